From an optimization exercise on the open Yosys and OpenROAD flow, aimed at small area, a short achievable clock period and few clock cycles per item; shortcuts taken in it are not production practice. Function was checked by simulation only, so behaviour that the tests miss may differ from the original. Order is by start time. A run may have started before the one above it ended, and the first run may already hold edits. The series may have gaps, and a smaller design here may also do less where the tests do not look. Power figures rest on the tool's default switching activity, not on a simulated workload.

--- flow/config.mk ---
export PLATFORM = sky130hd
export DESIGN_NAME = shift_add_multiplier
export DESIGN_NICKNAME = shift_add_multiplier
export VERILOG_FILES = /design/flow/design.v
export SDC_FILE = /design/flow/constraint.sdc
export NUM_CORES = 4
export LEC_CHECK = 0
export CAP_MARGIN = 20
export CORE_MARGIN = 2
export CORE_UTILIZATION = 40
export SLEW_MARGIN = 20
--- flow/constraint.sdc ---
create_clock -name core_clock -period 5.0 [get_ports {clk}]
set_input_delay 1.0000 -clock core_clock [delete_from_list [all_inputs] [get_ports {clk}]]
set_output_delay 1.0000 -clock core_clock [all_outputs]
set_load 0.01 [all_outputs]
--- flow/design.v ---
`default_nettype none `timescale 1ns / 1ns
module shift_add_multiplier #(
    parameter integer WIDTH = 16
) (
    input wire clk,
    input wire reset_n,
    input wire tvalid_slave_1,
    input signed [WIDTH-1:0] tdata_slave_1,
    output wire tready_slave_1,
    input wire tvalid_slave_2,
    input signed [WIDTH-1:0] tdata_slave_2,
    output wire tready_slave_2,
    output reg tvalid_master,
    output reg signed [WIDTH-1:0] tdata_master,
    input wire tready_master
);
  localparam StateInput = 0;
  localparam StateSignCorrection = 1;
  localparam StateCalc = 2;
  localparam StateOutput = 3;
  reg signed [2*WIDTH:0] product;
  wire input_transaction_1;
  wire input_transaction_2;
  wire output_transaction;
  reg [2:0] state;
  reg received_1;
  reg received_2;
  reg signed [WIDTH-1:0] factor_a;
  reg signed [WIDTH-1:0] factor_b;
  reg [$clog2(WIDTH-1):0] counter;
  assign input_transaction_1 = tvalid_slave_1 & tready_slave_1;
  assign input_transaction_2 = tvalid_slave_2 & tready_slave_2;
  assign output_transaction = tvalid_master & tready_master;
  assign tready_slave_1 = !received_1 & reset_n;
  assign tready_slave_2 = !received_2 & reset_n;
  always @(posedge clk) begin
    case (state)
      StateInput: begin
        if ((input_transaction_1 | received_1) & (input_transaction_2 | received_2)) begin
          state <= StateSignCorrection;
        end
        if (input_transaction_1) begin
          received_1 <= 1;
          factor_a   <= tdata_slave_1;
        end
        if (input_transaction_2) begin
          received_2 <= 1;
          factor_b   <= tdata_slave_2;
        end
      end
      StateSignCorrection: begin
        state <= StateCalc;
        product[2*WIDTH:WIDTH] <= {factor_a[WIDTH-1], {(WIDTH) {1'b0}}};
        if (factor_a < 0) begin
          factor_a <= ~factor_a + 1;
          product[WIDTH-1:0] <= ~factor_b + 1;
        end else begin
          product[WIDTH-1:0] <= factor_b;
        end
      end
      StateCalc: begin
        if (product[0] == 1) begin
          if (counter == WIDTH) begin
            product <= ({product[2*WIDTH:WIDTH] - factor_a, product[WIDTH-1:0]}) >>> 1;
          end else begin
            product <= ({product[2*WIDTH:WIDTH] + factor_a, product[WIDTH-1:0]}) >>> 1;
          end
        end else begin
          product <= product >>> 1;
        end
        if (counter == WIDTH) begin
          state <= StateOutput;
          tvalid_master <= 1;
          tdata_master <= product[WIDTH-1:0];
          counter <= 0;
        end else begin
          counter <= counter + 1;
        end
      end
      StateOutput: begin
        if (output_transaction) begin
          state <= StateInput;
          tvalid_master <= 0;
          received_1 <= 0;
          received_2 <= 0;
        end
      end
      default: begin
      end
    endcase
    if (!reset_n) begin
      state <= StateInput;
      product <= 0;
      received_1 <= 0;
      received_2 <= 0;
      factor_a <= 0;
      factor_b <= 0;
      counter <= 0;
      tvalid_master <= 0;
      tdata_master <= 0;
    end
  end
endmodule
--- flow/run.sh ---
#!/bin/bash
# synth_recipe.tcl (not shown) runs the flow's synth.tcl, then flattens the netlist and writes it again
# the make line also repeats each setting of config.mk as NAME=value (left out here)
make -C /OpenROAD-flow-scripts/flow DESIGN_CONFIG=/design/flow/config.mk WORK_HOME=/design/flow/orfs CLKGATE_MAP_FILE= SYNTH_SCRIPT=/design/flow/synth_recipe.tcl finish
==> results.json, run 1 <==
{
  "setup.worst_path.end_class": "output port",
  "min_period_over_period_pct": 60.2,
  "critical_path.max_stage_delay_ns": 0.61,
  "synth_top_cell_by_area": "sky130_fd_sc_hd__dfxtp_1",
  "worst_r2r_endpoint": "product[28]",
  "ordered_cell_list_for_the_critical_path": "buf_2, nor2b_1, clkdlybuf4s50_1",
  "synth.lib_cells_used.distinct": 68,
  "synth_enable_flop_cells": 0,
  "antenna_found_initial": 0,
  "setup_repair_after_global_routing_missed_its_margin": "false",
  "crit_path_end": "tready_slave_2",
  "cts.repair_timing.setup_buffer_count": 0,
  "fin_tns_setup_ns": 0,
  "io_pins": 56,
  "path_buf_inv": 2,
  "synth_seq_cells": 91,
  "place_congestion": 0.905,
  "worst_tran_pin_value_ns": 0.999,
  "grt_start_max_net_pins": 93,
  "grt_pass1_wl_um": 26800,
  "power-per-cell-area_nw_per_um2": 445,
  "leakagePower_uw": 0.00273,
  "drc_violation_count_after_routing": 0,
  "worst_path_max_delay_cell": "sky130_fd_sc_hd__clkdlybuf4s50_1",
  "routedWlPerCell_um": 16.2,
  "hold_class": "reg2reg",
  "cts.htree.levels": 3,
  "fin_hold_ws_ns": 0.454,
  "first_global_vias": 5267,
  "yosys.cell_count.top_type": "sky130_fd_sc_hd__nand2_1",
  "fmax_mhz": 332,
  "timing.setup.critical_path_class": "in2out",
  "per_cell_via_count_in_the_routed_design": 5.52,
  "area_growth_pct": 15.5,
  "timing.critical_path.required_ns": 4.00,
  "cts.reportedPaths.clkPinSlew_ns": 0.07,
  "clock_insertion_delay_at_the_later_pin_of_the_skew_report_ns": 0.34,
  "drt_iter0_markers": 479,
  "cts.repair.resized": 0,
  "clk_root_buffer_cell": "sky130_fd_sc_hd__clkbuf_16",
  "synth_area_leaders": "sky130_fd_sc_hd__dfxtp_1 (29%), sky130_fd_sc_hd__ha_1 (8.1%), sky130_fd_sc_hd__nand2_1 (7.6%)",
  "yosysWarnings": 1,
  "std_cell_rows": 45,
  "routed_wirelength_um": 16700,
  "worst_setup_path_startpoint": "reset_n",
  "total_power_uw": 3190,
  "synth_flop_cell": "sky130_fd_sc_hd__dfxtp_1",
  "io_buffers": 55,
  "start_util_pct": 40.8,
  "die-width_um": 129,
  "regToRegSetupSlack_ns": 2.06,
  "cts.sink_count": 91,
  "timing.critical_path.depth": 3,
  "groute.usage.overall_pct": 20.3,
  "hp_start": "tdata_master[9]",
  "antenna_cells_inserted": 0,
  "detail_route.first_pass.iterations": 5,
  "timing_max_transition_violations_final": 0,
  "critical_path_peak_fanout": 3,
  "mappedNetlistArea_um2": 6210,
  "synthesis.instances": 818,
  "ys_seq_area_share_pct": 29.3,
  "dp_hpwl_um": 12300,
  "netlist.area_leader.share_pct": 29.3,
  "y_dimension_of_the_die_um": 129,
  "clock_tree_from_tritoncts": "built",
  "mean_post_synth_cell_area_um2": 7.59,
  "vdd_drop_max_mv": 0.221,
  "vias": 5706,
  "finalClockSkew_ns": 0.00795,
  "run_status": "no timing/DRC/antenna violations",
  "postSynth.asyncResetShare_pct": 0,
  "fp.dieArea_um2": 16500,
  "worst_setup_path_start_kind": "input pin",
  "arrival_ns": 2.01,
  "cap_viol_max_count": 0,
  "cell_family_with_the_largest_share_of_critical_path_delay": "buffers and inverters",
  "slew_headroom_pct": 33.0,
  "nNetsFinal": 919,
  "finalSetupViolations": 0,
  "timing.final.crit_period_ns": 3.01,
  "reg2reg_from": "factor_a[1]",
  "overflow": 0,
  "hold_buffers": 0,
  "cts_inserted_buffers": 9,
  "core_region_area_um2": 15200,
  "cts-root-to-sink-buffers": 2,
  "antenna_violating_nets_post_route": 0,
  "drive_gt1_share_pct": 4.14,
  "synth_fp_nets": 897,
  "synth_top_cells_by_count": "sky130_fd_sc_hd__nand2_1 (125), sky130_fd_sc_hd__dfxtp_1 (91), sky130_fd_sc_hd__o21ai_0 (59), sky130_fd_sc_hd__a21oi_1 (56), sky130_fd_sc_hd__inv_1 (51)",
  "worst-r2r-cell-count": 9,
  "final-hold-violation-count": 0
}
==> worst min-delay path, stage by stage (launching register included) <==
cell and delay (ns):
sky130_fd_sc_hd__dfxtp_1 0.31, sky130_fd_sc_hd__nand2_1 0.05, sky130_fd_sc_hd__a21boi_1 0.05
==> per-stage QoR <==
step           util (%)  cell area (um^2)  cells  setup WS [ns]
2_1_floorplan         -              6210    818           2.05
3_3_place_gp       44.9              6830   1017           1.67
3_5_place_dp       44.9              6830   1017           1.69
5_1_grt            47.2              7170   1033           1.76
4_1_cts            47.1              7170   1033           1.99
6_report           47.2              7170   1033           1.99
==> worst min-delay path by stage <==
stage	to	slack (ns)	cells past startpoint
after floorplan	tdata_master[11]	0.44	2
after global placement	tdata_master[8]	0.45	2
after detailed placement	tdata_master[9]	0.45	2
after CTS	tdata_master[9]	0.46	2
after global routing	tdata_master[11]	0.48	2
final	tdata_master[9]	0.45	2
==> per-layer routing <==
layer | global-route usage (%) | vias up | share of wire (%)
met5 | 0 | - | 0
met4 | 4.60 | 0 | 1.5
met3 | 3.33 | 16 | 5.1
met2 | 32.1 | 162 | 44
met1 | 29.0 | 2627 | 50
li1 | - | 2901 | -
==> flip-flops by register name, summed over array words and instances (netlist names) <==
name and flops:
tvalid_master 1, tdata_master 16, received_1 1, factor_a 16, counter 5, product 33
factor_b 16, state 2, received_2 1
==> logic make-up after synthesis <==
logic type      count (synthesis)  synth area share [%]
xor+xnor                       32                  4.52
flops                          91                  29.3
mux                            21                  3.39
compound gates                249                  25.9
simple gates                  281                  21.8
buf+inv                       102                  6.41
fa+ha+maj                      42                  8.71
==> layout make-up <==
type                       instances  area [um^2]
sequential                        91         1820
timing repair buffer              61          591
multi-input combinational        625         3990
clock buffer                      11          253
fill                            1552         8030
tap                              188          235
inverter                          52          195
clock inverter                     5         83.8
==> power by group <==
| part | leakage, uW | total, uW | internal (uW) | switching, uW |
|---|---|---|---|---|
| Combinational | 0.00183 | 1440 | 534 | 904 |
| Clock | 0.000158 | 765 | 467 | 298 |
| Sequential | 0.000739 | 988 | 832 | 156 |
| Total | 0.00273 | 3190 | 1830 | 1360 |
==> cells in the final DEF, fill, tap and decap left out, types with 4 or more instances in the layout <==
master | Yosys | final
sky130_fd_sc_hd__nand3_1 | 22 | 22
sky130_fd_sc_hd__o31ai_1 | 5 | 5
sky130_fd_sc_hd__a21boi_1 | 13 | 13
sky130_fd_sc_hd__o21ai_1 | 21 | 21
sky130_fd_sc_hd__and3_1 | 6 | 6
sky130_fd_sc_hd__nor3b_1 | 5 | 5
sky130_fd_sc_hd__clkdlybuf4s50_1 | 0 | 54
sky130_fd_sc_hd__xor2_1 | 15 | 15
sky130_fd_sc_hd__clkbuf_16 | 0 | 9
sky130_fd_sc_hd__a21oi_1 | 56 | 56
sky130_fd_sc_hd__nand2_1 | 125 | 125
sky130_fd_sc_hd__o22ai_1 | 7 | 7
sky130_fd_sc_hd__mux2i_1 | 21 | 21
sky130_fd_sc_hd__inv_1 | 51 | 51
sky130_fd_sc_hd__a21o_1 | 8 | 8
sky130_fd_sc_hd__o211ai_1 | 11 | 11
sky130_fd_sc_hd__buf_4 | 0 | 6
sky130_fd_sc_hd__o211a_1 | 4 | 4
sky130_fd_sc_hd__dfxtp_1 | 91 | 91
sky130_fd_sc_hd__nand2b_1 | 6 | 6
sky130_fd_sc_hd__a2111oi_0 | 4 | 4
sky130_fd_sc_hd__and2_1 | 10 | 10
sky130_fd_sc_hd__a21boi_0 | 21 | 21
sky130_fd_sc_hd__nor4_1 | 7 | 7
sky130_fd_sc_hd__nor2_1 | 38 | 37
sky130_fd_sc_hd__nor2b_1 | 25 | 25
sky130_fd_sc_hd__nor3_1 | 14 | 14
sky130_fd_sc_hd__ha_1 | 40 | 40
sky130_fd_sc_hd__o21ai_0 | 59 | 59
sky130_fd_sc_hd__nand4_1 | 8 | 8
sky130_fd_sc_hd__xnor2_1 | 17 | 17
sky130_fd_sc_hd__o21a_1 | 4 | 4
sky130_fd_sc_hd__a31oi_1 | 7 | 7
Testbench counts, summed over its fixed seeds: cycles 24,000, items 1,200.
==> run 2, diff against run 1 <==
==> flow/design.v (replaced) <==
`default_nettype none `timescale 1ns / 1ns
module shift_add_multiplier #(
    parameter integer WIDTH = 16
) (
    input wire clk,
    input wire reset_n,
    input wire tvalid_slave_1,
    input signed [WIDTH-1:0] tdata_slave_1,
    output wire tready_slave_1,
    input wire tvalid_slave_2,
    input signed [WIDTH-1:0] tdata_slave_2,
    output wire tready_slave_2,
    output wire tvalid_master,
    output wire signed [WIDTH-1:0] tdata_master,
    input wire tready_master
);
  reg held_1;
  reg held_2;
  reg [WIDTH-1:0] factor_a;
  reg [WIDTH-1:0] factor_b;
  wire output_transaction = tvalid_master & tready_master;
  wire input_transaction_1 = tvalid_slave_1 & tready_slave_1;
  wire input_transaction_2 = tvalid_slave_2 & tready_slave_2;
  assign tvalid_master  = held_1 & held_2;
  assign tready_slave_1 = ~held_1 | output_transaction;
  assign tready_slave_2 = ~held_2 | output_transaction;
  assign tdata_master   = factor_a * factor_b;
  always @(posedge clk) begin
    if (input_transaction_1) factor_a <= tdata_slave_1;
    if (input_transaction_2) factor_b <= tdata_slave_2;
    if (!reset_n) begin
      held_1 <= 1'b0;
      held_2 <= 1'b0;
    end else begin
      if (input_transaction_1) held_1 <= 1'b1;
      else if (output_transaction) held_1 <= 1'b0;
      if (input_transaction_2) held_2 <= 1'b1;
      else if (output_transaction) held_2 <= 1'b0;
    end
  end
endmodule
==> run 2 against run 1 <==
Register-to-register slack improved by 1.3 ns. Highest routed layer unchanged. Wire length is 36% lower. Clock skew down 0.0050 ns. Die area is 18% lower. Largest power group unchanged. The layout now fails its checks (negative setup slack). Non-clock buffer count increased by 79.
==> results.json, run 2 <==
{
  "run_status": "complete, but fails checks",
  "checkFailReasons": "negative setup slack",
  "die-width_um": 116,
  "ys_seq_area_share_pct": 19.9,
  "synthSimpleGateAreaFrac_pct": 15.4,
  "arrival_ns": 5.22,
  "hold_buffers": 0,
  "io_pins": 56,
  "holdPathStages": 2,
  "cap_viol_max_count": 0,
  "yosys-mux-area-fraction_pct": 0,
  "synth_enable_flop_cells": 32,
  "detail_route.first_pass.iterations": 4,
  "slew_headroom_pct": 50.4,
  "clock_insertion_delay_at_the_later_pin_of_the_skew_report_ns": 0.27,
  "routedWlPerCell_um": 13.1,
  "mappedNetlistArea_um2": 5030,
  "layout_setup_ws_ns": -1.22,
  "worst-r2r-cell-count": 4,
  "fillerInstances": 1091,
  "nNetsFinal": 814,
  "seq_area_um2": 1000,
  "setup.worst_path.end_class": "output port",
  "post_synth_xor_area_fraction_pct": 7.37,
  "synth_area_leaders": "sky130_fd_sc_hd__fa_1 (32%), sky130_fd_sc_hd__edfxtp_1 (19%), sky130_fd_sc_hd__ha_1 (12%)",
  "timing_max_transition_violations_final": 0,
  "synth_top_cell_by_area": "sky130_fd_sc_hd__fa_1",
  "netlist.area_leader.share_pct": 31.9,
  "antenna_cells_inserted": 0,
  "worst_setup_path_start_kind": "flip-flop",
  "postSynth.asyncResetShare_pct": 0,
  "routed_wirelength_um": 10700,
  "min_period_over_period_pct": 124,
  "timing.setup.critical_path_class": "reg2out",
  "utilization_pct": 56.2,
  "setup_repair_after_global_routing_missed_its_margin": "true",
  "timing.final.crit_period_ns": 6.22,
  "synth_top_cells_by_count": "sky130_fd_sc_hd__inv_1 (115), sky130_fd_sc_hd__fa_1 (80), sky130_fd_sc_hd__nand2_1 (78), sky130_fd_sc_hd__and2_1 (67), sky130_fd_sc_hd__ha_1 (49)",
  "drt_iter0_markers": 147,
  "synth_fp_nets": 680,
  "fp.dieArea_um2": 13500,
  "clk_root_buffer_cell": "sky130_fd_sc_hd__clkbuf_16",
  "vdd_drop_max_mv": 0.602,
  "largest_registers": "factor_a: 16 flops, factor_b: 16 flops",
  "per_cell_via_count_in_the_routed_design": 4.46,
  "dp_hpwl_um": 9250,
  "vias": 3645,
  "leakagePower_uw": 0.00323,
  "synth_seq_cells": 34,
  "worst_tran_pin_value_ns": 0.744,
  "finalSetupViolations": 9,
  "timing.critical_path.required_ns": 4.00,
  "power-per-cell-area_nw_per_um2": 718,
  "cts_inserted_buffers": 5,
  "layout.cells.non_filler": 817,
  "fmax_mhz": 161,
  "mean_post_synth_cell_area_um2": 9.78,
  "finalClockSkew_ns": 0.00295,
  "io_buffers": 55,
  "antenna_violating_nets_post_route": 0,
  "final-hold-violation-count": 0,
  "groute.usage.overall_pct": 17.3,
  "std_cell_rows": 40,
  "clock_tree_from_tritoncts": "built",
  "synth.lib_cells_used.distinct": 30,
  "grt_start_max_net_pins": 17,
  "synthAdderAreaFrac_pct": 44.1,
  "antenna_found_initial": 0,
  "start_util_pct": 41.3,
  "cts.htree.levels": 2,
  "synth_top_family_by_area": "adder cells",
  "drc_violation_count_after_routing": 0,
  "critical_path_peak_fanout": 7,
  "cts-root-to-sink-buffers": 2,
  "most-common-layout-cells": "sky130_fd_sc_hd__inv_1 (105), sky130_fd_sc_hd__fa_1 (78), sky130_fd_sc_hd__nand2_1 (73)",
  "multi_input_area_um2": 3840,
  "area_growth_pct": 35.9,
  "first_global_vias": 3879,
  "place_congestion": 0.860,
  "cts.reportedPaths.clkPinSlew_ns": 0.05,
  "hold_class": "reg2reg",
  "y_dimension_of_the_die_um": 116,
  "synth_flop_cell": "sky130_fd_sc_hd__edfxtp_1",
  "synth_compound_gate_area_share_pct": 3.53,
  "most_common_library_cell_in_the_layout_ignoring_fill_and_taps": "sky130_fd_sc_hd__inv_1",
  "drive_gt1_share_pct": 26.3,
  "overflow": 0,
  "cts.sink_count": 34,
  "grt_pass1_wl_um": 18100,
  "yosysWarnings": 1,
  "synthesis.instances": 514,
  "placedCellCount": 800,
  "yosys.cell_count.top_type": "sky130_fd_sc_hd__inv_1",
  "core_region_area_um2": 12200
}
==> run 2: changes by cell type after synthesis, moves of 25 or more <==
cell / change
sky130_fd_sc_hd__o21ai_0: -57
sky130_fd_sc_hd__inv_1: +64
sky130_fd_sc_hd__nor2b_1: -25
sky130_fd_sc_hd__dfxtp_1: -89
sky130_fd_sc_hd__and2_1: +57
sky130_fd_sc_hd__nand2_1: -47
sky130_fd_sc_hd__a21oi_1: -47
sky130_fd_sc_hd__fa_1: +78
sky130_fd_sc_hd__clkbuf_1: -26
sky130_fd_sc_hd__edfxtp_1: +32
sky130_fd_sc_hd__nor2_1: -32
==> run 2: metrics by stage <==
step	cell area (um^2)	setup slack (ns)	power, uW	setup TNS, ns	hold WS [ns]
after detailed placement	6430	-1.42	4670	-10.51	0.616
after floorplan	5190	-0.797	3020	-3.52	0.564
after global routing	6830	-1.43	5360	-10.06	0.668
after CTS	6740	-1.25	4850	-8.29	0.634
after global placement	6430	-1.37	4580	-10.06	0.585
final	6830	-1.22	4900	-8.34	0.622
==> run 2: timing repair <==
item	4_1_cts	5_1_grt
setup buffers	7	3
gates resized for setup	84	23
setup endpoints to repair	11	11
pin swaps	28	32
==> run 2: final timing paths <==
path / startpoint / to / slack, ns
worst max-delay path: factor_b[3] / tdata_master[13] / -1.22
worst min-delay path: held_1 / held_1 / 0.62
worst max register to register: held_1 / factor_b[12] / 3.40
worst min register to register: held_1 / held_1 / 0.62
==> run 2: worst max-delay path, cell delays in order (launching register included) <==
cell	delay, ns
sky130_fd_sc_hd__edfxtp_1	0.52
sky130_fd_sc_hd__buf_6	0.19
sky130_fd_sc_hd__and2_1	0.17
sky130_fd_sc_hd__fa_1	0.59
sky130_fd_sc_hd__fa_1	0.44
sky130_fd_sc_hd__ha_2	0.19
sky130_fd_sc_hd__fa_1	0.47
sky130_fd_sc_hd__inv_1	0.05
sky130_fd_sc_hd__fa_1	0.45
sky130_fd_sc_hd__fa_1	0.50
sky130_fd_sc_hd__inv_2	0.04
sky130_fd_sc_hd__ha_4	0.15
sky130_fd_sc_hd__or4_4	0.54
sky130_fd_sc_hd__a31o_1	0.23
sky130_fd_sc_hd__a21oi_2	0.16
sky130_fd_sc_hd__xnor2_2	0.12
sky130_fd_sc_hd__buf_2	0.14
==> run 2: area by class of cell <==
class | count | share of cell area (%)
multi-input cells | 352 | 56.2
flip-flops and latches | 34 | 14.6
repair buffers | 140 | 17.8
inverters | 115 | 6.32
clock inverters | 2 | 0.128
clock buffers | 6 | 1.89
well taps | 168 | 3.08
==> run 2: cells by family after synthesis <==
kind of cell / after synthesis
AND/OR/NAND/NOR: 157
adder cells (fa/ha/maj): 129
buffers and inverters: 128
XOR/XNOR: 39
flip-flops: 34
AO/OA/AOI/OAI: 27
==> run 2: metal layers <==
| layer | part of all wire (%) | GRT usage (%) |
|---|---|---|
| met1 | 48 | 24.7 |
| met2 | 47 | 28.8 |
| met3 | 3.6 | 1.56 |
| met4 | 1.1 | 4.29 |
| met5 | 0 | 0 |
==> run 2: where the power goes <==
| part | internal (uW) | switching [uW] | total, uW |
|---|---|---|---|
| registers | 334 | 16.9 | 351 |
| logic | 2270 | 2000 | 4270 |
| clock network | 181 | 100 | 281 |
| total | 2780 | 2120 | 4900 |
Testbench counts for the RTL of run 2, summed over its fixed seeds: cycles 1,208, items 1,200.
--- run 3: outline of the changes from run 2 ---
flow/design.v: 41 -> 417 lines; modules unchanged: 0
  shift_add_multiplier: edited, 40 -> 416 lines, shown in part
==> module shift_add_multiplier, changes in run 3, first 26 of 420 lines <==
@@ -9,32 +9,408 @@
     input wire tvalid_slave_2,
     input signed [WIDTH-1:0] tdata_slave_2,
     output wire tready_slave_2,
-    output wire tvalid_master,
-    output wire signed [WIDTH-1:0] tdata_master,
+    output reg tvalid_master,
+    output reg signed [WIDTH-1:0] tdata_master,
     input wire tready_master
 );
   reg held_1;
   reg held_2;
   reg [WIDTH-1:0] factor_a;
   reg [WIDTH-1:0] factor_b;
-  wire output_transaction = tvalid_master & tready_master;
+  wire [WIDTH-1:0] product;
+  wire advance = held_1 & held_2 & (~tvalid_master | tready_master);
   wire input_transaction_1 = tvalid_slave_1 & tready_slave_1;
   wire input_transaction_2 = tvalid_slave_2 & tready_slave_2;
-  assign tvalid_master  = held_1 & held_2;
-  assign tready_slave_1 = ~held_1 | output_transaction;
-  assign tready_slave_2 = ~held_2 | output_transaction;
-  assign tdata_master   = factor_a * factor_b;
+  assign tready_slave_1 = ~held_1 | advance;
+  assign tready_slave_2 = ~held_2 | advance;
   always @(posedge clk) begin
==> run 3 against run 2 <==
Flip-flop and latch count rose by 17. Utilization fell by 5.5 points. Cell count fell by 20%. Sequential share of layout area rose by 10 points. Critical endpoint is now tdata_master[15]. The layout still fails its checks (negative setup slack). Register-to-register slack got worse by 5.4 ns. Maximum frequency fell by 11%. Sequential power rose by 86%. Global-route usage rose by 1.1 points. Combinational power fell by 62%. Critical path depth rose by 5.
==> results.json, run 3 <==
{
  "run_status": "complete, but fails checks",
  "checkFailReasons": "negative setup slack",
  "grt_start_max_net_pins": 20,
  "fp.dieArea_um2": 13200,
  "ys_seq_area_share_pct": 30.5,
  "antenna_violating_nets_post_route": 0,
  "ordered_cell_list_for_the_critical_path": "and2_4, fa_1, inv_1, fa_1, fa_1, inv_2, fa_2, fa_2, fa_2, fa_2, fa_2, fa_2, fa_2, fa_2, fa_2, fa_2, xnor2_2, xnor2_2, xnor2_2, xnor2_1, xnor3_1",
  "grt_pass1_wl_um": 18100,
  "layout.cells.non_filler": 657,
  "postSynth.asyncResetShare_pct": 0,
  "grt_use_met3_pct": 2.64,
  "mappedNetlistArea_um2": 4920,
  "synth_top_cells_by_count": "sky130_fd_sc_hd__and2_1 (95), sky130_fd_sc_hd__fa_1 (91), sky130_fd_sc_hd__inv_1 (81), sky130_fd_sc_hd__edfxtp_1 (48), sky130_fd_sc_hd__nand2_1 (44)",
  "hold_buffers": 0,
  "arrival_ns": 7.07,
  "drt_iter0_markers": 120,
  "largest_registers": "factor_a: 16 flops, factor_b: 16 flops, tdata_master: 16 flops",
  "global_route.peak_usage_layer": "met2",
  "placedCellCount": 647,
  "io_pins": 56,
  "yosysWarnings": 1,
  "cap_viol_max_count": 0,
  "antenna_cells_inserted": 0,
  "detail_route.first_pass.iterations": 4,
  "worst_tran_pin_value_ns": 0.748,
  "setup_repair_after_global_routing_missed_its_margin": "true",
  "synth_fp_nets": 566,
  "yosys.cell_count.top_type": "sky130_fd_sc_hd__and2_1",
  "setup.worst_path.end_class": "flip-flop",
  "synth.lib_cells_used.distinct": 16,
  "critical_path_peak_fanout": 6,
  "cts.reportedPaths.clkPinSlew_ns": 0.09,
  "overflow": 0,
  "hold_class": "reg2reg",
  "timing_max_transition_violations_final": 0,
  "fin_tns_setup_ns": -4.48,
  "mean_post_synth_cell_area_um2": 11.6,
  "finalSetupViolations": 5,
  "area_growth_pct": 23.8,
  "grt_util_met1_pct": 24.5,
  "nNetsFinal": 651,
  "timing.final.crit_period_ns": 7.01,
  "cts.htree.levels": 2,
  "y_dimension_of_the_die_um": 115,
  "place_congestion": 0.894,
  "timing.critical_path.mode_cell": "sky130_fd_sc_hd__fa_2",
  "fmax_mhz": 143,
  "netlist.area_leader.share_pct": 37.0,
  "power-per-cell-area_nw_per_um2": 437,
  "vias": 3004,
  "first_global_vias": 3417,
  "groute.usage.overall_pct": 18.4,
  "clk_root_buffer_cell": "sky130_fd_sc_hd__clkbuf_16",
  "dp_hpwl_um": 9100,
  "std_cell_rows": 40,
  "comb_power_share_pct": 61.0,
  "routedWlPerCell_um": 16.5,
  "leakagePower_uw": 0.00259,
  "fillerInstances": 1115,
  "global_route.usage.met2_pct": 31.8,
  "layout_setup_ws_ns": -2.01,
  "most-common-layout-cells": "sky130_fd_sc_hd__and2_1 (93), sky130_fd_sc_hd__inv_1 (79), sky130_fd_sc_hd__fa_1 (79)",
  "p_sw_uw": 1020,
  "final-hold-violation-count": 0,
  "synth_seq_cells": 51,
  "start_util_pct": 41.0,
  "cts_inserted_buffers": 5,
  "synth_flop_cell": "sky130_fd_sc_hd__edfxtp_1",
  "final_area_um2": 6090,
  "critical_path.max_stage_delay_ns": 0.54,
  "swShare_pct": 38.3,
  "most_common_library_cell_in_the_layout_ignoring_fill_and_taps": "sky130_fd_sc_hd__and2_1",
  "clock_insertion_delay_at_the_later_pin_of_the_skew_report_ns": 0.31,
  "cts.sink_count": 51,
  "path_buf_inv": 2,
  "power_share_of_the_clock_group_pct": 14.4,
  "worst_setup_path_start_kind": "flip-flop",
  "timing.critical_path.required_ns": 5.06,
  "timing.setup.critical_path_class": "reg2reg",
  "drive_gt1_share_pct": 12.5,
  "die-width_um": 115,
  "synth_area_leaders": "sky130_fd_sc_hd__fa_1 (37%), sky130_fd_sc_hd__edfxtp_1 (29%), sky130_fd_sc_hd__and2_1 (12%)",
  "drc_violation_count_after_routing": 0,
  "antenna_found_initial": 0,
  "power_frac_seq_pct": 24.6,
  "worst_path_max_delay_cell": "sky130_fd_sc_hd__fa_1",
  "per_cell_via_count_in_the_routed_design": 4.57,
  "dp_slack_ns": -2.03,
  "clock_tree_from_tritoncts": "built",
  "synth_enable_flop_cells": 48,
  "internal_power_contribution_uw": 1640,
  "post_dp_cell_area_um2": 5890,
  "min_period_over_period_pct": 140,
  "slew_headroom_pct": 50.1,
  "cts-root-to-sink-buffers": 2,
  "routed_wirelength_um": 10900,
  "synthesis.instances": 424,
  "vdd_drop_max_mv": 0.253,
  "finalClockSkew_ns": 0.0113,
  "synth_top_cell_by_area": "sky130_fd_sc_hd__fa_1",
  "cell_family_with_the_largest_share_of_critical_path_delay": "adder cells",
  "core_region_area_um2": 12000,
  "io_buffers": 55
}
## run 3: logic make-up (layout without fill, tap and decap cells)
family                   after synthesis  in the layout  synth area share [%]
XOR/XNOR                              28             28                  5.42
AND/OR/NAND/NOR                      141            141                  15.7
adder cells (fa/ha/maj)              105            105                  40.6
AO/OA/AOI/OAI                          5              5                 0.661
buffers and inverters                 94            180                  7.17
flip-flops                            51             51                  30.5
## run 3: cell type report
class                      count  area, um^2  area share (%)
sequential                    51        1500            24.6
clock inverter                 3        33.8           0.554
tap                          147         184            3.02
multi-input combinational    279        3120            51.3
inverter                      81         304            4.99
clock buffer                   5         125            2.05
timing repair buffer          91         821            13.5
## run 3: path summary, 6_finish.rpt
path	start	to	slack [ns]	cells past startpoint
hold reg to reg	held_2	tvalid_master	0.51	2
hold / removal	held_2	tvalid_master	0.51	2
setup / recovery	factor_a[0]	tdata_master[15]	-2.01	21
setup reg to reg	factor_a[0]	tdata_master[15]	-2.01	21
## run 3: metrics by stage
step,utilization [%],hold slack [ns],power [uW]
2_1_floorplan,-,0.470,1770
6_report,50.7,0.512,2660
3_5_place_dp,49.1,0.500,2240
3_3_place_gp,49.1,0.493,2180
4_1_cts,50.5,0.521,2660
5_1_grt,50.7,0.561,2950
## run 3: power by group through the flow
stage / Sequential, uW / Combinational, uW / Clock (uW)
finish: 654 / 1630 / 383
detailed placement: 664 / 1580 / 0
global placement: 663 / 1520 / 0
global route: 660 / 1880 / 407
CTS: 654 / 1610 / 390
floorplan: 675 / 1090 / 0
## run 3: per-layer routing
metal  wire length, um  part of all wire [%]
met1              4770                    44
met3               364                   3.4
met2              5500                    51
met4               223                   2.1
met5                 0                     0
## run 3: what timing repair did
| item | 4_1_cts | 5_1_grt |
|---|---|---|
| pin swaps | 2 | 3 |
| setup buffers | 1 | 1 |
| cloned | 0 | 0 |
| resized for setup | 2 | 4 |
| endpoints found under the setup margin | 5 | 5 |
## run 3: worst register-to-register path, stage by stage (launching register included)
cell,delay (ns)
sky130_fd_sc_hd__edfxtp_1,0.48
sky130_fd_sc_hd__and2_4,0.19
sky130_fd_sc_hd__fa_1,0.50
sky130_fd_sc_hd__inv_1,0.05
sky130_fd_sc_hd__fa_1,0.47
sky130_fd_sc_hd__fa_1,0.54
sky130_fd_sc_hd__inv_2,0.05
sky130_fd_sc_hd__fa_2,0.38
sky130_fd_sc_hd__fa_2,0.36
sky130_fd_sc_hd__fa_2,0.35
sky130_fd_sc_hd__fa_2,0.35
sky130_fd_sc_hd__fa_2,0.35
sky130_fd_sc_hd__fa_2,0.36
sky130_fd_sc_hd__fa_2,0.35
sky130_fd_sc_hd__fa_2,0.36
sky130_fd_sc_hd__fa_2,0.35
sky130_fd_sc_hd__fa_2,0.38
sky130_fd_sc_hd__xnor2_2,0.17
sky130_fd_sc_hd__xnor2_2,0.16
sky130_fd_sc_hd__xnor2_2,0.16
sky130_fd_sc_hd__xnor2_1,0.18
sky130_fd_sc_hd__xnor3_1,0.24
Testbench counts for the RTL of run 3, summed over its fixed seeds: cycles 1,216, items 1,200.
## Run 4: large edit since run 3, in outline
flow/design.v: 417 -> 322 lines; modules unchanged: 0
  shift_add_multiplier: edited, 416 -> 321 lines, shown in part
==> module shift_add_multiplier as of run 4, first 30 of 321 lines <==
module shift_add_multiplier #(
    parameter integer WIDTH = 16
) (
    input wire clk,
    input wire reset_n,
    input wire tvalid_slave_1,
    input signed [WIDTH-1:0] tdata_slave_1,
    output wire tready_slave_1,
    input wire tvalid_slave_2,
    input signed [WIDTH-1:0] tdata_slave_2,
    output wire tready_slave_2,
    output reg tvalid_master,
    output reg signed [WIDTH-1:0] tdata_master,
    input wire tready_master
);
  reg held_1;
  reg held_2;
  reg [WIDTH-1:0] factor_a;
  reg [WIDTH-1:0] factor_b;
  wire [WIDTH-1:0] product;
  wire advance = held_1 & held_2 & (~tvalid_master | tready_master);
  wire input_transaction_1 = tvalid_slave_1 & tready_slave_1;
  wire input_transaction_2 = tvalid_slave_2 & tready_slave_2;
  assign tready_slave_1 = ~held_1 | advance;
  assign tready_slave_2 = ~held_2 | advance;
  always @(posedge clk) begin
    if (input_transaction_1) factor_a <= tdata_slave_1;
    if (input_transaction_2) factor_b <= tdata_slave_2;
    if (advance) tdata_master <= product;
    if (!reset_n) begin
==> run 4 against run 3 <==
The run now finishes clean. Maximum frequency rose by 46%. Hold slack improved by 0.021 ns. Die area rose by 10%. Via count rose by 59%. Combinational power rose by 23%. Non-clock buffer count rose by 26. Worst setup slack improved by 2.2 ns. Critical path depth fell by 5. Register-to-register slack improved by 2.2 ns. Wire length rose by 39%.
==> results.json, run 4 <==
{
  "vdd_drop_max_mv": 0.364,
  "run_status": "no timing/DRC/antenna violations",
  "timing.setup.critical_path_class": "reg2reg",
  "clock_insertion_delay_at_the_later_pin_of_the_skew_report_ns": 0.31,
  "routedWlPerCell_um": 17.5,
  "synth_top_cells_by_count": "sky130_fd_sc_hd__a21oi_1 (61), sky130_fd_sc_hd__nor2_1 (51), sky130_fd_sc_hd__edfxtp_1 (48), sky130_fd_sc_hd__inv_1 (43), sky130_fd_sc_hd__o21ai_0 (41)",
  "placedCellCount": 844,
  "antenna_cells_inserted": 0,
  "drive_gt1_share_pct": 12.6,
  "synth_top_cell_by_area": "sky130_fd_sc_hd__edfxtp_1",
  "vias": 4764,
  "overflow": 0,
  "synth_area_leaders": "sky130_fd_sc_hd__edfxtp_1 (26%), sky130_fd_sc_hd__fa_1 (14%), sky130_fd_sc_hd__a21oi_1 (5.6%)",
  "cts-root-to-sink-buffers": 2,
  "yosys.cell_count.top_type": "sky130_fd_sc_hd__a21oi_1",
  "start_util_pct": 41.0,
  "leakagePower_uw": 0.00262,
  "mappedNetlistArea_um2": 5450,
  "synthesis.instances": 616,
  "hold_class": "reg2reg",
  "synth_seq_cells": 51,
  "total_power_uw": 3100,
  "worst_setup_path_start_kind": "flip-flop",
  "synth_top_family_by_area": "compound AO/OA/AOI/OAI gates",
  "place_congestion": 0.890,
  "ys_seq_area_share_pct": 27.5,
  "synth_compound_gate_area_share_pct": 24.1,
  "utilization_pct": 50.2,
  "layout.cells.non_filler": 860,
  "detail_route.first_pass.iterations": 5,
  "hold_buffers": 0,
  "first_global_vias": 4623,
  "yosys-mux-area-fraction_pct": 0.184,
  "drc_violation_count_after_routing": 0,
  "finalClockSkew_ns": 0.00592,
  "antenna_found_initial": 0,
  "setup.worst_path.end_class": "flip-flop",
  "synth_flop_cell": "sky130_fd_sc_hd__edfxtp_1",
  "post_synth_xor_area_fraction_pct": 8.51,
  "routed_wirelength_um": 15000,
  "most_common_library_cell_in_the_layout_ignoring_fill_and_taps": "sky130_fd_sc_hd__buf_4",
  "fp.dieArea_um2": 14600,
  "std_cell_rows": 42,
  "dp_hpwl_um": 11600,
  "dp_slack_ns": -0.0239,
  "mean_post_synth_cell_area_um2": 8.85,
  "fmax_mhz": 208,
  "cts.reportedPaths.clkPinSlew_ns": 0.07,
  "critical_path.max_stage_delay_ns": 0.59,
  "ordered_cell_list_for_the_critical_path": "buf_4, buf_4, and2_1, a22oi_1, o21ai_0, fa_1, fa_1, fa_1, fa_1, xor2_2, xnor2_2, xnor2_2, xnor2_1, xnor3_2, xnor2_2, xor2_1",
  "grt_start_max_net_pins": 25,
  "synthAdderAreaFrac_pct": 19.6,
  "grt_pass1_wl_um": 24300,
  "clock_tree_from_tritoncts": "built",
  "timing.critical_path.required_ns": 5.05,
  "synthSimpleGateAreaFrac_pct": 12.6,
  "synth_enable_flop_cells": 48,
  "finalSetupViolations": 0,
  "fin_hold_ws_ns": 0.533,
  "area_growth_pct": 22.3,
  "timing.critical_path.mode_cell": "sky130_fd_sc_hd__fa_1",
  "slew_headroom_pct": 44.5,
  "io_pins": 56,
  "layout_setup_ws_ns": 0.200,
  "nNetsFinal": 779,
  "groute.usage.overall_pct": 21.5,
  "worst_tran_pin_value_ns": 0.833,
  "largest_registers": "factor_a: 16 flops, factor_b: 16 flops, tdata_master: 16 flops",
  "postSynth.asyncResetShare_pct": 0,
  "clk_root_buffer_cell": "sky130_fd_sc_hd__clkbuf_16",
  "setup_repair_after_global_routing_missed_its_margin": "true",
  "antenna_violating_nets_post_route": 0,
  "cts.sink_count": 51,
  "power-per-cell-area_nw_per_um2": 465,
  "netlist.area_leader.share_pct": 26.4,
  "yosysWarnings": 1,
  "core_region_area_um2": 13300,
  "cap_viol_max_count": 0,
  "most-common-layout-cells": "sky130_fd_sc_hd__buf_4 (62), sky130_fd_sc_hd__a21oi_1 (61), sky130_fd_sc_hd__clkdlybuf4s50_1 (55)",
  "synth_fp_nets": 712,
  "drt_iter0_markers": 349,
  "min_period_over_period_pct": 96.0,
  "worst_path_max_delay_cell": "sky130_fd_sc_hd__fa_1",
  "die-width_um": 121,
  "timing_max_transition_violations_final": 0,
  "arrival_ns": 4.85,
  "io_buffers": 55,
  "timing.final.crit_period_ns": 4.80,
  "per_cell_via_count_in_the_routed_design": 5.54,
  "cts_inserted_buffers": 5,
  "synth.lib_cells_used.distinct": 50,
  "y_dimension_of_the_die_um": 121,
  "final-hold-violation-count": 0,
  "cts.htree.levels": 2,
  "critical_path_peak_fanout": 9
}
==> run 4: changes by cell type after synthesis, moves of 19 or more <==
cell,previous run,this run
sky130_fd_sc_hd__a211oi_1,0,19
sky130_fd_sc_hd__a21oi_1,2,61
sky130_fd_sc_hd__a22oi_1,0,28
sky130_fd_sc_hd__and2_1,95,16
sky130_fd_sc_hd__clkbuf_1,13,33
sky130_fd_sc_hd__fa_1,91,39
sky130_fd_sc_hd__inv_1,81,43
sky130_fd_sc_hd__nor2_1,0,51
sky130_fd_sc_hd__o21ai_0,0,41
==> run 4: worst max-delay path: cells and delay by family (launching register included) <==
kind	cells	cell delay, ns
flip-flops	1	0.46
AO/OA/AOI/OAI	2	0.28
AND/OR/NAND/NOR	1	0.17
XOR/XNOR	7	1.28
adder cells (fa/ha/maj)	4	1.99
buffers and inverters	2	0.36
==> run 4: worst paths after layout <==
kind	depth (start not counted)	endpoint	from	slack (ns)
hold reg to reg	2	tvalid_master	tvalid_master	0.53
setup reg to reg	16	tdata_master[15]	factor_b[9]	0.20
setup / recovery	16	tdata_master[15]	factor_b[9]	0.20
hold / removal	2	tvalid_master	tvalid_master	0.53
==> run 4: per-layer routing <==
layer | wire length [um] | up-vias | part of all wire [%] | track usage, %
met4 | 276 | 0 | 1.8 | 5.89
met5 | 0 | - | 0 | 0
met1 | 6810 | 2290 | 45 | 29.7
met3 | 759 | 19 | 5.0 | 3.30
met2 | 7190 | 142 | 48 | 35.1
li1 | - | 2313 | - | -
==> run 4: cells by family after synthesis <==
family / Yosys count
AO/OA/AOI/OAI: 207
XOR/XNOR: 49
adder cells (fa/ha/maj): 63
buffers and inverters: 101
flip-flops: 51
multiplexers: 1
AND/OR/NAND/NOR: 144
==> run 4: area by class of cell <==
| cell class | instances | area [um^2] |
|---|---|---|
| clock inverters | 2 | 38.8 |
| multi-input cells | 464 | 3590 |
| inverters | 44 | 165 |
| clock buffers | 6 | 139 |
| flip-flops and latches | 51 | 1500 |
| well taps | 176 | 220 |
| fillers | 1292 | 6630 |
| repair buffers | 117 | 1020 |
==> run 4: where the power goes <==
group          internal [uW]  total [uW]  switching (uW)
registers                627         657            30.3
logic                    983        2010            1030
clock network            252         426             174
total                   1860        3100            1240
==> run 4: through the flow <==
step | setup TNS (ns) | instance area (um^2)
finish | 0 | 6670
global route | -0.0451 | 6670
CTS | 0 | 6600
detailed placement | -0.0239 | 6390
global placement | 0 | 6390
floorplan | 0 | 5460
==> run 4: what timing repair did <==
| item | CTS | global route |
|---|---|---|
| resized for setup | 1 | 8 |
| setup buffers | 4 | 4 |
| pin swaps | 0 | 1 |
| hold endpoints to repair | 0 | 0 |
| endpoints found under the setup margin | 2 | 3 |
Testbench counts for the RTL of run 4, summed over its fixed seeds: cycles 1,216, items 1,200.
==> run 5: too many edits to list; what changed since run 4 <==
flow/design.v: 322 -> 459 lines; modules unchanged: 0
  shift_add_multiplier: edited, 321 -> 429 lines, not shown
  sam_fa: new, 10 lines
  sam_ha: new, 9 lines
  sam_bsel: new, 10 lines, not shown
==> module sam_fa as of run 5 <==
module sam_fa (
    input wire a,
    input wire b,
    input wire c,
    output wire s,
    output wire co
);
  assign s  = a ^ b ^ c;
  assign co = (a & b) | (a & c) | (b & c);
endmodule
==> module sam_ha as of run 5 <==
module sam_ha (
    input wire a,
    input wire b,
    output wire s,
    output wire co
);
  assign s  = a ^ b;
  assign co = a & b;
endmodule
--- a/flow/config.mk
+++ b/flow/config.mk
@@ -9,3 +9,4 @@
 export CORE_MARGIN = 2
 export CORE_UTILIZATION = 40
 export SLEW_MARGIN = 20
+export SYNTH_HIERARCHICAL = 1
==> run 5 against run 4 <==
Hold slack worse by 0.016 ns. Combinational power up 7%. Sequential share of layout area up 3.8 points. Wire length down 35%. Register-to-register slack better by 0.32 ns. Final area down 14%. Clock skew up 0.0051 ns.
==> results.json, run 5 <==
{
  "yosys.cell_count.top_type": "sky130_fd_sc_hd__xnor2_1",
  "postSynth.asyncResetShare_pct": 0,
  "synth_fp_nets": 469,
  "regToRegSetupSlack_ns": 0.52,
  "synth_top_cell_by_area": "sky130_fd_sc_hd__edfxtp_1",
  "cts_inserted_buffers": 5,
  "grt_pass1_wl_um": 16300,
  "io_pins": 56,
  "hold_class": "reg2reg",
  "power_frac_seq_pct": 21.9,
  "clock_insertion_delay_at_the_later_pin_of_the_skew_report_ns": 0.30,
  "antenna_cells_inserted": 0,
  "antenna_violating_nets_post_route": 0,
  "per_cell_via_count_in_the_routed_design": 5.17,
  "timing.critical_path.required_ns": 5.04,
  "mean_post_synth_cell_area_um2": 12.6,
  "overflow": 0,
  "worstHoldEndpoint": "tvalid_master",
  "routedWlPerCell_um": 16.3,
  "fin_tns_setup_ns": 0,
  "largest_registers": "factor_a: 16 flops, factor_b: 16 flops, tdata_master: 16 flops",
  "finalSetupViolations": 0,
  "synthesis.instances": 375,
  "holdPathStages": 2,
  "swShare_pct": 40.3,
  "synth_top_cells_by_count": "sky130_fd_sc_hd__xnor2_1 (86), sky130_fd_sc_hd__a22oi_2 (64), sky130_fd_sc_hd__edfxtp_1 (48), sky130_fd_sc_hd__fa_1 (37), sky130_fd_sc_hd__nand2_1 (22)",
  "drc_violation_count_after_routing": 0,
  "timing.setup.critical_path_class": "reg2reg",
  "power_share_of_the_clock_group_pct": 11.3,
  "routed_wirelength_um": 9710,
  "cts-root-to-sink-buffers": 2,
  "most-common-layout-cells": "sky130_fd_sc_hd__xnor2_1 (86), sky130_fd_sc_hd__a22oi_2 (64), sky130_fd_sc_hd__clkdlybuf4s50_1 (55)",
  "reg2reg_from": "factor_b[1]",
  "synth_flop_cell": "sky130_fd_sc_hd__edfxtp_1",
  "setup.worst_path.end_class": "flip-flop",
  "cap_viol_max_count": 0,
  "critical_path_peak_fanout": 17,
  "internal_power_contribution_uw": 1930,
  "timing.final.crit_period_ns": 4.48,
  "std_cell_rows": 39,
  "seq_area_um2": 1500,
  "synth_enable_flop_cells": 48,
  "placedCellCount": 589,
  "netlist.area_leader.share_pct": 30.6,
  "fmax_mhz": 223,
  "min_period_over_period_pct": 89.6,
  "worst-r2r-cell-count": 15,
  "worst_setup_path_start_kind": "flip-flop",
  "hold_buffers": 0,
  "timing_max_transition_violations_final": 0,
  "clock_tree_from_tritoncts": "built",
  "worst_tran_pin_value_ns": 0.835,
  "antenna_found_initial": 0,
  "finalClockSkew_ns": 0.0110,
  "hp_start": "held_1",
  "grt_start_max_net_pins": 19,
  "layout.cells.non_filler": 597,
  "start_util_pct": 41.1,
  "synth.lib_cells_used.distinct": 29,
  "multi_input_area_um2": 3190,
  "ys_seq_area_share_pct": 31.9,
  "power-per-cell-area_nw_per_um2": 567,
  "area_growth_pct": 21.3,
  "nNetsFinal": 547,
  "io_buffers": 55,
  "cts.htree.levels": 2,
  "vias": 3087,
  "final-hold-violation-count": 0,
  "detail_route.first_pass.iterations": 4,
  "synth_area_leaders": "sky130_fd_sc_hd__edfxtp_1 (31%), sky130_fd_sc_hd__a22oi_2 (17%), sky130_fd_sc_hd__xnor2_1 (16%)",
  "die-width_um": 113,
  "cts.repair.resized": 0,
  "leakagePower_uw": 0.00193,
  "dp_hpwl_um": 7650,
  "p_sw_uw": 1310,
  "most_common_library_cell_in_the_layout_ignoring_fill_and_taps": "sky130_fd_sc_hd__xnor2_1",
  "setup_repair_after_global_routing_missed_its_margin": "false",
  "mappedNetlistArea_um2": 4710,
  "fp.dieArea_um2": 12700,
  "cts.sink_count": 51,
  "synth_seq_cells": 51,
  "drive_gt1_share_pct": 20.5,
  "fillerInstances": 988,
  "cts.reportedPaths.clkPinSlew_ns": 0.07,
  "slew_headroom_pct": 44.1,
  "arrival_ns": 4.52,
  "run_status": "no timing/DRC/antenna violations",
  "first_global_vias": 3205,
  "worst_r2r_endpoint": "tdata_master[15]",
  "yosysWarnings": 7,
  "vdd_drop_max_mv": 0.596,
  "cts.repair_timing.setup_buffer_count": 0,
  "clk_root_buffer_cell": "sky130_fd_sc_hd__clkbuf_16",
  "comb_power_share_pct": 66.8,
  "drt_iter0_markers": 101,
  "place_congestion": 0.787,
  "core_region_area_um2": 11500,
  "y_dimension_of_the_die_um": 113,
  "groute.usage.overall_pct": 16.4
}
-- run 5: logic make-up after synthesis --
group                    after synthesis  share of synthesized area, %
AO/OA/AOI/OAI                        100                          22.0
buffers and inverters                  4                         0.319
AND/OR/NAND/NOR                       65                          6.56
XOR/XNOR                              98                          18.2
adder cells (fa/ha/maj)               57                          21.0
flip-flops                            51                          31.9
-- run 5: power groups by stage --
stage	Combinational [uW]	Sequential (uW)	Clock, uW
2_1_floorplan	1670	744	0
3_3_place_gp	2120	719	0
3_5_place_dp	2170	720	0
4_1_cts	2180	711	378
5_1_grt	2460	716	393
6_report	2160	709	365
-- run 5: worst max path at each step --
| stage | depth (start not counted) | slack [ns] | start | end |
|---|---|---|---|---|
| finish | 15 | 0.52 | factor_b[1] | tdata_master[15] |
| global route | 15 | 0.26 | factor_b[1] | tdata_master[15] |
| CTS | 15 | 0.50 | factor_b[1] | tdata_master[15] |
| detailed placement | 15 | 0.52 | factor_b[1] | tdata_master[15] |
| global placement | 15 | 0.57 | factor_b[1] | tdata_master[15] |
| floorplan | 13 | 0.04 | factor_b[1] | tdata_master[15] |
-- run 5: through the flow --
stage                     utilization (%)  hold WS, ns  power (uW)  area, um^2  worst slack (ns)
after detailed placement             48.5        0.510        2890        5560             0.519
after CTS                            49.8        0.519        3270        5710             0.502
final                                49.8        0.518        3240        5710             0.518
after global routing                 49.8        0.559        3570        5710             0.258
after floorplan                         -        0.470        2410        4710            0.0381
after global placement               48.5        0.497        2840        5560             0.573
-- run 5: layer usage --
metal	share of wire [%]	vias to the layer above	GRT usage (%)
li1	-	1528	-
met2	49	55	27.6
met3	2.7	9	2.48
met1	47	1495	22.3
met4	1.2	0	4.23
met5	0	-	0
-- run 5: per-module statistics from Yosys (local to each module, per instance) --
module	copies in the design	flops+latches	cells inside	cell area [um^2]
sam_bsel	64	0	2	21.3
shift_add_multiplier	1	51	205	2550
sam_fa	36	0	1	20.0
sam_ha	6	0	1	12.5
-- run 5: cell type report --
| type | count | area share (%) |
|---|---|---|
| Inverter | 4 | 0.263 |
| Tap cell | 143 | 3.13 |
| Multi-Input combinational cell | 320 | 55.9 |
| Sequential cell | 51 | 26.3 |
| Clock inverter | 3 | 0.504 |
| Clock buffer | 5 | 2.19 |
| Timing Repair Buffer | 71 | 11.7 |
-- run 5: worst max-delay path, cell delays in order (launching register included) --
cell                       delay (ns)
sky130_fd_sc_hd__edfxtp_1        0.40
sky130_fd_sc_hd__buf_4           0.31
sky130_fd_sc_hd__nor2b_1         0.17
sky130_fd_sc_hd__buf_4           0.28
sky130_fd_sc_hd__a22oi_2         0.09
sky130_fd_sc_hd__xnor2_1         0.27
sky130_fd_sc_hd__fa_1            0.48
sky130_fd_sc_hd__fa_1            0.39
sky130_fd_sc_hd__fa_1            0.40
sky130_fd_sc_hd__fa_1            0.41
sky130_fd_sc_hd__xnor2_1         0.18
sky130_fd_sc_hd__xnor2_1         0.15
sky130_fd_sc_hd__xnor2_1         0.16
sky130_fd_sc_hd__xnor2_1         0.10
sky130_fd_sc_hd__xnor2_1         0.30
sky130_fd_sc_hd__xnor2_1         0.11
Testbench counts for the RTL of run 5, summed over its fixed seeds: cycles 1,216, items 1,200.
## Run 6: large edit since run 5, in outline
flow/design.v: 459 -> 547 lines; modules unchanged: 3
  shift_add_multiplier: edited, 429 -> 517 lines, shown in part
==> module shift_add_multiplier as of run 6, first 30 of 517 lines <==
module shift_add_multiplier #(
    parameter integer WIDTH = 16
) (
    input wire clk,
    input wire reset_n,
    input wire tvalid_slave_1,
    input signed [WIDTH-1:0] tdata_slave_1,
    output wire tready_slave_1,
    input wire tvalid_slave_2,
    input signed [WIDTH-1:0] tdata_slave_2,
    output wire tready_slave_2,
    output reg tvalid_master,
    output reg signed [WIDTH-1:0] tdata_master,
    input wire tready_master
);
  reg held_1;
  reg held_2;
  reg [WIDTH-1:0] factor_a;
  reg [WIDTH-1:0] factor_b;
  wire [WIDTH-1:0] product;
  wire advance = held_1 & held_2 & (~tvalid_master | tready_master);
  wire input_transaction_1 = tvalid_slave_1 & tready_slave_1;
  wire input_transaction_2 = tvalid_slave_2 & tready_slave_2;
  assign tready_slave_1 = ~held_1 | advance;
  assign tready_slave_2 = ~held_2 | advance;
  always @(posedge clk) begin
    if (input_transaction_1) factor_a <= tdata_slave_1;
    if (input_transaction_2) factor_b <= tdata_slave_2;
    if (advance) tdata_master <= product;
    if (!reset_n) begin
==> run 6 against run 5 <==
Cell count rose by 6.2%. Critical path depth down 3. Still clean on timing, DRC and antenna. Non-clock buffer count down 11. Largest cell class unchanged. Worst setup slack got worse by 0.12 ns. Clock power decreased by 2%.
==> results.json, run 6 <==
{
  "synth_compound_gate_area_share_pct": 3.78,
  "power-per-cell-area_nw_per_um2": 475,
  "power_frac_seq_pct": 23.7,
  "fmax_mhz": 217,
  "grt_start_max_net_pins": 18,
  "fp.dieArea_um2": 13400,
  "mappedNetlistArea_um2": 5000,
  "cts.sink_count": 51,
  "worst_setup_path_start_kind": "flip-flop",
  "finalClockSkew_ns": 0.00559,
  "power_share_of_the_clock_group_pct": 12.8,
  "synth_area_leaders": "sky130_fd_sc_hd__fa_1 (32%), sky130_fd_sc_hd__edfxtp_1 (29%), sky130_fd_sc_hd__and2_1 (15%)",
  "clk_root_buffer_cell": "sky130_fd_sc_hd__clkbuf_16",
  "synth_top_cells_by_count": "sky130_fd_sc_hd__and2_1 (121), sky130_fd_sc_hd__fa_1 (79), sky130_fd_sc_hd__edfxtp_1 (48), sky130_fd_sc_hd__xnor2_1 (32), sky130_fd_sc_hd__ha_1 (27)",
  "yosysWarnings": 7,
  "grt_pass1_wl_um": 18800,
  "cap_viol_max_count": 0,
  "internal_power_contribution_uw": 1720,
  "cts_inserted_buffers": 5,
  "per_cell_via_count_in_the_routed_design": 4.80,
  "area_growth_pct": 18.0,
  "std_cell_rows": 40,
  "clock_insertion_delay_at_the_later_pin_of_the_skew_report_ns": 0.30,
  "detail_route.first_pass.iterations": 4,
  "drive_gt1_share_pct": 3.86,
  "yosys.cell_count.top_type": "sky130_fd_sc_hd__and2_1",
  "swShare_pct": 38.7,
  "ordered_cell_list_for_the_critical_path": "and2_1, fa_1, fa_1, fa_1, fa_1, fa_1, ha_1, o21ai_0, nor2_1, a21o_1, o41a_1, xnor2_1",
  "overflow": 0,
  "finalSetupViolations": 0,
  "hold_class": "reg2reg",
  "vdd_drop_max_mv": 0.266,
  "synth_seq_cells": 51,
  "cts.repair_timing.setup_buffer_count": 0,
  "hp_start": "held_2",
  "netlist.area_leader.share_pct": 31.6,
  "critical_path_peak_fanout": 14,
  "arrival_ns": 4.66,
  "worst_path_max_delay_cell": "sky130_fd_sc_hd__edfxtp_1",
  "timing.final.crit_period_ns": 4.60,
  "nNetsFinal": 608,
  "worst_r2r_endpoint": "tdata_master[15]",
  "core_region_area_um2": 12100,
  "drc_violation_count_after_routing": 0,
  "final-hold-violation-count": 0,
  "min_period_over_period_pct": 92.1,
  "cts.repair.resized": 0,
  "vias": 3045,
  "synthAdderAreaFrac_pct": 38.4,
  "synth_flop_cell": "sky130_fd_sc_hd__edfxtp_1",
  "synth_fp_nets": 553,
  "ys_seq_area_share_pct": 30.0,
  "die-width_um": 116,
  "synth_top_family_by_area": "adder cells",
  "synth_enable_flop_cells": 48,
  "setup.worst_path.end_class": "flip-flop",
  "drt_iter0_markers": 155,
  "synth.lib_cells_used.distinct": 31,
  "largest_registers": "factor_a: 16 flops, factor_b: 16 flops, tdata_master: 16 flops",
  "cts.reportedPaths.clkPinSlew_ns": 0.08,
  "timing.setup.critical_path_class": "reg2reg",
  "antenna_violating_nets_post_route": 0,
  "yosys-mux-area-fraction_pct": 0,
  "worst-r2r-cell-count": 12,
  "post_synth_xor_area_fraction_pct": 7.33,
  "io_pins": 56,
  "reg2reg_from": "factor_a[2]",
  "critical_path.max_stage_delay_ns": 0.58,
  "synth_top_cell_by_area": "sky130_fd_sc_hd__fa_1",
  "timing.critical_path.mode_cell": "sky130_fd_sc_hd__fa_1",
  "postSynth.asyncResetShare_pct": 0,
  "comb_power_share_pct": 63.5,
  "p_sw_uw": 1080,
  "start_util_pct": 41.3,
  "slew_headroom_pct": 49.6,
  "synthesis.instances": 410,
  "timing_max_transition_violations_final": 0,
  "routed_wirelength_um": 11300,
  "worstHoldEndpoint": "tvalid_master",
  "antenna_found_initial": 0,
  "regToRegSetupSlack_ns": 0.40,
  "fin_tns_setup_ns": 0,
  "first_global_vias": 3480,
  "cts.htree.levels": 2,
  "y_dimension_of_the_die_um": 116,
  "cts-root-to-sink-buffers": 2,
  "worst_tran_pin_value_ns": 0.756,
  "fillerInstances": 1113,
  "antenna_cells_inserted": 0,
  "timing.critical_path.required_ns": 5.06,
  "hold_buffers": 0,
  "utilization_pct": 48.7,
  "run_status": "no timing/DRC/antenna violations",
  "dp_hpwl_um": 8990,
  "clock_tree_from_tritoncts": "built",
  "setup_repair_after_global_routing_missed_its_margin": "false",
  "groute.usage.overall_pct": 18.7,
  "mean_post_synth_cell_area_um2": 12.2,
  "holdPathStages": 2,
  "most-common-layout-cells": "sky130_fd_sc_hd__and2_1 (121), sky130_fd_sc_hd__fa_1 (79), sky130_fd_sc_hd__clkdlybuf4s50_1 (55)",
  "routedWlPerCell_um": 17.8,
  "place_congestion": 0.840,
  "leakagePower_uw": 0.00238,
  "io_buffers": 55,
  "synthSimpleGateAreaFrac_pct": 19.1,
  "most_common_library_cell_in_the_layout_ignoring_fill_and_taps": "sky130_fd_sc_hd__and2_1"
}
## run 6: per-stage QoR
| step | area (um^2) | std cells | setup slack [ns] | hold slack [ns] | total power [uW] |
|---|---|---|---|---|---|
| 6_report | 5900 | 634 | 0.396 | 0.516 | 2800 |
| 5_1_grt | 5900 | 634 | 0.181 | 0.571 | 3060 |
| 4_1_cts | 5900 | 634 | 0.399 | 0.523 | 2820 |
| 3_5_place_dp | 5760 | 626 | 0.418 | 0.513 | 2450 |
| 3_3_place_gp | 5760 | 626 | 0.504 | 0.491 | 2410 |
| 2_1_floorplan | 5000 | 410 | 0.600 | 0.470 | 2050 |
## run 6: critical path: cells and delay by family (launching register included)
family	cells	cell delay (ns)
adder cells (fa/ha/maj)	6	2.59
AO/OA/AOI/OAI	3	0.75
flip-flops	1	0.58
AND/OR/NAND/NOR	2	0.32
XOR/XNOR	1	0.13
## run 6: modules after synthesis, one instance, submodules excluded
module                flip-flops and latches  cells  times used  cell area, um^2
shift_add_multiplier                      51    319           1             3280
sam_ha                                     0      1          13             12.5
sam_fa                                     0      1          78             20.0
## run 6: cells by family (layout without fill, tap and decap cells)
kind of cell	count (synthesis)	in the layout
buffers and inverters	19	75
flip-flops	51	51
AO/OA/AOI/OAI	28	28
XOR/XNOR	41	41
adder cells (fa/ha/maj)	106	106
AND/OR/NAND/NOR	165	165
## run 6: worst max path at each step
stage / startpoint / end / slack [ns] / cells past startpoint
4_1_cts: factor_a[2] / tdata_master[15] / 0.40 / 12
2_1_floorplan: factor_a[1] / tdata_master[15] / 0.60 / 13
3_3_place_gp: factor_a[2] / tdata_master[15] / 0.50 / 12
3_5_place_dp: factor_a[2] / tdata_master[15] / 0.42 / 12
5_1_grt: factor_a[2] / tdata_master[15] / 0.18 / 12
6_report: factor_a[2] / tdata_master[15] / 0.40 / 12
## run 6: power groups by stage
stage	registers, uW	logic (uW)	clock network, uW
finish	665	1780	359
global placement	675	1740	0
global route	672	2000	384
CTS	666	1790	364
floorplan	673	1380	0
detailed placement	676	1780	0
## run 6: layout make-up
class	count	area, um^2	share of cell area [%]
clock buffers	5	125	2.12
clock inverters	3	22.5	0.382
inverters	7	26.3	0.445
multi-input cells	340	3430	58.1
flip-flops and latches	51	1500	25.4
well taps	168	210	3.56
repair buffers	60	588	9.96
## run 6: layer usage
metal | up-vias | track usage (%) | routed length, um
met5 | - | 0 | 0
met3 | 11 | 3.66 | 463
met4 | 0 | 4.68 | 193
li1 | 1444 | - | -
met2 | 74 | 31.6 | 5350
met1 | 1516 | 25.1 | 5290
Testbench counts for the RTL of run 6, summed over its fixed seeds: cycles 1,216, items 1,200.
## Run 7: large edit since run 6, in outline
flow/design.v: 547 -> 481 lines; modules unchanged: 3
  shift_add_multiplier: edited, 517 -> 444 lines, shown in part
  sam_x2: new, 7 lines
==> module shift_add_multiplier as of run 7, first 27 of 444 lines <==
module shift_add_multiplier #(
    parameter integer WIDTH = 16
) (
    input wire clk,
    input wire reset_n,
    input wire tvalid_slave_1,
    input signed [WIDTH-1:0] tdata_slave_1,
    output wire tready_slave_1,
    input wire tvalid_slave_2,
    input signed [WIDTH-1:0] tdata_slave_2,
    output wire tready_slave_2,
    output reg tvalid_master,
    output reg signed [WIDTH-1:0] tdata_master,
    input wire tready_master
);
  reg held_1;
  reg held_2;
  reg [WIDTH-1:0] factor_a;
  reg [WIDTH-1:0] factor_b;
  wire [WIDTH-1:0] product;
  wire advance = held_1 & held_2 & (~tvalid_master | tready_master);
  wire input_transaction_1 = tvalid_slave_1 & tready_slave_1;
  wire input_transaction_2 = tvalid_slave_2 & tready_slave_2;
  assign tready_slave_1 = ~held_1 | advance;
  assign tready_slave_2 = ~held_2 | advance;
  always @(posedge clk) begin
    if (input_transaction_1) factor_a <= tdata_slave_1;
==> module sam_x2 as of run 7 <==
module sam_x2 (
    input wire a,
    input wire b,
    output wire y
);
  assign y = a ^ b;
endmodule
==> run 7 against run 6 <==
Flip-flop and latch count is the same. Synthesized area decreased by 4.1%. Still clean. Via count increased by 6.0%. Combinational power increased by 31%. Clock power is 4% higher.
==> results.json, run 7 <==
{
  "synth.lib_cells_used.distinct": 33,
  "arrival_ns": 4.78,
  "vdd_drop_max_mv": 0.278,
  "timing.setup.critical_path_class": "reg2reg",
  "overflow": 0,
  "first_global_vias": 3323,
  "synthesis.instances": 388,
  "cts-root-to-sink-buffers": 2,
  "leakagePower_uw": 0.00205,
  "fin_tns_setup_ns": 0,
  "detail_route.first_pass.iterations": 4,
  "clock_tree_from_tritoncts": "built",
  "dp_hpwl_um": 8120,
  "netlist.area_leader.share_pct": 30.0,
  "std_cell_rows": 40,
  "fillerInstances": 1083,
  "dp_slack_ns": 0.287,
  "setup.worst_path.end_class": "flip-flop",
  "finalSetupViolations": 0,
  "most-common-layout-cells": "sky130_fd_sc_hd__xnor2_1 (71), sky130_fd_sc_hd__a22oi_2 (64), sky130_fd_sc_hd__clkdlybuf4s50_1 (55)",
  "synth_top_cells_by_count": "sky130_fd_sc_hd__xnor2_1 (71), sky130_fd_sc_hd__a22oi_2 (64), sky130_fd_sc_hd__edfxtp_1 (48), sky130_fd_sc_hd__fa_1 (37), sky130_fd_sc_hd__xor2_1 (25)",
  "io_buffers": 55,
  "cell_family_with_the_largest_share_of_critical_path_delay": "adder cells",
  "slew_headroom_pct": 25.6,
  "synth_top_cell_by_area": "sky130_fd_sc_hd__edfxtp_1",
  "io_pins": 56,
  "comb_power_share_pct": 68.5,
  "timing.critical_path.required_ns": 5.04,
  "path_buf_inv": 1,
  "antenna_violating_nets_post_route": 0,
  "cts.repair.resized": 0,
  "routedWlPerCell_um": 16.5,
  "ys_seq_area_share_pct": 31.3,
  "worst_path_max_delay_cell": "sky130_fd_sc_hd__edfxtp_1",
  "post_dp_cell_area_um2": 5720,
  "grt_start_max_net_pins": 20,
  "clk_root_buffer_cell": "sky130_fd_sc_hd__clkbuf_16",
  "area_growth_pct": 22.4,
  "fp.dieArea_um2": 12900,
  "synth_fp_nets": 482,
  "mappedNetlistArea_um2": 4800,
  "place_congestion": 0.845,
  "ordered_cell_list_for_the_critical_path": "buf_4, xor2_1, and2_1, nor2b_1, ha_1, fa_1, fa_1, fa_1, ha_1, a21o_1, a21o_1, a221o_1, xor2_1",
  "drt_iter0_markers": 123,
  "cts_inserted_buffers": 5,
  "hold_buffers": 0,
  "final_area_um2": 5870,
  "cts.sink_count": 51,
  "fmax_mhz": 211,
  "power_share_of_the_clock_group_pct": 11.0,
  "groute.usage.overall_pct": 16.9,
  "mean_post_synth_cell_area_um2": 12.4,
  "timing.critical_path.mode_cell": "sky130_fd_sc_hd__fa_1",
  "synth_seq_cells": 51,
  "cts.htree.levels": 2,
  "internal_power_contribution_uw": 1970,
  "worst_setup_path_start_kind": "flip-flop",
  "most_common_library_cell_in_the_layout_ignoring_fill_and_taps": "sky130_fd_sc_hd__xnor2_1",
  "antenna_cells_inserted": 0,
  "total_power_uw": 3420,
  "antenna_found_initial": 0,
  "grt_pass1_wl_um": 17000,
  "yosys.cell_count.top_type": "sky130_fd_sc_hd__xnor2_1",
  "synth_flop_cell": "sky130_fd_sc_hd__edfxtp_1",
  "drc_violation_count_after_routing": 0,
  "layout_setup_ws_ns": 0.259,
  "synth_enable_flop_cells": 48,
  "swShare_pct": 42.4,
  "per_cell_via_count_in_the_routed_design": 5.21,
  "vias": 3229,
  "cts.repair_timing.setup_buffer_count": 0,
  "largest_registers": "factor_a: 16 flops, factor_b: 16 flops, tdata_master: 16 flops",
  "critical_path_peak_fanout": 8,
  "yosysWarnings": 7,
  "core_region_area_um2": 11900,
  "y_dimension_of_the_die_um": 114,
  "hold_class": "reg2reg",
  "power-per-cell-area_nw_per_um2": 582,
  "drive_gt1_share_pct": 22.4,
  "finalClockSkew_ns": 0.00750,
  "p_sw_uw": 1450,
  "timing.final.crit_period_ns": 4.74,
  "final-hold-violation-count": 0,
  "setup_repair_after_global_routing_missed_its_margin": "false",
  "cap_viol_max_count": 0,
  "power_frac_seq_pct": 20.6,
  "die-width_um": 114,
  "min_period_over_period_pct": 94.8,
  "routed_wirelength_um": 10200,
  "cts.reportedPaths.clkPinSlew_ns": 0.08,
  "nNetsFinal": 566,
  "postSynth.asyncResetShare_pct": 0,
  "start_util_pct": 40.5,
  "run_status": "no timing/DRC/antenna violations",
  "timing_max_transition_violations_final": 0,
  "synth_area_leaders": "sky130_fd_sc_hd__edfxtp_1 (30%), sky130_fd_sc_hd__a22oi_2 (17%), sky130_fd_sc_hd__fa_1 (15%)",
  "worst_tran_pin_value_ns": 1.10,
  "critical_path.max_stage_delay_ns": 0.53,
  "clock_insertion_delay_at_the_later_pin_of_the_skew_report_ns": 0.31
}
## run 7: cell types whose count changed in the layout (fill, tap and decap cells not counted), moves of 7 or more
cell,delta
sky130_fd_sc_hd__a22oi_2,+64
sky130_fd_sc_hd__and2_1,-113
sky130_fd_sc_hd__buf_4,+18
sky130_fd_sc_hd__fa_1,-42
sky130_fd_sc_hd__ha_1,-7
sky130_fd_sc_hd__nor2_1,+8
sky130_fd_sc_hd__xnor2_1,+39
sky130_fd_sc_hd__xor2_1,+16
## run 7: worst register-to-register path: stages, from the launching register on
cell,delay [ns]
sky130_fd_sc_hd__edfxtp_1,0.53
sky130_fd_sc_hd__buf_4,0.23
sky130_fd_sc_hd__xor2_1,0.52
sky130_fd_sc_hd__and2_1,0.27
sky130_fd_sc_hd__nor2b_1,0.06
sky130_fd_sc_hd__ha_1,0.31
sky130_fd_sc_hd__fa_1,0.38
sky130_fd_sc_hd__fa_1,0.52
sky130_fd_sc_hd__fa_1,0.42
sky130_fd_sc_hd__ha_1,0.37
sky130_fd_sc_hd__a21o_1,0.19
sky130_fd_sc_hd__a21o_1,0.18
sky130_fd_sc_hd__a221o_1,0.35
sky130_fd_sc_hd__xor2_1,0.16
## run 7: logic make-up after synthesis
logic type / share of synthesized area, %
AND/OR/NAND/NOR: 6.91
adder cells (fa/ha/maj): 20.6
XOR/XNOR: 17.5
buffers and inverters: 0.730
flip-flops: 31.3
AO/OA/AOI/OAI: 22.9
## run 7: through the flow
step                      cells  hold slack, ns  util (%)
after floorplan             388           0.470         -
after global placement      612           0.485      48.2
after detailed placement    612           0.493      48.2
after CTS                   620           0.505      49.5
after global routing        620           0.558      49.5
final                       620           0.515      49.5
## run 7: final cells by class
type	instances	area, um^2	share of cell area, %
multi-input cells	328	3280	55.8
clock buffers	5	125	2.13
repair buffers	78	723	12.3
well taps	147	184	3.13
clock inverters	3	33.8	0.575
flip-flops and latches	51	1500	25.6
inverters	8	30.0	0.511
## run 7: worst paths after layout
check	from	to	slack, ns	cells after the start
setup / recovery	factor_b[9]	tdata_master[15]	0.26	13
hold / removal	held_2	tvalid_master	0.52	2
setup reg to reg	factor_b[9]	tdata_master[15]	0.26	13
hold reg to reg	held_2	tvalid_master	0.52	2
## run 7: power groups by stage
stage               Combinational (uW)  Sequential, uW  Clock (uW)
floorplan                         1800             742           0
global placement                  2290             712           0
detailed placement                2340             714           0
CTS                               2350             704         384
global route                      2630             710         406
finish                            2340             703         375
## run 7: per-layer routing
layer,share of wire [%],vias up,track usage [%]
li1,-,1596,-
met1,46,1562,22.3
met2,50,61,29.5
met3,2.7,10,2.55
met4,1.2,0,4.23
met5,0,-,0
## run 7: per-module statistics from Yosys (local to each module, per instance)
module,cell area [um^2],cells,times used
sam_x2,8.76,1,15
sam_fa,20.0,1,36
sam_bsel,21.3,2,64
sam_ha,12.5,1,6
shift_add_multiplier,2510,203,1
Testbench counts for the RTL of run 7, summed over its fixed seeds: cycles 1,216, items 1,200.
==> run 8, diff against run 7 <==
--- a/flow/config.mk
+++ b/flow/config.mk
@@ -5,8 +5,9 @@
 export SDC_FILE = /design/flow/constraint.sdc
 export NUM_CORES = 4
 export LEC_CHECK = 0
-export CAP_MARGIN = 20
+export CAP_MARGIN = 0
 export CORE_MARGIN = 2
 export CORE_UTILIZATION = 40
-export SLEW_MARGIN = 20
+export CTS_BUF_LIST = sky130_fd_sc_hd__clkbuf_4 sky130_fd_sc_hd__clkbuf_8
+export SLEW_MARGIN = 0
 export SYNTH_HIERARCHICAL = 1
==> run 8 against run 7 <==
Still clean on timing, DRC and antenna. First-iteration DRC count down 15%. Worst setup slack worse by 0.0054 ns. Via count down 0.25%. Register-to-register slack about the same. Hold slack about the same. Combinational power about the same. Largest power group unchanged.
==> results.json, run 8 <==
{
  "dp_hpwl_um": 8120,
  "regToRegSetupSlack_ns": 0.25,
  "total_power_uw": 3330,
  "fp.dieArea_um2": 12900,
  "per_cell_via_count_in_the_routed_design": 5.20,
  "synth_fp_nets": 482,
  "antenna_found_initial": 0,
  "synth_top_cell_by_area": "sky130_fd_sc_hd__edfxtp_1",
  "groute.usage.overall_pct": 16.9,
  "hold_buffers": 0,
  "worst_tran_pin_value_ns": 1.05,
  "timing.critical_path.mode_cell": "sky130_fd_sc_hd__fa_1",
  "cap_viol_max_count": 0,
  "io_buffers": 55,
  "min_period_over_period_pct": 94.9,
  "grt_pass1_wl_um": 17100,
  "fillerInstances": 1091,
  "timing.setup.critical_path_class": "reg2reg",
  "vdd_drop_max_mv": 0.280,
  "hold_class": "reg2reg",
  "drt_iter0_markers": 105,
  "first_global_vias": 3328,
  "postSynth.asyncResetShare_pct": 0,
  "critical_path_peak_fanout": 8,
  "detail_route.first_pass.iterations": 4,
  "cts_inserted_buffers": 5,
  "fin_tns_setup_ns": 0,
  "path_buf_inv": 1,
  "place_congestion": 0.845,
  "cts.sink_count": 51,
  "std_cell_rows": 40,
  "cts.reportedPaths.clkPinSlew_ns": 0.11,
  "synthesis.instances": 388,
  "cts-root-to-sink-buffers": 2,
  "synth_flop_cell": "sky130_fd_sc_hd__edfxtp_1",
  "timing.final.crit_period_ns": 4.75,
  "fmax_mhz": 211,
  "power-per-cell-area_nw_per_um2": 572,
  "synth_compound_gate_area_share_pct": 22.9,
  "ys_seq_area_share_pct": 31.3,
  "yosys.cell_count.top_type": "sky130_fd_sc_hd__xnor2_1",
  "cts.repair_timing.setup_buffer_count": 0,
  "timing_max_transition_violations_final": 0,
  "most-common-layout-cells": "sky130_fd_sc_hd__xnor2_1 (71), sky130_fd_sc_hd__a22oi_2 (64), sky130_fd_sc_hd__clkdlybuf4s50_1 (55)",
  "setup.worst_path.end_class": "flip-flop",
  "synth_top_cells_by_count": "sky130_fd_sc_hd__xnor2_1 (71), sky130_fd_sc_hd__a22oi_2 (64), sky130_fd_sc_hd__edfxtp_1 (48), sky130_fd_sc_hd__fa_1 (37), sky130_fd_sc_hd__xor2_1 (25)",
  "die-width_um": 114,
  "critical_path.max_stage_delay_ns": 0.54,
  "yosysWarnings": 7,
  "ordered_cell_list_for_the_critical_path": "buf_4, xor2_1, and2_1, nor2b_1, ha_1, fa_1, fa_1, fa_1, ha_1, a21o_1, a21o_1, a221o_1, xor2_1",
  "synth_enable_flop_cells": 48,
  "most_common_library_cell_in_the_layout_ignoring_fill_and_taps": "sky130_fd_sc_hd__xnor2_1",
  "finalSetupViolations": 0,
  "area_growth_pct": 21.2,
  "routedWlPerCell_um": 16.5,
  "setup_repair_after_global_routing_missed_its_margin": "false",
  "layout.cells.non_filler": 620,
  "yosys-mux-area-fraction_pct": 0,
  "synthSimpleGateAreaFrac_pct": 6.91,
  "post_synth_xor_area_fraction_pct": 17.5,
  "utilization_pct": 49.1,
  "y_dimension_of_the_die_um": 114,
  "placedCellCount": 612,
  "overflow": 0,
  "antenna_violating_nets_post_route": 0,
  "slew_headroom_pct": 29.4,
  "run_status": "no timing/DRC/antenna violations",
  "cts.htree.levels": 2,
  "cts.repair.resized": 0,
  "start_util_pct": 40.5,
  "final-hold-violation-count": 0,
  "core_region_area_um2": 11900,
  "fin_hold_ws_ns": 0.515,
  "routed_wirelength_um": 10200,
  "cell_family_with_the_largest_share_of_critical_path_delay": "adder cells",
  "clk_root_buffer_cell": "sky130_fd_sc_hd__clkbuf_8",
  "synthAdderAreaFrac_pct": 20.6,
  "arrival_ns": 4.82,
  "mappedNetlistArea_um2": 4800,
  "timing.critical_path.required_ns": 5.07,
  "io_pins": 56,
  "leakagePower_uw": 0.00202,
  "synth.lib_cells_used.distinct": 33,
  "worst_path_max_delay_cell": "sky130_fd_sc_hd__edfxtp_1",
  "synth_area_leaders": "sky130_fd_sc_hd__edfxtp_1 (30%), sky130_fd_sc_hd__a22oi_2 (17%), sky130_fd_sc_hd__fa_1 (15%)",
  "drive_gt1_share_pct": 22.4,
  "nNetsFinal": 566,
  "worst_setup_path_start_kind": "flip-flop",
  "synth_top_family_by_area": "compound AO/OA/AOI/OAI gates",
  "finalClockSkew_ns": 0.0113,
  "clock_insertion_delay_at_the_later_pin_of_the_skew_report_ns": 0.33,
  "grt_start_max_net_pins": 20,
  "largest_registers": "factor_a: 16 flops, factor_b: 16 flops, tdata_master: 16 flops",
  "clock_tree_from_tritoncts": "built",
  "netlist.area_leader.share_pct": 30.0,
  "drc_violation_count_after_routing": 0,
  "synth_seq_cells": 51,
  "antenna_cells_inserted": 0,
  "mean_post_synth_cell_area_um2": 12.4,
  "vias": 3221
}
-- run 8: where the power goes --
part / switching [uW] / total (uW) / internal, uW
Combinational: 1230 / 2350 / 1120
Sequential: 43.3 / 703 / 659
Clock: 169 / 276 / 107
-- run 8: final cells by class --
cell class	instances	area, um^2	share of cell area, %
Clock buffer	5	68.8	1.18
Clock inverter	3	33.8	0.581
Inverter	8	30.0	0.516
Multi-Input combinational cell	328	3280	56.3
Sequential cell	51	1500	25.8
Tap cell	147	184	3.16
Timing Repair Buffer	78	723	12.4
-- run 8: per-module statistics from Yosys, one instance, submodules excluded --
module | flops+latches | copies in the design | cell area [um^2]
sam_bsel | 0 | 64 | 21.3
sam_fa | 0 | 36 | 20.0
sam_ha | 0 | 6 | 12.5
sam_x2 | 0 | 15 | 8.76
shift_add_multiplier | 51 | 1 | 2510
-- run 8: kinds of logic after synthesis --
family,Yosys count
AOI/OAI and AO/OA,106
xor gates and xnor gates,96
adders and majority gates,57
buffers and inverters,9
DFF,51
and+or+nand+nor,69
-- run 8: through the flow --
| stage | cell area [um^2] | setup slack [ns] |
|---|---|---|
| floorplan | 4810 | 0.0820 |
| global placement | 5720 | 0.371 |
| detailed placement | 5720 | 0.287 |
| CTS | 5820 | 0.263 |
| global route | 5820 | 0.0204 |
| finish | 5820 | 0.253 |
-- run 8: path summary, 6_finish.rpt --
path                      end        start  depth (start not counted)
max          tdata_master[15]  factor_b[9]                         13
min             tvalid_master       held_2                          2
max reg2reg  tdata_master[15]  factor_b[9]                         13
min reg2reg     tvalid_master       held_2                          2
-- run 8: layer usage --
layer  track usage (%)  share of wire [%]  up-vias
met2              29.5                 50       61
met5                 0                  0        -
met1              22.3                 46     1555
met3              2.39                2.8        9
li1                  -                  -     1596
met4              4.47                1.3        0
-- run 8: worst reg2reg max path, cell delays in order (launching register included) --
cell,delay [ns]
sky130_fd_sc_hd__edfxtp_1,0.54
sky130_fd_sc_hd__buf_4,0.23
sky130_fd_sc_hd__xor2_1,0.52
sky130_fd_sc_hd__and2_1,0.27
sky130_fd_sc_hd__nor2b_1,0.07
sky130_fd_sc_hd__ha_1,0.32
sky130_fd_sc_hd__fa_1,0.39
sky130_fd_sc_hd__fa_1,0.52
sky130_fd_sc_hd__fa_1,0.42
sky130_fd_sc_hd__ha_1,0.37
sky130_fd_sc_hd__a21o_1,0.19
sky130_fd_sc_hd__a21o_1,0.18
sky130_fd_sc_hd__a221o_1,0.35
sky130_fd_sc_hd__xor2_1,0.16
==> run 9: too many edits to list; what changed since run 8 <==
flow/design.v: 481 -> 534 lines; modules unchanged: 4
  shift_add_multiplier: edited, 444 -> 497 lines, not shown
==> flow/config.mk (replaced) <==
export PLATFORM = sky130hd
export DESIGN_NAME = shift_add_multiplier
export DESIGN_NICKNAME = shift_add_multiplier
export VERILOG_FILES = /design/flow/design.v
export SDC_FILE = /design/flow/constraint.sdc
export NUM_CORES = 4
export LEC_CHECK = 0
export CAP_MARGIN = 20
export CORE_MARGIN = 2
export CORE_UTILIZATION = 40
export SLEW_MARGIN = 20
export SYNTH_HIERARCHICAL = 1
==> run 9 against run 8 <==
Register-to-register slack better by 1.1 ns. Combinational power down 66%. Still clean. Highest routed layer unchanged. Sequential power up 47%. Clock skew down 0.0054 ns. Via count up 7.2%. Critical path type unchanged. Utilization down 0.37 points. Critical path depth down 5. Cell count up 8.7%. Clock power up 140%. Worst setup slack better by 1.1 ns.
==> results.json, run 9 <==
{
  "cts_inserted_buffers": 9,
  "vdd_drop_max_mv": 0.179,
  "utilization_pct": 48.7,
  "critical_path_peak_fanout": 20,
  "start_util_pct": 40.6,
  "cts-root-to-sink-buffers": 2,
  "hold_buffers": 0,
  "synth_flop_cell": "sky130_fd_sc_hd__edfxtp_1",
  "placedCellCount": 658,
  "cts.htree.levels": 3,
  "clock_tree_from_tritoncts": "built",
  "synthesis.instances": 407,
  "io_pins": 56,
  "nNetsFinal": 581,
  "leakagePower_uw": 0.00238,
  "io_buffers": 55,
  "hold_class": "reg2reg",
  "timing.setup.critical_path_class": "reg2reg",
  "die-width_um": 125,
  "total_power_uw": 2500,
  "dp_slack_ns": 1.36,
  "power_frac_seq_pct": 41.2,
  "fmax_mhz": 274,
  "grt_start_max_net_pins": 39,
  "overflow": 0,
  "fillerInstances": 1281,
  "slew_headroom_pct": 36.8,
  "finalSetupViolations": 0,
  "antenna_violating_nets_post_route": 0,
  "timing.final.crit_period_ns": 3.65,
  "clock_insertion_delay_at_the_later_pin_of_the_skew_report_ns": 0.35,
  "yosysWarnings": 7,
  "p_sw_uw": 750,
  "power-per-cell-area_nw_per_um2": 355,
  "vias": 3454,
  "finalClockSkew_ns": 0.00592,
  "synth_area_leaders": "sky130_fd_sc_hd__edfxtp_1 (44%), sky130_fd_sc_hd__a22oi_2 (14%), sky130_fd_sc_hd__fa_1 (13%)",
  "std_cell_rows": 44,
  "run_status": "no timing/DRC/antenna violations",
  "grt_util_met1_pct": 19.3,
  "timing.critical_path.required_ns": 5.10,
  "cap_viol_max_count": 0,
  "grt_pass1_wl_um": 19000,
  "synth_top_cells_by_count": "sky130_fd_sc_hd__edfxtp_1 (86), sky130_fd_sc_hd__xnor2_1 (67), sky130_fd_sc_hd__a22oi_2 (64), sky130_fd_sc_hd__fa_1 (39), sky130_fd_sc_hd__xor2_1 (25)",
  "detail_route.first_pass.iterations": 4,
  "grt_use_met3_pct": 2.61,
  "netlist.area_leader.share_pct": 43.9,
  "worst_setup_path_start_kind": "flip-flop",
  "most_common_library_cell_in_the_layout_ignoring_fill_and_taps": "sky130_fd_sc_hd__edfxtp_1",
  "setup_repair_after_global_routing_missed_its_margin": "false",
  "postSynth.asyncResetShare_pct": 0,
  "routed_wirelength_um": 11200,
  "area_growth_pct": 19.8,
  "global_route.usage.met2_pct": 26.5,
  "comb_power_share_pct": 32.2,
  "first_global_vias": 3757,
  "drc_violation_count_after_routing": 0,
  "fp.dieArea_um2": 15700,
  "drive_gt1_share_pct": 19.8,
  "synth_enable_flop_cells": 86,
  "y_dimension_of_the_die_um": 125,
  "drt_iter0_markers": 97,
  "antenna_found_initial": 0,
  "min_period_over_period_pct": 72.9,
  "synth_fp_nets": 503,
  "cts.repair_timing.setup_buffer_count": 0,
  "core_region_area_um2": 14500,
  "most-common-layout-cells": "sky130_fd_sc_hd__edfxtp_1 (86), sky130_fd_sc_hd__xnor2_1 (67), sky130_fd_sc_hd__a22oi_2 (64)",
  "cts.repair.resized": 0,
  "worst_tran_pin_value_ns": 0.948,
  "mean_post_synth_cell_area_um2": 14.5,
  "dp_hpwl_um": 8340,
  "swShare_pct": 30.0,
  "mappedNetlistArea_um2": 5880,
  "clk_root_buffer_cell": "sky130_fd_sc_hd__clkbuf_16",
  "place_congestion": 0.803,
  "layout_setup_ws_ns": 1.35,
  "groute.usage.overall_pct": 15.6,
  "antenna_cells_inserted": 0,
  "cts.sink_count": 90,
  "yosys.cell_count.top_type": "sky130_fd_sc_hd__edfxtp_1",
  "internal_power_contribution_uw": 1750,
  "fin_tns_setup_ns": 0,
  "final-hold-violation-count": 0,
  "per_cell_via_count_in_the_routed_design": 5.12,
  "setup.worst_path.end_class": "flip-flop",
  "timing_max_transition_violations_final": 0,
  "largest_registers": "factor_a: 16 flops, factor_b: 16 flops, tdata_master: 16 flops",
  "routedWlPerCell_um": 16.6,
  "arrival_ns": 3.74,
  "global_route.peak_usage_layer": "met2",
  "cts.reportedPaths.clkPinSlew_ns": 0.06,
  "synth.lib_cells_used.distinct": 36,
  "power_share_of_the_clock_group_pct": 26.6,
  "ys_seq_area_share_pct": 45.2,
  "synth_seq_cells": 90,
  "layout.cells.non_filler": 674,
  "synth_top_cell_by_area": "sky130_fd_sc_hd__edfxtp_1"
}
run 9: changes by cell type after synthesis, moves of 3 or more:
cell	before	now
sky130_fd_sc_hd__o21a_1	0	4
sky130_fd_sc_hd__inv_1	8	3
sky130_fd_sc_hd__xnor2_1	71	67
sky130_fd_sc_hd__a21oi_1	12	4
sky130_fd_sc_hd__edfxtp_1	48	86
sky130_fd_sc_hd__nor3_1	3	0
sky130_fd_sc_hd__nand2_1	24	19
sky130_fd_sc_hd__nor2b_1	9	15
sky130_fd_sc_hd__nor2_1	15	11
sky130_fd_sc_hd__nand2b_1	4	1
run 9: through the flow:
stage / area [um^2] / hold WS (ns)
final: 7050 / 0.425
after floorplan: 5880 / 0.400
after global placement: 6750 / 0.406
after CTS: 7050 / 0.426
after detailed placement: 6750 / 0.411
after global routing: 7050 / 0.430
run 9: power groups by stage:
stage               sequential [uW]  clock [uW]  combinational (uW)
floorplan                      1030           0                 595
global placement               1050           0                 793
detailed placement             1050           0                 812
CTS                            1030         690                 817
global route                   1040         717                 921
finish                         1030         665                 804
run 9: kinds of logic (layout without fill, tap and decap cells):
kind of cell	Yosys count	in the layout	synth area share [%]
adder cells (fa/ha/maj)	59	59	17.5
XOR/XNOR	92	92	13.7
buffers and inverters	4	87	0.383
AO/OA/AOI/OAI	101	101	17.9
flip-flops	90	90	45.2
AND/OR/NAND/NOR	61	61	5.21
run 9: per-layer routing:
| layer | vias to the layer above | wire, um |
|---|---|---|
| met5 | - | 0 |
| met4 | 0 | 267 |
| met3 | 15 | 323 |
| met2 | 55 | 5530 |
| met1 | 1708 | 5090 |
| li1 | 1676 | - |
run 9: path summary, 6_finish.rpt:
| check | start | to | depth (start not counted) | slack, ns |
|---|---|---|---|---|
| setup / recovery | factor_b[1] | pipe_p194 | 8 | 1.35 |
| hold / removal | pipe_r267 | tdata_master[5] | 0 | 0.42 |
| setup reg to reg | factor_b[1] | pipe_p194 | 8 | 1.35 |
| hold reg to reg | pipe_r267 | tdata_master[5] | 0 | 0.42 |
run 9: final cells by class:
class | count | area, um^2 | share of cell area, %
clock buffer | 10 | 229 | 3.25
multi-input combinational | 313 | 3200 | 45.4
timing repair buffer | 68 | 648 | 9.20
clock inverter | 6 | 67.6 | 0.959
tap | 184 | 230 | 3.27
sequential | 90 | 2660 | 37.8
inverter | 3 | 11.3 | 0.160
run 9: worst max-delay path: stages, from the launching register on:
cell	delay [ns]
sky130_fd_sc_hd__edfxtp_1	0.97
sky130_fd_sc_hd__nand2_1	0.10
sky130_fd_sc_hd__o21ai_1	0.46
sky130_fd_sc_hd__buf_4	0.30
sky130_fd_sc_hd__a22oi_2	0.08
sky130_fd_sc_hd__xnor2_1	0.18
sky130_fd_sc_hd__fa_1	0.58
sky130_fd_sc_hd__fa_1	0.41
sky130_fd_sc_hd__ha_1	0.29
run 9: per-module statistics from Yosys, one instance, submodules excluded:
module	cells	copies in the design	flip-flops and latches	area (um^2)
sam_bsel	2	64	0	21.3
shift_add_multiplier	222	1	90	3600
sam_x2	1	15	0	8.76
sam_fa	1	36	0	20.0
sam_ha	1	6	0	12.5
Testbench counts for the RTL of run 9, summed over its fixed seeds: cycles 1,224, items 1,200.
==> run 10, diff against run 9 <==
--- a/flow/design.v
+++ b/flow/design.v
@@ -20,45 +20,39 @@
   reg [WIDTH-1:0] factor_b;
   wire [WIDTH-1:0] product;
   reg mid_valid;
-  reg pipe_s126;
-  reg pipe_s129;
-  reg pipe_s128;
-  reg pipe_s130;
-  reg pipe_s133;
-  reg pipe_s132;
-  reg pipe_s113;
-  reg pipe_s144;
-  reg pipe_s145;
-  reg pipe_s119;
-  reg pipe_s146;
-  reg pipe_s147;
-  reg pipe_s123;
-  reg pipe_s148;
-  reg pipe_s149;
-  reg pipe_s150;
-  reg pipe_s127;
-  reg pipe_s151;
   reg pipe_s131;
   reg pipe_s152;
+  reg pipe_s153;
   reg pipe_s135;
-  reg pipe_s167;
-  reg pipe_s166;
-  reg pipe_s168;
-  reg pipe_g193;
-  reg pipe_p194;
-  reg pipe_g191;
-  reg pipe_p192;
-  reg pipe_G212;
-  reg pipe_P213;
+  reg pipe_s154;
+  reg pipe_s155;
+  reg pipe_s171;
+  reg pipe_s170;
+  reg pipe_s173;
+  reg pipe_s172;
+  reg pipe_s175;
+  reg pipe_s174;
+  reg pipe_s176;
+  reg pipe_g197;
+  reg pipe_p198;
+  reg pipe_g195;
+  reg pipe_p196;
+  reg pipe_g201;
+  reg pipe_g199;
+  reg pipe_G228;
+  reg pipe_P229;
   reg pipe_G224;
   reg pipe_P225;
-  reg pipe_x288;
+  reg pipe_p194;
+  reg pipe_G240;
+  reg pipe_x289;
   reg pipe_pp3;
   reg pipe_p182;
   reg pipe_r264;
   reg pipe_r265;
   reg pipe_r266;
   reg pipe_r267;
+  reg pipe_r268;
   wire advance_out = mid_valid & (~tvalid_master | tready_master);
   wire advance = held_1 & held_2 & (~mid_valid | advance_out);
   wire input_transaction_1 = tvalid_slave_1 & tready_slave_1;
@@ -69,45 +63,39 @@
     if (input_transaction_1) factor_a <= tdata_slave_1;
     if (input_transaction_2) factor_b <= tdata_slave_2;
     if (advance) begin
-      pipe_s126 <= s126;
-      pipe_s129 <= s129;
-      pipe_s128 <= s128;
-      pipe_s130 <= s130;
-      pipe_s133 <= s133;
-      pipe_s132 <= s132;
-      pipe_s113 <= s113;
-      pipe_s144 <= s144;
-      pipe_s145 <= s145;
-      pipe_s119 <= s119;
-      pipe_s146 <= s146;
-      pipe_s147 <= s147;
-      pipe_s123 <= s123;
-      pipe_s148 <= s148;
-      pipe_s149 <= s149;
-      pipe_s150 <= s150;
-      pipe_s127 <= s127;
-      pipe_s151 <= s151;
       pipe_s131 <= s131;
       pipe_s152 <= s152;
+      pipe_s153 <= s153;
       pipe_s135 <= s135;
-      pipe_s167 <= s167;
-      pipe_s166 <= s166;
-      pipe_s168 <= s168;
-      pipe_g193 <= g193;
-      pipe_p194 <= p194;
-      pipe_g191 <= g191;
-      pipe_p192 <= p192;
-      pipe_G212 <= G212;
-      pipe_P213 <= P213;
+      pipe_s154 <= s154;
+      pipe_s155 <= s155;
+      pipe_s171 <= s171;
+      pipe_s170 <= s170;
+      pipe_s173 <= s173;
+      pipe_s172 <= s172;
+      pipe_s175 <= s175;
+      pipe_s174 <= s174;
+      pipe_s176 <= s176;
+      pipe_g197 <= g197;
+      pipe_p198 <= p198;
+      pipe_g195 <= g195;
+      pipe_p196 <= p196;
+      pipe_g201 <= g201;
+      pipe_g199 <= g199;
+      pipe_G228 <= G228;
+      pipe_P229 <= P229;
       pipe_G224 <= G224;
       pipe_P225 <= P225;
-      pipe_x288 <= x288;
+      pipe_p194 <= p194;
+      pipe_G240 <= G240;
+      pipe_x289 <= x289;
       pipe_pp3 <= pp3;
       pipe_p182 <= p182;
       pipe_r264 <= r264;
       pipe_r265 <= r265;
       pipe_r266 <= r266;
       pipe_r267 <= r267;
+      pipe_r268 <= r268;
     end
     if (advance_out) tdata_master <= product;
     if (!reset_n) begin
@@ -341,9 +329,9 @@
   wire s151, s152;
   sam_fa u_s151 (.a(s122), .b(s125), .c(s124), .s(s151), .co(s152));
   wire s153, s154;
-  sam_fa u_s153 (.a(pipe_s126), .b(pipe_s129), .c(pipe_s128), .s(s153), .co(s154));
+  sam_fa u_s153 (.a(s126), .b(s129), .c(s128), .s(s153), .co(s154));
   wire s155, s156;
-  sam_fa u_s155 (.a(pipe_s130), .b(pipe_s133), .c(pipe_s132), .s(s155), .co(s156));
+  sam_fa u_s155 (.a(s130), .b(s133), .c(s132), .s(s155), .co(s156));
   wire s157, s158;
   sam_ha u_s157 (.a(pc23), .b(pp7), .s(s157), .co(s158));
   wire s159, s160;
@@ -357,17 +345,17 @@
   wire s167, s168;
   sam_fa u_s167 (.a(s142), .b(s111), .c(s143), .s(s167), .co(s168));
   wire s169, s170;
-  sam_fa u_s169 (.a(pipe_s113), .b(pipe_s144), .c(pipe_s145), .s(s169), .co(s170));
+  sam_fa u_s169 (.a(s113), .b(s144), .c(s145), .s(s169), .co(s170));
   wire s171, s172;
-  sam_fa u_s171 (.a(pipe_s119), .b(pipe_s146), .c(pipe_s147), .s(s171), .co(s172));
+  sam_fa u_s171 (.a(s119), .b(s146), .c(s147), .s(s171), .co(s172));
   wire s173, s174;
-  sam_fa u_s173 (.a(pipe_s123), .b(pipe_s148), .c(pipe_s149), .s(s173), .co(s174));
+  sam_fa u_s173 (.a(s123), .b(s148), .c(s149), .s(s173), .co(s174));
   wire s175, s176;
-  sam_fa u_s175 (.a(pipe_s150), .b(pipe_s127), .c(pipe_s151), .s(s175), .co(s176));
+  sam_fa u_s175 (.a(s150), .b(s127), .c(s151), .s(s175), .co(s176));
   wire s177, s178;
-  sam_fa u_s177 (.a(pipe_s131), .b(pipe_s152), .c(s153), .s(s177), .co(s178));
+  sam_fa u_s177 (.a(pipe_s131), .b(pipe_s152), .c(pipe_s153), .s(s177), .co(s178));
   wire s179, s180;
-  sam_fa u_s179 (.a(pipe_s135), .b(s154), .c(s155), .s(s179), .co(s180));
+  sam_fa u_s179 (.a(pipe_s135), .b(pipe_s154), .c(pipe_s155), .s(s179), .co(s180));
   wire g181 = pc4 & pp5;
   wire p182 = pc4 ^ pp5;
   wire g183 = pp22 & pp6;
@@ -382,18 +370,18 @@
   wire p192 = s163 ^ s162;
   wire g193 = s165 & s164;
   wire p194 = s165 ^ s164;
-  wire g195 = pipe_s167 & pipe_s166;
-  wire p196 = pipe_s167 ^ pipe_s166;
-  wire g197 = s169 & pipe_s168;
-  wire p198 = s169 ^ pipe_s168;
+  wire g195 = s167 & s166;
+  wire p196 = s167 ^ s166;
+  wire g197 = s169 & s168;
+  wire p198 = s169 ^ s168;
   wire g199 = s171 & s170;
-  wire p200 = s171 ^ s170;
+  wire p200 = pipe_s171 ^ pipe_s170;
   wire g201 = s173 & s172;
-  wire p202 = s173 ^ s172;
-  wire g203 = s175 & s174;
-  wire p204 = s175 ^ s174;
-  wire g205 = s177 & s176;
-  wire p206 = s177 ^ s176;
+  wire p202 = pipe_s173 ^ pipe_s172;
+  wire g203 = pipe_s175 & pipe_s174;
+  wire p204 = pipe_s175 ^ pipe_s174;
+  wire g205 = s177 & pipe_s176;
+  wire p206 = s177 ^ pipe_s176;
   wire g207 = s179 & s178;
   wire p208 = s179 ^ s178;
   wire P209 = p182 & pp3;
@@ -401,11 +389,11 @@
   wire P211 = p186 & p184;
   wire G212 = g189 | (p190 & g187);
   wire P213 = p190 & p188;
-  wire G214 = pipe_g193 | (pipe_p194 & pipe_g191);
-  wire P215 = pipe_p194 & pipe_p192;
-  wire G216 = g197 | (p198 & g195);
-  wire P217 = p198 & p196;
-  wire G218 = g201 | (p202 & g199);
+  wire G214 = g193 | (p194 & g191);
+  wire P215 = p194 & p192;
+  wire G216 = pipe_g197 | (pipe_p198 & pipe_g195);
+  wire P217 = pipe_p198 & pipe_p196;
+  wire G218 = pipe_g201 | (p202 & pipe_g199);
   wire P219 = p202 & p200;
   wire G220 = g205 | (p206 & g203);
   wire P221 = p206 & p204;
@@ -413,11 +401,11 @@
   wire P223 = p184 & P209;
   wire G224 = G210 | (P211 & g181);
   wire P225 = P211 & P209;
-  wire G226 = pipe_g191 | (pipe_p192 & pipe_G212);
-  wire P227 = pipe_p192 & pipe_P213;
-  wire G228 = G214 | (P215 & pipe_G212);
-  wire P229 = P215 & pipe_P213;
-  wire G230 = g199 | (p200 & G216);
+  wire G226 = g191 | (p192 & G212);
+  wire P227 = p192 & P213;
+  wire G228 = G214 | (P215 & G212);
+  wire P229 = P215 & P213;
+  wire G230 = pipe_g199 | (p200 & G216);
   wire P231 = p200 & P217;
   wire G232 = G218 | (P219 & G216);
   wire P233 = P219 & P217;
@@ -425,20 +413,20 @@
   wire P235 = p208 & P221;
   wire G236 = g187 | (p188 & G224);
   wire P237 = p188 & P225;
-  wire G238 = pipe_G212 | (pipe_P213 & pipe_G224);
-  wire P239 = pipe_P213 & pipe_P225;
-  wire G240 = G226 | (P227 & pipe_G224);
-  wire P241 = P227 & pipe_P225;
-  wire G242 = G228 | (P229 & pipe_G224);
-  wire P243 = P229 & pipe_P225;
+  wire G238 = G212 | (P213 & G224);
+  wire P239 = P213 & P225;
+  wire G240 = G226 | (P227 & G224);
+  wire P241 = P227 & P225;
+  wire G242 = pipe_G228 | (pipe_P229 & pipe_G224);
+  wire P243 = pipe_P229 & pipe_P225;
   wire G244 = g203 | (p204 & G232);
   wire P245 = p204 & P233;
   wire G246 = G220 | (P221 & G232);
   wire P247 = P221 & P233;
   wire G248 = G234 | (P235 & G232);
   wire P249 = P235 & P233;
-  wire G250 = g195 | (p196 & G242);
-  wire P251 = p196 & P243;
+  wire G250 = pipe_g195 | (pipe_p196 & G242);
+  wire P251 = pipe_p196 & P243;
   wire G252 = G216 | (P217 & G242);
   wire P253 = P217 & P243;
   wire G254 = G230 | (P231 & G242);
@@ -455,10 +443,10 @@
   wire r265 = p186 ^ G222;
   wire r266 = p188 ^ G224;
   wire r267 = p190 ^ G236;
-  wire r268 = pipe_p192 ^ G238;
-  wire r269 = pipe_p194 ^ G240;
-  wire r270 = p196 ^ G242;
-  wire r271 = p198 ^ G250;
+  wire r268 = p192 ^ G238;
+  wire r269 = pipe_p194 ^ pipe_G240;
+  wire r270 = pipe_p196 ^ G242;
+  wire r271 = pipe_p198 ^ G250;
   wire r272 = p200 ^ G252;
   wire r273 = p202 ^ G254;
   wire r274 = p204 ^ G256;
@@ -489,12 +477,12 @@
   wire x288;
   sam_x2 u_x288 (.a(s136), .b(x287), .y(x288));
   wire x289;
-  sam_x2 u_x289 (.a(pipe_x288), .b(s156), .y(x289));
+  sam_x2 u_x289 (.a(x288), .b(s156), .y(x289));
   wire x290;
-  sam_x2 u_x290 (.a(x289), .b(s180), .y(x290));
+  sam_x2 u_x290 (.a(pipe_x289), .b(s180), .y(x290));
   wire x291;
   sam_x2 u_x291 (.a(x290), .b(G262), .y(x291));
-  assign product = {x291, r276, r275, r274, r273, r272, r271, r270, r269, r268, pipe_r267, pipe_r266, pipe_r265, pipe_r264, pipe_p182, pipe_pp3};
+  assign product = {x291, r276, r275, r274, r273, r272, r271, r270, r269, pipe_r268, pipe_r267, pipe_r266, pipe_r265, pipe_r264, pipe_p182, pipe_pp3};
 endmodule
 module sam_fa (
     input wire a,
==> run 10 against run 9 <==
Combinational power increased by 17%. Synthesized cell count decreased by 3.2%. Utilization is 0.58 points higher. Clock-buffer cell count shrank 1. Sequential power hardly changed. Largest cell class unchanged. Largest power group unchanged.
==> results.json, run 10 <==
{
  "synth_seq_cells": 84,
  "finalClockSkew_ns": 0.0108,
  "multi_input_area_um2": 3130,
  "io_pins": 56,
  "worst_setup_path_start_kind": "flip-flop",
  "synth_fp_nets": 488,
  "power_share_of_the_clock_group_pct": 24.6,
  "setup_repair_after_global_routing_missed_its_margin": "false",
  "yosys.cell_count.top_type": "sky130_fd_sc_hd__edfxtp_1",
  "place_congestion": 0.791,
  "most-common-layout-cells": "sky130_fd_sc_hd__edfxtp_1 (80), sky130_fd_sc_hd__xnor2_1 (69), sky130_fd_sc_hd__a22oi_2 (64)",
  "power-per-cell-area_nw_per_um2": 379,
  "post_dp_cell_area_um2": 6530,
  "core_region_area_um2": 13800,
  "drc_violation_count_after_routing": 0,
  "vdd_drop_max_mv": 0.179,
  "drive_gt1_share_pct": 20.4,
  "antenna_violating_nets_post_route": 0,
  "yosysWarnings": 7,
  "critical_path_peak_fanout": 19,
  "drt_iter0_markers": 170,
  "io_buffers": 55,
  "timing.final.crit_period_ns": 3.82,
  "cap_viol_max_count": 0,
  "final_area_um2": 6810,
  "p_sw_uw": 828,
  "swShare_pct": 32.1,
  "netlist.area_leader.share_pct": 42.7,
  "largest_registers": "factor_a: 16 flops, factor_b: 16 flops, tdata_master: 16 flops",
  "timing_max_transition_violations_final": 0,
  "routedWlPerCell_um": 16.7,
  "hold_class": "reg2reg",
  "cts.reportedPaths.clkPinSlew_ns": 0.07,
  "dp_hpwl_um": 7950,
  "leakagePower_uw": 0.00233,
  "clk_root_buffer_cell": "sky130_fd_sc_hd__clkbuf_16",
  "mappedNetlistArea_um2": 5630,
  "synth_top_cell_by_area": "sky130_fd_sc_hd__edfxtp_1",
  "groute.usage.overall_pct": 16.3,
  "layout_setup_ws_ns": 1.18,
  "detail_route.first_pass.iterations": 4,
  "run_status": "no timing/DRC/antenna violations",
  "routed_wirelength_um": 11000,
  "cts.repair_timing.setup_buffer_count": 0,
  "clock_tree_from_tritoncts": "built",
  "hold_buffers": 0,
  "arrival_ns": 3.91,
  "mean_post_synth_cell_area_um2": 14.3,
  "cts.repair.resized": 0,
  "total_power_uw": 2580,
  "power_frac_seq_pct": 38.9,
  "fin_hold_ws_ns": 0.419,
  "fillerInstances": 1191,
  "cts-root-to-sink-buffers": 2,
  "cts.sink_count": 84,
  "worst_tran_pin_value_ns": 0.972,
  "seq_area_um2": 2480,
  "timing.critical_path.required_ns": 5.10,
  "fmax_mhz": 262,
  "std_cell_rows": 43,
  "ys_seq_area_share_pct": 44.1,
  "area_growth_pct": 21.0,
  "setup.worst_path.end_class": "flip-flop",
  "nNetsFinal": 570,
  "comb_power_share_pct": 36.5,
  "synth_area_leaders": "sky130_fd_sc_hd__edfxtp_1 (43%), sky130_fd_sc_hd__a22oi_2 (14%), sky130_fd_sc_hd__fa_1 (14%)",
  "start_util_pct": 40.7,
  "cts.htree.levels": 3,
  "clock_insertion_delay_at_the_later_pin_of_the_skew_report_ns": 0.35,
  "synth_enable_flop_cells": 80,
  "first_global_vias": 3431,
  "final-hold-violation-count": 0,
  "synth_flop_cell": "sky130_fd_sc_hd__edfxtp_1",
  "most_common_library_cell_in_the_layout_ignoring_fill_and_taps": "sky130_fd_sc_hd__edfxtp_1",
  "internal_power_contribution_uw": 1750,
  "vias": 3353,
  "postSynth.asyncResetShare_pct": 0,
  "die-width_um": 123,
  "antenna_found_initial": 0,
  "timing.setup.critical_path_class": "reg2reg",
  "y_dimension_of_the_die_um": 123,
  "antenna_cells_inserted": 0,
  "slew_headroom_pct": 35.2,
  "per_cell_via_count_in_the_routed_design": 5.07,
  "grt_start_max_net_pins": 33,
  "fp.dieArea_um2": 15000,
  "grt_pass1_wl_um": 18100,
  "synth.lib_cells_used.distinct": 24,
  "dp_slack_ns": 1.25,
  "fin_tns_setup_ns": 0,
  "finalSetupViolations": 0,
  "synthesis.instances": 394,
  "overflow": 0,
  "cts_inserted_buffers": 9,
  "synth_top_cells_by_count": "sky130_fd_sc_hd__edfxtp_1 (80), sky130_fd_sc_hd__xnor2_1 (69), sky130_fd_sc_hd__a22oi_2 (64), sky130_fd_sc_hd__fa_1 (38), sky130_fd_sc_hd__xor2_1 (28)",
  "min_period_over_period_pct": 76.4
}
==> run 10: cell types whose count changed after synthesis, sizes merged, moves of 2 or more <==
cell    delta
xnor2      +3
xor2       +3
edfxtp     -6
or2        -2
a211oi     -2
a32oi      -2
inv        +3
a31o       -2
==> run 10: cells by family after synthesis <==
family | synth area share (%)
AO/OA/AOI/OAI | 17.3
buffers and inverters | 0.400
XOR/XNOR | 15.4
flip-flops | 44.1
AND/OR/NAND/NOR | 5.09
adder cells (fa/ha/maj) | 17.7
==> run 10: stage by stage <==
stage | utilization (%) | instances
final | 49.3 | 661
after global routing | 49.3 | 661
after CTS | 49.3 | 661
after detailed placement | 47.2 | 645
after global placement | 47.2 | 645
after floorplan | - | 394
==> run 10: worst paths after layout <==
kind,startpoint,to,slack (ns),depth (start not counted)
setup / recovery,factor_b[3],pipe_p198,1.18,9
hold / removal,pipe_r266,tdata_master[4],0.42,0
setup reg to reg,factor_b[3],pipe_p198,1.18,9
hold reg to reg,pipe_r266,tdata_master[4],0.42,0
==> run 10: worst max-delay path, cell delays in order, from the launching register on <==
cell	delay, ns
sky130_fd_sc_hd__edfxtp_1	0.95
sky130_fd_sc_hd__nand2_1	0.10
sky130_fd_sc_hd__o21ai_1	0.31
sky130_fd_sc_hd__buf_4	0.29
sky130_fd_sc_hd__a22oi_2	0.08
sky130_fd_sc_hd__xnor2_1	0.19
sky130_fd_sc_hd__fa_1	0.44
sky130_fd_sc_hd__fa_1	0.51
sky130_fd_sc_hd__fa_1	0.41
sky130_fd_sc_hd__ha_1	0.28
==> run 10: routing by layer <==
layer  vias up  track usage (%)  part of all wire, %
met3        13             3.76                  3.3
met2        53             26.8                   49
met4         0             5.75                  1.5
met1      1673             21.2                   46
li1       1614                -                    -
met5         -                0                    0
==> run 10: layout make-up <==
type / count / share of cell area, %
Clock buffer: 9 / 3.31
Tap cell: 180 / 3.31
Multi-Input combinational cell: 304 / 45.9
Clock inverter: 7 / 0.863
Inverter: 6 / 0.331
Sequential cell: 84 / 36.5
Timing Repair Buffer: 71 / 9.85
==> run 10: power groups by stage <==
stage               registers, uW  clock network [uW]  logic [uW]
global route                 1010                 685        1080
detailed placement           1020                   0         960
floorplan                    1010                   0         711
global placement             1020                   0         937
CTS                          1000                 657         964
finish                       1000                 635         943
==> run 10: per-module statistics from Yosys, one instance, submodules excluded <==
module	times used	area, um^2
shift_add_multiplier	1	3340
sam_bsel	64	21.3
sam_ha	6	12.5
sam_fa	36	20.0
sam_x2	15	8.76
Testbench counts for the RTL of run 10, summed over its fixed seeds: cycles 1,224, items 1,200.
==> run 11, diff against run 10 <==
==> flow/design.v: back to that of run 5 <==
--- a/flow/config.mk
+++ b/flow/config.mk
@@ -8,5 +8,6 @@
 export CAP_MARGIN = 20
 export CORE_MARGIN = 2
 export CORE_UTILIZATION = 40
+export SETUP_SLACK_MARGIN = 1.0
 export SLEW_MARGIN = 20
 export SYNTH_HIERARCHICAL = 1
==> run 11 against run 10 <==
Synthesized area fell by 16%. Still clean. Die area fell by 16%. Via count shrank 2.8%. Register-to-register slack got worse by 0.25 ns. Total power grew 43%. Highest routed layer unchanged. Critical path depth is 8 higher. Flip-flop and latch count down 33. Utilization rose by 5.8 points. Clock-buffer cell count is 4 lower. Clock skew fell by 0.0074 ns.
==> results.json, run 11 <==
{
  "total_power_uw": 3680,
  "ordered_cell_list_for_the_critical_path": "buf_12, nor2_1, nand2_1, o21ai_4, buf_12, a22oi_2, xnor2_1, ha_1, fa_2, fa_1, fa_2, xnor2_2, xnor2_1, xnor2_1, xnor2_1, xnor2_1, xnor2_1",
  "vias": 3260,
  "dp_slack_ns": 0.604,
  "layout_setup_ws_ns": 0.936,
  "synth_top_cell_by_area": "sky130_fd_sc_hd__edfxtp_1",
  "final-hold-violation-count": 0,
  "std_cell_rows": 39,
  "critical_path_peak_fanout": 8,
  "synth_top_cells_by_count": "sky130_fd_sc_hd__xnor2_1 (86), sky130_fd_sc_hd__a22oi_2 (64), sky130_fd_sc_hd__edfxtp_1 (48), sky130_fd_sc_hd__fa_1 (37), sky130_fd_sc_hd__nand2_1 (22)",
  "grt_start_max_net_pins": 19,
  "timing.critical_path.required_ns": 5.05,
  "synth_seq_cells": 51,
  "ys_seq_area_share_pct": 31.9,
  "worst_tran_pin_value_ns": 0.806,
  "worst_path_max_delay_cell": "sky130_fd_sc_hd__edfxtp_1",
  "arrival_ns": 4.12,
  "yosys.cell_count.top_type": "sky130_fd_sc_hd__xnor2_1",
  "grt_pass1_wl_um": 17400,
  "synth_flop_cell": "sky130_fd_sc_hd__edfxtp_1",
  "leakagePower_uw": 0.00219,
  "fin_tns_setup_ns": 0,
  "first_global_vias": 3274,
  "drt_iter0_markers": 103,
  "start_util_pct": 41.1,
  "io_pins": 56,
  "setup_repair_after_global_routing_missed_its_margin": "true",
  "most-common-layout-cells": "sky130_fd_sc_hd__xnor2_1 (77), sky130_fd_sc_hd__a22oi_2 (64), sky130_fd_sc_hd__clkdlybuf4s50_1 (55)",
  "core_region_area_um2": 11500,
  "mappedNetlistArea_um2": 4710,
  "timing_max_transition_violations_final": 0,
  "antenna_cells_inserted": 0,
  "netlist.area_leader.share_pct": 30.6,
  "routedWlPerCell_um": 16.8,
  "hold_class": "reg2reg",
  "cap_viol_max_count": 0,
  "synthesis.instances": 375,
  "worst_setup_path_start_kind": "flip-flop",
  "mean_post_synth_cell_area_um2": 12.6,
  "most_common_library_cell_in_the_layout_ignoring_fill_and_taps": "sky130_fd_sc_hd__xnor2_1",
  "cts.sink_count": 51,
  "cts_inserted_buffers": 5,
  "critical_path.max_stage_delay_ns": 0.49,
  "routed_wirelength_um": 10600,
  "synth_fp_nets": 469,
  "timing.critical_path.mode_cell": "sky130_fd_sc_hd__xnor2_1",
  "synth_enable_flop_cells": 48,
  "vdd_drop_max_mv": 0.616,
  "regToRegSetupSlack_ns": 0.94,
  "synth.lib_cells_used.distinct": 29,
  "antenna_found_initial": 0,
  "y_dimension_of_the_die_um": 113,
  "detail_route.first_pass.iterations": 4,
  "groute.usage.overall_pct": 17.6,
  "fillerInstances": 965,
  "die-width_um": 113,
  "largest_registers": "factor_a: 16 flops, factor_b: 16 flops, tdata_master: 16 flops",
  "cts-root-to-sink-buffers": 2,
  "timing.final.crit_period_ns": 4.06,
  "finalSetupViolations": 0,
  "drc_violation_count_after_routing": 0,
  "min_period_over_period_pct": 81.3,
  "per_cell_via_count_in_the_routed_design": 5.17,
  "drive_gt1_share_pct": 33.6,
  "fmax_mhz": 246,
  "io_buffers": 55,
  "antenna_violating_nets_post_route": 0,
  "cts.reportedPaths.clkPinSlew_ns": 0.07,
  "postSynth.asyncResetShare_pct": 0,
  "timing.setup.critical_path_class": "reg2reg",
  "dp_hpwl_um": 8140,
  "finalClockSkew_ns": 0.00337,
  "overflow": 0,
  "clock_insertion_delay_at_the_later_pin_of_the_skew_report_ns": 0.31,
  "synth_area_leaders": "sky130_fd_sc_hd__edfxtp_1 (31%), sky130_fd_sc_hd__a22oi_2 (17%), sky130_fd_sc_hd__xnor2_1 (16%)",
  "setup.worst_path.end_class": "flip-flop",
  "run_status": "no timing/DRC/antenna violations",
  "clock_tree_from_tritoncts": "built",
  "place_congestion": 0.883,
  "slew_headroom_pct": 46.3,
  "nNetsFinal": 581,
  "clk_root_buffer_cell": "sky130_fd_sc_hd__clkbuf_16",
  "yosysWarnings": 7,
  "area_growth_pct": 34.1,
  "power-per-cell-area_nw_per_um2": 582,
  "fp.dieArea_um2": 12700,
  "cts.htree.levels": 2
}
[run 11: changes by cell type in the layout (fill, tap and decap cells not counted), moves of 8 or more]
cell and delta:
sky130_fd_sc_hd__xnor2_2 +8, sky130_fd_sc_hd__xnor2_1 +8, sky130_fd_sc_hd__buf_4 +23, sky130_fd_sc_hd__edfxtp_1 -32, sky130_fd_sc_hd__xor2_1 -20
[run 11: worst paths after layout]
path                                   from          endpoint  cells past startpoint
worst min-delay path                 held_2     tvalid_master                      2
worst min register to register       held_2     tvalid_master                      2
worst max-delay path            factor_b[3]  tdata_master[15]                     17
worst max register to register  factor_b[3]  tdata_master[15]                     17
[run 11: final cells by class]
type	instances	area, um^2	area share (%)
Clock buffer	5	125	1.98
Clock inverter	3	27.5	0.436
Inverter	4	15.0	0.238
Multi-Input combinational cell	320	3470	54.9
Sequential cell	51	1500	23.8
Tap cell	143	179	2.83
Timing Repair Buffer	105	1000	15.8
[run 11: worst max-delay path, delay by kind of cell, from the launching register on]
kind                     cells  cell delay, ns
flip-flops                   1            0.49
adder cells (fa/ha/maj)      4            1.56
buffers and inverters        2            0.32
AO/OA/AOI/OAI                2            0.14
AND/OR/NAND/NOR              2            0.18
XOR/XNOR                     7            1.12
[run 11: what timing repair did]
item | CTS | global route
hold buffers | 0 | 0
hold endpoints to repair | 0 | 0
endpoints found under the setup margin | 5 | 4
gates cloned | 0 | 0
pin swaps | 12 | 19
buffers inserted | 20 | 15
resized for setup | 16 | 21
[run 11: metal layers]
metal  vias to the layer above  track usage (%)  wire length, um
met5                         -                0                0
met4                         0             6.18              199
met3                        12             2.65              297
met2                        58             29.2             5200
met1                      1593             23.8             4930
li1                       1597                -                -
[run 11: kinds of logic (layout without fill, tap and decap cells)]
| family | count (synthesis) | count (layout) | share of synthesized area (%) |
|---|---|---|---|
| flip-flops | 51 | 51 | 31.9 |
| buffers and inverters | 4 | 117 | 0.319 |
| AND/OR/NAND/NOR | 65 | 65 | 6.56 |
| XOR/XNOR | 98 | 98 | 18.2 |
| AO/OA/AOI/OAI | 100 | 100 | 22.0 |
| adder cells (fa/ha/maj) | 57 | 57 | 21.0 |
[run 11: power breakdown]
part | internal (uW) | switching (uW) | total (uW)
logic | 1370 | 1230 | 2600
registers | 662 | 47.8 | 710
clock network | 190 | 174 | 364
[run 11: Yosys stat by module, one instance, submodules excluded]
module / copies in the design / flip-flops and latches / area, um^2 / cells inside
sam_ha: 6 / 0 / 12.5 / 1
sam_fa: 36 / 0 / 20.0 / 1
shift_add_multiplier: 1 / 51 / 2550 / 205
sam_bsel: 64 / 0 / 21.3 / 2
[run 11: metrics by stage]
step | hold slack, ns | instances | instance area (um^2) | utilization [%]
detailed placement | 0.500 | 588 | 5680 | 49.5
CTS | 0.512 | 616 | 6080 | 53.1
finish | 0.506 | 631 | 6320 | 55.1
global route | 0.569 | 631 | 6320 | 55.1
floorplan | 0.470 | 375 | 4840 | -
global placement | 0.487 | 588 | 5680 | 49.5
Testbench counts for the RTL of run 11, summed over its fixed seeds: cycles 1,216, items 1,200.
==> run 12, diff against run 11 <==
==> flow/design.v: back to that of run 9 <==
--- a/flow/config.mk
+++ b/flow/config.mk
@@ -8,6 +8,6 @@
 export CAP_MARGIN = 20
 export CORE_MARGIN = 2
 export CORE_UTILIZATION = 40
-export SETUP_SLACK_MARGIN = 1.0
+export SETUP_SLACK_MARGIN = 2.2
 export SLEW_MARGIN = 20
 export SYNTH_HIERARCHICAL = 1
==> run 12 against run 11 <==
Wire length up 15%. Maximum frequency is 43% higher. Register-to-register slack improved by 1.3 ns. Synthesized cell count rose by 8.5%. Flip-flop and latch count rose by 39. Clock power is 87% higher. Sequential share of layout area rose by 9.9 points. Hold slack worse by 0.087 ns. Critical path type is now in2out. Critical endpoint is now tready_slave_1. Largest power group is now sequential cells.
==> results.json, run 12 <==
{
  "synth_seq_cells": 90,
  "dp_slack_ns": 1.41,
  "synth_top_cell_by_area": "sky130_fd_sc_hd__edfxtp_1",
  "hold_class": "reg2reg",
  "cts.htree.levels": 3,
  "min_period_over_period_pct": 56.8,
  "arrival_ns": 1.84,
  "vdd_drop_max_mv": 0.178,
  "mean_post_synth_cell_area_um2": 14.5,
  "cts-root-to-sink-buffers": 2,
  "layout_setup_ws_ns": 2.16,
  "per_cell_via_count_in_the_routed_design": 5.08,
  "setup_repair_after_global_routing_missed_its_margin": "true",
  "most_common_library_cell_in_the_layout_ignoring_fill_and_taps": "sky130_fd_sc_hd__edfxtp_1",
  "dp_hpwl_um": 8430,
  "vias": 3740,
  "total_power_uw": 2670,
  "synth_top_cells_by_count": "sky130_fd_sc_hd__edfxtp_1 (86), sky130_fd_sc_hd__xnor2_1 (67), sky130_fd_sc_hd__a22oi_2 (64), sky130_fd_sc_hd__fa_1 (39), sky130_fd_sc_hd__xor2_1 (25)",
  "detail_route.first_pass.iterations": 4,
  "power_frac_seq_pct": 38.0,
  "power_share_of_the_clock_group_pct": 25.5,
  "post_dp_cell_area_um2": 6890,
  "synth.lib_cells_used.distinct": 36,
  "finalClockSkew_ns": 0.00625,
  "fin_tns_setup_ns": 0,
  "grt_pass1_wl_um": 19100,
  "groute.usage.overall_pct": 15.9,
  "antenna_cells_inserted": 0,
  "clock_insertion_delay_at_the_later_pin_of_the_skew_report_ns": 0.36,
  "final-hold-violation-count": 0,
  "first_global_vias": 3827,
  "setup.worst_path.end_class": "output port",
  "io_buffers": 55,
  "run_status": "no timing/DRC/antenna violations",
  "reg2reg_from": "pipe_s126",
  "most-common-layout-cells": "sky130_fd_sc_hd__edfxtp_1 (86), sky130_fd_sc_hd__a22oi_2 (64), sky130_fd_sc_hd__xnor2_1 (63)",
  "yosys.cell_count.top_type": "sky130_fd_sc_hd__edfxtp_1",
  "timing_max_transition_violations_final": 0,
  "largest_registers": "factor_a: 16 flops, factor_b: 16 flops, tdata_master: 16 flops",
  "mappedNetlistArea_um2": 5880,
  "drive_gt1_share_pct": 38.2,
  "clock_tree_from_tritoncts": "built",
  "timing.final.crit_period_ns": 2.84,
  "clk_root_buffer_cell": "sky130_fd_sc_hd__clkbuf_16",
  "swShare_pct": 30.4,
  "nNetsFinal": 643,
  "p_sw_uw": 812,
  "yosysWarnings": 7,
  "antenna_found_initial": 0,
  "fin_hold_ws_ns": 0.419,
  "slew_headroom_pct": 50.1,
  "grt_start_max_net_pins": 39,
  "routed_wirelength_um": 12200,
  "synth_area_leaders": "sky130_fd_sc_hd__edfxtp_1 (44%), sky130_fd_sc_hd__a22oi_2 (14%), sky130_fd_sc_hd__fa_1 (13%)",
  "die-width_um": 125,
  "leakagePower_uw": 0.00276,
  "final_area_um2": 7910,
  "cts.reportedPaths.clkPinSlew_ns": 0.06,
  "synth_enable_flop_cells": 86,
  "power-per-cell-area_nw_per_um2": 337,
  "drc_violation_count_after_routing": 0,
  "worst_setup_path_start_kind": "input pin",
  "antenna_violating_nets_post_route": 0,
  "postSynth.asyncResetShare_pct": 0,
  "cts.sink_count": 90,
  "start_util_pct": 40.6,
  "synthesis.instances": 407,
  "timing.setup.critical_path_class": "in2out",
  "drt_iter0_markers": 112,
  "area_growth_pct": 34.5,
  "fmax_mhz": 352,
  "cap_viol_max_count": 0,
  "synth_flop_cell": "sky130_fd_sc_hd__edfxtp_1",
  "hp_start": "pipe_r266",
  "place_congestion": 0.822,
  "cts_inserted_buffers": 9,
  "netlist.area_leader.share_pct": 43.9,
  "ys_seq_area_share_pct": 45.2,
  "synth_fp_nets": 503,
  "std_cell_rows": 44,
  "fp.dieArea_um2": 15700,
  "critical_path_peak_fanout": 3,
  "finalSetupViolations": 0,
  "routedWlPerCell_um": 16.6,
  "overflow": 0,
  "internal_power_contribution_uw": 1850,
  "core_region_area_um2": 14500,
  "y_dimension_of_the_die_um": 125,
  "timing.critical_path.required_ns": 4.00,
  "comb_power_share_pct": 36.5,
  "worst_tran_pin_value_ns": 0.748,
  "io_pins": 56,
  "worst_setup_path_startpoint": "tready_master"
}
run 12: cell families (layout without fill, tap and decap cells):
group | Yosys count | count (layout) | synth area share (%)
adders and majority gates | 59 | 59 | 17.5
xor gates and xnor gates | 92 | 92 | 13.7
buffers and inverters | 4 | 149 | 0.383
and+or+nand+nor | 61 | 61 | 5.21
AOI/OAI and AO/OA | 101 | 101 | 17.9
DFF | 90 | 90 | 45.2
run 12: worst paths after layout:
path / to / slack, ns / cells past startpoint
setup / recovery: tready_slave_1 / 2.16 / 9
hold / removal: tdata_master[4] / 0.42 / 0
setup reg to reg: tdata_master[15] / 2.19 / 7
hold reg to reg: tdata_master[4] / 0.42 / 0
run 12: final cells by class:
class                   count  area (um^2)
clock inverters             6         65.1
multi-input cells         313         3500
flip-flops and latches     90         2660
repair buffers            130         1210
fillers                  1192         6570
clock buffers              10          229
inverters                   3         15.0
well taps                 184          230
run 12: power by group through the flow:
| stage | Sequential, uW | Combinational (uW) | Clock, uW |
|---|---|---|---|
| 3_3_place_gp | 1050 | 831 | 0 |
| 6_report | 1010 | 973 | 681 |
| 3_5_place_dp | 1050 | 855 | 0 |
| 5_1_grt | 1020 | 1090 | 726 |
| 4_1_cts | 1020 | 932 | 699 |
| 2_1_floorplan | 1040 | 634 | 0 |
run 12: Yosys stat by module, one instance, submodules excluded:
module,cell area [um^2],cells inside
sam_bsel,21.3,2
sam_x2,8.76,1
shift_add_multiplier,3600,222
sam_ha,12.5,1
sam_fa,20.0,1
run 12: repair_timing:
action / in CTS / in global routing
hold buffers: 0 / 0
resized for setup: 24 / 24
endpoints found under the setup margin: 35 / 13
setup buffers: 50 / 19
pin swaps: 8 / 19
run 12: metrics by stage:
stage	std cells	utilization, %
2_1_floorplan	407	-
3_3_place_gp	651	47.6
3_5_place_dp	651	47.6
4_1_cts	717	52.8
5_1_grt	736	54.6
6_report	736	54.6
run 12: layer usage:
| metal | global-route usage [%] | vias to the layer above | routed length, um |
|---|---|---|---|
| met3 | 3.59 | 13 | 350 |
| li1 | - | 1805 | - |
| met2 | 26.8 | 58 | 6220 |
| met4 | 6.86 | 0 | 281 |
| met5 | 0 | - | 0 |
| met1 | 19.8 | 1864 | 5350 |
run 12: critical path, stage by stage:
cell and delay (ns):
sky130_fd_sc_hd__buf_6 0.09, sky130_fd_sc_hd__nor2b_4 0.12, sky130_fd_sc_hd__nand2_2 0.07, sky130_fd_sc_hd__nand3_2 0.08, sky130_fd_sc_hd__clkinvlp_4 0.10, sky130_fd_sc_hd__buf_6 0.13
sky130_fd_sc_hd__nor2b_4 0.11, sky130_fd_sc_hd__inv_2 0.04, sky130_fd_sc_hd__buf_6 0.11
Testbench counts for the RTL of run 12, summed over its fixed seeds: cycles 1,224, items 1,200.
==> run 13, diff against run 12 <==
--- a/flow/config.mk
+++ b/flow/config.mk
@@ -8,6 +8,6 @@
 export CAP_MARGIN = 20
 export CORE_MARGIN = 2
 export CORE_UTILIZATION = 40
-export SETUP_SLACK_MARGIN = 2.2
+export SETUP_SLACK_MARGIN = 2.6
 export SLEW_MARGIN = 20
 export SYNTH_HIERARCHICAL = 1
==> run 13 against run 12 <==
Clock-buffer cell count decreased by 1. Combinational power rose by 11%. First-iteration DRC count up 33%. Global-route usage rose by 1.3 points. Worst setup slack got worse by 0.0021 ns. Flip-flop and latch count did not move. Maximum frequency barely moved. Wire length up 6.9%. Via count increased by 4.9%. Sequential share of layout area down 2.1 points. Cell count up 3.1%. Synthesized cell count stayed put. Largest power group is now combinational cells. Highest routed layer unchanged.
==> results.json, run 13 <==
{
  "run_status": "no timing/DRC/antenna violations",
  "vdd_drop_max_mv": 0.174,
  "io_buffers": 55,
  "finalClockSkew_ns": 0.00544,
  "worst_setup_path_startpoint": "tready_master",
  "timing.critical_path.required_ns": 4.00,
  "nNetsFinal": 666,
  "start_util_pct": 40.6,
  "final-hold-violation-count": 0,
  "worst_tran_pin_value_ns": 0.666,
  "antenna_violating_nets_post_route": 0,
  "mean_post_synth_cell_area_um2": 14.5,
  "synth_area_leaders": "sky130_fd_sc_hd__edfxtp_1 (44%), sky130_fd_sc_hd__a22oi_2 (14%), sky130_fd_sc_hd__fa_1 (13%)",
  "hold_class": "reg2reg",
  "synth_top_cell_by_area": "sky130_fd_sc_hd__edfxtp_1",
  "synthesis.instances": 407,
  "per_cell_via_count_in_the_routed_design": 5.17,
  "clock_tree_from_tritoncts": "built",
  "synth_top_cells_by_count": "sky130_fd_sc_hd__edfxtp_1 (86), sky130_fd_sc_hd__xnor2_1 (67), sky130_fd_sc_hd__a22oi_2 (64), sky130_fd_sc_hd__fa_1 (39), sky130_fd_sc_hd__xor2_1 (25)",
  "synth_compound_gate_area_share_pct": 17.9,
  "io_pins": 56,
  "netlist.area_leader.share_pct": 43.9,
  "leakagePower_uw": 0.00304,
  "area_growth_pct": 43.5,
  "timing.final.crit_period_ns": 2.84,
  "timing.setup.critical_path_class": "in2out",
  "min_period_over_period_pct": 56.9,
  "drc_violation_count_after_routing": 0,
  "fin_tns_setup_ns": 0,
  "cts.htree.levels": 3,
  "arrival_ns": 1.84,
  "synth_flop_cell": "sky130_fd_sc_hd__edfxtp_1",
  "cts.sink_count": 90,
  "fmax_mhz": 352,
  "antenna_found_initial": 0,
  "die-width_um": 125,
  "yosysWarnings": 7,
  "dp_hpwl_um": 8430,
  "cts.reportedPaths.clkPinSlew_ns": 0.06,
  "setup.worst_path.end_class": "output port",
  "cts_inserted_buffers": 9,
  "vias": 3925,
  "drt_iter0_markers": 149,
  "hp_start": "pipe_r266",
  "power-per-cell-area_nw_per_um2": 340,
  "final_area_um2": 8440,
  "std_cell_rows": 44,
  "cap_viol_max_count": 0,
  "hold_buffers": 0,
  "core_region_area_um2": 14500,
  "synth_fp_nets": 503,
  "largest_registers": "factor_a: 16 flops, factor_b: 16 flops, tdata_master: 16 flops",
  "fp.dieArea_um2": 15700,
  "synth_seq_cells": 90,
  "most-common-layout-cells": "sky130_fd_sc_hd__edfxtp_1 (86), sky130_fd_sc_hd__buf_4 (67), sky130_fd_sc_hd__a22oi_2 (64)",
  "yosys.cell_count.top_type": "sky130_fd_sc_hd__edfxtp_1",
  "synthAdderAreaFrac_pct": 17.5,
  "routed_wirelength_um": 13000,
  "grt_start_max_net_pins": 39,
  "finalSetupViolations": 0,
  "groute.usage.overall_pct": 17.2,
  "detail_route.first_pass.iterations": 4,
  "cts-root-to-sink-buffers": 2,
  "fin_hold_ws_ns": 0.426,
  "postSynth.asyncResetShare_pct": 0,
  "slew_headroom_pct": 55.6,
  "clock_insertion_delay_at_the_later_pin_of_the_skew_report_ns": 0.35,
  "first_global_vias": 4205,
  "antenna_cells_inserted": 0,
  "place_congestion": 0.840,
  "reg2reg_from": "pipe_s126",
  "mappedNetlistArea_um2": 5880,
  "post_synth_xor_area_fraction_pct": 13.7,
  "post_dp_cell_area_um2": 6890,
  "timing_max_transition_violations_final": 0,
  "grt_pass1_wl_um": 21100,
  "routedWlPerCell_um": 17.2,
  "yosys-mux-area-fraction_pct": 0,
  "total_power_uw": 2870,
  "critical_path_peak_fanout": 2,
  "synthSimpleGateAreaFrac_pct": 5.21,
  "worst_setup_path_start_kind": "input pin",
  "ys_seq_area_share_pct": 45.2,
  "drive_gt1_share_pct": 47.5,
  "synth.lib_cells_used.distinct": 36,
  "synth_top_family_by_area": "compound AO/OA/AOI/OAI gates",
  "overflow": 0,
  "clk_root_buffer_cell": "sky130_fd_sc_hd__clkbuf_16",
  "most_common_library_cell_in_the_layout_ignoring_fill_and_taps": "sky130_fd_sc_hd__edfxtp_1",
  "setup_repair_after_global_routing_missed_its_margin": "true",
  "synth_enable_flop_cells": 86,
  "y_dimension_of_the_die_um": 125
}
[run 13: cell counts after synthesis]
Identical to the previous run, type by type.
[run 13: final timing paths]
kind	endpoint	slack, ns	depth (start not counted)
max	tready_slave_1	2.16	9
min	tdata_master[4]	0.43	0
max reg2reg	tdata_master[15]	2.17	7
min reg2reg	tdata_master[4]	0.43	0
[run 13: worst max-delay path, stage by stage]
cell and delay, ns:
sky130_fd_sc_hd__buf_6 0.09, sky130_fd_sc_hd__nor2b_4 0.11, sky130_fd_sc_hd__nand2_2 0.07, sky130_fd_sc_hd__nand3_2 0.09, sky130_fd_sc_hd__clkinvlp_4 0.10, sky130_fd_sc_hd__buf_6 0.12
sky130_fd_sc_hd__nor2b_4 0.12, sky130_fd_sc_hd__inv_2 0.04, sky130_fd_sc_hd__buf_6 0.11
[run 13: cell families after synthesis]
| logic type | count (synthesis) |
|---|---|
| XOR/XNOR | 92 |
| buffers and inverters | 4 |
| flip-flops | 90 |
| AND/OR/NAND/NOR | 61 |
| AO/OA/AOI/OAI | 101 |
| adder cells (fa/ha/maj) | 59 |
[run 13: final cells by class]
class                           count  area, um^2
Sequential cell                    90        2660
Inverter                            3        15.0
Multi-Input combinational cell    313        3730
Timing Repair Buffer              153        1460
Clock inverter                      7         125
Tap cell                          184         230
Fill cell                        1154        6040
Clock buffer                        9         225
[run 13: timing repair]
action                                  CTS  global route
resized for setup                        72            28
endpoints found under the setup margin   42            33
pin swaps                                49            29
endpoints found under the hold margin     0             0
setup buffers                            80            15
[run 13: metrics by stage]
step | setup slack [ns] | utilization [%] | std cells
final | 2.16 | 58.3 | 759
after global routing | 2.08 | 58.3 | 759
after CTS | 2.16 | 56.5 | 744
after detailed placement | 1.40 | 47.6 | 648
after global placement | 1.46 | 47.6 | 648
after floorplan | 1.78 | - | 407
[run 13: modules after synthesis (local to each module, per instance)]
module,flops+latches,cells inside,copies in the design,area [um^2]
sam_ha,0,1,6,12.5
sam_x2,0,1,15,8.76
sam_bsel,0,2,64,21.3
shift_add_multiplier,90,222,1,3600
sam_fa,0,1,36,20.0
[run 13: where the power goes]
| part | internal, uW | switching, uW |
|---|---|---|
| sequential | 959 | 48.5 |
| combinational | 569 | 507 |
| clock | 493 | 298 |
[run 13: routing by layer]
metal	wire length, um	share of wire, %	vias to the layer above	GRT usage, %
met4	293	2.2	0	6.01
met3	443	3.4	22	3.77
met2	6760	52	90	30.0
met1	5550	43	1966	21.0
met5	0	0	-	0
li1	-	-	1847	-
==> run 14, diff against run 13 <==
==> flow/flow/run.sh (new file) <==
#!/bin/bash
# The standard layout (standard.sh), with the port buffers that global
# placement inserts made from the smallest buffer cell instead of the default.
set -euo pipefail
export BUFFER_PORTS_ARGS="-buffer_cell sky130_fd_sc_hd__buf_1"
bash standard.sh > standard.log 2>&1
==> flow/standard.sh (new file) <==
#!/bin/bash
# synth_recipe.tcl (not shown) runs the flow's synth.tcl, then flattens the netlist and writes it again
# the make line also repeats each setting of config.mk as NAME=value (left out here)
make -C /OpenROAD-flow-scripts/flow DESIGN_CONFIG=/design/flow/config.mk WORK_HOME=/design/flow/orfs CLKGATE_MAP_FILE= SYNTH_SCRIPT=/design/flow/synth_recipe.tcl "${@:-finish}"
--- a/flow/config.mk
+++ b/flow/config.mk
@@ -8,6 +8,6 @@
 export CAP_MARGIN = 20
 export CORE_MARGIN = 2
 export CORE_UTILIZATION = 40
-export SETUP_SLACK_MARGIN = 2.6
+export SETUP_SLACK_MARGIN = 2.2
 export SLEW_MARGIN = 20
 export SYNTH_HIERARCHICAL = 1
removed: flow/run.sh
==> run 14 against run 13 <==
Synthesized area did not move. Global-route usage shrank 0.69 points. Clock skew is 0.00091 ns higher. Worst setup slack gained 0.0096 ns. Critical path depth decreased by 2. Utilization fell by 5.3 points. Clock-buffer cell count is the same. Critical endpoint is now tdata_master[15]. Via count is 2.2% lower. Cell count decreased by 0.92%. Still clean on timing, DRC and antenna. Register-to-register slack is essentially flat. Die area did not move.
==> results.json, run 14 <==
{
  "routed_wirelength_um": 12600,
  "y_dimension_of_the_die_um": 125,
  "core_region_area_um2": 14500,
  "antenna_violating_nets_post_route": 0,
  "synth_top_cell_by_area": "sky130_fd_sc_hd__edfxtp_1",
  "dp_slack_ns": 1.39,
  "place_congestion": 0.818,
  "nNetsFinal": 660,
  "vias": 3838,
  "arrival_ns": 2.93,
  "path_buf_inv": 0,
  "cts.reportedPaths.clkPinSlew_ns": 0.06,
  "synth.lib_cells_used.distinct": 36,
  "cap_viol_max_count": 0,
  "first_global_vias": 3986,
  "worst_setup_path_startpoint": "pipe_s126",
  "most_common_library_cell_in_the_layout_ignoring_fill_and_taps": "sky130_fd_sc_hd__edfxtp_1",
  "slew_headroom_pct": 55.6,
  "drive_gt1_share_pct": 39.3,
  "antenna_cells_inserted": 0,
  "clk_root_buffer_cell": "sky130_fd_sc_hd__clkbuf_16",
  "fin_tns_setup_ns": 0,
  "start_util_pct": 40.6,
  "setup.worst_path.end_class": "flip-flop",
  "fp.dieArea_um2": 15700,
  "hold_class": "reg2reg",
  "timing.critical_path.depth": 7,
  "most-common-layout-cells": "sky130_fd_sc_hd__edfxtp_1 (86), sky130_fd_sc_hd__buf_4 (82), sky130_fd_sc_hd__a22oi_2 (64)",
  "antenna_found_initial": 0,
  "cts_inserted_buffers": 9,
  "timing.critical_path.mode_cell": "sky130_fd_sc_hd__fa_1",
  "finalSetupViolations": 0,
  "min_period_over_period_pct": 56.7,
  "worst-r2r-cell-count": 7,
  "timing.critical_path.required_ns": 5.10,
  "final_area_um2": 7680,
  "layout_setup_ws_ns": 2.17,
  "synth_top_cells_by_count": "sky130_fd_sc_hd__edfxtp_1 (86), sky130_fd_sc_hd__xnor2_1 (67), sky130_fd_sc_hd__a22oi_2 (64), sky130_fd_sc_hd__fa_1 (39), sky130_fd_sc_hd__xor2_1 (25)",
  "post_dp_cell_area_um2": 6530,
  "largest_registers": "factor_a: 16 flops, factor_b: 16 flops, tdata_master: 16 flops",
  "routedWlPerCell_um": 16.8,
  "grt_pass1_wl_um": 20100,
  "clock_tree_from_tritoncts": "built",
  "worst_r2r_endpoint": "tdata_master[15]",
  "drc_violation_count_after_routing": 0,
  "finalClockSkew_ns": 0.00635,
  "timing.setup.critical_path_class": "reg2reg",
  "io_buffers": 55,
  "netlist.area_leader.share_pct": 43.9,
  "cts.sink_count": 90,
  "io_pins": 56,
  "worst_setup_path_start_kind": "flip-flop",
  "mappedNetlistArea_um2": 5880,
  "postSynth.asyncResetShare_pct": 0,
  "leakagePower_uw": 0.00269,
  "vdd_drop_max_mv": 0.201,
  "area_growth_pct": 30.5,
  "timing_max_transition_violations_final": 0,
  "mean_post_synth_cell_area_um2": 14.5,
  "yosysWarnings": 7,
  "synth_seq_cells": 90,
  "detail_route.first_pass.iterations": 4,
  "reg2reg_from": "pipe_s126",
  "final-hold-violation-count": 0,
  "placedCellCount": 649,
  "setup_repair_after_global_routing_missed_its_margin": "true",
  "std_cell_rows": 44,
  "crit_path_end": "tdata_master[15]",
  "synth_fp_nets": 503,
  "cts.htree.levels": 3,
  "ordered_cell_list_for_the_critical_path": "fa_1, fa_1, ha_4, a21o_1, or4_4, a31o_1, xor2_1",
  "grt_start_max_net_pins": 39,
  "drt_iter0_markers": 145,
  "regToRegSetupSlack_ns": 2.17,
  "dp_hpwl_um": 8550,
  "yosys.cell_count.top_type": "sky130_fd_sc_hd__edfxtp_1",
  "worst_path_max_delay_cell": "sky130_fd_sc_hd__fa_1",
  "fmax_mhz": 353,
  "run_status": "no timing/DRC/antenna violations",
  "synth_enable_flop_cells": 86,
  "layout.cells.non_filler": 752,
  "cts-root-to-sink-buffers": 2,
  "timing.final.crit_period_ns": 2.83,
  "critical_path_peak_fanout": 2,
  "overflow": 0,
  "die-width_um": 125,
  "per_cell_via_count_in_the_routed_design": 5.10,
  "cell_family_with_the_largest_share_of_critical_path_delay": "adder cells",
  "groute.usage.overall_pct": 16.5,
  "ys_seq_area_share_pct": 45.2,
  "critical_path.max_stage_delay_ns": 0.54,
  "worst_tran_pin_value_ns": 0.666,
  "synthesis.instances": 407,
  "synth_area_leaders": "sky130_fd_sc_hd__edfxtp_1 (44%), sky130_fd_sc_hd__a22oi_2 (14%), sky130_fd_sc_hd__fa_1 (13%)",
  "clock_insertion_delay_at_the_later_pin_of_the_skew_report_ns": 0.35,
  "synth_flop_cell": "sky130_fd_sc_hd__edfxtp_1",
  "power-per-cell-area_nw_per_um2": 344
}
-- run 14: changes by cell type in the layout (fill, tap and decap cells not counted), moves of 5 or more --
cell,change
sky130_fd_sc_hd__xnor2_1,+16
sky130_fd_sc_hd__buf_1,+52
sky130_fd_sc_hd__ha_1,+5
sky130_fd_sc_hd__fa_1,+7
sky130_fd_sc_hd__clkdlybuf4s50_1,-52
sky130_fd_sc_hd__buf_4,+15
sky130_fd_sc_hd__ha_2,-5
sky130_fd_sc_hd__buf_6,-19
sky130_fd_sc_hd__xnor2_2,-16
sky130_fd_sc_hd__fa_2,-7
-- run 14: worst min-delay path by stage --
stage,endpoint,cells after the start,start
floorplan,tdata_master[0],0,pipe_pp3
global placement,tdata_master[2],0,pipe_r264
detailed placement,tdata_master[0],0,pipe_pp3
CTS,tdata_master[0],0,pipe_pp3
global route,tdata_master[0],0,pipe_pp3
finish,tdata_master[3],0,pipe_r265
-- run 14: layer usage --
metal | GRT usage [%] | vias up | share of wire [%]
met4 | 8.37 | 0 | 2.3
met1 | 20.6 | 1898 | 44
met2 | 27.4 | 82 | 51
met5 | 0 | - | 0
li1 | - | 1841 | -
met3 | 3.04 | 17 | 3.4
-- run 14: area by class of cell --
class | count | area (um^2)
sequential | 90 | 2660
clock buffer | 9 | 225
clock inverter | 6 | 58.8
timing repair buffer | 145 | 952
fill | 1217 | 6800
multi-input combinational | 315 | 3540
tap | 184 | 230
inverter | 3 | 15.0
-- run 14: report_power, final --
group / internal (uW) / switching [uW]
Combinational: 491 / 487
Clock: 380 / 271
Sequential: 959 / 51.0
Total: 1830 / 809
-- run 14: what timing repair did --
item	CTS	global route
hold buffers	0	0
setup buffers	56	30
cloned	1	1
setup endpoints to repair	35	15
pin swaps	6	16
gates resized for setup	8	26
-- run 14: cells by family (layout without fill, tap and decap cells) --
kind of cell / count (synthesis) / count (layout) / share of synthesized area, %
flops: 90 / 90 / 45.2
fa+ha+maj: 59 / 59 / 17.5
buf+inv: 4 / 163 / 0.383
xor+xnor: 92 / 93 / 13.7
compound gates: 101 / 102 / 17.9
simple gates: 61 / 61 / 5.21
-- run 14: modules after synthesis, one instance, submodules excluded --
module                cells  cell area, um^2  copies in the design  flip-flops and latches
sam_bsel                  2             21.3                    64                       0
sam_fa                    1             20.0                    36                       0
shift_add_multiplier    222             3600                     1                      90
sam_ha                    1             12.5                     6                       0
sam_x2                    1             8.76                    15                       0
-- run 14: stage by stage --
stage	power [uW]	hold slack, ns	util (%)
2_1_floorplan	1670	0.400	-
3_3_place_gp	1860	0.407	45.1
3_5_place_dp	1880	0.407	45.1
4_1_cts	2610	0.423	50.5
5_1_grt	2820	0.428	53.0
6_report	2640	0.419	53.0
-- run 14: worst register-to-register path: stages (launching register included) --
cell and delay (ns):
sky130_fd_sc_hd__edfxtp_1 0.41, sky130_fd_sc_hd__fa_1 0.50, sky130_fd_sc_hd__fa_1 0.54, sky130_fd_sc_hd__ha_4 0.21, sky130_fd_sc_hd__a21o_1 0.17, sky130_fd_sc_hd__or4_4 0.42
sky130_fd_sc_hd__a31o_1 0.20, sky130_fd_sc_hd__xor2_1 0.13
==> run 15, diff against run 14 <==
--- a/flow/design.v
+++ b/flow/design.v
@@ -19,7 +19,7 @@
   reg [WIDTH-1:0] factor_a;
   reg [WIDTH-1:0] factor_b;
   wire [WIDTH-1:0] product;
-  reg mid_valid;
+  reg mid_valid_1;
   reg pipe_s126;
   reg pipe_s129;
   reg pipe_s128;
@@ -59,16 +59,18 @@
   reg pipe_r265;
   reg pipe_r266;
   reg pipe_r267;
-  wire advance_out = mid_valid & (~tvalid_master | tready_master);
-  wire advance = held_1 & held_2 & (~mid_valid | advance_out);
+  wire room_1 = ~mid_valid_1 | ~tvalid_master;
+  wire room_2 = ~tvalid_master;
+  wire advance_1 = held_1 & held_2 & (room_1 | tready_master);
+  wire advance_2 = mid_valid_1 & (room_2 | tready_master);
   wire input_transaction_1 = tvalid_slave_1 & tready_slave_1;
   wire input_transaction_2 = tvalid_slave_2 & tready_slave_2;
-  assign tready_slave_1 = ~held_1 | advance;
-  assign tready_slave_2 = ~held_2 | advance;
+  sam_rdy u_rdy_1 (.held(held_1), .other(held_2), .room(room_1), .tready_master(tready_master), .tready(tready_slave_1));
+  sam_rdy u_rdy_2 (.held(held_2), .other(held_1), .room(room_1), .tready_master(tready_master), .tready(tready_slave_2));
   always @(posedge clk) begin
     if (input_transaction_1) factor_a <= tdata_slave_1;
     if (input_transaction_2) factor_b <= tdata_slave_2;
-    if (advance) begin
+    if (advance_1) begin
       pipe_s126 <= s126;
       pipe_s129 <= s129;
       pipe_s128 <= s128;
@@ -109,17 +111,17 @@
       pipe_r266 <= r266;
       pipe_r267 <= r267;
     end
-    if (advance_out) tdata_master <= product;
+    if (advance_2) tdata_master <= product;
     if (!reset_n) begin
       held_1 <= 1'b0;
       held_2 <= 1'b0;
-      mid_valid <= 1'b0;
+      mid_valid_1 <= 1'b0;
       tvalid_master <= 1'b0;
     end else begin
-      held_1 <= input_transaction_1 | (held_1 & ~advance);
-      held_2 <= input_transaction_2 | (held_2 & ~advance);
-      mid_valid <= advance | (mid_valid & ~advance_out);
-      tvalid_master <= advance_out | (tvalid_master & ~tready_master);
+      held_1 <= input_transaction_1 | (held_1 & ~advance_1);
+      held_2 <= input_transaction_2 | (held_2 & ~advance_1);
+      mid_valid_1 <= advance_1 | (mid_valid_1 & ~advance_2);
+      tvalid_master <= advance_2 | (tvalid_master & ~tready_master);
     end
   end
   wire [15:0] a = factor_a;
@@ -496,6 +498,15 @@
   sam_x2 u_x291 (.a(x290), .b(G262), .y(x291));
   assign product = {x291, r276, r275, r274, r273, r272, r271, r270, r269, r268, pipe_r267, pipe_r266, pipe_r265, pipe_r264, pipe_p182, pipe_pp3};
 endmodule
+module sam_rdy (
+    input wire held,
+    input wire other,
+    input wire room,
+    input wire tready_master,
+    output wire tready
+);
+  assign tready = ~held | (other & (room | tready_master));
+endmodule
 module sam_fa (
     input wire a,
     input wire b,
==> run 15 against run 14 <==
Clock-buffer cell count grew 2. Cell count fell by 2.8%. Utilization fell by 1.4 points. Highest routed layer unchanged. Wire length is 4.5% lower. Global-route usage down 0.29 points. Critical path type unchanged. Combinational power hardly changed. Still clean on timing, DRC and antenna. Critical path depth unchanged.
==> results.json, run 15 <==
{
  "run_status": "no timing/DRC/antenna violations",
  "timing.critical_path.required_ns": 5.10,
  "critical_path.max_stage_delay_ns": 0.57,
  "routed_wirelength_um": 12000,
  "synth_area_leaders": "sky130_fd_sc_hd__edfxtp_1 (44%), sky130_fd_sc_hd__a22oi_2 (14%), sky130_fd_sc_hd__fa_1 (13%)",
  "timing_max_transition_violations_final": 0,
  "y_dimension_of_the_die_um": 125,
  "layout.cells.non_filler": 731,
  "setup_repair_after_global_routing_missed_its_margin": "true",
  "vdd_drop_max_mv": 0.179,
  "io_buffers": 55,
  "antenna_found_initial": 0,
  "swShare_pct": 30.0,
  "fp.dieArea_um2": 15700,
  "global_route.peak_usage_layer": "met2",
  "start_util_pct": 40.7,
  "die-width_um": 125,
  "nNetsFinal": 638,
  "clock_tree_from_tritoncts": "built",
  "yosys.cell_count.top_type": "sky130_fd_sc_hd__edfxtp_1",
  "cts.sink_count": 90,
  "cts.reportedPaths.clkPinSlew_ns": 0.06,
  "timing.final.crit_period_ns": 2.80,
  "postSynth.asyncResetShare_pct": 0,
  "drc_violation_count_after_routing": 0,
  "global_route.usage.met2_pct": 26.3,
  "ys_seq_area_share_pct": 45.2,
  "fin_tns_setup_ns": 0,
  "core_region_area_um2": 14500,
  "cell_family_with_the_largest_share_of_critical_path_delay": "adder cells",
  "final-hold-violation-count": 0,
  "cts-root-to-sink-buffers": 2,
  "first_global_vias": 3869,
  "hold_buffers": 0,
  "worst_path_max_delay_cell": "sky130_fd_sc_hd__fa_1",
  "slew_headroom_pct": 45.1,
  "clock_insertion_delay_at_the_later_pin_of_the_skew_report_ns": 0.35,
  "clk_root_buffer_cell": "sky130_fd_sc_hd__clkbuf_16",
  "power_share_of_the_clock_group_pct": 26.7,
  "arrival_ns": 2.90,
  "worst_tran_pin_value_ns": 0.823,
  "cts.htree.levels": 3,
  "cts_inserted_buffers": 9,
  "synth_fp_nets": 505,
  "synth_top_cells_by_count": "sky130_fd_sc_hd__edfxtp_1 (86), sky130_fd_sc_hd__xnor2_1 (67), sky130_fd_sc_hd__a22oi_2 (64), sky130_fd_sc_hd__fa_1 (39), sky130_fd_sc_hd__xor2_1 (25)",
  "multi_input_area_um2": 3450,
  "setup.worst_path.end_class": "flip-flop",
  "worst_setup_path_start_kind": "flip-flop",
  "power_frac_seq_pct": 37.3,
  "internal_power_contribution_uw": 1900,
  "largest_registers": "factor_a: 16 flops, factor_b: 16 flops, tdata_master: 16 flops",
  "fillerInstances": 1256,
  "std_cell_rows": 44,
  "dp_hpwl_um": 8420,
  "synth_enable_flop_cells": 86,
  "groute.usage.overall_pct": 16.2,
  "yosysWarnings": 7,
  "antenna_violating_nets_post_route": 0,
  "drt_iter0_markers": 116,
  "grt_pass1_wl_um": 19800,
  "power-per-cell-area_nw_per_um2": 362,
  "grt_util_met1_pct": 21.3,
  "detail_route.first_pass.iterations": 5,
  "min_period_over_period_pct": 56.0,
  "cap_viol_max_count": 0,
  "critical_path_peak_fanout": 2,
  "mean_post_synth_cell_area_um2": 14.4,
  "routedWlPerCell_um": 16.5,
  "synth_flop_cell": "sky130_fd_sc_hd__edfxtp_1",
  "grt_start_max_net_pins": 39,
  "fmax_mhz": 357,
  "drive_gt1_share_pct": 34.0,
  "synthesis.instances": 409,
  "most_common_library_cell_in_the_layout_ignoring_fill_and_taps": "sky130_fd_sc_hd__edfxtp_1",
  "synth.lib_cells_used.distinct": 37,
  "most-common-layout-cells": "sky130_fd_sc_hd__edfxtp_1 (86), sky130_fd_sc_hd__xnor2_1 (66), sky130_fd_sc_hd__a22oi_2 (64)",
  "finalSetupViolations": 0,
  "placedCellCount": 649,
  "hold_class": "reg2reg",
  "p_sw_uw": 812,
  "timing.setup.critical_path_class": "reg2reg",
  "antenna_cells_inserted": 0,
  "ordered_cell_list_for_the_critical_path": "fa_1, fa_1, ha_4, a21o_1, or4_4, a31o_1, xor2_1",
  "vias": 3740,
  "seq_area_um2": 2660,
  "leakagePower_uw": 0.00256,
  "overflow": 0,
  "path_buf_inv": 0,
  "netlist.area_leader.share_pct": 43.8,
  "synth_seq_cells": 90,
  "per_cell_via_count_in_the_routed_design": 5.12,
  "area_growth_pct": 26.8,
  "synth_top_cell_by_area": "sky130_fd_sc_hd__edfxtp_1",
  "timing.critical_path.mode_cell": "sky130_fd_sc_hd__fa_1",
  "finalClockSkew_ns": 0.00752,
  "grt_use_met3_pct": 3.04,
  "mappedNetlistArea_um2": 5900,
  "comb_power_share_pct": 36.0,
  "regToRegSetupSlack_ns": 2.20,
  "io_pins": 56,
  "place_congestion": 0.776
}
[run 15: cell count changes in the layout (fill, tap and decap cells not counted), sizes merged, moves of 2 or more]
| cell | change |
|---|---|
| and2 | +2 |
| buf | -22 |
| clkinv | -2 |
| clkbuf | +2 |
| nor2b | -3 |
[run 15: cell families (layout without fill, tap and decap cells)]
| logic type | after synthesis | count (layout) | share of synthesized area, % |
|---|---|---|---|
| fa+ha+maj | 59 | 59 | 17.5 |
| buf+inv | 2 | 140 | 0.255 |
| simple gates | 62 | 62 | 5.28 |
| flops | 90 | 90 | 45.2 |
| compound gates | 104 | 104 | 18.2 |
| xor+xnor | 92 | 92 | 13.7 |
[run 15: final timing paths]
check / start / end / cells past startpoint
min reg2reg: pipe_pp3 / tdata_master[0] / 0
max reg2reg: pipe_s126 / tdata_master[15] / 7
max: pipe_s126 / tdata_master[15] / 7
min: pipe_pp3 / tdata_master[0] / 0
[run 15: routing by layer]
metal | wire [um] | share of wire, %
met2 | 5940 | 49
met4 | 263 | 2.2
met3 | 381 | 3.2
met5 | 0 | 0
met1 | 5460 | 45
[run 15: worst reg2reg max path, stage by stage (launching register included)]
cell	delay, ns
sky130_fd_sc_hd__edfxtp_1	0.40
sky130_fd_sc_hd__fa_1	0.57
sky130_fd_sc_hd__fa_1	0.45
sky130_fd_sc_hd__ha_4	0.23
sky130_fd_sc_hd__a21o_1	0.16
sky130_fd_sc_hd__or4_4	0.41
sky130_fd_sc_hd__a31o_1	0.19
sky130_fd_sc_hd__xor2_1	0.13
[run 15: modules after synthesis (local to each module, per instance)]
module	flops+latches	copies in the design	area (um^2)
sam_ha	0	6	12.5
sam_bsel	0	64	21.3
sam_rdy	0	2	8.76
shift_add_multiplier	90	1	3590
sam_x2	0	15	8.76
sam_fa	0	36	20.0
[run 15: area by class of cell]
cell class,count,area share [%]
clock buffer,11,3.25
clock inverter,5,1.04
inverter,1,0.0502
multi-input combinational,317,46.2
sequential,90,35.6
tap,184,3.08
timing repair buffer,123,10.8
[run 15: per-stage QoR]
stage                     util (%)  setup slack (ns)  hold slack [ns]  instance area (um^2)  total power, uW
after floorplan                  -              1.78            0.400                  6050             1700
after global placement        44.8              1.49            0.407                  6490             1890
after CTS                     50.3              2.18            0.423                  7280             2710
after global routing          51.7              2.14            0.426                  7480             2890
final                         51.7              2.20            0.420                  7480             2710
after detailed placement      44.8              1.35            0.407                  6490             1910
[run 15: what timing repair did]
item	CTS	global route
buffers inserted	47	19
gates resized for setup	8	10
pin swaps	8	10
setup endpoints to repair	34	7
[run 15: power by group through the flow]
stage | combinational [uW] | clock (uW) | sequential [uW]
2_1_floorplan | 658 | 0 | 1040
3_5_place_dp | 854 | 0 | 1060
5_1_grt | 1090 | 776 | 1020
6_report | 975 | 723 | 1010
4_1_cts | 948 | 748 | 1020
3_3_place_gp | 835 | 0 | 1060
Testbench counts for the RTL of run 15, summed over its fixed seeds: cycles 1,224, items 1,200.
==> run 16, diff against run 15 <==
--- a/flow/config.mk
+++ b/flow/config.mk
@@ -8,6 +8,6 @@
 export CAP_MARGIN = 20
 export CORE_MARGIN = 2
 export CORE_UTILIZATION = 40
-export SETUP_SLACK_MARGIN = 2.2
+export SETUP_SLACK_MARGIN = 2.5
 export SLEW_MARGIN = 20
 export SYNTH_HIERARCHICAL = 1
==> run 16 against run 15 <==
Wire length rose by 0.50%. Still clean. Flip-flop and latch count did not move. Utilization rose by 1.7 points. Synthesized area did not move. Total power is 4.1% higher. Sequential share of layout area shrank 1.1 points. Register-to-register slack worse by 0.03 ns.
==> results.json, run 16 <==
{
  "antenna_found_initial": 0,
  "std_cell_rows": 44,
  "grt_start_max_net_pins": 39,
  "finalClockSkew_ns": 0.00600,
  "arrival_ns": 2.93,
  "y_dimension_of_the_die_um": 125,
  "vdd_drop_max_mv": 0.212,
  "cts.sink_count": 90,
  "dp_slack_ns": 1.35,
  "timing_max_transition_violations_final": 0,
  "start_util_pct": 40.7,
  "area_growth_pct": 31.0,
  "worst_setup_path_start_kind": "flip-flop",
  "multi_input_area_um2": 3620,
  "yosysWarnings": 7,
  "first_global_vias": 3907,
  "detail_route.first_pass.iterations": 4,
  "synth_fp_nets": 505,
  "yosys.cell_count.top_type": "sky130_fd_sc_hd__edfxtp_1",
  "core_region_area_um2": 14500,
  "worst_setup_path_startpoint": "pipe_s126",
  "route.layer.met1.wl_um": 5370,
  "synth_enable_flop_cells": 86,
  "reg2reg_from": "pipe_s126",
  "met2RoutedLength_um": 6120,
  "io_pins": 56,
  "synth_top_cell_by_area": "sky130_fd_sc_hd__edfxtp_1",
  "utilization_pct": 53.3,
  "routed_wirelength_um": 12100,
  "final-hold-violation-count": 0,
  "critical_path.max_stage_delay_ns": 0.58,
  "timing.setup.critical_path_class": "reg2reg",
  "synth.lib_cells_used.distinct": 37,
  "drc_violation_count_after_routing": 0,
  "cts.htree.levels": 3,
  "fp.dieArea_um2": 15700,
  "setup.worst_path.end_class": "flip-flop",
  "die-width_um": 125,
  "fmax_mhz": 353,
  "ys_seq_area_share_pct": 45.2,
  "netlist.area_leader.share_pct": 43.8,
  "mappedNetlistArea_um2": 5900,
  "hold_buffers": 0,
  "io_buffers": 55,
  "critical_path_peak_fanout": 2,
  "overflow": 0,
  "synth_seq_cells": 90,
  "holdPathStages": 0,
  "fin_tns_setup_ns": 0,
  "most_common_library_cell_in_the_layout_ignoring_fill_and_taps": "sky130_fd_sc_hd__edfxtp_1",
  "leakagePower_uw": 0.00269,
  "drt_iter0_markers": 116,
  "clock_insertion_delay_at_the_later_pin_of_the_skew_report_ns": 0.35,
  "hp_start": "pipe_r264",
  "slew_headroom_pct": 43.6,
  "min_period_over_period_pct": 56.6,
  "regToRegSetupSlack_ns": 2.17,
  "timing.final.crit_period_ns": 2.83,
  "drive_gt1_share_pct": 39.8,
  "power-per-cell-area_nw_per_um2": 365,
  "seq_area_um2": 2660,
  "synth_top_cells_by_count": "sky130_fd_sc_hd__edfxtp_1 (86), sky130_fd_sc_hd__xnor2_1 (67), sky130_fd_sc_hd__a22oi_2 (64), sky130_fd_sc_hd__fa_1 (39), sky130_fd_sc_hd__xor2_1 (25)",
  "place_congestion": 0.776,
  "layout_setup_ws_ns": 2.17,
  "antenna_violating_nets_post_route": 0,
  "setup_repair_after_global_routing_missed_its_margin": "true",
  "met3_length_um": 378,
  "largest_registers": "factor_a: 16 flops, factor_b: 16 flops, tdata_master: 16 flops",
  "worst_tran_pin_value_ns": 0.846,
  "timing.critical_path.required_ns": 5.10,
  "grt_pass1_wl_um": 19600,
  "postSynth.asyncResetShare_pct": 0,
  "routedWlPerCell_um": 16.4,
  "most-common-layout-cells": "sky130_fd_sc_hd__edfxtp_1 (86), sky130_fd_sc_hd__a22oi_2 (64), sky130_fd_sc_hd__buf_4 (59)",
  "groute.usage.overall_pct": 16.1,
  "fillerInstances": 1218,
  "per_cell_via_count_in_the_routed_design": 5.08,
  "mean_post_synth_cell_area_um2": 14.4,
  "synth_area_leaders": "sky130_fd_sc_hd__edfxtp_1 (44%), sky130_fd_sc_hd__a22oi_2 (14%), sky130_fd_sc_hd__fa_1 (13%)",
  "clk_root_buffer_cell": "sky130_fd_sc_hd__clkbuf_16",
  "cts.reportedPaths.clkPinSlew_ns": 0.06,
  "cts-root-to-sink-buffers": 2,
  "clock_tree_from_tritoncts": "built",
  "cts_inserted_buffers": 9,
  "synth_flop_cell": "sky130_fd_sc_hd__edfxtp_1",
  "hold_class": "reg2reg",
  "dr.max_layer_used": "met4",
  "antenna_cells_inserted": 0,
  "vias": 3747,
  "dp_hpwl_um": 8260,
  "worst-r2r-cell-count": 7,
  "worst_path_max_delay_cell": "sky130_fd_sc_hd__fa_1",
  "ordered_cell_list_for_the_critical_path": "fa_1, fa_1, ha_4, a21o_1, or4_4, a31o_1, xor2_1",
  "nNetsFinal": 644,
  "finalSetupViolations": 0,
  "run_status": "no timing/DRC/antenna violations",
  "cap_viol_max_count": 0,
  "synthesis.instances": 409,
  "timing.critical_path.mode_cell": "sky130_fd_sc_hd__fa_1"
}
## run 16: cell types whose count changed in the layout (fill, tap and decap cells not counted), moves of 3 or more
cell                      previous run  this run
sky130_fd_sc_hd__xnor2_2             1        17
sky130_fd_sc_hd__fa_1               26        23
sky130_fd_sc_hd__ha_1               16        10
sky130_fd_sc_hd__xnor2_1            66        50
sky130_fd_sc_hd__fa_2               13        16
sky130_fd_sc_hd__buf_6               3        10
sky130_fd_sc_hd__ha_2                1         6
## run 16: final timing paths
check / endpoint
worst max-delay path: tdata_master[15]
worst min-delay path: tdata_master[2]
worst max register to register: tdata_master[15]
worst min register to register: tdata_master[2]
## run 16: kinds of logic after synthesis
logic type                 share of synthesized area (%)
AOI/OAI and AO/OA                                   18.2
and+or+nand+nor                                     5.28
buffers and inverters                              0.255
xor gates and xnor gates                            13.7
DFF                                                 45.2
adders and majority gates                           17.5
## run 16: critical path: cells and delay by family (launching register included)
kind / cells / cell delay [ns]
AOI/OAI and AO/OA: 2 / 0.36
xor gates and xnor gates: 1 / 0.14
adders and majority gates: 3 / 1.28
and+or+nand+nor: 1 / 0.42
DFF: 1 / 0.39
## run 16: through the flow
step                      hold WS [ns]  std cells  total power (uW)  instance area, um^2
after detailed placement         0.408        650              1920                 6510
final                            0.420        737              2820                 7720
after CTS                        0.423        724              2800                 7540
after global routing             0.442        737              3000                 7720
after floorplan                  0.400        409              1700                 6060
after global placement           0.406        650              1900                 6510
## run 16: timing repair
action | CTS | global route
gates resized for setup | 34 | 18
endpoints found under the setup margin | 40 | 29
pin swaps | 29 | 21
setup buffers | 58 | 13
endpoints found under the hold margin | 0 | 0
## run 16: per-layer routing
metal | up-vias | track usage (%)
met5 | - | 0
met4 | 0 | 7.12
met3 | 14 | 2.87
met2 | 70 | 27.0
met1 | 1846 | 20.4
li1 | 1817 | -
## run 16: power breakdown
| part | switching (uW) | internal [uW] |
|---|---|---|
| Clock | 285 | 490 |
| Sequential | 46.9 | 960 |
| Combinational | 513 | 526 |
## run 16: final cells by class
type,instances,area share [%]
Inverter,1,0.0486
Clock buffer,10,2.97
Sequential cell,90,34.5
Timing Repair Buffer,129,11.1
Multi-Input combinational cell,317,46.9
Clock inverter,6,1.47
Tap cell,184,2.98
## run 16: per-module statistics from Yosys, one instance, submodules excluded
module,cells,flops+latches,times used
shift_add_multiplier,220,90,1
sam_bsel,2,0,64
sam_fa,1,0,36
sam_ha,1,0,6
sam_rdy,2,0,2
sam_x2,1,0,15
==> run 17, diff against run 16 <==
--- a/flow/config.mk
+++ b/flow/config.mk
@@ -8,6 +8,7 @@
 export CAP_MARGIN = 20
 export CORE_MARGIN = 2
 export CORE_UTILIZATION = 40
-export SETUP_SLACK_MARGIN = 2.5
+export CTS_BUF_LIST = sky130_fd_sc_hd__clkbuf_8
+export SETUP_SLACK_MARGIN = 2.2
 export SLEW_MARGIN = 20
 export SYNTH_HIERARCHICAL = 1
==> run 17 against run 16 <==
Non-clock buffer count decreased by 7. Maximum frequency increased by 1.2%. First-iteration DRC count increased by 45%. Synthesized area unchanged. Clock skew increased by 0.0059 ns. Clock power decreased by about 30%. Utilization decreased by 2.3 points. Critical path depth unchanged.
==> results.json, run 17 <==
{
  "synth_seq_cells": 90,
  "netlist.area_leader.share_pct": 43.8,
  "drt_iter0_markers": 168,
  "finalClockSkew_ns": 0.0119,
  "clock_insertion_delay_at_the_later_pin_of_the_skew_report_ns": 0.38,
  "synth.lib_cells_used.distinct": 37,
  "fin_tns_setup_ns": 0,
  "synth_flop_cell": "sky130_fd_sc_hd__edfxtp_1",
  "yosysWarnings": 7,
  "ys_seq_area_share_pct": 45.2,
  "power-per-cell-area_nw_per_um2": 344,
  "hold_buffers": 0,
  "reg2reg_from": "pipe_s126",
  "run_status": "no timing/DRC/antenna violations",
  "worst-r2r-cell-count": 7,
  "synth_top_cells_by_count": "sky130_fd_sc_hd__edfxtp_1 (86), sky130_fd_sc_hd__xnor2_1 (67), sky130_fd_sc_hd__a22oi_2 (64), sky130_fd_sc_hd__fa_1 (39), sky130_fd_sc_hd__xor2_1 (25)",
  "timing.setup.critical_path_class": "reg2reg",
  "nNetsFinal": 637,
  "leakagePower_uw": 0.00252,
  "io_buffers": 55,
  "per_cell_via_count_in_the_routed_design": 5.08,
  "layout.cells.non_filler": 730,
  "worst_tran_pin_value_ns": 0.832,
  "fmax_mhz": 357,
  "grt_start_max_net_pins": 39,
  "worst_r2r_endpoint": "tdata_master[15]",
  "arrival_ns": 2.93,
  "utilization_pct": 51.1,
  "std_cell_rows": 44,
  "timing.critical_path.required_ns": 5.13,
  "antenna_cells_inserted": 0,
  "synth_area_leaders": "sky130_fd_sc_hd__edfxtp_1 (44%), sky130_fd_sc_hd__a22oi_2 (14%), sky130_fd_sc_hd__fa_1 (13%)",
  "detail_route.first_pass.iterations": 4,
  "final-hold-violation-count": 0,
  "antenna_violating_nets_post_route": 0,
  "synth_enable_flop_cells": 86,
  "clock_tree_from_tritoncts": "built",
  "most_common_library_cell_in_the_layout_ignoring_fill_and_taps": "sky130_fd_sc_hd__edfxtp_1",
  "critical_path_peak_fanout": 2,
  "cts_inserted_buffers": 9,
  "cts.htree.levels": 3,
  "worst_setup_path_startpoint": "pipe_s126",
  "first_global_vias": 3836,
  "multi_input_area_um2": 3450,
  "setup.worst_path.end_class": "flip-flop",
  "finalSetupViolations": 0,
  "worst_setup_path_start_kind": "flip-flop",
  "min_period_over_period_pct": 56.0,
  "core_region_area_um2": 14500,
  "drive_gt1_share_pct": 33.5,
  "routed_wirelength_um": 12100,
  "crit_path_end": "tdata_master[15]",
  "vdd_drop_max_mv": 0.178,
  "cap_viol_max_count": 0,
  "dp_hpwl_um": 8420,
  "hp_start": "pipe_pp3",
  "die-width_um": 125,
  "area_growth_pct": 25.4,
  "io_pins": 56,
  "placedCellCount": 649,
  "synthesis.instances": 409,
  "synth_fp_nets": 505,
  "largest_registers": "factor_a: 16 flops, factor_b: 16 flops, tdata_master: 16 flops",
  "grt_pass1_wl_um": 19800,
  "yosys.cell_count.top_type": "sky130_fd_sc_hd__edfxtp_1",
  "most-common-layout-cells": "sky130_fd_sc_hd__edfxtp_1 (86), sky130_fd_sc_hd__xnor2_1 (66), sky130_fd_sc_hd__a22oi_2 (64)",
  "seq_area_um2": 2660,
  "overflow": 0,
  "drc_violation_count_after_routing": 0,
  "groute.usage.overall_pct": 16.1,
  "fin_hold_ws_ns": 0.427,
  "synth_top_cell_by_area": "sky130_fd_sc_hd__edfxtp_1",
  "cts.reportedPaths.clkPinSlew_ns": 0.08,
  "vias": 3709,
  "timing_max_transition_violations_final": 0,
  "hold_class": "reg2reg",
  "antenna_found_initial": 0,
  "start_util_pct": 40.7,
  "mappedNetlistArea_um2": 5900,
  "cts.sink_count": 90,
  "fp.dieArea_um2": 15700,
  "routedWlPerCell_um": 16.5,
  "postSynth.asyncResetShare_pct": 0,
  "fillerInstances": 1266,
  "y_dimension_of_the_die_um": 125,
  "cts-root-to-sink-buffers": 2,
  "setup_repair_after_global_routing_missed_its_margin": "true",
  "place_congestion": 0.776,
  "regToRegSetupSlack_ns": 2.20,
  "mean_post_synth_cell_area_um2": 14.4,
  "clk_root_buffer_cell": "sky130_fd_sc_hd__clkbuf_8",
  "slew_headroom_pct": 44.5,
  "timing.final.crit_period_ns": 2.80
}
==> run 17: cell counts after synthesis <==
Identical to the previous run, type by type.
==> run 17: worst min path at each step <==
stage	end	slack [ns]	cells after the start
detailed placement	tdata_master[0]	0.41	0
global route	tdata_master[1]	0.43	0
finish	tdata_master[0]	0.43	0
floorplan	tdata_master[0]	0.40	0
CTS	tdata_master[0]	0.43	0
global placement	tdata_master[3]	0.41	0
==> run 17: report_power, final <==
group          internal (uW)  switching (uW)
clock                    291             253
combinational            495             492
sequential               959            52.0
total                   1750             797
==> run 17: through the flow <==
stage | power, uW | setup WS (ns) | cell area [um^2]
floorplan | 1700 | 1.78 | 6050
global placement | 1890 | 1.49 | 6490
detailed placement | 1910 | 1.35 | 6490
CTS | 2530 | 2.19 | 7210
global route | 2720 | 2.13 | 7390
finish | 2540 | 2.20 | 7390
==> run 17: critical path, stage by stage, from the launching register on <==
cell                       delay [ns]
sky130_fd_sc_hd__edfxtp_1        0.41
sky130_fd_sc_hd__fa_1            0.57
sky130_fd_sc_hd__fa_1            0.45
sky130_fd_sc_hd__ha_4            0.23
sky130_fd_sc_hd__a21o_1          0.16
sky130_fd_sc_hd__or4_4           0.41
sky130_fd_sc_hd__a31o_1          0.19
sky130_fd_sc_hd__xor2_1          0.13
==> run 17: what timing repair did <==
item                       CTS  global route
setup endpoints to repair   35            11
resized for setup            8             4
setup buffers               48            17
pin swaps                    8            10
==> run 17: per-layer routing <==
metal	track usage, %	wire (um)	vias to the layer above	share of wire [%]
met5	0	0	-	0
met1	21.4	5480	1828	45
met4	6.41	249	0	2.1
met3	2.78	398	16	3.3
li1	-	-	1796	-
met2	26.4	5940	69	49
==> run 17: Yosys stat by module (local to each module, per instance) <==
module | cells inside | cell area (um^2)
sam_bsel | 2 | 21.3
sam_fa | 1 | 20.0
sam_ha | 1 | 12.5
sam_rdy | 2 | 8.76
sam_x2 | 1 | 8.76
shift_add_multiplier | 220 | 3590
==> run 17: area by class of cell <==
cell class                      count  share of cell area [%]
Sequential cell                    90                    36.0
Inverter                            1                  0.0508
Tap cell                          184                    3.11
Timing Repair Buffer              122                    11.2
Clock inverter                      6                    1.10
Multi-Input combinational cell    317                    46.6
Clock buffer                       10                    1.86
==> run 17: cell families after synthesis <==
kind of cell / Yosys count / share of synthesized area (%)
compound gates: 104 / 18.2
xor+xnor: 92 / 13.7
flops: 90 / 45.2
simple gates: 62 / 5.28
fa+ha+maj: 59 / 17.5
buf+inv: 2 / 0.255
==> run 18, diff against run 17 <==
==> flow/config.mk (replaced) <==
export PLATFORM = sky130hd
export DESIGN_NAME = shift_add_multiplier
export DESIGN_NICKNAME = shift_add_multiplier
export VERILOG_FILES = /design/flow/design.v
export SDC_FILE = /design/flow/constraint.sdc
export NUM_CORES = 4
export LEC_CHECK = 0
export CAP_MARGIN = 0
export CORE_MARGIN = 2
export CORE_UTILIZATION = 40
export GPL_TIMING_DRIVEN = 0
export SETUP_SLACK_MARGIN = 2.2
export SLEW_MARGIN = 0
export SYNTH_HIERARCHICAL = 1
==> run 18 against run 17 <==
Sequential share of layout area increased by 0.20 points. Maximum frequency decreased by 0.77%. Flip-flop and latch count unchanged. First-iteration DRC count decreased by 41%. Hold slack got worse by 0.0083 ns. Global-route usage decreased by 0.31 points. Critical path depth unchanged. Critical path type unchanged. Largest cell class unchanged.
==> results.json, run 18 <==
{
  "grt_pass1_wl_um": 19400,
  "synth.lib_cells_used.distinct": 37,
  "run_status": "no timing/DRC/antenna violations",
  "die-width_um": 125,
  "worst_setup_path_start_kind": "flip-flop",
  "timing.setup.critical_path_class": "reg2reg",
  "start_util_pct": 40.7,
  "grt_start_max_net_pins": 39,
  "worst-r2r-cell-count": 7,
  "yosysWarnings": 7,
  "worst_tran_pin_value_ns": 0.810,
  "postSynth.asyncResetShare_pct": 0,
  "cts-root-to-sink-buffers": 2,
  "std_cell_rows": 44,
  "cts_inserted_buffers": 9,
  "yosys.cell_count.top_type": "sky130_fd_sc_hd__edfxtp_1",
  "fmax_mhz": 355,
  "antenna_cells_inserted": 0,
  "reg2reg_from": "pipe_s128",
  "synth_fp_nets": 505,
  "cell_family_with_the_largest_share_of_critical_path_delay": "adder cells",
  "vias": 3684,
  "antenna_violating_nets_post_route": 0,
  "core_region_area_um2": 14500,
  "y_dimension_of_the_die_um": 125,
  "synth_top_cell_by_area": "sky130_fd_sc_hd__edfxtp_1",
  "total_power_uw": 2600,
  "hp_start": "pipe_pp3",
  "per_cell_via_count_in_the_routed_design": 5.09,
  "min_period_over_period_pct": 56.4,
  "antenna_found_initial": 0,
  "synth_enable_flop_cells": 86,
  "area_growth_pct": 24.7,
  "hold_class": "reg2reg",
  "synth_flop_cell": "sky130_fd_sc_hd__edfxtp_1",
  "final-hold-violation-count": 0,
  "worst_path_max_delay_cell": "sky130_fd_sc_hd__fa_1",
  "nNetsFinal": 631,
  "power-per-cell-area_nw_per_um2": 354,
  "finalSetupViolations": 0,
  "clk_root_buffer_cell": "sky130_fd_sc_hd__clkbuf_16",
  "overflow": 0,
  "ys_seq_area_share_pct": 45.2,
  "routed_wirelength_um": 11800,
  "cap_viol_max_count": 0,
  "most-common-layout-cells": "sky130_fd_sc_hd__edfxtp_1 (86), sky130_fd_sc_hd__xnor2_1 (65), sky130_fd_sc_hd__a22oi_2 (64)",
  "timing.final.crit_period_ns": 2.82,
  "critical_path.max_stage_delay_ns": 0.56,
  "synth_area_leaders": "sky130_fd_sc_hd__edfxtp_1 (44%), sky130_fd_sc_hd__a22oi_2 (14%), sky130_fd_sc_hd__fa_1 (13%)",
  "mappedNetlistArea_um2": 5900,
  "slew_headroom_pct": 46.0,
  "seq_area_um2": 2660,
  "timing_max_transition_violations_final": 0,
  "arrival_ns": 2.92,
  "timing.critical_path.mode_cell": "sky130_fd_sc_hd__fa_1",
  "clock_tree_from_tritoncts": "built",
  "synth_top_cells_by_count": "sky130_fd_sc_hd__edfxtp_1 (86), sky130_fd_sc_hd__xnor2_1 (67), sky130_fd_sc_hd__a22oi_2 (64), sky130_fd_sc_hd__fa_1 (39), sky130_fd_sc_hd__xor2_1 (25)",
  "cts.sink_count": 90,
  "drc_violation_count_after_routing": 0,
  "synth_seq_cells": 90,
  "mean_post_synth_cell_area_um2": 14.4,
  "detail_route.first_pass.iterations": 4,
  "worst_r2r_endpoint": "tdata_master[15]",
  "first_global_vias": 3753,
  "netlist.area_leader.share_pct": 43.8,
  "regToRegSetupSlack_ns": 2.18,
  "io_pins": 56,
  "cts.htree.levels": 3,
  "routedWlPerCell_um": 16.3,
  "finalClockSkew_ns": 0.00646,
  "io_buffers": 55,
  "holdPathStages": 0,
  "drt_iter0_markers": 99,
  "setup_repair_after_global_routing_missed_its_margin": "true",
  "synthesis.instances": 409,
  "most_common_library_cell_in_the_layout_ignoring_fill_and_taps": "sky130_fd_sc_hd__edfxtp_1",
  "setup.worst_path.end_class": "flip-flop",
  "critical_path_peak_fanout": 2,
  "groute.usage.overall_pct": 15.8,
  "timing.critical_path.required_ns": 5.10,
  "vdd_drop_max_mv": 0.213,
  "largest_registers": "factor_a: 16 flops, factor_b: 16 flops, tdata_master: 16 flops",
  "cts.reportedPaths.clkPinSlew_ns": 0.06,
  "fillerInstances": 1258,
  "dp_hpwl_um": 8020,
  "fin_tns_setup_ns": 0,
  "multi_input_area_um2": 3450,
  "worstHoldEndpoint": "tdata_master[0]",
  "fp.dieArea_um2": 15700,
  "ordered_cell_list_for_the_critical_path": "fa_1, fa_1, ha_4, a21o_1, or4_4, a31o_1, xor2_1",
  "path_buf_inv": 0,
  "leakagePower_uw": 0.00250,
  "place_congestion": 0.778,
  "drive_gt1_share_pct": 32.6,
  "clock_insertion_delay_at_the_later_pin_of_the_skew_report_ns": 0.35
}
[run 18: cell counts after synthesis]
Identical to the previous run, type by type.
[run 18: cells by family (layout without fill, tap and decap cells)]
group,Yosys count,in the layout,share of synthesized area (%)
buffers and inverters,2,133,0.255
AO/OA/AOI/OAI,104,104,18.2
adder cells (fa/ha/maj),59,59,17.5
flip-flops,90,90,45.2
AND/OR/NAND/NOR,62,62,5.28
XOR/XNOR,92,92,13.7
[run 18: metal layers]
layer / wire [um] / vias up / global-route usage, %
met5: 0 / - / 0
met4: 391 / 0 / 8.63
met3: 399 / 24 / 2.87
met2: 5410 / 72 / 24.5
met1: 5580 / 1802 / 21.2
li1: - / 1786 / -
[run 18: metrics by stage]
step                      util [%]  cell area (um^2)  setup slack [ns]  hold slack [ns]  std cells
after floorplan                  -              6050              1.78            0.400        409
after global placement        44.8              6490              1.41            0.403        648
after detailed placement      44.9              6490              1.37            0.405        649
after CTS                     49.6              7180              2.15            0.420        709
after global routing          50.8              7350              2.09            0.434        724
final                         50.8              7350              2.18            0.419        724
[run 18: power by group]
group / leakage [uW] / switching (uW) / internal [uW]
combinational: 0.00154 / 487 / 484
sequential: 0.000832 / 51.0 / 960
clock: 0.000125 / 285 / 335
[run 18: modules after synthesis, one instance, submodules excluded]
module | area (um^2) | times used | flops+latches
sam_bsel | 21.3 | 64 | 0
sam_fa | 20.0 | 36 | 0
sam_ha | 12.5 | 6 | 0
sam_rdy | 8.76 | 2 | 0
sam_x2 | 8.76 | 15 | 0
shift_add_multiplier | 3590 | 1 | 90
[run 18: how the worst max path moves through the flow]
stage / startpoint / endpoint / slack [ns] / depth (start not counted)
2_1_floorplan: factor_b[1] / pipe_r267 / 1.78 / 8
3_3_place_gp: factor_b[1] / pipe_r267 / 1.41 / 8
3_5_place_dp: factor_b[1] / pipe_r267 / 1.37 / 8
4_1_cts: factor_a[2] / pipe_r267 / 2.15 / 7
5_1_grt: pipe_s128 / tdata_master[15] / 2.09 / 7
6_report: pipe_s128 / tdata_master[15] / 2.18 / 7
[run 18: cell type report]
cell class,count,area share (%)
Multi-Input combinational cell,317,46.9
Sequential cell,90,36.2
Timing Repair Buffer,115,9.87
Tap cell,184,3.13
Clock buffer,9,3.06
Clock inverter,7,0.596
Buffer,1,0.153
Inverter,1,0.0510
[run 18: what timing repair did]
action / CTS / global route
buffers inserted: 44 / 15
resized for setup: 7 / 9
hold buffers: 0 / 0
pin swaps: 6 / 6
setup endpoints to repair: 35 / 9
## Run 19: large edit since run 18, in outline
flow/design.v: 545 -> 682 lines; modules unchanged: 5
  shift_add_multiplier: edited, 499 -> 627 lines, not shown
  sam_ao22: new, 9 lines
==> module sam_ao22 as of run 19 <==
module sam_ao22 (
    input wire x1,
    input wire x2,
    input wire one,
    input wire two,
    output wire m
);
  assign m = (one & x1) | (two & x2);
endmodule
--- a/flow/config.mk
+++ b/flow/config.mk
@@ -8,6 +8,7 @@
 export CAP_MARGIN = 0
 export CORE_MARGIN = 2
 export CORE_UTILIZATION = 40
+export CTS_BUF_LIST = sky130_fd_sc_hd__clkbuf_8
 export GPL_TIMING_DRIVEN = 0
 export SETUP_SLACK_MARGIN = 2.2
 export SLEW_MARGIN = 0
==> run 19 against run 18 <==
Flip-flop and latch count did not move. Synthesized cell count did not move. Worst setup slack got worse by 0.0070 ns. Clock power fell by about 20%. Die area fell by 3.9%. Sequential power barely moved. Largest power group unchanged.
==> results.json, run 19 <==
{
  "synth_enable_flop_cells": 86,
  "dp_slack_ns": 1.38,
  "drt_iter0_markers": 181,
  "cts-root-to-sink-buffers": 2,
  "clock_insertion_delay_at_the_later_pin_of_the_skew_report_ns": 0.38,
  "cap_viol_max_count": 0,
  "std_cell_rows": 43,
  "final-hold-violation-count": 0,
  "vdd_drop_max_mv": 0.244,
  "min_period_over_period_pct": 56.5,
  "critical_path_peak_fanout": 2,
  "most-common-layout-cells": "sky130_fd_sc_hd__edfxtp_1 (86), sky130_fd_sc_hd__xor2_1 (82), sky130_fd_sc_hd__a22o_1 (64)",
  "grt_pass1_wl_um": 17900,
  "synth.lib_cells_used.distinct": 37,
  "setup_repair_after_global_routing_missed_its_margin": "true",
  "ys_seq_area_share_pct": 47.1,
  "cts.reportedPaths.clkPinSlew_ns": 0.09,
  "grt_util_met1_pct": 20.0,
  "synth_seq_cells": 90,
  "antenna_violating_nets_post_route": 0,
  "grt_use_met3_pct": 3.37,
  "fin_hold_ws_ns": 0.425,
  "mappedNetlistArea_um2": 5660,
  "largest_registers": "factor_a: 16 flops, factor_b: 16 flops, tdata_master: 16 flops",
  "nNetsFinal": 613,
  "mean_post_synth_cell_area_um2": 13.8,
  "overflow": 0,
  "synth_fp_nets": 505,
  "place_congestion": 0.843,
  "finalSetupViolations": 0,
  "layout_setup_ws_ns": 2.17,
  "routed_wirelength_um": 10800,
  "postSynth.asyncResetShare_pct": 0,
  "routedWlPerCell_um": 15.4,
  "antenna_found_initial": 0,
  "synthesis.instances": 409,
  "run_status": "no timing/DRC/antenna violations",
  "per_cell_via_count_in_the_routed_design": 5.08,
  "first_global_vias": 3657,
  "io_pins": 56,
  "clock_tree_from_tritoncts": "built",
  "y_dimension_of_the_die_um": 123,
  "synth_flop_cell": "sky130_fd_sc_hd__edfxtp_1",
  "timing_max_transition_violations_final": 0,
  "grt_start_max_net_pins": 39,
  "synth_top_cells_by_count": "sky130_fd_sc_hd__xor2_1 (89), sky130_fd_sc_hd__edfxtp_1 (86), sky130_fd_sc_hd__a22o_1 (64), sky130_fd_sc_hd__fa_1 (39)",
  "hold_class": "reg2reg",
  "fmax_mhz": 354,
  "start_util_pct": 40.9,
  "timing.setup.critical_path_class": "reg2reg",
  "most_common_library_cell_in_the_layout_ignoring_fill_and_taps": "sky130_fd_sc_hd__edfxtp_1",
  "fp.dieArea_um2": 15100,
  "vias": 3563,
  "finalClockSkew_ns": 0.0120,
  "die-width_um": 123,
  "drive_gt1_share_pct": 15.5,
  "leakagePower_uw": 0.00261,
  "netlist.area_leader.share_pct": 45.7,
  "global_route.usage.met2_pct": 26.0,
  "detail_route.first_pass.iterations": 4,
  "timing.final.crit_period_ns": 2.83,
  "seq_area_um2": 2660,
  "arrival_ns": 2.96,
  "synth_top_cell_by_area": "sky130_fd_sc_hd__edfxtp_1",
  "fin_tns_setup_ns": 0,
  "cts.sink_count": 90,
  "area_growth_pct": 21.0,
  "core_region_area_um2": 13800,
  "fillerInstances": 1223,
  "slew_headroom_pct": 44.6,
  "cts_inserted_buffers": 9,
  "dp_hpwl_um": 7570,
  "worst_tran_pin_value_ns": 0.827,
  "io_buffers": 55,
  "cts.htree.levels": 3,
  "global_route.peak_usage_layer": "met2",
  "clk_root_buffer_cell": "sky130_fd_sc_hd__clkbuf_8",
  "timing.critical_path.required_ns": 5.13,
  "groute.usage.overall_pct": 15.7,
  "worst_setup_path_start_kind": "flip-flop",
  "drc_violation_count_after_routing": 0,
  "yosysWarnings": 7,
  "synth_area_leaders": "sky130_fd_sc_hd__edfxtp_1 (46%), sky130_fd_sc_hd__fa_1 (14%), sky130_fd_sc_hd__xor2_1 (14%)",
  "multi_input_area_um2": 3180,
  "setup.worst_path.end_class": "flip-flop",
  "power-per-cell-area_nw_per_um2": 346,
  "antenna_cells_inserted": 0,
  "yosys.cell_count.top_type": "sky130_fd_sc_hd__xor2_1"
}
[run 19: cell count changes after synthesis, sizes merged]
cell   previous run  this run
a22o              0        64
a22oi            64         0
xnor2            67         3
xor2             25        89
[run 19: cell families after synthesis]
kind of cell               synth area share [%]
AOI/OAI and AO/OA                          14.7
xor gates and xnor gates                   14.2
adders and majority gates                  18.2
buffers and inverters                     0.265
DFF                                        47.1
and+or+nand+nor                            5.51
[run 19: cell type report]
class                   instances  area share (%)
repair buffers                 97            8.37
well taps                     180            3.29
flip-flops and latches         90            38.9
multi-input cells             317            46.4
clock inverters                 7           0.987
clock buffers                   9            1.81
inverters                       1          0.0548
plain buffers                   1           0.165
[run 19: routing by layer]
| metal | part of all wire, % | up-vias |
|---|---|---|
| li1 | - | 1743 |
| met1 | 45 | 1729 |
| met2 | 49 | 71 |
| met3 | 3.7 | 20 |
| met4 | 2.1 | 0 |
| met5 | 0 | - |
[run 19: timing repair]
| item | 4_1_cts | 5_1_grt |
|---|---|---|
| buffers inserted | 31 | 10 |
| gates resized for setup | 12 | 13 |
| pin swaps | 7 | 13 |
| endpoints found under the setup margin | 32 | 10 |
| hold buffers | 0 | 0 |
[run 19: final timing paths]
path | depth (start not counted) | from | to | slack, ns
max | 7 | pipe_s190 | tdata_master[15] | 2.17
min | 0 | pipe_r328 | tdata_master[2] | 0.42
max reg2reg | 7 | pipe_s190 | tdata_master[15] | 2.17
min reg2reg | 0 | pipe_r328 | tdata_master[2] | 0.42
[run 19: power by group]
group | leakage, uW | switching, uW | internal [uW]
logic | 0.00168 | 440 | 423
clock network | 0.0000989 | 263 | 230
registers | 0.000832 | 50.1 | 959
total | 0.00261 | 753 | 1610
[run 19: modules after synthesis, one instance, submodules excluded]
| module | times used | cells | cell area, um^2 | flops+latches |
|---|---|---|---|---|
| sam_ha | 6 | 1 | 12.5 | 0 |
| sam_fa | 36 | 1 | 20.0 | 0 |
| shift_add_multiplier | 1 | 220 | 3590 | 90 |
| sam_rdy | 2 | 2 | 8.76 | 0 |
| sam_x2 | 79 | 1 | 8.76 | 0 |
| sam_ao22 | 64 | 1 | 8.76 | 0 |
[run 19: critical path: stages, from the launching register on]
cell and delay (ns):
sky130_fd_sc_hd__edfxtp_1 0.40, sky130_fd_sc_hd__fa_1 0.58, sky130_fd_sc_hd__fa_1 0.45, sky130_fd_sc_hd__ha_4 0.24, sky130_fd_sc_hd__a21o_1 0.16, sky130_fd_sc_hd__or4_4 0.42
sky130_fd_sc_hd__a31o_1 0.20, sky130_fd_sc_hd__xor2_1 0.13
[run 19: through the flow]
| step | util (%) | power (uW) | cell area (um^2) | std cells |
|---|---|---|---|---|
| after global routing | 49.5 | 2540 | 6840 | 702 |
| after detailed placement | 44.6 | 1830 | 6160 | 644 |
| after global placement | 44.6 | 1810 | 6160 | 644 |
| after CTS | 48.3 | 2370 | 6680 | 691 |
| final | 49.5 | 2360 | 6840 | 702 |
| after floorplan | - | 1620 | 5730 | 409 |
Testbench counts for the RTL of run 19, summed over its fixed seeds: cycles 1,224, items 1,200.
==> run 20, diff against run 19 <==
--- a/flow/config.mk
+++ b/flow/config.mk
@@ -5,11 +5,10 @@
 export SDC_FILE = /design/flow/constraint.sdc
 export NUM_CORES = 4
 export LEC_CHECK = 0
-export CAP_MARGIN = 0
+export CAP_MARGIN = 20
 export CORE_MARGIN = 2
 export CORE_UTILIZATION = 40
 export CTS_BUF_LIST = sky130_fd_sc_hd__clkbuf_8
-export GPL_TIMING_DRIVEN = 0
 export SETUP_SLACK_MARGIN = 2.2
-export SLEW_MARGIN = 0
+export SLEW_MARGIN = 20
 export SYNTH_HIERARCHICAL = 1
==> run 20 against run 19 <==
Still clean. Hold slack improved by 0.0017 ns. Worst setup slack got worse by 0.036 ns. Critical path depth did not move. Synthesized cell count did not move. Maximum frequency fell by 1.3%. Largest cell class unchanged. Largest power group unchanged. Highest routed layer unchanged.
==> results.json, run 20 <==
{
  "run_status": "no timing/DRC/antenna violations",
  "antenna_cells_inserted": 0,
  "vias": 3547,
  "postSynth.asyncResetShare_pct": 0,
  "synth_top_cell_by_area": "sky130_fd_sc_hd__edfxtp_1",
  "overflow": 0,
  "min_period_over_period_pct": 57.3,
  "worst_setup_path_start_kind": "flip-flop",
  "io_buffers": 55,
  "slew_headroom_pct": 46.6,
  "arrival_ns": 2.99,
  "routedWlPerCell_um": 16.1,
  "grt_util_met1_pct": 20.0,
  "nNetsFinal": 610,
  "cts_inserted_buffers": 9,
  "place_congestion": 0.848,
  "timing_max_transition_violations_final": 0,
  "vdd_drop_max_mv": 0.185,
  "clock_insertion_delay_at_the_later_pin_of_the_skew_report_ns": 0.38,
  "worst_setup_path_startpoint": "pipe_s190",
  "drt_iter0_markers": 225,
  "start_util_pct": 40.9,
  "dp_hpwl_um": 8050,
  "finalClockSkew_ns": 0.00707,
  "global_route.usage.met2_pct": 26.2,
  "finalSetupViolations": 0,
  "synth_area_leaders": "sky130_fd_sc_hd__edfxtp_1 (46%), sky130_fd_sc_hd__fa_1 (14%), sky130_fd_sc_hd__xor2_1 (14%)",
  "clock_tree_from_tritoncts": "built",
  "drc_violation_count_after_routing": 0,
  "antenna_found_initial": 0,
  "mappedNetlistArea_um2": 5660,
  "routed_wirelength_um": 11300,
  "regToRegSetupSlack_ns": 2.14,
  "synth.lib_cells_used.distinct": 37,
  "mean_post_synth_cell_area_um2": 13.8,
  "timing.critical_path.required_ns": 5.13,
  "grt_use_met3_pct": 3.04,
  "global_route.peak_usage_layer": "met2",
  "hold_class": "reg2reg",
  "antenna_violating_nets_post_route": 0,
  "yosys.cell_count.top_type": "sky130_fd_sc_hd__xor2_1",
  "timing.final.crit_period_ns": 2.86,
  "yosysWarnings": 7,
  "grt_start_max_net_pins": 39,
  "timing.setup.critical_path_class": "reg2reg",
  "clk_root_buffer_cell": "sky130_fd_sc_hd__clkbuf_8",
  "setup.worst_path.end_class": "flip-flop",
  "first_global_vias": 3506,
  "synthesis.instances": 409,
  "worst-r2r-cell-count": 7,
  "per_cell_via_count_in_the_routed_design": 5.07,
  "cts.reportedPaths.clkPinSlew_ns": 0.08,
  "holdPathStages": 0,
  "netlist.area_leader.share_pct": 45.7,
  "reg2reg_from": "pipe_s190",
  "cts-root-to-sink-buffers": 2,
  "fp.dieArea_um2": 15100,
  "fin_hold_ws_ns": 0.426,
  "cts.htree.levels": 3,
  "synth_seq_cells": 90,
  "worst_r2r_endpoint": "tdata_master[15]",
  "setup_repair_after_global_routing_missed_its_margin": "true",
  "worstHoldEndpoint": "tdata_master[0]",
  "cap_viol_max_count": 0,
  "largest_registers": "factor_a: 16 flops, factor_b: 16 flops, tdata_master: 16 flops",
  "fmax_mhz": 349,
  "y_dimension_of_the_die_um": 123,
  "hp_start": "pipe_pp3",
  "hold_buffers": 0,
  "synth_fp_nets": 505,
  "leakagePower_uw": 0.00261,
  "power-per-cell-area_nw_per_um2": 352,
  "most-common-layout-cells": "sky130_fd_sc_hd__edfxtp_1 (86), sky130_fd_sc_hd__xor2_1 (82), sky130_fd_sc_hd__a22o_1 (64)",
  "synth_top_cells_by_count": "sky130_fd_sc_hd__xor2_1 (89), sky130_fd_sc_hd__edfxtp_1 (86), sky130_fd_sc_hd__a22o_1 (64), sky130_fd_sc_hd__fa_1 (39)",
  "io_pins": 56,
  "most_common_library_cell_in_the_layout_ignoring_fill_and_taps": "sky130_fd_sc_hd__edfxtp_1",
  "critical_path_peak_fanout": 2,
  "fin_tns_setup_ns": 0,
  "die-width_um": 123,
  "final-hold-violation-count": 0,
  "grt_pass1_wl_um": 17700,
  "synth_flop_cell": "sky130_fd_sc_hd__edfxtp_1",
  "groute.usage.overall_pct": 15.7,
  "drive_gt1_share_pct": 15.0,
  "detail_route.first_pass.iterations": 4,
  "worst_tran_pin_value_ns": 0.801,
  "area_growth_pct": 20.9,
  "std_cell_rows": 43,
  "ys_seq_area_share_pct": 47.1,
  "synth_enable_flop_cells": 86,
  "core_region_area_um2": 13800,
  "cts.sink_count": 90
}
[run 20: timing repair]
item / in CTS / in global routing
gates cloned: 0 / 1
resized for setup: 8 / 10
setup endpoints to repair: 30 / 12
buffers inserted: 24 / 13
pin swaps: 5 / 4
[run 20: layer usage]
layer,vias up,part of all wire (%)
met5,-,0
li1,1743,-
met3,17,2.8
met1,1719,46
met4,0,2.1
met2,68,49
[run 20: through the flow]
step | cells | utilization (%) | total power (uW) | worst slack (ns) | cell area [um^2]
CTS | 685 | 48.0 | 2410 | 2.14 | 6640
global placement | 645 | 44.6 | 1800 | 1.66 | 6160
detailed placement | 645 | 44.6 | 1820 | 1.55 | 6160
floorplan | 409 | - | 1620 | 1.90 | 5730
global route | 699 | 49.5 | 2570 | 2.06 | 6840
finish | 699 | 49.5 | 2410 | 2.14 | 6840
[run 20: cell type report]
type	instances	area [um^2]
fill	1176	6990
multi-input combinational	318	3180
sequential	90	2660
timing repair buffer	94	553
tap	180	225
clock buffer	9	124
clock inverter	7	93.8
inverter	1	3.75
[run 20: kinds of logic (layout without fill, tap and decap cells)]
kind of cell | after synthesis | after routing | share of synthesized area [%]
AOI/OAI and AO/OA | 104 | 104 | 14.7
xor gates and xnor gates | 92 | 93 | 14.2
adders and majority gates | 59 | 59 | 18.2
buffers and inverters | 2 | 111 | 0.265
DFF | 90 | 90 | 47.1
and+or+nand+nor | 62 | 62 | 5.51
[run 20: worst max-delay path by stage]
stage                                   to  slack [ns]  cells past startpoint
final                     tdata_master[15]        2.14                      7
after global routing      tdata_master[15]        2.06                      7
after CTS                 tdata_master[15]        2.14                      7
after detailed placement         pipe_r331        1.55                      8
after global placement           pipe_r331        1.66                      8
after floorplan                  pipe_r331        1.90                      8
[run 20: power breakdown]
group          switching (uW)  total [uW]  internal, uW
Clock                     265         545           280
Sequential               50.5        1010           959
Combinational             442         852           411
[run 20: critical path, stage by stage, from the launching register on]
cell and delay (ns):
sky130_fd_sc_hd__edfxtp_1 0.41, sky130_fd_sc_hd__fa_1 0.57, sky130_fd_sc_hd__fa_1 0.46, sky130_fd_sc_hd__ha_4 0.24, sky130_fd_sc_hd__a21o_1 0.16, sky130_fd_sc_hd__or4_4 0.43, sky130_fd_sc_hd__a31o_1 0.20, sky130_fd_sc_hd__xor2_1 0.14
[run 20: Yosys stat by module (local to each module, per instance)]
module	times used	area [um^2]	flops+latches
sam_ao22	64	8.76	0
sam_fa	36	20.0	0
sam_ha	6	12.5	0
sam_rdy	2	8.76	0
sam_x2	79	8.76	0
shift_add_multiplier	1	3590	90
## Run 21: large edit since run 20, in outline
flow/design.v: 682 -> 681 lines; modules unchanged: 6
  shift_add_multiplier: edited, 627 -> 626 lines, not shown
--- a/flow/config.mk
+++ b/flow/config.mk
@@ -5,10 +5,11 @@
 export SDC_FILE = /design/flow/constraint.sdc
 export NUM_CORES = 4
 export LEC_CHECK = 0
-export CAP_MARGIN = 20
+export CAP_MARGIN = 0
 export CORE_MARGIN = 2
 export CORE_UTILIZATION = 40
 export CTS_BUF_LIST = sky130_fd_sc_hd__clkbuf_8
+export GPL_TIMING_DRIVEN = 0
 export SETUP_SLACK_MARGIN = 2.2
-export SLEW_MARGIN = 20
+export SLEW_MARGIN = 0
 export SYNTH_HIERARCHICAL = 1
==> run 21 against run 20 <==
Cell count increased by 1.1%. Synthesized area is 4.2% higher. Total power is 0.28% higher. Via count increased by 1.8%. Global-route usage down 1.3 points. Maximum frequency grew 4.0%. Die area is 4.0% higher. Utilization decreased by 2.2 points. Clock-buffer cell count unchanged. Final area about the same. Critical path depth fell by 1. Wire length fell by 3.7%.
==> results.json, run 21 <==
{
  "finalClockSkew_ns": 0.00945,
  "synth_seq_cells": 98,
  "most-common-layout-cells": "sky130_fd_sc_hd__edfxtp_1 (94), sky130_fd_sc_hd__xor2_1 (90), sky130_fd_sc_hd__a22o_1 (64)",
  "fmax_mhz": 363,
  "cts.repair.resized": 0,
  "synth_flop_cell": "sky130_fd_sc_hd__edfxtp_1",
  "dp_hpwl_um": 7710,
  "slew_headroom_pct": 26.6,
  "start_util_pct": 40.7,
  "timing.critical_path.depth": 6,
  "layout_setup_ws_ns": 2.25,
  "critical_path.max_stage_delay_ns": 0.57,
  "grt_start_max_net_pins": 39,
  "hold_class": "reg2reg",
  "synth_top_cells_by_count": "sky130_fd_sc_hd__edfxtp_1 (94), sky130_fd_sc_hd__xor2_1 (90), sky130_fd_sc_hd__a22o_1 (64), sky130_fd_sc_hd__fa_1 (38), sky130_fd_sc_hd__ha_1 (21)",
  "clk_root_buffer_cell": "sky130_fd_sc_hd__clkbuf_8",
  "timing.critical_path.required_ns": 5.14,
  "most_common_library_cell_in_the_layout_ignoring_fill_and_taps": "sky130_fd_sc_hd__edfxtp_1",
  "std_cell_rows": 44,
  "cell_family_with_the_largest_share_of_critical_path_delay": "adder cells",
  "worst-r2r-cell-count": 6,
  "clock_tree_from_tritoncts": "built",
  "mappedNetlistArea_um2": 5890,
  "drive_gt1_share_pct": 11.7,
  "overflow": 0,
  "dp_slack_ns": 2.10,
  "groute.usage.overall_pct": 14.4,
  "antenna_violating_nets_post_route": 0,
  "seq_area_um2": 2900,
  "power-per-cell-area_nw_per_um2": 353,
  "netlist.area_leader.share_pct": 47.9,
  "cap_viol_max_count": 0,
  "yosys.cell_count.top_type": "sky130_fd_sc_hd__edfxtp_1",
  "place_congestion": 0.811,
  "timing_max_transition_violations_final": 0,
  "hold_buffers": 0,
  "final-hold-violation-count": 0,
  "holdPathStages": 0,
  "ordered_cell_list_for_the_critical_path": "a22o_1, xor2_1, fa_1, fa_1, ha_1, and3_1",
  "timing.setup.critical_path_class": "reg2reg",
  "cts.sink_count": 98,
  "synth_top_cell_by_area": "sky130_fd_sc_hd__edfxtp_1",
  "worst_tran_pin_value_ns": 1.10,
  "fp.dieArea_um2": 15700,
  "setup.worst_path.end_class": "flip-flop",
  "routedWlPerCell_um": 15.3,
  "critical_path_peak_fanout": 10,
  "mean_post_synth_cell_area_um2": 14.4,
  "worst_setup_path_start_kind": "flip-flop",
  "die-width_um": 125,
  "core_region_area_um2": 14500,
  "antenna_found_initial": 0,
  "cts-root-to-sink-buffers": 2,
  "fillerInstances": 1294,
  "synth.lib_cells_used.distinct": 31,
  "detail_route.first_pass.iterations": 4,
  "setup_repair_after_global_routing_missed_its_margin": "false",
  "yosysWarnings": 7,
  "leakagePower_uw": 0.00264,
  "grt_pass1_wl_um": 17800,
  "multi_input_area_um2": 2970,
  "cts.reportedPaths.clkPinSlew_ns": 0.09,
  "synth_enable_flop_cells": 94,
  "synth_area_leaders": "sky130_fd_sc_hd__edfxtp_1 (48%), sky130_fd_sc_hd__xor2_1 (13%), sky130_fd_sc_hd__fa_1 (13%)",
  "synth_fp_nets": 506,
  "area_growth_pct": 16.1,
  "run_status": "no timing/DRC/antenna violations",
  "largest_registers": "factor_a: 16 flops, tdata_master: 16 flops",
  "cts.htree.levels": 3,
  "timing.critical_path.mode_cell": "sky130_fd_sc_hd__fa_1",
  "clock_insertion_delay_at_the_later_pin_of_the_skew_report_ns": 0.38,
  "total_power_uw": 2410,
  "cts_inserted_buffers": 9,
  "y_dimension_of_the_die_um": 125,
  "antenna_cells_inserted": 0,
  "io_pins": 56,
  "path_buf_inv": 0,
  "drt_iter0_markers": 163,
  "nNetsFinal": 614,
  "worst_path_max_delay_cell": "sky130_fd_sc_hd__edfxtp_1",
  "routed_wirelength_um": 10800,
  "vias": 3612,
  "ys_seq_area_share_pct": 49.3,
  "arrival_ns": 2.90,
  "postSynth.asyncResetShare_pct": 0,
  "min_period_over_period_pct": 55.1,
  "first_global_vias": 3591,
  "drc_violation_count_after_routing": 0,
  "fin_tns_setup_ns": 0,
  "per_cell_via_count_in_the_routed_design": 5.11,
  "io_buffers": 55,
  "finalSetupViolations": 0,
  "timing.final.crit_period_ns": 2.75,
  "synthesis.instances": 410,
  "vdd_drop_max_mv": 0.152
}
==> run 21: cell types whose count changed after synthesis, sizes merged, moves of 5 or more <==
cell    previous run  this run
nand2             20         3
edfxtp            86        94
nand3b             1         8
nor2              11         4
nand2b             1         7
inv                1         6
==> run 21: modules after synthesis, one instance, submodules excluded <==
module                cells  times used
shift_add_multiplier    221           1
sam_x2                    1          79
sam_rdy                   2           2
sam_ao22                  1          64
sam_ha                    1           6
sam_fa                    1          36
==> run 21: layout make-up <==
cell class	count	share of cell area [%]
timing repair buffer	97	7.63
clock buffer	9	1.81
inverter	6	0.329
clock inverter	7	1.02
multi-input combinational	306	43.4
sequential	98	42.4
tap	184	3.37
==> run 21: cells by family (layout without fill, tap and decap cells) <==
| logic type | after synthesis | count (layout) | share of synthesized area, % |
|---|---|---|---|
| compound gates | 102 | 102 | 13.7 |
| xor+xnor | 95 | 95 | 14.1 |
| fa+ha+maj | 59 | 59 | 17.4 |
| buf+inv | 6 | 119 | 0.382 |
| flops | 98 | 98 | 49.3 |
| simple gates | 50 | 50 | 5.16 |
==> run 21: routing by layer <==
layer | track usage [%] | part of all wire (%)
met1 | 18.8 | 45
met4 | 7.91 | 3.0
met3 | 2.57 | 3.5
met5 | 0 | 0
met2 | 23.0 | 48
==> run 21: worst register-to-register path, stage by stage, from the launching register on <==
cell and delay [ns]:
sky130_fd_sc_hd__edfxtp_1 0.57, sky130_fd_sc_hd__a22o_1 0.29, sky130_fd_sc_hd__xor2_1 0.21, sky130_fd_sc_hd__fa_1 0.46, sky130_fd_sc_hd__fa_1 0.45, sky130_fd_sc_hd__ha_1 0.34
sky130_fd_sc_hd__and3_1 0.19
==> run 21: stage by stage <==
step	utilization (%)	area [um^2]	cells	hold slack [ns]
floorplan	-	5890	410	0.400
global placement	43.7	6330	649	0.403
detailed placement	43.7	6330	649	0.410
CTS	46.2	6690	687	0.432
global route	47.3	6840	707	0.439
finish	47.3	6840	707	0.426
==> run 21: final timing paths <==
path / slack (ns) / endpoint / startpoint
hold reg to reg: 0.43 / tdata_master[0] / pipe_pp1
hold / removal: 0.43 / tdata_master[0] / pipe_pp1
setup / recovery: 2.25 / pipe_P275 / b_two[1]
setup reg to reg: 2.25 / pipe_P275 / b_two[1]
==> run 21: timing repair <==
action / 4_1_cts / 5_1_grt
pin swaps: 0 / 0
endpoints found under the setup margin: 7 / 7
buffers inserted: 22 / 20
endpoints found under the hold margin: 0 / 0
gates cloned: 0 / 0
==> run 21: where the power goes <==
group / switching [uW] / internal, uW / total (uW)
combinational: 423 / 388 / 811
sequential: 49.2 / 1050 / 1100
clock: 272 / 229 / 501
total: 745 / 1670 / 2410
Testbench counts for the RTL of run 21, summed over its fixed seeds: cycles 1,224, items 1,200.
==> run 22, diff against run 21 <==
==> flow/design.v: back to that of run 19 <==
--- a/flow/config.mk
+++ b/flow/config.mk
@@ -7,7 +7,7 @@
 export LEC_CHECK = 0
 export CAP_MARGIN = 0
 export CORE_MARGIN = 2
-export CORE_UTILIZATION = 40
+export CORE_UTILIZATION = 60
 export CTS_BUF_LIST = sky130_fd_sc_hd__clkbuf_8
 export GPL_TIMING_DRIVEN = 0
 export SETUP_SLACK_MARGIN = 2.2
==> run 22 against run 21 <==
Critical endpoint is now tdata_master[15]. Utilization up 25 points. Hold slack better by 0.0019 ns. Global-route usage is 8.1 points higher. Via count grew 0.55%.
==> results.json, run 22 <==
{
  "clock_insertion_delay_at_the_later_pin_of_the_skew_report_ns": 0.36,
  "antenna_cells_inserted": 0,
  "mappedNetlistArea_um2": 5660,
  "antenna_found_initial": 0,
  "drt_iter0_markers": 188,
  "placedCellCount": 575,
  "finalSetupViolations": 0,
  "fmax_mhz": 352,
  "timing.setup.critical_path_class": "reg2reg",
  "cts.reportedPaths.clkPinSlew_ns": 0.09,
  "final-hold-violation-count": 0,
  "io_pins": 56,
  "synth_top_cell_by_area": "sky130_fd_sc_hd__edfxtp_1",
  "postSynth.asyncResetShare_pct": 0,
  "groute.usage.overall_pct": 22.6,
  "yosys.cell_count.top_type": "sky130_fd_sc_hd__xor2_1",
  "timing.final.crit_period_ns": 2.84,
  "leakagePower_uw": 0.00258,
  "first_global_vias": 3630,
  "yosysWarnings": 7,
  "dp_hpwl_um": 7240,
  "timing.critical_path.required_ns": 5.11,
  "detail_route.first_pass.iterations": 5,
  "nNetsFinal": 606,
  "synth_enable_flop_cells": 86,
  "routedWlPerCell_um": 17.0,
  "io_buffers": 55,
  "cts.sink_count": 90,
  "antenna_violating_nets_post_route": 0,
  "grt_pass1_wl_um": 17400,
  "cts-root-to-sink-buffers": 2,
  "start_util_pct": 61.5,
  "critical_path_peak_fanout": 2,
  "vdd_drop_max_mv": 0.237,
  "global_route.usage.met2_pct": 39.2,
  "synth_top_cells_by_count": "sky130_fd_sc_hd__xor2_1 (89), sky130_fd_sc_hd__edfxtp_1 (86), sky130_fd_sc_hd__a22o_1 (64), sky130_fd_sc_hd__fa_1 (39)",
  "timing_max_transition_violations_final": 0,
  "synth.lib_cells_used.distinct": 37,
  "netlist.area_leader.share_pct": 45.7,
  "core_region_area_um2": 9200,
  "fin_tns_setup_ns": 0,
  "grt_util_met1_pct": 28.9,
  "area_growth_pct": 18.0,
  "arrival_ns": 2.95,
  "cap_viol_max_count": 0,
  "setup_repair_after_global_routing_missed_its_margin": "true",
  "drive_gt1_share_pct": 14.2,
  "per_cell_via_count_in_the_routed_design": 5.80,
  "most_common_library_cell_in_the_layout_ignoring_fill_and_taps": "sky130_fd_sc_hd__edfxtp_1",
  "ys_seq_area_share_pct": 47.1,
  "worst_setup_path_start_kind": "flip-flop",
  "synth_fp_nets": 505,
  "worst_tran_pin_value_ns": 0.926,
  "die-width_um": 101,
  "overflow": 0,
  "synth_area_leaders": "sky130_fd_sc_hd__edfxtp_1 (46%), sky130_fd_sc_hd__fa_1 (14%), sky130_fd_sc_hd__xor2_1 (14%)",
  "hold_class": "reg2reg",
  "routed_wirelength_um": 10700,
  "grt_use_met3_pct": 4.02,
  "run_status": "no timing/DRC/antenna violations",
  "hold_buffers": 0,
  "place_congestion": 0.827,
  "drc_violation_count_after_routing": 0,
  "cts.htree.levels": 3,
  "mean_post_synth_cell_area_um2": 13.8,
  "grt_start_max_net_pins": 39,
  "y_dimension_of_the_die_um": 101,
  "synthesis.instances": 409,
  "most-common-layout-cells": "sky130_fd_sc_hd__edfxtp_1 (86), sky130_fd_sc_hd__xor2_1 (83), sky130_fd_sc_hd__a22o_1 (63)",
  "clock_tree_from_tritoncts": "built",
  "slew_headroom_pct": 38.0,
  "layout.cells.non_filler": 626,
  "synth_seq_cells": 90,
  "fp.dieArea_um2": 10200,
  "setup.worst_path.end_class": "flip-flop",
  "utilization_pct": 72.6,
  "global_route.peak_usage_layer": "met2",
  "power-per-cell-area_nw_per_um2": 358,
  "finalClockSkew_ns": 0.0168,
  "vias": 3632,
  "synth_flop_cell": "sky130_fd_sc_hd__edfxtp_1",
  "min_period_over_period_pct": 56.7,
  "cts_inserted_buffers": 9,
  "largest_registers": "factor_a: 16 flops, factor_b: 16 flops, tdata_master: 16 flops",
  "clk_root_buffer_cell": "sky130_fd_sc_hd__clkbuf_8",
  "std_cell_rows": 35
}
run 22: area by class of cell:
class / instances / area (um^2)
Buffer: 1 / 11.3
Clock buffer: 10 / 138
Clock inverter: 6 / 83.8
Fill cell: 626 / 2520
Inverter: 1 / 3.75
Multi-Input combinational cell: 317 / 3140
Sequential cell: 90 / 2660
Tap cell: 111 / 139
Timing Repair Buffer: 90 / 493
run 22: worst paths after layout:
| check | from | slack, ns | cells past startpoint | end |
|---|---|---|---|---|
| worst max register to register | pipe_s190 | 2.16 | 7 | tdata_master[15] |
| worst min-delay path | pipe_r330 | 0.43 | 0 | tdata_master[4] |
| worst min register to register | pipe_r330 | 0.43 | 0 | tdata_master[4] |
| worst max-delay path | pipe_s190 | 2.16 | 7 | tdata_master[15] |
run 22: critical path, stage by stage (launching register included):
cell and delay (ns):
sky130_fd_sc_hd__edfxtp_1 0.40, sky130_fd_sc_hd__fa_1 0.51, sky130_fd_sc_hd__fa_1 0.54, sky130_fd_sc_hd__ha_4 0.21
sky130_fd_sc_hd__a21o_1 0.17, sky130_fd_sc_hd__or4_4 0.43, sky130_fd_sc_hd__a31o_1 0.20, sky130_fd_sc_hd__xor2_1 0.13
run 22: metrics by stage:
step / hold WS, ns / instance area, um^2 / setup slack, ns / power (uW)
detailed placement: 0.405 / 6080 / 1.43 / 1820
global placement: 0.401 / 6070 / 1.47 / 1800
global route: 0.433 / 6670 / 2.10 / 2550
finish: 0.428 / 6670 / 2.16 / 2390
CTS: 0.429 / 6600 / 2.16 / 2390
floorplan: 0.400 / 5730 / 1.90 / 1620
run 22: cell families (layout without fill, tap and decap cells):
kind of cell,count (synthesis),after routing,share of synthesized area (%)
flops,90,90,47.1
simple gates,62,62,5.51
fa+ha+maj,59,59,18.2
buf+inv,2,108,0.265
xor+xnor,92,92,14.2
compound gates,104,104,14.7
run 22: modules after synthesis (local to each module, per instance):
module,times used,cell area (um^2),cells
sam_ao22,64,8.76,1
sam_fa,36,20.0,1
sam_ha,6,12.5,1
sam_rdy,2,8.76,2
sam_x2,79,8.76,1
shift_add_multiplier,1,3590,220
run 22: routing by layer:
metal	share of wire [%]	wire (um)
met1	43	4540
met2	51	5450
met3	4.7	501
met4	1.6	171
met5	0	0
run 22: power breakdown:
| group | leakage [uW] | switching, uW | internal (uW) |
|---|---|---|---|
| Sequential | 0.000832 | 50.6 | 959 |
| Combinational | 0.00163 | 441 | 405 |
| Clock | 0.000115 | 244 | 292 |
| Total | 0.00258 | 735 | 1660 |
run 22: timing repair:
action                     in CTS  in global routing
buffers inserted               32                  2
setup endpoints to repair      31                 18
pin swaps                       7                  3
resized for setup               9                  7
Testbench counts for the RTL of run 22, summed over its fixed seeds: cycles 1,224, items 1,200.
==> run 23: too many edits to list; what changed since run 22 <==
flow/design.v: 682 -> 681 lines; modules unchanged: 6
  shift_add_multiplier: edited, 627 -> 626 lines, not shown
--- a/flow/config.mk
+++ b/flow/config.mk
@@ -7,9 +7,9 @@
 export LEC_CHECK = 0
 export CAP_MARGIN = 0
 export CORE_MARGIN = 2
-export CORE_UTILIZATION = 60
+export CORE_UTILIZATION = 40
 export CTS_BUF_LIST = sky130_fd_sc_hd__clkbuf_8
 export GPL_TIMING_DRIVEN = 0
-export SETUP_SLACK_MARGIN = 2.2
+export SETUP_SLACK_MARGIN = 2.3
 export SLEW_MARGIN = 0
 export SYNTH_HIERARCHICAL = 1
==> run 23 against run 22 <==
Via count fell by 3.3%. Register-to-register slack improved by 0.23 ns. Cell count rose by 10%. Clock-buffer cell count fell by 1. Utilization fell by 26 points. Hold slack got worse by 0.0023 ns. Worst setup slack improved by 0.23 ns. Clock power fell by 19%. Highest routed layer unchanged.
==> results.json, run 23 <==
{
  "fin_tns_setup_ns": 0,
  "start_util_pct": 40.7,
  "post_dp_cell_area_um2": 6310,
  "run_status": "no timing/DRC/antenna violations",
  "timing.critical_path.required_ns": 5.13,
  "place_congestion": 0.796,
  "dp_hpwl_um": 7720,
  "io_buffers": 55,
  "groute.usage.overall_pct": 14.4,
  "cap_viol_max_count": 0,
  "power-per-cell-area_nw_per_um2": 336,
  "worst_tran_pin_value_ns": 1.13,
  "most-common-layout-cells": "sky130_fd_sc_hd__edfxtp_1 (94), sky130_fd_sc_hd__xor2_1 (92), sky130_fd_sc_hd__a22o_1 (64)",
  "synth_area_leaders": "sky130_fd_sc_hd__edfxtp_1 (48%), sky130_fd_sc_hd__xor2_1 (14%), sky130_fd_sc_hd__fa_1 (13%)",
  "critical_path.max_stage_delay_ns": 0.48,
  "clk_root_buffer_cell": "sky130_fd_sc_hd__clkbuf_8",
  "antenna_cells_inserted": 0,
  "setup_repair_after_global_routing_missed_its_margin": "true",
  "fillerInstances": 1316,
  "antenna_found_initial": 0,
  "synth_top_cell_by_area": "sky130_fd_sc_hd__edfxtp_1",
  "finalClockSkew_ns": 0.00867,
  "timing.final.crit_period_ns": 2.61,
  "std_cell_rows": 44,
  "cts_inserted_buffers": 9,
  "power_frac_seq_pct": 48.6,
  "drt_iter0_markers": 203,
  "routedWlPerCell_um": 15.8,
  "total_power_uw": 2260,
  "per_cell_via_count_in_the_routed_design": 5.10,
  "final_area_um2": 6740,
  "drive_gt1_share_pct": 9.50,
  "cts.reportedPaths.clkPinSlew_ns": 0.09,
  "hold_class": "reg2reg",
  "comb_power_share_pct": 32.1,
  "p_sw_uw": 703,
  "slew_headroom_pct": 24.7,
  "synth_seq_cells": 98,
  "worst_setup_path_start_kind": "flip-flop",
  "synth_enable_flop_cells": 94,
  "area_growth_pct": 14.8,
  "cts.sink_count": 98,
  "clock_insertion_delay_at_the_later_pin_of_the_skew_report_ns": 0.37,
  "y_dimension_of_the_die_um": 125,
  "critical_path_peak_fanout": 12,
  "grt_pass1_wl_um": 17700,
  "swShare_pct": 31.0,
  "mean_post_synth_cell_area_um2": 14.4,
  "postSynth.asyncResetShare_pct": 0,
  "synth_fp_nets": 504,
  "drc_violation_count_after_routing": 0,
  "finalSetupViolations": 0,
  "setup.worst_path.end_class": "flip-flop",
  "synth.lib_cells_used.distinct": 31,
  "vdd_drop_max_mv": 0.144,
  "path_buf_inv": 1,
  "synth_flop_cell": "sky130_fd_sc_hd__edfxtp_1",
  "arrival_ns": 2.74,
  "die-width_um": 125,
  "mappedNetlistArea_um2": 5880,
  "min_period_over_period_pct": 52.2,
  "seq_area_um2": 2900,
  "nNetsFinal": 596,
  "ordered_cell_list_for_the_critical_path": "buf_4, a22o_1, xor2_1, fa_1, fa_1, ha_1",
  "most_common_library_cell_in_the_layout_ignoring_fill_and_taps": "sky130_fd_sc_hd__edfxtp_1",
  "overflow": 0,
  "ys_seq_area_share_pct": 49.4,
  "cell_family_with_the_largest_share_of_critical_path_delay": "adder cells",
  "clock_tree_from_tritoncts": "built",
  "largest_registers": "factor_a: 16 flops, tdata_master: 16 flops",
  "yosysWarnings": 7,
  "leakagePower_uw": 0.00256,
  "fmax_mhz": 383,
  "synthesis.instances": 408,
  "synth_top_cells_by_count": "sky130_fd_sc_hd__edfxtp_1 (94), sky130_fd_sc_hd__xor2_1 (92), sky130_fd_sc_hd__a22o_1 (64), sky130_fd_sc_hd__fa_1 (39), sky130_fd_sc_hd__ha_1 (20)",
  "multi_input_area_um2": 3020,
  "routed_wirelength_um": 10900,
  "antenna_violating_nets_post_route": 0,
  "core_region_area_um2": 14400,
  "timing.critical_path.mode_cell": "sky130_fd_sc_hd__fa_1",
  "first_global_vias": 3461,
  "vias": 3511,
  "cts-root-to-sink-buffers": 2,
  "fp.dieArea_um2": 15700,
  "utilization_pct": 46.7,
  "cts.htree.levels": 3,
  "final-hold-violation-count": 0,
  "power_share_of_the_clock_group_pct": 19.3,
  "internal_power_contribution_uw": 1560,
  "timing.setup.critical_path_class": "reg2reg",
  "yosys.cell_count.top_type": "sky130_fd_sc_hd__edfxtp_1",
  "io_pins": 56,
  "timing_max_transition_violations_final": 0,
  "detail_route.first_pass.iterations": 4,
  "worst_path_max_delay_cell": "sky130_fd_sc_hd__fa_1",
  "netlist.area_leader.share_pct": 48.0,
  "grt_start_max_net_pins": 39
}
==> run 23: cell types whose count changed in the layout (fill, tap and decap cells not counted), sizes merged, moves of 2 or more <==
cell,before,now
bufinv,2,0
nand2,20,7
nand2b,1,8
clkinv,2,5
a31o,2,0
xor2,89,92
nand3b,1,7
buf,91,81
a32oi,2,0
nor2,11,7
edfxtp,86,94
==> run 23: Yosys stat by module, one instance, submodules excluded <==
module                flip-flops and latches  cells inside
sam_ao22                                   0             1
sam_ha                                     0             1
sam_rdy                                    0             2
sam_fa                                     0             1
sam_x2                                     0             1
shift_add_multiplier                      98           219
==> run 23: through the flow <==
stage / std cells / setup WS, ns / hold slack (ns)
2_1_floorplan: 408 / 2.47 / 0.400
3_3_place_gp: 647 / 2.20 / 0.404
3_5_place_dp: 647 / 2.07 / 0.406
4_1_cts: 673 / 2.31 / 0.427
5_1_grt: 689 / 2.29 / 0.432
6_report: 689 / 2.39 / 0.425
==> run 23: metal layers <==
metal | share of wire (%) | wire length, um | up-vias | global-route usage, %
li1 | - | - | 1709 | -
met1 | 46 | 4950 | 1696 | 19.3
met2 | 48 | 5170 | 88 | 22.3
met3 | 4.5 | 492 | 18 | 2.61
met4 | 2.4 | 257 | 0 | 7.45
met5 | 0 | 0 | - | 0
==> run 23: what timing repair did <==
item,4_1_cts,5_1_grt
buffers inserted,10,15
setup endpoints to repair,2,4
gates cloned,0,0
gates resized for setup,1,6
pin swaps,0,6
hold buffers,0,0
==> run 23: logic make-up (layout without fill, tap and decap cells) <==
group,count (synthesis),after routing,synth area share (%)
compound gates,94,94,12.8
xor+xnor,94,94,14.0
fa+ha+maj,59,59,17.5
buf+inv,1,98,0.0638
flops,98,98,49.4
simple gates,62,62,6.15
==> run 23: power by group through the flow <==
stage               logic [uW]  clock network, uW  registers, uW
floorplan                  500                  0           1110
global placement           652                  0           1130
detailed placement         672                  0           1140
CTS                        692                458           1110
global route               837                490           1110
finish                     727                437           1100
==> run 23: worst paths after layout <==
path	start	endpoint	slack [ns]	depth (start not counted)
max	b_one[0]	pipe_p240	2.39	6
min	pipe_r314	tdata_master[4]	0.43	0
max reg2reg	b_one[0]	pipe_p240	2.39	6
min reg2reg	pipe_r314	tdata_master[4]	0.43	0
==> run 23: final cells by class <==
cell class,instances,share of cell area [%]
flip-flops and latches,98,43.1
multi-input cells,309,44.7
repair buffers,81,6.33
clock buffers,9,1.84
well taps,184,3.41
clock inverters,7,0.575
inverters,1,0.0557
Testbench counts for the RTL of run 23, summed over its fixed seeds: cycles 1,224, items 1,200.
==> run 24, diff against run 23 <==
==> flow/design.v: back to that of run 21 <==
--- a/flow/config.mk
+++ b/flow/config.mk
@@ -10,6 +10,6 @@
 export CORE_UTILIZATION = 40
 export CTS_BUF_LIST = sky130_fd_sc_hd__clkbuf_8
 export GPL_TIMING_DRIVEN = 0
-export SETUP_SLACK_MARGIN = 2.3
+export SETUP_SLACK_MARGIN = 2.4
 export SLEW_MARGIN = 0
 export SYNTH_HIERARCHICAL = 1
==> run 24 against run 23 <==
Wire length increased by 4.6%. Critical endpoint is now pipe_G262. Worst setup slack worse by 0.030 ns. Synthesized area up 0.30%. Non-clock buffer count up 29. Utilization rose by 2.6 points. Register-to-register slack lost 0.03 ns. Largest cell class unchanged. Total power is 14% higher. Sequential share of layout area is 2.4 points lower. Synthesized cell count is 0.49% higher.
==> results.json, run 24 <==
{
  "synth_area_leaders": "sky130_fd_sc_hd__edfxtp_1 (48%), sky130_fd_sc_hd__xor2_1 (13%), sky130_fd_sc_hd__fa_1 (13%)",
  "netlist.area_leader.share_pct": 47.9,
  "synth_top_cells_by_count": "sky130_fd_sc_hd__edfxtp_1 (94), sky130_fd_sc_hd__xor2_1 (90), sky130_fd_sc_hd__a22o_1 (64), sky130_fd_sc_hd__fa_1 (38), sky130_fd_sc_hd__ha_1 (21)",
  "layout_setup_ws_ns": 2.36,
  "mean_post_synth_cell_area_um2": 14.4,
  "run_status": "no timing/DRC/antenna violations",
  "final_area_um2": 7150,
  "min_period_over_period_pct": 52.8,
  "most_common_library_cell_in_the_layout_ignoring_fill_and_taps": "sky130_fd_sc_hd__edfxtp_1",
  "antenna_cells_inserted": 0,
  "crit_path_end": "pipe_G262",
  "finalSetupViolations": 0,
  "synthesis.instances": 410,
  "fmax_mhz": 379,
  "worst_setup_path_startpoint": "b_one[1]",
  "worst-r2r-cell-count": 7,
  "holdPathStages": 0,
  "io_buffers": 55,
  "hold_buffers": 0,
  "grt_start_max_net_pins": 39,
  "vias": 3638,
  "leakagePower_uw": 0.00275,
  "yosys.cell_count.top_type": "sky130_fd_sc_hd__edfxtp_1",
  "cts.reportedPaths.clkPinSlew_ns": 0.10,
  "largest_registers": "factor_a: 16 flops, tdata_master: 16 flops",
  "die-width_um": 125,
  "cts.htree.levels": 3,
  "ys_seq_area_share_pct": 49.3,
  "total_power_uw": 2580,
  "arrival_ns": 2.79,
  "finalClockSkew_ns": 0.0103,
  "area_growth_pct": 21.3,
  "power-per-cell-area_nw_per_um2": 361,
  "setup.worst_path.end_class": "flip-flop",
  "hp_start": "pipe_r314",
  "reg2reg_from": "b_one[1]",
  "synth.lib_cells_used.distinct": 31,
  "worst_setup_path_start_kind": "flip-flop",
  "core_region_area_um2": 14500,
  "critical_path_peak_fanout": 3,
  "dp_slack_ns": 2.08,
  "first_global_vias": 3718,
  "postSynth.asyncResetShare_pct": 0,
  "place_congestion": 0.803,
  "slew_headroom_pct": 24.4,
  "timing.setup.critical_path_class": "reg2reg",
  "grt_pass1_wl_um": 18600,
  "nNetsFinal": 627,
  "most-common-layout-cells": "sky130_fd_sc_hd__edfxtp_1 (94), sky130_fd_sc_hd__xor2_1 (82), sky130_fd_sc_hd__a22o_1 (64)",
  "timing.final.crit_period_ns": 2.64,
  "overflow": 0,
  "hold_class": "reg2reg",
  "clock_insertion_delay_at_the_later_pin_of_the_skew_report_ns": 0.38,
  "std_cell_rows": 44,
  "regToRegSetupSlack_ns": 2.36,
  "fillerInstances": 1286,
  "synth_seq_cells": 98,
  "seq_area_um2": 2900,
  "yosysWarnings": 7,
  "vdd_drop_max_mv": 0.182,
  "synth_flop_cell": "sky130_fd_sc_hd__edfxtp_1",
  "routed_wirelength_um": 11400,
  "cts-root-to-sink-buffers": 2,
  "fin_tns_setup_ns": 0,
  "synth_fp_nets": 506,
  "cts.sink_count": 98,
  "setup_repair_after_global_routing_missed_its_margin": "true",
  "worst_tran_pin_value_ns": 1.13,
  "io_pins": 56,
  "per_cell_via_count_in_the_routed_design": 5.05,
  "clock_tree_from_tritoncts": "built",
  "start_util_pct": 40.7,
  "antenna_found_initial": 0,
  "clk_root_buffer_cell": "sky130_fd_sc_hd__clkbuf_8",
  "y_dimension_of_the_die_um": 125,
  "synth_enable_flop_cells": 94,
  "timing.critical_path.required_ns": 5.15,
  "mappedNetlistArea_um2": 5890,
  "groute.usage.overall_pct": 15.1,
  "timing_max_transition_violations_final": 0,
  "multi_input_area_um2": 3110,
  "synth_top_cell_by_area": "sky130_fd_sc_hd__edfxtp_1",
  "final-hold-violation-count": 0,
  "detail_route.first_pass.iterations": 4,
  "drc_violation_count_after_routing": 0,
  "drt_iter0_markers": 156,
  "fp.dieArea_um2": 15700,
  "routedWlPerCell_um": 15.8,
  "drive_gt1_share_pct": 18.1,
  "post_dp_cell_area_um2": 6330,
  "dp_hpwl_um": 7730,
  "worst_r2r_endpoint": "pipe_G262",
  "antenna_violating_nets_post_route": 0,
  "cap_viol_max_count": 0,
  "cts_inserted_buffers": 9
}
run 24: cell count changes after synthesis, moves of 2 or more:
cell                       change
sky130_fd_sc_hd__nand4_1       -2
sky130_fd_sc_hd__o21bai_1      +2
sky130_fd_sc_hd__inv_1         +5
sky130_fd_sc_hd__xnor2_1       +3
sky130_fd_sc_hd__nor2_1        -3
sky130_fd_sc_hd__o211ai_1      +3
sky130_fd_sc_hd__a31oi_1       +2
sky130_fd_sc_hd__nand2_1       -4
sky130_fd_sc_hd__xor2_1        -2
run 24: logic make-up (layout without fill, tap and decap cells):
kind of cell,count (synthesis),in the layout,share of synthesized area (%)
AOI/OAI and AO/OA,102,102,13.7
xor gates and xnor gates,95,95,14.1
buffers and inverters,6,132,0.382
adders and majority gates,59,59,17.4
and+or+nand+nor,50,50,5.16
DFF,98,98,49.3
run 24: per-layer routing:
metal,up-vias,global-route usage [%],part of all wire (%)
li1,1772,-,-
met1,1766,19.6,44
met2,80,24.3,49
met3,20,2.78,4.2
met4,0,7.58,2.7
met5,-,0,0
run 24: layout make-up:
cell class,instances,area share (%)
clock inverters,7,1.31
well taps,184,3.22
multi-input cells,306,43.5
inverters,6,0.315
flip-flops and latches,98,40.6
clock buffers,9,1.73
repair buffers,110,9.26
run 24: stage by stage:
step	cells	hold slack, ns	utilization, %
final	720	0.425	49.4
after global routing	720	0.434	49.4
after CTS	716	0.428	48.6
after detailed placement	649	0.406	43.7
after global placement	649	0.403	43.7
after floorplan	410	0.400	-
run 24: worst max-delay path: stages (launching register included):
cell and delay (ns):
sky130_fd_sc_hd__edfxtp_1 0.42, sky130_fd_sc_hd__buf_4 0.16, sky130_fd_sc_hd__a22o_1 0.23, sky130_fd_sc_hd__xor2_1 0.20, sky130_fd_sc_hd__fa_1 0.49, sky130_fd_sc_hd__fa_1 0.54, sky130_fd_sc_hd__ha_4 0.21, sky130_fd_sc_hd__a21o_1 0.15
run 24: worst min-delay path by stage:
stage                            to  slack [ns]
floorplan           tdata_master[0]        0.40
global placement    tdata_master[1]        0.40
detailed placement  tdata_master[5]        0.41
CTS                 tdata_master[5]        0.43
global route        tdata_master[4]        0.43
finish              tdata_master[4]        0.43
run 24: timing repair:
| action | in CTS | in global routing |
|---|---|---|
| setup endpoints to repair | 19 | 19 |
| gates cloned | 0 | 0 |
| pin swaps | 4 | 7 |
| setup buffers | 51 | 4 |
| gates resized for setup | 11 | 15 |
run 24: report_power, final:
part | switching (uW) | internal [uW]
Combinational | 461 | 462
Sequential | 43.3 | 1050
Clock | 277 | 282
Total | 781 | 1800
run 24: modules after synthesis, one instance, submodules excluded:
module                area (um^2)  times used  flops+latches
sam_ha                       12.5           6              0
sam_ao22                     8.76          64              0
sam_x2                       8.76          79              0
sam_rdy                      8.76           2              0
shift_add_multiplier         3830           1             98
sam_fa                       20.0          36              0
Testbench counts for the RTL of run 24, summed over its fixed seeds: cycles 1,224, items 1,200.
## Run 25: large edit since run 24, in outline
flow/design.v: 681 -> 645 lines; modules unchanged: 6
  shift_add_multiplier: edited, 626 -> 590 lines, not shown
--- a/flow/config.mk
+++ b/flow/config.mk
@@ -10,6 +10,6 @@
 export CORE_UTILIZATION = 40
 export CTS_BUF_LIST = sky130_fd_sc_hd__clkbuf_8
 export GPL_TIMING_DRIVEN = 0
-export SETUP_SLACK_MARGIN = 2.4
+export SETUP_SLACK_MARGIN = 2.3
 export SLEW_MARGIN = 0
 export SYNTH_HIERARCHICAL = 1
==> run 25 against run 24 <==
Still clean on timing, DRC and antenna. Synthesized cell count down 2.9%. Register-to-register slack worse by 0.12 ns. Final area down 7.8%. Largest cell class unchanged. Largest power group unchanged. Highest routed layer unchanged.
==> results.json, run 25 <==
{
  "synth_top_cell_by_area": "sky130_fd_sc_hd__edfxtp_1",
  "finalClockSkew_ns": 0.00792,
  "synthesis.instances": 398,
  "core_region_area_um2": 14000,
  "final-hold-violation-count": 0,
  "antenna_violating_nets_post_route": 0,
  "overflow": 0,
  "io_pins": 56,
  "synth_seq_cells": 96,
  "power_frac_seq_pct": 47.1,
  "worst_setup_path_start_kind": "flip-flop",
  "routedWlPerCell_um": 16.0,
  "clock_insertion_delay_at_the_later_pin_of_the_skew_report_ns": 0.37,
  "antenna_cells_inserted": 0,
  "comb_power_share_pct": 29.4,
  "grt_pass1_wl_um": 17600,
  "die-width_um": 124,
  "drc_violation_count_after_routing": 0,
  "global_route.peak_usage_layer": "met2",
  "cap_viol_max_count": 0,
  "cts.htree.levels": 3,
  "vdd_drop_max_mv": 0.143,
  "per_cell_via_count_in_the_routed_design": 5.11,
  "start_util_pct": 41.2,
  "clock_tree_from_tritoncts": "built",
  "drt_iter0_markers": 164,
  "clk_root_buffer_cell": "sky130_fd_sc_hd__clkbuf_8",
  "cts.reportedPaths.clkPinSlew_ns": 0.09,
  "nNetsFinal": 580,
  "mappedNetlistArea_um2": 5760,
  "io_buffers": 55,
  "groute.usage.overall_pct": 15.4,
  "fmax_mhz": 363,
  "mean_post_synth_cell_area_um2": 14.5,
  "place_congestion": 0.811,
  "area_growth_pct": 14.4,
  "global_route.usage.met2_pct": 25.1,
  "detail_route.first_pass.iterations": 4,
  "power-per-cell-area_nw_per_um2": 347,
  "seq_area_um2": 2840,
  "synth.lib_cells_used.distinct": 27,
  "multi_input_area_um2": 2920,
  "cts.sink_count": 96,
  "worst_tran_pin_value_ns": 1.12,
  "synth_enable_flop_cells": 92,
  "synth_flop_cell": "sky130_fd_sc_hd__edfxtp_1",
  "arrival_ns": 3.00,
  "swShare_pct": 29.7,
  "antenna_found_initial": 0,
  "finalSetupViolations": 0,
  "first_global_vias": 3577,
  "grt_use_met3_pct": 2.43,
  "y_dimension_of_the_die_um": 124,
  "ys_seq_area_share_pct": 49.3,
  "run_status": "no timing/DRC/antenna violations",
  "fin_tns_setup_ns": 0,
  "timing.critical_path.required_ns": 5.25,
  "timing_max_transition_violations_final": 0,
  "grt_util_met1_pct": 19.7,
  "min_period_over_period_pct": 55.1,
  "timing.final.crit_period_ns": 2.76,
  "post_dp_cell_area_um2": 6210,
  "p_sw_uw": 680,
  "cts_inserted_buffers": 9,
  "postSynth.asyncResetShare_pct": 0,
  "setup_repair_after_global_routing_missed_its_margin": "true",
  "synth_area_leaders": "sky130_fd_sc_hd__edfxtp_1 (48%), sky130_fd_sc_hd__fa_1 (15%), sky130_fd_sc_hd__xor2_1 (13%)",
  "cts-root-to-sink-buffers": 2,
  "fp.dieArea_um2": 15400,
  "leakagePower_uw": 0.00248,
  "power_share_of_the_clock_group_pct": 23.5,
  "largest_registers": "factor_a: 16 flops, tdata_master: 16 flops",
  "drive_gt1_share_pct": 9.03,
  "synth_top_cells_by_count": "sky130_fd_sc_hd__edfxtp_1 (92), sky130_fd_sc_hd__xor2_1 (88), sky130_fd_sc_hd__a22o_1 (64), sky130_fd_sc_hd__fa_1 (42), sky130_fd_sc_hd__ha_1 (18)",
  "std_cell_rows": 43,
  "synth_fp_nets": 495,
  "most_common_library_cell_in_the_layout_ignoring_fill_and_taps": "sky130_fd_sc_hd__edfxtp_1",
  "fillerInstances": 1295,
  "yosys.cell_count.top_type": "sky130_fd_sc_hd__edfxtp_1",
  "netlist.area_leader.share_pct": 47.9,
  "routed_wirelength_um": 10700,
  "hold_class": "reg2reg",
  "timing.setup.critical_path_class": "reg2reg",
  "grt_start_max_net_pins": 37,
  "critical_path_peak_fanout": 5,
  "slew_headroom_pct": 25.1,
  "final_area_um2": 6590,
  "yosysWarnings": 7,
  "vias": 3411,
  "internal_power_contribution_uw": 1610,
  "dp_hpwl_um": 7680,
  "most-common-layout-cells": "sky130_fd_sc_hd__edfxtp_1 (92), sky130_fd_sc_hd__xor2_1 (86), sky130_fd_sc_hd__a22o_1 (64)",
  "setup.worst_path.end_class": "flip-flop"
}
==> run 25: power by group through the flow <==
stage	clock [uW]	combinational, uW	sequential (uW)
2_1_floorplan	0	482	1090
4_1_cts	558	679	1080
3_5_place_dp	0	650	1110
5_1_grt	590	782	1090
6_report	537	674	1080
3_3_place_gp	0	629	1110
==> run 25: modules after synthesis (local to each module, per instance) <==
module	times used	cells inside	flops+latches	area, um^2
sam_ha	6	1	0	12.5
sam_fa	36	1	0	20.0
sam_x2	79	1	0	8.76
sam_rdy	2	2	0	8.76
sam_ao22	64	1	0	8.76
shift_add_multiplier	1	209	96	3700
==> run 25: final timing paths <==
path	start	end	slack (ns)	cells past startpoint
max	b_one[0]	pipe_r285	2.24	9
min	pipe_r285	tdata_master[5]	0.42	0
max reg2reg	b_one[0]	pipe_r285	2.24	9
min reg2reg	pipe_r285	tdata_master[5]	0.42	0
==> run 25: cell families after synthesis <==
family	Yosys count	synth area share, %
fa+ha+maj	60	18.5
flops	96	49.3
mux	1	0.174
xor+xnor	90	13.7
buf+inv	8	0.521
simple gates	54	5.34
compound gates	89	12.4
==> run 25: area by class of cell <==
cell class,instances,share of cell area [%]
clock buffer,9,1.88
clock inverter,6,1.29
inverter,8,0.455
multi-input combinational,294,44.3
sequential,96,43.1
tap,180,3.42
timing repair buffer,74,5.60
==> run 25: stage by stage <==
stage / util (%) / power (uW) / worst slack (ns) / instances / hold WS [ns]
floorplan: - / 1570 / 2.20 / 398 / 0.400
global placement: 44.3 / 1740 / 1.97 / 633 / 0.403
detailed placement: 44.4 / 1760 / 1.95 / 634 / 0.406
CTS: 46.7 / 2320 / 2.23 / 665 / 0.426
global route: 47.1 / 2460 / 2.15 / 667 / 0.439
finish: 47.1 / 2290 / 2.24 / 667 / 0.424
==> run 25: timing repair <==
item,CTS,global route
hold buffers,0,0
buffers inserted,16,1
resized for setup,0,4
pin swaps,0,1
setup endpoints to repair,3,6
==> run 25: worst max-delay path, cell delays in order, from the launching register on <==
cell,delay [ns]
sky130_fd_sc_hd__edfxtp_1,0.47
sky130_fd_sc_hd__a22o_1,0.28
sky130_fd_sc_hd__xor2_1,0.14
sky130_fd_sc_hd__ha_2,0.19
sky130_fd_sc_hd__fa_2,0.35
sky130_fd_sc_hd__fa_2,0.35
sky130_fd_sc_hd__fa_2,0.33
sky130_fd_sc_hd__inv_1,0.07
sky130_fd_sc_hd__fa_1,0.40
sky130_fd_sc_hd__inv_1,0.06
==> run 25: layer usage <==
layer	routed length (um)	vias up
li1	-	1643
met1	4850	1666
met2	5120	78
met3	404	24
met4	306	0
met5	0	-
Testbench counts for the RTL of run 25, summed over its fixed seeds: cycles 1,224, items 1,200.
==> run 26, diff against run 25 <==
--- a/flow/design.v
+++ b/flow/design.v
@@ -32,15 +32,6 @@
   endgenerate
   wire [WIDTH-1:0] product;
   reg mid_valid_1;
-  reg pipe_s174;
-  reg pipe_s177;
-  reg pipe_s176;
-  reg pipe_s178;
-  reg pipe_s181;
-  reg pipe_s180;
-  reg pipe_s161;
-  reg pipe_s192;
-  reg pipe_s193;
   reg pipe_s167;
   reg pipe_s194;
   reg pipe_s195;
@@ -52,22 +43,27 @@
   reg pipe_s199;
   reg pipe_s179;
   reg pipe_s200;
+  reg pipe_s201;
   reg pipe_s183;
-  reg pipe_s215;
-  reg pipe_s214;
+  reg pipe_s202;
+  reg pipe_s203;
+  reg pipe_s217;
   reg pipe_s216;
-  reg pipe_g239;
-  reg pipe_p240;
-  reg pipe_G260;
+  reg pipe_s218;
+  reg pipe_g243;
+  reg pipe_p244;
   reg pipe_g241;
   reg pipe_p242;
+  reg pipe_G261;
   reg pipe_x306;
+  reg pipe_s204;
   reg pipe_pp1;
   reg pipe_p230;
   reg pipe_r282;
   reg pipe_r283;
   reg pipe_r284;
   reg pipe_r285;
+  reg pipe_r286;
   wire room_1 = ~mid_valid_1 | ~tvalid_master;
   wire room_2 = ~tvalid_master;
   wire advance_1 = held_1 & held_2 & (room_1 | tready_master);
@@ -84,15 +80,6 @@
       b_two <= b_in_two;
     end
     if (advance_1) begin
-      pipe_s174 <= s174;
-      pipe_s177 <= s177;
-      pipe_s176 <= s176;
-      pipe_s178 <= s178;
-      pipe_s181 <= s181;
-      pipe_s180 <= s180;
-      pipe_s161 <= s161;
-      pipe_s192 <= s192;
-      pipe_s193 <= s193;
       pipe_s167 <= s167;
       pipe_s194 <= s194;
       pipe_s195 <= s195;
@@ -104,22 +91,27 @@
       pipe_s199 <= s199;
       pipe_s179 <= s179;
       pipe_s200 <= s200;
+      pipe_s201 <= s201;
       pipe_s183 <= s183;
-      pipe_s215 <= s215;
-      pipe_s214 <= s214;
+      pipe_s202 <= s202;
+      pipe_s203 <= s203;
+      pipe_s217 <= s217;
       pipe_s216 <= s216;
-      pipe_g239 <= g239;
-      pipe_p240 <= p240;
-      pipe_G260 <= G260;
+      pipe_s218 <= s218;
+      pipe_g243 <= g243;
+      pipe_p244 <= p244;
       pipe_g241 <= g241;
       pipe_p242 <= p242;
+      pipe_G261 <= G261;
       pipe_x306 <= x306;
+      pipe_s204 <= s204;
       pipe_pp1 <= pp1;
       pipe_p230 <= p230;
       pipe_r282 <= r282;
       pipe_r283 <= r283;
       pipe_r284 <= r284;
       pipe_r285 <= r285;
+      pipe_r286 <= r286;
     end
     if (advance_2) tdata_master <= product;
     if (!reset_n) begin
@@ -464,9 +456,9 @@
   wire s199, s200;
   sam_fa u_s199 (.a(s170), .b(s173), .c(s172), .s(s199), .co(s200));
   wire s201, s202;
-  sam_fa u_s201 (.a(pipe_s174), .b(pipe_s177), .c(pipe_s176), .s(s201), .co(s202));
+  sam_fa u_s201 (.a(s174), .b(s177), .c(s176), .s(s201), .co(s202));
   wire s203, s204;
-  sam_fa u_s203 (.a(pipe_s178), .b(pipe_s181), .c(pipe_s180), .s(s203), .co(s204));
+  sam_fa u_s203 (.a(s178), .b(s181), .c(s180), .s(s203), .co(s204));
   wire s205, s206;
   sam_ha u_s205 (.a(pc34), .b(pp8), .s(s205), .co(s206));
   wire s207, s208;
@@ -480,7 +472,7 @@
   wire s215, s216;
   sam_fa u_s215 (.a(s190), .b(s159), .c(s191), .s(s215), .co(s216));
   wire s217, s218;
-  sam_fa u_s217 (.a(pipe_s161), .b(pipe_s192), .c(pipe_s193), .s(s217), .co(s218));
+  sam_fa u_s217 (.a(s161), .b(s192), .c(s193), .s(s217), .co(s218));
   wire s219, s220;
   sam_fa u_s219 (.a(pipe_s167), .b(pipe_s194), .c(pipe_s195), .s(s219), .co(s220));
   wire s221, s222;
@@ -488,9 +480,9 @@
   wire s223, s224;
   sam_fa u_s223 (.a(pipe_s198), .b(pipe_s175), .c(pipe_s199), .s(s223), .co(s224));
   wire s225, s226;
-  sam_fa u_s225 (.a(pipe_s179), .b(pipe_s200), .c(s201), .s(s225), .co(s226));
+  sam_fa u_s225 (.a(pipe_s179), .b(pipe_s200), .c(pipe_s201), .s(s225), .co(s226));
   wire s227, s228;
-  sam_fa u_s227 (.a(pipe_s183), .b(s202), .c(s203), .s(s227), .co(s228));
+  sam_fa u_s227 (.a(pipe_s183), .b(pipe_s202), .c(pipe_s203), .s(s227), .co(s228));
   wire g229 = pc2 & pp4;
   wire p230 = pc2 ^ pp4;
   wire g231 = pp33 & pp6;
@@ -505,12 +497,12 @@
   wire p240 = s211 ^ s210;
   wire g241 = s213 & s212;
   wire p242 = s213 ^ s212;
-  wire g243 = pipe_s215 & pipe_s214;
-  wire p244 = pipe_s215 ^ pipe_s214;
-  wire g245 = s217 & pipe_s216;
-  wire p246 = s217 ^ pipe_s216;
-  wire g247 = s219 & s218;
-  wire p248 = s219 ^ s218;
+  wire g243 = s215 & s214;
+  wire p244 = s215 ^ s214;
+  wire g245 = pipe_s217 & pipe_s216;
+  wire p246 = pipe_s217 ^ pipe_s216;
+  wire g247 = s219 & pipe_s218;
+  wire p248 = s219 ^ pipe_s218;
   wire g249 = s221 & s220;
   wire p250 = s221 ^ s220;
   wire g251 = s223 & s222;
@@ -523,17 +515,17 @@
   wire G258 = g233 | (p234 & G257);
   wire G259 = g235 | (p236 & G258);
   wire G260 = g237 | (p238 & G259);
-  wire G261 = pipe_g239 | (pipe_p240 & pipe_G260);
-  wire G262 = g243 | (p244 & pipe_g241);
-  wire P263 = p244 & pipe_p242;
+  wire G261 = g239 | (p240 & G260);
+  wire G262 = pipe_g243 | (pipe_p244 & pipe_g241);
+  wire P263 = pipe_p244 & pipe_p242;
   wire G264 = g247 | (p248 & g245);
   wire P265 = p248 & p246;
   wire G266 = g251 | (p252 & g249);
   wire P267 = p252 & p250;
   wire G268 = g255 | (p256 & g253);
   wire P269 = p256 & p254;
-  wire G270 = pipe_g241 | (pipe_p242 & G261);
-  wire G271 = G262 | (P263 & G261);
+  wire G270 = pipe_g241 | (pipe_p242 & pipe_G261);
+  wire G271 = G262 | (P263 & pipe_G261);
   wire G272 = g249 | (p250 & G264);
   wire P273 = p250 & P265;
   wire G274 = G266 | (P267 & G264);
@@ -548,9 +540,9 @@
   wire r283 = p234 ^ G257;
   wire r284 = p236 ^ G258;
   wire r285 = p238 ^ G259;
-  wire r286 = pipe_p240 ^ pipe_G260;
-  wire r287 = pipe_p242 ^ G261;
-  wire r288 = p244 ^ G270;
+  wire r286 = p240 ^ G260;
+  wire r287 = pipe_p242 ^ pipe_G261;
+  wire r288 = pipe_p244 ^ G270;
   wire r289 = p246 ^ G271;
   wire r290 = p248 ^ G276;
   wire r291 = p250 ^ G277;
@@ -582,12 +574,12 @@
   wire x306;
   sam_x2 u_x306 (.a(s184), .b(x305), .y(x306));
   wire x307;
-  sam_x2 u_x307 (.a(pipe_x306), .b(s204), .y(x307));
+  sam_x2 u_x307 (.a(pipe_x306), .b(pipe_s204), .y(x307));
   wire x308;
   sam_x2 u_x308 (.a(x307), .b(s228), .y(x308));
   wire x309;
   sam_x2 u_x309 (.a(x308), .b(G281), .y(x309));
-  assign product = {x309, r294, r293, r292, r291, r290, r289, r288, r287, r286, pipe_r285, pipe_r284, pipe_r283, pipe_r282, pipe_p230, pipe_pp1};
+  assign product = {x309, r294, r293, r292, r291, r290, r289, r288, r287, pipe_r286, pipe_r285, pipe_r284, pipe_r283, pipe_r282, pipe_p230, pipe_pp1};
 endmodule
 module sam_rdy (
     input wire held,
==> run 26 against run 25 <==
Flip-flop and latch count is 4 lower. Wire length down 2.4%. First-iteration DRC count up 31%. Via count fell by 1.2%. Global-route usage about the same. Sequential share of layout area is 1.4 points lower. Worst setup slack got worse by 0.31 ns. Total power grew 5.5%. Non-clock buffer count rose by 1. Maximum frequency shrank 10%. Synthesized cell count decreased by 1.3%. Critical path type unchanged. Highest routed layer unchanged.
==> results.json, run 26 <==
{
  "hold_buffers": 0,
  "arrival_ns": 3.33,
  "synth_flop_cell": "sky130_fd_sc_hd__edfxtp_1",
  "most_common_library_cell_in_the_layout_ignoring_fill_and_taps": "sky130_fd_sc_hd__edfxtp_1",
  "routed_wirelength_um": 10400,
  "timing.critical_path.required_ns": 5.26,
  "slew_headroom_pct": 27.1,
  "mean_post_synth_cell_area_um2": 14.4,
  "cts.sink_count": 92,
  "setup_repair_after_global_routing_missed_its_margin": "true",
  "detail_route.first_pass.iterations": 4,
  "first_global_vias": 3555,
  "finalSetupViolations": 0,
  "netlist.area_leader.share_pct": 46.7,
  "drive_gt1_share_pct": 11.8,
  "timing.setup.critical_path_class": "reg2reg",
  "drt_iter0_markers": 215,
  "std_cell_rows": 43,
  "antenna_cells_inserted": 0,
  "synth_enable_flop_cells": 88,
  "grt_pass1_wl_um": 17400,
  "synth_top_cell_by_area": "sky130_fd_sc_hd__edfxtp_1",
  "postSynth.asyncResetShare_pct": 0,
  "drc_violation_count_after_routing": 0,
  "dp_hpwl_um": 7490,
  "synth_seq_cells": 92,
  "clock_tree_from_tritoncts": "built",
  "vdd_drop_max_mv": 0.180,
  "fp.dieArea_um2": 15100,
  "finalClockSkew_ns": 0.00480,
  "regToRegSetupSlack_ns": 1.93,
  "place_congestion": 0.791,
  "antenna_found_initial": 0,
  "cts.htree.levels": 3,
  "routedWlPerCell_um": 15.7,
  "cts_inserted_buffers": 9,
  "fin_tns_setup_ns": 0,
  "cts.reportedPaths.clkPinSlew_ns": 0.09,
  "die-width_um": 123,
  "hold_class": "reg2reg",
  "synthesis.instances": 393,
  "worst_setup_path_start_kind": "flip-flop",
  "vias": 3370,
  "y_dimension_of_the_die_um": 123,
  "io_buffers": 55,
  "leakagePower_uw": 0.00245,
  "power-per-cell-area_nw_per_um2": 370,
  "run_status": "no timing/DRC/antenna violations",
  "most-common-layout-cells": "sky130_fd_sc_hd__edfxtp_1 (88), sky130_fd_sc_hd__xor2_1 (86), sky130_fd_sc_hd__a22o_1 (64)",
  "groute.usage.overall_pct": 15.4,
  "final-hold-violation-count": 0,
  "clk_root_buffer_cell": "sky130_fd_sc_hd__clkbuf_8",
  "fin_hold_ws_ns": 0.424,
  "per_cell_via_count_in_the_routed_design": 5.08,
  "yosysWarnings": 7,
  "cap_viol_max_count": 0,
  "fillerInstances": 1232,
  "largest_registers": "factor_a: 16 flops, tdata_master: 16 flops",
  "overflow": 0,
  "synth_area_leaders": "sky130_fd_sc_hd__edfxtp_1 (47%), sky130_fd_sc_hd__fa_1 (15%), sky130_fd_sc_hd__xor2_1 (14%)",
  "setup.worst_path.end_class": "flip-flop",
  "synth.lib_cells_used.distinct": 30,
  "clock_insertion_delay_at_the_later_pin_of_the_skew_report_ns": 0.38,
  "antenna_violating_nets_post_route": 0,
  "min_period_over_period_pct": 61.4,
  "critical_path_peak_fanout": 5,
  "worst_tran_pin_value_ns": 1.09,
  "cts-root-to-sink-buffers": 2,
  "grt_start_max_net_pins": 35,
  "start_util_pct": 40.9,
  "ys_seq_area_share_pct": 48.2,
  "timing.final.crit_period_ns": 3.07,
  "timing_max_transition_violations_final": 0,
  "mappedNetlistArea_um2": 5650,
  "core_region_area_um2": 13800,
  "area_growth_pct": 15.5,
  "fmax_mhz": 326,
  "nNetsFinal": 575,
  "synth_top_cells_by_count": "sky130_fd_sc_hd__edfxtp_1 (88), sky130_fd_sc_hd__xor2_1 (88), sky130_fd_sc_hd__a22o_1 (64), sky130_fd_sc_hd__fa_1 (43), sky130_fd_sc_hd__ha_1 (16)",
  "io_pins": 56,
  "synth_fp_nets": 489
}
## run 26: what timing repair did
action                     4_1_cts  5_1_grt
pin swaps                        0        1
hold endpoints to repair         0        0
gates resized for setup          4       11
setup buffers                   19        1
setup endpoints to repair        9       13
## run 26: metal layers
layer / vias to the layer above / track usage (%) / share of wire, %
met2: 91 / 25.1 / 48
met4: 0 / 8.33 / 3.0
met1: 1633 / 19.5 / 44
met3: 21 / 2.60 / 4.4
li1: 1625 / - / -
met5: - / 0 / 0
## run 26: area by class of cell
cell class | count | area, um^2 | share of cell area (%)
Clock inverter | 7 | 92.6 | 1.42
Sequential cell | 92 | 2720 | 41.7
Tap cell | 180 | 225 | 3.45
Inverter | 10 | 37.5 | 0.575
Timing Repair Buffer | 75 | 372 | 5.69
Clock buffer | 9 | 124 | 1.90
Multi-Input combinational cell | 291 | 2950 | 45.3
## run 26: path summary, 6_finish.rpt
path	startpoint	end	cells after the start
worst max-delay path	b_one[0]	pipe_r286	10
worst min-delay path	pipe_r285	tdata_master[5]	0
worst max register to register	b_one[0]	pipe_r286	10
worst min register to register	pipe_r285	tdata_master[5]	0
## run 26: power breakdown
part | switching (uW) | internal, uW
sequential | 71.6 | 1000
combinational | 417 | 383
clock | 259 | 279
## run 26: per-stage QoR
step                cells  instance area, um^2  util [%]  setup WS [ns]  total power, uW
floorplan             393                 5670         -           1.89             1650
global placement      628                 6100      44.1           1.66             1850
detailed placement    628                 6100      44.1           1.66             1870
CTS                   663                 6470      46.8           1.97             2430
global route          664                 6530      47.2           1.83             2600
finish                664                 6530      47.2           1.93             2410
## run 26: worst max-delay path, cell delays in order, from the launching register on
cell and delay (ns):
sky130_fd_sc_hd__edfxtp_1 0.49, sky130_fd_sc_hd__a22o_1 0.26, sky130_fd_sc_hd__xor2_1 0.14, sky130_fd_sc_hd__ha_2 0.18, sky130_fd_sc_hd__fa_2 0.34, sky130_fd_sc_hd__fa_2 0.35, sky130_fd_sc_hd__fa_2 0.35, sky130_fd_sc_hd__fa_2 0.34
sky130_fd_sc_hd__inv_2 0.06, sky130_fd_sc_hd__fa_1 0.39, sky130_fd_sc_hd__inv_1 0.06
## run 26: cells by family (layout without fill, tap and decap cells)
| family | count (synthesis) | after routing | share of synthesized area, % |
|---|---|---|---|
| DFF | 92 | 92 | 48.2 |
| AOI/OAI and AO/OA | 90 | 90 | 13.1 |
| xor gates and xnor gates | 90 | 90 | 13.9 |
| adders and majority gates | 59 | 59 | 18.8 |
| and+or+nand+nor | 52 | 52 | 5.33 |
| buffers and inverters | 10 | 101 | 0.664 |
## run 26: modules after synthesis, one instance, submodules excluded
module / flip-flops and latches / cells inside / area, um^2 / copies in the design
shift_add_multiplier: 92 / 204 / 3590 / 1
sam_fa: 0 / 1 / 20.0 / 36
sam_ha: 0 / 1 / 12.5 / 6
sam_ao22: 0 / 1 / 8.76 / 64
sam_rdy: 0 / 2 / 8.76 / 2
sam_x2: 0 / 1 / 8.76 / 79
Testbench counts for the RTL of run 26, summed over its fixed seeds: cycles 1,224, items 1,200.
## Run 27: large edit since run 26, in outline
flow/design.v: 637 -> 797 lines; modules unchanged: 6
  shift_add_multiplier: edited, 582 -> 734 lines, not shown
  sam_maj: new, 8 lines
==> module sam_maj as of run 27 <==
module sam_maj (
    input wire a,
    input wire b,
    input wire c,
    output wire y
);
  assign y = (a & b) | (a & c) | (b & c);
endmodule
==> run 27 against run 26 <==
Non-clock buffer count is 4 lower. Global-route usage is 0.54 points lower. Clock-buffer cell count stayed put. Clock power is 13% lower. Utilization is 1.5 points lower. Sequential share of layout area is 0.52 points lower. Hold slack better by 0.0073 ns. Wire length is 6.2% higher. Maximum frequency is 19% higher. First-iteration DRC count is 13% lower. Critical endpoint is now tdata_master[14]. Highest routed layer unchanged.
==> results.json, run 27 <==
{
  "vias": 3849,
  "per_cell_via_count_in_the_routed_design": 5.10,
  "y_dimension_of_the_die_um": 128,
  "overflow": 0,
  "antenna_violating_nets_post_route": 0,
  "synth_enable_flop_cells": 92,
  "postSynth.asyncResetShare_pct": 0,
  "start_util_pct": 40.7,
  "fillerInstances": 1437,
  "netlist.area_leader.share_pct": 45.0,
  "hold_class": "reg2reg",
  "mean_post_synth_cell_area_um2": 12.8,
  "synthesis.instances": 479,
  "holdPathStages": 0,
  "finalSetupViolations": 0,
  "met3_length_um": 483,
  "final-hold-violation-count": 0,
  "placedCellCount": 723,
  "power-per-cell-area_nw_per_um2": 358,
  "io_buffers": 55,
  "cts.reportedPaths.clkPinSlew_ns": 0.10,
  "worst-r2r-cell-count": 8,
  "clock_insertion_delay_at_the_later_pin_of_the_skew_report_ns": 0.39,
  "io_pins": 56,
  "yosysWarnings": 7,
  "vdd_drop_max_mv": 0.233,
  "slew_headroom_pct": 23.0,
  "clk_root_buffer_cell": "sky130_fd_sc_hd__clkbuf_8",
  "detail_route.first_pass.iterations": 4,
  "synth_flop_cell": "sky130_fd_sc_hd__edfxtp_1",
  "multi_input_area_um2": 3270,
  "std_cell_rows": 45,
  "cts_inserted_buffers": 9,
  "fmax_mhz": 387,
  "first_global_vias": 3777,
  "drc_violation_count_after_routing": 0,
  "area_growth_pct": 12.5,
  "ys_seq_area_share_pct": 46.3,
  "timing_max_transition_violations_final": 0,
  "groute.usage.overall_pct": 14.8,
  "largest_registers": "factor_a: 16 flops, tdata_master: 16 flops",
  "die-width_um": 128,
  "synth_area_leaders": "sky130_fd_sc_hd__edfxtp_1 (45%), sky130_fd_sc_hd__xor2_1 (23%), sky130_fd_sc_hd__a22o_1 (9.1%)",
  "route.layer.met1.wl_um": 4980,
  "yosys.cell_count.top_type": "sky130_fd_sc_hd__xor2_1",
  "synth_top_cells_by_count": "sky130_fd_sc_hd__xor2_1 (159), sky130_fd_sc_hd__edfxtp_1 (92), sky130_fd_sc_hd__a22o_1 (64), sky130_fd_sc_hd__maj3_2 (36), sky130_fd_sc_hd__ha_1 (20)",
  "critical_path_peak_fanout": 4,
  "grt_pass1_wl_um": 18700,
  "seq_area_um2": 2840,
  "timing.critical_path.required_ns": 5.14,
  "core_region_area_um2": 15100,
  "dp_slack_ns": 2.19,
  "drt_iter0_markers": 187,
  "place_congestion": 0.792,
  "nNetsFinal": 622,
  "cts-root-to-sink-buffers": 2,
  "worst_tran_pin_value_ns": 1.15,
  "finalClockSkew_ns": 0.0144,
  "arrival_ns": 2.72,
  "setup.worst_path.end_class": "flip-flop",
  "setup_repair_after_global_routing_missed_its_margin": "true",
  "most_common_library_cell_in_the_layout_ignoring_fill_and_taps": "sky130_fd_sc_hd__xor2_1",
  "synth_top_cell_by_area": "sky130_fd_sc_hd__edfxtp_1",
  "min_period_over_period_pct": 51.7,
  "fin_hold_ws_ns": 0.431,
  "antenna_cells_inserted": 0,
  "synth.lib_cells_used.distinct": 29,
  "grt_start_max_net_pins": 37,
  "clock_tree_from_tritoncts": "built",
  "fin_tns_setup_ns": 0,
  "cts.htree.levels": 3,
  "dp_hpwl_um": 8190,
  "timing.final.crit_period_ns": 2.58,
  "timing.setup.critical_path_class": "reg2reg",
  "antenna_found_initial": 0,
  "cts.sink_count": 96,
  "layout.cells.non_filler": 754,
  "dr.max_layer_used": "met4",
  "drive_gt1_share_pct": 13.3,
  "synth_fp_nets": 540,
  "met2RoutedLength_um": 5410,
  "cap_viol_max_count": 0,
  "worst_setup_path_start_kind": "flip-flop",
  "routed_wirelength_um": 11100,
  "utilization_pct": 45.7,
  "run_status": "no timing/DRC/antenna violations",
  "layout_setup_ws_ns": 2.42,
  "leakagePower_uw": 0.00267,
  "fp.dieArea_um2": 16300,
  "mappedNetlistArea_um2": 6140,
  "most-common-layout-cells": "sky130_fd_sc_hd__xor2_1 (159), sky130_fd_sc_hd__edfxtp_1 (92), sky130_fd_sc_hd__a22o_1 (64)",
  "synth_seq_cells": 96,
  "routedWlPerCell_um": 14.7
}
[run 27: area by class of cell]
class | instances | area share (%)
well taps | 188 | 3.41
inverters | 10 | 0.544
clock buffers | 9 | 1.79
multi-input cells | 373 | 47.4
flip-flops and latches | 96 | 41.2
clock inverters | 7 | 0.780
repair buffers | 71 | 4.91
[run 27: path summary, 6_finish.rpt]
check             startpoint                to  slack, ns
hold / removal     pipe_p266   tdata_master[1]       0.43
setup / recovery   pipe_p274  tdata_master[14]       2.42
setup reg to reg   pipe_p274  tdata_master[14]       2.42
hold reg to reg    pipe_p266   tdata_master[1]       0.43
[run 27: worst max-delay path, stage by stage (launching register included)]
cell,delay (ns)
sky130_fd_sc_hd__edfxtp_1,0.37
sky130_fd_sc_hd__ha_1,0.19
sky130_fd_sc_hd__or2_2,0.27
sky130_fd_sc_hd__ha_1,0.19
sky130_fd_sc_hd__o211ai_1,0.28
sky130_fd_sc_hd__nand2_2,0.16
sky130_fd_sc_hd__a211o_1,0.32
sky130_fd_sc_hd__fa_1,0.38
sky130_fd_sc_hd__xor2_1,0.18
[run 27: where the power goes]
part	switching, uW	internal, uW
registers	65.8	1030
logic	471	429
clock network	284	186
[run 27: Yosys stat by module (local to each module, per instance)]
| module | cells | copies in the design | flip-flops and latches | area [um^2] |
|---|---|---|---|---|
| sam_maj | 1 | 36 | 0 | 11.3 |
| sam_x2 | 1 | 151 | 0 | 8.76 |
| sam_ao22 | 1 | 64 | 0 | 8.76 |
| sam_ha | 1 | 6 | 0 | 12.5 |
| sam_rdy | 2 | 2 | 0 | 8.76 |
| shift_add_multiplier | 218 | 1 | 96 | 3760 |
[run 27: through the flow]
| step | instance area (um^2) | power [uW] |
|---|---|---|
| after floorplan | 6140 | 1830 |
| after CTS | 6880 | 2510 |
| after global routing | 6900 | 2660 |
| after detailed placement | 6610 | 2020 |
| after global placement | 6580 | 2000 |
| final | 6900 | 2470 |
[run 27: routing by layer]
layer	up-vias	global-route usage, %
met1	1818	19.0
met3	13	3.34
li1	1940	-
met2	78	24.6
met4	0	5.62
met5	-	0
[run 27: logic make-up after synthesis]
group / count (synthesis) / synth area share, %
buf+inv: 10 / 0.612
fa+ha+maj: 60 / 12.0
xor+xnor: 162 / 23.1
simple gates: 57 / 5.28
compound gates: 94 / 12.7
flops: 96 / 46.3
[run 27: timing repair]
action                                  CTS  global route
pin swaps                                 1             0
endpoints found under the setup margin    2             2
buffers inserted                         13             2
cloned                                    0             0
resized for setup                         0             1
hold buffers                              0             0
Testbench counts for the RTL of run 27, summed over its fixed seeds: cycles 1,224, items 1,200.
==> run 28, diff against run 27 <==
--- a/flow/design.v
+++ b/flow/design.v
@@ -32,42 +32,39 @@
   endgenerate
   wire [WIDTH-1:0] product;
   reg mid_valid_1;
-  reg pipe_xy253;
-  reg pipe_c217;
-  reg pipe_xy256;
-  reg pipe_s222;
-  reg pipe_s187;
-  reg pipe_c220;
+  reg pipe_xy259;
+  reg pipe_s225;
   reg pipe_c188;
   reg pipe_c223;
-  reg pipe_s225;
+  reg pipe_xy262;
+  reg pipe_c226;
   reg pipe_s199;
   reg pipe_s228;
-  reg pipe_c226;
-  reg pipe_s248;
-  reg pipe_c246;
   reg pipe_s251;
   reg pipe_c249;
+  reg pipe_s254;
   reg pipe_c252;
+  reg pipe_s257;
   reg pipe_c255;
-  reg pipe_g273;
-  reg pipe_p274;
-  reg pipe_G295;
+  reg pipe_c258;
   reg pipe_g275;
   reg pipe_p276;
+  reg pipe_G296;
   reg pipe_g279;
   reg pipe_p280;
   reg pipe_g277;
   reg pipe_p278;
+  reg pipe_g283;
   reg pipe_g281;
-  reg pipe_x340;
-  reg pipe_x341;
+  reg pipe_p282;
   reg pipe_c229;
+  reg pipe_x342;
   reg pipe_pp1;
   reg pipe_p266;
   reg pipe_r318;
   reg pipe_r319;
   reg pipe_r320;
+  reg pipe_r321;
   wire room_1 = ~mid_valid_1 | ~tvalid_master;
   wire room_2 = ~tvalid_master;
   wire advance_1 = held_1 & held_2 & (room_1 | tready_master);
@@ -84,42 +81,39 @@
       b_two <= b_in_two;
     end
     if (advance_1) begin
-      pipe_xy253 <= xy253;
-      pipe_c217 <= c217;
-      pipe_xy256 <= xy256;
-      pipe_s222 <= s222;
-      pipe_s187 <= s187;
-      pipe_c220 <= c220;
+      pipe_xy259 <= xy259;
+      pipe_s225 <= s225;
       pipe_c188 <= c188;
       pipe_c223 <= c223;
-      pipe_s225 <= s225;
+      pipe_xy262 <= xy262;
+      pipe_c226 <= c226;
       pipe_s199 <= s199;
       pipe_s228 <= s228;
-      pipe_c226 <= c226;
-      pipe_s248 <= s248;
-      pipe_c246 <= c246;
       pipe_s251 <= s251;
       pipe_c249 <= c249;
+      pipe_s254 <= s254;
       pipe_c252 <= c252;
+      pipe_s257 <= s257;
       pipe_c255 <= c255;
-      pipe_g273 <= g273;
-      pipe_p274 <= p274;
-      pipe_G295 <= G295;
+      pipe_c258 <= c258;
       pipe_g275 <= g275;
       pipe_p276 <= p276;
+      pipe_G296 <= G296;
       pipe_g279 <= g279;
       pipe_p280 <= p280;
       pipe_g277 <= g277;
       pipe_p278 <= p278;
+      pipe_g283 <= g283;
       pipe_g281 <= g281;
-      pipe_x340 <= x340;
-      pipe_x341 <= x341;
+      pipe_p282 <= p282;
       pipe_c229 <= c229;
+      pipe_x342 <= x342;
       pipe_pp1 <= pp1;
       pipe_p266 <= p266;
       pipe_r318 <= r318;
       pipe_r319 <= r319;
       pipe_r320 <= r320;
+      pipe_r321 <= r321;
     end
     if (advance_2) tdata_master <= product;
     if (!reset_n) begin
@@ -614,25 +608,25 @@
   wire xy253;
   sam_x2 u_xy253 (.a(s181), .b(s219), .y(xy253));
   wire s254;
-  sam_x2 u_s254 (.a(pipe_xy253), .b(pipe_c217), .y(s254));
+  sam_x2 u_s254 (.a(xy253), .b(c217), .y(s254));
   wire c255;
   sam_maj u_c255 (.a(s181), .b(s219), .c(c217), .y(c255));
   wire xy256;
   sam_x2 u_xy256 (.a(s187), .b(c220), .y(xy256));
   wire s257;
-  sam_x2 u_s257 (.a(pipe_xy256), .b(pipe_s222), .y(s257));
+  sam_x2 u_s257 (.a(xy256), .b(s222), .y(s257));
   wire c258;
-  sam_maj u_c258 (.a(pipe_s187), .b(pipe_c220), .c(pipe_s222), .y(c258));
+  sam_maj u_c258 (.a(s187), .b(c220), .c(s222), .y(c258));
   wire xy259;
-  sam_x2 u_xy259 (.a(pipe_c188), .b(pipe_c223), .y(xy259));
+  sam_x2 u_xy259 (.a(c188), .b(c223), .y(xy259));
   wire s260;
-  sam_x2 u_s260 (.a(xy259), .b(pipe_s225), .y(s260));
+  sam_x2 u_s260 (.a(pipe_xy259), .b(pipe_s225), .y(s260));
   wire c261;
   sam_maj u_c261 (.a(pipe_c188), .b(pipe_c223), .c(pipe_s225), .y(c261));
   wire xy262;
-  sam_x2 u_xy262 (.a(pipe_s199), .b(pipe_s228), .y(xy262));
+  sam_x2 u_xy262 (.a(s199), .b(s228), .y(xy262));
   wire s263;
-  sam_x2 u_s263 (.a(xy262), .b(pipe_c226), .y(s263));
+  sam_x2 u_s263 (.a(pipe_xy262), .b(pipe_c226), .y(s263));
   wire c264;
   sam_maj u_c264 (.a(pipe_s199), .b(pipe_s228), .c(pipe_c226), .y(c264));
   wire g265 = pc2 & pp4;
@@ -652,26 +646,26 @@
   wire g279 = s245 & c243;
   wire p280 = s245 ^ c243;
   wire g281 = s248 & c246;
-  wire p282 = pipe_s248 ^ pipe_c246;
-  wire g283 = pipe_s251 & pipe_c249;
+  wire p282 = s248 ^ c246;
+  wire g283 = s251 & c249;
   wire p284 = pipe_s251 ^ pipe_c249;
-  wire g285 = s254 & pipe_c252;
-  wire p286 = s254 ^ pipe_c252;
-  wire g287 = s257 & pipe_c255;
-  wire p288 = s257 ^ pipe_c255;
-  wire g289 = s260 & c258;
-  wire p290 = s260 ^ c258;
+  wire g285 = pipe_s254 & pipe_c252;
+  wire p286 = pipe_s254 ^ pipe_c252;
+  wire g287 = pipe_s257 & pipe_c255;
+  wire p288 = pipe_s257 ^ pipe_c255;
+  wire g289 = s260 & pipe_c258;
+  wire p290 = s260 ^ pipe_c258;
   wire g291 = s263 & c261;
   wire p292 = s263 ^ c261;
   wire G293 = g267 | (p268 & g265);
   wire G294 = g269 | (p270 & G293);
   wire G295 = g271 | (p272 & G294);
-  wire G296 = pipe_g273 | (pipe_p274 & pipe_G295);
-  wire G297 = pipe_g275 | (pipe_p276 & G296);
+  wire G296 = g273 | (p274 & G295);
+  wire G297 = pipe_g275 | (pipe_p276 & pipe_G296);
   wire G298 = pipe_g279 | (pipe_p280 & pipe_g277);
   wire P299 = pipe_p280 & pipe_p278;
-  wire G300 = g283 | (p284 & pipe_g281);
-  wire P301 = p284 & p282;
+  wire G300 = pipe_g283 | (p284 & pipe_g281);
+  wire P301 = p284 & pipe_p282;
   wire G302 = g287 | (p288 & g285);
   wire P303 = p288 & p286;
   wire G304 = g291 | (p292 & g289);
@@ -682,7 +676,7 @@
   wire P309 = p286 & P301;
   wire G310 = G302 | (P303 & G300);
   wire P311 = P303 & P301;
-  wire G312 = pipe_g281 | (p282 & G307);
+  wire G312 = pipe_g281 | (pipe_p282 & G307);
   wire G313 = G300 | (P301 & G307);
   wire G314 = G308 | (P309 & G307);
   wire G315 = G310 | (P311 & G307);
@@ -691,11 +685,11 @@
   wire r318 = p268 ^ g265;
   wire r319 = p270 ^ G293;
   wire r320 = p272 ^ G294;
-  wire r321 = pipe_p274 ^ pipe_G295;
-  wire r322 = pipe_p276 ^ G296;
+  wire r321 = p274 ^ G295;
+  wire r322 = pipe_p276 ^ pipe_G296;
   wire r323 = pipe_p278 ^ G297;
   wire r324 = pipe_p280 ^ G306;
-  wire r325 = p282 ^ G307;
+  wire r325 = pipe_p282 ^ G307;
   wire r326 = p284 ^ G312;
   wire r327 = p286 ^ G313;
   wire r328 = p288 ^ G314;
@@ -724,14 +718,14 @@
   wire x341;
   sam_x2 u_x341 (.a(x339), .b(c200), .y(x341));
   wire x342;
-  sam_x2 u_x342 (.a(pipe_x340), .b(pipe_x341), .y(x342));
+  sam_x2 u_x342 (.a(x340), .b(x341), .y(x342));
   wire x343;
-  sam_x2 u_x343 (.a(pipe_c229), .b(x342), .y(x343));
+  sam_x2 u_x343 (.a(pipe_c229), .b(pipe_x342), .y(x343));
   wire x344;
   sam_x2 u_x344 (.a(c264), .b(x343), .y(x344));
   wire x345;
   sam_x2 u_x345 (.a(x344), .b(G317), .y(x345));
-  assign product = {x345, r330, r329, r328, r327, r326, r325, r324, r323, r322, r321, pipe_r320, pipe_r319, pipe_r318, pipe_p266, pipe_pp1};
+  assign product = {x345, r330, r329, r328, r327, r326, r325, r324, r323, r322, pipe_r321, pipe_r320, pipe_r319, pipe_r318, pipe_p266, pipe_pp1};
 endmodule
 module sam_rdy (
     input wire held,
==> run 28 against run 27 <==
Still clean. Clock power hardly changed. First-iteration DRC count shrank 29%. Register-to-register slack worse by 0.13 ns. Sequential share of layout area decreased by 1.1 points. Critical path depth is 1 higher. Die area down 2.2%. Clock skew is 0.0029 ns higher. Largest power group unchanged. Largest cell class unchanged. Flip-flop and latch count fell by 3. Maximum frequency fell by 4.8%. Cell count fell by 2.0%. Highest routed layer unchanged. Sequential power about the same. Final area decreased by 0.60%.
==> results.json, run 28 <==
{
  "run_status": "no timing/DRC/antenna violations",
  "drive_gt1_share_pct": 16.0,
  "power-per-cell-area_nw_per_um2": 372,
  "timing.critical_path.mode_cell": "sky130_fd_sc_hd__fa_2",
  "antenna_violating_nets_post_route": 0,
  "fin_tns_setup_ns": 0,
  "reg2reg_from": "b_one[0]",
  "worst_tran_pin_value_ns": 1.21,
  "postSynth.asyncResetShare_pct": 0,
  "timing_max_transition_violations_final": 0,
  "vdd_drop_max_mv": 0.172,
  "area_growth_pct": 14.4,
  "cap_viol_max_count": 0,
  "min_period_over_period_pct": 54.3,
  "vias": 3757,
  "grt_start_max_net_pins": 34,
  "most_common_library_cell_in_the_layout_ignoring_fill_and_taps": "sky130_fd_sc_hd__xor2_1",
  "cts_inserted_buffers": 9,
  "timing.critical_path.required_ns": 5.25,
  "fin_hold_ws_ns": 0.427,
  "worst_setup_path_start_kind": "flip-flop",
  "timing.setup.critical_path_class": "reg2reg",
  "arrival_ns": 2.97,
  "critical_path.max_stage_delay_ns": 0.46,
  "clk_root_buffer_cell": "sky130_fd_sc_hd__clkbuf_8",
  "io_pins": 56,
  "synth_area_leaders": "sky130_fd_sc_hd__edfxtp_1 (45%), sky130_fd_sc_hd__xor2_1 (23%), sky130_fd_sc_hd__a22o_1 (9.4%)",
  "regToRegSetupSlack_ns": 2.29,
  "place_congestion": 0.830,
  "worst_r2r_endpoint": "pipe_r321",
  "routedWlPerCell_um": 14.7,
  "finalSetupViolations": 0,
  "clock_tree_from_tritoncts": "built",
  "std_cell_rows": 44,
  "cts.sink_count": 93,
  "synth_flop_cell": "sky130_fd_sc_hd__edfxtp_1",
  "die-width_um": 126,
  "ordered_cell_list_for_the_critical_path": "a22o_1, xor2_1, ha_2, fa_2, fa_2, fa_2, inv_1, fa_1, inv_1",
  "yosys.cell_count.top_type": "sky130_fd_sc_hd__xor2_1",
  "start_util_pct": 41.1,
  "most-common-layout-cells": "sky130_fd_sc_hd__xor2_1 (150), sky130_fd_sc_hd__edfxtp_1 (89), sky130_fd_sc_hd__a22o_1 (64)",
  "ys_seq_area_share_pct": 45.9,
  "worst-r2r-cell-count": 9,
  "synth_top_cell_by_area": "sky130_fd_sc_hd__edfxtp_1",
  "groute.usage.overall_pct": 14.0,
  "setup_repair_after_global_routing_missed_its_margin": "true",
  "drc_violation_count_after_routing": 0,
  "leakagePower_uw": 0.00262,
  "clock_insertion_delay_at_the_later_pin_of_the_skew_report_ns": 0.38,
  "worstHoldEndpoint": "tdata_master[5]",
  "per_cell_via_count_in_the_routed_design": 5.08,
  "setup.worst_path.end_class": "flip-flop",
  "cts-root-to-sink-buffers": 2,
  "mean_post_synth_cell_area_um2": 12.9,
  "synth_enable_flop_cells": 89,
  "timing.final.crit_period_ns": 2.71,
  "largest_registers": "factor_a: 16 flops, tdata_master: 16 flops",
  "synth_fp_nets": 526,
  "grt_pass1_wl_um": 17800,
  "drt_iter0_markers": 132,
  "synth.lib_cells_used.distinct": 30,
  "core_region_area_um2": 14600,
  "cts.htree.levels": 3,
  "dp_hpwl_um": 8000,
  "worst_path_max_delay_cell": "sky130_fd_sc_hd__edfxtp_1",
  "yosysWarnings": 7,
  "final-hold-violation-count": 0,
  "cts.reportedPaths.clkPinSlew_ns": 0.10,
  "overflow": 0,
  "mappedNetlistArea_um2": 5990,
  "holdPathStages": 0,
  "fp.dieArea_um2": 16000,
  "antenna_found_initial": 0,
  "layout_setup_ws_ns": 2.29,
  "post_dp_cell_area_um2": 6440,
  "critical_path_peak_fanout": 4,
  "nNetsFinal": 610,
  "synth_top_cells_by_count": "sky130_fd_sc_hd__xor2_1 (160), sky130_fd_sc_hd__edfxtp_1 (89), sky130_fd_sc_hd__a22o_1 (64), sky130_fd_sc_hd__maj3_2 (36), sky130_fd_sc_hd__ha_1 (18)",
  "netlist.area_leader.share_pct": 44.6,
  "synth_seq_cells": 93,
  "slew_headroom_pct": 19.1,
  "antenna_cells_inserted": 0,
  "final_area_um2": 6860,
  "finalClockSkew_ns": 0.0173,
  "fillerInstances": 1316,
  "hp_start": "pipe_r321",
  "timing.critical_path.depth": 9,
  "routed_wirelength_um": 10900,
  "synthesis.instances": 466,
  "dp_slack_ns": 1.91,
  "io_buffers": 55,
  "first_global_vias": 3757,
  "cell_family_with_the_largest_share_of_critical_path_delay": "adder cells",
  "detail_route.first_pass.iterations": 4,
  "hold_class": "reg2reg",
  "y_dimension_of_the_die_um": 126,
  "fmax_mhz": 369,
  "path_buf_inv": 2
}
[run 28: area by class of cell]
class,count,area [um^2],area share (%)
multi-input cells,363,3290,48.0
well taps,184,230,3.36
clock buffers,9,124,1.81
repair buffers,73,367,5.34
flip-flops and latches,93,2750,40.1
clock inverters,7,57.6,0.839
inverters,10,37.5,0.547
[run 28: stage by stage]
step,instances,utilization [%],power [uW]
after floorplan,466,-,1880
after detailed placement,705,44.2,2070
final,739,47.0,2550
after global routing,739,47.0,2740
after global placement,705,44.1,2050
after CTS,737,46.3,2560
[run 28: logic make-up after synthesis]
| kind of cell | count (synthesis) | synth area share (%) |
|---|---|---|
| AND/OR/NAND/NOR | 51 | 4.91 |
| XOR/XNOR | 164 | 24.0 |
| adder cells (fa/ha/maj) | 59 | 12.2 |
| flip-flops | 93 | 45.9 |
| AO/OA/AOI/OAI | 89 | 12.4 |
| buffers and inverters | 10 | 0.626 |
[run 28: routing by layer]
layer / track usage [%] / vias to the layer above / wire length [um]
li1: - / 1877 / -
met1: 17.3 / 1806 / 5010
met2: 24.1 / 57 / 5330
met3: 2.24 / 17 / 294
met4: 6.53 / 0 / 261
met5: 0 / - / 0
[run 28: power by group]
group          leakage (uW)  internal [uW]  switching [uW]
clock             0.0000935            187             281
sequential         0.000867           1020            63.7
combinational       0.00166            472             526
total               0.00262           1680             871
[run 28: Yosys stat by module (local to each module, per instance)]
module	area (um^2)	times used
sam_rdy	8.76	2
sam_ha	12.5	6
sam_maj	11.3	36
sam_x2	8.76	151
sam_ao22	8.76	64
shift_add_multiplier	3610	1
[run 28: repair_timing]
item                       4_1_cts  5_1_grt
setup endpoints to repair        3       10
resized for setup                1       10
buffers inserted                16        2
hold buffers                     0        0
pin swaps                        1        3
[run 28: worst register-to-register path: cells and delay by family, from the launching register on]
family                   cells  cell delay, ns
adder cells (fa/ha/maj)      5            1.62
flip-flops                   1            0.46
AO/OA/AOI/OAI                1            0.24
XOR/XNOR                     1            0.14
buffers and inverters        2            0.13
[run 28: how the worst max path moves through the flow]
stage | slack, ns | start | endpoint
final | 2.29 | b_one[0] | pipe_r321
after global routing | 2.17 | b_one[0] | pipe_r321
after CTS | 2.26 | b_one[0] | pipe_r321
after detailed placement | 1.91 | factor_a[1] | pipe_r321
after global placement | 1.93 | factor_a[1] | pipe_r321
after floorplan | 2.20 | factor_a[1] | pipe_r321
Testbench counts for the RTL of run 28, summed over its fixed seeds: cycles 1,224, items 1,200.
--- run 29: outline of the changes from run 28 ---
flow/design.v: 791 -> 833 lines; modules unchanged: 7
  shift_add_multiplier: edited, 728 -> 770 lines, not shown
==> run 29 against run 28 <==
Final area increased by 1.1%. Maximum frequency increased by 10%. Critical path depth decreased by 3. Critical endpoint is now pipe_c226. Largest cell class unchanged. Highest routed layer unchanged.
==> results.json, run 29 <==
{
  "cts_inserted_buffers": 9,
  "antenna_cells_inserted": 0,
  "p_sw_uw": 811,
  "cap_viol_max_count": 0,
  "cts-root-to-sink-buffers": 2,
  "power_share_of_the_clock_group_pct": 21.7,
  "cts.repair_timing.setup_buffer_count": 0,
  "vias": 3840,
  "io_buffers": 55,
  "clock_tree_from_tritoncts": "built",
  "yosys.cell_count.top_type": "sky130_fd_sc_hd__xor2_1",
  "critical_path_peak_fanout": 14,
  "most_common_library_cell_in_the_layout_ignoring_fill_and_taps": "sky130_fd_sc_hd__xor2_1",
  "synth.lib_cells_used.distinct": 31,
  "global_route.peak_usage_layer": "met2",
  "antenna_found_initial": 0,
  "grt_util_met1_pct": 17.5,
  "min_period_over_period_pct": 49.2,
  "drive_gt1_share_pct": 11.3,
  "synth_top_cells_by_count": "sky130_fd_sc_hd__xor2_1 (162), sky130_fd_sc_hd__edfxtp_1 (94), sky130_fd_sc_hd__a22o_1 (64), sky130_fd_sc_hd__maj3_2 (36), sky130_fd_sc_hd__ha_1 (21)",
  "power-per-cell-area_nw_per_um2": 371,
  "final_area_um2": 6940,
  "setup_repair_after_global_routing_missed_its_margin": "false",
  "power_frac_seq_pct": 43.8,
  "worst_tran_pin_value_ns": 1.14,
  "antenna_violating_nets_post_route": 0,
  "fin_hold_ws_ns": 0.426,
  "finalClockSkew_ns": 0.00931,
  "fp.dieArea_um2": 16500,
  "cts.htree.levels": 3,
  "placedCellCount": 722,
  "groute.usage.overall_pct": 14.4,
  "drc_violation_count_after_routing": 0,
  "std_cell_rows": 45,
  "fillerInstances": 1392,
  "synth_enable_flop_cells": 94,
  "y_dimension_of_the_die_um": 128,
  "synthesis.instances": 479,
  "ordered_cell_list_for_the_critical_path": "a22o_1, xor2_1, maj3_2, xor2_1, xor2_1, maj3_2",
  "internal_power_contribution_uw": 1770,
  "synth_seq_cells": 98,
  "timing_max_transition_violations_final": 0,
  "worst_setup_path_start_kind": "flip-flop",
  "setup.worst_path.end_class": "flip-flop",
  "detail_route.first_pass.iterations": 4,
  "post_dp_cell_area_um2": 6630,
  "hold_class": "reg2reg",
  "leakagePower_uw": 0.00267,
  "routedWlPerCell_um": 15.0,
  "routed_wirelength_um": 11200,
  "arrival_ns": 2.59,
  "total_power_uw": 2580,
  "timing.setup.critical_path_class": "reg2reg",
  "area_growth_pct": 12.3,
  "dp_hpwl_um": 8280,
  "grt_start_max_net_pins": 39,
  "cts.sink_count": 98,
  "drt_iter0_markers": 198,
  "layout.cells.non_filler": 746,
  "worst_path_max_delay_cell": "sky130_fd_sc_hd__edfxtp_1",
  "hold_buffers": 0,
  "clk_root_buffer_cell": "sky130_fd_sc_hd__clkbuf_8",
  "critical_path.max_stage_delay_ns": 0.64,
  "path_buf_inv": 0,
  "timing.critical_path.mode_cell": "sky130_fd_sc_hd__xor2_1",
  "first_global_vias": 3753,
  "timing.critical_path.required_ns": 5.13,
  "overflow": 0,
  "postSynth.asyncResetShare_pct": 0,
  "mappedNetlistArea_um2": 6180,
  "place_congestion": 0.830,
  "core_region_area_um2": 15100,
  "nNetsFinal": 612,
  "final-hold-violation-count": 0,
  "grt_use_met3_pct": 2.13,
  "synth_top_cell_by_area": "sky130_fd_sc_hd__edfxtp_1",
  "cts.repair.resized": 0,
  "vdd_drop_max_mv": 0.177,
  "die-width_um": 128,
  "mean_post_synth_cell_area_um2": 12.9,
  "synth_flop_cell": "sky130_fd_sc_hd__edfxtp_1",
  "io_pins": 56,
  "cell_family_with_the_largest_share_of_critical_path_delay": "adder cells",
  "fin_tns_setup_ns": 0,
  "timing.final.crit_period_ns": 2.46,
  "fmax_mhz": 407,
  "run_status": "no timing/DRC/antenna violations",
  "largest_registers": "factor_a: 16 flops, tdata_master: 16 flops",
  "finalSetupViolations": 0,
  "synth_area_leaders": "sky130_fd_sc_hd__edfxtp_1 (46%), sky130_fd_sc_hd__xor2_1 (23%), sky130_fd_sc_hd__a22o_1 (9.1%)",
  "netlist.area_leader.share_pct": 45.7,
  "grt_pass1_wl_um": 18500,
  "swShare_pct": 31.5,
  "per_cell_via_count_in_the_routed_design": 5.15,
  "comb_power_share_pct": 34.5,
  "clock_insertion_delay_at_the_later_pin_of_the_skew_report_ns": 0.38,
  "cts.reportedPaths.clkPinSlew_ns": 0.09,
  "synth_fp_nets": 538,
  "start_util_pct": 40.8,
  "slew_headroom_pct": 23.9,
  "ys_seq_area_share_pct": 47.0,
  "global_route.usage.met2_pct": 25.2,
  "yosysWarnings": 7,
  "most-common-layout-cells": "sky130_fd_sc_hd__xor2_1 (162), sky130_fd_sc_hd__edfxtp_1 (94), sky130_fd_sc_hd__a22o_1 (64)"
}
==> run 29: cell count changes in the layout (fill, tap and decap cells not counted), moves of 3 or more <==
cell / change
sky130_fd_sc_hd__nor2b_1: +3
sky130_fd_sc_hd__xor2_1: +12
sky130_fd_sc_hd__ha_1: +4
sky130_fd_sc_hd__edfxtp_1: +5
sky130_fd_sc_hd__a21o_1: +5
sky130_fd_sc_hd__xor2_2: -10
sky130_fd_sc_hd__inv_1: -8
sky130_fd_sc_hd__fa_2: -3
sky130_fd_sc_hd__buf_4: -11
sky130_fd_sc_hd__nand2_1: -3
==> run 29: logic make-up (layout without fill, tap and decap cells) <==
group,Yosys count,in the layout,share of synthesized area [%]
AO/OA/AOI/OAI,93,93,12.1
XOR/XNOR,168,168,23.8
adder cells (fa/ha/maj),58,58,11.1
buffers and inverters,2,81,0.122
flip-flops,98,98,47.0
multiplexers,1,1,0.162
AND/OR/NAND/NOR,59,59,5.67
==> run 29: layer usage <==
layer	vias up	part of all wire, %
met5	-	0
met4	0	2.3
met3	19	3.3
li1	1931	-
met2	68	49
met1	1822	46
==> run 29: stage by stage <==
stage                     setup slack [ns]  utilization, %
after floorplan                       2.60               -
after global placement                2.16            43.7
after detailed placement              2.04            43.7
after CTS                             2.46            45.2
after global routing                  2.42            45.8
final                                 2.54            45.8
==> run 29: power groups by stage <==
stage	Combinational (uW)	Clock, uW	Sequential (uW)
4_1_cts	885	579	1140
3_5_place_dp	880	0	1160
6_report	888	560	1130
5_1_grt	1010	605	1140
3_3_place_gp	862	0	1150
2_1_floorplan	724	0	1130
==> run 29: final cells by class <==
type	instances	area (um^2)	share of cell area, %
multi-input combinational	379	3270	47.2
sequential	98	2900	41.8
timing repair buffer	63	304	4.38
tap	188	235	3.39
clock buffer	9	124	1.79
clock inverter	7	92.6	1.33
inverter	2	7.51	0.108
==> run 29: path summary, 6_finish.rpt <==
| path | slack [ns] | start | endpoint | cells after the start |
|---|---|---|---|---|
| max | 2.54 | b_one[1] | pipe_c226 | 6 |
| min | 0.43 | pipe_r349 | tdata_master[3] | 0 |
| max reg2reg | 2.54 | b_one[1] | pipe_c226 | 6 |
| min reg2reg | 0.43 | pipe_r349 | tdata_master[3] | 0 |
==> run 29: modules after synthesis (local to each module, per instance) <==
module                copies in the design  flip-flops and latches  cells inside  cell area [um^2]
shift_add_multiplier                     1                      98           218              3800
sam_ha                                   6                       0             1              12.5
sam_maj                                 36                       0             1              11.3
sam_ao22                                64                       0             1              8.76
sam_rdy                                  2                       0             2              8.76
sam_x2                                 151                       0             1              8.76
Testbench counts for the RTL of run 29, summed over its fixed seeds: cycles 1,224, items 1,200.
==> run 30, diff against run 29 <==
==> flow/design.v: back to that of run 27 <==
--- a/flow/config.mk
+++ b/flow/config.mk
@@ -10,6 +10,6 @@
 export CORE_UTILIZATION = 40
 export CTS_BUF_LIST = sky130_fd_sc_hd__clkbuf_8
 export GPL_TIMING_DRIVEN = 0
-export SETUP_SLACK_MARGIN = 2.3
+export SETUP_SLACK_MARGIN = 2.5
 export SLEW_MARGIN = 0
 export SYNTH_HIERARCHICAL = 1
==> run 30 against run 29 <==
Utilization grew 1.3 points. Non-clock buffer count is 24 higher. Die area is 0.68% lower.
==> results.json, run 30 <==
{
  "critical_path_peak_fanout": 4,
  "synth_enable_flop_cells": 92,
  "yosysWarnings": 7,
  "fillerInstances": 1414,
  "vdd_drop_max_mv": 0.215,
  "worst-r2r-cell-count": 8,
  "nNetsFinal": 638,
  "arrival_ns": 2.71,
  "antenna_found_initial": 0,
  "cts.reportedPaths.clkPinSlew_ns": 0.10,
  "run_status": "no timing/DRC/antenna violations",
  "drc_violation_count_after_routing": 0,
  "slew_headroom_pct": 27.4,
  "power-per-cell-area_nw_per_um2": 363,
  "fin_tns_setup_ns": 0,
  "per_cell_via_count_in_the_routed_design": 5.14,
  "synth_top_cells_by_count": "sky130_fd_sc_hd__xor2_1 (159), sky130_fd_sc_hd__edfxtp_1 (92), sky130_fd_sc_hd__a22o_1 (64), sky130_fd_sc_hd__maj3_2 (36), sky130_fd_sc_hd__ha_1 (20)",
  "cts.htree.levels": 3,
  "overflow": 0,
  "regToRegSetupSlack_ns": 2.55,
  "y_dimension_of_the_die_um": 128,
  "routed_wirelength_um": 11600,
  "global_route.peak_usage_layer": "met2",
  "antenna_violating_nets_post_route": 0,
  "cell_family_with_the_largest_share_of_critical_path_delay": "adder cells",
  "io_buffers": 55,
  "synth_fp_nets": 540,
  "reg2reg_from": "b_one[0]",
  "setup.worst_path.end_class": "flip-flop",
  "synthesis.instances": 479,
  "std_cell_rows": 45,
  "die-width_um": 128,
  "fp.dieArea_um2": 16300,
  "largest_registers": "factor_a: 16 flops, tdata_master: 16 flops",
  "synth.lib_cells_used.distinct": 29,
  "detail_route.first_pass.iterations": 4,
  "worst_r2r_endpoint": "pipe_r320",
  "cts_inserted_buffers": 9,
  "groute.usage.overall_pct": 15.2,
  "timing.setup.critical_path_class": "reg2reg",
  "drive_gt1_share_pct": 17.5,
  "start_util_pct": 40.7,
  "mean_post_synth_cell_area_um2": 12.8,
  "seq_area_um2": 2840,
  "finalSetupViolations": 0,
  "first_global_vias": 3858,
  "grt_use_met3_pct": 3.38,
  "global_route.usage.met2_pct": 25.5,
  "dp_hpwl_um": 8380,
  "cts.sink_count": 96,
  "ordered_cell_list_for_the_critical_path": "buf_4, a22o_1, xor2_1, fa_2, fa_2, inv_1, fa_1, inv_1",
  "fmax_mhz": 408,
  "min_period_over_period_pct": 49.0,
  "most-common-layout-cells": "sky130_fd_sc_hd__xor2_1 (157), sky130_fd_sc_hd__edfxtp_1 (92), sky130_fd_sc_hd__a22o_1 (64)",
  "postSynth.asyncResetShare_pct": 0,
  "final-hold-violation-count": 0,
  "synth_seq_cells": 96,
  "synth_flop_cell": "sky130_fd_sc_hd__edfxtp_1",
  "hold_class": "reg2reg",
  "dp_slack_ns": 2.24,
  "grt_start_max_net_pins": 38,
  "ys_seq_area_share_pct": 46.3,
  "netlist.area_leader.share_pct": 45.0,
  "area_growth_pct": 15.9,
  "path_buf_inv": 3,
  "critical_path.max_stage_delay_ns": 0.46,
  "worst_tran_pin_value_ns": 1.09,
  "synth_top_cell_by_area": "sky130_fd_sc_hd__edfxtp_1",
  "vias": 3955,
  "yosys.cell_count.top_type": "sky130_fd_sc_hd__xor2_1",
  "place_congestion": 0.810,
  "clock_insertion_delay_at_the_later_pin_of_the_skew_report_ns": 0.39,
  "synth_area_leaders": "sky130_fd_sc_hd__edfxtp_1 (45%), sky130_fd_sc_hd__xor2_1 (23%), sky130_fd_sc_hd__a22o_1 (9.1%)",
  "setup_repair_after_global_routing_missed_its_margin": "true",
  "timing.critical_path.required_ns": 5.26,
  "cap_viol_max_count": 0,
  "timing.final.crit_period_ns": 2.45,
  "clock_tree_from_tritoncts": "built",
  "worst_setup_path_startpoint": "b_one[0]",
  "layout_setup_ws_ns": 2.55,
  "grt_pass1_wl_um": 19000,
  "most_common_library_cell_in_the_layout_ignoring_fill_and_taps": "sky130_fd_sc_hd__xor2_1",
  "timing_max_transition_violations_final": 0,
  "mappedNetlistArea_um2": 6140,
  "crit_path_end": "pipe_r320",
  "routedWlPerCell_um": 15.1,
  "worst_setup_path_start_kind": "flip-flop",
  "drt_iter0_markers": 184,
  "finalClockSkew_ns": 0.0158,
  "io_pins": 56,
  "clk_root_buffer_cell": "sky130_fd_sc_hd__clkbuf_8",
  "core_region_area_um2": 15100,
  "timing.critical_path.depth": 8,
  "worst_path_max_delay_cell": "sky130_fd_sc_hd__edfxtp_1",
  "leakagePower_uw": 0.00276,
  "antenna_cells_inserted": 0,
  "cts-root-to-sink-buffers": 2,
  "multi_input_area_um2": 3320,
  "grt_util_met1_pct": 18.7
}
run 30: logic make-up (layout without fill, tap and decap cells):
group	count (synthesis)	in the layout	share of synthesized area (%)
xor gates and xnor gates	162	162	23.1
DFF	96	96	46.3
AOI/OAI and AO/OA	94	94	12.7
adders and majority gates	60	60	12.0
and+or+nand+nor	57	57	5.28
buffers and inverters	10	113	0.612
run 30: how the worst min path moves through the flow:
stage / startpoint / endpoint / depth (start not counted)
6_report: pipe_r318 / tdata_master[2] / 0
5_1_grt: pipe_p266 / tdata_master[1] / 0
4_1_cts: pipe_p266 / tdata_master[1] / 0
3_5_place_dp: pipe_p266 / tdata_master[1] / 0
3_3_place_gp: pipe_r319 / tdata_master[3] / 0
2_1_floorplan: pipe_pp1 / tdata_master[0] / 0
run 30: layer usage:
| layer | vias to the layer above | wire [um] |
|---|---|---|
| met1 | 1895 | 5280 |
| li1 | 1970 | - |
| met2 | 70 | 5730 |
| met5 | - | 0 |
| met4 | 0 | 298 |
| met3 | 20 | 342 |
run 30: cell type report:
cell class / count / area share (%)
inverter: 10 / 0.528
timing repair buffer: 87 / 6.65
clock inverter: 6 / 0.985
sequential: 96 / 40.0
tap: 188 / 3.31
clock buffer: 10 / 1.94
multi-input combinational: 373 / 46.6
run 30: timing repair:
item,in CTS,in global routing
setup endpoints to repair,5,13
gates resized for setup,6,5
pin swaps,5,5
buffers inserted,17,15
hold buffers,0,0
run 30: Yosys stat by module (local to each module, per instance):
| module | times used | cell area (um^2) |
|---|---|---|
| sam_rdy | 2 | 8.76 |
| sam_ha | 6 | 12.5 |
| sam_x2 | 151 | 8.76 |
| shift_add_multiplier | 1 | 3760 |
| sam_maj | 36 | 11.3 |
| sam_ao22 | 64 | 8.76 |
run 30: stage by stage:
step	cell area [um^2]	utilization, %	power, uW	hold slack, ns	cells
floorplan	6150	-	1830	0.400	479
global placement	6590	43.7	2000	0.405	722
detailed placement	6590	43.7	2030	0.405	722
CTS	6960	46.2	2600	0.429	755
global route	7110	47.1	2760	0.436	770
finish	7110	47.1	2580	0.427	770
run 30: report_power, final:
group          switching, uW  leakage, uW  internal [uW]
logic                    506      0.00176            448
registers               53.5     0.000895           1030
clock network            291     0.000108            251
total                    851      0.00276           1730
Testbench counts for the RTL of run 30, summed over its fixed seeds: cycles 1,224, items 1,200.
==> run 31: too many edits to list; what changed since run 30 <==
flow/design.v: 797 -> 823 lines; modules unchanged: 7
  shift_add_multiplier: edited, 734 -> 760 lines, shown in part
==> module shift_add_multiplier, changes in run 31, first 54 of 321 lines <==
@@ -31,12 +31,6 @@
   endgenerate
   wire [WIDTH-1:0] product;
   reg mid_valid_1;
-  reg pipe_xy253;
-  reg pipe_c217;
-  reg pipe_xy256;
-  reg pipe_s222;
-  reg pipe_s187;
-  reg pipe_c220;
   reg pipe_c188;
   reg pipe_c223;
   reg pipe_s225;
@@ -47,26 +41,30 @@
   reg pipe_c246;
   reg pipe_s251;
   reg pipe_c249;
+  reg pipe_s254;
   reg pipe_c252;
+  reg pipe_s257;
   reg pipe_c255;
-  reg pipe_g273;
-  reg pipe_p274;
-  reg pipe_G295;
+  reg pipe_c258;
+  reg pipe_g277;
+  reg pipe_p278;
   reg pipe_g275;
   reg pipe_p276;
   reg pipe_g279;
   reg pipe_p280;
-  reg pipe_g277;
-  reg pipe_p278;
-  reg pipe_g281;
-  reg pipe_x340;
-  reg pipe_x341;
+  reg pipe_G296;
+  reg pipe_P297;
+  reg pipe_g271;
+  reg pipe_p272;
+  reg pipe_G308;
+  reg pipe_P309;
+  reg pipe_p274;
   reg pipe_c229;
+  reg pipe_x372;
   reg pipe_pp1;
   reg pipe_p266;
-  reg pipe_r318;
-  reg pipe_r319;
-  reg pipe_r320;
+  reg pipe_r348;
+  reg pipe_r349;
   wire room_1 = ~mid_valid_1 | ~tvalid_master;
   wire room_2 = ~tvalid_master;
==> run 31 against run 30 <==
Still clean on timing, DRC and antenna. Via count is 0.58% lower. Critical path depth is 4 lower. Hold slack got worse by 0.0028 ns. Synthesized cell count down 0.42%. Largest cell class unchanged. Largest power group unchanged.
==> results.json, run 31 <==
{
  "synthSimpleGateAreaFrac_pct": 6.12,
  "synth_fp_nets": 537,
  "groute.usage.overall_pct": 14.7,
  "post_synth_xor_area_fraction_pct": 24.1,
  "area_growth_pct": 17.3,
  "timing.setup.critical_path_class": "in2out",
  "vias": 3932,
  "yosysWarnings": 7,
  "synth_top_cell_by_area": "sky130_fd_sc_hd__edfxtp_1",
  "cts_inserted_buffers": 9,
  "hold_class": "reg2reg",
  "post_dp_cell_area_um2": 6470,
  "fin_hold_ws_ns": 0.425,
  "ys_seq_area_share_pct": 45.6,
  "slew_headroom_pct": 24.2,
  "grt_pass1_wl_um": 18800,
  "placedCellCount": 716,
  "mappedNetlistArea_um2": 6030,
  "worst_tran_pin_value_ns": 1.14,
  "leakagePower_uw": 0.00276,
  "place_congestion": 0.819,
  "synth_enable_flop_cells": 89,
  "cts.reportedPaths.clkPinSlew_ns": 0.09,
  "yosys.cell_count.top_type": "sky130_fd_sc_hd__xor2_1",
  "fp.dieArea_um2": 16100,
  "finalSetupViolations": 0,
  "per_cell_via_count_in_the_routed_design": 5.08,
  "setup.worst_path.end_class": "output port",
  "worst_path_max_delay_cell": "sky130_fd_sc_hd__buf_1",
  "mean_post_synth_cell_area_um2": 12.6,
  "fmax_mhz": 406,
  "antenna_cells_inserted": 0,
  "antenna_found_initial": 0,
  "layout.cells.non_filler": 774,
  "critical_path.max_stage_delay_ns": 0.15,
  "timing.critical_path.required_ns": 4.00,
  "detail_route.first_pass.iterations": 5,
  "synthesis.instances": 477,
  "synthAdderAreaFrac_pct": 11.6,
  "drc_violation_count_after_routing": 0,
  "fin_tns_setup_ns": 0,
  "std_cell_rows": 44,
  "synth_area_leaders": "sky130_fd_sc_hd__edfxtp_1 (44%), sky130_fd_sc_hd__xor2_1 (24%), sky130_fd_sc_hd__a22o_1 (9.3%)",
  "drt_iter0_markers": 168,
  "final_area_um2": 7070,
  "overflow": 0,
  "worst-r2r-cell-count": 7,
  "worstHoldEndpoint": "tdata_master[2]",
  "run_status": "no timing/DRC/antenna violations",
  "first_global_vias": 3807,
  "cap_viol_max_count": 0,
  "largest_registers": "factor_a: 16 flops, tdata_master: 16 flops",
  "ordered_cell_list_for_the_critical_path": "buf_1, o21ai_1, nand2_1, buf_1",
  "timing.critical_path.mode_cell": "sky130_fd_sc_hd__buf_1",
  "hp_start": "pipe_r348",
  "cts.htree.levels": 3,
  "synth_flop_cell": "sky130_fd_sc_hd__edfxtp_1",
  "io_buffers": 55,
  "synth_seq_cells": 93,
  "fillerInstances": 1346,
  "setup_repair_after_global_routing_missed_its_margin": "true",
  "worst_setup_path_start_kind": "input pin",
  "timing.final.crit_period_ns": 2.46,
  "start_util_pct": 41.2,
  "clock_tree_from_tritoncts": "built",
  "grt_start_max_net_pins": 34,
  "most_common_library_cell_in_the_layout_ignoring_fill_and_taps": "sky130_fd_sc_hd__xor2_1",
  "synth_compound_gate_area_share_pct": 12.5,
  "nNetsFinal": 645,
  "routed_wirelength_um": 11500,
  "core_region_area_um2": 14600,
  "clock_insertion_delay_at_the_later_pin_of_the_skew_report_ns": 0.39,
  "netlist.area_leader.share_pct": 44.3,
  "die-width_um": 127,
  "min_period_over_period_pct": 49.2,
  "final-hold-violation-count": 0,
  "cts-root-to-sink-buffers": 2,
  "regToRegSetupSlack_ns": 2.58,
  "postSynth.asyncResetShare_pct": 0,
  "io_pins": 56,
  "synth_top_cells_by_count": "sky130_fd_sc_hd__xor2_1 (162), sky130_fd_sc_hd__edfxtp_1 (89), sky130_fd_sc_hd__a22o_1 (64), sky130_fd_sc_hd__maj3_2 (36), sky130_fd_sc_hd__ha_1 (22)",
  "holdPathStages": 0,
  "timing_max_transition_violations_final": 0,
  "worst_r2r_endpoint": "pipe_p280",
  "most-common-layout-cells": "sky130_fd_sc_hd__xor2_1 (153), sky130_fd_sc_hd__edfxtp_1 (89), sky130_fd_sc_hd__a22o_1 (64)",
  "arrival_ns": 1.46,
  "y_dimension_of_the_die_um": 127,
  "yosys-mux-area-fraction_pct": 0,
  "finalClockSkew_ns": 0.0129,
  "synth_top_family_by_area": "XOR/XNOR gates",
  "vdd_drop_max_mv": 0.178,
  "power-per-cell-area_nw_per_um2": 354,
  "reg2reg_from": "b_one[2]",
  "routedWlPerCell_um": 14.9,
  "cts.sink_count": 93,
  "critical_path_peak_fanout": 3,
  "antenna_violating_nets_post_route": 0,
  "synth.lib_cells_used.distinct": 32,
  "drive_gt1_share_pct": 18.0,
  "clk_root_buffer_cell": "sky130_fd_sc_hd__clkbuf_8",
  "dp_hpwl_um": 8030
}
-- run 31: changes by cell type in the layout (fill, tap and decap cells not counted), moves of 4 or more --
cell,before,now
sky130_fd_sc_hd__inv_1,10,1
sky130_fd_sc_hd__buf_4,30,38
sky130_fd_sc_hd__xor2_2,2,9
sky130_fd_sc_hd__ha_1,17,22
sky130_fd_sc_hd__xor2_1,157,153
-- run 31: repair_timing --
item	in CTS	in global routing
cloned	0	1
hold buffers	0	0
gates resized for setup	0	12
buffers inserted	12	29
setup endpoints to repair	3	45
pin swaps	0	2
-- run 31: cell families (layout without fill, tap and decap cells) --
kind of cell,Yosys count,after routing
adders and majority gates,59,59
DFF,93,93
AOI/OAI and AO/OA,94,94
and+or+nand+nor,64,64
buffers and inverters,1,114
xor gates and xnor gates,166,166
-- run 31: cell type report --
cell class | instances | area, um^2 | area share, %
clock inverter | 7 | 50.0 | 0.707
tap | 184 | 230 | 3.25
sequential | 93 | 2750 | 38.9
clock buffer | 9 | 124 | 1.75
inverter | 1 | 7.51 | 0.106
multi-input combinational | 383 | 3350 | 47.4
timing repair buffer | 96 | 552 | 7.80
timing repair inverter | 1 | 7.51 | 0.106
-- run 31: layer usage --
metal  GRT usage [%]  share of wire [%]  up-vias
met3            2.57                3.4       22
met2            25.6                 49       77
li1                -                  -     1988
met1            18.0                 45     1845
met4            6.21                2.4        0
met5               0                  0        -
-- run 31: critical path, delay by kind of cell --
family	cells	cell delay (ns)
buffers and inverters	2	0.29
AO/OA/AOI/OAI	1	0.09
AND/OR/NAND/NOR	1	0.08
-- run 31: worst max path at each step --
stage	endpoint	cells after the start	slack [ns]	start
after global placement	tdata_master[15]	3	2.23	tready_master
final	tready_slave_1	4	2.54	tready_master
after global routing	pipe_c258	7	2.44	factor_a[6]
after floorplan	pipe_c258	6	2.65	b_one[0]
after detailed placement	pipe_x372	5	2.21	tready_master
after CTS	pipe_c258	7	2.51	b_one[2]
-- run 31: stage by stage --
stage	util (%)	setup WS [ns]	power, uW
finish	48.3	2.54	2510
global route	48.3	2.44	2690
CTS	46.0	2.51	2500
detailed placement	44.2	2.21	2020
global placement	44.2	2.23	2000
floorplan	-	2.65	1840
-- run 31: Yosys stat by module (local to each module, per instance) --
| module | area (um^2) | times used |
|---|---|---|
| sam_maj | 11.3 | 36 |
| sam_x2 | 8.76 | 151 |
| sam_ao22 | 8.76 | 64 |
| sam_rdy | 8.76 | 2 |
| sam_ha | 12.5 | 6 |
| shift_add_multiplier | 3650 | 1 |
-- run 31: power by group --
group	internal (uW)	switching, uW	leakage [uW]
sequential	1000	57.7	0.000866
combinational	480	512	0.00181
clock	183	272	0.0000895
Testbench counts for the RTL of run 31, summed over its fixed seeds: cycles 1,224, items 1,200.
==> run 32, diff against run 31 <==
--- a/flow/design.v
+++ b/flow/design.v
@@ -38,8 +38,6 @@
   reg pipe_s199;
   reg pipe_s228;
   reg pipe_c226;
-  reg pipe_s248;
-  reg pipe_c246;
   reg pipe_s251;
   reg pipe_c249;
   reg pipe_s254;
@@ -51,6 +49,8 @@
   reg pipe_p278;
   reg pipe_g275;
   reg pipe_p276;
+  reg pipe_g281;
+  reg pipe_p282;
   reg pipe_g279;
   reg pipe_p280;
   reg pipe_G296;
@@ -88,8 +88,6 @@
       pipe_s199 <= s199;
       pipe_s228 <= s228;
       pipe_c226 <= c226;
-      pipe_s248 <= s248;
-      pipe_c246 <= c246;
       pipe_s251 <= s251;
       pipe_c249 <= c249;
       pipe_s254 <= s254;
@@ -101,6 +99,8 @@
       pipe_p278 <= p278;
       pipe_g275 <= g275;
       pipe_p276 <= p276;
+      pipe_g281 <= g281;
+      pipe_p282 <= p282;
       pipe_g279 <= g279;
       pipe_p280 <= p280;
       pipe_G296 <= G296;
@@ -647,8 +647,8 @@
   wire p278 = s242 ^ c240;
   wire g279 = s245 & c243;
   wire p280 = s245 ^ c243;
-  wire g281 = pipe_s248 & pipe_c246;
-  wire p282 = pipe_s248 ^ pipe_c246;
+  wire g281 = s248 & c246;
+  wire p282 = s248 ^ c246;
   wire g283 = pipe_s251 & pipe_c249;
   wire p284 = pipe_s251 ^ pipe_c249;
   wire g285 = pipe_s254 & pipe_c252;
@@ -666,8 +666,8 @@
   wire P297 = p274 & p272;
   wire G298 = pipe_g277 | (pipe_p278 & pipe_g275);
   wire P299 = pipe_p278 & pipe_p276;
-  wire G300 = g281 | (p282 & pipe_g279);
-  wire P301 = p282 & pipe_p280;
+  wire G300 = pipe_g281 | (pipe_p282 & pipe_g279);
+  wire P301 = pipe_p282 & pipe_p280;
   wire G302 = g285 | (p286 & g283);
   wire P303 = p286 & p284;
   wire G304 = g289 | (p290 & g287);
@@ -721,7 +721,7 @@
   wire r352 = pipe_p276 ^ G322;
   wire r353 = pipe_p278 ^ G324;
   wire r354 = pipe_p280 ^ G326;
-  wire r355 = p282 ^ G334;
+  wire r355 = pipe_p282 ^ G334;
   wire r356 = p284 ^ G336;
   wire r357 = p286 ^ G338;
   wire r358 = p288 ^ G340;
==> run 32 against run 31 <==
Synthesized cell count is 0.21% higher. Sequential share of layout area is 0.68 points lower. Final area is 1.8% higher. Sequential power hardly changed. Critical endpoint is now tready_slave_2. Largest cell class unchanged.
==> results.json, run 32 <==
{
  "antenna_found_initial": 0,
  "fin_hold_ws_ns": 0.426,
  "first_global_vias": 3946,
  "regToRegSetupSlack_ns": 2.58,
  "power-per-cell-area_nw_per_um2": 358,
  "die-width_um": 127,
  "place_congestion": 0.816,
  "mean_post_synth_cell_area_um2": 12.6,
  "routed_wirelength_um": 11600,
  "critical_path_peak_fanout": 3,
  "timing.critical_path.required_ns": 4.00,
  "min_period_over_period_pct": 49.5,
  "detail_route.first_pass.iterations": 4,
  "core_region_area_um2": 14600,
  "setup_repair_after_global_routing_missed_its_margin": "true",
  "synthesis.instances": 478,
  "drc_violation_count_after_routing": 0,
  "area_growth_pct": 19.3,
  "most_common_library_cell_in_the_layout_ignoring_fill_and_taps": "sky130_fd_sc_hd__xor2_1",
  "start_util_pct": 41.2,
  "fp.dieArea_um2": 16100,
  "mappedNetlistArea_um2": 6040,
  "clk_root_buffer_cell": "sky130_fd_sc_hd__clkbuf_8",
  "met3_length_um": 453,
  "worst-r2r-cell-count": 7,
  "met2RoutedLength_um": 5800,
  "per_cell_via_count_in_the_routed_design": 5.10,
  "timing.setup.critical_path_class": "in2out",
  "finalSetupViolations": 0,
  "run_status": "no timing/DRC/antenna violations",
  "cts.htree.levels": 3,
  "largest_registers": "factor_a: 16 flops, tdata_master: 16 flops",
  "synth_top_cell_by_area": "sky130_fd_sc_hd__edfxtp_1",
  "routedWlPerCell_um": 14.7,
  "overflow": 0,
  "slew_headroom_pct": 25.9,
  "worst_r2r_endpoint": "pipe_p280",
  "holdPathStages": 0,
  "leakagePower_uw": 0.00285,
  "fin_tns_setup_ns": 0,
  "finalClockSkew_ns": 0.00992,
  "vias": 4015,
  "fmax_mhz": 404,
  "cts-root-to-sink-buffers": 2,
  "reg2reg_from": "b_one[2]",
  "synth_seq_cells": 93,
  "grt_start_max_net_pins": 34,
  "timing.final.crit_period_ns": 2.47,
  "placedCellCount": 717,
  "yosys.cell_count.top_type": "sky130_fd_sc_hd__xor2_1",
  "worst_setup_path_start_kind": "input pin",
  "synth.lib_cells_used.distinct": 33,
  "hold_class": "reg2reg",
  "yosysWarnings": 7,
  "timing_max_transition_violations_final": 0,
  "arrival_ns": 1.47,
  "cts.reportedPaths.clkPinSlew_ns": 0.09,
  "worstHoldEndpoint": "tdata_master[2]",
  "route.layer.met1.wl_um": 5080,
  "groute.usage.overall_pct": 15.1,
  "worst_path_max_delay_cell": "sky130_fd_sc_hd__clkbuf_2",
  "clock_insertion_delay_at_the_later_pin_of_the_skew_report_ns": 0.37,
  "hp_start": "pipe_r348",
  "io_buffers": 55,
  "layout.cells.non_filler": 788,
  "io_pins": 56,
  "std_cell_rows": 44,
  "critical_path.max_stage_delay_ns": 0.14,
  "worst_tran_pin_value_ns": 1.11,
  "antenna_cells_inserted": 0,
  "synth_flop_cell": "sky130_fd_sc_hd__edfxtp_1",
  "netlist.area_leader.share_pct": 44.3,
  "synth_enable_flop_cells": 89,
  "cts_inserted_buffers": 9,
  "clock_tree_from_tritoncts": "built",
  "dp_hpwl_um": 8030,
  "synth_area_leaders": "sky130_fd_sc_hd__edfxtp_1 (44%), sky130_fd_sc_hd__xor2_1 (24%), sky130_fd_sc_hd__a22o_1 (9.3%)",
  "nNetsFinal": 659,
  "cts.sink_count": 93,
  "cell_family_with_the_largest_share_of_critical_path_delay": "buffers and inverters",
  "drive_gt1_share_pct": 19.9,
  "utilization_pct": 49.2,
  "path_buf_inv": 2,
  "cap_viol_max_count": 0,
  "synth_fp_nets": 538,
  "setup.worst_path.end_class": "output port",
  "drt_iter0_markers": 180,
  "postSynth.asyncResetShare_pct": 0,
  "synth_top_cells_by_count": "sky130_fd_sc_hd__xor2_1 (162), sky130_fd_sc_hd__edfxtp_1 (89), sky130_fd_sc_hd__a22o_1 (64), sky130_fd_sc_hd__maj3_2 (36), sky130_fd_sc_hd__ha_1 (22)",
  "y_dimension_of_the_die_um": 127,
  "vdd_drop_max_mv": 0.166,
  "final-hold-violation-count": 0,
  "grt_pass1_wl_um": 19100,
  "dr.max_layer_used": "met4",
  "ordered_cell_list_for_the_critical_path": "buf_1, o21ai_1, nand2_1, clkbuf_2",
  "antenna_violating_nets_post_route": 0,
  "most-common-layout-cells": "sky130_fd_sc_hd__xor2_1 (154), sky130_fd_sc_hd__edfxtp_1 (89), sky130_fd_sc_hd__a22o_1 (64)",
  "ys_seq_area_share_pct": 45.6
}
-- run 32: metal layers --
layer | vias to the layer above | GRT usage [%]
met5 | - | 0
met4 | 0 | 7.69
met3 | 16 | 2.66
met2 | 84 | 25.6
met1 | 1900 | 18.4
li1 | 2015 | -
-- run 32: cell families (layout without fill, tap and decap cells) --
group,count (synthesis),after routing,share of synthesized area [%]
simple gates,65,65,6.18
buf+inv,1,127,0.0621
compound gates,94,94,12.5
xor+xnor,166,166,24.1
fa+ha+maj,59,59,11.6
flops,93,93,45.6
-- run 32: final cells by class --
class | count | area (um^2)
Multi-Input combinational cell | 384 | 3340
Clock buffer | 9 | 124
Sequential cell | 93 | 2750
Fill cell | 1318 | 7440
Tap cell | 184 | 230
Timing Repair Buffer | 110 | 671
Inverter | 1 | 7.51
Clock inverter | 7 | 72.6
-- run 32: power breakdown --
part	leakage [uW]	internal [uW]	switching, uW
clock	0.0000997	234	268
combinational	0.00189	494	524
sequential	0.000866	1010	53.0
total	0.00285	1730	845
-- run 32: stage by stage --
step                setup WS (ns)  area, um^2  total power (uW)
finish                       2.53        7200              2580
global route                 2.46        7200              2760
CTS                          2.52        6930              2580
detailed placement           2.22        6480              2040
global placement             2.23        6470              2020
floorplan                    2.65        6040              1850
-- run 32: per-module statistics from Yosys (local to each module, per instance) --
module / times used / flops+latches / cell area, um^2 / cells inside
shift_add_multiplier: 1 / 93 / 3660 / 217
sam_rdy: 2 / 0 / 8.76 / 2
sam_maj: 36 / 0 / 11.3 / 1
sam_x2: 151 / 0 / 8.76 / 1
sam_ha: 6 / 0 / 12.5 / 1
sam_ao22: 64 / 0 / 8.76 / 1
-- run 32: repair_timing --
item	in CTS	in global routing
hold buffers	0	0
pin swaps	0	5
endpoints found under the setup margin	4	48
gates resized for setup	0	15
gates cloned	0	0
buffers inserted	33	22
-- run 32: worst max-delay path by stage --
stage,start,endpoint,slack (ns),depth (start not counted)
6_report,tready_master,tready_slave_2,2.53,4
5_1_grt,b_one[2],pipe_s254,2.46,8
4_1_cts,b_one[0],pipe_c258,2.52,7
3_5_place_dp,tready_master,pipe_s199,2.22,5
3_3_place_gp,tready_master,tdata_master[15],2.23,3
2_1_floorplan,b_one[0],pipe_c258,2.65,6
Testbench counts for the RTL of run 32, summed over its fixed seeds: cycles 1,224, items 1,200.
==> run 33, diff against run 32 <==
--- a/flow/design.v
+++ b/flow/design.v
@@ -32,25 +32,29 @@
   endgenerate
   wire [WIDTH-1:0] product;
   reg mid_valid_1;
+  reg pipe_xy253;
+  reg pipe_c217;
+  reg pipe_xy256;
+  reg pipe_s222;
+  reg pipe_s187;
+  reg pipe_c220;
   reg pipe_c188;
   reg pipe_c223;
   reg pipe_s225;
   reg pipe_s199;
   reg pipe_s228;
   reg pipe_c226;
+  reg pipe_s248;
+  reg pipe_c246;
   reg pipe_s251;
   reg pipe_c249;
-  reg pipe_s254;
   reg pipe_c252;
-  reg pipe_s257;
   reg pipe_c255;
-  reg pipe_c258;
   reg pipe_g277;
   reg pipe_p278;
   reg pipe_g275;
   reg pipe_p276;
   reg pipe_g281;
-  reg pipe_p282;
   reg pipe_g279;
   reg pipe_p280;
   reg pipe_G296;
@@ -60,8 +64,9 @@
   reg pipe_G308;
   reg pipe_P309;
   reg pipe_p274;
+  reg pipe_x370;
+  reg pipe_x371;
   reg pipe_c229;
-  reg pipe_x372;
   reg pipe_pp1;
   reg pipe_p266;
   reg pipe_r348;
@@ -72,8 +77,10 @@
   wire advance_2 = mid_valid_1 & (room_2 | tready_master);
   wire input_transaction_1 = tvalid_slave_1 & tready_slave_1;
   wire input_transaction_2 = tvalid_slave_2 & tready_slave_2;
-  sam_rdy u_rdy_1 (.held(held_1), .other(held_2), .room(room_1), .tready_master(tready_master), .tready(tready_slave_1));
-  sam_rdy u_rdy_2 (.held(held_2), .other(held_1), .room(room_1), .tready_master(tready_master), .tready(tready_slave_2));
+  wire free_1 = ~held_1 | (held_2 & room_1);
+  wire free_2 = ~held_2 | (held_1 & room_1);
+  sam_ao21 u_rdy_1 (.a(held_2), .b(tready_master), .c(free_1), .y(tready_slave_1));
+  sam_ao21 u_rdy_2 (.a(held_1), .b(tready_master), .c(free_2), .y(tready_slave_2));
   always @(posedge clk) begin
     if (input_transaction_1) factor_a <= tdata_slave_1;
     if (input_transaction_2) begin
@@ -82,25 +89,29 @@
       b_two <= b_in_two;
     end
     if (advance_1) begin
+      pipe_xy253 <= xy253;
+      pipe_c217 <= c217;
+      pipe_xy256 <= xy256;
+      pipe_s222 <= s222;
+      pipe_s187 <= s187;
+      pipe_c220 <= c220;
       pipe_c188 <= c188;
       pipe_c223 <= c223;
       pipe_s225 <= s225;
       pipe_s199 <= s199;
       pipe_s228 <= s228;
       pipe_c226 <= c226;
+      pipe_s248 <= s248;
+      pipe_c246 <= c246;
       pipe_s251 <= s251;
       pipe_c249 <= c249;
-      pipe_s254 <= s254;
       pipe_c252 <= c252;
-      pipe_s257 <= s257;
       pipe_c255 <= c255;
-      pipe_c258 <= c258;
       pipe_g277 <= g277;
       pipe_p278 <= p278;
       pipe_g275 <= g275;
       pipe_p276 <= p276;
       pipe_g281 <= g281;
-      pipe_p282 <= p282;
       pipe_g279 <= g279;
       pipe_p280 <= p280;
       pipe_G296 <= G296;
@@ -110,8 +121,9 @@
       pipe_G308 <= G308;
       pipe_P309 <= P309;
       pipe_p274 <= p274;
+      pipe_x370 <= x370;
+      pipe_x371 <= x371;
       pipe_c229 <= c229;
-      pipe_x372 <= x372;
       pipe_pp1 <= pp1;
       pipe_p266 <= p266;
       pipe_r348 <= r348;
@@ -610,15 +622,15 @@
   wire xy253;
   sam_x2 u_xy253 (.a(s181), .b(s219), .y(xy253));
   wire s254;
-  sam_x2 u_s254 (.a(xy253), .b(c217), .y(s254));
+  sam_x2 u_s254 (.a(pipe_xy253), .b(pipe_c217), .y(s254));
   wire c255;
   sam_maj u_c255 (.a(s181), .b(s219), .c(c217), .y(c255));
   wire xy256;
   sam_x2 u_xy256 (.a(s187), .b(c220), .y(xy256));
   wire s257;
-  sam_x2 u_s257 (.a(xy256), .b(s222), .y(s257));
+  sam_x2 u_s257 (.a(pipe_xy256), .b(pipe_s222), .y(s257));
   wire c258;
-  sam_maj u_c258 (.a(s187), .b(c220), .c(s222), .y(c258));
+  sam_maj u_c258 (.a(pipe_s187), .b(pipe_c220), .c(pipe_s222), .y(c258));
   wire xy259;
   sam_x2 u_xy259 (.a(pipe_c188), .b(pipe_c223), .y(xy259));
   wire s260;
@@ -648,15 +660,15 @@
   wire g279 = s245 & c243;
   wire p280 = s245 ^ c243;
   wire g281 = s248 & c246;
-  wire p282 = s248 ^ c246;
+  wire p282 = pipe_s248 ^ pipe_c246;
   wire g283 = pipe_s251 & pipe_c249;
   wire p284 = pipe_s251 ^ pipe_c249;
-  wire g285 = pipe_s254 & pipe_c252;
-  wire p286 = pipe_s254 ^ pipe_c252;
-  wire g287 = pipe_s257 & pipe_c255;
-  wire p288 = pipe_s257 ^ pipe_c255;
-  wire g289 = s260 & pipe_c258;
-  wire p290 = s260 ^ pipe_c258;
+  wire g285 = s254 & pipe_c252;
+  wire p286 = s254 ^ pipe_c252;
+  wire g287 = s257 & pipe_c255;
+  wire p288 = s257 ^ pipe_c255;
+  wire g289 = s260 & c258;
+  wire p290 = s260 ^ c258;
   wire g291 = s263 & c261;
   wire p292 = s263 ^ c261;
   wire P293 = p266 & pp1;
@@ -666,8 +678,8 @@
   wire P297 = p274 & p272;
   wire G298 = pipe_g277 | (pipe_p278 & pipe_g275);
   wire P299 = pipe_p278 & pipe_p276;
-  wire G300 = pipe_g281 | (pipe_p282 & pipe_g279);
-  wire P301 = pipe_p282 & pipe_p280;
+  wire G300 = pipe_g281 | (p282 & pipe_g279);
+  wire P301 = p282 & pipe_p280;
   wire G302 = g285 | (p286 & g283);
   wire P303 = p286 & p284;
   wire G304 = g289 | (p290 & g287);
@@ -721,7 +733,7 @@
   wire r352 = pipe_p276 ^ G322;
   wire r353 = pipe_p278 ^ G324;
   wire r354 = pipe_p280 ^ G326;
-  wire r355 = pipe_p282 ^ G334;
+  wire r355 = p282 ^ G334;
   wire r356 = p284 ^ G336;
   wire r357 = p286 ^ G338;
   wire r358 = p288 ^ G340;
@@ -750,9 +762,9 @@
   wire x371;
   sam_x2 u_x371 (.a(x369), .b(c200), .y(x371));
   wire x372;
-  sam_x2 u_x372 (.a(x370), .b(x371), .y(x372));
+  sam_x2 u_x372 (.a(pipe_x370), .b(pipe_x371), .y(x372));
   wire x373;
-  sam_x2 u_x373 (.a(pipe_c229), .b(pipe_x372), .y(x373));
+  sam_x2 u_x373 (.a(pipe_c229), .b(x372), .y(x373));
   wire x374;
   sam_x2 u_x374 (.a(c264), .b(x373), .y(x374));
   wire x375;
@@ -768,6 +780,14 @@
 );
   assign tready = ~held | (other & (room | tready_master));
 endmodule
+module sam_ao21 (
+    input wire a,
+    input wire b,
+    input wire c,
+    output wire y
+);
+  assign y = (a & b) | c;
+endmodule
 module sam_fa (
     input wire a,
     input wire b,
--- a/flow/config.mk
+++ b/flow/config.mk
@@ -10,6 +10,6 @@
 export CORE_UTILIZATION = 40
 export CTS_BUF_LIST = sky130_fd_sc_hd__clkbuf_8
 export GPL_TIMING_DRIVEN = 0
-export SETUP_SLACK_MARGIN = 2.5
+export SETUP_SLACK_MARGIN = 2.3
 export SLEW_MARGIN = 0
 export SYNTH_HIERARCHICAL = 1
==> run 33 against run 32 <==
Clock power up 15%. Critical path type is now reg2reg. Worst setup slack worse by 0.036 ns. Non-clock buffer count down 45. Critical path depth up 3. Synthesized cell count up 0.63%.
==> results.json, run 33 <==
{
  "run_status": "no timing/DRC/antenna violations",
  "largest_registers": "factor_a: 16 flops, tdata_master: 16 flops",
  "arrival_ns": 2.64,
  "synth.lib_cells_used.distinct": 31,
  "min_period_over_period_pct": 50.2,
  "finalSetupViolations": 0,
  "start_util_pct": 40.9,
  "clock_tree_from_tritoncts": "built",
  "power_frac_seq_pct": 43.4,
  "cts_inserted_buffers": 9,
  "critical_path_peak_fanout": 8,
  "mean_post_synth_cell_area_um2": 12.9,
  "synth_enable_flop_cells": 94,
  "antenna_cells_inserted": 0,
  "leakagePower_uw": 0.00269,
  "core_region_area_um2": 15100,
  "per_cell_via_count_in_the_routed_design": 5.14,
  "p_sw_uw": 828,
  "io_pins": 56,
  "timing.critical_path.required_ns": 5.13,
  "setup.worst_path.end_class": "flip-flop",
  "io_buffers": 55,
  "fmax_mhz": 398,
  "antenna_found_initial": 0,
  "most-common-layout-cells": "sky130_fd_sc_hd__xor2_1 (163), sky130_fd_sc_hd__edfxtp_1 (94), sky130_fd_sc_hd__a22o_1 (64)",
  "dp_slack_ns": 2.05,
  "finalClockSkew_ns": 0.00957,
  "synth_area_leaders": "sky130_fd_sc_hd__edfxtp_1 (46%), sky130_fd_sc_hd__xor2_1 (23%), sky130_fd_sc_hd__a22o_1 (9.1%)",
  "synth_top_cell_by_area": "sky130_fd_sc_hd__edfxtp_1",
  "synth_top_cells_by_count": "sky130_fd_sc_hd__xor2_1 (163), sky130_fd_sc_hd__edfxtp_1 (94), sky130_fd_sc_hd__a22o_1 (64), sky130_fd_sc_hd__maj3_2 (36), sky130_fd_sc_hd__ha_1 (21)",
  "clock_insertion_delay_at_the_later_pin_of_the_skew_report_ns": 0.38,
  "placedCellCount": 724,
  "power-per-cell-area_nw_per_um2": 377,
  "cts-root-to-sink-buffers": 2,
  "cts.htree.levels": 3,
  "yosys.cell_count.top_type": "sky130_fd_sc_hd__xor2_1",
  "std_cell_rows": 45,
  "post_dp_cell_area_um2": 6630,
  "vias": 3858,
  "fillerInstances": 1371,
  "antenna_violating_nets_post_route": 0,
  "total_power_uw": 2630,
  "yosysWarnings": 7,
  "grt_start_max_net_pins": 39,
  "worst_setup_path_start_kind": "flip-flop",
  "dp_hpwl_um": 8100,
  "first_global_vias": 3638,
  "cap_viol_max_count": 0,
  "internal_power_contribution_uw": 1800,
  "power_share_of_the_clock_group_pct": 22.0,
  "postSynth.asyncResetShare_pct": 0,
  "synth_seq_cells": 98,
  "drive_gt1_share_pct": 11.6,
  "cts.reportedPaths.clkPinSlew_ns": 0.10,
  "most_common_library_cell_in_the_layout_ignoring_fill_and_taps": "sky130_fd_sc_hd__xor2_1",
  "timing_max_transition_violations_final": 0,
  "layout_setup_ws_ns": 2.49,
  "slew_headroom_pct": 22.5,
  "timing.final.crit_period_ns": 2.51,
  "layout.cells.non_filler": 750,
  "overflow": 0,
  "routed_wirelength_um": 11100,
  "cts.sink_count": 98,
  "synthesis.instances": 481,
  "worst_tran_pin_value_ns": 1.16,
  "synth_fp_nets": 540,
  "netlist.area_leader.share_pct": 45.6,
  "synth_flop_cell": "sky130_fd_sc_hd__edfxtp_1",
  "clk_root_buffer_cell": "sky130_fd_sc_hd__clkbuf_8",
  "hold_class": "reg2reg",
  "setup_repair_after_global_routing_missed_its_margin": "false",
  "final_area_um2": 6960,
  "comb_power_share_pct": 34.6,
  "place_congestion": 0.833,
  "final-hold-violation-count": 0,
  "mappedNetlistArea_um2": 6190,
  "nNetsFinal": 616,
  "detail_route.first_pass.iterations": 4,
  "vdd_drop_max_mv": 0.147,
  "drc_violation_count_after_routing": 0,
  "groute.usage.overall_pct": 14.2,
  "routedWlPerCell_um": 14.8,
  "timing.setup.critical_path_class": "reg2reg",
  "ys_seq_area_share_pct": 46.9,
  "swShare_pct": 31.5,
  "hold_buffers": 0,
  "drt_iter0_markers": 168,
  "area_growth_pct": 12.5,
  "fp.dieArea_um2": 16500,
  "grt_pass1_wl_um": 18100,
  "fin_tns_setup_ns": 0,
  "y_dimension_of_the_die_um": 128,
  "die-width_um": 128
}
## run 33: cell types whose count changed after synthesis, moves of 2 or more
cell                       change
sky130_fd_sc_hd__nor2_1        -3
sky130_fd_sc_hd__edfxtp_1      +5
sky130_fd_sc_hd__inv_1         +2
sky130_fd_sc_hd__a21o_1        +3
sky130_fd_sc_hd__a21oi_1       -2
sky130_fd_sc_hd__a31oi_1       +2
sky130_fd_sc_hd__o21ai_1       -2
sky130_fd_sc_hd__nand2_1       -2
## run 33: routing by layer
metal / GRT usage [%] / part of all wire (%) / up-vias / routed length, um
li1: - / - / 1940 / -
met1: 18.3 / 46 / 1819 / 5140
met2: 23.5 / 48 / 82 / 5290
met3: 2.04 / 3.3 / 17 / 361
met4: 7.56 / 2.8 / 0 / 315
met5: 0 / 0 / - / 0
## run 33: logic make-up after synthesis
group                      share of synthesized area [%]
and+or+nand+nor                                     5.62
DFF                                                 46.9
muxes                                              0.162
adders and majority gates                           11.1
buffers and inverters                              0.182
AOI/OAI and AO/OA                                   12.2
xor gates and xnor gates                            23.8
## run 33: worst paths after layout
path | startpoint | to | slack [ns] | cells after the start
max | b_one[0] | pipe_c229 | 2.49 | 7
min | pipe_r348 | tdata_master[2] | 0.43 | 0
max reg2reg | b_one[0] | pipe_c229 | 2.49 | 7
min reg2reg | pipe_r348 | tdata_master[2] | 0.43 | 0
## run 33: critical path, stage by stage, from the launching register on
cell and delay [ns]:
sky130_fd_sc_hd__edfxtp_1 0.56, sky130_fd_sc_hd__buf_12 0.21, sky130_fd_sc_hd__a22o_1 0.23, sky130_fd_sc_hd__xor2_1 0.25, sky130_fd_sc_hd__xor2_1 0.20, sky130_fd_sc_hd__xor2_1 0.12, sky130_fd_sc_hd__maj3_2 0.36, sky130_fd_sc_hd__maj3_2 0.32
## run 33: power by group through the flow
stage | clock network (uW) | registers [uW] | logic [uW]
after floorplan | 0 | 1140 | 743
after detailed placement | 0 | 1160 | 901
after global placement | 0 | 1160 | 884
after CTS | 597 | 1140 | 907
after global routing | 629 | 1150 | 1030
final | 578 | 1140 | 909
## run 33: per-module statistics from Yosys, one instance, submodules excluded
module                cells inside  flip-flops and latches  area [um^2]  copies in the design
shift_add_multiplier           222                      98         3810                     1
sam_x2                           1                       0         8.76                   151
sam_maj                          1                       0         11.3                    36
sam_ha                           1                       0         12.5                     6
sam_ao21                         1                       0         7.51                     2
sam_ao22                         1                       0         8.76                    64
## run 33: cell type report
cell class	instances	area, um^2	share of cell area [%]
multi-input combinational	380	3280	47.1
sequential	98	2900	41.7
timing repair buffer	65	307	4.40
tap	188	235	3.38
clock buffer	10	138	1.98
clock inverter	6	90.1	1.29
inverter	3	11.3	0.162
## run 33: metrics by stage
step | hold slack [ns] | utilization [%]
after floorplan | 0.400 | -
after global routing | 0.439 | 46.0
after CTS | 0.428 | 45.3
after detailed placement | 0.407 | 43.8
final | 0.428 | 46.0
after global placement | 0.405 | 43.8
## run 33: timing repair
item / in CTS / in global routing
buffers inserted: 0 / 10
resized for setup: 0 / 0
endpoints found under the setup margin: 0 / 1
Testbench counts for the RTL of run 33, summed over its fixed seeds: cycles 1,224, items 1,200.
==> run 34, diff against run 33 <==
--- a/flow/design.v
+++ b/flow/design.v
@@ -77,10 +77,8 @@
   wire advance_2 = mid_valid_1 & (room_2 | tready_master);
   wire input_transaction_1 = tvalid_slave_1 & tready_slave_1;
   wire input_transaction_2 = tvalid_slave_2 & tready_slave_2;
-  wire free_1 = ~held_1 | (held_2 & room_1);
-  wire free_2 = ~held_2 | (held_1 & room_1);
-  sam_ao21 u_rdy_1 (.a(held_2), .b(tready_master), .c(free_1), .y(tready_slave_1));
-  sam_ao21 u_rdy_2 (.a(held_1), .b(tready_master), .c(free_2), .y(tready_slave_2));
+  sam_rdy u_rdy_1 (.held(held_1), .other(held_2), .room(room_1), .tready_master(tready_master), .tready(tready_slave_1));
+  sam_rdy u_rdy_2 (.held(held_2), .other(held_1), .room(room_1), .tready_master(tready_master), .tready(tready_slave_2));
   always @(posedge clk) begin
     if (input_transaction_1) factor_a <= tdata_slave_1;
     if (input_transaction_2) begin
@@ -780,14 +778,6 @@
 );
   assign tready = ~held | (other & (room | tready_master));
 endmodule
-module sam_ao21 (
-    input wire a,
-    input wire b,
-    input wire c,
-    output wire y
-);
-  assign y = (a & b) | c;
-endmodule
 module sam_fa (
     input wire a,
     input wire b,
==> flow/flow/run.sh (replaced) <==
#!/bin/bash
# The standard layout (standard.sh), with the port buffers that global
# placement inserts made from the smallest buffer cell, and clock tree
# synthesis building larger sink clusters without dummy loads.
set -euo pipefail
export BUFFER_PORTS_ARGS="-buffer_cell sky130_fd_sc_hd__buf_1"
export CTS_ARGS="-sink_clustering_enable -repair_clock_nets -buf_list sky130_fd_sc_hd__clkbuf_8 -sink_clustering_size 24 -dont_use_dummy_load"
bash standard.sh > standard.log 2>&1
==> run 34 against run 33 <==
Non-clock buffer count fell by 2. Utilization down 0.75 points. First-iteration DRC count rose by 12%. Total power fell by 7.9%. Global-route usage rose by 0.16 points. Still clean on timing, DRC and antenna. Via count is 0.75% lower.
==> results.json, run 34 <==
{
  "clock_tree_from_tritoncts": "built",
  "routedWlPerCell_um": 15.1,
  "most-common-layout-cells": "sky130_fd_sc_hd__xor2_1 (162), sky130_fd_sc_hd__edfxtp_1 (94), sky130_fd_sc_hd__a22o_1 (64)",
  "std_cell_rows": 45,
  "yosys.cell_count.top_type": "sky130_fd_sc_hd__xor2_1",
  "ys_seq_area_share_pct": 47.0,
  "hold_buffers": 0,
  "timing.critical_path.required_ns": 5.11,
  "slew_headroom_pct": 23.4,
  "antenna_cells_inserted": 0,
  "yosysWarnings": 7,
  "grt_start_max_net_pins": 39,
  "dp_hpwl_um": 8280,
  "nNetsFinal": 612,
  "reg2reg_from": "b_two[0]",
  "largest_registers": "factor_a: 16 flops, tdata_master: 16 flops",
  "cts.reportedPaths.clkPinSlew_ns": 0.09,
  "synthesis.instances": 479,
  "synth_seq_cells": 98,
  "hold_class": "reg2reg",
  "y_dimension_of_the_die_um": 128,
  "clk_root_buffer_cell": "sky130_fd_sc_hd__clkbuf_8",
  "worst_r2r_endpoint": "pipe_c223",
  "worst_tran_pin_value_ns": 1.15,
  "setup.worst_path.end_class": "flip-flop",
  "start_util_pct": 40.8,
  "groute.usage.overall_pct": 14.4,
  "synth_fp_nets": 538,
  "mappedNetlistArea_um2": 6180,
  "routed_wirelength_um": 11200,
  "power-per-cell-area_nw_per_um2": 353,
  "min_period_over_period_pct": 49.4,
  "arrival_ns": 2.58,
  "total_power_uw": 2420,
  "fp.dieArea_um2": 16500,
  "cts_inserted_buffers": 9,
  "grt_pass1_wl_um": 18500,
  "netlist.area_leader.share_pct": 45.7,
  "die-width_um": 128,
  "final-hold-violation-count": 0,
  "synth_enable_flop_cells": 94,
  "postSynth.asyncResetShare_pct": 0,
  "cts.htree.levels": 3,
  "synth_top_cell_by_area": "sky130_fd_sc_hd__edfxtp_1",
  "antenna_violating_nets_post_route": 0,
  "place_congestion": 0.830,
  "synth_flop_cell": "sky130_fd_sc_hd__edfxtp_1",
  "synth_area_leaders": "sky130_fd_sc_hd__edfxtp_1 (46%), sky130_fd_sc_hd__xor2_1 (23%), sky130_fd_sc_hd__a22o_1 (9.1%)",
  "leakagePower_uw": 0.00262,
  "timing.final.crit_period_ns": 2.47,
  "cts.repair_timing.setup_buffer_count": 0,
  "cts.repair.resized": 0,
  "vias": 3829,
  "overflow": 0,
  "clock_insertion_delay_at_the_later_pin_of_the_skew_report_ns": 0.38,
  "worst_setup_path_startpoint": "b_two[0]",
  "regToRegSetupSlack_ns": 2.53,
  "io_buffers": 55,
  "finalClockSkew_ns": 0.0258,
  "crit_path_end": "pipe_c223",
  "worst-r2r-cell-count": 6,
  "detail_route.first_pass.iterations": 4,
  "run_status": "no timing/DRC/antenna violations",
  "critical_path_peak_fanout": 7,
  "vdd_drop_max_mv": 0.177,
  "mean_post_synth_cell_area_um2": 12.9,
  "drive_gt1_share_pct": 10.5,
  "cts-root-to-sink-buffers": 2,
  "synth.lib_cells_used.distinct": 31,
  "per_cell_via_count_in_the_routed_design": 5.18,
  "area_growth_pct": 10.8,
  "worst_setup_path_start_kind": "flip-flop",
  "timing_max_transition_violations_final": 0,
  "fin_tns_setup_ns": 0,
  "io_pins": 56,
  "fmax_mhz": 405,
  "core_region_area_um2": 15100,
  "finalSetupViolations": 0,
  "drt_iter0_markers": 188,
  "antenna_found_initial": 0,
  "timing.setup.critical_path_class": "reg2reg",
  "cap_viol_max_count": 0,
  "most_common_library_cell_in_the_layout_ignoring_fill_and_taps": "sky130_fd_sc_hd__xor2_1",
  "first_global_vias": 3740,
  "synth_top_cells_by_count": "sky130_fd_sc_hd__xor2_1 (162), sky130_fd_sc_hd__edfxtp_1 (94), sky130_fd_sc_hd__a22o_1 (64), sky130_fd_sc_hd__maj3_2 (36), sky130_fd_sc_hd__ha_1 (21)",
  "cts.sink_count": 98,
  "drc_violation_count_after_routing": 0,
  "setup_repair_after_global_routing_missed_its_margin": "false"
}
==> run 34: cell count changes after synthesis, sizes merged, moves of 2 or more <==
| cell | change |
|---|---|
| nor2b | +3 |
| a21o | -3 |
| a31oi | -2 |
| nand2 | -3 |
==> run 34: layout make-up <==
type                    instances  area (um^2)
repair buffers                 63          304
inverters                       2         7.51
clock buffers                   9          124
well taps                     188          235
fillers                      1397         8300
flip-flops and latches         98         2900
multi-input cells             379         3270
==> run 34: modules after synthesis, one instance, submodules excluded <==
| module | times used | cells inside | flip-flops and latches | cell area, um^2 |
|---|---|---|---|---|
| sam_ha | 6 | 1 | 0 | 12.5 |
| sam_rdy | 2 | 2 | 0 | 8.76 |
| sam_ao22 | 64 | 1 | 0 | 8.76 |
| sam_maj | 36 | 1 | 0 | 11.3 |
| sam_x2 | 151 | 1 | 0 | 8.76 |
| shift_add_multiplier | 1 | 218 | 98 | 3800 |
==> run 34: report_power, final <==
group	leakage [uW]	switching [uW]	internal (uW)	total, uW
Combinational	0.00164	455	430	885
Clock	0.0000647	240	162	401
Sequential	0.000912	76.0	1050	1130
Total	0.00262	770	1650	2420
==> run 34: per-layer routing <==
| metal | global-route usage [%] | vias up | part of all wire (%) |
|---|---|---|---|
| met5 | 0 | - | 0 |
| met4 | 6.79 | 0 | 1.7 |
| met3 | 2.13 | 12 | 3.5 |
| met2 | 25.0 | 69 | 50 |
| met1 | 17.7 | 1825 | 45 |
| li1 | - | 1923 | - |
==> run 34: metrics by stage <==
stage               util (%)  instance area, um^2  setup slack (ns)  hold slack [ns]  cells
finish                  45.2                 6850              2.53            0.429    739
global route            45.2                 6850              2.41            0.432    739
CTS                     44.6                 6750              2.44            0.425    731
detailed placement      43.7                 6630              2.04            0.407    722
global placement        43.7                 6620              2.16            0.403    722
floorplan                  -                 6180              2.60            0.400    479
==> run 34: worst min-delay path by stage <==
stage,start,endpoint,slack (ns),cells past startpoint
floorplan,pipe_pp1,tdata_master[0],0.40,0
global placement,pipe_r349,tdata_master[3],0.40,0
detailed placement,pipe_r349,tdata_master[3],0.41,0
CTS,pipe_r349,tdata_master[3],0.42,0
global route,pipe_r349,tdata_master[3],0.43,0
finish,pipe_r349,tdata_master[3],0.43,0
==> run 34: critical path, cell delays in order (launching register included) <==
cell and delay, ns:
sky130_fd_sc_hd__edfxtp_1 0.54, sky130_fd_sc_hd__buf_12 0.20, sky130_fd_sc_hd__a22o_1 0.22, sky130_fd_sc_hd__xor2_1 0.26
sky130_fd_sc_hd__ha_1 0.33, sky130_fd_sc_hd__maj3_2 0.34, sky130_fd_sc_hd__maj3_2 0.31
==> run 34: cell families after synthesis <==
| logic type | Yosys count | share of synthesized area (%) |
|---|---|---|
| xor+xnor | 168 | 23.8 |
| flops | 98 | 47.0 |
| compound gates | 93 | 12.1 |
| simple gates | 59 | 5.67 |
| fa+ha+maj | 58 | 11.1 |
| buf+inv | 2 | 0.122 |
| mux | 1 | 0.162 |
Testbench counts for the RTL of run 34, summed over its fixed seeds: cycles 1,224, items 1,200.
==> run 35, diff against run 34 <==
==> flow/design.v: back to that of run 32 <==
==> run 35 against run 34 <==
Sequential power decreased by 4%. Synthesized cell count decreased by 0.21%. Combinational power increased by 5.8%. Global-route usage decreased by 0.13 points. Sequential share of layout area decreased by 1.2 points. Synthesized area decreased by 2.3%. Critical path depth unchanged. Highest routed layer unchanged. Clock power decreased by 4%. Maximum frequency decreased by 4.0%. Non-clock buffer count increased by 2. Clock skew increased by 0.0012 ns. Still clean. First-iteration DRC count decreased by 31%.
==> results.json, run 35 <==
{
  "detail_route.first_pass.iterations": 4,
  "most_common_library_cell_in_the_layout_ignoring_fill_and_taps": "sky130_fd_sc_hd__xor2_1",
  "grt_pass1_wl_um": 18200,
  "timing.setup.critical_path_class": "reg2reg",
  "worst_path_max_delay_cell": "sky130_fd_sc_hd__edfxtp_1",
  "clock_insertion_delay_at_the_later_pin_of_the_skew_report_ns": 0.37,
  "mappedNetlistArea_um2": 6040,
  "hold_buffers": 0,
  "seq_area_um2": 2750,
  "yosysWarnings": 7,
  "synth_seq_cells": 93,
  "reg2reg_from": "factor_a[0]",
  "hp_start": "pipe_r348",
  "place_congestion": 0.816,
  "synth.lib_cells_used.distinct": 33,
  "synth_flop_cell": "sky130_fd_sc_hd__edfxtp_1",
  "dp_hpwl_um": 8030,
  "drt_iter0_markers": 130,
  "fmax_mhz": 389,
  "synth_top_cells_by_count": "sky130_fd_sc_hd__xor2_1 (162), sky130_fd_sc_hd__edfxtp_1 (89), sky130_fd_sc_hd__a22o_1 (64), sky130_fd_sc_hd__maj3_2 (36), sky130_fd_sc_hd__ha_1 (22)",
  "finalClockSkew_ns": 0.0270,
  "std_cell_rows": 44,
  "drc_violation_count_after_routing": 0,
  "area_growth_pct": 10.8,
  "largest_registers": "factor_a: 16 flops, tdata_master: 16 flops",
  "leakagePower_uw": 0.00258,
  "critical_path.max_stage_delay_ns": 0.76,
  "multi_input_area_um2": 3280,
  "power-per-cell-area_nw_per_um2": 359,
  "vias": 3808,
  "synth_area_leaders": "sky130_fd_sc_hd__edfxtp_1 (44%), sky130_fd_sc_hd__xor2_1 (24%), sky130_fd_sc_hd__a22o_1 (9.3%)",
  "antenna_violating_nets_post_route": 0,
  "setup.worst_path.end_class": "flip-flop",
  "holdPathStages": 0,
  "clock_tree_from_tritoncts": "built",
  "critical_path_peak_fanout": 16,
  "grt_start_max_net_pins": 34,
  "start_util_pct": 41.2,
  "cts-root-to-sink-buffers": 2,
  "worst-r2r-cell-count": 6,
  "worst_setup_path_startpoint": "factor_a[0]",
  "ordered_cell_list_for_the_critical_path": "and2_1, nor2b_1, ha_1, maj3_2, xor2_1, maj3_2",
  "die-width_um": 127,
  "netlist.area_leader.share_pct": 44.3,
  "overflow": 0,
  "slew_headroom_pct": 22.1,
  "routedWlPerCell_um": 14.8,
  "final-hold-violation-count": 0,
  "vdd_drop_max_mv": 0.158,
  "antenna_cells_inserted": 0,
  "run_status": "no timing/DRC/antenna violations",
  "timing.critical_path.mode_cell": "sky130_fd_sc_hd__maj3_2",
  "drive_gt1_share_pct": 10.7,
  "regToRegSetupSlack_ns": 2.43,
  "first_global_vias": 3761,
  "setup_repair_after_global_routing_missed_its_margin": "false",
  "cts.sink_count": 93,
  "clk_root_buffer_cell": "sky130_fd_sc_hd__clkbuf_8",
  "timing_max_transition_violations_final": 0,
  "cap_viol_max_count": 0,
  "hold_class": "reg2reg",
  "per_cell_via_count_in_the_routed_design": 5.17,
  "synth_top_cell_by_area": "sky130_fd_sc_hd__edfxtp_1",
  "cts.htree.levels": 3,
  "most-common-layout-cells": "sky130_fd_sc_hd__xor2_1 (162), sky130_fd_sc_hd__edfxtp_1 (89), sky130_fd_sc_hd__a22o_1 (64)",
  "groute.usage.overall_pct": 14.3,
  "min_period_over_period_pct": 51.5,
  "routed_wirelength_um": 10900,
  "finalSetupViolations": 0,
  "core_region_area_um2": 14600,
  "yosys.cell_count.top_type": "sky130_fd_sc_hd__xor2_1",
  "ys_seq_area_share_pct": 45.6,
  "worst_tran_pin_value_ns": 1.17,
  "nNetsFinal": 614,
  "y_dimension_of_the_die_um": 127,
  "timing.final.crit_period_ns": 2.57,
  "fin_hold_ws_ns": 0.422,
  "mean_post_synth_cell_area_um2": 12.6,
  "fillerInstances": 1339,
  "postSynth.asyncResetShare_pct": 0,
  "cts.reportedPaths.clkPinSlew_ns": 0.09,
  "synth_fp_nets": 538,
  "synth_enable_flop_cells": 89,
  "io_buffers": 55,
  "io_pins": 56,
  "timing.critical_path.required_ns": 5.10,
  "fp.dieArea_um2": 16100,
  "cts_inserted_buffers": 9,
  "antenna_found_initial": 0,
  "worst_setup_path_start_kind": "flip-flop",
  "fin_tns_setup_ns": 0,
  "arrival_ns": 2.67,
  "synthesis.instances": 478
}
[run 35: cell types whose count changed after synthesis, moves of 2 or more]
cell | previous run | this run
sky130_fd_sc_hd__a21oi_1 | 3 | 5
sky130_fd_sc_hd__a21oi_2 | 2 | 0
sky130_fd_sc_hd__edfxtp_1 | 94 | 89
sky130_fd_sc_hd__nand2_1 | 4 | 9
sky130_fd_sc_hd__nor2_1 | 7 | 10
sky130_fd_sc_hd__nor2b_1 | 15 | 13
sky130_fd_sc_hd__xnor2_1 | 6 | 4
[run 35: cell families after synthesis]
kind of cell	Yosys count	share of synthesized area (%)
XOR/XNOR	166	24.1
AND/OR/NAND/NOR	65	6.18
flip-flops	93	45.6
buffers and inverters	1	0.0621
adder cells (fa/ha/maj)	59	11.6
AO/OA/AOI/OAI	94	12.5
[run 35: final cells by class]
type / count / area share, %
clock buffer: 9 / 1.85
inverter: 1 / 0.0561
multi-input combinational: 384 / 49.1
sequential: 93 / 41.2
tap: 184 / 3.44
timing repair buffer: 65 / 4.40
[run 35: power by group]
group          internal (uW)  switching, uW  leakage (uW)  total (uW)
registers               1010           76.3      0.000866        1080
logic                    450            486       0.00165         936
clock network            161            222     0.0000647         383
total                   1620            784       0.00258        2400
[run 35: worst max-delay path: cells and delay by family, from the launching register on]
| kind | cells | cell delay (ns) |
|---|---|---|
| adder cells (fa/ha/maj) | 3 | 0.98 |
| AND/OR/NAND/NOR | 2 | 0.37 |
| flip-flops | 1 | 0.76 |
| XOR/XNOR | 1 | 0.19 |
[run 35: path summary, 6_finish.rpt]
| path | end |
|---|---|
| max | pipe_c258 |
| min | tdata_master[2] |
| max reg2reg | pipe_c258 |
| min reg2reg | tdata_master[2] |
[run 35: timing repair]
action	CTS	global route
endpoints found under the setup margin	0	5
setup buffers	0	10
gates resized for setup	0	0
[run 35: routing by layer]
metal,track usage [%],wire (um),vias up
met5,0,0,-
met4,7.05,252,0
met3,2.36,475,17
met2,24.1,5170,83
met1,17.8,4970,1787
li1,-,-,1921
[run 35: modules after synthesis (local to each module, per instance)]
module	times used	area (um^2)	flip-flops and latches	cells
shift_add_multiplier	1	3660	93	217
sam_maj	36	11.3	0	1
sam_ao22	64	8.76	0	1
sam_rdy	2	8.76	0	2
sam_x2	151	8.76	0	1
sam_ha	6	12.5	0	1
[run 35: per-stage QoR]
stage	instances	power, uW	setup slack (ns)	instance area, um^2	utilization (%)
6_report	736	2400	2.43	6690	45.7
5_1_grt	736	2580	2.30	6690	45.7
4_1_cts	726	2430	2.31	6600	45.1
3_5_place_dp	717	2040	2.22	6480	44.2
3_3_place_gp	717	2020	2.23	6470	44.2
2_1_floorplan	478	1850	2.65	6040	-
Testbench counts for the RTL of run 35, summed over its fixed seeds: cycles 1,224, items 1,200.
==> run 36, diff against run 35 <==
--- a/flow/design.v
+++ b/flow/design.v
@@ -38,6 +38,8 @@
   reg pipe_s199;
   reg pipe_s228;
   reg pipe_c226;
+  reg pipe_s248;
+  reg pipe_c246;
   reg pipe_s251;
   reg pipe_c249;
   reg pipe_s254;
@@ -49,8 +51,6 @@
   reg pipe_p278;
   reg pipe_g275;
   reg pipe_p276;
-  reg pipe_g281;
-  reg pipe_p282;
   reg pipe_g279;
   reg pipe_p280;
   reg pipe_G296;
@@ -88,6 +88,8 @@
       pipe_s199 <= s199;
       pipe_s228 <= s228;
       pipe_c226 <= c226;
+      pipe_s248 <= s248;
+      pipe_c246 <= c246;
       pipe_s251 <= s251;
       pipe_c249 <= c249;
       pipe_s254 <= s254;
@@ -99,8 +101,6 @@
       pipe_p278 <= p278;
       pipe_g275 <= g275;
       pipe_p276 <= p276;
-      pipe_g281 <= g281;
-      pipe_p282 <= p282;
       pipe_g279 <= g279;
       pipe_p280 <= p280;
       pipe_G296 <= G296;
@@ -647,8 +647,8 @@
   wire p278 = s242 ^ c240;
   wire g279 = s245 & c243;
   wire p280 = s245 ^ c243;
-  wire g281 = s248 & c246;
-  wire p282 = s248 ^ c246;
+  wire g281 = pipe_s248 & pipe_c246;
+  wire p282 = pipe_s248 ^ pipe_c246;
   wire g283 = pipe_s251 & pipe_c249;
   wire p284 = pipe_s251 ^ pipe_c249;
   wire g285 = pipe_s254 & pipe_c252;
@@ -666,8 +666,8 @@
   wire P297 = p274 & p272;
   wire G298 = pipe_g277 | (pipe_p278 & pipe_g275);
   wire P299 = pipe_p278 & pipe_p276;
-  wire G300 = pipe_g281 | (pipe_p282 & pipe_g279);
-  wire P301 = pipe_p282 & pipe_p280;
+  wire G300 = g281 | (p282 & pipe_g279);
+  wire P301 = p282 & pipe_p280;
   wire G302 = g285 | (p286 & g283);
   wire P303 = p286 & p284;
   wire G304 = g289 | (p290 & g287);
@@ -721,7 +721,7 @@
   wire r352 = pipe_p276 ^ G322;
   wire r353 = pipe_p278 ^ G324;
   wire r354 = pipe_p280 ^ G326;
-  wire r355 = pipe_p282 ^ G334;
+  wire r355 = p282 ^ G334;
   wire r356 = p284 ^ G336;
   wire r357 = p286 ^ G338;
   wire r358 = p288 ^ G340;
==> run 36 against run 35 <==
Still clean. Sequential power hardly changed. Utilization is 0.23 points higher. Hold slack worse by 0.00093 ns. Critical path type unchanged. Highest routed layer unchanged.
==> results.json, run 36 <==
{
  "place_congestion": 0.819,
  "cts-root-to-sink-buffers": 2,
  "cell_family_with_the_largest_share_of_critical_path_delay": "XOR/XNOR gates",
  "cap_viol_max_count": 0,
  "timing.setup.critical_path_class": "reg2reg",
  "worst_setup_path_startpoint": "b_one[2]",
  "hold_class": "reg2reg",
  "timing.critical_path.mode_cell": "sky130_fd_sc_hd__xor2_1",
  "area_growth_pct": 11.4,
  "synth_top_cells_by_count": "sky130_fd_sc_hd__xor2_1 (162), sky130_fd_sc_hd__edfxtp_1 (89), sky130_fd_sc_hd__a22o_1 (64), sky130_fd_sc_hd__maj3_2 (36), sky130_fd_sc_hd__ha_1 (22)",
  "crit_path_end": "pipe_c258",
  "worst-r2r-cell-count": 7,
  "synth_enable_flop_cells": 89,
  "run_status": "no timing/DRC/antenna violations",
  "finalSetupViolations": 0,
  "worst_path_max_delay_cell": "sky130_fd_sc_hd__edfxtp_1",
  "critical_path.max_stage_delay_ns": 0.58,
  "setup_repair_after_global_routing_missed_its_margin": "false",
  "final_area_um2": 6720,
  "antenna_cells_inserted": 0,
  "cts_inserted_buffers": 9,
  "ordered_cell_list_for_the_critical_path": "a22o_1, xor2_1, xor2_1, xor2_1, xor2_1, xor2_1, maj3_2",
  "worst_r2r_endpoint": "pipe_c258",
  "power_share_of_the_clock_group_pct": 16.1,
  "critical_path_peak_fanout": 12,
  "post_dp_cell_area_um2": 6470,
  "synth_fp_nets": 537,
  "path_buf_inv": 0,
  "y_dimension_of_the_die_um": 127,
  "most-common-layout-cells": "sky130_fd_sc_hd__xor2_1 (162), sky130_fd_sc_hd__edfxtp_1 (89), sky130_fd_sc_hd__a22o_1 (64)",
  "overflow": 0,
  "synth_seq_cells": 93,
  "fmax_mhz": 401,
  "per_cell_via_count_in_the_routed_design": 5.16,
  "routed_wirelength_um": 10900,
  "arrival_ns": 2.60,
  "utilization_pct": 45.9,
  "power-per-cell-area_nw_per_um2": 356,
  "core_region_area_um2": 14600,
  "setup.worst_path.end_class": "flip-flop",
  "fillerInstances": 1363,
  "finalClockSkew_ns": 0.0289,
  "worst_tran_pin_value_ns": 1.19,
  "slew_headroom_pct": 20.5,
  "yosysWarnings": 7,
  "p_sw_uw": 775,
  "io_pins": 56,
  "cts.reportedPaths.clkPinSlew_ns": 0.10,
  "synth_top_cell_by_area": "sky130_fd_sc_hd__edfxtp_1",
  "worst_setup_path_start_kind": "flip-flop",
  "timing.critical_path.depth": 7,
  "synth_area_leaders": "sky130_fd_sc_hd__edfxtp_1 (44%), sky130_fd_sc_hd__xor2_1 (24%), sky130_fd_sc_hd__a22o_1 (9.3%)",
  "grt_pass1_wl_um": 18300,
  "drc_violation_count_after_routing": 0,
  "fin_tns_setup_ns": 0,
  "drive_gt1_share_pct": 11.3,
  "first_global_vias": 3706,
  "drt_iter0_markers": 153,
  "cts.sink_count": 93,
  "detail_route.first_pass.iterations": 4,
  "clock_tree_from_tritoncts": "built",
  "power_frac_seq_pct": 45.0,
  "routedWlPerCell_um": 14.8,
  "fp.dieArea_um2": 16100,
  "layout_setup_ws_ns": 2.51,
  "timing.critical_path.required_ns": 5.10,
  "grt_start_max_net_pins": 34,
  "mean_post_synth_cell_area_um2": 12.6,
  "vdd_drop_max_mv": 0.178,
  "leakagePower_uw": 0.00260,
  "timing_max_transition_violations_final": 0,
  "most_common_library_cell_in_the_layout_ignoring_fill_and_taps": "sky130_fd_sc_hd__xor2_1",
  "dp_hpwl_um": 8030,
  "ys_seq_area_share_pct": 45.6,
  "hold_buffers": 0,
  "clk_root_buffer_cell": "sky130_fd_sc_hd__clkbuf_8",
  "groute.usage.overall_pct": 14.4,
  "std_cell_rows": 44,
  "antenna_found_initial": 0,
  "postSynth.asyncResetShare_pct": 0,
  "swShare_pct": 32.4,
  "mappedNetlistArea_um2": 6030,
  "netlist.area_leader.share_pct": 44.3,
  "timing.final.crit_period_ns": 2.49,
  "synth_flop_cell": "sky130_fd_sc_hd__edfxtp_1",
  "yosys.cell_count.top_type": "sky130_fd_sc_hd__xor2_1",
  "vias": 3816,
  "nNetsFinal": 618,
  "synthesis.instances": 477,
  "clock_insertion_delay_at_the_later_pin_of_the_skew_report_ns": 0.38,
  "antenna_violating_nets_post_route": 0,
  "dp_slack_ns": 2.21,
  "min_period_over_period_pct": 49.9,
  "cts.htree.levels": 3,
  "largest_registers": "factor_a: 16 flops, tdata_master: 16 flops",
  "seq_area_um2": 2750,
  "reg2reg_from": "b_one[2]",
  "regToRegSetupSlack_ns": 2.51,
  "final-hold-violation-count": 0,
  "comb_power_share_pct": 38.9,
  "internal_power_contribution_uw": 1620,
  "die-width_um": 127,
  "io_buffers": 55,
  "multi_input_area_um2": 3280,
  "start_util_pct": 41.2,
  "fin_hold_ws_ns": 0.421,
  "synth.lib_cells_used.distinct": 32
}
[run 36: cell count changes after synthesis, sizes merged]
cell / before / now
nand2: 9 / 7
nand2b: 7 / 8
nand3b: 6 / 7
nor2: 10 / 9
[run 36: per-stage QoR]
step	cells	total power, uW
final	740	2390
after CTS	725	2420
after floorplan	477	1840
after detailed placement	716	2020
after global routing	740	2570
after global placement	716	2000
[run 36: cells by family after synthesis]
logic type,after synthesis,share of synthesized area [%]
buf+inv,1,0.0622
compound gates,94,12.5
flops,93,45.6
xor+xnor,166,24.1
simple gates,64,6.12
fa+ha+maj,59,11.6
[run 36: routing by layer]
layer | global-route usage, % | routed length (um)
met5 | 0 | 0
met4 | 7.05 | 257
met3 | 2.57 | 340
met2 | 24.1 | 5260
met1 | 17.9 | 5060
[run 36: cell type report]
type / count / share of cell area (%)
Tap cell: 184 / 3.43
Sequential cell: 93 / 41.0
Multi-Input combinational cell: 383 / 48.8
Timing Repair Buffer: 70 / 4.93
Clock buffer: 9 / 1.84
Inverter: 1 / 0.0558
[run 36: power by group through the flow]
stage	logic [uW]	registers (uW)	clock network (uW)
after floorplan	765	1080	0
after global placement	901	1100	0
after detailed placement	919	1100	0
after CTS	924	1090	408
after global routing	1060	1080	434
final	930	1080	385
[run 36: Yosys stat by module (local to each module, per instance)]
module                cell area (um^2)  flip-flops and latches
sam_ao22                          8.76                       0
sam_x2                            8.76                       0
shift_add_multiplier              3650                      93
sam_ha                            12.5                       0
sam_rdy                           8.76                       0
sam_maj                           11.3                       0
[run 36: timing repair]
action / CTS / global route
buffers inserted: 0 / 15
gates resized for setup: 0 / 0
endpoints found under the setup margin: 0 / 3
[run 36: how the worst min path moves through the flow]
stage,from,to,slack (ns),cells after the start
2_1_floorplan,pipe_pp1,tdata_master[0],0.40,0
3_3_place_gp,pipe_r349,tdata_master[3],0.40,0
3_5_place_dp,pipe_r348,tdata_master[2],0.40,0
4_1_cts,pipe_r348,tdata_master[2],0.42,0
5_1_grt,pipe_r348,tdata_master[2],0.43,0
6_report,pipe_r349,tdata_master[3],0.42,0
[run 36: worst register-to-register path: stages, from the launching register on]
cell and delay [ns]:
sky130_fd_sc_hd__edfxtp_1 0.58, sky130_fd_sc_hd__a22o_1 0.31, sky130_fd_sc_hd__xor2_1 0.24, sky130_fd_sc_hd__xor2_1 0.20
sky130_fd_sc_hd__xor2_1 0.26, sky130_fd_sc_hd__xor2_1 0.19, sky130_fd_sc_hd__xor2_1 0.12, sky130_fd_sc_hd__maj3_2 0.31
Testbench counts for the RTL of run 36, summed over its fixed seeds: cycles 1,224, items 1,200.
==> run 37, diff against run 36 <==
==> flow/design.v: back to that of run 29 <==
==> flow/flow/run.sh (replaced) <==
#!/bin/bash
# The standard layout (standard.sh), with the port buffers that global
# placement inserts made from the smallest buffer cell, and clock tree
# synthesis building larger sink clusters without dummy loads.
set -euo pipefail
export BUFFER_PORTS_ARGS="-buffer_cell sky130_fd_sc_hd__buf_1"
export CTS_ARGS="-sink_clustering_enable -repair_clock_nets -buf_list sky130_fd_sc_hd__clkbuf_8 -sink_clustering_size 30 -sink_clustering_max_diameter 150 -dont_use_dummy_load"
bash standard.sh > standard.log 2>&1
==> run 37 against run 36 <==
Final area up 1.9%. Worst setup slack improved by 0.022 ns. Clock-buffer cell count unchanged. Die area is 2.4% higher. Combinational power fell by 4.8%. Synthesized cell count grew 0.42%. Clock power up 4%.
==> results.json, run 37 <==
{
  "detail_route.first_pass.iterations": 4,
  "post_synth_xor_area_fraction_pct": 23.8,
  "synth_seq_cells": 98,
  "fin_tns_setup_ns": 0,
  "grt_util_met1_pct": 17.7,
  "most_common_library_cell_in_the_layout_ignoring_fill_and_taps": "sky130_fd_sc_hd__xor2_1",
  "worst_setup_path_start_kind": "flip-flop",
  "clock_tree_from_tritoncts": "built",
  "synth_area_leaders": "sky130_fd_sc_hd__edfxtp_1 (46%), sky130_fd_sc_hd__xor2_1 (23%), sky130_fd_sc_hd__a22o_1 (9.1%)",
  "cap_viol_max_count": 0,
  "y_dimension_of_the_die_um": 128,
  "place_congestion": 0.830,
  "postSynth.asyncResetShare_pct": 0,
  "worst_setup_path_startpoint": "b_two[0]",
  "global_route.peak_usage_layer": "met2",
  "cts.sink_count": 98,
  "synthSimpleGateAreaFrac_pct": 5.67,
  "ys_seq_area_share_pct": 47.0,
  "cts-root-to-sink-buffers": 2,
  "total_power_uw": 2420,
  "cts.htree.levels": 3,
  "reg2reg_from": "b_two[0]",
  "start_util_pct": 40.8,
  "routedWlPerCell_um": 15.1,
  "hold_class": "reg2reg",
  "drt_iter0_markers": 188,
  "std_cell_rows": 45,
  "synth_top_cell_by_area": "sky130_fd_sc_hd__edfxtp_1",
  "yosys-mux-area-fraction_pct": 0.162,
  "synth_enable_flop_cells": 94,
  "synth_top_family_by_area": "XOR/XNOR gates",
  "cts_inserted_buffers": 9,
  "drc_violation_count_after_routing": 0,
  "fp.dieArea_um2": 16500,
  "vdd_drop_max_mv": 0.177,
  "netlist.area_leader.share_pct": 45.7,
  "fmax_mhz": 405,
  "grt_pass1_wl_um": 18500,
  "drive_gt1_share_pct": 10.5,
  "first_global_vias": 3740,
  "min_period_over_period_pct": 49.4,
  "routed_wirelength_um": 11200,
  "synth_fp_nets": 538,
  "synth_compound_gate_area_share_pct": 12.1,
  "synth.lib_cells_used.distinct": 31,
  "most-common-layout-cells": "sky130_fd_sc_hd__xor2_1 (162), sky130_fd_sc_hd__edfxtp_1 (94), sky130_fd_sc_hd__a22o_1 (64)",
  "clk_root_buffer_cell": "sky130_fd_sc_hd__clkbuf_8",
  "mean_post_synth_cell_area_um2": 12.9,
  "timing.setup.critical_path_class": "reg2reg",
  "largest_registers": "factor_a: 16 flops, tdata_master: 16 flops",
  "groute.usage.overall_pct": 14.4,
  "yosysWarnings": 7,
  "cts.repair.resized": 0,
  "worst-r2r-cell-count": 6,
  "grt_start_max_net_pins": 39,
  "regToRegSetupSlack_ns": 2.53,
  "overflow": 0,
  "synth_flop_cell": "sky130_fd_sc_hd__edfxtp_1",
  "synthesis.instances": 479,
  "timing_max_transition_violations_final": 0,
  "critical_path_peak_fanout": 7,
  "finalClockSkew_ns": 0.0258,
  "io_pins": 56,
  "synth_top_cells_by_count": "sky130_fd_sc_hd__xor2_1 (162), sky130_fd_sc_hd__edfxtp_1 (94), sky130_fd_sc_hd__a22o_1 (64), sky130_fd_sc_hd__maj3_2 (36), sky130_fd_sc_hd__ha_1 (21)",
  "arrival_ns": 2.58,
  "timing.final.crit_period_ns": 2.47,
  "grt_use_met3_pct": 2.13,
  "mappedNetlistArea_um2": 6180,
  "nNetsFinal": 612,
  "leakagePower_uw": 0.00262,
  "yosys.cell_count.top_type": "sky130_fd_sc_hd__xor2_1",
  "antenna_cells_inserted": 0,
  "dp_hpwl_um": 8280,
  "crit_path_end": "pipe_c223",
  "worst_tran_pin_value_ns": 1.15,
  "run_status": "no timing/DRC/antenna violations",
  "per_cell_via_count_in_the_routed_design": 5.18,
  "power-per-cell-area_nw_per_um2": 353,
  "setup_repair_after_global_routing_missed_its_margin": "false",
  "core_region_area_um2": 15100,
  "finalSetupViolations": 0,
  "global_route.usage.met2_pct": 25.0,
  "timing.critical_path.required_ns": 5.11,
  "slew_headroom_pct": 23.4,
  "worst_r2r_endpoint": "pipe_c223",
  "setup.worst_path.end_class": "flip-flop",
  "cts.reportedPaths.clkPinSlew_ns": 0.09,
  "io_buffers": 55,
  "clock_insertion_delay_at_the_later_pin_of_the_skew_report_ns": 0.38,
  "antenna_violating_nets_post_route": 0,
  "die-width_um": 128,
  "synthAdderAreaFrac_pct": 11.1,
  "final-hold-violation-count": 0,
  "vias": 3829,
  "antenna_found_initial": 0,
  "area_growth_pct": 10.8,
  "fillerInstances": 1397,
  "hold_buffers": 0
}
-- run 37: how the worst min path moves through the flow --
stage,startpoint,endpoint,slack [ns],cells after the start
global placement,pipe_r349,tdata_master[3],0.40,0
detailed placement,pipe_r349,tdata_master[3],0.41,0
CTS,pipe_r349,tdata_master[3],0.42,0
floorplan,pipe_pp1,tdata_master[0],0.40,0
finish,pipe_r349,tdata_master[3],0.43,0
global route,pipe_r349,tdata_master[3],0.43,0
-- run 37: stage by stage --
step           setup WS [ns]  std cells  hold slack, ns  area (um^2)  util, %
3_5_place_dp            2.04        722           0.407         6630     43.7
4_1_cts                 2.44        731           0.425         6750     44.6
6_report                2.53        739           0.429         6850     45.2
5_1_grt                 2.41        739           0.432         6850     45.2
3_3_place_gp            2.16        722           0.403         6620     43.7
2_1_floorplan           2.60        479           0.400         6180        -
-- run 37: what timing repair did --
| item | 4_1_cts | 5_1_grt |
|---|---|---|
| endpoints found under the hold margin | 0 | 0 |
| setup endpoints to repair | 0 | 1 |
| buffers inserted | 0 | 8 |
-- run 37: layout make-up --
type,count,area [um^2],area share (%)
Sequential cell,98,2900,42.4
Inverter,2,7.51,0.110
Timing Repair Buffer,63,304,4.44
Tap cell,188,235,3.44
Clock buffer,9,124,1.81
Multi-Input combinational cell,379,3270,47.8
-- run 37: kinds of logic (layout without fill, tap and decap cells) --
| kind of cell | count (synthesis) | in the layout |
|---|---|---|
| DFF | 98 | 98 |
| AOI/OAI and AO/OA | 93 | 93 |
| muxes | 1 | 1 |
| xor gates and xnor gates | 168 | 168 |
| buffers and inverters | 2 | 74 |
| and+or+nand+nor | 59 | 59 |
| adders and majority gates | 58 | 58 |
-- run 37: power by group --
group          leakage, uW  total [uW]  internal, uW  switching (uW)
sequential        0.000912        1130          1050            76.0
combinational      0.00164         885           430             455
clock            0.0000647         401           162             240
total              0.00262        2420          1650             770
-- run 37: worst max-delay path, stage by stage (launching register included) --
cell                       delay [ns]
sky130_fd_sc_hd__edfxtp_1        0.54
sky130_fd_sc_hd__buf_12          0.20
sky130_fd_sc_hd__a22o_1          0.22
sky130_fd_sc_hd__xor2_1          0.26
sky130_fd_sc_hd__ha_1            0.33
sky130_fd_sc_hd__maj3_2          0.34
sky130_fd_sc_hd__maj3_2          0.31
-- run 37: Yosys stat by module (local to each module, per instance) --
module	area, um^2	times used	cells inside	flops+latches
sam_maj	11.3	36	1	0
sam_x2	8.76	151	1	0
sam_ao22	8.76	64	1	0
sam_ha	12.5	6	1	0
sam_rdy	8.76	2	2	0
shift_add_multiplier	3800	1	218	98
-- run 37: metal layers --
metal  up-vias  wire (um)
li1       1923          -
met1      1825       5050
met2        69       5540
met3        12        391
met4         0        187
met5         -          0
Testbench counts for the RTL of run 37, summed over its fixed seeds: cycles 1,224, items 1,200.
==> run 38, diff against run 37 <==
==> flow/design.v: back to that of run 31 <==
==> run 38 against run 37 <==
Still clean on timing, DRC and antenna. Critical path depth grew 1. Sequential share of layout area shrank 1.4 points. Non-clock buffer count grew 7. Clock-buffer cell count is the same. Clock power shrank 4%. Worst setup slack lost 0.022 ns. Hold slack lost 0.0078 ns. Final area shrank 1.8%. Clock skew grew 0.0030 ns. Die area shrank 2.3%. First-iteration DRC count shrank 19%. Flip-flop and latch count shrank 5.
==> results.json, run 38 <==
{
  "comb_power_share_pct": 38.9,
  "ys_seq_area_share_pct": 45.6,
  "routedWlPerCell_um": 14.8,
  "drt_iter0_markers": 153,
  "netlist.area_leader.share_pct": 44.3,
  "hold_buffers": 0,
  "synth_seq_cells": 93,
  "clock_tree_from_tritoncts": "built",
  "routed_wirelength_um": 10900,
  "overflow": 0,
  "fillerInstances": 1363,
  "hold_class": "reg2reg",
  "power-per-cell-area_nw_per_um2": 356,
  "final-hold-violation-count": 0,
  "clock_insertion_delay_at_the_later_pin_of_the_skew_report_ns": 0.38,
  "finalClockSkew_ns": 0.0289,
  "grt_pass1_wl_um": 18300,
  "leakagePower_uw": 0.00260,
  "worst_path_max_delay_cell": "sky130_fd_sc_hd__edfxtp_1",
  "synth_area_leaders": "sky130_fd_sc_hd__edfxtp_1 (44%), sky130_fd_sc_hd__xor2_1 (24%), sky130_fd_sc_hd__a22o_1 (9.3%)",
  "mean_post_synth_cell_area_um2": 12.6,
  "postSynth.asyncResetShare_pct": 0,
  "io_pins": 56,
  "io_buffers": 55,
  "detail_route.first_pass.iterations": 4,
  "y_dimension_of_the_die_um": 127,
  "cts.reportedPaths.clkPinSlew_ns": 0.10,
  "synth_enable_flop_cells": 89,
  "p_sw_uw": 775,
  "run_status": "no timing/DRC/antenna violations",
  "grt_start_max_net_pins": 34,
  "setup.worst_path.end_class": "flip-flop",
  "area_growth_pct": 11.4,
  "place_congestion": 0.819,
  "per_cell_via_count_in_the_routed_design": 5.16,
  "fp.dieArea_um2": 16100,
  "cts-root-to-sink-buffers": 2,
  "setup_repair_after_global_routing_missed_its_margin": "false",
  "fmax_mhz": 401,
  "finalSetupViolations": 0,
  "critical_path_peak_fanout": 12,
  "mappedNetlistArea_um2": 6030,
  "drive_gt1_share_pct": 11.3,
  "synthesis.instances": 477,
  "cts.htree.levels": 3,
  "ordered_cell_list_for_the_critical_path": "a22o_1, xor2_1, xor2_1, xor2_1, xor2_1, xor2_1, maj3_2",
  "final_area_um2": 6720,
  "die-width_um": 127,
  "holdPathStages": 0,
  "internal_power_contribution_uw": 1620,
  "timing_max_transition_violations_final": 0,
  "groute.usage.overall_pct": 14.4,
  "synth_top_cell_by_area": "sky130_fd_sc_hd__edfxtp_1",
  "antenna_violating_nets_post_route": 0,
  "antenna_found_initial": 0,
  "utilization_pct": 45.9,
  "vias": 3816,
  "first_global_vias": 3706,
  "worst-r2r-cell-count": 7,
  "yosysWarnings": 7,
  "cts.sink_count": 93,
  "arrival_ns": 2.60,
  "core_region_area_um2": 14600,
  "antenna_cells_inserted": 0,
  "worst_tran_pin_value_ns": 1.19,
  "cap_viol_max_count": 0,
  "most-common-layout-cells": "sky130_fd_sc_hd__xor2_1 (162), sky130_fd_sc_hd__edfxtp_1 (89), sky130_fd_sc_hd__a22o_1 (64)",
  "slew_headroom_pct": 20.5,
  "start_util_pct": 41.2,
  "post_dp_cell_area_um2": 6470,
  "power_share_of_the_clock_group_pct": 16.1,
  "dp_hpwl_um": 8030,
  "yosys.cell_count.top_type": "sky130_fd_sc_hd__xor2_1",
  "std_cell_rows": 44,
  "clk_root_buffer_cell": "sky130_fd_sc_hd__clkbuf_8",
  "timing.critical_path.mode_cell": "sky130_fd_sc_hd__xor2_1",
  "worst_setup_path_start_kind": "flip-flop",
  "synth.lib_cells_used.distinct": 32,
  "nNetsFinal": 618,
  "largest_registers": "factor_a: 16 flops, tdata_master: 16 flops",
  "seq_area_um2": 2750,
  "cts_inserted_buffers": 9,
  "synth_flop_cell": "sky130_fd_sc_hd__edfxtp_1",
  "power_frac_seq_pct": 45.0,
  "timing.final.crit_period_ns": 2.49,
  "timing.setup.critical_path_class": "reg2reg",
  "multi_input_area_um2": 3280,
  "critical_path.max_stage_delay_ns": 0.58,
  "timing.critical_path.required_ns": 5.10,
  "min_period_over_period_pct": 49.9,
  "swShare_pct": 32.4,
  "most_common_library_cell_in_the_layout_ignoring_fill_and_taps": "sky130_fd_sc_hd__xor2_1",
  "drc_violation_count_after_routing": 0,
  "synth_top_cells_by_count": "sky130_fd_sc_hd__xor2_1 (162), sky130_fd_sc_hd__edfxtp_1 (89), sky130_fd_sc_hd__a22o_1 (64), sky130_fd_sc_hd__maj3_2 (36), sky130_fd_sc_hd__ha_1 (22)",
  "synth_fp_nets": 537,
  "fin_tns_setup_ns": 0,
  "vdd_drop_max_mv": 0.178
}
==> run 38: cell type report <==
class / instances / area share [%]
tap: 184 / 3.43
clock buffer: 9 / 1.84
inverter: 1 / 0.0558
sequential: 93 / 41.0
timing repair buffer: 70 / 4.93
multi-input combinational: 383 / 48.8
==> run 38: power groups by stage <==
stage	Sequential, uW	Combinational [uW]	Clock [uW]
after global routing	1080	1060	434
after detailed placement	1100	919	0
after CTS	1090	924	408
after floorplan	1080	765	0
final	1080	930	385
after global placement	1100	901	0
==> run 38: kinds of logic (layout without fill, tap and decap cells) <==
family,count (synthesis),after routing,synth area share (%)
AOI/OAI and AO/OA,94,94,12.5
xor gates and xnor gates,166,166,24.1
adders and majority gates,59,59,11.6
buffers and inverters,1,80,0.0622
DFF,93,93,45.6
and+or+nand+nor,64,64,6.12
==> run 38: metrics by stage <==
stage | worst slack, ns | power (uW) | hold slack, ns | instances
after floorplan | 2.65 | 1840 | 0.400 | 477
after global placement | 2.23 | 2000 | 0.404 | 716
after detailed placement | 2.21 | 2020 | 0.405 | 716
after CTS | 2.32 | 2420 | 0.423 | 725
after global routing | 2.30 | 2570 | 0.429 | 740
final | 2.51 | 2390 | 0.421 | 740
==> run 38: per-layer routing <==
metal,up-vias,track usage [%],wire length [um]
met3,17,2.57,340
met5,-,0,0
li1,1935,-,-
met4,0,7.05,257
met1,1797,17.9,5060
met2,67,24.1,5260
==> run 38: final timing paths <==
path,startpoint,end,slack (ns)
hold / removal,pipe_r349,tdata_master[3],0.42
setup reg to reg,b_one[2],pipe_c258,2.51
hold reg to reg,pipe_r349,tdata_master[3],0.42
setup / recovery,b_one[2],pipe_c258,2.51
==> run 38: timing repair <==
item / 4_1_cts / 5_1_grt
buffers inserted: 0 / 15
gates resized for setup: 0 / 0
setup endpoints to repair: 0 / 3
==> run 38: critical path, delay by kind of cell, from the launching register on <==
family / cells / cell delay [ns]
adders and majority gates: 1 / 0.31
AOI/OAI and AO/OA: 1 / 0.31
DFF: 1 / 0.58
xor gates and xnor gates: 5 / 1.01
==> run 38: per-module statistics from Yosys (local to each module, per instance) <==
| module | flops+latches | times used | cells inside |
|---|---|---|---|
| shift_add_multiplier | 93 | 1 | 216 |
| sam_x2 | 0 | 151 | 1 |
| sam_ao22 | 0 | 64 | 1 |
| sam_rdy | 0 | 2 | 2 |
| sam_maj | 0 | 36 | 1 |
| sam_ha | 0 | 6 | 1 |
Testbench counts for the RTL of run 38, summed over its fixed seeds: cycles 1,224, items 1,200.
==> run 39, diff against run 38 <==
==> flow/flow/run.sh (replaced) <==
#!/bin/bash
# The standard layout (standard.sh), with the port buffers that global
# placement inserts made from the smallest buffer cell, and clock tree
# synthesis building larger sink clusters without dummy loads.
set -euo pipefail
export BUFFER_PORTS_ARGS="-buffer_cell sky130_fd_sc_hd__buf_1"
export CTS_ARGS="-sink_clustering_enable -repair_clock_nets -buf_list sky130_fd_sc_hd__clkbuf_8 -sink_clustering_size 24 -dont_use_dummy_load"
bash standard.sh > standard.log 2>&1
--- a/flow/config.mk
+++ b/flow/config.mk
@@ -10,6 +10,6 @@
 export CORE_UTILIZATION = 40
 export CTS_BUF_LIST = sky130_fd_sc_hd__clkbuf_8
 export GPL_TIMING_DRIVEN = 0
-export SETUP_SLACK_MARGIN = 2.3
+export SETUP_SLACK_MARGIN = 2.1
 export SLEW_MARGIN = 0
 export SYNTH_HIERARCHICAL = 1
==> run 39 against run 38 <==
First-iteration DRC count up 7.8%. Still clean on timing, DRC and antenna. Via count shrank 1.1%. Total power down 0.61%. Maximum frequency shrank 5.7%. Synthesized area stayed put. Clock power about the same. Cell count decreased by 2.0%. Synthesized cell count unchanged. Register-to-register slack got worse by 0.15 ns. Flip-flop and latch count unchanged.
==> results.json, run 39 <==
{
  "run_status": "no timing/DRC/antenna violations",
  "cts_inserted_buffers": 9,
  "total_power_uw": 2380,
  "postSynth.asyncResetShare_pct": 0,
  "first_global_vias": 3706,
  "die-width_um": 127,
  "fillerInstances": 1368,
  "arrival_ns": 2.74,
  "y_dimension_of_the_die_um": 127,
  "drt_iter0_markers": 165,
  "cell_family_with_the_largest_share_of_critical_path_delay": "adder cells",
  "setup_repair_after_global_routing_missed_its_margin": "false",
  "ordered_cell_list_for_the_critical_path": "xor2_1, ha_1, maj3_2, xor2_1, maj3_2",
  "hold_buffers": 0,
  "drc_violation_count_after_routing": 0,
  "synthAdderAreaFrac_pct": 11.6,
  "cts.htree.levels": 3,
  "start_util_pct": 41.2,
  "io_pins": 56,
  "worst_tran_pin_value_ns": 1.18,
  "fp.dieArea_um2": 16100,
  "worst_path_max_delay_cell": "sky130_fd_sc_hd__edfxtp_1",
  "dp_hpwl_um": 8030,
  "synthSimpleGateAreaFrac_pct": 6.12,
  "synth_enable_flop_cells": 89,
  "largest_registers": "factor_a: 16 flops, tdata_master: 16 flops",
  "detail_route.first_pass.iterations": 4,
  "finalSetupViolations": 0,
  "multi_input_area_um2": 3280,
  "finalClockSkew_ns": 0.0292,
  "mean_post_synth_cell_area_um2": 12.6,
  "io_buffers": 55,
  "synth_fp_nets": 537,
  "cts.reportedPaths.clkPinSlew_ns": 0.10,
  "mappedNetlistArea_um2": 6030,
  "yosys-mux-area-fraction_pct": 0,
  "drive_gt1_share_pct": 8.87,
  "power-per-cell-area_nw_per_um2": 360,
  "timing.setup.critical_path_class": "reg2reg",
  "synth_compound_gate_area_share_pct": 12.5,
  "nNetsFinal": 603,
  "worst_setup_path_start_kind": "flip-flop",
  "slew_headroom_pct": 20.9,
  "groute.usage.overall_pct": 14.4,
  "seq_area_um2": 2750,
  "fmax_mhz": 378,
  "grt_pass1_wl_um": 18300,
  "clk_root_buffer_cell": "sky130_fd_sc_hd__clkbuf_8",
  "yosys.cell_count.top_type": "sky130_fd_sc_hd__xor2_1",
  "fin_tns_setup_ns": 0,
  "synth_top_cell_by_area": "sky130_fd_sc_hd__edfxtp_1",
  "cts.repair_timing.setup_buffer_count": 0,
  "clock_insertion_delay_at_the_later_pin_of_the_skew_report_ns": 0.37,
  "ys_seq_area_share_pct": 45.6,
  "synthesis.instances": 477,
  "hold_class": "reg2reg",
  "synth_seq_cells": 93,
  "final-hold-violation-count": 0,
  "netlist.area_leader.share_pct": 44.3,
  "most-common-layout-cells": "sky130_fd_sc_hd__xor2_1 (162), sky130_fd_sc_hd__edfxtp_1 (89), sky130_fd_sc_hd__a22o_1 (64)",
  "place_congestion": 0.819,
  "routed_wirelength_um": 10800,
  "antenna_violating_nets_post_route": 0,
  "cts-root-to-sink-buffers": 2,
  "area_growth_pct": 9.33,
  "overflow": 0,
  "core_region_area_um2": 14600,
  "leakagePower_uw": 0.00252,
  "synth.lib_cells_used.distinct": 32,
  "grt_start_max_net_pins": 34,
  "vdd_drop_max_mv": 0.178,
  "std_cell_rows": 44,
  "most_common_library_cell_in_the_layout_ignoring_fill_and_taps": "sky130_fd_sc_hd__xor2_1",
  "antenna_cells_inserted": 0,
  "timing.final.crit_period_ns": 2.64,
  "setup.worst_path.end_class": "flip-flop",
  "synth_flop_cell": "sky130_fd_sc_hd__edfxtp_1",
  "yosysWarnings": 7,
  "cts.repair.resized": 0,
  "vias": 3774,
  "critical_path_peak_fanout": 16,
  "routedWlPerCell_um": 14.9,
  "post_synth_xor_area_fraction_pct": 24.1,
  "clock_tree_from_tritoncts": "built",
  "final_area_um2": 6600,
  "antenna_found_initial": 0,
  "post_dp_cell_area_um2": 6470,
  "cts.sink_count": 93,
  "critical_path.max_stage_delay_ns": 0.90,
  "synth_area_leaders": "sky130_fd_sc_hd__edfxtp_1 (44%), sky130_fd_sc_hd__xor2_1 (24%), sky130_fd_sc_hd__a22o_1 (9.3%)",
  "synth_top_cells_by_count": "sky130_fd_sc_hd__xor2_1 (162), sky130_fd_sc_hd__edfxtp_1 (89), sky130_fd_sc_hd__a22o_1 (64), sky130_fd_sc_hd__maj3_2 (36), sky130_fd_sc_hd__ha_1 (22)",
  "timing_max_transition_violations_final": 0,
  "per_cell_via_count_in_the_routed_design": 5.21,
  "min_period_over_period_pct": 52.9,
  "timing.critical_path.required_ns": 5.10,
  "path_buf_inv": 0,
  "synth_top_family_by_area": "XOR/XNOR gates",
  "cap_viol_max_count": 0
}
[run 39: layout make-up]
| type | instances | share of cell area (%) |
|---|---|---|
| multi-input combinational | 383 | 49.7 |
| tap | 184 | 3.49 |
| inverter | 1 | 0.0569 |
| clock buffer | 9 | 1.88 |
| sequential | 93 | 41.7 |
| timing repair buffer | 55 | 3.13 |
[run 39: modules after synthesis (local to each module, per instance)]
module | cell area [um^2] | copies in the design | flip-flops and latches | cells inside
sam_x2 | 8.76 | 151 | 0 | 1
shift_add_multiplier | 3650 | 1 | 93 | 216
sam_maj | 11.3 | 36 | 0 | 1
sam_ha | 12.5 | 6 | 0 | 1
sam_ao22 | 8.76 | 64 | 0 | 1
sam_rdy | 8.76 | 2 | 0 | 2
[run 39: final timing paths]
path              from         endpoint  slack, ns  depth (start not counted)
max           b_neg[0]        pipe_c258       2.36                          5
min          pipe_r349  tdata_master[3]       0.42                          0
max reg2reg   b_neg[0]        pipe_c258       2.36                          5
min reg2reg  pipe_r349  tdata_master[3]       0.42                          0
[run 39: logic make-up after synthesis]
kind of cell | after synthesis
AOI/OAI and AO/OA | 94
xor gates and xnor gates | 166
DFF | 93
adders and majority gates | 59
buffers and inverters | 1
and+or+nand+nor | 64
[run 39: power breakdown]
part	total, uW	internal (uW)	switching (uW)
sequential	1090	1000	81.8
clock	384	161	223
combinational	906	439	467
total	2380	1610	771
[run 39: layer usage]
| metal | vias up | part of all wire, % | track usage, % |
|---|---|---|---|
| met5 | - | 0 | 0 |
| met4 | 0 | 2.1 | 7.05 |
| met3 | 15 | 3.4 | 2.57 |
| met2 | 76 | 48 | 24.1 |
| met1 | 1780 | 47 | 17.9 |
| li1 | 1903 | - | - |
[run 39: worst register-to-register path, stage by stage, from the launching register on]
cell and delay, ns:
sky130_fd_sc_hd__edfxtp_1 0.90, sky130_fd_sc_hd__xor2_1 0.31, sky130_fd_sc_hd__ha_1 0.31, sky130_fd_sc_hd__maj3_2 0.34, sky130_fd_sc_hd__xor2_1 0.19, sky130_fd_sc_hd__maj3_2 0.31
[run 39: through the flow]
stage / setup WS [ns] / utilization [%] / cells / hold WS (ns)
global placement: 2.23 / 44.2 / 716 / 0.404
CTS: 2.32 / 45.0 / 725 / 0.423
finish: 2.36 / 45.0 / 725 / 0.421
floorplan: 2.65 / - / 477 / 0.400
detailed placement: 2.21 / 44.2 / 716 / 0.405
global route: 2.18 / 45.0 / 725 / 0.429
==> run 40, diff against run 39 <==
--- a/flow/config.mk
+++ b/flow/config.mk
@@ -10,6 +10,6 @@
 export CORE_UTILIZATION = 40
 export CTS_BUF_LIST = sky130_fd_sc_hd__clkbuf_8
 export GPL_TIMING_DRIVEN = 0
-export SETUP_SLACK_MARGIN = 2.1
+export SETUP_SLACK_MARGIN = 2.4
 export SLEW_MARGIN = 0
 export SYNTH_HIERARCHICAL = 1
==> run 40 against run 39 <==
Cell count increased by 3.0%. Synthesized cell count unchanged. Flip-flop and latch count unchanged. First-iteration DRC count decreased by 8.5%. Via count increased by 2.5%. Combinational power increased by 4.1%. Clock power about the same. Non-clock buffer count increased by 22. Hold slack about the same. Synthesized area unchanged. Final area increased by 2.8%. Clock-buffer cell count unchanged.
==> results.json, run 40 <==
{
  "run_status": "no timing/DRC/antenna violations",
  "arrival_ns": 2.58,
  "comb_power_share_pct": 39.3,
  "postSynth.asyncResetShare_pct": 0,
  "drive_gt1_share_pct": 13.0,
  "vias": 3868,
  "synth_compound_gate_area_share_pct": 12.5,
  "routedWlPerCell_um": 14.9,
  "setup.worst_path.end_class": "flip-flop",
  "most_common_library_cell_in_the_layout_ignoring_fill_and_taps": "sky130_fd_sc_hd__xor2_1",
  "hold_class": "reg2reg",
  "swShare_pct": 32.5,
  "slew_headroom_pct": 23.5,
  "synth_top_family_by_area": "XOR/XNOR gates",
  "core_region_area_um2": 14600,
  "synth_enable_flop_cells": 89,
  "synth_area_leaders": "sky130_fd_sc_hd__edfxtp_1 (44%), sky130_fd_sc_hd__xor2_1 (24%), sky130_fd_sc_hd__a22o_1 (9.3%)",
  "cts.htree.levels": 3,
  "drc_violation_count_after_routing": 0,
  "cts.sink_count": 93,
  "hold_buffers": 0,
  "yosys.cell_count.top_type": "sky130_fd_sc_hd__xor2_1",
  "vdd_drop_max_mv": 0.179,
  "dp_hpwl_um": 8030,
  "io_buffers": 55,
  "timing.setup.critical_path_class": "reg2reg",
  "die-width_um": 127,
  "synth_top_cell_by_area": "sky130_fd_sc_hd__edfxtp_1",
  "synthSimpleGateAreaFrac_pct": 6.12,
  "critical_path.max_stage_delay_ns": 0.53,
  "cts.reportedPaths.clkPinSlew_ns": 0.09,
  "synth_seq_cells": 93,
  "worst_tran_pin_value_ns": 1.15,
  "nNetsFinal": 625,
  "start_util_pct": 41.2,
  "p_sw_uw": 780,
  "routed_wirelength_um": 11100,
  "mappedNetlistArea_um2": 6030,
  "synthAdderAreaFrac_pct": 11.6,
  "synth_flop_cell": "sky130_fd_sc_hd__edfxtp_1",
  "power_share_of_the_clock_group_pct": 16.1,
  "clk_root_buffer_cell": "sky130_fd_sc_hd__clkbuf_8",
  "ordered_cell_list_for_the_critical_path": "a22o_1, xor2_1, ha_1, maj3_2, xor2_1, maj3_2",
  "cts-root-to-sink-buffers": 2,
  "worst_path_max_delay_cell": "sky130_fd_sc_hd__edfxtp_1",
  "antenna_found_initial": 0,
  "synth.lib_cells_used.distinct": 32,
  "mean_post_synth_cell_area_um2": 12.6,
  "power_frac_seq_pct": 44.6,
  "fin_hold_ws_ns": 0.421,
  "first_global_vias": 3791,
  "netlist.area_leader.share_pct": 44.3,
  "final-hold-violation-count": 0,
  "timing.critical_path.required_ns": 5.10,
  "clock_insertion_delay_at_the_later_pin_of_the_skew_report_ns": 0.38,
  "power-per-cell-area_nw_per_um2": 354,
  "utilization_pct": 46.3,
  "critical_path_peak_fanout": 6,
  "yosysWarnings": 7,
  "ys_seq_area_share_pct": 45.6,
  "std_cell_rows": 44,
  "min_period_over_period_pct": 49.6,
  "drt_iter0_markers": 151,
  "finalSetupViolations": 0,
  "synth_fp_nets": 537,
  "fmax_mhz": 403,
  "setup_repair_after_global_routing_missed_its_margin": "true",
  "io_pins": 56,
  "finalClockSkew_ns": 0.0304,
  "worst_setup_path_start_kind": "flip-flop",
  "grt_start_max_net_pins": 34,
  "leakagePower_uw": 0.00262,
  "timing.final.crit_period_ns": 2.48,
  "place_congestion": 0.819,
  "y_dimension_of_the_die_um": 127,
  "cts_inserted_buffers": 9,
  "area_growth_pct": 12.4,
  "synth_top_cells_by_count": "sky130_fd_sc_hd__xor2_1 (162), sky130_fd_sc_hd__edfxtp_1 (89), sky130_fd_sc_hd__a22o_1 (64), sky130_fd_sc_hd__maj3_2 (36), sky130_fd_sc_hd__ha_1 (22)",
  "largest_registers": "factor_a: 16 flops, tdata_master: 16 flops",
  "most-common-layout-cells": "sky130_fd_sc_hd__xor2_1 (160), sky130_fd_sc_hd__edfxtp_1 (89), sky130_fd_sc_hd__a22o_1 (64)",
  "fin_tns_setup_ns": 0,
  "timing_max_transition_violations_final": 0,
  "fp.dieArea_um2": 16100,
  "internal_power_contribution_uw": 1620,
  "antenna_cells_inserted": 0,
  "detail_route.first_pass.iterations": 4,
  "antenna_violating_nets_post_route": 0,
  "total_power_uw": 2400,
  "post_synth_xor_area_fraction_pct": 24.1,
  "groute.usage.overall_pct": 14.7,
  "synthesis.instances": 477,
  "grt_pass1_wl_um": 18600,
  "clock_tree_from_tritoncts": "built",
  "yosys-mux-area-fraction_pct": 0,
  "overflow": 0,
  "per_cell_via_count_in_the_routed_design": 5.18,
  "cap_viol_max_count": 0
}
-- run 40: cell families after synthesis --
| kind of cell | after synthesis |
|---|---|
| flops | 93 |
| xor+xnor | 166 |
| fa+ha+maj | 59 |
| buf+inv | 1 |
| simple gates | 64 |
| compound gates | 94 |
-- run 40: worst max-delay path, delay by kind of cell (launching register included) --
family | cells | cell delay [ns]
AOI/OAI and AO/OA | 1 | 0.29
xor gates and xnor gates | 2 | 0.43
adders and majority gates | 3 | 0.96
DFF | 1 | 0.53
-- run 40: cell type report --
cell class | count | area (um^2)
Clock buffer | 9 | 124
Tap cell | 184 | 230
Timing Repair Buffer | 77 | 372
Sequential cell | 93 | 2750
Multi-Input combinational cell | 383 | 3290
Inverter | 1 | 7.51
Fill cell | 1368 | 7860
-- run 40: worst paths after layout --
check        cells past startpoint              end       from  slack (ns)
max                              6        pipe_c258   b_one[0]        2.52
min                              0  tdata_master[3]  pipe_r349        0.42
max reg2reg                      6        pipe_c258   b_one[0]        2.52
min reg2reg                      0  tdata_master[3]  pipe_r349        0.42
-- run 40: what timing repair did --
action	in CTS	in global routing
setup buffers	15	7
cloned	0	0
gates resized for setup	0	3
setup endpoints to repair	1	20
-- run 40: per-module statistics from Yosys (local to each module, per instance) --
module,area [um^2],flops+latches,cells inside,times used
sam_ao22,8.76,0,1,64
sam_ha,12.5,0,1,6
sam_maj,11.3,0,1,36
sam_rdy,8.76,0,2,2
sam_x2,8.76,0,1,151
shift_add_multiplier,3650,93,216,1
-- run 40: stage by stage --
stage	cells	setup slack [ns]	area [um^2]
5_1_grt	747	2.36	6780
2_1_floorplan	477	2.65	6030
3_3_place_gp	716	2.23	6470
6_report	747	2.52	6780
4_1_cts	740	2.48	6710
3_5_place_dp	716	2.21	6470
-- run 40: power groups by stage --
| stage | clock (uW) | sequential, uW | combinational (uW) |
|---|---|---|---|
| final | 386 | 1070 | 943 |
| after detailed placement | 0 | 1100 | 919 |
| after global routing | 434 | 1080 | 1070 |
| after global placement | 0 | 1100 | 901 |
| after floorplan | 0 | 1080 | 765 |
| after CTS | 408 | 1080 | 943 |
-- run 40: per-layer routing --
| layer | vias up | wire (um) | global-route usage (%) |
|---|---|---|---|
| li1 | 1948 | - | - |
| met1 | 1824 | 5060 | 18.0 |
| met2 | 79 | 5410 | 25.0 |
| met3 | 17 | 401 | 2.57 |
| met4 | 0 | 245 | 7.05 |
| met5 | - | 0 | 0 |
==> run 41, diff against run 40 <==
--- a/flow/config.mk
+++ b/flow/config.mk
@@ -10,6 +10,7 @@
 export CORE_UTILIZATION = 40
 export CTS_BUF_LIST = sky130_fd_sc_hd__clkbuf_8
 export GPL_TIMING_DRIVEN = 0
-export SETUP_SLACK_MARGIN = 2.4
+export PLACE_DENSITY = 0.75
+export SETUP_SLACK_MARGIN = 2.3
 export SLEW_MARGIN = 0
 export SYNTH_HIERARCHICAL = 1
==> run 41 against run 40 <==
Still clean on timing, DRC and antenna. Hold slack gained 0.0018 ns. Via count decreased by 1.9%. Global-route usage fell by 0.52 points. First-iteration DRC count is 13% higher. Die area stayed put. Critical path type unchanged. Critical endpoint unchanged. Largest cell class unchanged.
==> results.json, run 41 <==
{
  "run_status": "no timing/DRC/antenna violations",
  "fin_hold_ws_ns": 0.423,
  "synth_top_cell_by_area": "sky130_fd_sc_hd__edfxtp_1",
  "crit_path_end": "pipe_c258",
  "detail_route.first_pass.iterations": 4,
  "y_dimension_of_the_die_um": 127,
  "critical_path_peak_fanout": 15,
  "synth_fp_nets": 537,
  "core_region_area_um2": 14600,
  "fin_tns_setup_ns": 0,
  "worst_path_max_delay_cell": "sky130_fd_sc_hd__edfxtp_1",
  "vdd_drop_max_mv": 0.197,
  "drive_gt1_share_pct": 9.04,
  "largest_registers": "factor_a: 16 flops, tdata_master: 16 flops",
  "final-hold-violation-count": 0,
  "synthesis.instances": 477,
  "timing.setup.critical_path_class": "reg2reg",
  "synth.lib_cells_used.distinct": 32,
  "routed_wirelength_um": 10900,
  "io_buffers": 55,
  "ordered_cell_list_for_the_critical_path": "a22o_1, xor2_1, ha_1, maj3_2, xor2_1, maj3_2",
  "yosysWarnings": 7,
  "vias": 3796,
  "drc_violation_count_after_routing": 0,
  "worst_r2r_endpoint": "pipe_c258",
  "reg2reg_from": "b_two[0]",
  "hold_buffers": 0,
  "clock_tree_from_tritoncts": "built",
  "worst_setup_path_start_kind": "flip-flop",
  "synth_enable_flop_cells": 89,
  "slew_headroom_pct": 17.7,
  "fmax_mhz": 390,
  "start_util_pct": 41.2,
  "cts-root-to-sink-buffers": 2,
  "per_cell_via_count_in_the_routed_design": 5.23,
  "drt_iter0_markers": 171,
  "netlist.area_leader.share_pct": 44.3,
  "cts.sink_count": 93,
  "route.layer.met1.wl_um": 5090,
  "die-width_um": 127,
  "cts_inserted_buffers": 9,
  "grt_pass1_wl_um": 18100,
  "std_cell_rows": 44,
  "synth_area_leaders": "sky130_fd_sc_hd__edfxtp_1 (44%), sky130_fd_sc_hd__xor2_1 (24%), sky130_fd_sc_hd__a22o_1 (9.3%)",
  "antenna_violating_nets_post_route": 0,
  "setup.worst_path.end_class": "flip-flop",
  "clk_root_buffer_cell": "sky130_fd_sc_hd__clkbuf_8",
  "synth_flop_cell": "sky130_fd_sc_hd__edfxtp_1",
  "timing.final.crit_period_ns": 2.57,
  "groute.usage.overall_pct": 14.2,
  "first_global_vias": 3694,
  "critical_path.max_stage_delay_ns": 0.63,
  "cts.htree.levels": 3,
  "cap_viol_max_count": 0,
  "setup_repair_after_global_routing_missed_its_margin": "false",
  "met3_length_um": 470,
  "cts.repair.resized": 0,
  "hold_class": "reg2reg",
  "mappedNetlistArea_um2": 6030,
  "cts.repair_timing.setup_buffer_count": 0,
  "most_common_library_cell_in_the_layout_ignoring_fill_and_taps": "sky130_fd_sc_hd__xor2_1",
  "met2RoutedLength_um": 5110,
  "io_pins": 56,
  "mean_post_synth_cell_area_um2": 12.6,
  "utilization_pct": 45.2,
  "antenna_cells_inserted": 0,
  "synth_top_cells_by_count": "sky130_fd_sc_hd__xor2_1 (162), sky130_fd_sc_hd__edfxtp_1 (89), sky130_fd_sc_hd__a22o_1 (64), sky130_fd_sc_hd__maj3_2 (36), sky130_fd_sc_hd__ha_1 (22)",
  "min_period_over_period_pct": 51.3,
  "timing.critical_path.required_ns": 5.12,
  "worst_tran_pin_value_ns": 1.23,
  "ys_seq_area_share_pct": 45.6,
  "clock_insertion_delay_at_the_later_pin_of_the_skew_report_ns": 0.38,
  "regToRegSetupSlack_ns": 2.43,
  "grt_start_max_net_pins": 34,
  "area_growth_pct": 9.66,
  "timing_max_transition_violations_final": 0,
  "dp_hpwl_um": 8170,
  "nNetsFinal": 604,
  "worst-r2r-cell-count": 6,
  "seq_area_um2": 2750,
  "overflow": 0,
  "hp_start": "pipe_pp1",
  "antenna_found_initial": 0,
  "fp.dieArea_um2": 16100,
  "arrival_ns": 2.68,
  "most-common-layout-cells": "sky130_fd_sc_hd__xor2_1 (162), sky130_fd_sc_hd__edfxtp_1 (89), sky130_fd_sc_hd__a22o_1 (64)",
  "place_congestion": 0.866,
  "synth_seq_cells": 93,
  "worst_setup_path_startpoint": "b_two[0]",
  "finalSetupViolations": 0,
  "fillerInstances": 1378,
  "cts.reportedPaths.clkPinSlew_ns": 0.10,
  "power-per-cell-area_nw_per_um2": 363,
  "dr.max_layer_used": "met4",
  "multi_input_area_um2": 3280,
  "leakagePower_uw": 0.00253,
  "routedWlPerCell_um": 15.0,
  "yosys.cell_count.top_type": "sky130_fd_sc_hd__xor2_1",
  "finalClockSkew_ns": 0.0277,
  "postSynth.asyncResetShare_pct": 0
}
-- run 41: cell counts after synthesis --
No cell type changed its count.
-- run 41: worst min path at each step --
stage                            to  slack [ns]  cells past startpoint
floorplan           tdata_master[0]        0.40                      0
global placement    tdata_master[0]        0.41                      0
detailed placement  tdata_master[0]        0.40                      0
CTS                 tdata_master[0]        0.42                      0
global route        tdata_master[1]        0.44                      0
finish              tdata_master[0]        0.42                      0
-- run 41: kinds of logic (layout without fill, tap and decap cells) --
family                     after synthesis  after routing  synth area share (%)
xor gates and xnor gates               166            166                  24.1
AOI/OAI and AO/OA                       94             94                  12.5
DFF                                     93             93                  45.6
and+or+nand+nor                         64             64                  6.12
adders and majority gates               59             59                  11.6
buffers and inverters                    1             66                0.0622
-- run 41: report_power, final --
group	leakage (uW)	switching (uW)	total (uW)	internal, uW
clock network	0.0000647	228	390	161
logic	0.00160	482	927	445
registers	0.000866	78.0	1080	1000
total	0.00253	788	2400	1610
-- run 41: metrics by stage --
| step | area [um^2] | std cells | total power (uW) | worst slack (ns) |
|---|---|---|---|---|
| global route | 6620 | 726 | 2570 | 2.30 |
| finish | 6620 | 726 | 2400 | 2.43 |
| detailed placement | 6470 | 716 | 2030 | 2.21 |
| global placement | 6470 | 716 | 2000 | 2.24 |
| floorplan | 6030 | 477 | 1840 | 2.65 |
| CTS | 6600 | 725 | 2410 | 2.37 |
-- run 41: area by class of cell --
type,instances,share of cell area (%)
inverter,1,0.0567
sequential,93,41.6
clock buffer,9,1.87
tap,184,3.48
multi-input combinational,383,49.6
timing repair buffer,56,3.42
-- run 41: modules after synthesis (local to each module, per instance) --
module	times used	flip-flops and latches	area, um^2
sam_ha	6	0	12.5
shift_add_multiplier	1	93	3650
sam_x2	151	0	8.76
sam_ao22	64	0	8.76
sam_rdy	2	0	8.76
sam_maj	36	0	11.3
-- run 41: worst max-delay path, delay by kind of cell (launching register included) --
family / cells / cell delay, ns
DFF: 1 / 0.63
AOI/OAI and AO/OA: 1 / 0.30
adders and majority gates: 3 / 1.02
xor gates and xnor gates: 2 / 0.34
-- run 41: metal layers --
layer / vias to the layer above / GRT usage [%]
met5: - / 0
met4: 0 / 6.46
met3: 15 / 2.74
met2: 88 / 23.2
met1: 1789 / 18.2
li1: 1904 / -
==> run 42, diff against run 41 <==
--- a/flow/design.v
+++ b/flow/design.v
@@ -32,6 +32,12 @@
   endgenerate
   wire [WIDTH-1:0] product;
   reg mid_valid_1;
+  reg pipe_xy253;
+  reg pipe_c217;
+  reg pipe_xy256;
+  reg pipe_s222;
+  reg pipe_s187;
+  reg pipe_c220;
   reg pipe_c188;
   reg pipe_c223;
   reg pipe_s225;
@@ -42,11 +48,8 @@
   reg pipe_c246;
   reg pipe_s251;
   reg pipe_c249;
-  reg pipe_s254;
   reg pipe_c252;
-  reg pipe_s257;
   reg pipe_c255;
-  reg pipe_c258;
   reg pipe_g277;
   reg pipe_p278;
   reg pipe_g275;
@@ -60,8 +63,9 @@
   reg pipe_G308;
   reg pipe_P309;
   reg pipe_p274;
+  reg pipe_x370;
+  reg pipe_x371;
   reg pipe_c229;
-  reg pipe_x372;
   reg pipe_pp1;
   reg pipe_p266;
   reg pipe_r348;
@@ -82,6 +86,12 @@
       b_two <= b_in_two;
     end
     if (advance_1) begin
+      pipe_xy253 <= xy253;
+      pipe_c217 <= c217;
+      pipe_xy256 <= xy256;
+      pipe_s222 <= s222;
+      pipe_s187 <= s187;
+      pipe_c220 <= c220;
       pipe_c188 <= c188;
       pipe_c223 <= c223;
       pipe_s225 <= s225;
@@ -92,11 +102,8 @@
       pipe_c246 <= c246;
       pipe_s251 <= s251;
       pipe_c249 <= c249;
-      pipe_s254 <= s254;
       pipe_c252 <= c252;
-      pipe_s257 <= s257;
       pipe_c255 <= c255;
-      pipe_c258 <= c258;
       pipe_g277 <= g277;
       pipe_p278 <= p278;
       pipe_g275 <= g275;
@@ -110,8 +117,9 @@
       pipe_G308 <= G308;
       pipe_P309 <= P309;
       pipe_p274 <= p274;
+      pipe_x370 <= x370;
+      pipe_x371 <= x371;
       pipe_c229 <= c229;
-      pipe_x372 <= x372;
       pipe_pp1 <= pp1;
       pipe_p266 <= p266;
       pipe_r348 <= r348;
@@ -610,15 +618,15 @@
   wire xy253;
   sam_x2 u_xy253 (.a(s181), .b(s219), .y(xy253));
   wire s254;
-  sam_x2 u_s254 (.a(xy253), .b(c217), .y(s254));
+  sam_x2 u_s254 (.a(pipe_xy253), .b(pipe_c217), .y(s254));
   wire c255;
   sam_maj u_c255 (.a(s181), .b(s219), .c(c217), .y(c255));
   wire xy256;
   sam_x2 u_xy256 (.a(s187), .b(c220), .y(xy256));
   wire s257;
-  sam_x2 u_s257 (.a(xy256), .b(s222), .y(s257));
+  sam_x2 u_s257 (.a(pipe_xy256), .b(pipe_s222), .y(s257));
   wire c258;
-  sam_maj u_c258 (.a(s187), .b(c220), .c(s222), .y(c258));
+  sam_maj u_c258 (.a(pipe_s187), .b(pipe_c220), .c(pipe_s222), .y(c258));
   wire xy259;
   sam_x2 u_xy259 (.a(pipe_c188), .b(pipe_c223), .y(xy259));
   wire s260;
@@ -651,12 +659,12 @@
   wire p282 = pipe_s248 ^ pipe_c246;
   wire g283 = pipe_s251 & pipe_c249;
   wire p284 = pipe_s251 ^ pipe_c249;
-  wire g285 = pipe_s254 & pipe_c252;
-  wire p286 = pipe_s254 ^ pipe_c252;
-  wire g287 = pipe_s257 & pipe_c255;
-  wire p288 = pipe_s257 ^ pipe_c255;
-  wire g289 = s260 & pipe_c258;
-  wire p290 = s260 ^ pipe_c258;
+  wire g285 = s254 & pipe_c252;
+  wire p286 = s254 ^ pipe_c252;
+  wire g287 = s257 & pipe_c255;
+  wire p288 = s257 ^ pipe_c255;
+  wire g289 = s260 & c258;
+  wire p290 = s260 ^ c258;
   wire g291 = s263 & c261;
   wire p292 = s263 ^ c261;
   wire P293 = p266 & pp1;
@@ -750,9 +758,9 @@
   wire x371;
   sam_x2 u_x371 (.a(x369), .b(c200), .y(x371));
   wire x372;
-  sam_x2 u_x372 (.a(x370), .b(x371), .y(x372));
+  sam_x2 u_x372 (.a(pipe_x370), .b(pipe_x371), .y(x372));
   wire x373;
-  sam_x2 u_x373 (.a(pipe_c229), .b(pipe_x372), .y(x373));
+  sam_x2 u_x373 (.a(pipe_c229), .b(x372), .y(x373));
   wire x374;
   sam_x2 u_x374 (.a(c264), .b(x373), .y(x374));
   wire x375;
--- a/flow/config.mk
+++ b/flow/config.mk
@@ -10,7 +10,6 @@
 export CORE_UTILIZATION = 40
 export CTS_BUF_LIST = sky130_fd_sc_hd__clkbuf_8
 export GPL_TIMING_DRIVEN = 0
-export PLACE_DENSITY = 0.75
-export SETUP_SLACK_MARGIN = 2.3
+export SETUP_SLACK_MARGIN = 2.4
 export SLEW_MARGIN = 0
 export SYNTH_HIERARCHICAL = 1
==> run 42 against run 41 <==
Still clean. Hold slack barely moved. Final area rose by 3.6%. Critical path depth fell by 1. Clock-buffer cell count did not move. Worst setup slack improved by 0.095 ns. Global-route usage rose by 0.41 points. Combinational power fell by 4.2%. Clock skew fell by 0.0035 ns. First-iteration DRC count fell by 26%. Flip-flop and latch count rose by 4. Synthesized cell count rose by 0.84%. Register-to-register slack improved by 0.095 ns. Largest power group unchanged.
==> results.json, run 42 <==
{
  "reg2reg_from": "b_neg[1]",
  "synth_flop_cell": "sky130_fd_sc_hd__edfxtp_1",
  "overflow": 0,
  "antenna_violating_nets_post_route": 0,
  "cts-root-to-sink-buffers": 2,
  "worst_r2r_endpoint": "pipe_c226",
  "largest_registers": "factor_a: 16 flops, tdata_master: 16 flops",
  "timing_max_transition_violations_final": 0,
  "detail_route.first_pass.iterations": 4,
  "synth_fp_nets": 541,
  "io_buffers": 55,
  "timing.final.crit_period_ns": 2.47,
  "synth_top_cell_by_area": "sky130_fd_sc_hd__edfxtp_1",
  "synth_seq_cells": 97,
  "worst_setup_path_start_kind": "flip-flop",
  "first_global_vias": 3864,
  "antenna_found_initial": 0,
  "min_period_over_period_pct": 49.4,
  "most-common-layout-cells": "sky130_fd_sc_hd__xor2_1 (162), sky130_fd_sc_hd__edfxtp_1 (93), sky130_fd_sc_hd__a22o_1 (64)",
  "drc_violation_count_after_routing": 0,
  "ordered_cell_list_for_the_critical_path": "xor2_1, maj3_2, xor2_1, xor2_1, maj3_2",
  "finalSetupViolations": 0,
  "cell_family_with_the_largest_share_of_critical_path_delay": "flip-flops",
  "final-hold-violation-count": 0,
  "fp.dieArea_um2": 16400,
  "cts.repair_timing.setup_buffer_count": 0,
  "setup.worst_path.end_class": "flip-flop",
  "holdPathStages": 0,
  "timing.setup.critical_path_class": "reg2reg",
  "core_region_area_um2": 15100,
  "io_pins": 56,
  "postSynth.asyncResetShare_pct": 0,
  "area_growth_pct": 11.3,
  "per_cell_via_count_in_the_routed_design": 5.12,
  "timing.critical_path.required_ns": 5.11,
  "timing.critical_path.mode_cell": "sky130_fd_sc_hd__xor2_1",
  "final_area_um2": 6850,
  "setup_repair_after_global_routing_missed_its_margin": "false",
  "grt_start_max_net_pins": 38,
  "cap_viol_max_count": 0,
  "drive_gt1_share_pct": 10.6,
  "mean_post_synth_cell_area_um2": 12.8,
  "groute.usage.overall_pct": 14.6,
  "die-width_um": 128,
  "fmax_mhz": 405,
  "vdd_drop_max_mv": 0.148,
  "start_util_pct": 40.7,
  "hold_class": "reg2reg",
  "clock_insertion_delay_at_the_later_pin_of_the_skew_report_ns": 0.38,
  "synthesis.instances": 481,
  "clock_tree_from_tritoncts": "built",
  "cts.sink_count": 97,
  "worst_tran_pin_value_ns": 1.12,
  "cts.repair.resized": 0,
  "path_buf_inv": 0,
  "cts_inserted_buffers": 9,
  "run_status": "no timing/DRC/antenna violations",
  "hold_buffers": 0,
  "grt_pass1_wl_um": 18600,
  "drt_iter0_markers": 127,
  "dp_hpwl_um": 8240,
  "worst-r2r-cell-count": 5,
  "synth_enable_flop_cells": 93,
  "netlist.area_leader.share_pct": 45.3,
  "place_congestion": 0.810,
  "routedWlPerCell_um": 14.8,
  "yosysWarnings": 7,
  "y_dimension_of_the_die_um": 128,
  "power-per-cell-area_nw_per_um2": 350,
  "cts.reportedPaths.clkPinSlew_ns": 0.09,
  "synth_area_leaders": "sky130_fd_sc_hd__edfxtp_1 (45%), sky130_fd_sc_hd__xor2_1 (23%), sky130_fd_sc_hd__a22o_1 (9.1%)",
  "critical_path_peak_fanout": 14,
  "timing.critical_path.depth": 5,
  "most_common_library_cell_in_the_layout_ignoring_fill_and_taps": "sky130_fd_sc_hd__xor2_1",
  "arrival_ns": 2.58,
  "synth.lib_cells_used.distinct": 33,
  "fin_tns_setup_ns": 0,
  "finalClockSkew_ns": 0.0241,
  "nNetsFinal": 617,
  "clk_root_buffer_cell": "sky130_fd_sc_hd__clkbuf_8",
  "cts.htree.levels": 3,
  "ys_seq_area_share_pct": 46.6,
  "std_cell_rows": 45,
  "yosys.cell_count.top_type": "sky130_fd_sc_hd__xor2_1",
  "critical_path.max_stage_delay_ns": 0.87,
  "antenna_cells_inserted": 0,
  "leakagePower_uw": 0.00262,
  "worstHoldEndpoint": "tdata_master[3]",
  "fin_hold_ws_ns": 0.422,
  "vias": 3805,
  "slew_headroom_pct": 25.3,
  "synth_top_cells_by_count": "sky130_fd_sc_hd__xor2_1 (162), sky130_fd_sc_hd__edfxtp_1 (93), sky130_fd_sc_hd__a22o_1 (64), sky130_fd_sc_hd__maj3_2 (36), sky130_fd_sc_hd__ha_1 (22)",
  "mappedNetlistArea_um2": 6160,
  "post_dp_cell_area_um2": 6600,
  "worst_path_max_delay_cell": "sky130_fd_sc_hd__edfxtp_1",
  "routed_wirelength_um": 11000,
  "regToRegSetupSlack_ns": 2.53,
  "hp_start": "pipe_r349"
}
run 42: changes by cell type in the layout (fill, tap and decap cells not counted), sizes merged:
cell    before  now
edfxtp      89   93
inv          1    0
clkinv       0    1
buf         56   65
run 42: cell type report:
cell class,instances,area [um^2]
fillers,1412,8290
flip-flops and latches,97,2870
well taps,188,235
inverters,1,3.75
clock buffers,9,124
repair buffers,65,332
multi-input cells,383,3290
run 42: how the worst max path moves through the flow:
stage	startpoint	endpoint	slack, ns
3_5_place_dp	tready_master	pipe_x371	2.12
6_report	b_neg[1]	pipe_c226	2.53
4_1_cts	b_one[0]	pipe_c229	2.44
5_1_grt	b_neg[1]	pipe_c226	2.40
2_1_floorplan	tready_master	pipe_G296	2.62
3_3_place_gp	tready_master	pipe_x371	2.19
run 42: report_power, final:
group	switching, uW	internal [uW]	total, uW
sequential	74.8	1040	1120
clock	234	161	395
combinational	460	427	888
run 42: per-layer routing:
metal	GRT usage (%)	share of wire (%)	vias to the layer above
li1	-	-	1941
met1	18.0	46	1779
met2	24.5	48	66
met3	2.59	3.6	19
met4	7.50	2.4	0
met5	0	0	-
run 42: through the flow:
stage                     setup WS [ns]  util, %  instances  total power, uW
after floorplan                    2.62        -        481             1840
after global placement             2.19     43.6        724             2000
after detailed placement           2.12     43.6        724             2020
after CTS                          2.44     44.4        733             2420
after global routing               2.40     45.2        743             2580
final                              2.53     45.2        743             2400
run 42: worst reg2reg max path, cell delays in order, from the launching register on:
cell                       delay, ns
sky130_fd_sc_hd__edfxtp_1       0.87
sky130_fd_sc_hd__xor2_1         0.26
sky130_fd_sc_hd__maj3_2         0.38
sky130_fd_sc_hd__xor2_1         0.17
sky130_fd_sc_hd__xor2_1         0.18
sky130_fd_sc_hd__maj3_2         0.33
run 42: logic make-up (layout without fill, tap and decap cells):
| kind of cell | Yosys count | count (layout) | share of synthesized area [%] |
|---|---|---|---|
| compound gates | 94 | 94 | 12.2 |
| xor+xnor | 166 | 166 | 23.6 |
| buf+inv | 1 | 75 | 0.0609 |
| simple gates | 64 | 64 | 6.09 |
| fa+ha+maj | 59 | 59 | 11.4 |
| flops | 97 | 97 | 46.6 |
run 42: modules after synthesis (local to each module, per instance):
module,cells inside,times used,flip-flops and latches
sam_ao22,1,64,0
sam_ha,1,6,0
sam_maj,1,36,0
sam_rdy,2,2,0
sam_x2,1,151,0
shift_add_multiplier,220,1,97
Testbench counts for the RTL of run 42, summed over its fixed seeds: cycles 1,224, items 1,200.
==> run 43, diff against run 42 <==
--- a/flow/design.v
+++ b/flow/design.v
@@ -32,30 +32,29 @@
   endgenerate
   wire [WIDTH-1:0] product;
   reg mid_valid_1;
-  reg pipe_xy253;
+  reg pipe_s181;
+  reg pipe_s219;
   reg pipe_c217;
-  reg pipe_xy256;
-  reg pipe_s222;
   reg pipe_s187;
   reg pipe_c220;
+  reg pipe_s222;
   reg pipe_c188;
   reg pipe_c223;
   reg pipe_s225;
   reg pipe_s199;
   reg pipe_s228;
   reg pipe_c226;
+  reg pipe_s245;
+  reg pipe_c243;
   reg pipe_s248;
   reg pipe_c246;
   reg pipe_s251;
   reg pipe_c249;
   reg pipe_c252;
-  reg pipe_c255;
   reg pipe_g277;
   reg pipe_p278;
   reg pipe_g275;
   reg pipe_p276;
-  reg pipe_g279;
-  reg pipe_p280;
   reg pipe_G296;
   reg pipe_P297;
   reg pipe_g271;
@@ -86,30 +85,29 @@
       b_two <= b_in_two;
     end
     if (advance_1) begin
-      pipe_xy253 <= xy253;
+      pipe_s181 <= s181;
+      pipe_s219 <= s219;
       pipe_c217 <= c217;
-      pipe_xy256 <= xy256;
-      pipe_s222 <= s222;
       pipe_s187 <= s187;
       pipe_c220 <= c220;
+      pipe_s222 <= s222;
       pipe_c188 <= c188;
       pipe_c223 <= c223;
       pipe_s225 <= s225;
       pipe_s199 <= s199;
       pipe_s228 <= s228;
       pipe_c226 <= c226;
+      pipe_s245 <= s245;
+      pipe_c243 <= c243;
       pipe_s248 <= s248;
       pipe_c246 <= c246;
       pipe_s251 <= s251;
       pipe_c249 <= c249;
       pipe_c252 <= c252;
-      pipe_c255 <= c255;
       pipe_g277 <= g277;
       pipe_p278 <= p278;
       pipe_g275 <= g275;
       pipe_p276 <= p276;
-      pipe_g279 <= g279;
-      pipe_p280 <= p280;
       pipe_G296 <= G296;
       pipe_P297 <= P297;
       pipe_g271 <= g271;
@@ -616,15 +614,15 @@
   wire c252;
   sam_maj u_c252 (.a(s175), .b(c214), .c(s216), .y(c252));
   wire xy253;
-  sam_x2 u_xy253 (.a(s181), .b(s219), .y(xy253));
+  sam_x2 u_xy253 (.a(pipe_s181), .b(pipe_s219), .y(xy253));
   wire s254;
-  sam_x2 u_s254 (.a(pipe_xy253), .b(pipe_c217), .y(s254));
+  sam_x2 u_s254 (.a(xy253), .b(pipe_c217), .y(s254));
   wire c255;
-  sam_maj u_c255 (.a(s181), .b(s219), .c(c217), .y(c255));
+  sam_maj u_c255 (.a(pipe_s181), .b(pipe_s219), .c(pipe_c217), .y(c255));
   wire xy256;
-  sam_x2 u_xy256 (.a(s187), .b(c220), .y(xy256));
+  sam_x2 u_xy256 (.a(pipe_s187), .b(pipe_c220), .y(xy256));
   wire s257;
-  sam_x2 u_s257 (.a(pipe_xy256), .b(pipe_s222), .y(s257));
+  sam_x2 u_s257 (.a(xy256), .b(pipe_s222), .y(s257));
   wire c258;
   sam_maj u_c258 (.a(pipe_s187), .b(pipe_c220), .c(pipe_s222), .y(c258));
   wire xy259;
@@ -653,16 +651,16 @@
   wire p276 = s239 ^ c237;
   wire g277 = s242 & c240;
   wire p278 = s242 ^ c240;
-  wire g279 = s245 & c243;
-  wire p280 = s245 ^ c243;
+  wire g279 = pipe_s245 & pipe_c243;
+  wire p280 = pipe_s245 ^ pipe_c243;
   wire g281 = pipe_s248 & pipe_c246;
   wire p282 = pipe_s248 ^ pipe_c246;
   wire g283 = pipe_s251 & pipe_c249;
   wire p284 = pipe_s251 ^ pipe_c249;
   wire g285 = s254 & pipe_c252;
   wire p286 = s254 ^ pipe_c252;
-  wire g287 = s257 & pipe_c255;
-  wire p288 = s257 ^ pipe_c255;
+  wire g287 = s257 & c255;
+  wire p288 = s257 ^ c255;
   wire g289 = s260 & c258;
   wire p290 = s260 ^ c258;
   wire g291 = s263 & c261;
@@ -674,8 +672,8 @@
   wire P297 = p274 & p272;
   wire G298 = pipe_g277 | (pipe_p278 & pipe_g275);
   wire P299 = pipe_p278 & pipe_p276;
-  wire G300 = g281 | (p282 & pipe_g279);
-  wire P301 = p282 & pipe_p280;
+  wire G300 = g281 | (p282 & g279);
+  wire P301 = p282 & p280;
   wire G302 = g285 | (p286 & g283);
   wire P303 = p286 & p284;
   wire G304 = g289 | (p290 & g287);
@@ -708,8 +706,8 @@
   wire P331 = P305 & P317;
   wire G332 = G318 | (P319 & G316);
   wire P333 = P319 & P317;
-  wire G334 = pipe_g279 | (pipe_p280 & G326);
-  wire P335 = pipe_p280 & P327;
+  wire G334 = g279 | (p280 & G326);
+  wire P335 = p280 & P327;
   wire G336 = G300 | (P301 & G326);
   wire P337 = P301 & P327;
   wire G338 = G314 | (P315 & G326);
@@ -728,7 +726,7 @@
   wire r351 = pipe_p274 ^ G320;
   wire r352 = pipe_p276 ^ G322;
   wire r353 = pipe_p278 ^ G324;
-  wire r354 = pipe_p280 ^ G326;
+  wire r354 = p280 ^ G326;
   wire r355 = p282 ^ G334;
   wire r356 = p284 ^ G336;
   wire r357 = p286 ^ G338;
==> run 43 against run 42 <==
Still clean. Sequential share of layout area down 0.19 points. Clock skew up 0.0080 ns. Worst setup slack worse by 0.025 ns. Sequential power about the same. Synthesized area up 0.10%. Non-clock buffer count down 2. Wire length up 2.1%. Final area down 0.60%. First-iteration DRC count down 12%. Critical path depth up 1. Critical endpoint is now tdata_master[15]. Largest power group unchanged. Highest routed layer unchanged.
==> results.json, run 43 <==
{
  "power-per-cell-area_nw_per_um2": 345,
  "most_common_library_cell_in_the_layout_ignoring_fill_and_taps": "sky130_fd_sc_hd__xor2_1",
  "finalSetupViolations": 0,
  "per_cell_via_count_in_the_routed_design": 5.19,
  "reg2reg_from": "pipe_c220",
  "clock_tree_from_tritoncts": "built",
  "netlist.area_leader.share_pct": 44.8,
  "fp.dieArea_um2": 16400,
  "drt_iter0_markers": 112,
  "cts.htree.levels": 3,
  "postSynth.asyncResetShare_pct": 0,
  "y_dimension_of_the_die_um": 128,
  "largest_registers": "factor_a: 16 flops, tdata_master: 16 flops",
  "mappedNetlistArea_um2": 6170,
  "global_route.usage.met2_pct": 23.8,
  "io_pins": 56,
  "synth_fp_nets": 541,
  "crit_path_end": "tdata_master[15]",
  "nNetsFinal": 614,
  "hold_class": "reg2reg",
  "final-hold-violation-count": 0,
  "synthesis.instances": 481,
  "path_buf_inv": 0,
  "synthSimpleGateAreaFrac_pct": 5.40,
  "grt_use_met3_pct": 3.59,
  "hold_buffers": 0,
  "timing.final.crit_period_ns": 2.49,
  "timing.setup.critical_path_class": "reg2reg",
  "routedWlPerCell_um": 15.2,
  "synth_compound_gate_area_share_pct": 13.5,
  "std_cell_rows": 45,
  "critical_path_peak_fanout": 5,
  "cts.repair.resized": 0,
  "setup.worst_path.end_class": "flip-flop",
  "hp_start": "pipe_r348",
  "antenna_violating_nets_post_route": 0,
  "clk_root_buffer_cell": "sky130_fd_sc_hd__clkbuf_8",
  "cts_inserted_buffers": 9,
  "ordered_cell_list_for_the_critical_path": "maj3_2, ha_1, a21o_1, or4_1, a31o_1, xor2_1",
  "leakagePower_uw": 0.00259,
  "arrival_ns": 2.61,
  "synth.lib_cells_used.distinct": 38,
  "setup_repair_after_global_routing_missed_its_margin": "false",
  "worst_tran_pin_value_ns": 1.14,
  "global_route.peak_usage_layer": "met2",
  "overflow": 0,
  "synth_top_family_by_area": "XOR/XNOR gates",
  "groute.usage.overall_pct": 14.4,
  "worst_setup_path_startpoint": "pipe_c220",
  "synth_enable_flop_cells": 92,
  "drc_violation_count_after_routing": 0,
  "grt_start_max_net_pins": 37,
  "drive_gt1_share_pct": 10.7,
  "synth_flop_cell": "sky130_fd_sc_hd__edfxtp_1",
  "synth_top_cells_by_count": "sky130_fd_sc_hd__xor2_1 (160), sky130_fd_sc_hd__edfxtp_1 (92), sky130_fd_sc_hd__a22o_1 (64), sky130_fd_sc_hd__maj3_2 (36), sky130_fd_sc_hd__ha_1 (21)",
  "cell_family_with_the_largest_share_of_critical_path_delay": "adder cells",
  "fmax_mhz": 401,
  "timing.critical_path.required_ns": 5.11,
  "start_util_pct": 40.7,
  "ys_seq_area_share_pct": 46.1,
  "mean_post_synth_cell_area_um2": 12.8,
  "area_growth_pct": 10.5,
  "synthAdderAreaFrac_pct": 11.5,
  "first_global_vias": 3785,
  "finalClockSkew_ns": 0.0321,
  "place_congestion": 0.791,
  "yosys-mux-area-fraction_pct": 0,
  "worst_setup_path_start_kind": "flip-flop",
  "slew_headroom_pct": 24.0,
  "fin_hold_ws_ns": 0.420,
  "run_status": "no timing/DRC/antenna violations",
  "yosys.cell_count.top_type": "sky130_fd_sc_hd__xor2_1",
  "regToRegSetupSlack_ns": 2.51,
  "timing_max_transition_violations_final": 0,
  "antenna_cells_inserted": 0,
  "dp_hpwl_um": 8330,
  "die-width_um": 128,
  "cts.sink_count": 96,
  "cts.repair_timing.setup_buffer_count": 0,
  "critical_path.max_stage_delay_ns": 0.54,
  "vias": 3837,
  "yosysWarnings": 7,
  "worst_r2r_endpoint": "tdata_master[15]",
  "most-common-layout-cells": "sky130_fd_sc_hd__xor2_1 (160), sky130_fd_sc_hd__edfxtp_1 (92), sky130_fd_sc_hd__a22o_1 (64)",
  "cap_viol_max_count": 0,
  "cts-root-to-sink-buffers": 2,
  "clock_insertion_delay_at_the_later_pin_of_the_skew_report_ns": 0.38,
  "detail_route.first_pass.iterations": 4,
  "cts.reportedPaths.clkPinSlew_ns": 0.08,
  "io_buffers": 55,
  "routed_wirelength_um": 11200,
  "synth_top_cell_by_area": "sky130_fd_sc_hd__edfxtp_1",
  "grt_util_met1_pct": 18.0,
  "core_region_area_um2": 15100,
  "worst_path_max_delay_cell": "sky130_fd_sc_hd__or4_1",
  "min_period_over_period_pct": 49.9,
  "fin_tns_setup_ns": 0,
  "synth_area_leaders": "sky130_fd_sc_hd__edfxtp_1 (45%), sky130_fd_sc_hd__xor2_1 (23%), sky130_fd_sc_hd__a22o_1 (9.1%)",
  "antenna_found_initial": 0,
  "worst-r2r-cell-count": 6,
  "vdd_drop_max_mv": 0.153,
  "post_synth_xor_area_fraction_pct": 23.3,
  "grt_pass1_wl_um": 18500,
  "timing.critical_path.depth": 6,
  "synth_seq_cells": 96
}
[run 43: logic make-up (layout without fill, tap and decap cells)]
family / Yosys count / after routing
DFF: 96 / 96
and+or+nand+nor: 56 / 56
xor gates and xnor gates: 164 / 164
adders and majority gates: 59 / 59
AOI/OAI and AO/OA: 104 / 104
buffers and inverters: 2 / 73
[run 43: worst min-delay path by stage]
stage | cells past startpoint | slack [ns] | to
6_report | 0 | 0.42 | tdata_master[2]
5_1_grt | 0 | 0.43 | tdata_master[2]
4_1_cts | 0 | 0.42 | tdata_master[2]
3_5_place_dp | 0 | 0.40 | tdata_master[2]
3_3_place_gp | 0 | 0.40 | tdata_master[3]
2_1_floorplan | 0 | 0.40 | tdata_master[0]
[run 43: routing by layer]
metal / vias up / share of wire [%]
li1: 1944 / -
met1: 1793 / 46
met2: 85 / 48
met3: 15 / 3.9
met4: 0 / 1.8
met5: - / 0
[run 43: Yosys stat by module, one instance, submodules excluded]
| module | copies in the design | area, um^2 | cells inside | flops+latches |
|---|---|---|---|---|
| shift_add_multiplier | 1 | 3780 | 220 | 96 |
| sam_ha | 6 | 12.5 | 1 | 0 |
| sam_maj | 36 | 11.3 | 1 | 0 |
| sam_ao22 | 64 | 8.76 | 1 | 0 |
| sam_x2 | 151 | 8.76 | 1 | 0 |
| sam_rdy | 2 | 8.76 | 2 | 0 |
[run 43: power breakdown]
part           switching, uW  total, uW  internal [uW]
Combinational            439        855            416
Clock                    231        392            161
Sequential              77.5       1100           1020
Total                    747       2350           1600
[run 43: layout make-up]
type / count / area [um^2]
Sequential cell: 96 / 2840
Timing Repair Buffer: 62 / 284
Inverter: 1 / 3.75
Clock buffer: 9 / 124
Fill cell: 1370 / 8330
Buffer: 1 / 11.3
Tap cell: 188 / 235
Multi-Input combinational cell: 383 / 3310
[run 43: through the flow]
step	setup WS (ns)	instances	instance area (um^2)	utilization [%]	total power (uW)
global placement	2.23	724	6610	43.6	1960
detailed placement	2.09	724	6610	43.6	1970
CTS	2.47	733	6730	44.5	2370
floorplan	2.63	481	6170	-	1800
finish	2.51	740	6810	45.0	2350
global route	2.41	740	6810	45.0	2520
Testbench counts for the RTL of run 43, summed over its fixed seeds: cycles 1,224, items 1,200.
==> run 44, diff against run 43 <==
==> flow/design.v: back to that of run 31 <==
==> flow/flow/run.sh (replaced) <==
#!/bin/bash
set -euo pipefail
export BUFFER_PORTS_ARGS="-buffer_cell sky130_fd_sc_hd__buf_1"
export CTS_ARGS="-sink_clustering_enable -repair_clock_nets -buf_list sky130_fd_sc_hd__clkbuf_8 -sink_clustering_size 24 -dont_use_dummy_load"
bash standard.sh > standard.log 2>&1
==> run 44 against run 43 <==
Still clean. Die area shrank 2.1%. Wire length decreased by 1.0%. Total power grew 2.3%. Critical path type unchanged.
==> results.json, run 44 <==
{
  "run_status": "no timing/DRC/antenna violations",
  "place_congestion": 0.819,
  "synth_fp_nets": 537,
  "first_global_vias": 3791,
  "io_pins": 56,
  "mappedNetlistArea_um2": 6030,
  "setup.worst_path.end_class": "flip-flop",
  "worst_r2r_endpoint": "pipe_c258",
  "nNetsFinal": 625,
  "final-hold-violation-count": 0,
  "holdPathStages": 0,
  "area_growth_pct": 12.4,
  "synth_compound_gate_area_share_pct": 12.5,
  "core_region_area_um2": 14600,
  "vias": 3868,
  "ys_seq_area_share_pct": 45.6,
  "antenna_violating_nets_post_route": 0,
  "synth_enable_flop_cells": 89,
  "reg2reg_from": "b_one[0]",
  "grt_pass1_wl_um": 18600,
  "timing.final.crit_period_ns": 2.48,
  "regToRegSetupSlack_ns": 2.52,
  "min_period_over_period_pct": 49.6,
  "arrival_ns": 2.58,
  "layout.cells.non_filler": 747,
  "setup_repair_after_global_routing_missed_its_margin": "true",
  "placedCellCount": 716,
  "clock_insertion_delay_at_the_later_pin_of_the_skew_report_ns": 0.38,
  "start_util_pct": 41.2,
  "cts.sink_count": 93,
  "antenna_found_initial": 0,
  "slew_headroom_pct": 23.5,
  "power-per-cell-area_nw_per_um2": 354,
  "most-common-layout-cells": "sky130_fd_sc_hd__xor2_1 (160), sky130_fd_sc_hd__edfxtp_1 (89), sky130_fd_sc_hd__a22o_1 (64)",
  "std_cell_rows": 44,
  "synthSimpleGateAreaFrac_pct": 6.12,
  "timing.setup.critical_path_class": "reg2reg",
  "grt_start_max_net_pins": 34,
  "yosysWarnings": 7,
  "groute.usage.overall_pct": 14.7,
  "synth_top_cells_by_count": "sky130_fd_sc_hd__xor2_1 (162), sky130_fd_sc_hd__edfxtp_1 (89), sky130_fd_sc_hd__a22o_1 (64), sky130_fd_sc_hd__maj3_2 (36), sky130_fd_sc_hd__ha_1 (22)",
  "cts.reportedPaths.clkPinSlew_ns": 0.09,
  "overflow": 0,
  "worst-r2r-cell-count": 6,
  "finalSetupViolations": 0,
  "drc_violation_count_after_routing": 0,
  "die-width_um": 127,
  "routed_wirelength_um": 11100,
  "cts.htree.levels": 3,
  "largest_registers": "factor_a: 16 flops, tdata_master: 16 flops",
  "timing.critical_path.required_ns": 5.10,
  "detail_route.first_pass.iterations": 4,
  "yosys.cell_count.top_type": "sky130_fd_sc_hd__xor2_1",
  "synth_seq_cells": 93,
  "timing_max_transition_violations_final": 0,
  "io_buffers": 55,
  "hold_class": "reg2reg",
  "netlist.area_leader.share_pct": 44.3,
  "hp_start": "pipe_r349",
  "most_common_library_cell_in_the_layout_ignoring_fill_and_taps": "sky130_fd_sc_hd__xor2_1",
  "leakagePower_uw": 0.00262,
  "vdd_drop_max_mv": 0.179,
  "per_cell_via_count_in_the_routed_design": 5.18,
  "postSynth.asyncResetShare_pct": 0,
  "total_power_uw": 2400,
  "antenna_cells_inserted": 0,
  "synth_top_family_by_area": "XOR/XNOR gates",
  "yosys-mux-area-fraction_pct": 0,
  "routedWlPerCell_um": 14.9,
  "synth_flop_cell": "sky130_fd_sc_hd__edfxtp_1",
  "y_dimension_of_the_die_um": 127,
  "finalClockSkew_ns": 0.0304,
  "fmax_mhz": 403,
  "synth_top_cell_by_area": "sky130_fd_sc_hd__edfxtp_1",
  "worst_setup_path_start_kind": "flip-flop",
  "synth_area_leaders": "sky130_fd_sc_hd__edfxtp_1 (44%), sky130_fd_sc_hd__xor2_1 (24%), sky130_fd_sc_hd__a22o_1 (9.3%)",
  "fillerInstances": 1368,
  "fin_hold_ws_ns": 0.421,
  "cts_inserted_buffers": 9,
  "fp.dieArea_um2": 16100,
  "synthAdderAreaFrac_pct": 11.6,
  "synthesis.instances": 477,
  "clock_tree_from_tritoncts": "built",
  "clk_root_buffer_cell": "sky130_fd_sc_hd__clkbuf_8",
  "worstHoldEndpoint": "tdata_master[3]",
  "post_synth_xor_area_fraction_pct": 24.1,
  "mean_post_synth_cell_area_um2": 12.6,
  "worst_tran_pin_value_ns": 1.15,
  "fin_tns_setup_ns": 0,
  "cts-root-to-sink-buffers": 2,
  "cap_viol_max_count": 0,
  "drt_iter0_markers": 151,
  "critical_path_peak_fanout": 6,
  "drive_gt1_share_pct": 13.0,
  "dp_hpwl_um": 8030,
  "synth.lib_cells_used.distinct": 32
}
run 44: cell types whose count changed after synthesis, moves of 2 or more:
cell	previous run	this run
sky130_fd_sc_hd__edfxtp_1	92	89
sky130_fd_sc_hd__nor2_1	5	9
sky130_fd_sc_hd__xor2_1	160	162
sky130_fd_sc_hd__a32oi_1	2	0
run 44: area by class of cell:
| cell class | count | area (um^2) | area share, % |
|---|---|---|---|
| inverters | 1 | 7.51 | 0.111 |
| multi-input cells | 383 | 3290 | 48.6 |
| clock buffers | 9 | 124 | 1.83 |
| well taps | 184 | 230 | 3.40 |
| flip-flops and latches | 93 | 2750 | 40.6 |
| repair buffers | 77 | 372 | 5.48 |
run 44: where the power goes:
part	total (uW)	leakage, uW	switching (uW)	internal (uW)
Clock	386	0.0000647	225	161
Combinational	943	0.00169	488	456
Sequential	1070	0.000866	67.5	1000
run 44: how the worst max path moves through the flow:
| stage | from | to | slack [ns] | depth (start not counted) |
|---|---|---|---|---|
| 3_5_place_dp | tready_master | pipe_x372 | 2.21 | 5 |
| 6_report | b_one[0] | pipe_c258 | 2.52 | 6 |
| 2_1_floorplan | b_one[0] | pipe_c258 | 2.65 | 6 |
| 3_3_place_gp | tready_master | tdata_master[15] | 2.23 | 3 |
| 4_1_cts | b_one[2] | pipe_c258 | 2.48 | 7 |
| 5_1_grt | b_two[2] | pipe_c258 | 2.36 | 7 |
run 44: metrics by stage:
step                util, %  worst slack (ns)  instance area, um^2
finish                 46.3              2.52                 6780
global route           46.3              2.36                 6780
global placement       44.2              2.23                 6470
detailed placement     44.2              2.21                 6470
floorplan                 -              2.65                 6030
CTS                    45.8              2.48                 6710
run 44: what timing repair did:
action,CTS,global route
resized for setup,0,3
buffers inserted,15,7
hold buffers,0,0
endpoints found under the setup margin,1,20
pin swaps,0,0
run 44: critical path, cell delays in order, from the launching register on:
cell                       delay (ns)
sky130_fd_sc_hd__edfxtp_1        0.53
sky130_fd_sc_hd__a22o_1          0.29
sky130_fd_sc_hd__xor2_1          0.24
sky130_fd_sc_hd__ha_1            0.31
sky130_fd_sc_hd__maj3_2          0.34
sky130_fd_sc_hd__xor2_1          0.19
sky130_fd_sc_hd__maj3_2          0.31
run 44: Yosys stat by module, one instance, submodules excluded:
module                flip-flops and latches  area (um^2)  copies in the design  cells inside
sam_rdy                                    0         8.76                     2             2
sam_maj                                    0         11.3                    36             1
shift_add_multiplier                      93         3650                     1           216
sam_ha                                     0         12.5                     6             1
sam_ao22                                   0         8.76                    64             1
sam_x2                                     0         8.76                   151             1
run 44: cell families after synthesis:
| group | Yosys count |
|---|---|
| compound gates | 94 |
| flops | 93 |
| fa+ha+maj | 59 |
| xor+xnor | 166 |
| simple gates | 64 |
| buf+inv | 1 |
run 44: per-layer routing:
metal  share of wire [%]  vias up  track usage [%]
li1                    -     1948                -
met1                  46     1824             18.0
met2                  49       79             25.0
met3                 3.6       17             2.57
met4                 2.2        0             7.05
met5                   0        -                0
Testbench counts for the RTL of run 44, summed over its fixed seeds: cycles 1,224, items 1,200.
==> run 45, diff against run 44 <==
--- a/flow/config.mk
+++ b/flow/config.mk
@@ -10,6 +10,6 @@
 export CORE_UTILIZATION = 40
 export CTS_BUF_LIST = sky130_fd_sc_hd__clkbuf_8
 export GPL_TIMING_DRIVEN = 0
-export SETUP_SLACK_MARGIN = 2.4
+export SETUP_SLACK_MARGIN = 2.65
 export SLEW_MARGIN = 0
 export SYNTH_HIERARCHICAL = 1
==> run 45 against run 44 <==
Final area is 7.5% higher. Synthesized area unchanged. Worst setup slack improved by 0.064 ns. Register-to-register slack improved by 0.099 ns. Sequential share of layout area is 2.8 points lower. Maximum frequency up 2.6%. Global-route usage is 0.65 points higher. Combinational power rose by 11%. Clock skew grew 0.00069 ns. Via count up 2.1%. Non-clock buffer count up 30. Utilization up 3.5 points. Largest cell class unchanged. Largest power group unchanged. Highest routed layer unchanged.
==> results.json, run 45 <==
{
  "cts.htree.levels": 3,
  "timing.critical_path.required_ns": 4.00,
  "multi_input_area_um2": 3460,
  "finalClockSkew_ns": 0.0311,
  "vias": 3949,
  "power-per-cell-area_nw_per_um2": 342,
  "largest_registers": "factor_a: 16 flops, tdata_master: 16 flops",
  "vdd_drop_max_mv": 0.161,
  "drc_violation_count_after_routing": 0,
  "die-width_um": 127,
  "mappedNetlistArea_um2": 6030,
  "leakagePower_uw": 0.00284,
  "synth_fp_nets": 537,
  "setup.worst_path.end_class": "output port",
  "critical_path.max_stage_delay_ns": 0.14,
  "run_status": "no timing/DRC/antenna violations",
  "io_pins": 56,
  "synth_top_cells_by_count": "sky130_fd_sc_hd__xor2_1 (162), sky130_fd_sc_hd__edfxtp_1 (89), sky130_fd_sc_hd__a22o_1 (64), sky130_fd_sc_hd__maj3_2 (36), sky130_fd_sc_hd__ha_1 (22)",
  "ys_seq_area_share_pct": 45.6,
  "yosys.cell_count.top_type": "sky130_fd_sc_hd__xor2_1",
  "area_growth_pct": 20.8,
  "start_util_pct": 41.2,
  "finalSetupViolations": 0,
  "cts_inserted_buffers": 9,
  "reg2reg_from": "factor_a[7]",
  "fillerInstances": 1318,
  "most_common_library_cell_in_the_layout_ignoring_fill_and_taps": "sky130_fd_sc_hd__xor2_1",
  "most-common-layout-cells": "sky130_fd_sc_hd__xor2_1 (141), sky130_fd_sc_hd__edfxtp_1 (89), sky130_fd_sc_hd__a22o_1 (64)",
  "final_area_um2": 7290,
  "post_dp_cell_area_um2": 6470,
  "regToRegSetupSlack_ns": 2.62,
  "setup_repair_after_global_routing_missed_its_margin": "true",
  "grt_pass1_wl_um": 19400,
  "overflow": 0,
  "yosysWarnings": 7,
  "arrival_ns": 1.42,
  "hp_start": "pipe_r348",
  "detail_route.first_pass.iterations": 4,
  "fp.dieArea_um2": 16100,
  "worst_tran_pin_value_ns": 1.15,
  "seq_area_um2": 2750,
  "routedWlPerCell_um": 15.1,
  "mean_post_synth_cell_area_um2": 12.6,
  "antenna_found_initial": 0,
  "io_buffers": 55,
  "worst_r2r_endpoint": "pipe_c226",
  "first_global_vias": 3907,
  "antenna_cells_inserted": 0,
  "timing_max_transition_violations_final": 0,
  "drive_gt1_share_pct": 21.9,
  "fmax_mhz": 414,
  "min_period_over_period_pct": 48.3,
  "cts.reportedPaths.clkPinSlew_ns": 0.07,
  "postSynth.asyncResetShare_pct": 0,
  "worstHoldEndpoint": "tdata_master[2]",
  "holdPathStages": 0,
  "worst_path_max_delay_cell": "sky130_fd_sc_hd__buf_2",
  "std_cell_rows": 44,
  "netlist.area_leader.share_pct": 44.3,
  "path_buf_inv": 2,
  "nNetsFinal": 656,
  "routed_wirelength_um": 11800,
  "dp_hpwl_um": 8080,
  "hold_class": "reg2reg",
  "groute.usage.overall_pct": 15.3,
  "slew_headroom_pct": 23.7,
  "worst_setup_path_start_kind": "input pin",
  "critical_path_peak_fanout": 3,
  "grt_start_max_net_pins": 26,
  "cts-root-to-sink-buffers": 2,
  "synth_seq_cells": 93,
  "clock_tree_from_tritoncts": "built",
  "y_dimension_of_the_die_um": 127,
  "fin_tns_setup_ns": 0,
  "ordered_cell_list_for_the_critical_path": "buf_6, o21ai_2, nand2_1, buf_2",
  "timing.setup.critical_path_class": "in2out",
  "synth_flop_cell": "sky130_fd_sc_hd__edfxtp_1",
  "hold_buffers": 0,
  "place_congestion": 0.833,
  "timing.final.crit_period_ns": 2.42,
  "core_region_area_um2": 14600,
  "clk_root_buffer_cell": "sky130_fd_sc_hd__clkbuf_8",
  "per_cell_via_count_in_the_routed_design": 5.08,
  "synthesis.instances": 477,
  "synth_enable_flop_cells": 89,
  "cap_viol_max_count": 0,
  "clock_insertion_delay_at_the_later_pin_of_the_skew_report_ns": 0.39,
  "final-hold-violation-count": 0,
  "synth_top_cell_by_area": "sky130_fd_sc_hd__edfxtp_1",
  "cell_family_with_the_largest_share_of_critical_path_delay": "buffers and inverters",
  "cts.sink_count": 93,
  "drt_iter0_markers": 160,
  "worst-r2r-cell-count": 7,
  "antenna_violating_nets_post_route": 0,
  "synth_area_leaders": "sky130_fd_sc_hd__edfxtp_1 (44%), sky130_fd_sc_hd__xor2_1 (24%), sky130_fd_sc_hd__a22o_1 (9.3%)",
  "synth.lib_cells_used.distinct": 32
}
run 45: cell counts after synthesis:
No cell type changed its count.
run 45: cells by family (layout without fill, tap and decap cells):
| family | count (synthesis) | after routing | synth area share (%) |
|---|---|---|---|
| AND/OR/NAND/NOR | 64 | 64 | 6.12 |
| flip-flops | 93 | 93 | 45.6 |
| buffers and inverters | 1 | 118 | 0.0622 |
| adder cells (fa/ha/maj) | 59 | 59 | 11.6 |
| AO/OA/AOI/OAI | 94 | 94 | 12.5 |
| XOR/XNOR | 166 | 166 | 24.1 |
run 45: layout make-up:
| type | instances | share of cell area, % |
|---|---|---|
| Timing Repair Buffer | 107 | 9.70 |
| Sequential cell | 93 | 37.8 |
| Multi-Input combinational cell | 383 | 47.5 |
| Clock buffer | 9 | 1.70 |
| Tap cell | 184 | 3.16 |
| Inverter | 1 | 0.103 |
| Timing Repair inverter | 1 | 0.103 |
run 45: worst max path at each step:
stage	from	to	cells past startpoint
detailed placement	tready_master	pipe_x372	5
global route	factor_a[6]	pipe_c258	7
finish	tready_master	tready_slave_2	4
CTS	tready_master	tready_slave_1	4
global placement	tready_master	tdata_master[15]	3
floorplan	b_one[0]	pipe_c258	6
run 45: modules after synthesis (local to each module, per instance):
| module | area (um^2) | copies in the design | cells inside | flip-flops and latches |
|---|---|---|---|---|
| sam_ao22 | 8.76 | 64 | 1 | 0 |
| sam_maj | 11.3 | 36 | 1 | 0 |
| shift_add_multiplier | 3650 | 1 | 216 | 93 |
| sam_ha | 12.5 | 6 | 1 | 0 |
| sam_x2 | 8.76 | 151 | 1 | 0 |
| sam_rdy | 8.76 | 2 | 2 | 0 |
run 45: stage by stage:
step | power, uW | setup slack, ns | hold WS (ns) | utilization, % | std cells
3_3_place_gp | 2000 | 2.24 | 0.404 | 44.2 | 716
2_1_floorplan | 1840 | 2.67 | 0.400 | - | 477
6_report | 2490 | 2.58 | 0.420 | 49.8 | 778
4_1_cts | 2460 | 2.59 | 0.422 | 48.0 | 763
3_5_place_dp | 2020 | 2.18 | 0.405 | 44.2 | 716
5_1_grt | 2670 | 2.50 | 0.429 | 49.8 | 778
run 45: per-layer routing:
| metal | global-route usage [%] | up-vias | share of wire (%) | routed length, um |
|---|---|---|---|---|
| met1 | 19.8 | 1875 | 46 | 5420 |
| met2 | 25.4 | 67 | 49 | 5820 |
| li1 | - | 1992 | - | - |
| met5 | 0 | - | 0 | 0 |
| met4 | 7.18 | 0 | 1.6 | 192 |
| met3 | 2.28 | 15 | 2.9 | 340 |
run 45: where the power goes:
part           switching (uW)  internal (uW)  total [uW]
clock network             226            161         387
logic                     533            517        1050
registers                52.0           1000        1060
run 45: timing repair:
action / 4_1_cts / 5_1_grt
pin swaps: 17 / 25
resized for setup: 21 / 26
hold endpoints to repair: 0 / 0
endpoints found under the setup margin: 53 / 40
buffers inserted: 37 / 15
cloned: 1 / 0
==> run 46: too many edits to list; what changed since run 45 <==
flow/design.v: 823 -> 835 lines; modules unchanged: 7
  shift_add_multiplier: edited, 760 -> 764 lines, shown in part
  sam_digit_reg: new, 8 lines
==> module shift_add_multiplier, changes in run 46, first 7 of 155 lines <==
@@ -29,6 +29,10 @@
       assign b_in_two[gk] = (b_in[2*gk+2] & ~b_in[2*gk+1] & ~b_in[2*gk]) | (~b_in[2*gk+2] & b_in[2*gk+1] & b_in[2*gk]);
     end
   endgenerate
+  wire [2:0] dup_neg, dup_one, dup_two;
+  sam_digit_reg u_dup_0 (.clk(clk), .en(input_transaction_2), .d({b_in_two[0], b_in_one[0], b_in_neg[0]}), .q({dup_two[0], dup_one[0], dup_neg[0]}));
+  sam_digit_reg u_dup_1 (.clk(clk), .en(input_transaction_2), .d({b_in_two[1], b_in_one[1], b_in_neg[1]}), .q({dup_two[1], dup_one[1], dup_neg[1]}));
==> module sam_digit_reg as of run 46 <==
module sam_digit_reg (
    input wire clk,
    input wire en,
    input wire [2:0] d,
    output reg [2:0] q
);
  always @(posedge clk) if (en) q <= d;
endmodule
--- a/flow/config.mk
+++ b/flow/config.mk
@@ -10,6 +10,6 @@
 export CORE_UTILIZATION = 40
 export CTS_BUF_LIST = sky130_fd_sc_hd__clkbuf_8
 export GPL_TIMING_DRIVEN = 0
-export SETUP_SLACK_MARGIN = 2.65
+export SETUP_SLACK_MARGIN = 2.4
 export SLEW_MARGIN = 0
 export SYNTH_HIERARCHICAL = 1
==> run 46 against run 45 <==
Wire length shrank 8.5%. Synthesized cell count grew 1.9%. Combinational power shrank 12%. Total power is essentially flat. Utilization shrank 4.3 points. Via count shrank 4.1%. First-iteration DRC count grew 6.9%. Register-to-register slack lost 0.08 ns. Die area grew 4.3%. Critical path depth is the same. Flip-flop and latch count grew 9.
==> results.json, run 46 <==
{
  "clk_root_buffer_cell": "sky130_fd_sc_hd__clkbuf_8",
  "drc_violation_count_after_routing": 0,
  "worstHoldEndpoint": "tdata_master[3]",
  "worst_setup_path_start_kind": "input pin",
  "fin_hold_ws_ns": 0.428,
  "cts-root-to-sink-buffers": 2,
  "cts.sink_count": 102,
  "die-width_um": 130,
  "synth_seq_cells": 102,
  "regToRegSetupSlack_ns": 2.54,
  "setup_repair_after_global_routing_missed_its_margin": "false",
  "place_congestion": 0.765,
  "postSynth.asyncResetShare_pct": 0,
  "cap_viol_max_count": 0,
  "timing_max_transition_violations_final": 0,
  "vdd_drop_max_mv": 0.172,
  "synth_area_leaders": "sky130_fd_sc_hd__edfxtp_1 (47%), sky130_fd_sc_hd__xor2_1 (23%), sky130_fd_sc_hd__a22o_1 (8.9%)",
  "vias": 3788,
  "yosysWarnings": 8,
  "routedWlPerCell_um": 14.0,
  "setup.worst_path.end_class": "output port",
  "synth.lib_cells_used.distinct": 32,
  "antenna_violating_nets_post_route": 0,
  "area_growth_pct": 10.5,
  "synthesis.instances": 486,
  "cts_inserted_buffers": 9,
  "hold_class": "reg2reg",
  "worst_r2r_endpoint": "pipe_c258",
  "min_period_over_period_pct": 49.5,
  "fin_tns_setup_ns": 0,
  "core_region_area_um2": 15300,
  "final-hold-violation-count": 0,
  "drive_gt1_share_pct": 10.1,
  "synth_fp_nets": 546,
  "worst_tran_pin_value_ns": 0.875,
  "dp_slack_ns": 2.07,
  "reg2reg_from": "u_dup_0.q[1]",
  "timing.final.crit_period_ns": 2.47,
  "layout_setup_ws_ns": 2.53,
  "routed_wirelength_um": 10800,
  "std_cell_rows": 45,
  "fp.dieArea_um2": 16800,
  "dp_hpwl_um": 8430,
  "leakagePower_uw": 0.00264,
  "io_pins": 56,
  "nNetsFinal": 618,
  "detail_route.first_pass.iterations": 4,
  "start_util_pct": 41.2,
  "placedCellCount": 752,
  "clock_tree_from_tritoncts": "built",
  "total_power_uw": 2490,
  "holdPathStages": 0,
  "yosys.cell_count.top_type": "sky130_fd_sc_hd__xor2_1",
  "hp_start": "pipe_r349",
  "overflow": 0,
  "arrival_ns": 1.47,
  "y_dimension_of_the_die_um": 130,
  "hold_buffers": 0,
  "synth_top_cell_by_area": "sky130_fd_sc_hd__edfxtp_1",
  "io_buffers": 55,
  "critical_path_peak_fanout": 3,
  "mean_post_synth_cell_area_um2": 13.0,
  "finalClockSkew_ns": 0.0305,
  "per_cell_via_count_in_the_routed_design": 4.94,
  "largest_registers": "factor_a: 16 flops, tdata_master: 16 flops",
  "ys_seq_area_share_pct": 48.0,
  "first_global_vias": 3759,
  "groute.usage.overall_pct": 13.8,
  "finalSetupViolations": 0,
  "grt_start_max_net_pins": 35,
  "run_status": "no timing/DRC/antenna violations",
  "netlist.area_leader.share_pct": 46.7,
  "most-common-layout-cells": "sky130_fd_sc_hd__xor2_1 (162), sky130_fd_sc_hd__edfxtp_1 (98), sky130_fd_sc_hd__a22o_1 (64)",
  "timing.setup.critical_path_class": "in2out",
  "cts.reportedPaths.clkPinSlew_ns": 0.09,
  "timing.critical_path.required_ns": 4.00,
  "layout.cells.non_filler": 767,
  "antenna_cells_inserted": 0,
  "slew_headroom_pct": 41.4,
  "most_common_library_cell_in_the_layout_ignoring_fill_and_taps": "sky130_fd_sc_hd__xor2_1",
  "mappedNetlistArea_um2": 6300,
  "clock_insertion_delay_at_the_later_pin_of_the_skew_report_ns": 0.38,
  "power-per-cell-area_nw_per_um2": 358,
  "worst-r2r-cell-count": 6,
  "cts.htree.levels": 3,
  "synth_top_cells_by_count": "sky130_fd_sc_hd__xor2_1 (162), sky130_fd_sc_hd__edfxtp_1 (98), sky130_fd_sc_hd__a22o_1 (64), sky130_fd_sc_hd__maj3_2 (36), sky130_fd_sc_hd__ha_1 (22)",
  "synth_enable_flop_cells": 98,
  "synth_flop_cell": "sky130_fd_sc_hd__edfxtp_1",
  "antenna_found_initial": 0,
  "fmax_mhz": 404,
  "grt_pass1_wl_um": 18100,
  "drt_iter0_markers": 171
}
==> run 46: cell count changes after synthesis, sizes merged <==
cell and change:
edfxtp +9
==> run 46: routing by layer <==
layer,share of wire [%],track usage [%],up-vias
met5,0,0,-
met4,1.9,6.51,0
li1,-,-,1944
met2,47,22.6,59
met1,48,18.0,1772
met3,3.0,2.27,13
==> run 46: area by class of cell <==
| cell class | instances | area (um^2) |
|---|---|---|
| Clock buffer | 9 | 124 |
| Fill cell | 1483 | 8350 |
| Inverter | 1 | 7.51 |
| Multi-Input combinational cell | 383 | 3280 |
| Sequential cell | 102 | 3020 |
| Tap cell | 211 | 264 |
| Timing Repair Buffer | 61 | 264 |
==> run 46: through the flow <==
step                      cell area [um^2]  util [%]
after floorplan                       6300         -
after global placement                6770      44.2
after detailed placement              6780      44.2
after CTS                             6900      45.1
after global routing                  6960      45.5
final                                 6960      45.5
==> run 46: power breakdown <==
group	switching, uW	internal (uW)	total [uW]
registers	72.1	1090	1170
clock network	240	162	401
logic	479	445	923
==> run 46: critical path, stage by stage <==
cell	delay [ns]
sky130_fd_sc_hd__buf_1	0.11
sky130_fd_sc_hd__o21ai_1	0.15
sky130_fd_sc_hd__nand2_1	0.08
sky130_fd_sc_hd__buf_1	0.13
==> run 46: cells by family (layout without fill, tap and decap cells) <==
group           count (synthesis)  after routing  synth area share, %
compound gates                 94             94                 11.9
xor+xnor                      166            166                 23.1
fa+ha+maj                      59             59                 11.1
buf+inv                         1             71               0.0595
flops                         102            102                 48.0
simple gates                   64             64                 5.86
==> run 46: worst max path at each step <==
stage,startpoint,endpoint,cells after the start
floorplan,tready_master,b_neg[0],3
global placement,tready_master,tdata_master[15],3
detailed placement,tready_master,b_one[5],4
CTS,factor_a[0],pipe_c258,6
global route,factor_a[5],pipe_c258,7
finish,tready_master,tready_slave_2,4
==> run 46: what timing repair did <==
action | 4_1_cts | 5_1_grt
setup endpoints to repair | 0 | 9
buffers inserted | 0 | 6
gates resized for setup | 0 | 1
==> run 46: modules after synthesis, one instance, submodules excluded <==
module | copies in the design | cell area (um^2) | cells | flops+latches
sam_ao22 | 64 | 8.76 | 1 | 0
sam_digit_reg | 3 | 90.1 | 3 | 3
sam_ha | 6 | 12.5 | 1 | 0
sam_maj | 36 | 11.3 | 1 | 0
sam_rdy | 2 | 8.76 | 2 | 0
sam_x2 | 151 | 8.76 | 1 | 0
shift_add_multiplier | 1 | 3650 | 216 | 93
Testbench counts for the RTL of run 46, summed over its fixed seeds: cycles 1,224, items 1,200.
==> run 47, diff against run 46 <==
--- a/flow/design.v
+++ b/flow/design.v
@@ -30,10 +30,11 @@
       assign b_in_two[gk] = (b_in[2*gk+2] & ~b_in[2*gk+1] & ~b_in[2*gk]) | (~b_in[2*gk+2] & b_in[2*gk+1] & b_in[2*gk]);
     end
   endgenerate
-  wire [2:0] dup_neg, dup_one, dup_two;
+  wire [3:0] dup_neg, dup_one, dup_two;
   sam_digit_reg u_dup_0 (.clk(clk), .en(input_transaction_2), .d({b_in_two[0], b_in_one[0], b_in_neg[0]}), .q({dup_two[0], dup_one[0], dup_neg[0]}));
   sam_digit_reg u_dup_1 (.clk(clk), .en(input_transaction_2), .d({b_in_two[1], b_in_one[1], b_in_neg[1]}), .q({dup_two[1], dup_one[1], dup_neg[1]}));
   sam_digit_reg u_dup_2 (.clk(clk), .en(input_transaction_2), .d({b_in_two[2], b_in_one[2], b_in_neg[2]}), .q({dup_two[2], dup_one[2], dup_neg[2]}));
+  sam_digit_reg u_dup_3 (.clk(clk), .en(input_transaction_2), .d({b_in_two[3], b_in_one[3], b_in_neg[3]}), .q({dup_two[3], dup_one[3], dup_neg[3]}));
   wire [WIDTH-1:0] product;
   reg mid_valid_1;
   reg pipe_c188;
@@ -316,25 +317,25 @@
   wire pp94;
   sam_x2 u_pp94 (.a(m93), .b(b_neg[3]), .y(pp94));
   wire m95;
-  sam_ao22 u_m95 (.x1(a[5]), .x2(a[4]), .one(b_one[3]), .two(b_two[3]), .m(m95));
+  sam_ao22 u_m95 (.x1(a[5]), .x2(a[4]), .one(dup_one[3]), .two(dup_two[3]), .m(m95));
   wire pp96;
-  sam_x2 u_pp96 (.a(m95), .b(b_neg[3]), .y(pp96));
+  sam_x2 u_pp96 (.a(m95), .b(dup_neg[3]), .y(pp96));
   wire m97;
-  sam_ao22 u_m97 (.x1(a[6]), .x2(a[5]), .one(b_one[3]), .two(b_two[3]), .m(m97));
+  sam_ao22 u_m97 (.x1(a[6]), .x2(a[5]), .one(dup_one[3]), .two(dup_two[3]), .m(m97));
   wire pp98;
-  sam_x2 u_pp98 (.a(m97), .b(b_neg[3]), .y(pp98));
+  sam_x2 u_pp98 (.a(m97), .b(dup_neg[3]), .y(pp98));
   wire m99;
-  sam_ao22 u_m99 (.x1(a[7]), .x2(a[6]), .one(b_one[3]), .two(b_two[3]), .m(m99));
+  sam_ao22 u_m99 (.x1(a[7]), .x2(a[6]), .one(dup_one[3]), .two(dup_two[3]), .m(m99));
   wire pp100;
-  sam_x2 u_pp100 (.a(m99), .b(b_neg[3]), .y(pp100));
+  sam_x2 u_pp100 (.a(m99), .b(dup_neg[3]), .y(pp100));
   wire m101;
-  sam_ao22 u_m101 (.x1(a[8]), .x2(a[7]), .one(b_one[3]), .two(b_two[3]), .m(m101));
+  sam_ao22 u_m101 (.x1(a[8]), .x2(a[7]), .one(dup_one[3]), .two(dup_two[3]), .m(m101));
   wire pp102;
-  sam_x2 u_pp102 (.a(m101), .b(b_neg[3]), .y(pp102));
+  sam_x2 u_pp102 (.a(m101), .b(dup_neg[3]), .y(pp102));
   wire m103;
-  sam_ao22 u_m103 (.x1(a[9]), .x2(a[8]), .one(b_one[3]), .two(b_two[3]), .m(m103));
+  sam_ao22 u_m103 (.x1(a[9]), .x2(a[8]), .one(dup_one[3]), .two(dup_two[3]), .m(m103));
   wire pp104;
-  sam_x2 u_pp104 (.a(m103), .b(b_neg[3]), .y(pp104));
+  sam_x2 u_pp104 (.a(m103), .b(dup_neg[3]), .y(pp104));
   wire pp105 = b_one[4] & a[0];
   wire pc106 = b_neg[4] & ~pp105;
   wire m107;
==> run 47 against run 46 <==
Register-to-register slack lost 0.02 ns. Critical path depth grew 2. Flip-flop and latch count rose by 3. Utilization is 0.58 points lower. First-iteration DRC count down 24%. Via count grew 3.8%. Clock-buffer cell count stayed put. Largest cell class unchanged. Synthesized area increased by 1.4%. Total power rose by 2.3%. Global-route usage increased by 0.47 points.
==> results.json, run 47 <==
{
  "io_pins": 56,
  "synth_area_leaders": "sky130_fd_sc_hd__edfxtp_1 (47%), sky130_fd_sc_hd__xor2_1 (22%), sky130_fd_sc_hd__a22o_1 (8.8%)",
  "ys_seq_area_share_pct": 48.7,
  "run_status": "no timing/DRC/antenna violations",
  "synth_top_cells_by_count": "sky130_fd_sc_hd__xor2_1 (162), sky130_fd_sc_hd__edfxtp_1 (101), sky130_fd_sc_hd__a22o_1 (64), sky130_fd_sc_hd__maj3_2 (36), sky130_fd_sc_hd__ha_1 (22)",
  "timing.critical_path.required_ns": 5.10,
  "grt_start_max_net_pins": 38,
  "y_dimension_of_the_die_um": 130,
  "synthSimpleGateAreaFrac_pct": 5.77,
  "cap_viol_max_count": 0,
  "synth_seq_cells": 105,
  "routed_wirelength_um": 11300,
  "synth_top_cell_by_area": "sky130_fd_sc_hd__edfxtp_1",
  "std_cell_rows": 46,
  "multi_input_area_um2": 3290,
  "drive_gt1_share_pct": 10.3,
  "synth_compound_gate_area_share_pct": 11.8,
  "final_area_um2": 7080,
  "drc_violation_count_after_routing": 0,
  "most-common-layout-cells": "sky130_fd_sc_hd__xor2_1 (161), sky130_fd_sc_hd__edfxtp_1 (101), sky130_fd_sc_hd__a22o_1 (64)",
  "yosys-mux-area-fraction_pct": 0,
  "largest_registers": "factor_a: 16 flops, tdata_master: 16 flops",
  "cts-root-to-sink-buffers": 2,
  "cts.reportedPaths.clkPinSlew_ns": 0.12,
  "cts_inserted_buffers": 9,
  "yosys.cell_count.top_type": "sky130_fd_sc_hd__xor2_1",
  "arrival_ns": 2.58,
  "mappedNetlistArea_um2": 6390,
  "layout.cells.non_filler": 777,
  "area_growth_pct": 10.7,
  "cts.htree.levels": 3,
  "nNetsFinal": 623,
  "overflow": 0,
  "power-per-cell-area_nw_per_um2": 360,
  "post_dp_cell_area_um2": 6870,
  "timing.setup.critical_path_class": "reg2reg",
  "synth_top_family_by_area": "XOR/XNOR gates",
  "detail_route.first_pass.iterations": 4,
  "post_synth_xor_area_fraction_pct": 22.7,
  "timing_max_transition_violations_final": 0,
  "seq_area_um2": 3110,
  "mean_post_synth_cell_area_um2": 13.1,
  "layout_setup_ws_ns": 2.52,
  "first_global_vias": 3882,
  "synth.lib_cells_used.distinct": 32,
  "placedCellCount": 760,
  "netlist.area_leader.share_pct": 47.4,
  "worst_setup_path_start_kind": "flip-flop",
  "synthesis.instances": 489,
  "clock_tree_from_tritoncts": "built",
  "grt_pass1_wl_um": 18700,
  "setup.worst_path.end_class": "flip-flop",
  "antenna_cells_inserted": 0,
  "groute.usage.overall_pct": 14.3,
  "synth_flop_cell": "sky130_fd_sc_hd__edfxtp_1",
  "antenna_found_initial": 0,
  "finalClockSkew_ns": 0.0490,
  "vias": 3932,
  "min_period_over_period_pct": 49.6,
  "postSynth.asyncResetShare_pct": 0,
  "per_cell_via_count_in_the_routed_design": 5.06,
  "drt_iter0_markers": 130,
  "setup_repair_after_global_routing_missed_its_margin": "false",
  "routedWlPerCell_um": 14.5,
  "vdd_drop_max_mv": 0.141,
  "die-width_um": 130,
  "slew_headroom_pct": 19.0,
  "start_util_pct": 40.5,
  "most_common_library_cell_in_the_layout_ignoring_fill_and_taps": "sky130_fd_sc_hd__xor2_1",
  "dp_slack_ns": 2.23,
  "synth_enable_flop_cells": 101,
  "core_region_area_um2": 15800,
  "synthAdderAreaFrac_pct": 11.0,
  "clock_insertion_delay_at_the_later_pin_of_the_skew_report_ns": 0.40,
  "yosysWarnings": 8,
  "fin_hold_ws_ns": 0.422,
  "dp_hpwl_um": 8670,
  "final-hold-violation-count": 0,
  "antenna_violating_nets_post_route": 0,
  "critical_path_peak_fanout": 8,
  "fmax_mhz": 403,
  "synth_fp_nets": 549,
  "place_congestion": 0.803,
  "worst_tran_pin_value_ns": 1.21,
  "leakagePower_uw": 0.00269,
  "clk_root_buffer_cell": "sky130_fd_sc_hd__clkbuf_8",
  "fp.dieArea_um2": 17000,
  "fin_tns_setup_ns": 0,
  "finalSetupViolations": 0,
  "hold_class": "reg2reg",
  "timing.final.crit_period_ns": 2.48,
  "cts.sink_count": 105,
  "io_buffers": 55,
  "fillerInstances": 1519
}
==> run 47: cell count changes after synthesis <==
cell	previous run	this run
sky130_fd_sc_hd__edfxtp_1	98	101
==> run 47: critical path, cell delays in order, from the launching register on <==
cell                       delay, ns
sky130_fd_sc_hd__edfxtp_1       0.51
sky130_fd_sc_hd__a22o_1         0.25
sky130_fd_sc_hd__xor2_1         0.26
sky130_fd_sc_hd__ha_1           0.32
sky130_fd_sc_hd__maj3_2         0.34
sky130_fd_sc_hd__xor2_1         0.19
sky130_fd_sc_hd__maj3_2         0.31
==> run 47: worst paths after layout <==
kind,slack (ns),end,depth (start not counted),from
worst max-delay path,2.52,pipe_c258,6,u_dup_0.q[2]
worst min-delay path,0.42,tdata_master[3],0,pipe_r349
worst max register to register,2.52,pipe_c258,6,u_dup_0.q[2]
worst min register to register,0.42,tdata_master[3],0,pipe_r349
==> run 47: report_power, final <==
| part | internal (uW) | switching (uW) | total (uW) |
|---|---|---|---|
| clock network | 162 | 247 | 409 |
| logic | 448 | 495 | 943 |
| registers | 1130 | 71.1 | 1200 |
| total | 1730 | 814 | 2550 |
==> run 47: per-layer routing <==
metal  GRT usage, %  wire length [um]
met3           2.36               308
met4           6.95               267
met1           17.7              5100
met5              0                 0
met2           24.5              5590
==> run 47: layout make-up <==
cell class	count	area share, %
clock buffer	9	1.75
tap	216	3.82
multi-input combinational	383	46.5
sequential	105	44.0
timing repair buffer	63	3.94
inverter	1	0.0530
==> run 47: timing repair <==
item / 4_1_cts / 5_1_grt
hold buffers: 0 / 0
setup endpoints to repair: 0 / 4
resized for setup: 0 / 1
setup buffers: 0 / 8
==> run 47: stage by stage <==
step,utilization [%],power [uW]
after floorplan,-,1970
after global placement,43.6,2130
after detailed placement,43.6,2160
after CTS,44.4,2580
after global routing,44.9,2740
final,44.9,2550
==> run 47: logic make-up after synthesis <==
family                     count (synthesis)
AOI/OAI and AO/OA                         94
xor gates and xnor gates                 166
adders and majority gates                 59
buffers and inverters                      1
DFF                                      105
and+or+nand+nor                           64
==> run 47: per-module statistics from Yosys, one instance, submodules excluded <==
| module | area, um^2 | flip-flops and latches | times used |
|---|---|---|---|
| sam_ha | 12.5 | 0 | 6 |
| shift_add_multiplier | 3650 | 93 | 1 |
| sam_digit_reg | 90.1 | 3 | 4 |
| sam_ao22 | 8.76 | 0 | 64 |
| sam_rdy | 8.76 | 0 | 2 |
| sam_x2 | 8.76 | 0 | 151 |
| sam_maj | 11.3 | 0 | 36 |
Testbench counts for the RTL of run 47, summed over its fixed seeds: cycles 1,224, items 1,200.

-- separate check: timing with driven ports --
Ports are ideal in the flow. The routed layouts listed here were re-timed in OpenROAD. Step 1 assumes that a clkbuf_16 drives the clock port and a buf_2 every other input. Step 2 times the ports against the registers' clock, not the clock port: input delays grow and output delays shrink by t, the midpoint of the rising clock arrivals with the driver on. a / b / c = ideal / step 1 / step 2; a / b = the first two.
| run | shift t [ns] | slack for setup (ns) | worst hold slack (ns) | worst setup path at the end | latest minus earliest clock arrival (ns) |
|---|---|---|---|---|---|
| run 1 | 0.376 | 1.989 / 1.962 / 1.710 | 0.454 / 0.454 / 0.454 | input to register | 0.009 / 0.009 |
| run 2 | 0.301 | -1.223 / -1.253 / -0.952 | 0.622 / 0.622 / 0.622 | register to output | 0.003 / 0.003 |
| run 3 | 0.340 | -2.008 / -2.008 / -2.008 | 0.512 / 0.512 / 0.512 | register to register | 0.011 / 0.011 |
| run 4 | 0.346 | 0.200 / 0.200 / 0.200 | 0.533 / 0.533 / 0.533 | register to register | 0.006 / 0.006 |
| run 5 | 0.335 | 0.518 / 0.518 / 0.518 | 0.518 / 0.518 / 0.518 | register to register | 0.013 / 0.013 |
| run 6 | 0.335 | 0.396 / 0.396 / 0.396 | 0.516 / 0.516 / 0.516 | register to register | 0.006 / 0.006 |
| run 7 | 0.342 | 0.259 / 0.259 / 0.259 | 0.515 / 0.515 / 0.515 | register to register | 0.009 / 0.009 |
| run 8 | 0.361 | 0.253 / 0.253 / 0.253 | 0.515 / 0.515 / 0.515 | register to register | 0.012 / 0.012 |
| run 9 | 0.389 | 1.353 / 1.353 / 1.353 | 0.425 / 0.425 / 0.425 | register to register | 0.006 / 0.006 |
| run 10 | 0.385 | 1.182 / 1.182 / 1.182 | 0.419 / 0.419 / 0.419 | register to register | 0.011 / 0.012 |
| run 11 | 0.344 | 0.936 / 0.936 / 0.936 | 0.506 / 0.506 / 0.506 | register to register | 0.003 / 0.003 |
| run 12 | 0.399 | 2.160 / 2.129 / 2.129 | 0.419 / 0.419 / 0.419 | input to output | 0.006 / 0.006 |
| run 13 | 0.390 | 2.157 / 2.126 / 2.126 | 0.426 / 0.426 / 0.426 | input to output | 0.006 / 0.005 |
| run 14 | 0.385 | 2.167 / 2.167 / 2.167 | 0.419 / 0.419 / 0.419 | register to register | 0.007 / 0.006 |
| run 15 | 0.388 | 2.200 / 2.200 / 2.200 | 0.420 / 0.420 / 0.420 | register to register | 0.008 / 0.007 |
| run 16 | 0.391 | 2.169 / 2.169 / 2.169 | 0.420 / 0.420 / 0.420 | register to register | 0.006 / 0.006 |
| run 17 | 0.411 | 2.202 / 2.202 / 2.202 | 0.427 / 0.427 / 0.427 | register to register | 0.012 / 0.012 |
| run 18 | 0.388 | 2.180 / 2.180 / 2.180 | 0.419 / 0.419 / 0.419 | register to register | 0.007 / 0.006 |
| run 19 | 0.413 | 2.173 / 2.173 / 2.173 | 0.425 / 0.425 / 0.425 | register to register | 0.012 / 0.012 |
| run 20 | 0.410 | 2.137 / 2.137 / 2.137 | 0.426 / 0.426 / 0.426 | register to register | 0.007 / 0.007 |
| run 21 | 0.406 | 2.247 / 2.247 / 2.247 | 0.426 / 0.426 / 0.426 | register to register | 0.009 / 0.010 |
| run 22 | 0.388 | 2.163 / 2.163 / 2.163 | 0.428 / 0.428 / 0.428 | register to register | 0.017 / 0.017 |
| run 23 | 0.402 | 2.391 / 2.391 / 2.391 | 0.425 / 0.425 / 0.425 | register to register | 0.009 / 0.009 |
| run 24 | 0.408 | 2.361 / 2.361 / 2.361 | 0.425 / 0.425 / 0.425 | register to register | 0.012 / 0.012 |
| run 25 | 0.398 | 2.243 / 2.243 / 2.243 | 0.424 / 0.424 / 0.424 | register to register | 0.009 / 0.008 |
| run 26 | 0.407 | 1.928 / 1.928 / 1.928 | 0.424 / 0.424 / 0.424 | register to register | 0.005 / 0.006 |
| run 27 | 0.418 | 2.416 / 2.416 / 2.397 | 0.431 / 0.431 / 0.431 | input to register | 0.015 / 0.015 |
| run 28 | 0.408 | 2.287 / 2.287 / 2.236 | 0.427 / 0.427 / 0.427 | input to register | 0.018 / 0.017 |
| run 29 | 0.413 | 2.540 / 2.540 / 2.445 | 0.426 / 0.426 / 0.426 | input to register | 0.010 / 0.009 |
| run 30 | 0.415 | 2.551 / 2.528 / 2.403 | 0.427 / 0.427 / 0.427 | input to register | 0.016 / 0.017 |
| run 31 | 0.410 | 2.539 / 2.516 / 2.339 | 0.425 / 0.425 / 0.425 | input to register | 0.013 / 0.013 |
| run 32 | 0.407 | 2.526 / 2.502 / 2.285 | 0.426 / 0.426 / 0.426 | input to register | 0.010 / 0.010 |
| run 33 | 0.407 | 2.490 / 2.490 / 2.414 | 0.428 / 0.428 / 0.428 | input to register | 0.010 / 0.010 |
| run 34 | 0.404 | 2.530 / 2.530 / 2.424 | 0.429 / 0.429 / 0.429 | input to register | 0.026 / 0.026 |
| run 35 | 0.397 | 2.426 / 2.426 / 2.204 | 0.422 / 0.422 / 0.422 | input to register | 0.027 / 0.027 |
| run 36 | 0.397 | 2.507 / 2.507 / 2.211 | 0.421 / 0.421 / 0.421 | input to register | 0.029 / 0.029 |
| run 37 | 0.404 | 2.530 / 2.530 / 2.424 | 0.429 / 0.429 / 0.429 | input to register | 0.026 / 0.026 |
| run 38 | 0.397 | 2.507 / 2.507 / 2.211 | 0.421 / 0.421 / 0.421 | input to register | 0.029 / 0.029 |
| run 39 | 0.393 | 2.357 / 2.357 / 2.231 | 0.421 / 0.421 / 0.421 | input to register | 0.029 / 0.029 |
| run 40 | 0.399 | 2.521 / 2.521 / 2.236 | 0.421 / 0.421 / 0.421 | input to register | 0.030 / 0.030 |
| run 41 | 0.407 | 2.435 / 2.435 / 2.205 | 0.423 / 0.423 / 0.423 | input to register | 0.028 / 0.028 |
| run 42 | 0.402 | 2.530 / 2.530 / 2.444 | 0.422 / 0.422 / 0.422 | input to register | 0.025 / 0.025 |
| run 43 | 0.397 | 2.505 / 2.502 / 2.367 | 0.420 / 0.420 / 0.420 | input to register | 0.032 / 0.033 |
| run 44 | 0.399 | 2.521 / 2.521 / 2.236 | 0.421 / 0.421 / 0.421 | input to register | 0.030 / 0.030 |
| run 45 | 0.405 | 2.584 / 2.541 / 2.400 | 0.420 / 0.420 / 0.420 | input to register | 0.031 / 0.031 |
| run 46 | 0.395 | 2.527 / 2.507 / 2.262 | 0.428 / 0.428 / 0.428 | input to register | 0.030 / 0.031 |
| run 47 | 0.405 | 2.520 / 2.520 / 2.241 | 0.422 / 0.422 / 0.422 | input to register | 0.049 / 0.049 |
